From an optimization exercise on the open Yosys and OpenROAD flow, aimed at small area and a short achievable clock period; shortcuts taken in it are not production practice.
At most, simulation tests tie the RTL to the original design; equivalence was not proved.
Order is by start time. A run may have started before the one above it ended, and the first run may already hold edits.
The series may have gaps, and a smaller design here may also do less where the tests do not look.
Only the layout flow was run in runs 3, 4, 7 and 8; the RTL was not checked for function there.

$ cat flow/design.v
module ROM_12x16_z0
(
    input   wire            [3:0]   address ,
    input   wire                    clock   ,
    output  reg     signed  [11:0]  q
);
always@(posedge clock)
    case(address)
        4'd0  :   q<=12'sd0;
        4'd1  :   q<=12'sd362;
        4'd2  :   q<=12'sd362;
        4'd3  :   q<=12'sd724;
        4'd4  :   q<=12'sd362;
        4'd5  :   q<=12'sd724;
        4'd6  :   q<=12'sd724;
        4'd7  :   q<=12'sd1086;
        4'd8  :   q<=12'sd362;
        4'd9  :   q<=12'sd724;
        4'd10 :   q<=12'sd724;
        4'd11 :   q<=12'sd1086;
        4'd12 :   q<=12'sd724;
        4'd13 :   q<=12'sd1086;
        4'd14 :   q<=12'sd1086;
        4'd15 :   q<=12'sd1448;
        default:   q<=12'sd0;
    endcase
endmodule
module ROM_12x16_z1
(
    input   wire            [3:0]   address ,
    input   wire                    clock   ,
    output  reg     signed  [11:0]  q
);
always@(posedge clock)
    case(address)
        4'd0  :   q<=12'sd0;
        4'd1  :   q<=12'sd100;
        4'd2  :   q<=12'sd284;
        4'd3  :   q<=12'sd384;
        4'd4  :   q<=12'sd426;
        4'd5  :   q<=12'sd526;
        4'd6  :   q<=12'sd710;
        4'd7  :   q<=12'sd810;
        4'd8  :   q<=12'sd502;
        4'd9  :   q<=12'sd602;
        4'd10 :   q<=12'sd786;
        4'd11 :   q<=12'sd886;
        4'd12 :   q<=12'sd928;
        4'd13 :   q<=12'sd1028;
        4'd14 :   q<=12'sd1212;
        4'd15 :   q<=12'sd1312;
        default:   q<=12'sd0;
    endcase
endmodule
module ROM_12x16_z2
(
    input   wire            [3:0]   address ,
    input   wire                    clock   ,
    output  reg     signed  [11:0]  q
);
always@(posedge clock)
    case(address)
        4'd0  :   q<=12'sd0;
        4'd1  :   q<=-12'sd473;
        4'd2  :   q<=-12'sd196;
        4'd3  :   q<=-12'sd669;
        4'd4  :   q<=12'sd196;
        4'd5  :   q<=-12'sd277;
        4'd6  :   q<=12'sd0;
        4'd7  :   q<=-12'sd473;
        4'd8  :   q<=12'sd473;
        4'd9  :   q<=12'sd0;
        4'd10 :   q<=12'sd277;
        4'd11 :   q<=-12'sd196;
        4'd12 :   q<=12'sd669;
        4'd13 :   q<=12'sd196;
        4'd14 :   q<=12'sd473;
        4'd15 :   q<=12'sd0;
        default:   q<=12'sd0;
    endcase
endmodule
module ROM_12x16_z3
(
    input   wire            [3:0]   address ,
    input   wire                    clock   ,
    output  reg     signed  [11:0]  q
);
always@(posedge clock)
    case(address)
        4'd0  :   q<=12'sd0;
        4'd1  :   q<=-12'sd284;
        4'd2  :   q<=-12'sd502;
        4'd3  :   q<=-12'sd786;
        4'd4  :   q<=-12'sd100;
        4'd5  :   q<=-12'sd384;
        4'd6  :   q<=-12'sd602;
        4'd7  :   q<=-12'sd886;
        4'd8  :   q<=12'sd426;
        4'd9  :   q<=12'sd142;
        4'd10 :   q<=-12'sd76;
        4'd11 :   q<=-12'sd360;
        4'd12 :   q<=12'sd326;
        4'd13 :   q<=12'sd42;
        4'd14 :   q<=-12'sd176;
        4'd15 :   q<=-12'sd460;
        default:   q<=12'sd0;
    endcase
endmodule
module ROM_12x16_z4
(
    input   wire            [3:0]   address ,
    input   wire                    clock   ,
    output  reg     signed  [11:0]  q
);
always@(posedge clock)
    case(address)
        4'd0  :   q<=12'sd0;
        4'd1  :   q<=12'sd362;
        4'd2  :   q<=-12'sd362;
        4'd3  :   q<=12'sd0;
        4'd4  :   q<=-12'sd362;
        4'd5  :   q<=12'sd0;
        4'd6  :   q<=-12'sd724;
        4'd7  :   q<=-12'sd362;
        4'd8  :   q<=12'sd362;
        4'd9  :   q<=12'sd724;
        4'd10 :   q<=12'sd0;
        4'd11 :   q<=12'sd362;
        4'd12 :   q<=12'sd0;
        4'd13 :   q<=12'sd362;
        4'd14 :   q<=-12'sd362;
        4'd15 :   q<=12'sd0;
        default:   q<=12'sd0;
    endcase
endmodule
module ROM_12x16_z5
(
    input   wire            [3:0]   address ,
    input   wire                    clock   ,
    output  reg     signed  [11:0]  q
);
always@(posedge clock)
    case(address)
        4'd0  :   q<=12'sd0;
        4'd1  :   q<=12'sd426;
        4'd2  :   q<=12'sd100;
        4'd3  :   q<=12'sd526;
        4'd4  :   q<=-12'sd502;
        4'd5  :   q<=-12'sd76;
        4'd6  :   q<=-12'sd402;
        4'd7  :   q<=12'sd24;
        4'd8  :   q<=12'sd284;
        4'd9  :   q<=12'sd710;
        4'd10 :   q<=12'sd384;
        4'd11 :   q<=12'sd810;
        4'd12 :   q<=-12'sd218;
        4'd13 :   q<=12'sd208;
        4'd14 :   q<=-12'sd118;
        4'd15 :   q<=12'sd308;
        default:   q<=12'sd0;
    endcase
endmodule
module ROM_12x16_z6
(
    input   wire            [3:0]   address ,
    input   wire                    clock   ,
    output  reg     signed  [11:0]  q
);
always@(posedge clock)
    case(address)
        4'd0  :   q<=12'sd0;
        4'd1  :   q<=-12'sd196;
        4'd2  :   q<=12'sd473;
        4'd3  :   q<=12'sd277;
        4'd4  :   q<=-12'sd473;
        4'd5  :   q<=-12'sd669;
        4'd6  :   q<=12'sd0;
        4'd7  :   q<=-12'sd196;
        4'd8  :   q<=12'sd196;
        4'd9  :   q<=12'sd0;
        4'd10 :   q<=12'sd669;
        4'd11 :   q<=12'sd473;
        4'd12 :   q<=-12'sd277;
        4'd13 :   q<=-12'sd473;
        4'd14 :   q<=12'sd196;
        4'd15 :   q<=12'sd0;
        default:   q<=12'sd0;
    endcase
endmodule
module ROM_12x16_z7
(
    input   wire            [3:0]   address ,
    input   wire                    clock   ,
    output  reg     signed  [11:0]  q
);
always@(posedge clock)
    case(address)
        4'd0  :   q<=12'sd0;
        4'd1  :   q<=-12'sd502;
        4'd2  :   q<=12'sd426;
        4'd3  :   q<=-12'sd76;
        4'd4  :   q<=-12'sd284;
        4'd5  :   q<=-12'sd786;
        4'd6  :   q<=12'sd142;
        4'd7  :   q<=-12'sd360;
        4'd8  :   q<=12'sd100;
        4'd9  :   q<=-12'sd402;
        4'd10 :   q<=12'sd526;
        4'd11 :   q<=12'sd24;
        4'd12 :   q<=-12'sd184;
        4'd13 :   q<=-12'sd686;
        4'd14 :   q<=12'sd242;
        4'd15 :   q<=-12'sd260;
        default:   q<=12'sd0;
    endcase
endmodule
module DA_z0
(
    input   wire                    sys_clk         ,
    input   wire                    sys_rst_n       ,
    input   wire    signed  [11:0]  X0              ,
    input   wire    signed  [11:0]  X1              ,
    input   wire    signed  [11:0]  X2              ,
    input   wire    signed  [11:0]  X3              ,
    input   wire                    DA_start        ,
    output  reg     signed  [11:0]  DCT_data_o      
);
reg     [2:0]   cnt_addr        ;
wire    [3:0]   addr_1          ;
wire    [3:0]   addr_2          ;
wire    [3:0]   addr_3          ;
wire    [3:0]   addr_4          ;
reg             DA_out          ;
reg             DA_out_1        ;
wire    signed  [11:0]  Rom_dat_1       ;
wire    signed  [11:0]  Rom_dat_2       ;
wire    signed  [11:0]  Rom_dat_3       ;
wire    signed  [11:0]  Rom_dat_4       ;
reg     signed  [21:0]  Rom_dat_4_temp  ;
reg     signed  [21:0]  DCT_dat_1       ;
reg     signed  [21:0]  DCT_dat_2       ;
reg     signed  [21:0]  DCT_dat_3       ;
reg     signed  [21:0]  DCT_dat_4       ;
reg                     flag            ;
reg                     max_flag        ;
reg                     busy            ;
always@(posedge sys_clk or negedge sys_rst_n)
    if(sys_rst_n==1'b0)
        max_flag<=1'b0;
    else if(cnt_addr==3'd1)
        max_flag<=1'b1;
    else
        max_flag<=1'b0;
always@(posedge sys_clk or negedge sys_rst_n)
    if(sys_rst_n==1'b0)
        flag<=1'b0;
    else if(cnt_addr==3'd3 || DA_start==1'b1 || DA_out==1'b1)
        flag<=1'b1;
    else
        flag<=1'b0;
always@(posedge sys_clk or negedge sys_rst_n)
    if(sys_rst_n==1'b0)
        cnt_addr<=3'd0;
    else if(DA_start==1'b1 || cnt_addr==3'd3 || DA_out==1'b1)
        cnt_addr<=3'd0;
    else if(flag==1'b1)
        cnt_addr<=3'd0;
    else if(busy==1'b1)
        cnt_addr<=cnt_addr+1'b1;
    else
        cnt_addr<=cnt_addr;
always@(posedge sys_clk or negedge sys_rst_n)
    if(sys_rst_n==1'b0)
        busy<=1'b0;
    else if(DA_start==1'b1)
        busy<=1'b1;
    else if(cnt_addr==3'd3)
        busy<=1'b0;
    else
        busy<=busy;
always@(posedge sys_clk or negedge sys_rst_n)
    if(sys_rst_n==1'b0)
        DA_out<=1'b0;
    else if(cnt_addr==3'd3)
        DA_out<=1'b1;
    else
        DA_out<=1'b0;
always@(posedge sys_clk or negedge sys_rst_n)
    if(sys_rst_n==1'b0)
        DA_out_1<=1'b0;
    else
        DA_out_1<=DA_out;
assign  addr_1=(cnt_addr==3'd0)? 4'd0 : {X0[4'd3-cnt_addr],X1[4'd3-cnt_addr],X2[4'd3-cnt_addr],X3[4'd3-cnt_addr]};
assign  addr_2=(cnt_addr==3'd0)? 4'd0 : {X0[4'd6-cnt_addr],X1[4'd6-cnt_addr],X2[4'd6-cnt_addr],X3[4'd6-cnt_addr]};
assign  addr_3=(cnt_addr==3'd0)? 4'd0 : {X0[4'd9-cnt_addr],X1[4'd9-cnt_addr],X2[4'd9-cnt_addr],X3[4'd9-cnt_addr]};
assign  addr_4=(cnt_addr==3'd0)? 4'd0 : {X0[4'd12-cnt_addr],X1[4'd12-cnt_addr],X2[4'd12-cnt_addr],X3[4'd12-cnt_addr]};
ROM_12x16_z0	ROM_12x16_z0_inst_1
(
    .address(addr_1) ,
    .clock  ( sys_clk )   ,
    .q      ( Rom_dat_1)
);
ROM_12x16_z0	ROM_12x16_z0_inst_2
(
    .address(addr_2) ,
    .clock  ( sys_clk )   ,
    .q      ( Rom_dat_2)
);
ROM_12x16_z0	ROM_12x16_z0_inst_3
(
    .address(addr_3) ,
    .clock  ( sys_clk )   ,
    .q      ( Rom_dat_3)
);
ROM_12x16_z0	ROM_12x16_z0_inst_4
(
    .address(addr_4) ,
    .clock  ( sys_clk )   ,
    .q      ( Rom_dat_4)
);
always@(posedge sys_clk or negedge sys_rst_n)
    if(sys_rst_n==1'b0)
        Rom_dat_4_temp<=22'd0;
    else if(max_flag==1'b1)
        Rom_dat_4_temp<={{10{Rom_dat_4[11]}},Rom_dat_4};
    else
        Rom_dat_4_temp<=Rom_dat_4_temp;
always@(posedge sys_clk or negedge sys_rst_n)
    if(sys_rst_n==1'b0)
        begin
            DCT_dat_1<=22'd0;
            DCT_dat_2<=22'd0;
            DCT_dat_3<=22'd0;
            DCT_dat_4<=22'd0;
        end
    else if(DA_out_1==1'b1 || (cnt_addr==4'd0&&DA_out==1'b0))
        begin
            DCT_dat_1<=22'd0;
            DCT_dat_2<=22'd0;
            DCT_dat_3<=22'd0;
            DCT_dat_4<=22'd0;
        end
    else
        begin
            DCT_dat_1<=(DCT_dat_1<<1)+{{10{Rom_dat_1[11]}},Rom_dat_1};
            DCT_dat_2<=(DCT_dat_2<<1)+{{10{Rom_dat_2[11]}},Rom_dat_2};
            DCT_dat_3<=(DCT_dat_3<<1)+{{10{Rom_dat_3[11]}},Rom_dat_3};
            DCT_dat_4<=(DCT_dat_4<<1)+{{10{Rom_dat_4[11]}},Rom_dat_4};
        end
always@(posedge sys_clk or negedge sys_rst_n)
    if(sys_rst_n==1'b0)
        DCT_data_o<=12'd0;
    else if(DA_out_1==1'b1)
        DCT_data_o<=((DCT_dat_4<<9)+(DCT_dat_3<<6)+(DCT_dat_2<<3)+DCT_dat_1-(Rom_dat_4_temp<<12))>>>10;
    else
        DCT_data_o<=12'd0;
endmodule
module DA_z1
(
    input   wire                    sys_clk         ,
    input   wire                    sys_rst_n       ,
    input   wire    signed  [11:0]  X0              ,
    input   wire    signed  [11:0]  X1              ,
    input   wire    signed  [11:0]  X2              ,
    input   wire    signed  [11:0]  X3              ,
    input   wire                    DA_start        ,
    output  reg     signed  [11:0]  DCT_data_o      
);
reg     [2:0]   cnt_addr        ;
wire    [3:0]   addr_1          ;
wire    [3:0]   addr_2          ;
wire    [3:0]   addr_3          ;
wire    [3:0]   addr_4          ;
reg             DA_out          ;
reg             DA_out_1        ;
wire    signed  [11:0]  Rom_dat_1       ;
wire    signed  [11:0]  Rom_dat_2       ;
wire    signed  [11:0]  Rom_dat_3       ;
wire    signed  [11:0]  Rom_dat_4       ;
reg     signed  [21:0]  Rom_dat_4_temp  ;
reg     signed  [21:0]  DCT_dat_1       ;
reg     signed  [21:0]  DCT_dat_2       ;
reg     signed  [21:0]  DCT_dat_3       ;
reg     signed  [21:0]  DCT_dat_4       ;
reg                     flag            ;
reg                     max_flag        ;
reg                     busy            ;
always@(posedge sys_clk or negedge sys_rst_n)
    if(sys_rst_n==1'b0)
        max_flag<=1'b0;
    else if(cnt_addr==3'd1)
        max_flag<=1'b1;
    else
        max_flag<=1'b0;
always@(posedge sys_clk or negedge sys_rst_n)
    if(sys_rst_n==1'b0)
        flag<=1'b0;
    else if(cnt_addr==3'd3 || DA_start==1'b1 || DA_out==1'b1)
        flag<=1'b1;
    else
        flag<=1'b0;
always@(posedge sys_clk or negedge sys_rst_n)
    if(sys_rst_n==1'b0)
        cnt_addr<=3'd0;
    else if(DA_start==1'b1 || cnt_addr==3'd3 || DA_out==1'b1)
        cnt_addr<=3'd0;
    else if(flag==1'b1)
        cnt_addr<=3'd0;
    else if(busy==1'b1)
        cnt_addr<=cnt_addr+1'b1;
    else
        cnt_addr<=cnt_addr;
always@(posedge sys_clk or negedge sys_rst_n)
    if(sys_rst_n==1'b0)
        busy<=1'b0;
    else if(DA_start==1'b1)
        busy<=1'b1;
    else if(cnt_addr==3'd3)
        busy<=1'b0;
    else
        busy<=busy;
always@(posedge sys_clk or negedge sys_rst_n)
    if(sys_rst_n==1'b0)
        DA_out<=1'b0;
    else if(cnt_addr==3'd3)
        DA_out<=1'b1;
    else
        DA_out<=1'b0;
always@(posedge sys_clk or negedge sys_rst_n)
    if(sys_rst_n==1'b0)
        DA_out_1<=1'b0;
    else
        DA_out_1<=DA_out;
assign  addr_1=(cnt_addr==3'd0)? 4'd0 : {X0[4'd3-cnt_addr],X1[4'd3-cnt_addr],X2[4'd3-cnt_addr],X3[4'd3-cnt_addr]};
assign  addr_2=(cnt_addr==3'd0)? 4'd0 : {X0[4'd6-cnt_addr],X1[4'd6-cnt_addr],X2[4'd6-cnt_addr],X3[4'd6-cnt_addr]};
assign  addr_3=(cnt_addr==3'd0)? 4'd0 : {X0[4'd9-cnt_addr],X1[4'd9-cnt_addr],X2[4'd9-cnt_addr],X3[4'd9-cnt_addr]};
assign  addr_4=(cnt_addr==3'd0)? 4'd0 : {X0[4'd12-cnt_addr],X1[4'd12-cnt_addr],X2[4'd12-cnt_addr],X3[4'd12-cnt_addr]};
ROM_12x16_z1	ROM_12x16_z1_inst_1
(
    .address(addr_1) ,
    .clock  ( sys_clk )   ,
    .q      ( Rom_dat_1)
);
ROM_12x16_z1	ROM_12x16_z1_inst_2
(
    .address(addr_2) ,
    .clock  ( sys_clk )   ,
    .q      ( Rom_dat_2)
);
ROM_12x16_z1	ROM_12x16_z1_inst_3
(
    .address(addr_3) ,
    .clock  ( sys_clk )   ,
    .q      ( Rom_dat_3)
);
ROM_12x16_z1	ROM_12x16_z1_inst_4
(
    .address(addr_4) ,
    .clock  ( sys_clk )   ,
    .q      ( Rom_dat_4)
);
always@(posedge sys_clk or negedge sys_rst_n)
    if(sys_rst_n==1'b0)
        Rom_dat_4_temp<=22'd0;
    else if(max_flag==1'b1)
        Rom_dat_4_temp<={{10{Rom_dat_4[11]}},Rom_dat_4};
    else
        Rom_dat_4_temp<=Rom_dat_4_temp;
always@(posedge sys_clk or negedge sys_rst_n)
    if(sys_rst_n==1'b0)
        begin
            DCT_dat_1<=22'd0;
            DCT_dat_2<=22'd0;
            DCT_dat_3<=22'd0;
            DCT_dat_4<=22'd0;
        end
    else if(DA_out_1==1'b1 || (cnt_addr==4'd0&&DA_out==1'b0))
        begin
            DCT_dat_1<=22'd0;
            DCT_dat_2<=22'd0;
            DCT_dat_3<=22'd0;
            DCT_dat_4<=22'd0;
        end
    else
        begin
            DCT_dat_1<=(DCT_dat_1<<1)+{{10{Rom_dat_1[11]}},Rom_dat_1};
            DCT_dat_2<=(DCT_dat_2<<1)+{{10{Rom_dat_2[11]}},Rom_dat_2};
            DCT_dat_3<=(DCT_dat_3<<1)+{{10{Rom_dat_3[11]}},Rom_dat_3};
            DCT_dat_4<=(DCT_dat_4<<1)+{{10{Rom_dat_4[11]}},Rom_dat_4};
        end
always@(posedge sys_clk or negedge sys_rst_n)
    if(sys_rst_n==1'b0)
        DCT_data_o<=12'd0;
    else if(DA_out_1==1'b1)
        DCT_data_o<=((DCT_dat_4<<9)+(DCT_dat_3<<6)+(DCT_dat_2<<3)+DCT_dat_1-(Rom_dat_4_temp<<12))>>>10;
    else
        DCT_data_o<=12'd0;
endmodule
module DA_z2
(
    input   wire                    sys_clk         ,
    input   wire                    sys_rst_n       ,
    input   wire    signed  [11:0]  X0              ,
    input   wire    signed  [11:0]  X1              ,
    input   wire    signed  [11:0]  X2              ,
    input   wire    signed  [11:0]  X3              ,
    input   wire                    DA_start        ,
    output  reg     signed  [11:0]  DCT_data_o      
);
reg     [2:0]   cnt_addr        ;
wire    [3:0]   addr_1          ;
wire    [3:0]   addr_2          ;
wire    [3:0]   addr_3          ;
wire    [3:0]   addr_4          ;
reg             DA_out          ;
reg             DA_out_1        ;
wire    signed  [11:0]  Rom_dat_1       ;
wire    signed  [11:0]  Rom_dat_2       ;
wire    signed  [11:0]  Rom_dat_3       ;
wire    signed  [11:0]  Rom_dat_4       ;
reg     signed  [21:0]  Rom_dat_4_temp  ;
reg     signed  [21:0]  DCT_dat_1       ;
reg     signed  [21:0]  DCT_dat_2       ;
reg     signed  [21:0]  DCT_dat_3       ;
reg     signed  [21:0]  DCT_dat_4       ;
reg                     flag            ;
reg                     max_flag        ;
reg                     busy            ;
always@(posedge sys_clk or negedge sys_rst_n)
    if(sys_rst_n==1'b0)
        max_flag<=1'b0;
    else if(cnt_addr==3'd1)
        max_flag<=1'b1;
    else
        max_flag<=1'b0;
always@(posedge sys_clk or negedge sys_rst_n)
    if(sys_rst_n==1'b0)
        flag<=1'b0;
    else if(cnt_addr==3'd3 || DA_start==1'b1 || DA_out==1'b1)
        flag<=1'b1;
    else
        flag<=1'b0;
always@(posedge sys_clk or negedge sys_rst_n)
    if(sys_rst_n==1'b0)
        cnt_addr<=3'd0;
    else if(DA_start==1'b1 || cnt_addr==3'd3 || DA_out==1'b1)
        cnt_addr<=3'd0;
    else if(flag==1'b1)
        cnt_addr<=3'd0;
    else if(busy==1'b1)
        cnt_addr<=cnt_addr+1'b1;
    else
        cnt_addr<=cnt_addr;
always@(posedge sys_clk or negedge sys_rst_n)
    if(sys_rst_n==1'b0)
        busy<=1'b0;
    else if(DA_start==1'b1)
        busy<=1'b1;
    else if(cnt_addr==3'd3)
        busy<=1'b0;
    else
        busy<=busy;
always@(posedge sys_clk or negedge sys_rst_n)
    if(sys_rst_n==1'b0)
        DA_out<=1'b0;
    else if(cnt_addr==3'd3)
        DA_out<=1'b1;
    else
        DA_out<=1'b0;
always@(posedge sys_clk or negedge sys_rst_n)
    if(sys_rst_n==1'b0)
        DA_out_1<=1'b0;
    else
        DA_out_1<=DA_out;
assign  addr_1=(cnt_addr==3'd0)? 4'd0 : {X0[4'd3-cnt_addr],X1[4'd3-cnt_addr],X2[4'd3-cnt_addr],X3[4'd3-cnt_addr]};
assign  addr_2=(cnt_addr==3'd0)? 4'd0 : {X0[4'd6-cnt_addr],X1[4'd6-cnt_addr],X2[4'd6-cnt_addr],X3[4'd6-cnt_addr]};
assign  addr_3=(cnt_addr==3'd0)? 4'd0 : {X0[4'd9-cnt_addr],X1[4'd9-cnt_addr],X2[4'd9-cnt_addr],X3[4'd9-cnt_addr]};
assign  addr_4=(cnt_addr==3'd0)? 4'd0 : {X0[4'd12-cnt_addr],X1[4'd12-cnt_addr],X2[4'd12-cnt_addr],X3[4'd12-cnt_addr]};
ROM_12x16_z2	ROM_12x16_z2_inst_1
(
    .address(addr_1) ,
    .clock  ( sys_clk )   ,
    .q      ( Rom_dat_1)
);
ROM_12x16_z2	ROM_12x16_z2_inst_2
(
    .address(addr_2) ,
    .clock  ( sys_clk )   ,
    .q      ( Rom_dat_2)
);
ROM_12x16_z2	ROM_12x16_z2_inst_3
(
    .address(addr_3) ,
    .clock  ( sys_clk )   ,
    .q      ( Rom_dat_3)
);
ROM_12x16_z2	ROM_12x16_z2_inst_4
(
    .address(addr_4) ,
    .clock  ( sys_clk )   ,
    .q      ( Rom_dat_4)
);
always@(posedge sys_clk or negedge sys_rst_n)
    if(sys_rst_n==1'b0)
        Rom_dat_4_temp<=22'd0;
    else if(max_flag==1'b1)
        Rom_dat_4_temp<={{10{Rom_dat_4[11]}},Rom_dat_4};
    else
        Rom_dat_4_temp<=Rom_dat_4_temp;
always@(posedge sys_clk or negedge sys_rst_n)
    if(sys_rst_n==1'b0)
        begin
            DCT_dat_1<=22'd0;
            DCT_dat_2<=22'd0;
            DCT_dat_3<=22'd0;
            DCT_dat_4<=22'd0;
        end
    else if(DA_out_1==1'b1 || (cnt_addr==4'd0&&DA_out==1'b0))
        begin
            DCT_dat_1<=22'd0;
            DCT_dat_2<=22'd0;
            DCT_dat_3<=22'd0;
            DCT_dat_4<=22'd0;
        end
    else
        begin
            DCT_dat_1<=(DCT_dat_1<<1)+{{10{Rom_dat_1[11]}},Rom_dat_1};
            DCT_dat_2<=(DCT_dat_2<<1)+{{10{Rom_dat_2[11]}},Rom_dat_2};
            DCT_dat_3<=(DCT_dat_3<<1)+{{10{Rom_dat_3[11]}},Rom_dat_3};
            DCT_dat_4<=(DCT_dat_4<<1)+{{10{Rom_dat_4[11]}},Rom_dat_4};
        end
always@(posedge sys_clk or negedge sys_rst_n)
    if(sys_rst_n==1'b0)
        DCT_data_o<=12'd0;
    else if(DA_out_1==1'b1)
        DCT_data_o<=((DCT_dat_4<<9)+(DCT_dat_3<<6)+(DCT_dat_2<<3)+DCT_dat_1-(Rom_dat_4_temp<<12))>>>10;
    else
        DCT_data_o<=12'd0;
endmodule
module DA_z3
(
    input   wire                    sys_clk         ,
    input   wire                    sys_rst_n       ,
    input   wire    signed  [11:0]  X0              ,
    input   wire    signed  [11:0]  X1              ,
    input   wire    signed  [11:0]  X2              ,
    input   wire    signed  [11:0]  X3              ,
    input   wire                    DA_start        ,
    output  reg     signed  [11:0]  DCT_data_o      
);
reg     [2:0]   cnt_addr        ;
wire    [3:0]   addr_1          ;
wire    [3:0]   addr_2          ;
wire    [3:0]   addr_3          ;
wire    [3:0]   addr_4          ;
reg             DA_out          ;
reg             DA_out_1        ;
wire    signed  [11:0]  Rom_dat_1       ;
wire    signed  [11:0]  Rom_dat_2       ;
wire    signed  [11:0]  Rom_dat_3       ;
wire    signed  [11:0]  Rom_dat_4       ;
reg     signed  [21:0]  Rom_dat_4_temp  ;
reg     signed  [21:0]  DCT_dat_1       ;
reg     signed  [21:0]  DCT_dat_2       ;
reg     signed  [21:0]  DCT_dat_3       ;
reg     signed  [21:0]  DCT_dat_4       ;
reg                     flag            ;
reg                     max_flag        ;
reg                     busy            ;
always@(posedge sys_clk or negedge sys_rst_n)
    if(sys_rst_n==1'b0)
        max_flag<=1'b0;
    else if(cnt_addr==3'd1)
        max_flag<=1'b1;
    else
        max_flag<=1'b0;
always@(posedge sys_clk or negedge sys_rst_n)
    if(sys_rst_n==1'b0)
        flag<=1'b0;
    else if(cnt_addr==3'd3 || DA_start==1'b1 || DA_out==1'b1)
        flag<=1'b1;
    else
        flag<=1'b0;
always@(posedge sys_clk or negedge sys_rst_n)
    if(sys_rst_n==1'b0)
        cnt_addr<=3'd0;
    else if(DA_start==1'b1 || cnt_addr==3'd3 || DA_out==1'b1)
        cnt_addr<=3'd0;
    else if(flag==1'b1)
        cnt_addr<=3'd0;
    else if(busy==1'b1)
        cnt_addr<=cnt_addr+1'b1;
    else
        cnt_addr<=cnt_addr;
always@(posedge sys_clk or negedge sys_rst_n)
    if(sys_rst_n==1'b0)
        busy<=1'b0;
    else if(DA_start==1'b1)
        busy<=1'b1;
    else if(cnt_addr==3'd3)
        busy<=1'b0;
    else
        busy<=busy;
always@(posedge sys_clk or negedge sys_rst_n)
    if(sys_rst_n==1'b0)
        DA_out<=1'b0;
    else if(cnt_addr==3'd3)
        DA_out<=1'b1;
    else
        DA_out<=1'b0;
always@(posedge sys_clk or negedge sys_rst_n)
    if(sys_rst_n==1'b0)
        DA_out_1<=1'b0;
    else
        DA_out_1<=DA_out;
assign  addr_1=(cnt_addr==3'd0)? 4'd0 : {X0[4'd3-cnt_addr],X1[4'd3-cnt_addr],X2[4'd3-cnt_addr],X3[4'd3-cnt_addr]};
assign  addr_2=(cnt_addr==3'd0)? 4'd0 : {X0[4'd6-cnt_addr],X1[4'd6-cnt_addr],X2[4'd6-cnt_addr],X3[4'd6-cnt_addr]};
assign  addr_3=(cnt_addr==3'd0)? 4'd0 : {X0[4'd9-cnt_addr],X1[4'd9-cnt_addr],X2[4'd9-cnt_addr],X3[4'd9-cnt_addr]};
assign  addr_4=(cnt_addr==3'd0)? 4'd0 : {X0[4'd12-cnt_addr],X1[4'd12-cnt_addr],X2[4'd12-cnt_addr],X3[4'd12-cnt_addr]};
ROM_12x16_z3	ROM_12x16_z3_inst_1
(
    .address(addr_1) ,
    .clock  ( sys_clk )   ,
    .q      ( Rom_dat_1)
);
ROM_12x16_z3	ROM_12x16_z3_inst_2
(
    .address(addr_2) ,
    .clock  ( sys_clk )   ,
    .q      ( Rom_dat_2)
);
ROM_12x16_z3	ROM_12x16_z3_inst_3
(
    .address(addr_3) ,
    .clock  ( sys_clk )   ,
    .q      ( Rom_dat_3)
);
ROM_12x16_z3	ROM_12x16_z3_inst_4
(
    .address(addr_4) ,
    .clock  ( sys_clk )   ,
    .q      ( Rom_dat_4)
);
always@(posedge sys_clk or negedge sys_rst_n)
    if(sys_rst_n==1'b0)
        Rom_dat_4_temp<=22'd0;
    else if(max_flag==1'b1)
        Rom_dat_4_temp<={{10{Rom_dat_4[11]}},Rom_dat_4};
    else
        Rom_dat_4_temp<=Rom_dat_4_temp;
always@(posedge sys_clk or negedge sys_rst_n)
    if(sys_rst_n==1'b0)
        begin
            DCT_dat_1<=22'd0;
            DCT_dat_2<=22'd0;
            DCT_dat_3<=22'd0;
            DCT_dat_4<=22'd0;
        end
    else if(DA_out_1==1'b1 || (cnt_addr==4'd0&&DA_out==1'b0))
        begin
            DCT_dat_1<=22'd0;
            DCT_dat_2<=22'd0;
            DCT_dat_3<=22'd0;
            DCT_dat_4<=22'd0;
        end
    else
        begin
            DCT_dat_1<=(DCT_dat_1<<1)+{{10{Rom_dat_1[11]}},Rom_dat_1};
            DCT_dat_2<=(DCT_dat_2<<1)+{{10{Rom_dat_2[11]}},Rom_dat_2};
            DCT_dat_3<=(DCT_dat_3<<1)+{{10{Rom_dat_3[11]}},Rom_dat_3};
            DCT_dat_4<=(DCT_dat_4<<1)+{{10{Rom_dat_4[11]}},Rom_dat_4};
        end
always@(posedge sys_clk or negedge sys_rst_n)
    if(sys_rst_n==1'b0)
        DCT_data_o<=12'd0;
    else if(DA_out_1==1'b1)
        DCT_data_o<=((DCT_dat_4<<9)+(DCT_dat_3<<6)+(DCT_dat_2<<3)+DCT_dat_1-(Rom_dat_4_temp<<12))>>>10;
    else
        DCT_data_o<=12'd0;
endmodule
module DA_z4
(
    input   wire                    sys_clk         ,
    input   wire                    sys_rst_n       ,
    input   wire    signed  [11:0]  X0              ,
    input   wire    signed  [11:0]  X1              ,
    input   wire    signed  [11:0]  X2              ,
    input   wire    signed  [11:0]  X3              ,
    input   wire                    DA_start        ,
    output  reg     signed  [11:0]  DCT_data_o      
);
reg     [2:0]   cnt_addr        ;
wire    [3:0]   addr_1          ;
wire    [3:0]   addr_2          ;
wire    [3:0]   addr_3          ;
wire    [3:0]   addr_4          ;
reg             DA_out          ;
reg             DA_out_1        ;
wire    signed  [11:0]  Rom_dat_1       ;
wire    signed  [11:0]  Rom_dat_2       ;
wire    signed  [11:0]  Rom_dat_3       ;
wire    signed  [11:0]  Rom_dat_4       ;
reg     signed  [21:0]  Rom_dat_4_temp  ;
reg     signed  [21:0]  DCT_dat_1       ;
reg     signed  [21:0]  DCT_dat_2       ;
reg     signed  [21:0]  DCT_dat_3       ;
reg     signed  [21:0]  DCT_dat_4       ;
reg                     flag            ;
reg                     max_flag        ;
reg                     busy            ;
always@(posedge sys_clk or negedge sys_rst_n)
    if(sys_rst_n==1'b0)
        max_flag<=1'b0;
    else if(cnt_addr==3'd1)
        max_flag<=1'b1;
    else
        max_flag<=1'b0;
always@(posedge sys_clk or negedge sys_rst_n)
    if(sys_rst_n==1'b0)
        flag<=1'b0;
    else if(cnt_addr==3'd3 || DA_start==1'b1 || DA_out==1'b1)
        flag<=1'b1;
    else
        flag<=1'b0;
always@(posedge sys_clk or negedge sys_rst_n)
    if(sys_rst_n==1'b0)
        cnt_addr<=3'd0;
    else if(DA_start==1'b1 || cnt_addr==3'd3 || DA_out==1'b1)
        cnt_addr<=3'd0;
    else if(flag==1'b1)
        cnt_addr<=3'd0;
    else if(busy==1'b1)
        cnt_addr<=cnt_addr+1'b1;
    else
        cnt_addr<=cnt_addr;
always@(posedge sys_clk or negedge sys_rst_n)
    if(sys_rst_n==1'b0)
        busy<=1'b0;
    else if(DA_start==1'b1)
        busy<=1'b1;
    else if(cnt_addr==3'd3)
        busy<=1'b0;
    else
        busy<=busy;
always@(posedge sys_clk or negedge sys_rst_n)
    if(sys_rst_n==1'b0)
        DA_out<=1'b0;
    else if(cnt_addr==3'd3)
        DA_out<=1'b1;
    else
        DA_out<=1'b0;
always@(posedge sys_clk or negedge sys_rst_n)
    if(sys_rst_n==1'b0)
        DA_out_1<=1'b0;
    else
        DA_out_1<=DA_out;
assign  addr_1=(cnt_addr==3'd0)? 4'd0 : {X0[4'd3-cnt_addr],X1[4'd3-cnt_addr],X2[4'd3-cnt_addr],X3[4'd3-cnt_addr]};
assign  addr_2=(cnt_addr==3'd0)? 4'd0 : {X0[4'd6-cnt_addr],X1[4'd6-cnt_addr],X2[4'd6-cnt_addr],X3[4'd6-cnt_addr]};
assign  addr_3=(cnt_addr==3'd0)? 4'd0 : {X0[4'd9-cnt_addr],X1[4'd9-cnt_addr],X2[4'd9-cnt_addr],X3[4'd9-cnt_addr]};
assign  addr_4=(cnt_addr==3'd0)? 4'd0 : {X0[4'd12-cnt_addr],X1[4'd12-cnt_addr],X2[4'd12-cnt_addr],X3[4'd12-cnt_addr]};
ROM_12x16_z4	ROM_12x16_z4_inst_1
(
    .address(addr_1) ,
    .clock  ( sys_clk )   ,
    .q      ( Rom_dat_1)
);
ROM_12x16_z4	ROM_12x16_z4_inst_2
(
    .address(addr_2) ,
    .clock  ( sys_clk )   ,
    .q      ( Rom_dat_2)
);
ROM_12x16_z4	ROM_12x16_z4_inst_3
(
    .address(addr_3) ,
    .clock  ( sys_clk )   ,
    .q      ( Rom_dat_3)
);
ROM_12x16_z4	ROM_12x16_z4_inst_4
(
    .address(addr_4) ,
    .clock  ( sys_clk )   ,
    .q      ( Rom_dat_4)
);
always@(posedge sys_clk or negedge sys_rst_n)
    if(sys_rst_n==1'b0)
        Rom_dat_4_temp<=22'd0;
    else if(max_flag==1'b1)
        Rom_dat_4_temp<={{10{Rom_dat_4[11]}},Rom_dat_4};
    else
        Rom_dat_4_temp<=Rom_dat_4_temp;
always@(posedge sys_clk or negedge sys_rst_n)
    if(sys_rst_n==1'b0)
        begin
            DCT_dat_1<=22'd0;
            DCT_dat_2<=22'd0;
            DCT_dat_3<=22'd0;
            DCT_dat_4<=22'd0;
        end
    else if(DA_out_1==1'b1 || (cnt_addr==4'd0&&DA_out==1'b0))
        begin
            DCT_dat_1<=22'd0;
            DCT_dat_2<=22'd0;
            DCT_dat_3<=22'd0;
            DCT_dat_4<=22'd0;
        end
    else
        begin
            DCT_dat_1<=(DCT_dat_1<<1)+{{10{Rom_dat_1[11]}},Rom_dat_1};
            DCT_dat_2<=(DCT_dat_2<<1)+{{10{Rom_dat_2[11]}},Rom_dat_2};
            DCT_dat_3<=(DCT_dat_3<<1)+{{10{Rom_dat_3[11]}},Rom_dat_3};
            DCT_dat_4<=(DCT_dat_4<<1)+{{10{Rom_dat_4[11]}},Rom_dat_4};
        end
always@(posedge sys_clk or negedge sys_rst_n)
    if(sys_rst_n==1'b0)
        DCT_data_o<=12'd0;
    else if(DA_out_1==1'b1)
        DCT_data_o<=((DCT_dat_4<<9)+(DCT_dat_3<<6)+(DCT_dat_2<<3)+DCT_dat_1-(Rom_dat_4_temp<<12))>>>10;
    else
        DCT_data_o<=12'd0;
endmodule
module DA_z5
(
    input   wire                    sys_clk         ,
    input   wire                    sys_rst_n       ,
    input   wire    signed  [11:0]  X0              ,
    input   wire    signed  [11:0]  X1              ,
    input   wire    signed  [11:0]  X2              ,
    input   wire    signed  [11:0]  X3              ,
    input   wire                    DA_start        ,
    output  reg     signed  [11:0]  DCT_data_o      
);
reg     [2:0]   cnt_addr        ;
wire    [3:0]   addr_1          ;
wire    [3:0]   addr_2          ;
wire    [3:0]   addr_3          ;
wire    [3:0]   addr_4          ;
reg             DA_out          ;
reg             DA_out_1        ;
wire    signed  [11:0]  Rom_dat_1       ;
wire    signed  [11:0]  Rom_dat_2       ;
wire    signed  [11:0]  Rom_dat_3       ;
wire    signed  [11:0]  Rom_dat_4       ;
reg     signed  [21:0]  Rom_dat_4_temp  ;
reg     signed  [21:0]  DCT_dat_1       ;
reg     signed  [21:0]  DCT_dat_2       ;
reg     signed  [21:0]  DCT_dat_3       ;
reg     signed  [21:0]  DCT_dat_4       ;
reg                     flag            ;
reg                     max_flag        ;
reg                     busy            ;
always@(posedge sys_clk or negedge sys_rst_n)
    if(sys_rst_n==1'b0)
        max_flag<=1'b0;
    else if(cnt_addr==3'd1)
        max_flag<=1'b1;
    else
        max_flag<=1'b0;
always@(posedge sys_clk or negedge sys_rst_n)
    if(sys_rst_n==1'b0)
        flag<=1'b0;
    else if(cnt_addr==3'd3 || DA_start==1'b1 || DA_out==1'b1)
        flag<=1'b1;
    else
        flag<=1'b0;
always@(posedge sys_clk or negedge sys_rst_n)
    if(sys_rst_n==1'b0)
        cnt_addr<=3'd0;
    else if(DA_start==1'b1 || cnt_addr==3'd3 || DA_out==1'b1)
        cnt_addr<=3'd0;
    else if(flag==1'b1)
        cnt_addr<=3'd0;
    else if(busy==1'b1)
        cnt_addr<=cnt_addr+1'b1;
    else
        cnt_addr<=cnt_addr;
always@(posedge sys_clk or negedge sys_rst_n)
    if(sys_rst_n==1'b0)
        busy<=1'b0;
    else if(DA_start==1'b1)
        busy<=1'b1;
    else if(cnt_addr==3'd3)
        busy<=1'b0;
    else
        busy<=busy;
always@(posedge sys_clk or negedge sys_rst_n)
    if(sys_rst_n==1'b0)
        DA_out<=1'b0;
    else if(cnt_addr==3'd3)
        DA_out<=1'b1;
    else
        DA_out<=1'b0;
always@(posedge sys_clk or negedge sys_rst_n)
    if(sys_rst_n==1'b0)
        DA_out_1<=1'b0;
    else
        DA_out_1<=DA_out;
assign  addr_1=(cnt_addr==3'd0)? 4'd0 : {X0[4'd3-cnt_addr],X1[4'd3-cnt_addr],X2[4'd3-cnt_addr],X3[4'd3-cnt_addr]};
assign  addr_2=(cnt_addr==3'd0)? 4'd0 : {X0[4'd6-cnt_addr],X1[4'd6-cnt_addr],X2[4'd6-cnt_addr],X3[4'd6-cnt_addr]};
assign  addr_3=(cnt_addr==3'd0)? 4'd0 : {X0[4'd9-cnt_addr],X1[4'd9-cnt_addr],X2[4'd9-cnt_addr],X3[4'd9-cnt_addr]};
assign  addr_4=(cnt_addr==3'd0)? 4'd0 : {X0[4'd12-cnt_addr],X1[4'd12-cnt_addr],X2[4'd12-cnt_addr],X3[4'd12-cnt_addr]};
ROM_12x16_z5	ROM_12x16_z5_inst_1
(
    .address(addr_1) ,
    .clock  ( sys_clk )   ,
    .q      ( Rom_dat_1)
);
ROM_12x16_z5	ROM_12x16_z5_inst_2
(
    .address(addr_2) ,
    .clock  ( sys_clk )   ,
    .q      ( Rom_dat_2)
);
ROM_12x16_z5	ROM_12x16_z5_inst_3
(
    .address(addr_3) ,
    .clock  ( sys_clk )   ,
    .q      ( Rom_dat_3)
);
ROM_12x16_z5	ROM_12x16_z5_inst_4
(
    .address(addr_4) ,
    .clock  ( sys_clk )   ,
    .q      ( Rom_dat_4)
);
always@(posedge sys_clk or negedge sys_rst_n)
    if(sys_rst_n==1'b0)
        Rom_dat_4_temp<=22'd0;
    else if(max_flag==1'b1)
        Rom_dat_4_temp<={{10{Rom_dat_4[11]}},Rom_dat_4};
    else
        Rom_dat_4_temp<=Rom_dat_4_temp;
always@(posedge sys_clk or negedge sys_rst_n)
    if(sys_rst_n==1'b0)
        begin
            DCT_dat_1<=22'd0;
            DCT_dat_2<=22'd0;
            DCT_dat_3<=22'd0;
            DCT_dat_4<=22'd0;
        end
    else if(DA_out_1==1'b1 || (cnt_addr==4'd0&&DA_out==1'b0))
        begin
            DCT_dat_1<=22'd0;
            DCT_dat_2<=22'd0;
            DCT_dat_3<=22'd0;
            DCT_dat_4<=22'd0;
        end
    else
        begin
            DCT_dat_1<=(DCT_dat_1<<1)+{{10{Rom_dat_1[11]}},Rom_dat_1};
            DCT_dat_2<=(DCT_dat_2<<1)+{{10{Rom_dat_2[11]}},Rom_dat_2};
            DCT_dat_3<=(DCT_dat_3<<1)+{{10{Rom_dat_3[11]}},Rom_dat_3};
            DCT_dat_4<=(DCT_dat_4<<1)+{{10{Rom_dat_4[11]}},Rom_dat_4};
        end
always@(posedge sys_clk or negedge sys_rst_n)
    if(sys_rst_n==1'b0)
        DCT_data_o<=12'd0;
    else if(DA_out_1==1'b1)
        DCT_data_o<=((DCT_dat_4<<9)+(DCT_dat_3<<6)+(DCT_dat_2<<3)+DCT_dat_1-(Rom_dat_4_temp<<12))>>>10;
    else
        DCT_data_o<=12'd0;
endmodule
module DA_z6
(
    input   wire                    sys_clk         ,
    input   wire                    sys_rst_n       ,
    input   wire    signed  [11:0]  X0              ,
    input   wire    signed  [11:0]  X1              ,
    input   wire    signed  [11:0]  X2              ,
    input   wire    signed  [11:0]  X3              ,
    input   wire                    DA_start        ,
    output  reg     signed  [11:0]  DCT_data_o      
);
reg     [2:0]   cnt_addr        ;
wire    [3:0]   addr_1          ;
wire    [3:0]   addr_2          ;
wire    [3:0]   addr_3          ;
wire    [3:0]   addr_4          ;
reg             DA_out          ;
reg             DA_out_1        ;
wire    signed  [11:0]  Rom_dat_1       ;
wire    signed  [11:0]  Rom_dat_2       ;
wire    signed  [11:0]  Rom_dat_3       ;
wire    signed  [11:0]  Rom_dat_4       ;
reg     signed  [21:0]  Rom_dat_4_temp  ;
reg     signed  [21:0]  DCT_dat_1       ;
reg     signed  [21:0]  DCT_dat_2       ;
reg     signed  [21:0]  DCT_dat_3       ;
reg     signed  [21:0]  DCT_dat_4       ;
reg                     flag            ;
reg                     max_flag        ;
reg                     busy            ;
always@(posedge sys_clk or negedge sys_rst_n)
    if(sys_rst_n==1'b0)
        max_flag<=1'b0;
    else if(cnt_addr==3'd1)
        max_flag<=1'b1;
    else
        max_flag<=1'b0;
always@(posedge sys_clk or negedge sys_rst_n)
    if(sys_rst_n==1'b0)
        flag<=1'b0;
    else if(cnt_addr==3'd3 || DA_start==1'b1 || DA_out==1'b1)
        flag<=1'b1;
    else
        flag<=1'b0;
always@(posedge sys_clk or negedge sys_rst_n)
    if(sys_rst_n==1'b0)
        cnt_addr<=3'd0;
    else if(DA_start==1'b1 || cnt_addr==3'd3 || DA_out==1'b1)
        cnt_addr<=3'd0;
    else if(flag==1'b1)
        cnt_addr<=3'd0;
    else if(busy==1'b1)
        cnt_addr<=cnt_addr+1'b1;
    else
        cnt_addr<=cnt_addr;
always@(posedge sys_clk or negedge sys_rst_n)
    if(sys_rst_n==1'b0)
        busy<=1'b0;
    else if(DA_start==1'b1)
        busy<=1'b1;
    else if(cnt_addr==3'd3)
        busy<=1'b0;
    else
        busy<=busy;
always@(posedge sys_clk or negedge sys_rst_n)
    if(sys_rst_n==1'b0)
        DA_out<=1'b0;
    else if(cnt_addr==3'd3)
        DA_out<=1'b1;
    else
        DA_out<=1'b0;
always@(posedge sys_clk or negedge sys_rst_n)
    if(sys_rst_n==1'b0)
        DA_out_1<=1'b0;
    else
        DA_out_1<=DA_out;
assign  addr_1=(cnt_addr==3'd0)? 4'd0 : {X0[4'd3-cnt_addr],X1[4'd3-cnt_addr],X2[4'd3-cnt_addr],X3[4'd3-cnt_addr]};
assign  addr_2=(cnt_addr==3'd0)? 4'd0 : {X0[4'd6-cnt_addr],X1[4'd6-cnt_addr],X2[4'd6-cnt_addr],X3[4'd6-cnt_addr]};
assign  addr_3=(cnt_addr==3'd0)? 4'd0 : {X0[4'd9-cnt_addr],X1[4'd9-cnt_addr],X2[4'd9-cnt_addr],X3[4'd9-cnt_addr]};
assign  addr_4=(cnt_addr==3'd0)? 4'd0 : {X0[4'd12-cnt_addr],X1[4'd12-cnt_addr],X2[4'd12-cnt_addr],X3[4'd12-cnt_addr]};
ROM_12x16_z6	ROM_12x16_z6_inst_1
(
    .address(addr_1) ,
    .clock  ( sys_clk )   ,
    .q      ( Rom_dat_1)
);
ROM_12x16_z6	ROM_12x16_z6_inst_2
(
    .address(addr_2) ,
    .clock  ( sys_clk )   ,
    .q      ( Rom_dat_2)
);
ROM_12x16_z6	ROM_12x16_z6_inst_3
(
    .address(addr_3) ,
    .clock  ( sys_clk )   ,
    .q      ( Rom_dat_3)
);
ROM_12x16_z6	ROM_12x16_z6_inst_4
(
    .address(addr_4) ,
    .clock  ( sys_clk )   ,
    .q      ( Rom_dat_4)
);
always@(posedge sys_clk or negedge sys_rst_n)
    if(sys_rst_n==1'b0)
        Rom_dat_4_temp<=22'd0;
    else if(max_flag==1'b1)
        Rom_dat_4_temp<={{10{Rom_dat_4[11]}},Rom_dat_4};
    else
        Rom_dat_4_temp<=Rom_dat_4_temp;
always@(posedge sys_clk or negedge sys_rst_n)
    if(sys_rst_n==1'b0)
        begin
            DCT_dat_1<=22'd0;
            DCT_dat_2<=22'd0;
            DCT_dat_3<=22'd0;
            DCT_dat_4<=22'd0;
        end
    else if(DA_out_1==1'b1 || (cnt_addr==4'd0&&DA_out==1'b0))
        begin
            DCT_dat_1<=22'd0;
            DCT_dat_2<=22'd0;
            DCT_dat_3<=22'd0;
            DCT_dat_4<=22'd0;
        end
    else
        begin
            DCT_dat_1<=(DCT_dat_1<<1)+{{10{Rom_dat_1[11]}},Rom_dat_1};
            DCT_dat_2<=(DCT_dat_2<<1)+{{10{Rom_dat_2[11]}},Rom_dat_2};
            DCT_dat_3<=(DCT_dat_3<<1)+{{10{Rom_dat_3[11]}},Rom_dat_3};
            DCT_dat_4<=(DCT_dat_4<<1)+{{10{Rom_dat_4[11]}},Rom_dat_4};
        end
always@(posedge sys_clk or negedge sys_rst_n)
    if(sys_rst_n==1'b0)
        DCT_data_o<=12'd0;
    else if(DA_out_1==1'b1)
        DCT_data_o<=((DCT_dat_4<<9)+(DCT_dat_3<<6)+(DCT_dat_2<<3)+DCT_dat_1-(Rom_dat_4_temp<<12))>>>10;
    else
        DCT_data_o<=12'd0;
endmodule
module DA_z7
(
    input   wire                    sys_clk         ,
    input   wire                    sys_rst_n       ,
    input   wire    signed  [11:0]  X0              ,
    input   wire    signed  [11:0]  X1              ,
    input   wire    signed  [11:0]  X2              ,
    input   wire    signed  [11:0]  X3              ,
    input   wire                    DA_start        ,
    output  reg     signed  [11:0]  DCT_data_o      
);
reg     [2:0]   cnt_addr        ;
wire    [3:0]   addr_1          ;
wire    [3:0]   addr_2          ;
wire    [3:0]   addr_3          ;
wire    [3:0]   addr_4          ;
reg             DA_out          ;
reg             DA_out_1        ;
wire    signed  [11:0]  Rom_dat_1       ;
wire    signed  [11:0]  Rom_dat_2       ;
wire    signed  [11:0]  Rom_dat_3       ;
wire    signed  [11:0]  Rom_dat_4       ;
reg     signed  [21:0]  Rom_dat_4_temp  ;
reg     signed  [21:0]  DCT_dat_1       ;
reg     signed  [21:0]  DCT_dat_2       ;
reg     signed  [21:0]  DCT_dat_3       ;
reg     signed  [21:0]  DCT_dat_4       ;
reg                     flag            ;
reg                     max_flag        ;
reg                     busy            ;
always@(posedge sys_clk or negedge sys_rst_n)
    if(sys_rst_n==1'b0)
        max_flag<=1'b0;
    else if(cnt_addr==3'd1)
        max_flag<=1'b1;
    else
        max_flag<=1'b0;
always@(posedge sys_clk or negedge sys_rst_n)
    if(sys_rst_n==1'b0)
        flag<=1'b0;
    else if(cnt_addr==3'd3 || DA_start==1'b1 || DA_out==1'b1)
        flag<=1'b1;
    else
        flag<=1'b0;
always@(posedge sys_clk or negedge sys_rst_n)
    if(sys_rst_n==1'b0)
        cnt_addr<=3'd0;
    else if(DA_start==1'b1 || cnt_addr==3'd3 || DA_out==1'b1)
        cnt_addr<=3'd0;
    else if(flag==1'b1)
        cnt_addr<=3'd0;
    else if(busy==1'b1)
        cnt_addr<=cnt_addr+1'b1;
    else
        cnt_addr<=cnt_addr;
always@(posedge sys_clk or negedge sys_rst_n)
    if(sys_rst_n==1'b0)
        busy<=1'b0;
    else if(DA_start==1'b1)
        busy<=1'b1;
    else if(cnt_addr==3'd3)
        busy<=1'b0;
    else
        busy<=busy;
always@(posedge sys_clk or negedge sys_rst_n)
    if(sys_rst_n==1'b0)
        DA_out<=1'b0;
    else if(cnt_addr==3'd3)
        DA_out<=1'b1;
    else
        DA_out<=1'b0;
always@(posedge sys_clk or negedge sys_rst_n)
    if(sys_rst_n==1'b0)
        DA_out_1<=1'b0;
    else
        DA_out_1<=DA_out;
assign  addr_1=(cnt_addr==3'd0)? 4'd0 : {X0[4'd3-cnt_addr],X1[4'd3-cnt_addr],X2[4'd3-cnt_addr],X3[4'd3-cnt_addr]};
assign  addr_2=(cnt_addr==3'd0)? 4'd0 : {X0[4'd6-cnt_addr],X1[4'd6-cnt_addr],X2[4'd6-cnt_addr],X3[4'd6-cnt_addr]};
assign  addr_3=(cnt_addr==3'd0)? 4'd0 : {X0[4'd9-cnt_addr],X1[4'd9-cnt_addr],X2[4'd9-cnt_addr],X3[4'd9-cnt_addr]};
assign  addr_4=(cnt_addr==3'd0)? 4'd0 : {X0[4'd12-cnt_addr],X1[4'd12-cnt_addr],X2[4'd12-cnt_addr],X3[4'd12-cnt_addr]};
ROM_12x16_z7	ROM_12x16_z7_inst_1
(
    .address(addr_1) ,
    .clock  ( sys_clk )   ,
    .q      ( Rom_dat_1)
);
ROM_12x16_z7	ROM_12x16_z7_inst_2
(
    .address(addr_2) ,
    .clock  ( sys_clk )   ,
    .q      ( Rom_dat_2)
);
ROM_12x16_z7	ROM_12x16_z7_inst_3
(
    .address(addr_3) ,
    .clock  ( sys_clk )   ,
    .q      ( Rom_dat_3)
);
ROM_12x16_z7	ROM_12x16_z7_inst_4
(
    .address(addr_4) ,
    .clock  ( sys_clk )   ,
    .q      ( Rom_dat_4)
);
always@(posedge sys_clk or negedge sys_rst_n)
    if(sys_rst_n==1'b0)
        Rom_dat_4_temp<=22'd0;
    else if(max_flag==1'b1)
        Rom_dat_4_temp<={{10{Rom_dat_4[11]}},Rom_dat_4};
    else
        Rom_dat_4_temp<=Rom_dat_4_temp;
always@(posedge sys_clk or negedge sys_rst_n)
    if(sys_rst_n==1'b0)
        begin
            DCT_dat_1<=22'd0;
            DCT_dat_2<=22'd0;
            DCT_dat_3<=22'd0;
            DCT_dat_4<=22'd0;
        end
    else if(DA_out_1==1'b1 || (cnt_addr==4'd0&&DA_out==1'b0))
        begin
            DCT_dat_1<=22'd0;
            DCT_dat_2<=22'd0;
            DCT_dat_3<=22'd0;
            DCT_dat_4<=22'd0;
        end
    else
        begin
            DCT_dat_1<=(DCT_dat_1<<1)+{{10{Rom_dat_1[11]}},Rom_dat_1};
            DCT_dat_2<=(DCT_dat_2<<1)+{{10{Rom_dat_2[11]}},Rom_dat_2};
            DCT_dat_3<=(DCT_dat_3<<1)+{{10{Rom_dat_3[11]}},Rom_dat_3};
            DCT_dat_4<=(DCT_dat_4<<1)+{{10{Rom_dat_4[11]}},Rom_dat_4};
        end
always@(posedge sys_clk or negedge sys_rst_n)
    if(sys_rst_n==1'b0)
        DCT_data_o<=12'd0;
    else if(DA_out_1==1'b1)
        DCT_data_o<=((DCT_dat_4<<9)+(DCT_dat_3<<6)+(DCT_dat_2<<3)+DCT_dat_1-(Rom_dat_4_temp<<12))>>>10;
    else
        DCT_data_o<=12'd0;
endmodule
module DCT_one_dimensional
(
    input   wire                    sys_clk         ,
    input   wire                    sys_rst_n       ,
    input   wire                    start           ,
    input   wire            [95:0]  DCT_data_in     ,
    output  wire    signed  [11:0]  DCT_data_o_z0   ,
    output  wire    signed  [11:0]  DCT_data_o_z1   ,
    output  wire    signed  [11:0]  DCT_data_o_z2   ,
    output  wire    signed  [11:0]  DCT_data_o_z3   ,
    output  wire    signed  [11:0]  DCT_data_o_z4   ,
    output  wire    signed  [11:0]  DCT_data_o_z5   ,
    output  wire    signed  [11:0]  DCT_data_o_z6   ,
    output  wire    signed  [11:0]  DCT_data_o_z7   ,
    output  wire                    data_en         
);
reg             [95:0]  DCT_data            ;
reg     signed  [11:0]  X0                  ;
reg     signed  [11:0]  X1                  ;
reg     signed  [11:0]  X2                  ;
reg     signed  [11:0]  X3                  ;
reg     signed  [11:0]  X4                  ;
reg     signed  [11:0]  X5                  ;
reg     signed  [11:0]  X6                  ;
reg     signed  [11:0]  X7                  ;
reg                     DA_start            ;
reg             [2:0]   start_cnt           ;
reg                     DCT_start           ;
always@(posedge sys_clk or negedge sys_rst_n)
    if(sys_rst_n==1'b0)
        DCT_start<=1'b0;
    else if(start==1'b1)
        DCT_start<=1'b1;
    else
        DCT_start<=DCT_start;                        
always@(posedge sys_clk or negedge sys_rst_n)
    if(sys_rst_n==1'b0)
        start_cnt<=3'd0;
    else if(start_cnt==3'd7)
        start_cnt<=3'd0;
    else if(DA_start==1'b1)
        start_cnt<=3'd0;
    else if(DCT_start==1'b1)
        start_cnt<=start_cnt+1'b1;
    else
        start_cnt<=start_cnt;        
reg             [8:0]   en_sr               ;
always@(posedge sys_clk or negedge sys_rst_n)
    if(sys_rst_n==1'b0)
        en_sr<=9'd0;
    else
        en_sr<={en_sr[7:0],start};
assign data_en=en_sr[8];
always@(posedge sys_clk or negedge sys_rst_n)
    if(sys_rst_n==1'b0)
        DCT_data<=96'd0;
    else if(start==1'b1)
        DCT_data<=DCT_data_in;
    else
        DCT_data<=DCT_data;
always@(posedge sys_clk or negedge sys_rst_n)
    if(sys_rst_n==1'b0)
        begin
            X0<=12'd0;
            X1<=12'd0;
            X2<=12'd0;
            X3<=12'd0;
            X4<=12'd0;
            X5<=12'd0;
            X6<=12'd0;
            X7<=12'd0;
        end
    else
        begin
            X0<=DCT_data[11: 0]+DCT_data[95:84];
            X2<=DCT_data[23:12]+DCT_data[83:72];
            X4<=DCT_data[35:24]+DCT_data[71:60];
            X6<=DCT_data[47:36]+DCT_data[59:48];
            X1<=DCT_data[11: 0]-DCT_data[95:84];
            X3<=DCT_data[23:12]-DCT_data[83:72];
            X5<=DCT_data[35:24]-DCT_data[71:60];
            X7<=DCT_data[47:36]-DCT_data[59:48];
        end
always@(posedge sys_clk or negedge sys_rst_n)
    if(sys_rst_n==1'b0)
        DA_start<=1'b0;
    else
        DA_start<=start;
DA_z0   DA_z0_inst
(
    .sys_clk         (sys_clk   ),
    .sys_rst_n       (sys_rst_n ),
    .X0              (X0        ),
    .X1              (X2        ),
    .X2              (X4        ),
    .X3              (X6        ),
    .DA_start        (DA_start  ),
    .DCT_data_o      (DCT_data_o_z0)
);
DA_z1   DA_z1_inst
(
    .sys_clk         (sys_clk   ),
    .sys_rst_n       (sys_rst_n ),
    .X0              (X1        ),
    .X1              (X3        ),
    .X2              (X5        ),
    .X3              (X7        ),
    .DA_start        (DA_start  ),
    .DCT_data_o      (DCT_data_o_z1)
);
DA_z2   DA_z2_inst
(
    .sys_clk         (sys_clk   ),
    .sys_rst_n       (sys_rst_n ),
    .X0              (X0        ),
    .X1              (X2        ),
    .X2              (X4        ),
    .X3              (X6        ),
    .DA_start        (DA_start  ),
    .DCT_data_o      (DCT_data_o_z2)
);
DA_z3   DA_z3_inst
(
    .sys_clk         (sys_clk   ),
    .sys_rst_n       (sys_rst_n ),
    .X0              (X1        ),
    .X1              (X3        ),
    .X2              (X5        ),
    .X3              (X7        ),
    .DA_start        (DA_start  ),
    .DCT_data_o      (DCT_data_o_z3)
);
DA_z4   DA_z4_inst
(
    .sys_clk         (sys_clk   ),
    .sys_rst_n       (sys_rst_n ),
    .X0              (X0        ),
    .X1              (X2        ),
    .X2              (X4        ),
    .X3              (X6        ),
    .DA_start        (DA_start  ),
    .DCT_data_o      (DCT_data_o_z4)
);
DA_z5   DA_z5_inst
(
    .sys_clk         (sys_clk   ),
    .sys_rst_n       (sys_rst_n ),
    .X0              (X1        ),
    .X1              (X3        ),
    .X2              (X5        ),
    .X3              (X7        ),
    .DA_start        (DA_start  ),
    .DCT_data_o      (DCT_data_o_z5)
);
DA_z6   DA_z6_inst
(
    .sys_clk         (sys_clk   ),
    .sys_rst_n       (sys_rst_n ),
    .X0              (X0        ),
    .X1              (X2        ),
    .X2              (X4        ),
    .X3              (X6        ),
    .DA_start        (DA_start  ),
    .DCT_data_o      (DCT_data_o_z6)
);
DA_z7   DA_z7_inst
(
    .sys_clk         (sys_clk   ),
    .sys_rst_n       (sys_rst_n ),
    .X0              (X1        ),
    .X1              (X3        ),
    .X2              (X5        ),
    .X3              (X7        ),
    .DA_start        (DA_start  ),
    .DCT_data_o      (DCT_data_o_z7)
);
endmodule
$ cat flow/run.sh
#!/bin/bash
# synth_recipe.tcl (not shown) runs the flow's synth.tcl, then flattens the netlist and writes it again
# the make line also repeats each setting of config.mk as NAME=value (left out here)
make -C /OpenROAD-flow-scripts/flow DESIGN_CONFIG=/design/flow/config.mk WORK_HOME=/design/flow/orfs CLKGATE_MAP_FILE= SYNTH_SCRIPT=/design/flow/synth_recipe.tcl finish
$ cat flow/config.mk
export PLATFORM = sky130hd
export DESIGN_NAME = DCT_one_dimensional
export DESIGN_NICKNAME = DCT_one_dimensional
export VERILOG_FILES = /design/flow/design.v
export SDC_FILE = /design/flow/constraint.sdc
export NUM_CORES = 4
export LEC_CHECK = 0
export CAP_MARGIN = 20
export CORE_MARGIN = 2
export CORE_UTILIZATION = 40
export SLEW_MARGIN = 20
$ cat flow/constraint.sdc
create_clock -name core_clock -period 5.0 [get_ports {sys_clk}]
set_input_delay 1.0000 -clock core_clock [delete_from_list [all_inputs] [get_ports {sys_clk}]]
set_output_delay 1.0000 -clock core_clock [all_outputs]
set_load 0.01 [all_outputs]
==> results.yml, run 1 <==
clock_tree:
  cts_buffers: 152
  cts.path.max_buffers: 3
  clk_pin_slew_ns: 0.06
  cts_tree: "done"
  cts_resized: 0
  clock-sinks: 1257
  post-cts-setup-buffers: 0
  worstSkewPairLatency_ns: 0.82
  ctsHoldBuffers: 0
  cts-root-buf: "clkbuf_16"
  h-tree-depth: 4
synthesis:
  synth-edff-count: 0
  synthFlopType: "dfrtp_1"
  synth_top_area_share_pct: 25.7
  syn_inst: 9439
  ys_types: 120
  yosys_warnings: 17
  ys_ff_latch: 1257
  ys_top_cells_by_area: "dfrtp_1 26%, ha_1 15%, fa_1 6.6%"
  async_reset_ff_share_pct: 76.5
  avgSynthCellArea_um2: 9.90
  synth_seq_area_share_pct: 32.1
  synth_fp_nets: 10900
  synthesis.area_um2: 93500
  synth_area_leader_cell: "dfrtp_1"
sta:
  fmax_ghz: 0.243
  hold_viol: 0
  rsz0062_at_grt: "no"
  slew_viol_final: 0
  tns_ns: 0
  max_slew.worst_pin.slew_ns: 1.10
  fin_worst_skew_ns: 0.0374
  slew_headroom_pct: 26.9
  fin_crit_sh_pct: 82.4
  finalCriticalPeriod_ns: 4.12
  setup_viol: 0
  fin_hold_ws_ns: 0.245
critical_path:
  cp-end-kind: "register"
  crit-reg2reg-capture: "DA_z6_inst.ROM_12x16_z6_inst_4.q[2]"
  reg2reg_slack_ns: 0.88
  reg2reg_depth: 12
  startpoint_type: "register"
  worstReg2RegStart: "DA_z6_inst.cnt_addr[1]"
  critPathRequiredTime_ns: 5.70
  critPathKind: "reg -> reg"
  worst_ep_arrival_time_ns: 4.82
  cp_max_fo: 22
drt:
  wl_per_cell_um: 18.8
  drtIter0Drc: 4933
  ant_nets: 0
  vias: 67800
  first_pass_iters: 8
  remaining_drc_errors: 0
  wirelength_um: 238000
  routed_via_density: 5.34
power_and_ir_drop:
  power_density_nw_per_um2: 471
  leakage_uw: 0.0488
  totalPowerFinal_uw: 48600
  peakVddDrop_v: 0.000434
placement:
  hpwl_um: 178000
  portBuffers: 195
  dpl-instance-area_um2: 98200
  dpl.cell_count: 12400
  finalWeightedCongestion: 0.885
global_routing:
  gr-usage-all-layers_pct: 20.0
  grt_pass1_wl_um: 381000
  grt_pass1_vias: 69200
  grt_max_degree: 125
  grt-ovfl-total: 0
  antenna_found_initial: 9
die:
  floorplan.rows: 177
  die_area_um2: 238000
  fp.dieH_um: 487
  ioPinCount: 196
  start_util_pct: 40.2
  die_w_um: 487
  core-area_um2: 233000
cells_and_area:
  drive_above_1_share_pct: 8.85
  nets: 11000
  area_growth_syn_to_layout_pct: 10.6
  final_cells: 12700
  final_common_cell: "inv_1"
  layout_common_cells: "1150 x inv_1, 1096 x ha_1, 953 x dfrtp_1, 828 x nor2_1, 533 x a21oi_1"
  stdcell_area_um2: 103000
worst_hold_path:
  hold_path_class: "in -> async"
run:
  max_cap_violations: 0
outcome:
  status: "finished clean"
## worst max path at each step
stage	startpoint	to	depth (start not counted)
after floorplan	DA_z6_inst.DCT_dat_4[7]	DA_z6_inst.DCT_data_o[11]	14
after global placement	DA_z6_inst.cnt_addr[1]	DA_z6_inst.ROM_12x16_z6_inst_4.q[2]	12
after detailed placement	DA_z6_inst.cnt_addr[1]	DA_z6_inst.ROM_12x16_z6_inst_4.q[2]	12
after CTS	DA_z6_inst.cnt_addr[1]	DA_z6_inst.ROM_12x16_z6_inst_4.q[2]	12
after global routing	DA_z6_inst.cnt_addr[1]	DA_z6_inst.ROM_12x16_z6_inst_4.q[2]	12
final	DA_z6_inst.cnt_addr[1]	DA_z6_inst.ROM_12x16_z6_inst_4.q[2]	12
## synth_stat cells (243+ instances only)
cell type	count
nand2_1	487
fa_1	310
ha_1	1096
clkbuf_1	243
xnor2_1	410
nor2_1	828
dfrtp_1	961
mux4_2	267
inv_1	1150
a21oi_1	535
dfxtp_1	296
o21ai_0	437
## critical path, cell delays in order (launching register included)
cell	delay [ns]
dfrtp_1	0.89
inv_1	0.25
ha_1	0.26
ha_1	0.58
mux4_2	0.38
mux2i_1	0.14
nor2_1	0.05
a31oi_1	0.23
nor2_1	0.16
inv_1	0.24
ha_1	0.32
xor2_1	0.18
a211oi_1	0.32
## sequential cells by signal, summed over array words and instances (netlist names), 19 cells and up
name,count
DA_z7_inst.DCT_dat_1,21
DA_z3_inst.DCT_dat_1,21
DA_z6_inst.DCT_dat_2,19
DA_z4_inst.DCT_dat_1,21
DA_z6_inst.DCT_dat_1,22
DA_z2_inst.DCT_dat_2,19
DA_z2_inst.DCT_dat_1,22
DA_z5_inst.DCT_dat_1,21
DA_z0_inst.DCT_dat_1,21
DCT_data,96
DA_z1_inst.DCT_dat_1,21
## layout make-up
| class | instances | area (um^2) |
|---|---|---|
| fillers | 21800 | 129000 |
| multi-input cells | 6664 | 57400 |
| flip-flops and latches | 1257 | 30000 |
| clock buffers | 221 | 4490 |
| inverters | 1156 | 4340 |
| well taps | 3043 | 3810 |
| repair buffers | 271 | 2670 |
| clock inverters | 63 | 681 |
| diodes | 2 | 5.00 |
## layer usage
layer  GRT usage [%]  vias up  part of all wire (%)
li1                -    32400                     -
met1            26.1    33000                    43
met2            32.3     1894                    46
met3            3.84      447                   6.3
met4            8.43        2                   4.4
met5               0        -                0.0029
## cells by family (layout without fill, tap and decap cells)
family                   Yosys count  after routing  share of synthesized area (%)
AO/OA/AOI/OAI                   1848           1848                           12.6
XOR/XNOR                         630            630                           5.93
adder cells (fa/ha/maj)         1412           1412                           21.4
buffers and inverters           1518           1711                           6.53
flip-flops                      1257           1257                           32.1
multiplexers                     557            557                           10.3
other                              0              2                              0
AND/OR/NAND/NOR                 2217           2217                           11.2
## metrics by stage
step / utilization (%) / setup WS [ns]
final: 44.5 / 0.880
after global routing: 44.5 / 0.580
after CTS: 44.5 / 0.848
after detailed placement: 42.2 / 0.863
after global placement: 42.2 / 0.967
after floorplan: - / 1.22
## report_power, final
group / switching [uW] / internal [uW] / total (uW)
clock: 4700 / 6710 / 11400
sequential: 2760 / 11700 / 14500
combinational: 12300 / 10400 / 22700
total: 19800 / 28800 / 48600
==> inputs of run 2 (changes only) <==
==> flow/design.v (replaced) <==
module DA_z0
(
    input   wire            sys_clk ,
    input   wire    [3:0]   b_lo    ,
    input   wire    [3:0]   b_hi    ,
    input   wire            first   ,
    input   wire            last    ,
    output  wire    [11:0]  z
);
function [11:0] rom_lo(input [3:0] a);
    reg [11:0] r;
    begin
        case (a)
        4'd0: r = 12'h000;
        4'd1: r = 12'h16a;
        4'd2: r = 12'h16a;
        4'd3: r = 12'h2d4;
        4'd4: r = 12'h16a;
        4'd5: r = 12'h2d4;
        4'd6: r = 12'h2d4;
        4'd7: r = 12'h43e;
        4'd8: r = 12'h16a;
        4'd9: r = 12'h2d4;
        4'd10: r = 12'h2d4;
        4'd11: r = 12'h43e;
        4'd12: r = 12'h2d4;
        4'd13: r = 12'h43e;
        4'd14: r = 12'h43e;
        4'd15: r = 12'h5a8;
        endcase
        rom_lo = r;
    end
endfunction
function [11:0] rom_hi(input [4:0] a);
    reg [11:0] r;
    begin
        case (a)
        5'd0: r = 12'h000;
        5'd1: r = 12'h16a;
        5'd2: r = 12'h16a;
        5'd3: r = 12'h2d4;
        5'd4: r = 12'h16a;
        5'd5: r = 12'h2d4;
        5'd6: r = 12'h2d4;
        5'd7: r = 12'h43e;
        5'd8: r = 12'h16a;
        5'd9: r = 12'h2d4;
        5'd10: r = 12'h2d4;
        5'd11: r = 12'h43e;
        5'd12: r = 12'h2d4;
        5'd13: r = 12'h43e;
        5'd14: r = 12'h43e;
        5'd15: r = 12'h5a8;
        5'd16: r = 12'ha58;
        5'd17: r = 12'hbc2;
        5'd18: r = 12'hbc2;
        5'd19: r = 12'hd2c;
        5'd20: r = 12'hbc2;
        5'd21: r = 12'hd2c;
        5'd22: r = 12'hd2c;
        5'd23: r = 12'he96;
        5'd24: r = 12'hbc2;
        5'd25: r = 12'hd2c;
        5'd26: r = 12'hd2c;
        5'd27: r = 12'he96;
        5'd28: r = 12'hd2c;
        5'd29: r = 12'he96;
        5'd30: r = 12'he96;
        5'd31: r = 12'h000;
        endcase
        rom_hi = r;
    end
endfunction
reg     [11:0]  acc ;
reg     [1:0]   low ;
wire    [11:0]  ra  = rom_lo(b_lo);
wire    [11:0]  rb  = rom_hi({last, b_hi});
wire    [11:0]  ai  = first ? 12'd0 : acc;
wire    [13:0]  sum = {{2{ai[11]}}, ai} + {{2{ra[11]}}, ra} + {rb[11], rb, 1'b0};
always @(posedge sys_clk) begin
    acc <= sum[13:2];
    low <= sum[1:0];
end
assign z = {acc[9:0], low};
endmodule
module DA_z1
(
    input   wire            sys_clk ,
    input   wire    [3:0]   b_lo    ,
    input   wire    [3:0]   b_hi    ,
    input   wire            first   ,
    input   wire            last    ,
    output  wire    [11:0]  z
);
function [11:0] rom_lo(input [3:0] a);
    reg [11:0] r;
    begin
        case (a)
        4'd0: r = 12'h000;
        4'd1: r = 12'h1f6;
        4'd2: r = 12'h1aa;
        4'd3: r = 12'h3a0;
        4'd4: r = 12'h11c;
        4'd5: r = 12'h312;
        4'd6: r = 12'h2c6;
        4'd7: r = 12'h4bc;
        4'd8: r = 12'h064;
        4'd9: r = 12'h25a;
        4'd10: r = 12'h20e;
        4'd11: r = 12'h404;
        4'd12: r = 12'h180;
        4'd13: r = 12'h376;
        4'd14: r = 12'h32a;
        4'd15: r = 12'h520;
        endcase
        rom_lo = r;
    end
endfunction
function [11:0] rom_hi(input [4:0] a);
    reg [11:0] r;
    begin
        case (a)
        5'd0: r = 12'h000;
        5'd1: r = 12'h1f6;
        5'd2: r = 12'h1aa;
        5'd3: r = 12'h3a0;
        5'd4: r = 12'h11c;
        5'd5: r = 12'h312;
        5'd6: r = 12'h2c6;
        5'd7: r = 12'h4bc;
        5'd8: r = 12'h064;
        5'd9: r = 12'h25a;
        5'd10: r = 12'h20e;
        5'd11: r = 12'h404;
        5'd12: r = 12'h180;
        5'd13: r = 12'h376;
        5'd14: r = 12'h32a;
        5'd15: r = 12'h520;
        5'd16: r = 12'hae0;
        5'd17: r = 12'hcd6;
        5'd18: r = 12'hc8a;
        5'd19: r = 12'he80;
        5'd20: r = 12'hbfc;
        5'd21: r = 12'hdf2;
        5'd22: r = 12'hda6;
        5'd23: r = 12'hf9c;
        5'd24: r = 12'hb44;
        5'd25: r = 12'hd3a;
        5'd26: r = 12'hcee;
        5'd27: r = 12'hee4;
        5'd28: r = 12'hc60;
        5'd29: r = 12'he56;
        5'd30: r = 12'he0a;
        5'd31: r = 12'h000;
        endcase
        rom_hi = r;
    end
endfunction
reg     [11:0]  acc ;
reg     [1:0]   low ;
wire    [11:0]  ra  = rom_lo(b_lo);
wire    [11:0]  rb  = rom_hi({last, b_hi});
wire    [11:0]  ai  = first ? 12'd0 : acc;
wire    [13:0]  sum = {{2{ai[11]}}, ai} + {{2{ra[11]}}, ra} + {rb[11], rb, 1'b0};
always @(posedge sys_clk) begin
    acc <= sum[13:2];
    low <= sum[1:0];
end
assign z = {acc[9:0], low};
endmodule
module DA_z2
(
    input   wire            sys_clk ,
    input   wire    [3:0]   b_lo    ,
    input   wire    [3:0]   b_hi    ,
    input   wire            first   ,
    input   wire            last    ,
    output  wire    [11:0]  z
);
function [11:0] rom_lo(input [3:0] a);
    reg [11:0] r;
    begin
        case (a)
        4'd0: r = 12'h000;
        4'd1: r = 12'h1d9;
        4'd2: r = 12'h0c4;
        4'd3: r = 12'h29d;
        4'd4: r = 12'hf3c;
        4'd5: r = 12'h115;
        4'd6: r = 12'h000;
        4'd7: r = 12'h1d9;
        4'd8: r = 12'he27;
        4'd9: r = 12'h000;
        4'd10: r = 12'heeb;
        4'd11: r = 12'h0c4;
        4'd12: r = 12'hd63;
        4'd13: r = 12'hf3c;
        4'd14: r = 12'he27;
        4'd15: r = 12'h000;
        endcase
        rom_lo = r;
    end
endfunction
function [11:0] rom_hi(input [3:0] a);
    reg [11:0] r;
    begin
        case (a)
        4'd0: r = 12'h000;
        4'd1: r = 12'h1d9;
        4'd2: r = 12'h0c4;
        4'd3: r = 12'h29d;
        4'd4: r = 12'hf3c;
        4'd5: r = 12'h115;
        4'd6: r = 12'h000;
        4'd7: r = 12'h1d9;
        4'd8: r = 12'he27;
        4'd9: r = 12'h000;
        4'd10: r = 12'heeb;
        4'd11: r = 12'h0c4;
        4'd12: r = 12'hd63;
        4'd13: r = 12'hf3c;
        4'd14: r = 12'he27;
        4'd15: r = 12'h000;
        endcase
        rom_hi = r;
    end
endfunction
reg     [11:0]  acc ;
reg     [1:0]   low ;
wire    [11:0]  ra  = rom_lo(b_lo);
wire    [11:0]  rb  = rom_hi(b_hi);
wire    [11:0]  ai  = first ? 12'd0 : acc;
wire    [13:0]  sum = {{2{ai[11]}}, ai} + {{2{ra[11]}}, ra} + {rb[11], rb, 1'b0};
always @(posedge sys_clk) begin
    acc <= sum[13:2];
    low <= sum[1:0];
end
assign z = {acc[9:0], low};
endmodule
module DA_z3
(
    input   wire            sys_clk ,
    input   wire    [3:0]   b_lo    ,
    input   wire    [3:0]   b_hi    ,
    input   wire            first   ,
    input   wire            last    ,
    output  wire    [11:0]  z
);
function [11:0] rom_lo(input [3:0] a);
    reg [11:0] r;
    begin
        case (a)
        4'd0: r = 12'h000;
        4'd1: r = 12'h1aa;
        4'd2: r = 12'hf9c;
        4'd3: r = 12'h146;
        4'd4: r = 12'he0a;
        4'd5: r = 12'hfb4;
        4'd6: r = 12'hda6;
        4'd7: r = 12'hf50;
        4'd8: r = 12'hee4;
        4'd9: r = 12'h08e;
        4'd10: r = 12'he80;
        4'd11: r = 12'h02a;
        4'd12: r = 12'hcee;
        4'd13: r = 12'he98;
        4'd14: r = 12'hc8a;
        4'd15: r = 12'he34;
        endcase
        rom_lo = r;
    end
endfunction
function [11:0] rom_hi(input [4:0] a);
    reg [11:0] r;
    begin
        case (a)
        5'd0: r = 12'h000;
        5'd1: r = 12'h1aa;
        5'd2: r = 12'hf9c;
        5'd3: r = 12'h146;
        5'd4: r = 12'he0a;
        5'd5: r = 12'hfb4;
        5'd6: r = 12'hda6;
        5'd7: r = 12'hf50;
        5'd8: r = 12'hee4;
        5'd9: r = 12'h08e;
        5'd10: r = 12'he80;
        5'd11: r = 12'h02a;
        5'd12: r = 12'hcee;
        5'd13: r = 12'he98;
        5'd14: r = 12'hc8a;
        5'd15: r = 12'he34;
        5'd16: r = 12'h1cc;
        5'd17: r = 12'h376;
        5'd18: r = 12'h168;
        5'd19: r = 12'h312;
        5'd20: r = 12'hfd6;
        5'd21: r = 12'h180;
        5'd22: r = 12'hf72;
        5'd23: r = 12'h11c;
        5'd24: r = 12'h0b0;
        5'd25: r = 12'h25a;
        5'd26: r = 12'h04c;
        5'd27: r = 12'h1f6;
        5'd28: r = 12'heba;
        5'd29: r = 12'h064;
        5'd30: r = 12'he56;
        5'd31: r = 12'h000;
        endcase
        rom_hi = r;
    end
endfunction
reg     [11:0]  acc ;
reg     [1:0]   low ;
wire    [11:0]  ra  = rom_lo(b_lo);
wire    [11:0]  rb  = rom_hi({last, b_hi});
wire    [11:0]  ai  = first ? 12'd0 : acc;
wire    [13:0]  sum = {{2{ai[11]}}, ai} + {{2{ra[11]}}, ra} + {rb[11], rb, 1'b0};
always @(posedge sys_clk) begin
    acc <= sum[13:2];
    low <= sum[1:0];
end
assign z = {acc[9:0], low};
endmodule
module DA_z4
(
    input   wire            sys_clk ,
    input   wire    [3:0]   b_lo    ,
    input   wire    [3:0]   b_hi    ,
    input   wire            first   ,
    input   wire            last    ,
    output  wire    [11:0]  z
);
function [11:0] rom_lo(input [3:0] a);
    reg [11:0] r;
    begin
        case (a)
        4'd0: r = 12'h000;
        4'd1: r = 12'h16a;
        4'd2: r = 12'he96;
        4'd3: r = 12'h000;
        4'd4: r = 12'he96;
        4'd5: r = 12'h000;
        4'd6: r = 12'hd2c;
        4'd7: r = 12'he96;
        4'd8: r = 12'h16a;
        4'd9: r = 12'h2d4;
        4'd10: r = 12'h000;
        4'd11: r = 12'h16a;
        4'd12: r = 12'h000;
        4'd13: r = 12'h16a;
        4'd14: r = 12'he96;
        4'd15: r = 12'h000;
        endcase
        rom_lo = r;
    end
endfunction
function [11:0] rom_hi(input [3:0] a);
    reg [11:0] r;
    begin
        case (a)
        4'd0: r = 12'h000;
        4'd1: r = 12'h16a;
        4'd2: r = 12'he96;
        4'd3: r = 12'h000;
        4'd4: r = 12'he96;
        4'd5: r = 12'h000;
        4'd6: r = 12'hd2c;
        4'd7: r = 12'he96;
        4'd8: r = 12'h16a;
        4'd9: r = 12'h2d4;
        4'd10: r = 12'h000;
        4'd11: r = 12'h16a;
        4'd12: r = 12'h000;
        4'd13: r = 12'h16a;
        4'd14: r = 12'he96;
        4'd15: r = 12'h000;
        endcase
        rom_hi = r;
    end
endfunction
reg     [11:0]  acc ;
reg     [1:0]   low ;
wire    [11:0]  ra  = rom_lo(b_lo);
wire    [11:0]  rb  = rom_hi(b_hi);
wire    [11:0]  ai  = first ? 12'd0 : acc;
wire    [13:0]  sum = {{2{ai[11]}}, ai} + {{2{ra[11]}}, ra} + {rb[11], rb, 1'b0};
always @(posedge sys_clk) begin
    acc <= sum[13:2];
    low <= sum[1:0];
end
assign z = {acc[9:0], low};
endmodule
module DA_z5
(
    input   wire            sys_clk ,
    input   wire    [3:0]   b_lo    ,
    input   wire    [3:0]   b_hi    ,
    input   wire            first   ,
    input   wire            last    ,
    output  wire    [11:0]  z
);
function [11:0] rom_lo(input [3:0] a);
    reg [11:0] r;
    begin
        case (a)
        4'd0: r = 12'h000;
        4'd1: r = 12'h11c;
        4'd2: r = 12'he0a;
        4'd3: r = 12'hf26;
        4'd4: r = 12'h064;
        4'd5: r = 12'h180;
        4'd6: r = 12'he6e;
        4'd7: r = 12'hf8a;
        4'd8: r = 12'h1aa;
        4'd9: r = 12'h2c6;
        4'd10: r = 12'hfb4;
        4'd11: r = 12'h0d0;
        4'd12: r = 12'h20e;
        4'd13: r = 12'h32a;
        4'd14: r = 12'h018;
        4'd15: r = 12'h134;
        endcase
        rom_lo = r;
    end
endfunction
function [11:0] rom_hi(input [4:0] a);
    reg [11:0] r;
    begin
        case (a)
        5'd0: r = 12'h000;
        5'd1: r = 12'h11c;
        5'd2: r = 12'he0a;
        5'd3: r = 12'hf26;
        5'd4: r = 12'h064;
        5'd5: r = 12'h180;
        5'd6: r = 12'he6e;
        5'd7: r = 12'hf8a;
        5'd8: r = 12'h1aa;
        5'd9: r = 12'h2c6;
        5'd10: r = 12'hfb4;
        5'd11: r = 12'h0d0;
        5'd12: r = 12'h20e;
        5'd13: r = 12'h32a;
        5'd14: r = 12'h018;
        5'd15: r = 12'h134;
        5'd16: r = 12'hecc;
        5'd17: r = 12'hfe8;
        5'd18: r = 12'hcd6;
        5'd19: r = 12'hdf2;
        5'd20: r = 12'hf30;
        5'd21: r = 12'h04c;
        5'd22: r = 12'hd3a;
        5'd23: r = 12'he56;
        5'd24: r = 12'h076;
        5'd25: r = 12'h192;
        5'd26: r = 12'he80;
        5'd27: r = 12'hf9c;
        5'd28: r = 12'h0da;
        5'd29: r = 12'h1f6;
        5'd30: r = 12'hee4;
        5'd31: r = 12'h000;
        endcase
        rom_hi = r;
    end
endfunction
reg     [11:0]  acc ;
reg     [1:0]   low ;
wire    [11:0]  ra  = rom_lo(b_lo);
wire    [11:0]  rb  = rom_hi({last, b_hi});
wire    [11:0]  ai  = first ? 12'd0 : acc;
wire    [13:0]  sum = {{2{ai[11]}}, ai} + {{2{ra[11]}}, ra} + {rb[11], rb, 1'b0};
always @(posedge sys_clk) begin
    acc <= sum[13:2];
    low <= sum[1:0];
end
assign z = {acc[9:0], low};
endmodule
module DA_z6
(
    input   wire            sys_clk ,
    input   wire    [3:0]   b_lo    ,
    input   wire    [3:0]   b_hi    ,
    input   wire            first   ,
    input   wire            last    ,
    output  wire    [11:0]  z
);
function [11:0] rom_lo(input [3:0] a);
    reg [11:0] r;
    begin
        case (a)
        4'd0: r = 12'h000;
        4'd1: r = 12'h0c4;
        4'd2: r = 12'he27;
        4'd3: r = 12'heeb;
        4'd4: r = 12'h1d9;
        4'd5: r = 12'h29d;
        4'd6: r = 12'h000;
        4'd7: r = 12'h0c4;
        4'd8: r = 12'hf3c;
        4'd9: r = 12'h000;
        4'd10: r = 12'hd63;
        4'd11: r = 12'he27;
        4'd12: r = 12'h115;
        4'd13: r = 12'h1d9;
        4'd14: r = 12'hf3c;
        4'd15: r = 12'h000;
        endcase
        rom_lo = r;
    end
endfunction
function [11:0] rom_hi(input [3:0] a);
    reg [11:0] r;
    begin
        case (a)
        4'd0: r = 12'h000;
        4'd1: r = 12'h0c4;
        4'd2: r = 12'he27;
        4'd3: r = 12'heeb;
        4'd4: r = 12'h1d9;
        4'd5: r = 12'h29d;
        4'd6: r = 12'h000;
        4'd7: r = 12'h0c4;
        4'd8: r = 12'hf3c;
        4'd9: r = 12'h000;
        4'd10: r = 12'hd63;
        4'd11: r = 12'he27;
        4'd12: r = 12'h115;
        4'd13: r = 12'h1d9;
        4'd14: r = 12'hf3c;
        4'd15: r = 12'h000;
        endcase
        rom_hi = r;
    end
endfunction
reg     [11:0]  acc ;
reg     [1:0]   low ;
wire    [11:0]  ra  = rom_lo(b_lo);
wire    [11:0]  rb  = rom_hi(b_hi);
wire    [11:0]  ai  = first ? 12'd0 : acc;
wire    [13:0]  sum = {{2{ai[11]}}, ai} + {{2{ra[11]}}, ra} + {rb[11], rb, 1'b0};
always @(posedge sys_clk) begin
    acc <= sum[13:2];
    low <= sum[1:0];
end
assign z = {acc[9:0], low};
endmodule
module DA_z7
(
    input   wire            sys_clk ,
    input   wire    [3:0]   b_lo    ,
    input   wire    [3:0]   b_hi    ,
    input   wire            first   ,
    input   wire            last    ,
    output  wire    [11:0]  z
);
function [11:0] rom_lo(input [3:0] a);
    reg [11:0] r;
    begin
        case (a)
        4'd0: r = 12'h000;
        4'd1: r = 12'h064;
        4'd2: r = 12'hee4;
        4'd3: r = 12'hf48;
        4'd4: r = 12'h1aa;
        4'd5: r = 12'h20e;
        4'd6: r = 12'h08e;
        4'd7: r = 12'h0f2;
        4'd8: r = 12'he0a;
        4'd9: r = 12'he6e;
        4'd10: r = 12'hcee;
        4'd11: r = 12'hd52;
        4'd12: r = 12'hfb4;
        4'd13: r = 12'h018;
        4'd14: r = 12'he98;
        4'd15: r = 12'hefc;
        endcase
        rom_lo = r;
    end
endfunction
function [11:0] rom_hi(input [4:0] a);
    reg [11:0] r;
    begin
        case (a)
        5'd0: r = 12'h000;
        5'd1: r = 12'h064;
        5'd2: r = 12'hee4;
        5'd3: r = 12'hf48;
        5'd4: r = 12'h1aa;
        5'd5: r = 12'h20e;
        5'd6: r = 12'h08e;
        5'd7: r = 12'h0f2;
        5'd8: r = 12'he0a;
        5'd9: r = 12'he6e;
        5'd10: r = 12'hcee;
        5'd11: r = 12'hd52;
        5'd12: r = 12'hfb4;
        5'd13: r = 12'h018;
        5'd14: r = 12'he98;
        5'd15: r = 12'hefc;
        5'd16: r = 12'h104;
        5'd17: r = 12'h168;
        5'd18: r = 12'hfe8;
        5'd19: r = 12'h04c;
        5'd20: r = 12'h2ae;
        5'd21: r = 12'h312;
        5'd22: r = 12'h192;
        5'd23: r = 12'h1f6;
        5'd24: r = 12'hf0e;
        5'd25: r = 12'hf72;
        5'd26: r = 12'hdf2;
        5'd27: r = 12'he56;
        5'd28: r = 12'h0b8;
        5'd29: r = 12'h11c;
        5'd30: r = 12'hf9c;
        5'd31: r = 12'h000;
        endcase
        rom_hi = r;
    end
endfunction
reg     [11:0]  acc ;
reg     [1:0]   low ;
wire    [11:0]  ra  = rom_lo(b_lo);
wire    [11:0]  rb  = rom_hi({last, b_hi});
wire    [11:0]  ai  = first ? 12'd0 : acc;
wire    [13:0]  sum = {{2{ai[11]}}, ai} + {{2{ra[11]}}, ra} + {rb[11], rb, 1'b0};
always @(posedge sys_clk) begin
    acc <= sum[13:2];
    low <= sum[1:0];
end
assign z = {acc[9:0], low};
endmodule
module DCT_one_dimensional
(
    input   wire                    sys_clk         ,
    input   wire                    sys_rst_n       ,
    input   wire                    start           ,
    input   wire            [95:0]  DCT_data_in     ,
    output  wire    signed  [11:0]  DCT_data_o_z0   ,
    output  wire    signed  [11:0]  DCT_data_o_z1   ,
    output  wire    signed  [11:0]  DCT_data_o_z2   ,
    output  wire    signed  [11:0]  DCT_data_o_z3   ,
    output  wire    signed  [11:0]  DCT_data_o_z4   ,
    output  wire    signed  [11:0]  DCT_data_o_z5   ,
    output  wire    signed  [11:0]  DCT_data_o_z6   ,
    output  wire    signed  [11:0]  DCT_data_o_z7   ,
    output  wire                    data_en
);
reg     [2:0]   cnt     ;
reg             den     ;
always @(posedge sys_clk or negedge sys_rst_n)
    if (sys_rst_n == 1'b0)
        cnt <= 3'd0;
    else if (start == 1'b1)
        cnt <= 3'd1;
    else if (cnt != 3'd0)
        cnt <= cnt + 3'd1;
always @(posedge sys_clk or negedge sys_rst_n)
    if (sys_rst_n == 1'b0)
        den <= 1'b0;
    else
        den <= (cnt == 3'd7);
assign data_en = den;
wire    b_first = (cnt == 3'd1);
wire    b_last  = (cnt == 3'd6);
wire    a_first = (cnt == 3'd2);
wire    a_last  = (cnt == 3'd7);
reg     [95:0]  xs      ;
wire    [95:0]  xs_nxt  ;
genvar          gi, gj;
generate
    for (gi = 0; gi < 8; gi = gi + 1) begin : g_smp
        for (gj = 0; gj < 12; gj = gj + 1) begin : g_bit
            if (gj >= 10) begin : g_top
                assign xs_nxt[12*gi+gj] = DCT_data_in[12*gi+gj];
            end else begin : g_shf
                assign xs_nxt[12*gi+gj] = start ? DCT_data_in[12*gi+gj] : xs[12*gi+gj+2];
            end
        end
    end
endgenerate
always @(posedge sys_clk)
    xs <= xs_nxt;
reg     [3:0]   ce, cd  ;        
reg     [3:0]   e_lo, e_hi, d_lo, d_hi;      
wire    [3:0]   ce_n, cd_n, el_n, eh_n, dl_n, dh_n;
generate
    for (gi = 0; gi < 4; gi = gi + 1) begin : g_bfly
        wire a0 = xs[12*gi];
        wire a1 = xs[12*gi+1];
        wire b0 = xs[12*(7-gi)];
        wire b1 = xs[12*(7-gi)+1];
        wire n0 = ~b0;
        wire n1 = ~b1;
        wire ec0 = b_first ? 1'b0 : ce[gi];
        wire es0 = a0 ^ b0 ^ ec0;
        wire ec1 = (a0 & b0) | (a0 & ec0) | (b0 & ec0);
        wire es1 = a1 ^ b1 ^ ec1;
        wire ec2 = (a1 & b1) | (a1 & ec1) | (b1 & ec1);
        wire dc0 = b_first ? 1'b1 : cd[gi];
        wire ds0 = a0 ^ n0 ^ dc0;
        wire dc1 = (a0 & n0) | (a0 & dc0) | (n0 & dc0);
        wire ds1 = a1 ^ n1 ^ dc1;
        wire dc2 = (a1 & n1) | (a1 & dc1) | (n1 & dc1);
        assign ce_n[gi] = ec2;
        assign cd_n[gi] = dc2;
        assign el_n[gi] = es0;
        assign eh_n[gi] = es1 ^ b_last;
        assign dl_n[gi] = ds0;
        assign dh_n[gi] = ds1 ^ b_last;
    end
endgenerate
always @(posedge sys_clk) begin
    ce   <= ce_n;
    cd   <= cd_n;
    e_lo <= el_n;
    e_hi <= eh_n;
    d_lo <= dl_n;
    d_hi <= dh_n;
end
DA_z0 DA_z0_inst (.sys_clk(sys_clk), .b_lo(e_lo), .b_hi(e_hi), .first(a_first), .last(a_last), .z(DCT_data_o_z0));
DA_z1 DA_z1_inst (.sys_clk(sys_clk), .b_lo(d_lo), .b_hi(d_hi), .first(a_first), .last(a_last), .z(DCT_data_o_z1));
DA_z2 DA_z2_inst (.sys_clk(sys_clk), .b_lo(e_lo), .b_hi(e_hi), .first(a_first), .last(a_last), .z(DCT_data_o_z2));
DA_z3 DA_z3_inst (.sys_clk(sys_clk), .b_lo(d_lo), .b_hi(d_hi), .first(a_first), .last(a_last), .z(DCT_data_o_z3));
DA_z4 DA_z4_inst (.sys_clk(sys_clk), .b_lo(e_lo), .b_hi(e_hi), .first(a_first), .last(a_last), .z(DCT_data_o_z4));
DA_z5 DA_z5_inst (.sys_clk(sys_clk), .b_lo(d_lo), .b_hi(d_hi), .first(a_first), .last(a_last), .z(DCT_data_o_z5));
DA_z6 DA_z6_inst (.sys_clk(sys_clk), .b_lo(e_lo), .b_hi(e_hi), .first(a_first), .last(a_last), .z(DCT_data_o_z6));
DA_z7 DA_z7_inst (.sys_clk(sys_clk), .b_lo(d_lo), .b_hi(d_hi), .first(a_first), .last(a_last), .z(DCT_data_o_z7));
endmodule
==> run 2 against run 1 <==
Core utilization increased by 2.9 points. Global-route usage decreased by 0.86 points. Critical path depth increased by 7. Synthesized cell count decreased by 76%. Still clean on timing, DRC and antenna. Wire length decreased by 79%. Non-clock buffer count decreased by 52. Cell count decreased by 76%. Area after synthesis decreased by 78%. Largest cell class unchanged.
==> results.yml, run 2 <==
clock_tree:
  cts_tree: "done"
  clk_pin_slew_ns: 0.06
  cts_resized: 0
  cts.path.max_buffers: 3
  cts_buffers: 40
  post-cts-setup-buffers: 0
  clock-sinks: 321
  cts-root-buf: "clkbuf_16"
  ctsHoldBuffers: 0
  worstSkewPairLatency_ns: 0.57
  h-tree-depth: 2
placement:
  hpwl_um: 38700
  portBuffers: 195
  finalWeightedCongestion: 0.866
critical_path:
  cp_max_fo: 42
  crit-reg2reg-capture: "DA_z2_inst.acc[10]"
  critPathRequiredTime_ns: 5.45
  reg2reg_slack_ns: 0.59
  crit_end: "DA_z2_inst.acc[10]"
  crit_start: "cnt[0]"
  worstReg2RegStart: "cnt[0]"
  reg2reg_depth: 19
  startpoint_type: "register"
  worst_ep_arrival_time_ns: 4.86
  critPathKind: "reg -> reg"
  cp-end-kind: "register"
synthesis:
  avgSynthCellArea_um2: 8.93
  synth_top_area_share_pct: 31.2
  synthAdderAreaFrac_pct: 17.8
  synth_compound_area_share_pct: 16.6
  synth_top_family_by_area: "adder cells"
  yosys.area_share.simple_pct: 13.7
  ys_types: 75
  ys_top_cells_by_area: "dfxtp_1 31%, ha_1 14%, xnor2_1 5.1%"
  synth_mux_area_share_pct: 6.23
  async_reset_ff_share_pct: 1.25
  synthesis.area_um2: 20400
  synth.most_common_cell: "dfxtp_1"
  synth-edff-count: 0
  synth_common_cells: "317 x dfxtp_1, 236 x ha_1, 177 x a21oi_1"
  synthFlopType: "dfxtp_1"
  syn_inst: 2281
  synth_fp_nets: 2650
  synth_area_leader_cell: "dfxtp_1"
  yosys_warnings: 9
  synth-xor-area-share_pct: 7.17
  ys_ff_latch: 321
  synth_seq_area_share_pct: 31.6
sta:
  setup_viol: 0
  slew_viol_final: 0
  tns_ns: 0
  fmax_ghz: 0.227
  slew_headroom_pct: 27.4
  fin_crit_sh_pct: 88.2
  hold_viol: 0
  rsz0062_at_grt: "no"
  max_slew.worst_pin.slew_ns: 1.09
  fin_worst_skew_ns: 0.0100
  finalCriticalPeriod_ns: 4.41
cells_and_area:
  fillerInstances: 4812
  nets: 2742
  drive_above_1_share_pct: 8.74
  largest_reg_flops: 96
  multi_input_area_um2: 12500
  largest_register: "xs"
  final_common_cell: "dfxtp_1"
  layout_common_cells: "315 x dfxtp_1, 235 x ha_1, 194 x clkdlybuf4s50_1, 177 x a21oi_1, 162 x nand2_1"
  final-seq-area_um2: 6450
  area_growth_syn_to_layout_pct: 16.5
global_routing:
  grt_max_degree: 84
  grt_pass1_wl_um: 81600
  grt_pass1_vias: 15700
  gr-usage-all-layers_pct: 19.1
  grt-ovfl-total: 0
  antenna_found_initial: 1
run:
  max_cap_violations: 0
die:
  start_util_pct: 40.6
  ioPinCount: 196
  die_area_um2: 52800
  floorplan.rows: 82
  core-area_um2: 50200
  fp.dieH_um: 230
  die_w_um: 230
drt:
  wl_per_cell_um: 16.5
  ant_nets: 0
  first_pass_iters: 7
  drtIter0Drc: 794
  routed_via_density: 5.18
  vias: 15900
  remaining_drc_errors: 0
  wirelength_um: 50900
worst_hold_path:
  hold_path_class: "reg -> reg"
  hp-start: "xs[93]"
outcome:
  status: "finished clean"
-- run 2: changes by cell type after synthesis, moves of 276 or more --
cell     previous run  this run
a21oi_1           535       177
fa_1              310        34
nor2_1            828       152
inv_1            1150       114
o21ai_0           437       143
dfrtp_1           961         4
nand2_1           487       162
ha_1             1096       236
xnor2_1           410       118
-- run 2: cells by family (layout without fill, tap and decap cells) --
kind of cell / count (synthesis) / in the layout
compound gates: 546 / 546
buf+inv: 288 / 410
flops: 321 / 321
fa+ha+maj: 270 / 270
simple gates: 578 / 578
mux: 113 / 113
other cells: 0 / 1
xor+xnor: 165 / 165
-- run 2: how the worst min path moves through the flow --
stage / cells past startpoint / to / slack, ns
after floorplan: 1 / DA_z7_inst.low[1] / 0.42
after global placement: 1 / xs[52] / 0.44
after detailed placement: 1 / xs[18] / 0.44
after CTS: 1 / xs[43] / 0.45
after global routing: 1 / xs[6] / 0.46
final: 1 / xs[91] / 0.45
-- run 2: through the flow --
stage               cells  setup WS (ns)  area, um^2  util, %  hold WS (ns)
floorplan            2281           1.04       20400        -         0.420
global placement     3003          0.708       22400     44.7         0.437
detailed placement   3003          0.587       22400     44.7         0.440
CTS                  3075          0.579       23700     47.3         0.452
global route         3075          0.231       23700     47.3         0.461
finish               3076          0.590       23700     47.3         0.450
-- run 2: layer usage --
layer	vias to the layer above	share of wire [%]	GRT usage (%)
met1	7415	45	24.6
met5	-	0.026	0
met2	419	46	31.4
li1	7994	-	-
met4	2	3.0	6.49
met3	104	6.2	4.44
-- run 2: layout make-up --
| type | count | share of cell area, % |
|---|---|---|
| diodes | 1 | 0.0105 |
| clock buffers | 52 | 4.57 |
| clock inverters | 20 | 1.04 |
| inverters | 119 | 1.88 |
| multi-input cells | 1672 | 52.8 |
| flip-flops and latches | 321 | 27.2 |
| well taps | 672 | 3.54 |
| repair buffers | 219 | 8.97 |
-- run 2: worst max-delay path, cell delays in order, from the launching register on --
cell and delay [ns]:
dfrtp_1 0.37, inv_1 0.09, ha_1 0.25, nand2b_4 0.37
and2_1 0.19, ha_1 0.18, inv_1 0.07, fa_1 0.42
nor2b_1 0.11, o21ai_0 0.10, a21oi_1 0.21, o21ai_0 0.24
xnor2_1 0.19, ha_1 0.33, inv_1 0.09, a2111oi_2 0.33
o31ai_1 0.15, a21boi_2 0.19, nor4_1 0.07, a311o_1 0.32
Power of run 2 is not shown: default switching activity piles up to over one toggle a cycle in this logic, so the estimate is an artifact.
==> inputs of run 3 (changes only) <==
==> flow/design.v (replaced) <==
module DA_z0
(
    input   wire            sys_clk ,
    input   wire    [3:0]   b_lo    ,
    input   wire    [3:0]   b_hi    ,
    input   wire            clr     ,
    input   wire            last    ,
    output  wire    [11:0]  z
);
localparam [16*12-1:0] ROM_LO = {12'h5a8, 12'h43e, 12'h43e, 12'h2d4, 12'h43e, 12'h2d4, 12'h2d4, 12'h16a, 12'h43e, 12'h2d4, 12'h2d4, 12'h16a, 12'h2d4, 12'h16a, 12'h16a, 12'h000};
localparam [32*12-1:0] ROM_HI = {12'h000, 12'he96, 12'he96, 12'hd2c, 12'he96, 12'hd2c, 12'hd2c, 12'hbc2, 12'he96, 12'hd2c, 12'hd2c, 12'hbc2, 12'hd2c, 12'hbc2, 12'hbc2, 12'ha58, 12'h5a8, 12'h43e, 12'h43e, 12'h2d4, 12'h43e, 12'h2d4, 12'h2d4, 12'h16a, 12'h43e, 12'h2d4, 12'h2d4, 12'h16a, 12'h2d4, 12'h16a, 12'h16a, 12'h000};
reg     [11:0]  acc ;
reg     [1:0]   low ;
wire    [11:0]  ra  = ROM_LO[12*b_lo +: 12];
wire    [11:0]  rb  = ROM_HI[12*{last, b_hi} +: 12];
wire    [13:0]  sum = {{2{acc[11]}}, acc} + {{2{ra[11]}}, ra} + {rb[11], rb, 1'b0};
always @(posedge sys_clk) begin
    acc <= clr ? 12'd0 : sum[13:2];
    low <= sum[1:0];
end
assign z = {acc[9:0], low};
endmodule
module DA_z1
(
    input   wire            sys_clk ,
    input   wire    [3:0]   b_lo    ,
    input   wire    [3:0]   b_hi    ,
    input   wire            clr     ,
    input   wire            last    ,
    output  wire    [11:0]  z
);
localparam [16*12-1:0] ROM_LO = {12'h520, 12'h32a, 12'h376, 12'h180, 12'h404, 12'h20e, 12'h25a, 12'h064, 12'h4bc, 12'h2c6, 12'h312, 12'h11c, 12'h3a0, 12'h1aa, 12'h1f6, 12'h000};
localparam [32*12-1:0] ROM_HI = {12'h000, 12'he0a, 12'he56, 12'hc60, 12'hee4, 12'hcee, 12'hd3a, 12'hb44, 12'hf9c, 12'hda6, 12'hdf2, 12'hbfc, 12'he80, 12'hc8a, 12'hcd6, 12'hae0, 12'h520, 12'h32a, 12'h376, 12'h180, 12'h404, 12'h20e, 12'h25a, 12'h064, 12'h4bc, 12'h2c6, 12'h312, 12'h11c, 12'h3a0, 12'h1aa, 12'h1f6, 12'h000};
reg     [11:0]  acc ;
reg     [1:0]   low ;
wire    [11:0]  ra  = ROM_LO[12*b_lo +: 12];
wire    [11:0]  rb  = ROM_HI[12*{last, b_hi} +: 12];
wire    [13:0]  sum = {{2{acc[11]}}, acc} + {{2{ra[11]}}, ra} + {rb[11], rb, 1'b0};
always @(posedge sys_clk) begin
    acc <= clr ? 12'd0 : sum[13:2];
    low <= sum[1:0];
end
assign z = {acc[9:0], low};
endmodule
module DA_z2
(
    input   wire            sys_clk ,
    input   wire    [3:0]   b_lo    ,
    input   wire    [3:0]   b_hi    ,
    input   wire            clr     ,
    input   wire            last    ,
    output  wire    [11:0]  z
);
localparam [16*12-1:0] ROM_LO = {12'h000, 12'he27, 12'hf3c, 12'hd63, 12'h0c4, 12'heeb, 12'h000, 12'he27, 12'h1d9, 12'h000, 12'h115, 12'hf3c, 12'h29d, 12'h0c4, 12'h1d9, 12'h000};
localparam [16*12-1:0] ROM_HI = {12'h000, 12'he27, 12'hf3c, 12'hd63, 12'h0c4, 12'heeb, 12'h000, 12'he27, 12'h1d9, 12'h000, 12'h115, 12'hf3c, 12'h29d, 12'h0c4, 12'h1d9, 12'h000};
reg     [11:0]  acc ;
reg     [1:0]   low ;
wire    [11:0]  ra  = ROM_LO[12*b_lo +: 12];
wire    [11:0]  rb  = ROM_HI[12*b_hi +: 12];
wire    [13:0]  sum = {{2{acc[11]}}, acc} + {{2{ra[11]}}, ra} + {rb[11], rb, 1'b0};
always @(posedge sys_clk) begin
    acc <= clr ? 12'd0 : sum[13:2];
    low <= sum[1:0];
end
assign z = {acc[9:0], low};
endmodule
module DA_z3
(
    input   wire            sys_clk ,
    input   wire    [3:0]   b_lo    ,
    input   wire    [3:0]   b_hi    ,
    input   wire            clr     ,
    input   wire            last    ,
    output  wire    [11:0]  z
);
localparam [16*12-1:0] ROM_LO = {12'he34, 12'hc8a, 12'he98, 12'hcee, 12'h02a, 12'he80, 12'h08e, 12'hee4, 12'hf50, 12'hda6, 12'hfb4, 12'he0a, 12'h146, 12'hf9c, 12'h1aa, 12'h000};
localparam [32*12-1:0] ROM_HI = {12'h000, 12'he56, 12'h064, 12'heba, 12'h1f6, 12'h04c, 12'h25a, 12'h0b0, 12'h11c, 12'hf72, 12'h180, 12'hfd6, 12'h312, 12'h168, 12'h376, 12'h1cc, 12'he34, 12'hc8a, 12'he98, 12'hcee, 12'h02a, 12'he80, 12'h08e, 12'hee4, 12'hf50, 12'hda6, 12'hfb4, 12'he0a, 12'h146, 12'hf9c, 12'h1aa, 12'h000};
reg     [11:0]  acc ;
reg     [1:0]   low ;
wire    [11:0]  ra  = ROM_LO[12*b_lo +: 12];
wire    [11:0]  rb  = ROM_HI[12*{last, b_hi} +: 12];
wire    [13:0]  sum = {{2{acc[11]}}, acc} + {{2{ra[11]}}, ra} + {rb[11], rb, 1'b0};
always @(posedge sys_clk) begin
    acc <= clr ? 12'd0 : sum[13:2];
    low <= sum[1:0];
end
assign z = {acc[9:0], low};
endmodule
module DA_z4
(
    input   wire            sys_clk ,
    input   wire    [3:0]   b_lo    ,
    input   wire    [3:0]   b_hi    ,
    input   wire            clr     ,
    input   wire            last    ,
    output  wire    [11:0]  z
);
localparam [16*12-1:0] ROM_LO = {12'h000, 12'he96, 12'h16a, 12'h000, 12'h16a, 12'h000, 12'h2d4, 12'h16a, 12'he96, 12'hd2c, 12'h000, 12'he96, 12'h000, 12'he96, 12'h16a, 12'h000};
localparam [16*12-1:0] ROM_HI = {12'h000, 12'he96, 12'h16a, 12'h000, 12'h16a, 12'h000, 12'h2d4, 12'h16a, 12'he96, 12'hd2c, 12'h000, 12'he96, 12'h000, 12'he96, 12'h16a, 12'h000};
reg     [11:0]  acc ;
reg     [1:0]   low ;
wire    [11:0]  ra  = ROM_LO[12*b_lo +: 12];
wire    [11:0]  rb  = ROM_HI[12*b_hi +: 12];
wire    [13:0]  sum = {{2{acc[11]}}, acc} + {{2{ra[11]}}, ra} + {rb[11], rb, 1'b0};
always @(posedge sys_clk) begin
    acc <= clr ? 12'd0 : sum[13:2];
    low <= sum[1:0];
end
assign z = {acc[9:0], low};
endmodule
module DA_z5
(
    input   wire            sys_clk ,
    input   wire    [3:0]   b_lo    ,
    input   wire    [3:0]   b_hi    ,
    input   wire            clr     ,
    input   wire            last    ,
    output  wire    [11:0]  z
);
localparam [16*12-1:0] ROM_LO = {12'h134, 12'h018, 12'h32a, 12'h20e, 12'h0d0, 12'hfb4, 12'h2c6, 12'h1aa, 12'hf8a, 12'he6e, 12'h180, 12'h064, 12'hf26, 12'he0a, 12'h11c, 12'h000};
localparam [32*12-1:0] ROM_HI = {12'h000, 12'hee4, 12'h1f6, 12'h0da, 12'hf9c, 12'he80, 12'h192, 12'h076, 12'he56, 12'hd3a, 12'h04c, 12'hf30, 12'hdf2, 12'hcd6, 12'hfe8, 12'hecc, 12'h134, 12'h018, 12'h32a, 12'h20e, 12'h0d0, 12'hfb4, 12'h2c6, 12'h1aa, 12'hf8a, 12'he6e, 12'h180, 12'h064, 12'hf26, 12'he0a, 12'h11c, 12'h000};
reg     [11:0]  acc ;
reg     [1:0]   low ;
wire    [11:0]  ra  = ROM_LO[12*b_lo +: 12];
wire    [11:0]  rb  = ROM_HI[12*{last, b_hi} +: 12];
wire    [13:0]  sum = {{2{acc[11]}}, acc} + {{2{ra[11]}}, ra} + {rb[11], rb, 1'b0};
always @(posedge sys_clk) begin
    acc <= clr ? 12'd0 : sum[13:2];
    low <= sum[1:0];
end
assign z = {acc[9:0], low};
endmodule
module DA_z6
(
    input   wire            sys_clk ,
    input   wire    [3:0]   b_lo    ,
    input   wire    [3:0]   b_hi    ,
    input   wire            clr     ,
    input   wire            last    ,
    output  wire    [11:0]  z
);
localparam [16*12-1:0] ROM_LO = {12'h000, 12'hf3c, 12'h1d9, 12'h115, 12'he27, 12'hd63, 12'h000, 12'hf3c, 12'h0c4, 12'h000, 12'h29d, 12'h1d9, 12'heeb, 12'he27, 12'h0c4, 12'h000};
localparam [16*12-1:0] ROM_HI = {12'h000, 12'hf3c, 12'h1d9, 12'h115, 12'he27, 12'hd63, 12'h000, 12'hf3c, 12'h0c4, 12'h000, 12'h29d, 12'h1d9, 12'heeb, 12'he27, 12'h0c4, 12'h000};
reg     [11:0]  acc ;
reg     [1:0]   low ;
wire    [11:0]  ra  = ROM_LO[12*b_lo +: 12];
wire    [11:0]  rb  = ROM_HI[12*b_hi +: 12];
wire    [13:0]  sum = {{2{acc[11]}}, acc} + {{2{ra[11]}}, ra} + {rb[11], rb, 1'b0};
always @(posedge sys_clk) begin
    acc <= clr ? 12'd0 : sum[13:2];
    low <= sum[1:0];
end
assign z = {acc[9:0], low};
endmodule
module DA_z7
(
    input   wire            sys_clk ,
    input   wire    [3:0]   b_lo    ,
    input   wire    [3:0]   b_hi    ,
    input   wire            clr     ,
    input   wire            last    ,
    output  wire    [11:0]  z
);
localparam [16*12-1:0] ROM_LO = {12'hefc, 12'he98, 12'h018, 12'hfb4, 12'hd52, 12'hcee, 12'he6e, 12'he0a, 12'h0f2, 12'h08e, 12'h20e, 12'h1aa, 12'hf48, 12'hee4, 12'h064, 12'h000};
localparam [32*12-1:0] ROM_HI = {12'h000, 12'hf9c, 12'h11c, 12'h0b8, 12'he56, 12'hdf2, 12'hf72, 12'hf0e, 12'h1f6, 12'h192, 12'h312, 12'h2ae, 12'h04c, 12'hfe8, 12'h168, 12'h104, 12'hefc, 12'he98, 12'h018, 12'hfb4, 12'hd52, 12'hcee, 12'he6e, 12'he0a, 12'h0f2, 12'h08e, 12'h20e, 12'h1aa, 12'hf48, 12'hee4, 12'h064, 12'h000};
reg     [11:0]  acc ;
reg     [1:0]   low ;
wire    [11:0]  ra  = ROM_LO[12*b_lo +: 12];
wire    [11:0]  rb  = ROM_HI[12*{last, b_hi} +: 12];
wire    [13:0]  sum = {{2{acc[11]}}, acc} + {{2{ra[11]}}, ra} + {rb[11], rb, 1'b0};
always @(posedge sys_clk) begin
    acc <= clr ? 12'd0 : sum[13:2];
    low <= sum[1:0];
end
assign z = {acc[9:0], low};
endmodule
module DCT_one_dimensional
(
    input   wire                    sys_clk         ,
    input   wire                    sys_rst_n       ,
    input   wire                    start           ,
    input   wire            [95:0]  DCT_data_in     ,
    output  wire    signed  [11:0]  DCT_data_o_z0   ,
    output  wire    signed  [11:0]  DCT_data_o_z1   ,
    output  wire    signed  [11:0]  DCT_data_o_z2   ,
    output  wire    signed  [11:0]  DCT_data_o_z3   ,
    output  wire    signed  [11:0]  DCT_data_o_z4   ,
    output  wire    signed  [11:0]  DCT_data_o_z5   ,
    output  wire    signed  [11:0]  DCT_data_o_z6   ,
    output  wire    signed  [11:0]  DCT_data_o_z7   ,
    output  wire                    data_en
);
reg     [8:1]   st      ;
always @(posedge sys_clk or negedge sys_rst_n)
    if (sys_rst_n == 1'b0)
        st <= 8'd0;
    else
        st <= {st[7:1], start};
assign data_en = st[8];
wire    b_first = st[1];
wire    b_last  = st[6];
wire    a_clr   = st[1];
wire    a_last  = st[7];
reg     [95:0]  xs      ;
wire    [95:0]  xs_nxt  ;
genvar          gi, gj;
generate
    for (gi = 0; gi < 8; gi = gi + 1) begin : g_smp
        for (gj = 0; gj < 12; gj = gj + 1) begin : g_bit
            if (gj >= 10) begin : g_top
                assign xs_nxt[12*gi+gj] = DCT_data_in[12*gi+gj];
            end else begin : g_shf
                assign xs_nxt[12*gi+gj] = start ? DCT_data_in[12*gi+gj] : xs[12*gi+gj+2];
            end
        end
    end
endgenerate
always @(posedge sys_clk)
    xs <= xs_nxt;
reg     [3:0]   ce, cd  ;        
reg     [3:0]   e_lo, e_hi, d_lo, d_hi;      
wire    [3:0]   ce_n, cd_n, el_n, eh_n, dl_n, dh_n;
generate
    for (gi = 0; gi < 4; gi = gi + 1) begin : g_bfly
        wire a0 = xs[12*gi];
        wire a1 = xs[12*gi+1];
        wire b0 = xs[12*(7-gi)];
        wire b1 = xs[12*(7-gi)+1];
        wire n0 = ~b0;
        wire n1 = ~b1;
        wire ec0 = b_first ? 1'b0 : ce[gi];
        wire es0 = a0 ^ b0 ^ ec0;
        wire ec1 = (a0 & b0) | (a0 & ec0) | (b0 & ec0);
        wire es1 = a1 ^ b1 ^ ec1;
        wire ec2 = (a1 & b1) | (a1 & ec1) | (b1 & ec1);
        wire dc0 = b_first ? 1'b1 : cd[gi];
        wire ds0 = a0 ^ n0 ^ dc0;
        wire dc1 = (a0 & n0) | (a0 & dc0) | (n0 & dc0);
        wire ds1 = a1 ^ n1 ^ dc1;
        wire dc2 = (a1 & n1) | (a1 & dc1) | (n1 & dc1);
        assign ce_n[gi] = ec2;
        assign cd_n[gi] = dc2;
        assign el_n[gi] = es0;
        assign eh_n[gi] = es1 ^ b_last;
        assign dl_n[gi] = ds0;
        assign dh_n[gi] = ds1 ^ b_last;
    end
endgenerate
always @(posedge sys_clk) begin
    ce   <= ce_n;
    cd   <= cd_n;
    e_lo <= el_n;
    e_hi <= eh_n;
    d_lo <= dl_n;
    d_hi <= dh_n;
end
DA_z0 DA_z0_inst (.sys_clk(sys_clk), .b_lo(e_lo), .b_hi(e_hi), .clr(a_clr), .last(a_last), .z(DCT_data_o_z0));
DA_z1 DA_z1_inst (.sys_clk(sys_clk), .b_lo(d_lo), .b_hi(d_hi), .clr(a_clr), .last(a_last), .z(DCT_data_o_z1));
DA_z2 DA_z2_inst (.sys_clk(sys_clk), .b_lo(e_lo), .b_hi(e_hi), .clr(a_clr), .last(a_last), .z(DCT_data_o_z2));
DA_z3 DA_z3_inst (.sys_clk(sys_clk), .b_lo(d_lo), .b_hi(d_hi), .clr(a_clr), .last(a_last), .z(DCT_data_o_z3));
DA_z4 DA_z4_inst (.sys_clk(sys_clk), .b_lo(e_lo), .b_hi(e_hi), .clr(a_clr), .last(a_last), .z(DCT_data_o_z4));
DA_z5 DA_z5_inst (.sys_clk(sys_clk), .b_lo(d_lo), .b_hi(d_hi), .clr(a_clr), .last(a_last), .z(DCT_data_o_z5));
DA_z6 DA_z6_inst (.sys_clk(sys_clk), .b_lo(e_lo), .b_hi(e_hi), .clr(a_clr), .last(a_last), .z(DCT_data_o_z6));
DA_z7 DA_z7_inst (.sys_clk(sys_clk), .b_lo(d_lo), .b_hi(d_hi), .clr(a_clr), .last(a_last), .z(DCT_data_o_z7));
endmodule
--- a/flow/config.mk
+++ b/flow/config.mk
@@ -9,3 +9,4 @@
 export CORE_MARGIN = 2
 export CORE_UTILIZATION = 40
+export SETUP_SLACK_MARGIN = 2.0
 export SLEW_MARGIN = 20
==> run 3 against run 2 <==
Still clean. Wire length is 11% higher. Area after synthesis fell by 8.5%. Sequential share of layout area decreased by 8.2 points. Final area rose by 8.4%. Register-to-register slack better by 0.51 ns. First-iteration DRC count grew 35%. Critical path type unchanged. Critical endpoint is now DA_z0_inst.acc[10]. Largest cell class unchanged.
==> results.yml, run 3 <==
die:
  die_w_um: 220
  start_util_pct: 40.3
  floorplan.rows: 79
  fp.dieH_um: 220
  core-area_um2: 46300
  ioPinCount: 196
  die_area_um2: 48400
synthesis:
  syn_inst: 2194
  yosys_warnings: 9
  synth_common_cells: "232 x dfxtp_1, 223 x ha_1, 205 x nor2_1"
  synth_fp_nets: 2548
  synthFlopType: "dfxtp_1"
  synth_seq_area_share_pct: 26.0
  async_reset_ff_share_pct: 3.33
  ys_types: 76
  synth.most_common_cell: "dfxtp_1"
  avgSynthCellArea_um2: 8.50
  synth-edff-count: 0
  ys_top_cells_by_area: "dfxtp_1 25%, ha_1 15%, mux2_2 6.0%"
  synth_top_area_share_pct: 24.9
  synth_area_leader_cell: "dfxtp_1"
  ys_ff_latch: 240
  synthesis.area_um2: 18600
worst_hold_path:
  hp-start: "st[5]"
  worst_hold_path.endpoint: "st[6]"
  hold_path_class: "reg -> reg"
  worstHoldPathCells: 0
critical_path:
  cp_max_fo: 4
  crit_family: "adder cells"
  crit-reg2reg-capture: "DA_z0_inst.acc[10]"
  critPathKind: "reg -> reg"
  critPathMostFrequentCell: "ha_4"
  cp_cell_sequence: "inv_6, ha_4, nand2b_4, and2_4, xnor2_4, ha_4, inv_2, fa_2, inv_2, ha_4, fa_2, a211oi_2, nor2_2, o31a_1, o32ai_2, mux2_4"
  reg2reg_slack_ns: 1.10
  crit_path_top_delay_cell: "fa_2"
  cpPeakStageDelay_ns: 0.56
  path_depth: 16
  worstReg2RegStart: "e_lo[0]"
  critPathRequiredTime_ns: 5.48
  startpoint_type: "register"
  worst-path-buf-inv: 3
  cp-end-kind: "register"
  worst_ep_arrival_time_ns: 4.38
  reg2reg_depth: 16
run:
  max_cap_violations: 0
global_routing:
  grt_pass1_wl_um: 87300
  grt_pass1_vias: 16700
  grt_max_degree: 82
  gr-usage-all-layers_pct: 22.3
  antenna_found_initial: 1
  grt-ovfl-total: 0
cells_and_area:
  nets: 2789
  largest_reg_flops: 96
  layout_common_cells: "222 x dfxtp_1, 194 x clkdlybuf4s50_1, 182 x nor2_1, 153 x ha_1, 139 x buf_4"
  area_growth_syn_to_layout_pct: 38.0
  largest_register: "xs"
  drive_above_1_share_pct: 29.9
  final_common_cell: "dfxtp_1"
  diodes: 0
placement:
  portBuffers: 195
  hpwl_um: 39200
  finalWeightedCongestion: 0.922
sta:
  hold_viol: 0
  tns_ns: 0
  setup_viol: 0
  fmax_ghz: 0.257
  fin_worst_skew_ns: 0.0213
  slew_headroom_pct: 35.1
  slew_viol_final: 0
  finalCriticalPeriod_ns: 3.90
  max_slew.worst_pin.slew_ns: 0.973
  fin_crit_sh_pct: 78.0
  rsz0062_at_grt: "yes"
drt:
  wl_met2_um: 26500
  routed_via_density: 5.57
  highest_layer: "met5"
  drtIter0Drc: 1068
  ant_nets: 0
  vias: 17100
  wirelength_um: 56400
  met3WireLength_um: 3760
  first_pass_iters: 5
  wl_per_cell_um: 18.4
  wl_met1_um: 24800
  remaining_drc_errors: 0
clock_tree:
  cts_tree: "done"
  clock-sinks: 240
  cts_buffers: 29
  ctsHoldBuffers: 0
  cts-root-buf: "clkbuf_16"
  h-tree-depth: 1
  clk_pin_slew_ns: 0.06
  worstSkewPairLatency_ns: 0.60
  cts.path.max_buffers: 3
outcome:
  status: "finished clean"
run 3: cell types whose count changed in the layout (fill, tap and decap cells not counted), moves of 28 or more:
cell	previous run	this run
a21oi_1	177	88
xnor2_1	118	61
buf_4	25	139
nand2_1	162	120
nor2_1	152	182
buf_6	0	36
ha_1	235	153
o21ai_0	143	76
and2_1	100	2
ha_4	0	49
dfxtp_1	315	222
o21ai_2	0	34
o21a_1	12	40
run 3: final cells by class:
class	instances	area [um^2]
Fill cell	3981	20500
Multi-Input combinational cell	1675	15000
Sequential cell	240	4880
Timing Repair Buffer	382	3660
Clock buffer	40	848
Tap cell	607	759
Inverter	107	438
Clock inverter	14	174
run 3: per-stage QoR:
step | instance area (um^2) | instances | worst slack [ns] | hold slack, ns | util [%]
global placement | 21000 | 2837 | 0.905 | 0.333 | 45.3
global route | 25700 | 3065 | 0.954 | 0.358 | 55.6
floorplan | 19200 | 2194 | 1.25 | 0.331 | -
finish | 25700 | 3065 | 1.10 | 0.350 | 55.6
CTS | 24600 | 3023 | 1.20 | 0.353 | 53.1
detailed placement | 21000 | 2837 | 0.809 | 0.339 | 45.3
run 3: per-layer routing:
layer  up-vias  global-route usage, %
li1       8269                      -
met1      8180                   29.6
met2       534                   37.3
met3        89                   4.27
met4         2                   5.32
met5         -                      0
run 3: worst reg2reg max path: stages, from the launching register on:
cell	delay (ns)
dfxtp_4	0.40
inv_6	0.05
ha_4	0.25
nand2b_4	0.14
and2_4	0.16
xnor2_4	0.19
ha_4	0.17
inv_2	0.04
fa_2	0.56
inv_2	0.05
ha_4	0.16
fa_2	0.38
a211oi_2	0.26
nor2_2	0.06
o31a_1	0.36
o32ai_2	0.25
mux2_4	0.32
run 3: what timing repair did:
item                                    4_1_cts  5_1_grt
endpoints found under the setup margin       82       75
gates resized for setup                     337      148
pin swaps                                   222      140
buffers inserted                            131       41
cloned                                        1        1
run 3: worst max-delay path by stage:
stage               startpoint                  to
floorplan              e_lo[1]  DA_z0_inst.acc[10]
global placement       e_lo[0]  DA_z4_inst.acc[10]
detailed placement     e_lo[0]  DA_z0_inst.acc[10]
CTS                    e_lo[0]  DA_z4_inst.acc[10]
global route           e_lo[0]   DA_z4_inst.acc[8]
finish                 e_lo[0]  DA_z0_inst.acc[10]
run 3: cells by family (layout without fill, tap and decap cells):
family / count (synthesis) / after routing / share of synthesized area [%]
buffers and inverters: 279 / 543 / 7.24
XOR/XNOR: 121 / 121 / 5.68
multiplexers: 117 / 117 / 7.02
AO/OA/AOI/OAI: 582 / 582 / 20.5
AND/OR/NAND/NOR: 599 / 599 / 15.1
adder cells (fa/ha/maj): 256 / 256 / 18.5
flip-flops: 240 / 240 / 26.0
Power of run 3 is left out for the same reason.
==> inputs of run 4 (changes only) <==
--- a/flow/config.mk
+++ b/flow/config.mk
@@ -9,4 +9,4 @@
 export CORE_MARGIN = 2
 export CORE_UTILIZATION = 40
-export SETUP_SLACK_MARGIN = 2.0
+export SETUP_SLACK_MARGIN = 3.0
 export SLEW_MARGIN = 20
==> run 4 against run 3 <==
Still clean on timing, DRC and antenna. Wire length rose by 4.6%. Synthesized cell count did not move. Die area stayed put. Area after synthesis is the same. Largest cell class unchanged. Highest routed layer is now met4.
==> results.yml, run 4 <==
outcome:
  status: "finished clean"
critical_path:
  crit_start: "d_lo[0]"
  critPathKind: "reg -> reg"
  worst_ep_arrival_time_ns: 4.36
  startpoint_type: "register"
  cp-end-kind: "register"
  worstReg2RegStart: "d_lo[0]"
  cp_max_fo: 6
  critPathRequiredTime_ns: 5.49
worst_hold_path:
  hp-start: "st[3]"
  hold_path_class: "reg -> reg"
synthesis:
  ys_top_cells_by_area: "dfxtp_1 25%, ha_1 15%, mux2_2 6.0%"
  synth.most_common_cell: "dfxtp_1"
  async_reset_ff_share_pct: 3.33
  synth_area_leader_cell: "dfxtp_1"
  synthFlopType: "dfxtp_1"
  synthesis.area_um2: 18600
  synth_seq_area_share_pct: 26.0
  synth-edff-count: 0
  ys_ff_latch: 240
  yosys_warnings: 9
  synth_top_area_share_pct: 24.9
  synth_common_cells: "232 x dfxtp_1, 223 x ha_1, 205 x nor2_1"
  ys_types: 76
  synth_fp_nets: 2548
  syn_inst: 2194
  avgSynthCellArea_um2: 8.50
drt:
  wirelength_um: 59000
  ant_nets: 0
  routed_via_density: 5.56
  first_pass_iters: 5
  wl_per_cell_um: 18.8
  drtIter0Drc: 1061
  vias: 17500
  remaining_drc_errors: 0
clock_tree:
  clock-sinks: 240
  cts_buffers: 30
  ctsHoldBuffers: 0
  clk_pin_slew_ns: 0.06
  cts.path.max_buffers: 3
  h-tree-depth: 1
  cts-root-buf: "clkbuf_16"
  cts_tree: "done"
  worstSkewPairLatency_ns: 0.61
cells_and_area:
  largest_reg_flops: 96
  final_common_cell: "buf_4"
  layout_common_cells: "182 x buf_4, 175 x nor2_1, 156 x buf_6, 141 x ha_1, 137 x dfxtp_1"
  nets: 2869
  drive_above_1_share_pct: 41.2
  area_growth_syn_to_layout_pct: 44.7
  largest_register: "xs"
placement:
  portBuffers: 195
  finalWeightedCongestion: 0.888
  hpwl_um: 38900
sta:
  fin_crit_sh_pct: 77.4
  slew_headroom_pct: 34.3
  fmax_ghz: 0.258
  hold_viol: 0
  max_slew.worst_pin.slew_ns: 0.980
  tns_ns: 0
  finalCriticalPeriod_ns: 3.87
  slew_viol_final: 0
  fin_worst_skew_ns: 0.0296
  setup_viol: 0
  rsz0062_at_grt: "yes"
global_routing:
  use_met2_pct: 38.4
  grt_max_degree: 82
  met3_usage_pct: 4.11
  antenna_found_initial: 3
  top_usage_layer: "met2"
  gr-usage-all-layers_pct: 22.7
  grt-ovfl-total: 0
  grt_pass1_wl_um: 88800
  gr-usage-met1_pct: 29.5
  grt_pass1_vias: 16800
die:
  ioPinCount: 196
  die_area_um2: 48400
  core-area_um2: 46300
  fp.dieH_um: 220
  die_w_um: 220
  start_util_pct: 40.3
  floorplan.rows: 79
run:
  max_cap_violations: 0
## run 4: cells by family (layout without fill, tap and decap cells)
family / Yosys count / in the layout / synth area share, %
DFF: 240 / 240 / 26.0
and+or+nand+nor: 599 / 599 / 15.1
AOI/OAI and AO/OA: 582 / 582 / 20.5
buffers and inverters: 279 / 622 / 7.24
adders and majority gates: 256 / 256 / 18.5
muxes: 117 / 117 / 7.02
other: 0 / 1 / 0
xor gates and xnor gates: 121 / 121 / 5.68
## run 4: worst max-delay path: stages (launching register included)
cell and delay [ns]:
dfxtp_4 0.41, inv_8 0.05, ha_4 0.27, buf_6 0.13
buf_12 0.12, xnor2_4 0.18, ha_4 0.24, a21oi_4 0.19
o21ai_4 0.10, nor4_4 0.26, nor2b_1 0.09, xor2_1 0.15
ha_1 0.32, a211o_1 0.32, or2_4 0.23, o22a_1 0.18
a31oi_1 0.17, mux2_2 0.36
## run 4: path summary, 6_finish.rpt
path	slack, ns	to	cells after the start
worst max-delay path	1.13	DA_z7_inst.acc[10]	17
worst min-delay path	0.35	st[4]	0
min in group asynchronous	0.69	st[2]	1
worst max register to register	1.13	DA_z7_inst.acc[10]	17
worst min register to register	0.35	st[4]	0
max in group asynchronous	4.00	st[1]	1
## run 4: metal layers
layer	part of all wire (%)	routed length, um
met5	0	0
met4	3.0	1750
met3	6.3	3730
met2	47	28000
met1	43	25500
## run 4: layout make-up
class                      count  area [um^2]
clock buffer                  45          877
antenna                        1         2.50
timing repair buffer         461         4410
tap                          607          759
clock inverter                 9          128
sequential                   240         5070
fill                        3913        19300
multi-input combinational   1675        15300
inverter                     107          433
## run 4: through the flow
| stage | worst slack [ns] | instances | hold slack, ns | util (%) | area [um^2] |
|---|---|---|---|---|---|
| 2_1_floorplan | 1.25 | 2194 | 0.331 | - | 19300 |
| 3_3_place_gp | 0.828 | 2837 | 0.332 | 45.6 | 21100 |
| 3_5_place_dp | 0.742 | 2837 | 0.337 | 45.6 | 21100 |
| 4_1_cts | 1.14 | 3067 | 0.351 | 55.0 | 25500 |
| 5_1_grt | 1.03 | 3144 | 0.353 | 58.3 | 27000 |
| 6_report | 1.13 | 3145 | 0.352 | 58.3 | 27000 |
## run 4: repair_timing
action                     CTS  global route
hold endpoints to repair     0             0
pin swaps                  220           144
setup buffers              176            75
gates cloned                 0             2
resized for setup          973           182
setup endpoints to repair  211           195
Power of run 4 is left out for the same reason.
==> inputs of run 5 (changes only) <==
==> flow/design.v (replaced) <==
module DA_z0
(
    input   wire            sys_clk ,
    input   wire    [15:0]  h_lo    ,    
    input   wire    [15:0]  h_hi    ,    
    input   wire    [15:0]  h_p     ,    
    input   wire    [15:0]  h_n     ,    
    input   wire            clr     ,
    output  wire    [11:0]  z
);
wire    [11:0]  ra  ;
wire    [11:0]  rb  ;
assign  ra[ 0] = 1'b0;
assign  ra[ 1] = h_lo[1] | h_lo[2] | h_lo[4] | h_lo[7] | h_lo[8] | h_lo[11] | h_lo[13] | h_lo[14];
assign  ra[ 2] = h_lo[3] | h_lo[5] | h_lo[6] | h_lo[7] | h_lo[9] | h_lo[10] | h_lo[11] | h_lo[12] | h_lo[13] | h_lo[14];
assign  ra[ 3] = h_lo[1] | h_lo[2] | h_lo[4] | h_lo[7] | h_lo[8] | h_lo[11] | h_lo[13] | h_lo[14] | h_lo[15];
assign  ra[ 4] = h_lo[3] | h_lo[5] | h_lo[6] | h_lo[7] | h_lo[9] | h_lo[10] | h_lo[11] | h_lo[12] | h_lo[13] | h_lo[14];
assign  ra[ 5] = h_lo[1] | h_lo[2] | h_lo[4] | h_lo[7] | h_lo[8] | h_lo[11] | h_lo[13] | h_lo[14] | h_lo[15];
assign  ra[ 6] = h_lo[1] | h_lo[2] | h_lo[3] | h_lo[4] | h_lo[5] | h_lo[6] | h_lo[8] | h_lo[9] | h_lo[10] | h_lo[12];
assign  ra[ 7] = h_lo[3] | h_lo[5] | h_lo[6] | h_lo[9] | h_lo[10] | h_lo[12] | h_lo[15];
assign  ra[ 8] = h_lo[1] | h_lo[2] | h_lo[4] | h_lo[8] | h_lo[15];
assign  ra[ 9] = h_lo[3] | h_lo[5] | h_lo[6] | h_lo[9] | h_lo[10] | h_lo[12];
assign  ra[10] = h_lo[7] | h_lo[11] | h_lo[13] | h_lo[14] | h_lo[15];
assign  ra[11] = 1'b0;
assign  rb[ 0] = 1'b0;
assign  rb[ 1] = h_hi[1] | h_hi[2] | h_hi[4] | h_hi[7] | h_hi[8] | h_hi[11] | h_hi[13] | h_hi[14];
assign  rb[ 2] = h_hi[3] | h_hi[5] | h_hi[6] | h_hi[7] | h_hi[9] | h_hi[10] | h_hi[11] | h_hi[12] | h_hi[13] | h_hi[14];
assign  rb[ 3] = h_p[1] | h_p[2] | h_p[4] | h_p[7] | h_p[8] | h_p[11] | h_p[13] | h_p[14] | h_p[15] | h_n[0] | h_n[3] | h_n[5] | h_n[6] | h_n[9] | h_n[10] | h_n[12];
assign  rb[ 4] = h_hi[7] | h_hi[11] | h_hi[13] | h_hi[14] | h_p[3] | h_p[5] | h_p[6] | h_p[9] | h_p[10] | h_p[12] | h_n[0];
assign  rb[ 5] = h_p[1] | h_p[2] | h_p[4] | h_p[7] | h_p[8] | h_p[11] | h_p[13] | h_p[14] | h_p[15] | h_n[3] | h_n[5] | h_n[6] | h_n[9] | h_n[10] | h_n[12];
assign  rb[ 6] = h_hi[1] | h_hi[2] | h_hi[4] | h_hi[8] | h_p[3] | h_p[5] | h_p[6] | h_p[9] | h_p[10] | h_p[12] | h_n[0];
assign  rb[ 7] = h_p[3] | h_p[5] | h_p[6] | h_p[9] | h_p[10] | h_p[12] | h_p[15] | h_n[1] | h_n[2] | h_n[4] | h_n[7] | h_n[8] | h_n[11] | h_n[13] | h_n[14];
assign  rb[ 8] = h_hi[1] | h_hi[2] | h_hi[4] | h_hi[8] | h_p[15] | h_n[3] | h_n[5] | h_n[6] | h_n[9] | h_n[10] | h_n[12];
assign  rb[ 9] = h_p[3] | h_p[5] | h_p[6] | h_p[9] | h_p[10] | h_p[12] | h_n[0] | h_n[1] | h_n[2] | h_n[4] | h_n[7] | h_n[8] | h_n[11] | h_n[13] | h_n[14];
assign  rb[10] = h_hi[7] | h_hi[11] | h_hi[13] | h_hi[14] | h_p[15] | h_n[3] | h_n[5] | h_n[6] | h_n[9] | h_n[10] | h_n[12];
assign  rb[11] = h_n[0] | h_n[1] | h_n[2] | h_n[3] | h_n[4] | h_n[5] | h_n[6] | h_n[7] | h_n[8] | h_n[9] | h_n[10] | h_n[11] | h_n[12] | h_n[13] | h_n[14];
reg     [13:0]  v   ;
reg     [11:0]  acc ;
reg     [1:0]   low ;
wire    [13:0]  sum = {{2{acc[11]}}, acc} + v;
always @(posedge sys_clk) begin
    v   <= {{2{ra[11]}}, ra} + {rb[11], rb, 1'b0};
    acc <= sum[13:2] & {12{~clr}};
    low <= sum[1:0];
end
assign z = {acc[9:0], low};
endmodule
module DA_z1
(
    input   wire            sys_clk ,
    input   wire    [15:0]  h_lo    ,    
    input   wire    [15:0]  h_hi    ,    
    input   wire    [15:0]  h_p     ,    
    input   wire    [15:0]  h_n     ,    
    input   wire            clr     ,
    output  wire    [11:0]  z
);
wire    [11:0]  ra  ;
wire    [11:0]  rb  ;
assign  ra[ 0] = 1'b0;
assign  ra[ 1] = h_lo[1] | h_lo[2] | h_lo[5] | h_lo[6] | h_lo[9] | h_lo[10] | h_lo[13] | h_lo[14];
assign  ra[ 2] = h_lo[1] | h_lo[4] | h_lo[6] | h_lo[7] | h_lo[8] | h_lo[10] | h_lo[11] | h_lo[13];
assign  ra[ 3] = h_lo[2] | h_lo[4] | h_lo[7] | h_lo[9] | h_lo[10] | h_lo[14];
assign  ra[ 4] = h_lo[1] | h_lo[4] | h_lo[5] | h_lo[7] | h_lo[9] | h_lo[13];
assign  ra[ 5] = h_lo[1] | h_lo[2] | h_lo[3] | h_lo[7] | h_lo[8] | h_lo[13] | h_lo[14] | h_lo[15];
assign  ra[ 6] = h_lo[1] | h_lo[6] | h_lo[8] | h_lo[9] | h_lo[13];
assign  ra[ 7] = h_lo[1] | h_lo[2] | h_lo[3] | h_lo[6] | h_lo[7] | h_lo[12];
assign  ra[ 8] = h_lo[1] | h_lo[2] | h_lo[3] | h_lo[4] | h_lo[5] | h_lo[12] | h_lo[13] | h_lo[14] | h_lo[15];
assign  ra[ 9] = h_lo[3] | h_lo[5] | h_lo[6] | h_lo[9] | h_lo[10] | h_lo[13] | h_lo[14];
assign  ra[10] = h_lo[7] | h_lo[11] | h_lo[15];
assign  ra[11] = 1'b0;
assign  rb[ 0] = 1'b0;
assign  rb[ 1] = h_hi[1] | h_hi[2] | h_hi[5] | h_hi[6] | h_hi[9] | h_hi[10] | h_hi[13] | h_hi[14];
assign  rb[ 2] = h_hi[1] | h_hi[4] | h_hi[6] | h_hi[7] | h_hi[8] | h_hi[10] | h_hi[11] | h_hi[13];
assign  rb[ 3] = h_hi[2] | h_hi[4] | h_hi[7] | h_hi[9] | h_hi[10] | h_hi[14];
assign  rb[ 4] = h_hi[1] | h_hi[4] | h_hi[5] | h_hi[7] | h_hi[9] | h_hi[13];
assign  rb[ 5] = h_p[1] | h_p[2] | h_p[3] | h_p[7] | h_p[8] | h_p[13] | h_p[14] | h_p[15] | h_n[0] | h_n[4] | h_n[5] | h_n[6] | h_n[9] | h_n[10] | h_n[11] | h_n[12];
assign  rb[ 6] = h_hi[1] | h_hi[8] | h_hi[13] | h_p[6] | h_p[9] | h_n[0] | h_n[4] | h_n[5] | h_n[10] | h_n[11] | h_n[12];
assign  rb[ 7] = h_hi[1] | h_hi[2] | h_hi[3] | h_hi[6] | h_hi[7] | h_p[12] | h_n[0] | h_n[4] | h_n[5] | h_n[10] | h_n[11];
assign  rb[ 8] = h_hi[4] | h_hi[5] | h_p[1] | h_p[2] | h_p[3] | h_p[12] | h_p[13] | h_p[14] | h_p[15] | h_n[6] | h_n[7] | h_n[8] | h_n[9];
assign  rb[ 9] = h_hi[3] | h_hi[13] | h_hi[14] | h_p[5] | h_p[6] | h_p[9] | h_p[10] | h_n[0] | h_n[4] | h_n[7] | h_n[8] | h_n[11];
assign  rb[10] = h_hi[7] | h_hi[11] | h_p[15] | h_n[1] | h_n[2] | h_n[3] | h_n[5] | h_n[6] | h_n[9] | h_n[10] | h_n[12] | h_n[13] | h_n[14];
assign  rb[11] = h_n[0] | h_n[1] | h_n[2] | h_n[3] | h_n[4] | h_n[5] | h_n[6] | h_n[7] | h_n[8] | h_n[9] | h_n[10] | h_n[11] | h_n[12] | h_n[13] | h_n[14];
reg     [13:0]  v   ;
reg     [11:0]  acc ;
reg     [1:0]   low ;
wire    [13:0]  sum = {{2{acc[11]}}, acc} + v;
always @(posedge sys_clk) begin
    v   <= {{2{ra[11]}}, ra} + {rb[11], rb, 1'b0};
    acc <= sum[13:2] & {12{~clr}};
    low <= sum[1:0];
end
assign z = {acc[9:0], low};
endmodule
module DA_z2
(
    input   wire            sys_clk ,
    input   wire    [15:0]  h_lo    ,    
    input   wire    [15:0]  h_hi    ,    
    input   wire            clr     ,
    output  wire    [11:0]  z
);
wire    [11:0]  ra  ;
wire    [11:0]  rb  ;
assign  ra[ 0] = h_lo[1] | h_lo[3] | h_lo[5] | h_lo[7] | h_lo[8] | h_lo[10] | h_lo[12] | h_lo[14];
assign  ra[ 1] = h_lo[8] | h_lo[10] | h_lo[12] | h_lo[14];
assign  ra[ 2] = h_lo[2] | h_lo[3] | h_lo[4] | h_lo[5] | h_lo[8] | h_lo[11] | h_lo[13] | h_lo[14];
assign  ra[ 3] = h_lo[1] | h_lo[3] | h_lo[4] | h_lo[7] | h_lo[10] | h_lo[13];
assign  ra[ 4] = h_lo[1] | h_lo[3] | h_lo[4] | h_lo[5] | h_lo[7] | h_lo[13];
assign  ra[ 5] = h_lo[4] | h_lo[8] | h_lo[10] | h_lo[12] | h_lo[13] | h_lo[14];
assign  ra[ 6] = h_lo[1] | h_lo[2] | h_lo[7] | h_lo[10] | h_lo[11] | h_lo[12];
assign  ra[ 7] = h_lo[1] | h_lo[2] | h_lo[3] | h_lo[7] | h_lo[10] | h_lo[11];
assign  ra[ 8] = h_lo[1] | h_lo[4] | h_lo[5] | h_lo[7] | h_lo[12] | h_lo[13];
assign  ra[ 9] = h_lo[3] | h_lo[4] | h_lo[8] | h_lo[10] | h_lo[13] | h_lo[14];
assign  ra[10] = h_lo[4] | h_lo[8] | h_lo[10] | h_lo[12] | h_lo[13] | h_lo[14];
assign  ra[11] = h_lo[4] | h_lo[8] | h_lo[10] | h_lo[12] | h_lo[13] | h_lo[14];
assign  rb[ 0] = h_hi[1] | h_hi[3] | h_hi[5] | h_hi[7] | h_hi[8] | h_hi[10] | h_hi[12] | h_hi[14];
assign  rb[ 1] = h_hi[8] | h_hi[10] | h_hi[12] | h_hi[14];
assign  rb[ 2] = h_hi[2] | h_hi[3] | h_hi[4] | h_hi[5] | h_hi[8] | h_hi[11] | h_hi[13] | h_hi[14];
assign  rb[ 3] = h_hi[1] | h_hi[3] | h_hi[4] | h_hi[7] | h_hi[10] | h_hi[13];
assign  rb[ 4] = h_hi[1] | h_hi[3] | h_hi[4] | h_hi[5] | h_hi[7] | h_hi[13];
assign  rb[ 5] = h_hi[4] | h_hi[8] | h_hi[10] | h_hi[12] | h_hi[13] | h_hi[14];
assign  rb[ 6] = h_hi[1] | h_hi[2] | h_hi[7] | h_hi[10] | h_hi[11] | h_hi[12];
assign  rb[ 7] = h_hi[1] | h_hi[2] | h_hi[3] | h_hi[7] | h_hi[10] | h_hi[11];
assign  rb[ 8] = h_hi[1] | h_hi[4] | h_hi[5] | h_hi[7] | h_hi[12] | h_hi[13];
assign  rb[ 9] = h_hi[3] | h_hi[4] | h_hi[8] | h_hi[10] | h_hi[13] | h_hi[14];
assign  rb[10] = h_hi[4] | h_hi[8] | h_hi[10] | h_hi[12] | h_hi[13] | h_hi[14];
assign  rb[11] = h_hi[4] | h_hi[8] | h_hi[10] | h_hi[12] | h_hi[13] | h_hi[14];
reg     [13:0]  v   ;
reg     [11:0]  acc ;
reg     [1:0]   low ;
wire    [13:0]  sum = {{2{acc[11]}}, acc} + v;
always @(posedge sys_clk) begin
    v   <= {{2{ra[11]}}, ra} + {rb[11], rb, 1'b0};
    acc <= sum[13:2] & {12{~clr}};
    low <= sum[1:0];
end
assign z = {acc[9:0], low};
endmodule
module DA_z3
(
    input   wire            sys_clk ,
    input   wire    [15:0]  h_lo    ,    
    input   wire    [15:0]  h_hi    ,    
    input   wire    [15:0]  h_p     ,    
    input   wire    [15:0]  h_n     ,    
    input   wire            clr     ,
    output  wire    [11:0]  z
);
wire    [11:0]  ra  ;
wire    [11:0]  rb  ;
assign  ra[ 0] = 1'b0;
assign  ra[ 1] = h_lo[1] | h_lo[3] | h_lo[4] | h_lo[6] | h_lo[9] | h_lo[11] | h_lo[12] | h_lo[14];
assign  ra[ 2] = h_lo[2] | h_lo[3] | h_lo[5] | h_lo[6] | h_lo[8] | h_lo[9] | h_lo[12] | h_lo[15];
assign  ra[ 3] = h_lo[1] | h_lo[2] | h_lo[4] | h_lo[9] | h_lo[11] | h_lo[12] | h_lo[13] | h_lo[14];
assign  ra[ 4] = h_lo[2] | h_lo[5] | h_lo[7] | h_lo[13] | h_lo[15];
assign  ra[ 5] = h_lo[1] | h_lo[5] | h_lo[6] | h_lo[8] | h_lo[11] | h_lo[12] | h_lo[15];
assign  ra[ 6] = h_lo[3] | h_lo[7] | h_lo[8] | h_lo[12];
assign  ra[ 7] = h_lo[1] | h_lo[2] | h_lo[5] | h_lo[6] | h_lo[8] | h_lo[9] | h_lo[10] | h_lo[12] | h_lo[13] | h_lo[14];
assign  ra[ 8] = h_lo[1] | h_lo[2] | h_lo[3] | h_lo[5] | h_lo[6] | h_lo[7];
assign  ra[ 9] = h_lo[2] | h_lo[4] | h_lo[5] | h_lo[7] | h_lo[8] | h_lo[10] | h_lo[13] | h_lo[15];
assign  ra[10] = h_lo[2] | h_lo[4] | h_lo[5] | h_lo[6] | h_lo[7] | h_lo[8] | h_lo[10] | h_lo[12] | h_lo[13] | h_lo[14] | h_lo[15];
assign  ra[11] = h_lo[2] | h_lo[4] | h_lo[5] | h_lo[6] | h_lo[7] | h_lo[8] | h_lo[10] | h_lo[12] | h_lo[13] | h_lo[14] | h_lo[15];
assign  rb[ 0] = 1'b0;
assign  rb[ 1] = h_hi[1] | h_hi[3] | h_hi[4] | h_hi[6] | h_hi[9] | h_hi[11] | h_hi[12] | h_hi[14];
assign  rb[ 2] = h_p[2] | h_p[3] | h_p[5] | h_p[6] | h_p[8] | h_p[9] | h_p[12] | h_p[15] | h_n[0] | h_n[1] | h_n[4] | h_n[7] | h_n[10] | h_n[11] | h_n[13] | h_n[14];
assign  rb[ 3] = h_hi[2] | h_hi[9] | h_hi[12] | h_p[1] | h_p[4] | h_p[11] | h_p[13] | h_p[14] | h_n[0] | h_n[7] | h_n[10];
assign  rb[ 4] = h_hi[7] | h_p[2] | h_p[5] | h_p[13] | h_p[15] | h_n[1] | h_n[3] | h_n[4] | h_n[6] | h_n[8] | h_n[9] | h_n[11] | h_n[12] | h_n[14];
assign  rb[ 5] = h_hi[1] | h_hi[6] | h_hi[8] | h_hi[11] | h_hi[12] | h_p[5] | h_p[15] | h_n[2] | h_n[13];
assign  rb[ 6] = h_p[3] | h_p[7] | h_p[8] | h_p[12] | h_n[0] | h_n[1] | h_n[2] | h_n[4] | h_n[6] | h_n[9] | h_n[10] | h_n[11] | h_n[13] | h_n[14];
assign  rb[ 7] = h_hi[5] | h_hi[8] | h_hi[12] | h_p[1] | h_p[2] | h_p[6] | h_p[9] | h_p[10] | h_p[13] | h_p[14] | h_n[0] | h_n[4] | h_n[11];
assign  rb[ 8] = h_hi[1] | h_hi[2] | h_hi[3] | h_hi[5] | h_hi[6] | h_hi[7] | h_n[0] | h_n[4] | h_n[11];
assign  rb[ 9] = h_hi[4] | h_p[2] | h_p[5] | h_p[7] | h_p[8] | h_p[10] | h_p[13] | h_p[15] | h_n[1] | h_n[3] | h_n[6] | h_n[9] | h_n[12] | h_n[14];
assign  rb[10] = h_hi[4] | h_hi[6] | h_hi[12] | h_hi[14] | h_p[2] | h_p[5] | h_p[7] | h_p[8] | h_p[10] | h_p[13] | h_p[15];
assign  rb[11] = h_hi[4] | h_hi[6] | h_hi[12] | h_hi[14] | h_p[2] | h_p[5] | h_p[7] | h_p[8] | h_p[10] | h_p[13] | h_p[15];
reg     [13:0]  v   ;
reg     [11:0]  acc ;
reg     [1:0]   low ;
wire    [13:0]  sum = {{2{acc[11]}}, acc} + v;
always @(posedge sys_clk) begin
    v   <= {{2{ra[11]}}, ra} + {rb[11], rb, 1'b0};
    acc <= sum[13:2] & {12{~clr}};
    low <= sum[1:0];
end
assign z = {acc[9:0], low};
endmodule
module DA_z4
(
    input   wire            sys_clk ,
    input   wire    [15:0]  h_lo    ,    
    input   wire    [15:0]  h_hi    ,    
    input   wire            clr     ,
    output  wire    [11:0]  z
);
wire    [11:0]  ra  ;
wire    [11:0]  rb  ;
assign  ra[ 0] = 1'b0;
assign  ra[ 1] = h_lo[1] | h_lo[2] | h_lo[4] | h_lo[7] | h_lo[8] | h_lo[11] | h_lo[13] | h_lo[14];
assign  ra[ 2] = h_lo[2] | h_lo[4] | h_lo[6] | h_lo[7] | h_lo[9] | h_lo[14];
assign  ra[ 3] = h_lo[1] | h_lo[6] | h_lo[8] | h_lo[11] | h_lo[13];
assign  ra[ 4] = h_lo[2] | h_lo[4] | h_lo[7] | h_lo[9] | h_lo[14];
assign  ra[ 5] = h_lo[1] | h_lo[6] | h_lo[8] | h_lo[11] | h_lo[13];
assign  ra[ 6] = h_lo[1] | h_lo[8] | h_lo[9] | h_lo[11] | h_lo[13];
assign  ra[ 7] = h_lo[2] | h_lo[4] | h_lo[7] | h_lo[9] | h_lo[14];
assign  ra[ 8] = h_lo[1] | h_lo[6] | h_lo[8] | h_lo[11] | h_lo[13];
assign  ra[ 9] = h_lo[2] | h_lo[4] | h_lo[7] | h_lo[9] | h_lo[14];
assign  ra[10] = h_lo[2] | h_lo[4] | h_lo[6] | h_lo[7] | h_lo[14];
assign  ra[11] = h_lo[2] | h_lo[4] | h_lo[6] | h_lo[7] | h_lo[14];
assign  rb[ 0] = 1'b0;
assign  rb[ 1] = h_hi[1] | h_hi[2] | h_hi[4] | h_hi[7] | h_hi[8] | h_hi[11] | h_hi[13] | h_hi[14];
assign  rb[ 2] = h_hi[2] | h_hi[4] | h_hi[6] | h_hi[7] | h_hi[9] | h_hi[14];
assign  rb[ 3] = h_hi[1] | h_hi[6] | h_hi[8] | h_hi[11] | h_hi[13];
assign  rb[ 4] = h_hi[2] | h_hi[4] | h_hi[7] | h_hi[9] | h_hi[14];
assign  rb[ 5] = h_hi[1] | h_hi[6] | h_hi[8] | h_hi[11] | h_hi[13];
assign  rb[ 6] = h_hi[1] | h_hi[8] | h_hi[9] | h_hi[11] | h_hi[13];
assign  rb[ 7] = h_hi[2] | h_hi[4] | h_hi[7] | h_hi[9] | h_hi[14];
assign  rb[ 8] = h_hi[1] | h_hi[6] | h_hi[8] | h_hi[11] | h_hi[13];
assign  rb[ 9] = h_hi[2] | h_hi[4] | h_hi[7] | h_hi[9] | h_hi[14];
assign  rb[10] = h_hi[2] | h_hi[4] | h_hi[6] | h_hi[7] | h_hi[14];
assign  rb[11] = h_hi[2] | h_hi[4] | h_hi[6] | h_hi[7] | h_hi[14];
reg     [13:0]  v   ;
reg     [11:0]  acc ;
reg     [1:0]   low ;
wire    [13:0]  sum = {{2{acc[11]}}, acc} + v;
always @(posedge sys_clk) begin
    v   <= {{2{ra[11]}}, ra} + {rb[11], rb, 1'b0};
    acc <= sum[13:2] & {12{~clr}};
    low <= sum[1:0];
end
assign z = {acc[9:0], low};
endmodule
module DA_z5
(
    input   wire            sys_clk ,
    input   wire    [15:0]  h_lo    ,    
    input   wire    [15:0]  h_hi    ,    
    input   wire    [15:0]  h_p     ,    
    input   wire    [15:0]  h_n     ,    
    input   wire            clr     ,
    output  wire    [11:0]  z
);
wire    [11:0]  ra  ;
wire    [11:0]  rb  ;
assign  ra[ 0] = 1'b0;
assign  ra[ 1] = h_lo[2] | h_lo[3] | h_lo[6] | h_lo[7] | h_lo[8] | h_lo[9] | h_lo[12] | h_lo[13];
assign  ra[ 2] = h_lo[1] | h_lo[3] | h_lo[4] | h_lo[6] | h_lo[9] | h_lo[10] | h_lo[12] | h_lo[15];
assign  ra[ 3] = h_lo[1] | h_lo[2] | h_lo[6] | h_lo[7] | h_lo[8] | h_lo[12] | h_lo[13] | h_lo[14];
assign  ra[ 4] = h_lo[1] | h_lo[10] | h_lo[11] | h_lo[14] | h_lo[15];
assign  ra[ 5] = h_lo[3] | h_lo[4] | h_lo[6] | h_lo[8] | h_lo[10] | h_lo[13] | h_lo[15];
assign  ra[ 6] = h_lo[4] | h_lo[6] | h_lo[9] | h_lo[11];
assign  ra[ 7] = h_lo[5] | h_lo[7] | h_lo[8] | h_lo[9] | h_lo[10] | h_lo[11];
assign  ra[ 8] = h_lo[1] | h_lo[3] | h_lo[5] | h_lo[7] | h_lo[8] | h_lo[10] | h_lo[13] | h_lo[15];
assign  ra[ 9] = h_lo[2] | h_lo[3] | h_lo[6] | h_lo[7] | h_lo[9] | h_lo[10] | h_lo[12] | h_lo[13];
assign  ra[10] = h_lo[2] | h_lo[3] | h_lo[6] | h_lo[7] | h_lo[10];
assign  ra[11] = h_lo[2] | h_lo[3] | h_lo[6] | h_lo[7] | h_lo[10];
assign  rb[ 0] = 1'b0;
assign  rb[ 1] = h_hi[2] | h_hi[3] | h_hi[6] | h_hi[7] | h_hi[8] | h_hi[9] | h_hi[12] | h_hi[13];
assign  rb[ 2] = h_p[1] | h_p[3] | h_p[4] | h_p[6] | h_p[9] | h_p[10] | h_p[12] | h_p[15] | h_n[0] | h_n[2] | h_n[5] | h_n[7] | h_n[8] | h_n[11] | h_n[13] | h_n[14];
assign  rb[ 3] = h_hi[1] | h_hi[6] | h_hi[12] | h_p[2] | h_p[7] | h_p[8] | h_p[13] | h_p[14] | h_n[0] | h_n[5] | h_n[11];
assign  rb[ 4] = h_hi[11] | h_p[1] | h_p[10] | h_p[14] | h_p[15] | h_n[2] | h_n[3] | h_n[4] | h_n[6] | h_n[7] | h_n[8] | h_n[9] | h_n[12] | h_n[13];
assign  rb[ 5] = h_hi[3] | h_hi[4] | h_hi[6] | h_hi[8] | h_hi[13] | h_p[10] | h_p[15] | h_n[1] | h_n[14];
assign  rb[ 6] = h_p[4] | h_p[6] | h_p[9] | h_p[11] | h_n[0] | h_n[1] | h_n[2] | h_n[3] | h_n[5] | h_n[7] | h_n[8] | h_n[12] | h_n[13] | h_n[14];
assign  rb[ 7] = h_hi[9] | h_hi[10] | h_hi[11] | h_p[5] | h_p[7] | h_p[8] | h_n[0] | h_n[1] | h_n[2] | h_n[3] | h_n[12] | h_n[13] | h_n[14];
assign  rb[ 8] = h_hi[1] | h_hi[3] | h_hi[13] | h_p[5] | h_p[7] | h_p[8] | h_p[10] | h_p[15] | h_n[4] | h_n[6] | h_n[9] | h_n[11];
assign  rb[ 9] = h_hi[7] | h_hi[10] | h_p[2] | h_p[3] | h_p[6] | h_p[9] | h_p[12] | h_p[13] | h_n[0] | h_n[1] | h_n[4] | h_n[11] | h_n[14];
assign  rb[10] = h_hi[2] | h_hi[3] | h_hi[6] | h_hi[7] | h_hi[10] | h_n[0] | h_n[1] | h_n[4] | h_n[11] | h_n[14];
assign  rb[11] = h_hi[2] | h_hi[3] | h_hi[6] | h_hi[7] | h_hi[10] | h_n[0] | h_n[1] | h_n[4] | h_n[11] | h_n[14];
reg     [13:0]  v   ;
reg     [11:0]  acc ;
reg     [1:0]   low ;
wire    [13:0]  sum = {{2{acc[11]}}, acc} + v;
always @(posedge sys_clk) begin
    v   <= {{2{ra[11]}}, ra} + {rb[11], rb, 1'b0};
    acc <= sum[13:2] & {12{~clr}};
    low <= sum[1:0];
end
assign z = {acc[9:0], low};
endmodule
module DA_z6
(
    input   wire            sys_clk ,
    input   wire    [15:0]  h_lo    ,    
    input   wire    [15:0]  h_hi    ,    
    input   wire            clr     ,
    output  wire    [11:0]  z
);
wire    [11:0]  ra  ;
wire    [11:0]  rb  ;
assign  ra[ 0] = h_lo[2] | h_lo[3] | h_lo[4] | h_lo[5] | h_lo[10] | h_lo[11] | h_lo[12] | h_lo[13];
assign  ra[ 1] = h_lo[2] | h_lo[3] | h_lo[10] | h_lo[11];
assign  ra[ 2] = h_lo[1] | h_lo[2] | h_lo[5] | h_lo[7] | h_lo[8] | h_lo[11] | h_lo[12] | h_lo[14];
assign  ra[ 3] = h_lo[3] | h_lo[4] | h_lo[5] | h_lo[8] | h_lo[13] | h_lo[14];
assign  ra[ 4] = h_lo[4] | h_lo[5] | h_lo[8] | h_lo[12] | h_lo[13] | h_lo[14];
assign  ra[ 5] = h_lo[2] | h_lo[3] | h_lo[8] | h_lo[10] | h_lo[11] | h_lo[14];
assign  ra[ 6] = h_lo[1] | h_lo[3] | h_lo[4] | h_lo[7] | h_lo[10] | h_lo[13];
assign  ra[ 7] = h_lo[1] | h_lo[3] | h_lo[4] | h_lo[5] | h_lo[7] | h_lo[13];
assign  ra[ 8] = h_lo[4] | h_lo[8] | h_lo[10] | h_lo[12] | h_lo[13] | h_lo[14];
assign  ra[ 9] = h_lo[2] | h_lo[3] | h_lo[5] | h_lo[8] | h_lo[11] | h_lo[14];
assign  ra[10] = h_lo[2] | h_lo[3] | h_lo[8] | h_lo[10] | h_lo[11] | h_lo[14];
assign  ra[11] = h_lo[2] | h_lo[3] | h_lo[8] | h_lo[10] | h_lo[11] | h_lo[14];
assign  rb[ 0] = h_hi[2] | h_hi[3] | h_hi[4] | h_hi[5] | h_hi[10] | h_hi[11] | h_hi[12] | h_hi[13];
assign  rb[ 1] = h_hi[2] | h_hi[3] | h_hi[10] | h_hi[11];
assign  rb[ 2] = h_hi[1] | h_hi[2] | h_hi[5] | h_hi[7] | h_hi[8] | h_hi[11] | h_hi[12] | h_hi[14];
assign  rb[ 3] = h_hi[3] | h_hi[4] | h_hi[5] | h_hi[8] | h_hi[13] | h_hi[14];
assign  rb[ 4] = h_hi[4] | h_hi[5] | h_hi[8] | h_hi[12] | h_hi[13] | h_hi[14];
assign  rb[ 5] = h_hi[2] | h_hi[3] | h_hi[8] | h_hi[10] | h_hi[11] | h_hi[14];
assign  rb[ 6] = h_hi[1] | h_hi[3] | h_hi[4] | h_hi[7] | h_hi[10] | h_hi[13];
assign  rb[ 7] = h_hi[1] | h_hi[3] | h_hi[4] | h_hi[5] | h_hi[7] | h_hi[13];
assign  rb[ 8] = h_hi[4] | h_hi[8] | h_hi[10] | h_hi[12] | h_hi[13] | h_hi[14];
assign  rb[ 9] = h_hi[2] | h_hi[3] | h_hi[5] | h_hi[8] | h_hi[11] | h_hi[14];
assign  rb[10] = h_hi[2] | h_hi[3] | h_hi[8] | h_hi[10] | h_hi[11] | h_hi[14];
assign  rb[11] = h_hi[2] | h_hi[3] | h_hi[8] | h_hi[10] | h_hi[11] | h_hi[14];
reg     [13:0]  v   ;
reg     [11:0]  acc ;
reg     [1:0]   low ;
wire    [13:0]  sum = {{2{acc[11]}}, acc} + v;
always @(posedge sys_clk) begin
    v   <= {{2{ra[11]}}, ra} + {rb[11], rb, 1'b0};
    acc <= sum[13:2] & {12{~clr}};
    low <= sum[1:0];
end
assign z = {acc[9:0], low};
endmodule
module DA_z7
(
    input   wire            sys_clk ,
    input   wire    [15:0]  h_lo    ,    
    input   wire    [15:0]  h_hi    ,    
    input   wire    [15:0]  h_p     ,    
    input   wire    [15:0]  h_n     ,    
    input   wire            clr     ,
    output  wire    [11:0]  z
);
wire    [11:0]  ra  ;
wire    [11:0]  rb  ;
assign  ra[ 0] = 1'b0;
assign  ra[ 1] = h_lo[4] | h_lo[5] | h_lo[6] | h_lo[7] | h_lo[8] | h_lo[9] | h_lo[10] | h_lo[11];
assign  ra[ 2] = h_lo[1] | h_lo[2] | h_lo[5] | h_lo[6] | h_lo[9] | h_lo[10] | h_lo[12] | h_lo[15];
assign  ra[ 3] = h_lo[3] | h_lo[4] | h_lo[5] | h_lo[6] | h_lo[8] | h_lo[9] | h_lo[10] | h_lo[13] | h_lo[14] | h_lo[15];
assign  ra[ 4] = h_lo[7] | h_lo[11] | h_lo[12] | h_lo[13] | h_lo[14] | h_lo[15];
assign  ra[ 5] = h_lo[1] | h_lo[2] | h_lo[4] | h_lo[7] | h_lo[9] | h_lo[10] | h_lo[12] | h_lo[15];
assign  ra[ 6] = h_lo[1] | h_lo[2] | h_lo[3] | h_lo[7] | h_lo[9] | h_lo[10] | h_lo[11] | h_lo[15];
assign  ra[ 7] = h_lo[2] | h_lo[4] | h_lo[6] | h_lo[7] | h_lo[10] | h_lo[12] | h_lo[14] | h_lo[15];
assign  ra[ 8] = h_lo[3] | h_lo[4] | h_lo[11] | h_lo[12];
assign  ra[ 9] = h_lo[2] | h_lo[3] | h_lo[5] | h_lo[8] | h_lo[9] | h_lo[12] | h_lo[14] | h_lo[15];
assign  ra[10] = h_lo[2] | h_lo[3] | h_lo[8] | h_lo[9] | h_lo[10] | h_lo[11] | h_lo[12] | h_lo[14] | h_lo[15];
assign  ra[11] = h_lo[2] | h_lo[3] | h_lo[8] | h_lo[9] | h_lo[10] | h_lo[11] | h_lo[12] | h_lo[14] | h_lo[15];
assign  rb[ 0] = 1'b0;
assign  rb[ 1] = h_hi[4] | h_hi[5] | h_hi[6] | h_hi[7] | h_hi[8] | h_hi[9] | h_hi[10] | h_hi[11];
assign  rb[ 2] = h_p[1] | h_p[2] | h_p[5] | h_p[6] | h_p[9] | h_p[10] | h_p[12] | h_p[15] | h_n[0] | h_n[3] | h_n[4] | h_n[7] | h_n[8] | h_n[11] | h_n[13] | h_n[14];
assign  rb[ 3] = h_hi[3] | h_hi[4] | h_hi[8] | h_hi[13] | h_hi[14] | h_p[5] | h_p[6] | h_p[9] | h_p[10] | h_p[15] | h_n[1] | h_n[2] | h_n[12];
assign  rb[ 4] = h_hi[7] | h_hi[11] | h_hi[12] | h_hi[13] | h_hi[14] | h_p[15] | h_n[5] | h_n[6] | h_n[9] | h_n[10];
assign  rb[ 5] = h_hi[1] | h_hi[2] | h_hi[4] | h_hi[7] | h_hi[9] | h_hi[10] | h_hi[12] | h_p[15];
assign  rb[ 6] = h_hi[1] | h_hi[2] | h_hi[3] | h_hi[7] | h_hi[9] | h_hi[10] | h_hi[11] | h_p[15];
assign  rb[ 7] = h_hi[2] | h_hi[4] | h_hi[6] | h_hi[7] | h_hi[10] | h_hi[12] | h_hi[14] | h_p[15];
assign  rb[ 8] = h_p[3] | h_p[4] | h_p[11] | h_p[12] | h_n[0] | h_n[1] | h_n[2] | h_n[5] | h_n[6] | h_n[7] | h_n[8] | h_n[9] | h_n[10] | h_n[13] | h_n[14];
assign  rb[ 9] = h_hi[2] | h_hi[5] | h_hi[8] | h_hi[9] | h_hi[14] | h_p[3] | h_p[12] | h_p[15] | h_n[4] | h_n[11];
assign  rb[10] = h_hi[2] | h_hi[8] | h_hi[9] | h_hi[10] | h_hi[11] | h_hi[14] | h_p[3] | h_p[12] | h_p[15];
assign  rb[11] = h_hi[2] | h_hi[8] | h_hi[9] | h_hi[10] | h_hi[11] | h_hi[14] | h_p[3] | h_p[12] | h_p[15];
reg     [13:0]  v   ;
reg     [11:0]  acc ;
reg     [1:0]   low ;
wire    [13:0]  sum = {{2{acc[11]}}, acc} + v;
always @(posedge sys_clk) begin
    v   <= {{2{ra[11]}}, ra} + {rb[11], rb, 1'b0};
    acc <= sum[13:2] & {12{~clr}};
    low <= sum[1:0];
end
assign z = {acc[9:0], low};
endmodule
module DCT_one_dimensional
(
    input   wire                    sys_clk         ,
    input   wire                    sys_rst_n       ,
    input   wire                    start           ,
    input   wire            [95:0]  DCT_data_in     ,
    output  wire    signed  [11:0]  DCT_data_o_z0   ,
    output  wire    signed  [11:0]  DCT_data_o_z1   ,
    output  wire    signed  [11:0]  DCT_data_o_z2   ,
    output  wire    signed  [11:0]  DCT_data_o_z3   ,
    output  wire    signed  [11:0]  DCT_data_o_z4   ,
    output  wire    signed  [11:0]  DCT_data_o_z5   ,
    output  wire    signed  [11:0]  DCT_data_o_z6   ,
    output  wire    signed  [11:0]  DCT_data_o_z7   ,
    output  wire                    data_en
);
reg     [9:1]   st      ;
always @(posedge sys_clk or negedge sys_rst_n)
    if (sys_rst_n == 1'b0)
        st <= 9'd0;
    else
        st <= {st[8:1], start};
assign data_en = st[9];
reg             busy    ;
always @(posedge sys_clk or negedge sys_rst_n)
    if (sys_rst_n == 1'b0)
        busy <= 1'b0;
    else if (start == 1'b1)
        busy <= 1'b1;
    else if (st[5] == 1'b1)
        busy <= 1'b0;
wire    b_first = st[1];
wire    b_last  = st[6];
wire    r_last  = st[7];
wire    a_clr   = st[2];
reg     [95:0]  xs      ;
wire    [95:0]  xs_nxt  ;
genvar          gi, gj;
generate
    for (gi = 0; gi < 8; gi = gi + 1) begin : g_smp
        for (gj = 0; gj < 12; gj = gj + 1) begin : g_bit
            if (gj >= 10) begin : g_top
                assign xs_nxt[12*gi+gj] = DCT_data_in[12*gi+gj];
            end else begin : g_shf
                assign xs_nxt[12*gi+gj] = busy ? xs[12*gi+gj+2] : DCT_data_in[12*gi+gj];
            end
        end
    end
endgenerate
always @(posedge sys_clk)
    xs <= xs_nxt;
reg     [3:0]   ce, cd  ;        
wire    [3:0]   ce_n, cd_n, el_n, eh_n, dl_n, dh_n;
generate
    for (gi = 0; gi < 4; gi = gi + 1) begin : g_bfly
        wire a0 = xs[12*gi];
        wire a1 = xs[12*gi+1];
        wire b0 = xs[12*(7-gi)];
        wire b1 = xs[12*(7-gi)+1];
        wire n0 = ~b0;
        wire n1 = ~b1;
        wire ec0 = b_first ? 1'b0 : ce[gi];
        wire es0 = a0 ^ b0 ^ ec0;
        wire ec1 = (a0 & b0) | (a0 & ec0) | (b0 & ec0);
        wire es1 = a1 ^ b1 ^ ec1;
        wire ec2 = (a1 & b1) | (a1 & ec1) | (b1 & ec1);
        wire dc0 = b_first ? 1'b1 : cd[gi];
        wire ds0 = a0 ^ n0 ^ dc0;
        wire dc1 = (a0 & n0) | (a0 & dc0) | (n0 & dc0);
        wire ds1 = a1 ^ n1 ^ dc1;
        wire dc2 = (a1 & n1) | (a1 & dc1) | (n1 & dc1);
        assign ce_n[gi] = ec2;
        assign cd_n[gi] = dc2;
        assign el_n[gi] = es0;
        assign eh_n[gi] = es1 ^ b_last;
        assign dl_n[gi] = ds0;
        assign dh_n[gi] = ds1 ^ b_last;
    end
endgenerate
reg     [15:0]  oel, oeh, odl, odh;
always @(posedge sys_clk) begin
    ce  <= ce_n;
    cd  <= cd_n;
    oel <= 16'd1 << el_n;
    oeh <= 16'd1 << eh_n;
    odl <= 16'd1 << dl_n;
    odh <= 16'd1 << dh_n;
end
wire    [15:0]  oeh_p = oeh & {16{~r_last}};
wire    [15:0]  oeh_n = oeh & {16{r_last}};
wire    [15:0]  odh_p = odh & {16{~r_last}};
wire    [15:0]  odh_n = odh & {16{r_last}};
DA_z0 DA_z0_inst (.sys_clk(sys_clk), .h_lo(oel), .h_hi(oeh), .h_p(oeh_p), .h_n(oeh_n), .clr(a_clr), .z(DCT_data_o_z0));
DA_z1 DA_z1_inst (.sys_clk(sys_clk), .h_lo(odl), .h_hi(odh), .h_p(odh_p), .h_n(odh_n), .clr(a_clr), .z(DCT_data_o_z1));
DA_z2 DA_z2_inst (.sys_clk(sys_clk), .h_lo(oel), .h_hi(oeh),                            .clr(a_clr), .z(DCT_data_o_z2));
DA_z3 DA_z3_inst (.sys_clk(sys_clk), .h_lo(odl), .h_hi(odh), .h_p(odh_p), .h_n(odh_n), .clr(a_clr), .z(DCT_data_o_z3));
DA_z4 DA_z4_inst (.sys_clk(sys_clk), .h_lo(oel), .h_hi(oeh),                            .clr(a_clr), .z(DCT_data_o_z4));
DA_z5 DA_z5_inst (.sys_clk(sys_clk), .h_lo(odl), .h_hi(odh), .h_p(odh_p), .h_n(odh_n), .clr(a_clr), .z(DCT_data_o_z5));
DA_z6 DA_z6_inst (.sys_clk(sys_clk), .h_lo(oel), .h_hi(oeh),                            .clr(a_clr), .z(DCT_data_o_z6));
DA_z7 DA_z7_inst (.sys_clk(sys_clk), .h_lo(odl), .h_hi(odh), .h_p(odh_p), .h_n(odh_n), .clr(a_clr), .z(DCT_data_o_z7));
endmodule
--- a/flow/config.mk
+++ b/flow/config.mk
@@ -9,4 +9,4 @@
 export CORE_MARGIN = 2
 export CORE_UTILIZATION = 40
-export SETUP_SLACK_MARGIN = 3.0
+export SETUP_SLACK_MARGIN = 2.0
 export SLEW_MARGIN = 20
==> run 5 against run 4 <==
Worst hold slack worse by 0.0039 ns. Highest routed layer unchanged. Global-route usage shrank 4.1 points. Count of clock-buffer cells in the layout grew 6. Clock skew is 0.012 ns lower. Maximum frequency up 29%. Final area decreased by 10%. Wire length decreased by 17%.
==> results.yml, run 5 <==
outcome:
  status: "finished clean"
synthesis:
  synth.most_common_cell: "dfxtp_1"
  synthFlopType: "dfxtp_1"
  synth-edff-count: 0
  syn_inst: 2141
  avgSynthCellArea_um2: 9.33
  synth_area_leader_cell: "dfxtp_1"
  synth_common_cells: "377 x dfxtp_1, 262 x nor2_1, 174 x ha_1"
  ys_ff_latch: 387
  synth_top_area_share_pct: 37.8
  synthesis.area_um2: 20000
  synth_fp_nets: 2446
  synth_seq_area_share_pct: 39.1
  yosys_warnings: 9
  ys_top_cells_by_area: "dfxtp_1 38%, ha_1 11%, nor2_1 4.9%"
  async_reset_ff_share_pct: 2.58
  ys_types: 76
cells_and_area:
  final_cells: 2975
  area_growth_syn_to_layout_pct: 21.4
  fillerInstances: 4614
  diodes: 0
  stdcell_area_um2: 24200
  largest_register: "xs"
  drive_above_1_share_pct: 13.6
  reg_top3: "xs x96, odh x16, oeh x16"
  layout_common_cells: "364 x dfxtp_1, 253 x nor2_1, 195 x clkdlybuf4s50_1, 168 x ha_1, 103 x nand2_1"
  nets: 2583
  final_common_cell: "dfxtp_1"
  largest_reg_flops: 96
die:
  die_w_um: 227
  die_area_um2: 51700
  floorplan.rows: 81
  start_util_pct: 40.6
  core-area_um2: 49200
  ioPinCount: 196
  fp.dieH_um: 227
sta:
  worst_slack_ns: 1.99
  fin_worst_skew_ns: 0.0173
  rsz0062_at_grt: "yes"
  finalCriticalPeriod_ns: 3.01
  fin_crit_sh_pct: 60.1
  setup_viol: 0
  max_slew.worst_pin.slew_ns: 1.00
  slew_viol_final: 0
  hold_viol: 0
  tns_ns: 0
  slew_headroom_pct: 33.4
  fmax_ghz: 0.333
critical_path:
  crit_path_top_delay_cell: "or4_4"
  path_depth: 11
  cp_max_fo: 6
  worst-path-buf-inv: 1
  cpPeakStageDelay_ns: 0.53
  crit_start: "st[7]"
  reg2reg_slack_ns: 1.99
  startpoint_type: "register"
  critPathKind: "reg -> reg"
  cp_cell_sequence: "buf_6, nor3_4, a21oi_2, or4_4, ha_4, a21oi_4, o211ai_1, a2111oi_4, o21bai_1, a21oi_1, xnor2_1"
  critPathRequiredTime_ns: 5.51
  reg2reg_depth: 11
  crit_family: "compound AO/OA/AOI/OAI gates"
  worst_ep_arrival_time_ns: 3.52
  crit-reg2reg-capture: "DA_z3_inst.v[11]"
  cp-end-kind: "register"
  worstReg2RegStart: "st[7]"
  crit_end: "DA_z3_inst.v[11]"
placement:
  dpl.cell_count: 2864
  finalWeightedCongestion: 0.882
  hpwl_um: 37000
  portBuffers: 195
  dpl-instance-area_um2: 21900
  dp_slack_ns: 1.22
global_routing:
  antenna_found_initial: 0
  grt_pass1_vias: 15100
  gr-usage-all-layers_pct: 18.6
  grt-ovfl-total: 0
  grt_pass1_wl_um: 77200
  grt_max_degree: 82
worst_hold_path:
  hold_path_class: "reg -> reg"
  worstHoldPathCells: 0
drt:
  routed_via_density: 5.22
  ant_nets: 0
  first_pass_iters: 5
  wl_per_cell_um: 16.4
  drtIter0Drc: 1046
  wirelength_um: 48900
  vias: 15500
  remaining_drc_errors: 0
clock_tree:
  clk_pin_slew_ns: 0.06
  ctsHoldBuffers: 0
  worstSkewPairLatency_ns: 0.59
  h-tree-depth: 2
  cts_buffers: 43
  cts-root-buf: "clkbuf_16"
  cts.path.max_buffers: 3
  clock-sinks: 387
  cts_tree: "done"
run:
  max_cap_violations: 0
run 5: cell types whose count changed after synthesis, sizes merged, moves of 21 or more:
cell / change
dfxtp: +145
nor2: +56
o21ai: -30
a21oi: -40
nor4: +22
nor2b: -30
ha: -49
clkbuf: -21
nand2: -24
run 5: worst min path at each step:
| stage | start | end | slack, ns |
|---|---|---|---|
| 2_1_floorplan | st[3] | st[4] | 0.33 |
| 3_3_place_gp | DA_z3_inst.acc[0] | DA_z3_inst.low[0] | 0.33 |
| 3_5_place_dp | st[4] | st[5] | 0.33 |
| 4_1_cts | st[4] | st[5] | 0.35 |
| 5_1_grt | DA_z1_inst.acc[0] | DA_z1_inst.low[0] | 0.35 |
| 6_report | st[4] | st[5] | 0.35 |
run 5: area by class of cell:
type / instances / area [um^2] / area share (%)
clock inverters: 27 / 394 / 1.63
repair buffers: 232 / 2270 / 9.35
flip-flops and latches: 387 / 7820 / 32.3
clock buffers: 51 / 1160 / 4.77
well taps: 664 / 831 / 3.43
inverters: 94 / 357 / 1.47
multi-input cells: 1520 / 11400 / 47.1
run 5: worst register-to-register path, delay by kind of cell (launching register included):
family,cells,cell delay [ns]
DFF,1,0.48
buffers and inverters,1,0.16
adders and majority gates,1,0.27
AOI/OAI and AO/OA,6,1.08
xor gates and xnor gates,1,0.13
and+or+nand+nor,2,0.81
run 5: cells by family after synthesis:
kind of cell	count (synthesis)	share of synthesized area, %
flops	387	39.1
simple gates	658	15.8
fa+ha+maj	206	14.1
compound gates	460	15.5
mux	84	4.71
buf+inv	234	5.95
xor+xnor	112	4.91
run 5: metrics by stage:
stage	utilization (%)	hold slack (ns)
after floorplan	-	0.331
after global placement	44.6	0.332
after detailed placement	44.7	0.335
after CTS	48.2	0.349
after global routing	49.3	0.353
final	49.3	0.348
run 5: metal layers:
metal | vias to the layer above | track usage [%] | share of wire, %
met3 | 97 | 5.70 | 7.8
met4 | 0 | 6.33 | 2.8
li1 | 7777 | - | -
met5 | - | 0 | 0
met2 | 505 | 28.8 | 43
met1 | 7151 | 24.7 | 47
run 5: timing repair:
item	in CTS	in global routing
gates cloned	0	1
endpoints found under the setup margin	30	33
gates resized for setup	25	81
setup buffers	11	21
pin swaps	4	24
Power of run 5 is not shown: the default activity estimate is doubtful for this run.
==> inputs of run 6 (changes only) <==
--- a/flow/config.mk
+++ b/flow/config.mk
@@ -6,7 +6,8 @@
 export NUM_CORES = 4
 export LEC_CHECK = 0
+export ABC_AREA = 1
 export CAP_MARGIN = 20
 export CORE_MARGIN = 2
 export CORE_UTILIZATION = 40
-export SETUP_SLACK_MARGIN = 2.0
+export SETUP_SLACK_MARGIN = 2.2
 export SLEW_MARGIN = 20
==> run 6 against run 5 <==
First-iteration DRC count increased by 19%. Synthesized cell count increased by 51%. Worst hold slack got worse by 0.0026 ns.
==> results.yml, run 6 <==
global_routing:
  grt_pass1_vias: 18500
  grt_pass1_wl_um: 93600
  gr-usage-all-layers_pct: 20.1
  grt_max_degree: 68
  grt-ovfl-total: 0
  antenna_found_initial: 2
drt:
  drtIter0Drc: 1247
  vias: 19900
  first_pass_iters: 5
  wirelength_um: 58300
  wl_per_cell_um: 14.1
  highest_layer: "met5"
  wl_met2_um: 25900
  routed_via_density: 4.81
  met3WireLength_um: 3960
  ant_nets: 0
  wl_met1_um: 26900
  remaining_drc_errors: 0
clock_tree:
  h-tree-depth: 2
  ctsHoldBuffers: 0
  cts_buffers: 45
  cts-root-buf: "clkbuf_16"
  worstSkewPairLatency_ns: 0.59
  clock-sinks: 387
  cts.path.max_buffers: 3
  clk_pin_slew_ns: 0.06
  cts_tree: "done"
placement:
  dpl.cell_count: 4054
  portBuffers: 195
  hpwl_um: 45800
  finalWeightedCongestion: 0.972
  dpl-instance-area_um2: 24500
synthesis:
  syn_inst: 3227
  async_reset_ff_share_pct: 2.58
  synth_top_area_share_pct: 33.7
  synth-edff-count: 0
  yosys_warnings: 9
  synth_fp_nets: 3532
  ys_types: 46
  synthesis.area_um2: 22400
  synth_seq_area_share_pct: 34.9
  ys_top_cells_by_area: "dfxtp_1 34%, nand2_1 16%, ha_1 9.7%"
  synth_common_cells: "967 x nand2_1, 423 x inv_1, 403 x nor2_1"
  synth.most_common_cell: "nand2_1"
  synth_area_leader_cell: "dfxtp_1"
  synthFlopType: "dfxtp_1"
  avgSynthCellArea_um2: 6.93
  ys_ff_latch: 387
sta:
  slew_headroom_pct: 28.0
  setup_viol: 0
  max_slew.worst_pin.slew_ns: 1.08
  fin_crit_sh_pct: 54.0
  fin_worst_skew_ns: 0.0246
  fmax_ghz: 0.370
  rsz0062_at_grt: "yes"
  slew_viol_final: 0
  fin_hold_ws_ns: 0.345
  hold_viol: 0
  finalCriticalPeriod_ns: 2.70
  tns_ns: 0
critical_path:
  cp_cell_sequence: "buf_6, nand2_4, nand2_4, nor4_2, nand4_1, ha_1, nand2_1, inv_1, a21boi_1, nand3_1, nand2_1, nand2_1"
  cp-end-kind: "register"
  startpoint_type: "register"
  cpPeakStageDelay_ns: 0.56
  cp_max_fo: 10
  critPathMostFrequentCell: "nand2_1"
  worst_ep_arrival_time_ns: 3.17
  critPathKind: "reg -> reg"
  critPathRequiredTime_ns: 5.47
  crit_path_top_delay_cell: "dfrtp_4"
cells_and_area:
  stdcell_area_um2: 26200
  area_growth_syn_to_layout_pct: 17.2
  diodes: 0
  final_cells: 4140
  largest_reg_flops: 96
  layout_common_cells: "966 x nand2_1, 423 x inv_1, 401 x nor2_1, 376 x dfxtp_1, 226 x nand3_1"
  fillerInstances: 5628
  drive_above_1_share_pct: 4.22
  largest_register: "xs"
  nets: 3662
  final_common_cell: "nand2_1"
  reg_top3: "xs x96, odh x16, oeh x16"
outcome:
  status: "finished clean"
die:
  core-area_um2: 55200
  die_area_um2: 57800
  die_w_um: 240
  floorplan.rows: 86
  start_util_pct: 40.5
  ioPinCount: 196
  fp.dieH_um: 240
run:
  max_cap_violations: 0
worst_hold_path:
  hold_path_class: "reg -> reg"
## run 6: cell types whose count changed in the layout (fill, tap and decap cells not counted), moves of 41 or more
cell,delta
nand2_1,+863
inv_1,+330
nand3_1,+187
nor2_1,+148
mux2_2,-80
nand4_1,+62
xnor2_1,-57
a21oi_1,+51
a211oi_1,-41
## run 6: what timing repair did
| action | CTS | global route |
|---|---|---|
| pin swaps | 0 | 3 |
| resized for setup | 5 | 24 |
| setup endpoints to repair | 37 | 28 |
| buffers inserted | 2 | 2 |
## run 6: critical path, delay by kind of cell, from the launching register on
family,cells,cell delay [ns]
simple gates,8,1.14
flops,1,0.56
compound gates,1,0.20
buf+inv,2,0.24
fa+ha+maj,1,0.42
## run 6: path summary, 6_finish.rpt
path | slack (ns) | start | depth (start not counted) | to
setup / recovery | 2.30 | st[7] | 12 | DA_z7_inst.v[11]
hold / removal | 0.35 | DA_z0_inst.acc[0] | 0 | DA_z0_inst.low[0]
setup reg to reg | 2.30 | st[7] | 12 | DA_z7_inst.v[11]
hold reg to reg | 0.35 | DA_z0_inst.acc[0] | 0 | DA_z0_inst.low[0]
max in group asynchronous | 3.87 | sys_rst_n | 1 | st[7]
min in group asynchronous | 0.75 | sys_rst_n | 1 | st[5]
## run 6: cells by family (layout without fill, tap and decap cells)
family	count (synthesis)	in the layout	share of synthesized area, %
simple gates	1788	1788	33.5
buf+inv	548	713	10.8
flops	387	387	34.9
compound gates	232	232	5.58
fa+ha+maj	206	206	12.6
xor+xnor	66	66	2.65
## run 6: cell type report
type | count | area, um^2 | area share [%]
inverters | 428 | 1610 | 6.14
clock buffers | 55 | 1230 | 4.71
flip-flops and latches | 387 | 7800 | 29.8
well taps | 748 | 936 | 3.57
multi-input cells | 2292 | 12300 | 46.7
clock inverters | 27 | 363 | 1.38
repair buffers | 203 | 2020 | 7.70
## run 6: metal layers
layer	GRT usage (%)	vias to the layer above
met3	4.58	115
met1	26.7	8837
met5	0	-
li1	-	10400
met2	32.6	555
met4	5.89	2
## run 6: stage by stage
stage,setup WS [ns],utilization (%)
after floorplan,2.64,-
after global placement,1.57,44.3
after detailed placement,1.63,44.3
after CTS,2.14,47.3
after global routing,2.13,47.5
final,2.30,47.5
Power of run 6 is not shown: the default activity estimate is doubtful for this run.
==> inputs of run 7 (changes only) <==
--- a/flow/design.v
+++ b/flow/design.v
@@ -400,7 +400,5 @@
     else if (st[5] == 1'b1)
         busy <= 1'b0;
-wire    b_first = st[1];
 wire    b_last  = st[6];
-wire    r_last  = st[7];
 wire    a_clr   = st[2];
 reg     [95:0]  xs      ;
@@ -427,38 +425,40 @@
         wire a1 = xs[12*gi+1];
         wire b0 = xs[12*(7-gi)];
-        wire b1 = xs[12*(7-gi)+1];
-        wire n0 = ~b0;
-        wire n1 = ~b1;
-        wire ec0 = b_first ? 1'b0 : ce[gi];
+        wire b1 = xs[12*(7-gi)+1] ^ b_last;
+        wire n0 = ~xs[12*(7-gi)];
+        wire n1 = ~xs[12*(7-gi)+1] ^ b_last;
+        wire ec0 = ce[gi];
         wire es0 = a0 ^ b0 ^ ec0;
         wire ec1 = (a0 & b0) | (a0 & ec0) | (b0 & ec0);
         wire es1 = a1 ^ b1 ^ ec1;
         wire ec2 = (a1 & b1) | (a1 & ec1) | (b1 & ec1);
-        wire dc0 = b_first ? 1'b1 : cd[gi];
+        wire dc0 = cd[gi];
         wire ds0 = a0 ^ n0 ^ dc0;
         wire dc1 = (a0 & n0) | (a0 & dc0) | (n0 & dc0);
         wire ds1 = a1 ^ n1 ^ dc1;
         wire dc2 = (a1 & n1) | (a1 & dc1) | (n1 & dc1);
-        assign ce_n[gi] = ec2;
-        assign cd_n[gi] = dc2;
+        assign ce_n[gi] = busy & ec2;
+        assign cd_n[gi] = ~busy | dc2;
         assign el_n[gi] = es0;
-        assign eh_n[gi] = es1 ^ b_last;
+        assign eh_n[gi] = es1;
         assign dl_n[gi] = ds0;
-        assign dh_n[gi] = ds1 ^ b_last;
+        assign dh_n[gi] = ds1;
     end
 endgenerate
-reg     [15:0]  oel, oeh, odl, odh;
+wire    [15:0]  eh1 = 16'd1 << eh_n;
+wire    [15:0]  dh1 = 16'd1 << dh_n;
+reg     [15:0]  oel, oeh, odl, odh, oeh_p, oeh_n, odh_p, odh_n;
 always @(posedge sys_clk) begin
-    ce  <= ce_n;
-    cd  <= cd_n;
-    oel <= 16'd1 << el_n;
-    oeh <= 16'd1 << eh_n;
-    odl <= 16'd1 << dl_n;
-    odh <= 16'd1 << dh_n;
+    ce    <= ce_n;
+    cd    <= cd_n;
+    oel   <= 16'd1 << el_n;
+    odl   <= 16'd1 << dl_n;
+    oeh   <= eh1;
+    odh   <= dh1;
+    oeh_p <= eh1 & {16{~b_last}};
+    oeh_n <= eh1 & {16{b_last}};
+    odh_p <= dh1 & {16{~b_last}};
+    odh_n <= dh1 & {16{b_last}};
 end
-wire    [15:0]  oeh_p = oeh & {16{~r_last}};
-wire    [15:0]  oeh_n = oeh & {16{r_last}};
-wire    [15:0]  odh_p = odh & {16{~r_last}};
-wire    [15:0]  odh_n = odh & {16{r_last}};
 DA_z0 DA_z0_inst (.sys_clk(sys_clk), .h_lo(oel), .h_hi(oeh), .h_p(oeh_p), .h_n(oeh_n), .clr(a_clr), .z(DCT_data_o_z0));
 DA_z1 DA_z1_inst (.sys_clk(sys_clk), .h_lo(odl), .h_hi(odh), .h_p(odh_p), .h_n(odh_n), .clr(a_clr), .z(DCT_data_o_z1));
--- a/flow/config.mk
+++ b/flow/config.mk
@@ -10,4 +10,4 @@
 export CORE_MARGIN = 2
 export CORE_UTILIZATION = 40
-export SETUP_SLACK_MARGIN = 2.2
+export SETUP_SLACK_MARGIN = 2.5
 export SLEW_MARGIN = 20
==> run 7 against run 6 <==
First-iteration DRC count increased by 8.7%. Worst hold slack gained 0.0030 ns. Via count rose by 1.4%. Clock skew grew 0.011 ns. Wire length increased by 0.63%.
==> results.yml, run 7 <==
sta:
  fin_crit_sh_pct: 49.0
  setup_viol: 0
  max_slew.worst_pin.slew_ns: 1.11
  slew_headroom_pct: 25.7
  hold_viol: 0
  rsz0062_at_grt: "yes"
  finalCriticalPeriod_ns: 2.45
  tns_ns: 0
  fin_worst_skew_ns: 0.0351
  fin_hold_ws_ns: 0.348
  slew_viol_final: 0
  fmax_ghz: 0.408
clock_tree:
  cts.path.max_buffers: 3
  cts_buffers: 49
  clock-sinks: 443
  h-tree-depth: 2
  worstSkewPairLatency_ns: 0.62
  cts_tree: "done"
  clk_pin_slew_ns: 0.06
  cts-root-buf: "clkbuf_16"
cells_and_area:
  largest_register: "xs"
  layout_common_cells: "930 x nand2_1, 424 x nor2_1, 419 x dfxtp_1, 408 x inv_1, 217 x nand3_1"
  largest_reg_flops: 96
  fillerInstances: 5900
  area_growth_syn_to_layout_pct: 16.8
  nets: 3732
  diodes: 0
  drive_above_1_share_pct: 5.51
  final_common_cell: "nand2_1"
synthesis:
  synthFlopType: "dfxtp_1"
  synth_top_area_share_pct: 36.7
  yosys_warnings: 9
  synth_area_leader_cell: "dfxtp_1"
  ys_ff_latch: 443
  synth-edff-count: 0
  ys_types: 41
  async_reset_ff_share_pct: 2.26
  avgSynthCellArea_um2: 7.16
  ys_top_cells_by_area: "dfxtp_1 37%, nand2_1 15%, ha_1 9.2%"
  synthesis.area_um2: 23600
  synth_fp_nets: 3602
  synth_seq_area_share_pct: 37.8
  synth.most_common_cell: "nand2_1"
  syn_inst: 3297
  synth_common_cells: "931 x nand2_1, 433 x dfxtp_1, 428 x nor2_1"
critical_path:
  crit_path_top_delay_cell: "clkdlybuf4s50_1"
  crit-reg2reg-capture: "DA_z7_inst.v[12]"
  crit_start: "DA_z5_inst.acc[1]"
  cp-end-kind: "primary output"
  cpPeakStageDelay_ns: 0.54
  worst-path-buf-inv: 1
  critPathKind: "reg -> out"
  reg2reg_slack_ns: 2.65
  reg2reg_depth: 12
  worst_ep_arrival_time_ns: 1.45
  worstReg2RegStart: "odh_p[15]"
  cp_max_fo: 2
  critPathRequiredTime_ns: 4.00
  cp_cell_sequence: "clkdlybuf4s50_1"
  crit_family: "buffers and inverters"
  startpoint_type: "register"
drt:
  first_pass_iters: 6
  wirelength_um: 58700
  wl_per_cell_um: 13.9
  drtIter0Drc: 1355
  remaining_drc_errors: 0
  routed_via_density: 4.77
  vias: 20200
  ant_nets: 0
die:
  die_w_um: 247
  ioPinCount: 196
  core-area_um2: 58700
  start_util_pct: 40.3
  floorplan.rows: 89
  die_area_um2: 61000
  fp.dieH_um: 247
worst_hold_path:
  hp-start: "DA_z4_inst.acc[0]"
  worstHoldPathCells: 0
  hold_path_class: "reg -> reg"
  worst_hold_path.endpoint: "DA_z4_inst.low[0]"
global_routing:
  antenna_found_initial: 1
  grt_max_degree: 90
  gr-usage-all-layers_pct: 19.1
  grt-ovfl-total: 0
  grt_pass1_wl_um: 94500
  grt_pass1_vias: 18700
placement:
  hpwl_um: 45600
  portBuffers: 195
  finalWeightedCongestion: 0.950
run:
  max_cap_violations: 0
outcome:
  status: "finished clean"
-- run 7: cell types whose count changed after synthesis, sizes merged, moves of 8 or more --
cell    previous run  this run
a21oi            128       120
buf               91       108
clkbuf            29        21
dfxtp            377       433
inv              427       416
nand2            978       936
nand3            228       220
nand4             68        80
nor2             411       441
nor3              64        96
o21ai             69        53
xor2              44        52
-- run 7: final cells by class --
cell class                 instances  area, um^2  share of cell area [%]
tap                              773         967                    3.51
clock buffer                      56        1280                    4.65
timing repair buffer             208        1970                    7.13
inverter                         416        1570                    5.69
clock inverter                    33         438                    1.59
multi-input combinational       2309       12400                    45.0
sequential                       443        8940                    32.4
-- run 7: through the flow --
stage	area (um^2)	worst slack (ns)	utilization [%]	instances
after floorplan	23600	2.70	-	3297
after global placement	25700	2.44	43.9	4140
after detailed placement	25700	2.39	43.9	4140
after CTS	27400	2.50	46.7	4230
after global routing	27600	2.45	47.0	4238
final	27600	2.55	47.0	4238
-- run 7: logic make-up after synthesis --
logic type	synth area share [%]
simple gates	32.9
buf+inv	10.1
flops	37.8
compound gates	4.83
fa+ha+maj	11.9
xor+xnor	2.52
-- run 7: timing repair --
item / 4_1_cts / 5_1_grt
gates resized for setup: 82 / 44
buffers inserted: 1 / 8
pin swaps: 1 / 7
endpoints found under the setup margin: 131 / 46
hold buffers: 0 / 0
-- run 7: worst max-delay path by stage --
stage | endpoint | slack, ns | cells past startpoint
floorplan | DA_z0_inst.v[12] | 2.70 | 16
global placement | DA_z7_inst.acc[1] | 2.44 | 4
detailed placement | DA_z7_inst.acc[1] | 2.39 | 4
CTS | DCT_data_o_z0[1] | 2.50 | 1
global route | DA_z0_inst.v[12] | 2.45 | 16
finish | DCT_data_o_z5[3] | 2.55 | 1
-- run 7: routing by layer --
metal  vias to the layer above  track usage, %  wire [um]
met5                         -               0          0
met4                         0            5.88       1600
met3                        99            5.21       4420
met2                       594            28.9      24400
met1                      8825            26.4      28300
li1                      10700               -          -
Power of run 7 is not shown: default switching activity piles up to over one toggle a cycle in this logic, so the estimate is an artifact.
==> inputs of run 8 (changes only) <==
--- a/flow/config.mk
+++ b/flow/config.mk
@@ -10,4 +10,5 @@
 export CORE_MARGIN = 2
 export CORE_UTILIZATION = 40
+export CTS_BUF_LIST = sky130_fd_sc_hd__clkbuf_4 sky130_fd_sc_hd__clkbuf_8
 export SETUP_SLACK_MARGIN = 2.5
 export SLEW_MARGIN = 20
==> run 8 against run 7 <==
Area after synthesis unchanged. Global-route usage up 0.19 points. Die area unchanged. Register-to-register slack better by 0.02 ns. Sequential share of layout area about the same. Maximum frequency up 4.6%. Count of clock-buffer cells in the layout up 71. Sequential cell count unchanged. Largest cell class unchanged. Non-clock buffer count unchanged. First-iteration DRC count up 5.0%. Setup slack better by 0.11 ns.
==> results.yml, run 8 <==
outcome:
  status: "finished clean"
cells_and_area:
  largest_reg_flops: 96
  final_common_cell: "nand2_1"
  drive_above_1_share_pct: 6.99
  postLayoutCoreUtil_pct: 47.1
  layout_common_cells: "931 x nand2_1, 424 x nor2_1, 419 x dfxtp_1, 409 x inv_1, 217 x nand3_1"
  nets: 3761
  largest_register: "xs"
  fillerInstances: 5920
  area_growth_syn_to_layout_pct: 16.9
synthesis:
  synth_area_leader_cell: "dfxtp_1"
  synth_seq_area_share_pct: 37.8
  synthesis.area_um2: 23600
  synth_top_area_share_pct: 36.7
  synthFlopType: "dfxtp_1"
  avgSynthCellArea_um2: 7.16
  synth.most_common_cell: "nand2_1"
  ys_types: 41
  ys_top_cells_by_area: "dfxtp_1 37%, nand2_1 15%, ha_1 9.2%"
  syn_inst: 3297
  synth_common_cells: "931 x nand2_1, 433 x dfxtp_1, 428 x nor2_1"
  yosys_warnings: 9
  async_reset_ff_share_pct: 2.26
  synth-edff-count: 0
  synth_fp_nets: 3602
  ys_ff_latch: 443
critical_path:
  cpPeakStageDelay_ns: 0.37
  crit_family: "buffers and inverters"
  crit_start: "DA_z1_inst.acc[5]"
  critPathKind: "reg -> out"
  cp_max_fo: 2
  critPathRequiredTime_ns: 4.00
  worst_ep_arrival_time_ns: 1.34
  worstReg2RegStart: "oeh[1]"
  startpoint_type: "register"
  cp-end-kind: "primary output"
  worst-path-buf-inv: 1
  cp_cell_sequence: "dlygate4sd2_1"
  crit_path_top_delay_cell: "dlygate4sd2_1"
run:
  max_cap_violations: 0
sta:
  fmax_ghz: 0.427
  fin_crit_sh_pct: 46.8
  max_slew.worst_pin.slew_ns: 1.11
  worst_slack_ns: 2.66
  setup_viol: 0
  tns_ns: 0
  fin_worst_skew_ns: 0.0372
  hold_viol: 0
  slew_headroom_pct: 25.9
  finalCriticalPeriod_ns: 2.34
  slew_viol_final: 0
  rsz0062_at_grt: "yes"
placement:
  portBuffers: 195
  hpwl_um: 45600
  finalWeightedCongestion: 0.950
  dp_slack_ns: 2.39
global_routing:
  antenna_found_initial: 2
  grt_pass1_vias: 19000
  gr-usage-all-layers_pct: 19.3
  grt_pass1_wl_um: 95000
  grt_max_degree: 90
  grt-ovfl-total: 0
clock_tree:
  h-tree-depth: 3
  ctsHoldBuffers: 0
  cts_tree: "done"
  cts-root-buf: "clkbuf_8"
  cts.path.max_buffers: 3
  cts_buffers: 78
  clock-sinks: 443
  worstSkewPairLatency_ns: 0.66
  clk_pin_slew_ns: 0.06
die:
  fp.dieH_um: 247
  floorplan.rows: 89
  start_util_pct: 40.3
  die_w_um: 247
  die_area_um2: 61000
  core-area_um2: 58700
  ioPinCount: 196
drt:
  wirelength_um: 58900
  ant_nets: 0
  vias: 20400
  drtIter0Drc: 1423
  wl_per_cell_um: 13.7
  routed_via_density: 4.76
  first_pass_iters: 7
  remaining_drc_errors: 0
worst_hold_path:
  hold_path_class: "reg -> reg"
  hp-start: "DA_z7_inst.acc[0]"
[run 8: cell types whose count changed in the layout (fill, tap and decap cells not counted), sizes merged, moves of 4 or more]
cell           change
bufinv             -7
clkbuf            +71
clkdlybuf4s50     -17
clkinv             -7
dlygate4sd2       +21
dlymetal6s2s       -4
[run 8: worst register-to-register path, cell delays in order (launching register included)]
cell and delay [ns]:
dfxtp_1 0.33, nor2_2 0.19, inv_1 0.08, nor3_1 0.34
nand2_1 0.11, ha_1 0.44, nand2_1 0.11, nand2_1 0.10
inv_1 0.12, o21ai_1 0.07, nand2_1 0.08, nand3_1 0.09
nand2_1 0.07, nand2_1 0.07
[run 8: through the flow]
step                      area, um^2  hold WS (ns)  cells
final                          27600         0.345   4293
after global placement         25700         0.335   4140
after CTS                      27400         0.350   4283
after detailed placement       25700         0.339   4140
after global routing           27600         0.361   4293
after floorplan                23600         0.331   3297
[run 8: metal layers]
metal	vias up	track usage [%]	routed length, um
met1	8882	26.4	28100
met2	653	28.6	24200
li1	10800	-	-
met4	0	7.87	1930
met3	129	5.34	4650
met5	-	0	0
[run 8: cell families after synthesis]
family | count (synthesis) | synth area share (%)
simple gates | 1828 | 32.9
buf+inv | 545 | 10.1
flops | 443 | 37.8
compound gates | 207 | 4.83
fa+ha+maj | 206 | 11.9
xor+xnor | 68 | 2.52
[run 8: timing repair]
action / CTS / global route
setup buffers: 0 / 9
gates resized for setup: 102 / 39
pin swaps: 0 / 4
cloned: 0 / 0
setup endpoints to repair: 156 / 53
[run 8: final cells by class]
cell class	instances	area, um^2	share of cell area [%]
multi-input combinational	2309	12400	45.0
tap	773	967	3.50
clock buffer	127	1640	5.95
sequential	443	8940	32.4
timing repair buffer	208	1930	7.00
inverter	416	1570	5.69
antenna	1	2.50	0.00906
clock inverter	16	131	0.476
[run 8: worst paths after layout]
check,cells after the start,to,slack [ns]
min,0,DA_z7_inst.low[0],0.35
min reg2reg,0,DA_z7_inst.low[0],0.35
max,1,DCT_data_o_z1[7],2.66
max in group asynchronous,1,busy,3.96
max reg2reg,13,DA_z2_inst.v[10],2.67
min in group asynchronous,1,st[9],0.67
Power of run 8 is left out for the same reason.
==> inputs of run 9 (changes only) <==
--- a/flow/design.v
+++ b/flow/design.v
@@ -4,6 +4,5 @@
     input   wire    [15:0]  h_lo    ,    
     input   wire    [15:0]  h_hi    ,    
-    input   wire    [15:0]  h_p     ,    
-    input   wire    [15:0]  h_n     ,    
+    input   wire            last    ,    
     input   wire            clr     ,
     output  wire    [11:0]  z
@@ -23,16 +22,24 @@
 assign  ra[10] = h_lo[7] | h_lo[11] | h_lo[13] | h_lo[14] | h_lo[15];
 assign  ra[11] = 1'b0;
+wire    [4:0]   pc  ;    
+assign  pc[0] = h_hi[0];
+assign  pc[1] = h_hi[1] | h_hi[2] | h_hi[4] | h_hi[8];
+assign  pc[2] = h_hi[3] | h_hi[5] | h_hi[6] | h_hi[9] | h_hi[10] | h_hi[12];
+assign  pc[3] = h_hi[7] | h_hi[11] | h_hi[13] | h_hi[14];
+assign  pc[4] = h_hi[15];
+wire    [4:0]   pc_p = pc & {5{~last}};
+wire    [4:0]   pc_n = pc & {5{last}};
 assign  rb[ 0] = 1'b0;
-assign  rb[ 1] = h_hi[1] | h_hi[2] | h_hi[4] | h_hi[7] | h_hi[8] | h_hi[11] | h_hi[13] | h_hi[14];
-assign  rb[ 2] = h_hi[3] | h_hi[5] | h_hi[6] | h_hi[7] | h_hi[9] | h_hi[10] | h_hi[11] | h_hi[12] | h_hi[13] | h_hi[14];
-assign  rb[ 3] = h_p[1] | h_p[2] | h_p[4] | h_p[7] | h_p[8] | h_p[11] | h_p[13] | h_p[14] | h_p[15] | h_n[0] | h_n[3] | h_n[5] | h_n[6] | h_n[9] | h_n[10] | h_n[12];
-assign  rb[ 4] = h_hi[7] | h_hi[11] | h_hi[13] | h_hi[14] | h_p[3] | h_p[5] | h_p[6] | h_p[9] | h_p[10] | h_p[12] | h_n[0];
-assign  rb[ 5] = h_p[1] | h_p[2] | h_p[4] | h_p[7] | h_p[8] | h_p[11] | h_p[13] | h_p[14] | h_p[15] | h_n[3] | h_n[5] | h_n[6] | h_n[9] | h_n[10] | h_n[12];
-assign  rb[ 6] = h_hi[1] | h_hi[2] | h_hi[4] | h_hi[8] | h_p[3] | h_p[5] | h_p[6] | h_p[9] | h_p[10] | h_p[12] | h_n[0];
-assign  rb[ 7] = h_p[3] | h_p[5] | h_p[6] | h_p[9] | h_p[10] | h_p[12] | h_p[15] | h_n[1] | h_n[2] | h_n[4] | h_n[7] | h_n[8] | h_n[11] | h_n[13] | h_n[14];
-assign  rb[ 8] = h_hi[1] | h_hi[2] | h_hi[4] | h_hi[8] | h_p[15] | h_n[3] | h_n[5] | h_n[6] | h_n[9] | h_n[10] | h_n[12];
-assign  rb[ 9] = h_p[3] | h_p[5] | h_p[6] | h_p[9] | h_p[10] | h_p[12] | h_n[0] | h_n[1] | h_n[2] | h_n[4] | h_n[7] | h_n[8] | h_n[11] | h_n[13] | h_n[14];
-assign  rb[10] = h_hi[7] | h_hi[11] | h_hi[13] | h_hi[14] | h_p[15] | h_n[3] | h_n[5] | h_n[6] | h_n[9] | h_n[10] | h_n[12];
-assign  rb[11] = h_n[0] | h_n[1] | h_n[2] | h_n[3] | h_n[4] | h_n[5] | h_n[6] | h_n[7] | h_n[8] | h_n[9] | h_n[10] | h_n[11] | h_n[12] | h_n[13] | h_n[14];
+assign  rb[ 1] = pc[1] | pc[3];
+assign  rb[ 2] = pc[2] | pc[3];
+assign  rb[ 3] = pc_p[1] | pc_p[3] | pc_p[4] | pc_n[0] | pc_n[2];
+assign  rb[ 4] = pc[3] | pc_p[2] | pc_n[0];
+assign  rb[ 5] = pc_p[1] | pc_p[3] | pc_p[4] | pc_n[2];
+assign  rb[ 6] = pc[1] | pc_p[2] | pc_n[0];
+assign  rb[ 7] = pc_p[2] | pc_p[4] | pc_n[1] | pc_n[3];
+assign  rb[ 8] = pc[1] | pc_p[4] | pc_n[2];
+assign  rb[ 9] = pc_p[2] | pc_n[0] | pc_n[1] | pc_n[3];
+assign  rb[10] = pc[3] | pc_p[4] | pc_n[2];
+assign  rb[11] = pc_n[0] | pc_n[1] | pc_n[2] | pc_n[3];
 reg     [13:0]  v   ;
 reg     [11:0]  acc ;
@@ -50,5 +57,4 @@
     input   wire            sys_clk ,
     input   wire    [15:0]  h_lo    ,    
-    input   wire    [15:0]  h_hi    ,    
     input   wire    [15:0]  h_p     ,    
     input   wire    [15:0]  h_n     ,    
@@ -71,14 +77,14 @@
 assign  ra[11] = 1'b0;
 assign  rb[ 0] = 1'b0;
-assign  rb[ 1] = h_hi[1] | h_hi[2] | h_hi[5] | h_hi[6] | h_hi[9] | h_hi[10] | h_hi[13] | h_hi[14];
-assign  rb[ 2] = h_hi[1] | h_hi[4] | h_hi[6] | h_hi[7] | h_hi[8] | h_hi[10] | h_hi[11] | h_hi[13];
-assign  rb[ 3] = h_hi[2] | h_hi[4] | h_hi[7] | h_hi[9] | h_hi[10] | h_hi[14];
-assign  rb[ 4] = h_hi[1] | h_hi[4] | h_hi[5] | h_hi[7] | h_hi[9] | h_hi[13];
+assign  rb[ 1] = h_p[1] | h_p[2] | h_p[5] | h_p[6] | h_p[9] | h_p[10] | h_p[13] | h_p[14] | h_n[1] | h_n[2] | h_n[5] | h_n[6] | h_n[9] | h_n[10] | h_n[13] | h_n[14];
+assign  rb[ 2] = h_p[1] | h_p[4] | h_p[6] | h_p[7] | h_p[8] | h_p[10] | h_p[11] | h_p[13] | h_n[1] | h_n[4] | h_n[6] | h_n[7] | h_n[8] | h_n[10] | h_n[11] | h_n[13];
+assign  rb[ 3] = h_p[2] | h_p[4] | h_p[7] | h_p[9] | h_p[10] | h_p[14] | h_n[2] | h_n[4] | h_n[7] | h_n[9] | h_n[10] | h_n[14];
+assign  rb[ 4] = h_p[1] | h_p[4] | h_p[5] | h_p[7] | h_p[9] | h_p[13] | h_n[1] | h_n[4] | h_n[5] | h_n[7] | h_n[9] | h_n[13];
 assign  rb[ 5] = h_p[1] | h_p[2] | h_p[3] | h_p[7] | h_p[8] | h_p[13] | h_p[14] | h_p[15] | h_n[0] | h_n[4] | h_n[5] | h_n[6] | h_n[9] | h_n[10] | h_n[11] | h_n[12];
-assign  rb[ 6] = h_hi[1] | h_hi[8] | h_hi[13] | h_p[6] | h_p[9] | h_n[0] | h_n[4] | h_n[5] | h_n[10] | h_n[11] | h_n[12];
-assign  rb[ 7] = h_hi[1] | h_hi[2] | h_hi[3] | h_hi[6] | h_hi[7] | h_p[12] | h_n[0] | h_n[4] | h_n[5] | h_n[10] | h_n[11];
-assign  rb[ 8] = h_hi[4] | h_hi[5] | h_p[1] | h_p[2] | h_p[3] | h_p[12] | h_p[13] | h_p[14] | h_p[15] | h_n[6] | h_n[7] | h_n[8] | h_n[9];
-assign  rb[ 9] = h_hi[3] | h_hi[13] | h_hi[14] | h_p[5] | h_p[6] | h_p[9] | h_p[10] | h_n[0] | h_n[4] | h_n[7] | h_n[8] | h_n[11];
-assign  rb[10] = h_hi[7] | h_hi[11] | h_p[15] | h_n[1] | h_n[2] | h_n[3] | h_n[5] | h_n[6] | h_n[9] | h_n[10] | h_n[12] | h_n[13] | h_n[14];
+assign  rb[ 6] = h_p[1] | h_p[8] | h_p[13] | h_n[1] | h_n[8] | h_n[13] | h_p[6] | h_p[9] | h_n[0] | h_n[4] | h_n[5] | h_n[10] | h_n[11] | h_n[12];
+assign  rb[ 7] = h_p[1] | h_p[2] | h_p[3] | h_p[6] | h_p[7] | h_n[1] | h_n[2] | h_n[3] | h_n[6] | h_n[7] | h_p[12] | h_n[0] | h_n[4] | h_n[5] | h_n[10] | h_n[11];
+assign  rb[ 8] = h_p[4] | h_p[5] | h_n[4] | h_n[5] | h_p[1] | h_p[2] | h_p[3] | h_p[12] | h_p[13] | h_p[14] | h_p[15] | h_n[6] | h_n[7] | h_n[8] | h_n[9];
+assign  rb[ 9] = h_p[3] | h_p[13] | h_p[14] | h_n[3] | h_n[13] | h_n[14] | h_p[5] | h_p[6] | h_p[9] | h_p[10] | h_n[0] | h_n[4] | h_n[7] | h_n[8] | h_n[11];
+assign  rb[10] = h_p[7] | h_p[11] | h_n[7] | h_n[11] | h_p[15] | h_n[1] | h_n[2] | h_n[3] | h_n[5] | h_n[6] | h_n[9] | h_n[10] | h_n[12] | h_n[13] | h_n[14];
 assign  rb[11] = h_n[0] | h_n[1] | h_n[2] | h_n[3] | h_n[4] | h_n[5] | h_n[6] | h_n[7] | h_n[8] | h_n[9] | h_n[10] | h_n[11] | h_n[12] | h_n[13] | h_n[14];
 reg     [13:0]  v   ;
@@ -142,5 +148,4 @@
     input   wire            sys_clk ,
     input   wire    [15:0]  h_lo    ,    
-    input   wire    [15:0]  h_hi    ,    
     input   wire    [15:0]  h_p     ,    
     input   wire    [15:0]  h_n     ,    
@@ -163,15 +168,15 @@
 assign  ra[11] = h_lo[2] | h_lo[4] | h_lo[5] | h_lo[6] | h_lo[7] | h_lo[8] | h_lo[10] | h_lo[12] | h_lo[13] | h_lo[14] | h_lo[15];
 assign  rb[ 0] = 1'b0;
-assign  rb[ 1] = h_hi[1] | h_hi[3] | h_hi[4] | h_hi[6] | h_hi[9] | h_hi[11] | h_hi[12] | h_hi[14];
+assign  rb[ 1] = h_p[1] | h_p[3] | h_p[4] | h_p[6] | h_p[9] | h_p[11] | h_p[12] | h_p[14] | h_n[1] | h_n[3] | h_n[4] | h_n[6] | h_n[9] | h_n[11] | h_n[12] | h_n[14];
 assign  rb[ 2] = h_p[2] | h_p[3] | h_p[5] | h_p[6] | h_p[8] | h_p[9] | h_p[12] | h_p[15] | h_n[0] | h_n[1] | h_n[4] | h_n[7] | h_n[10] | h_n[11] | h_n[13] | h_n[14];
-assign  rb[ 3] = h_hi[2] | h_hi[9] | h_hi[12] | h_p[1] | h_p[4] | h_p[11] | h_p[13] | h_p[14] | h_n[0] | h_n[7] | h_n[10];
-assign  rb[ 4] = h_hi[7] | h_p[2] | h_p[5] | h_p[13] | h_p[15] | h_n[1] | h_n[3] | h_n[4] | h_n[6] | h_n[8] | h_n[9] | h_n[11] | h_n[12] | h_n[14];
-assign  rb[ 5] = h_hi[1] | h_hi[6] | h_hi[8] | h_hi[11] | h_hi[12] | h_p[5] | h_p[15] | h_n[2] | h_n[13];
+assign  rb[ 3] = h_p[2] | h_p[9] | h_p[12] | h_n[2] | h_n[9] | h_n[12] | h_p[1] | h_p[4] | h_p[11] | h_p[13] | h_p[14] | h_n[0] | h_n[7] | h_n[10];
+assign  rb[ 4] = h_p[7] | h_n[7] | h_p[2] | h_p[5] | h_p[13] | h_p[15] | h_n[1] | h_n[3] | h_n[4] | h_n[6] | h_n[8] | h_n[9] | h_n[11] | h_n[12] | h_n[14];
+assign  rb[ 5] = h_p[1] | h_p[6] | h_p[8] | h_p[11] | h_p[12] | h_n[1] | h_n[6] | h_n[8] | h_n[11] | h_n[12] | h_p[5] | h_p[15] | h_n[2] | h_n[13];
 assign  rb[ 6] = h_p[3] | h_p[7] | h_p[8] | h_p[12] | h_n[0] | h_n[1] | h_n[2] | h_n[4] | h_n[6] | h_n[9] | h_n[10] | h_n[11] | h_n[13] | h_n[14];
-assign  rb[ 7] = h_hi[5] | h_hi[8] | h_hi[12] | h_p[1] | h_p[2] | h_p[6] | h_p[9] | h_p[10] | h_p[13] | h_p[14] | h_n[0] | h_n[4] | h_n[11];
-assign  rb[ 8] = h_hi[1] | h_hi[2] | h_hi[3] | h_hi[5] | h_hi[6] | h_hi[7] | h_n[0] | h_n[4] | h_n[11];
-assign  rb[ 9] = h_hi[4] | h_p[2] | h_p[5] | h_p[7] | h_p[8] | h_p[10] | h_p[13] | h_p[15] | h_n[1] | h_n[3] | h_n[6] | h_n[9] | h_n[12] | h_n[14];
-assign  rb[10] = h_hi[4] | h_hi[6] | h_hi[12] | h_hi[14] | h_p[2] | h_p[5] | h_p[7] | h_p[8] | h_p[10] | h_p[13] | h_p[15];
-assign  rb[11] = h_hi[4] | h_hi[6] | h_hi[12] | h_hi[14] | h_p[2] | h_p[5] | h_p[7] | h_p[8] | h_p[10] | h_p[13] | h_p[15];
+assign  rb[ 7] = h_p[5] | h_p[8] | h_p[12] | h_n[5] | h_n[8] | h_n[12] | h_p[1] | h_p[2] | h_p[6] | h_p[9] | h_p[10] | h_p[13] | h_p[14] | h_n[0] | h_n[4] | h_n[11];
+assign  rb[ 8] = h_p[1] | h_p[2] | h_p[3] | h_p[5] | h_p[6] | h_p[7] | h_n[1] | h_n[2] | h_n[3] | h_n[5] | h_n[6] | h_n[7] | h_n[0] | h_n[4] | h_n[11];
+assign  rb[ 9] = h_p[4] | h_n[4] | h_p[2] | h_p[5] | h_p[7] | h_p[8] | h_p[10] | h_p[13] | h_p[15] | h_n[1] | h_n[3] | h_n[6] | h_n[9] | h_n[12] | h_n[14];
+assign  rb[10] = h_p[4] | h_p[6] | h_p[12] | h_p[14] | h_n[4] | h_n[6] | h_n[12] | h_n[14] | h_p[2] | h_p[5] | h_p[7] | h_p[8] | h_p[10] | h_p[13] | h_p[15];
+assign  rb[11] = h_p[4] | h_p[6] | h_p[12] | h_p[14] | h_n[4] | h_n[6] | h_n[12] | h_n[14] | h_p[2] | h_p[5] | h_p[7] | h_p[8] | h_p[10] | h_p[13] | h_p[15];
 reg     [13:0]  v   ;
 reg     [11:0]  acc ;
@@ -234,5 +239,4 @@
     input   wire            sys_clk ,
     input   wire    [15:0]  h_lo    ,    
-    input   wire    [15:0]  h_hi    ,    
     input   wire    [15:0]  h_p     ,    
     input   wire    [15:0]  h_n     ,    
@@ -255,15 +259,15 @@
 assign  ra[11] = h_lo[2] | h_lo[3] | h_lo[6] | h_lo[7] | h_lo[10];
 assign  rb[ 0] = 1'b0;
-assign  rb[ 1] = h_hi[2] | h_hi[3] | h_hi[6] | h_hi[7] | h_hi[8] | h_hi[9] | h_hi[12] | h_hi[13];
+assign  rb[ 1] = h_p[2] | h_p[3] | h_p[6] | h_p[7] | h_p[8] | h_p[9] | h_p[12] | h_p[13] | h_n[2] | h_n[3] | h_n[6] | h_n[7] | h_n[8] | h_n[9] | h_n[12] | h_n[13];
 assign  rb[ 2] = h_p[1] | h_p[3] | h_p[4] | h_p[6] | h_p[9] | h_p[10] | h_p[12] | h_p[15] | h_n[0] | h_n[2] | h_n[5] | h_n[7] | h_n[8] | h_n[11] | h_n[13] | h_n[14];
-assign  rb[ 3] = h_hi[1] | h_hi[6] | h_hi[12] | h_p[2] | h_p[7] | h_p[8] | h_p[13] | h_p[14] | h_n[0] | h_n[5] | h_n[11];
-assign  rb[ 4] = h_hi[11] | h_p[1] | h_p[10] | h_p[14] | h_p[15] | h_n[2] | h_n[3] | h_n[4] | h_n[6] | h_n[7] | h_n[8] | h_n[9] | h_n[12] | h_n[13];
-assign  rb[ 5] = h_hi[3] | h_hi[4] | h_hi[6] | h_hi[8] | h_hi[13] | h_p[10] | h_p[15] | h_n[1] | h_n[14];
+assign  rb[ 3] = h_p[1] | h_p[6] | h_p[12] | h_n[1] | h_n[6] | h_n[12] | h_p[2] | h_p[7] | h_p[8] | h_p[13] | h_p[14] | h_n[0] | h_n[5] | h_n[11];
+assign  rb[ 4] = h_p[11] | h_n[11] | h_p[1] | h_p[10] | h_p[14] | h_p[15] | h_n[2] | h_n[3] | h_n[4] | h_n[6] | h_n[7] | h_n[8] | h_n[9] | h_n[12] | h_n[13];
+assign  rb[ 5] = h_p[3] | h_p[4] | h_p[6] | h_p[8] | h_p[13] | h_n[3] | h_n[4] | h_n[6] | h_n[8] | h_n[13] | h_p[10] | h_p[15] | h_n[1] | h_n[14];
 assign  rb[ 6] = h_p[4] | h_p[6] | h_p[9] | h_p[11] | h_n[0] | h_n[1] | h_n[2] | h_n[3] | h_n[5] | h_n[7] | h_n[8] | h_n[12] | h_n[13] | h_n[14];
-assign  rb[ 7] = h_hi[9] | h_hi[10] | h_hi[11] | h_p[5] | h_p[7] | h_p[8] | h_n[0] | h_n[1] | h_n[2] | h_n[3] | h_n[12] | h_n[13] | h_n[14];
-assign  rb[ 8] = h_hi[1] | h_hi[3] | h_hi[13] | h_p[5] | h_p[7] | h_p[8] | h_p[10] | h_p[15] | h_n[4] | h_n[6] | h_n[9] | h_n[11];
-assign  rb[ 9] = h_hi[7] | h_hi[10] | h_p[2] | h_p[3] | h_p[6] | h_p[9] | h_p[12] | h_p[13] | h_n[0] | h_n[1] | h_n[4] | h_n[11] | h_n[14];
-assign  rb[10] = h_hi[2] | h_hi[3] | h_hi[6] | h_hi[7] | h_hi[10] | h_n[0] | h_n[1] | h_n[4] | h_n[11] | h_n[14];
-assign  rb[11] = h_hi[2] | h_hi[3] | h_hi[6] | h_hi[7] | h_hi[10] | h_n[0] | h_n[1] | h_n[4] | h_n[11] | h_n[14];
+assign  rb[ 7] = h_p[9] | h_p[10] | h_p[11] | h_n[9] | h_n[10] | h_n[11] | h_p[5] | h_p[7] | h_p[8] | h_n[0] | h_n[1] | h_n[2] | h_n[3] | h_n[12] | h_n[13] | h_n[14];
+assign  rb[ 8] = h_p[1] | h_p[3] | h_p[13] | h_n[1] | h_n[3] | h_n[13] | h_p[5] | h_p[7] | h_p[8] | h_p[10] | h_p[15] | h_n[4] | h_n[6] | h_n[9] | h_n[11];
+assign  rb[ 9] = h_p[7] | h_p[10] | h_n[7] | h_n[10] | h_p[2] | h_p[3] | h_p[6] | h_p[9] | h_p[12] | h_p[13] | h_n[0] | h_n[1] | h_n[4] | h_n[11] | h_n[14];
+assign  rb[10] = h_p[2] | h_p[3] | h_p[6] | h_p[7] | h_p[10] | h_n[2] | h_n[3] | h_n[6] | h_n[7] | h_n[10] | h_n[0] | h_n[1] | h_n[4] | h_n[11] | h_n[14];
+assign  rb[11] = h_p[2] | h_p[3] | h_p[6] | h_p[7] | h_p[10] | h_n[2] | h_n[3] | h_n[6] | h_n[7] | h_n[10] | h_n[0] | h_n[1] | h_n[4] | h_n[11] | h_n[14];
 reg     [13:0]  v   ;
 reg     [11:0]  acc ;
@@ -326,5 +330,4 @@
     input   wire            sys_clk ,
     input   wire    [15:0]  h_lo    ,    
-    input   wire    [15:0]  h_hi    ,    
     input   wire    [15:0]  h_p     ,    
     input   wire    [15:0]  h_n     ,    
@@ -347,15 +350,15 @@
 assign  ra[11] = h_lo[2] | h_lo[3] | h_lo[8] | h_lo[9] | h_lo[10] | h_lo[11] | h_lo[12] | h_lo[14] | h_lo[15];
 assign  rb[ 0] = 1'b0;
-assign  rb[ 1] = h_hi[4] | h_hi[5] | h_hi[6] | h_hi[7] | h_hi[8] | h_hi[9] | h_hi[10] | h_hi[11];
+assign  rb[ 1] = h_p[4] | h_p[5] | h_p[6] | h_p[7] | h_p[8] | h_p[9] | h_p[10] | h_p[11] | h_n[4] | h_n[5] | h_n[6] | h_n[7] | h_n[8] | h_n[9] | h_n[10] | h_n[11];
 assign  rb[ 2] = h_p[1] | h_p[2] | h_p[5] | h_p[6] | h_p[9] | h_p[10] | h_p[12] | h_p[15] | h_n[0] | h_n[3] | h_n[4] | h_n[7] | h_n[8] | h_n[11] | h_n[13] | h_n[14];
-assign  rb[ 3] = h_hi[3] | h_hi[4] | h_hi[8] | h_hi[13] | h_hi[14] | h_p[5] | h_p[6] | h_p[9] | h_p[10] | h_p[15] | h_n[1] | h_n[2] | h_n[12];
-assign  rb[ 4] = h_hi[7] | h_hi[11] | h_hi[12] | h_hi[13] | h_hi[14] | h_p[15] | h_n[5] | h_n[6] | h_n[9] | h_n[10];
-assign  rb[ 5] = h_hi[1] | h_hi[2] | h_hi[4] | h_hi[7] | h_hi[9] | h_hi[10] | h_hi[12] | h_p[15];
-assign  rb[ 6] = h_hi[1] | h_hi[2] | h_hi[3] | h_hi[7] | h_hi[9] | h_hi[10] | h_hi[11] | h_p[15];
-assign  rb[ 7] = h_hi[2] | h_hi[4] | h_hi[6] | h_hi[7] | h_hi[10] | h_hi[12] | h_hi[14] | h_p[15];
+assign  rb[ 3] = h_p[3] | h_p[4] | h_p[8] | h_p[13] | h_p[14] | h_n[3] | h_n[4] | h_n[8] | h_n[13] | h_n[14] | h_p[5] | h_p[6] | h_p[9] | h_p[10] | h_p[15] | h_n[1] | h_n[2] | h_n[12];
+assign  rb[ 4] = h_p[7] | h_p[11] | h_p[12] | h_p[13] | h_p[14] | h_n[7] | h_n[11] | h_n[12] | h_n[13] | h_n[14] | h_p[15] | h_n[5] | h_n[6] | h_n[9] | h_n[10];
+assign  rb[ 5] = h_p[1] | h_p[2] | h_p[4] | h_p[7] | h_p[9] | h_p[10] | h_p[12] | h_n[1] | h_n[2] | h_n[4] | h_n[7] | h_n[9] | h_n[10] | h_n[12] | h_p[15];
+assign  rb[ 6] = h_p[1] | h_p[2] | h_p[3] | h_p[7] | h_p[9] | h_p[10] | h_p[11] | h_n[1] | h_n[2] | h_n[3] | h_n[7] | h_n[9] | h_n[10] | h_n[11] | h_p[15];
+assign  rb[ 7] = h_p[2] | h_p[4] | h_p[6] | h_p[7] | h_p[10] | h_p[12] | h_p[14] | h_n[2] | h_n[4] | h_n[6] | h_n[7] | h_n[10] | h_n[12] | h_n[14] | h_p[15];
 assign  rb[ 8] = h_p[3] | h_p[4] | h_p[11] | h_p[12] | h_n[0] | h_n[1] | h_n[2] | h_n[5] | h_n[6] | h_n[7] | h_n[8] | h_n[9] | h_n[10] | h_n[13] | h_n[14];
-assign  rb[ 9] = h_hi[2] | h_hi[5] | h_hi[8] | h_hi[9] | h_hi[14] | h_p[3] | h_p[12] | h_p[15] | h_n[4] | h_n[11];
-assign  rb[10] = h_hi[2] | h_hi[8] | h_hi[9] | h_hi[10] | h_hi[11] | h_hi[14] | h_p[3] | h_p[12] | h_p[15];
-assign  rb[11] = h_hi[2] | h_hi[8] | h_hi[9] | h_hi[10] | h_hi[11] | h_hi[14] | h_p[3] | h_p[12] | h_p[15];
+assign  rb[ 9] = h_p[2] | h_p[5] | h_p[8] | h_p[9] | h_p[14] | h_n[2] | h_n[5] | h_n[8] | h_n[9] | h_n[14] | h_p[3] | h_p[12] | h_p[15] | h_n[4] | h_n[11];
+assign  rb[10] = h_p[2] | h_p[8] | h_p[9] | h_p[10] | h_p[11] | h_p[14] | h_n[2] | h_n[8] | h_n[9] | h_n[10] | h_n[11] | h_n[14] | h_p[3] | h_p[12] | h_p[15];
+assign  rb[11] = h_p[2] | h_p[8] | h_p[9] | h_p[10] | h_p[11] | h_p[14] | h_n[2] | h_n[8] | h_n[9] | h_n[10] | h_n[11] | h_n[14] | h_p[3] | h_p[12] | h_p[15];
 reg     [13:0]  v   ;
 reg     [11:0]  acc ;
@@ -401,4 +404,5 @@
         busy <= 1'b0;
 wire    b_last  = st[6];
+wire    r_last  = st[7];
 wire    a_clr   = st[2];
 reg     [95:0]  xs      ;
@@ -448,5 +452,5 @@
 wire    [15:0]  eh1 = 16'd1 << eh_n;
 wire    [15:0]  dh1 = 16'd1 << dh_n;
-reg     [15:0]  oel, oeh, odl, odh, oeh_p, oeh_n, odh_p, odh_n;
+reg     [15:0]  oel, oeh, odl, odh_p, odh_n;
 always @(posedge sys_clk) begin
     ce    <= ce_n;
@@ -455,17 +459,14 @@
     odl   <= 16'd1 << dl_n;
     oeh   <= eh1;
-    odh   <= dh1;
-    oeh_p <= eh1 & {16{~b_last}};
-    oeh_n <= eh1 & {16{b_last}};
     odh_p <= dh1 & {16{~b_last}};
     odh_n <= dh1 & {16{b_last}};
 end
-DA_z0 DA_z0_inst (.sys_clk(sys_clk), .h_lo(oel), .h_hi(oeh), .h_p(oeh_p), .h_n(oeh_n), .clr(a_clr), .z(DCT_data_o_z0));
-DA_z1 DA_z1_inst (.sys_clk(sys_clk), .h_lo(odl), .h_hi(odh), .h_p(odh_p), .h_n(odh_n), .clr(a_clr), .z(DCT_data_o_z1));
+DA_z0 DA_z0_inst (.sys_clk(sys_clk), .h_lo(oel), .h_hi(oeh), .last(r_last),            .clr(a_clr), .z(DCT_data_o_z0));
+DA_z1 DA_z1_inst (.sys_clk(sys_clk), .h_lo(odl), .h_p(odh_p), .h_n(odh_n),             .clr(a_clr), .z(DCT_data_o_z1));
 DA_z2 DA_z2_inst (.sys_clk(sys_clk), .h_lo(oel), .h_hi(oeh),                            .clr(a_clr), .z(DCT_data_o_z2));
-DA_z3 DA_z3_inst (.sys_clk(sys_clk), .h_lo(odl), .h_hi(odh), .h_p(odh_p), .h_n(odh_n), .clr(a_clr), .z(DCT_data_o_z3));
+DA_z3 DA_z3_inst (.sys_clk(sys_clk), .h_lo(odl), .h_p(odh_p), .h_n(odh_n),             .clr(a_clr), .z(DCT_data_o_z3));
 DA_z4 DA_z4_inst (.sys_clk(sys_clk), .h_lo(oel), .h_hi(oeh),                            .clr(a_clr), .z(DCT_data_o_z4));
-DA_z5 DA_z5_inst (.sys_clk(sys_clk), .h_lo(odl), .h_hi(odh), .h_p(odh_p), .h_n(odh_n), .clr(a_clr), .z(DCT_data_o_z5));
+DA_z5 DA_z5_inst (.sys_clk(sys_clk), .h_lo(odl), .h_p(odh_p), .h_n(odh_n),             .clr(a_clr), .z(DCT_data_o_z5));
 DA_z6 DA_z6_inst (.sys_clk(sys_clk), .h_lo(oel), .h_hi(oeh),                            .clr(a_clr), .z(DCT_data_o_z6));
-DA_z7 DA_z7_inst (.sys_clk(sys_clk), .h_lo(odl), .h_hi(odh), .h_p(odh_p), .h_n(odh_n), .clr(a_clr), .z(DCT_data_o_z7));
+DA_z7 DA_z7_inst (.sys_clk(sys_clk), .h_lo(odl), .h_p(odh_p), .h_n(odh_n),             .clr(a_clr), .z(DCT_data_o_z7));
 endmodule
==> flow/flow/run.sh (new file) <==
#!/bin/bash
# The standard layout, with the I/O port buffers made from plain buffers
# (sky130_fd_sc_hd__buf_2) instead of the delay-cell buffers buffer_ports
# picks by default. Every port still gets its buffer.
set -euo pipefail
export BUFFER_PORTS_ARGS="-buffer_cell sky130_fd_sc_hd__buf_2"
bash standard.sh > standard.log 2>&1
==> flow/standard.sh (new file) <==
#!/bin/bash
# synth_recipe.tcl (not shown) runs the flow's synth.tcl, then flattens the netlist and writes it again
# the make line also repeats each setting of config.mk as NAME=value (left out here)
make -C /OpenROAD-flow-scripts/flow DESIGN_CONFIG=/design/flow/config.mk WORK_HOME=/design/flow/orfs CLKGATE_MAP_FILE= SYNTH_SCRIPT=/design/flow/synth_recipe.tcl "${@:-finish}"
--- a/flow/config.mk
+++ b/flow/config.mk
@@ -10,5 +10,4 @@
 export CORE_MARGIN = 2
 export CORE_UTILIZATION = 40
-export CTS_BUF_LIST = sky130_fd_sc_hd__clkbuf_4 sky130_fd_sc_hd__clkbuf_8
-export SETUP_SLACK_MARGIN = 2.5
+export SETUP_SLACK_MARGIN = 2.6
 export SLEW_MARGIN = 20
removed: flow/run.sh
==> run 9 against run 8 <==
Synthesized cell count down 2.0%. Via count shrank 1.1%. Count of clock-buffer cells in the layout is 67 lower. Final area fell by 3.5%. Global-route usage grew 1.2 points. Cell count fell by 2.7%. Critical endpoint is now DA_z7_inst.v[10].
==> results.yml, run 9 <==
cells_and_area:
  largest_register: "xs"
  layout_common_cells: "941 x nand2_1, 386 x inv_1, 379 x nor2_1, 354 x dfxtp_1, 225 x nand3_1"
  nets: 3690
  drive_above_1_share_pct: 15.8
  largest_reg_flops: 96
  fillerInstances: 5703
  final_common_cell: "nand2_1"
  area_growth_syn_to_layout_pct: 17.7
  reg_top3: "xs x96, oeh x16"
  diodes: 0
sta:
  fin_worst_skew_ns: 0.0307
  finalCriticalPeriod_ns: 2.41
  hold_viol: 0
  max_slew.worst_pin.slew_ns: 0.938
  worst_slack_ns: 2.59
  fin_crit_sh_pct: 48.3
  setup_viol: 0
  slew_headroom_pct: 37.5
  tns_ns: 0
  slew_viol_final: 0
  fmax_ghz: 0.414
  rsz0062_at_grt: "yes"
global_routing:
  grt_pass1_wl_um: 97900
  grt_pass1_vias: 18800
  grt-ovfl-total: 0
  gr-usage-all-layers_pct: 20.5
  grt_max_degree: 88
  antenna_found_initial: 1
synthesis:
  synth_fp_nets: 3536
  ys_ff_latch: 401
  synth_seq_area_share_pct: 35.7
  synth_top_area_share_pct: 34.6
  synth.most_common_cell: "nand2_1"
  synthesis.area_um2: 22600
  synthFlopType: "dfxtp_1"
  yosys_warnings: 9
  ys_types: 39
  avgSynthCellArea_um2: 7.01
  synth_common_cells: "960 x nand2_1, 404 x nor2_1, 402 x inv_1"
  ys_top_cells_by_area: "dfxtp_1 35%, nand2_1 16%, ha_1 9.6%"
  synth-edff-count: 0
  async_reset_ff_share_pct: 2.49
  syn_inst: 3231
  synth_area_leader_cell: "dfxtp_1"
placement:
  portBuffers: 195
  dp_slack_ns: 2.06
  hpwl_um: 48100
  finalWeightedCongestion: 1.04
clock_tree:
  cts_tree: "done"
  clock-sinks: 401
  cts_buffers: 47
  clk_pin_slew_ns: 0.06
  cts.path.max_buffers: 3
  ctsHoldBuffers: 0
  worstSkewPairLatency_ns: 0.60
  h-tree-depth: 2
  cts-root-buf: "clkbuf_16"
drt:
  first_pass_iters: 10
  vias: 20200
  routed_via_density: 4.84
  drtIter0Drc: 1469
  wl_per_cell_um: 14.8
  wirelength_um: 61900
  remaining_drc_errors: 0
  ant_nets: 0
critical_path:
  worst_ep_arrival_time_ns: 2.88
  cp-end-kind: "register"
  cp_max_fo: 5
  critPathKind: "reg -> reg"
  startpoint_type: "register"
  critPathRequiredTime_ns: 5.47
die:
  die_area_um2: 58500
  die_w_um: 242
  core-area_um2: 56200
  ioPinCount: 196
  fp.dieH_um: 242
  start_util_pct: 40.3
  floorplan.rows: 87
outcome:
  status: "finished clean"
run:
  max_cap_violations: 0
worst_hold_path:
  hold_path_class: "in -> async"
==> run 9: layout make-up <==
class                           count  area, um^2  area share (%)
Sequential cell                   401        8160            30.6
Timing Repair Buffer              231        1260            4.72
Clock buffer                       60        1350            5.05
Multi-Input combinational cell   2294       13000            48.8
Clock inverter                     26         374            1.40
Inverter                          410        1560            5.84
Tap cell                          756         946            3.55
==> run 9: worst paths after layout <==
check / startpoint / to / slack [ns] / cells after the start
max in group asynchronous: sys_rst_n / busy / 4.55 / 1
worst max register to register: odh_n[8] / DA_z7_inst.v[10] / 2.59 / 11
worst min-delay path: sys_rst_n / st[9] / 0.24 / 1
worst min register to register: DA_z7_inst.acc[0] / DA_z7_inst.low[0] / 0.33 / 0
worst max-delay path: odh_n[8] / DA_z7_inst.v[10] / 2.59 / 11
min in group core_clock: DA_z7_inst.acc[0] / DA_z7_inst.low[0] / 0.33 / 0
==> run 9: routing by layer <==
layer  global-route usage [%]  vias to the layer above  wire length [um]
li1                         -                    10500                 -
met3                     4.36                      173              3700
met5                        0                        -                16
met2                     31.9                      573             26600
met4                     7.15                        2              2240
met1                     28.1                     8942             29300
==> run 9: logic make-up after synthesis <==
family	synth area share (%)
and+or+nand+nor	33.8
buffers and inverters	10.5
DFF	35.7
AOI/OAI and AO/OA	5.10
adders and majority gates	12.4
xor gates and xnor gates	2.48
==> run 9: stage by stage <==
stage / cell area [um^2] / instances / hold WS [ns] / utilization, %
2_1_floorplan: 22600 / 3231 / 0.331 / -
3_3_place_gp: 23800 / 4059 / 0.330 / 42.3
3_5_place_dp: 23800 / 4059 / 0.331 / 42.3
4_1_cts: 25800 / 4155 / 0.220 / 45.9
5_1_grt: 26600 / 4178 / 0.237 / 47.4
6_report: 26600 / 4178 / 0.244 / 47.4
==> run 9: what timing repair did <==
action	4_1_cts	5_1_grt
endpoints found under the setup margin	65	46
resized for setup	72	164
buffers inserted	10	23
pin swaps	15	41
==> run 9: worst max-delay path: stages, from the launching register on <==
cell,delay [ns]
dfxtp_4,0.37
nor2_4,0.14
inv_4,0.07
nor4_4,0.34
nand4_1,0.25
ha_2,0.28
fa_2,0.38
nand3_2,0.09
nand2_4,0.07
nand3_2,0.08
nand3_2,0.07
xor2_1,0.14
Power of run 9 is left out for the same reason.
==> inputs of run 10 (changes only) <==
==> flow/flow/run.sh (replaced) <==
#!/bin/bash
# The standard layout, with the I/O port buffers made from plain buffers
# (sky130_fd_sc_hd__buf_1) instead of the delay-cell buffers buffer_ports
# picks by default. Every port still gets its buffer.
set -euo pipefail
export BUFFER_PORTS_ARGS="-buffer_cell sky130_fd_sc_hd__buf_1"
bash standard.sh > standard.log 2>&1
==> run 10 against run 9 <==
First-iteration DRC count is 6.0% higher. Core utilization is 0.73 points lower. Critical path depth is 4 higher. Cell count is 0.29% higher. Maximum frequency is 2.1% higher. Register-to-register slack better by 0.05 ns. Die area stayed put. Clock skew is 0.013 ns higher.
==> results.yml, run 10 <==
clock_tree:
  h-tree-depth: 2
  cts-root-buf: "clkbuf_16"
  clock-sinks: 401
  clk_pin_slew_ns: 0.06
  worstSkewPairLatency_ns: 0.61
  cts.path.max_buffers: 3
  cts_buffers: 48
  cts_tree: "done"
drt:
  wl_per_cell_um: 14.9
  drtIter0Drc: 1557
  first_pass_iters: 9
  routed_via_density: 4.84
  wirelength_um: 62300
  remaining_drc_errors: 0
  ant_nets: 0
  vias: 20300
placement:
  dpl-instance-area_um2: 23500
  hpwl_um: 48100
  finalWeightedCongestion: 0.996
  portBuffers: 195
synthesis:
  synthesis.area_um2: 22600
  synth_fp_nets: 3536
  synth_mux_area_share_pct: 0
  synth-xor-area-share_pct: 2.48
  synth.most_common_cell: "nand2_1"
  async_reset_ff_share_pct: 2.49
  synth_compound_area_share_pct: 5.10
  synth-edff-count: 0
  synth_common_cells: "960 x nand2_1, 404 x nor2_1, 402 x inv_1"
  ys_top_cells_by_area: "dfxtp_1 35%, nand2_1 16%, ha_1 9.6%"
  synth_top_family_by_area: "simple AND/OR/NAND/NOR gates"
  avgSynthCellArea_um2: 7.01
  synth_area_leader_cell: "dfxtp_1"
  yosys.area_share.simple_pct: 33.8
  synthAdderAreaFrac_pct: 12.4
  syn_inst: 3231
  synthFlopType: "dfxtp_1"
  synth_top_area_share_pct: 34.6
  yosys_warnings: 9
  ys_types: 39
  synth_seq_area_share_pct: 35.7
  ys_ff_latch: 401
die:
  ioPinCount: 196
  floorplan.rows: 87
  fp.dieH_um: 242
  start_util_pct: 40.3
  die_w_um: 242
  die_area_um2: 58500
  core-area_um2: 56200
global_routing:
  grt_max_degree: 88
  met3_usage_pct: 4.36
  antenna_found_initial: 2
  grt_pass1_vias: 18800
  gr-usage-all-layers_pct: 20.6
  top_usage_layer: "met2"
  grt-ovfl-total: 0
  use_met2_pct: 32.4
  grt_pass1_wl_um: 97900
  gr-usage-met1_pct: 28.0
critical_path:
  critPathKind: "reg -> reg"
  critPathRequiredTime_ns: 5.50
  startpoint_type: "register"
  cp-end-kind: "register"
  worst_ep_arrival_time_ns: 2.86
  cp_max_fo: 6
  reg2reg_slack_ns: 2.64
sta:
  slew_viol_final: 0
  fin_crit_sh_pct: 47.3
  rsz0062_at_grt: "yes"
  slew_headroom_pct: 40.2
  tns_ns: 0
  max_slew.worst_pin.slew_ns: 0.897
  fmax_ghz: 0.423
  fin_worst_skew_ns: 0.0437
  finalCriticalPeriod_ns: 2.36
  hold_viol: 0
  setup_viol: 0
cells_and_area:
  layout_common_cells: "938 x nand2_1, 386 x inv_1, 377 x nor2_1, 359 x dfxtp_1, 229 x nand3_1"
  diodes: 0
  reg_top3: "xs x96, oeh x16"
  area_growth_syn_to_layout_pct: 15.9
  stdcell_area_um2: 26200
  drive_above_1_share_pct: 9.64
  multi_input_area_um2: 12800
  largest_register: "xs"
  final_common_cell: "nand2_1"
  largest_reg_flops: 96
  fillerInstances: 5787
  final-seq-area_um2: 8150
  nets: 3701
run:
  max_cap_violations: 0
worst_hold_path:
  hold_path_class: "reg -> reg"
outcome:
  status: "finished clean"
## run 10: cells by family (layout without fill, tap and decap cells)
kind of cell,count (synthesis),in the layout
fa+ha+maj,206,206
buf+inv,536,739
compound gates,212,212
xor+xnor,64,64
flops,401,401
simple gates,1812,1812
## run 10: cell type report
type | count | area share (%)
clock buffers | 66 | 5.26
clock inverters | 22 | 0.954
inverters | 410 | 5.91
multi-input cells | 2294 | 49.0
flip-flops and latches | 401 | 31.1
well taps | 756 | 3.61
repair buffers | 241 | 4.21
## run 10: final timing paths
| check | start | depth (start not counted) | end |
|---|---|---|---|
| setup reg to reg | odh_p[7] | 15 | DA_z1_inst.v[12] |
| min in group asynchronous | sys_rst_n | 1 | st[9] |
| hold reg to reg | DA_z7_inst.acc[0] | 0 | DA_z7_inst.low[0] |
| setup / recovery | odh_p[7] | 15 | DA_z1_inst.v[12] |
| max in group asynchronous | sys_rst_n | 1 | busy |
| hold / removal | DA_z7_inst.acc[0] | 0 | DA_z7_inst.low[0] |
## run 10: repair_timing
| item | in CTS | in global routing |
|---|---|---|
| hold buffers | 0 | 0 |
| setup buffers | 16 | 26 |
| gates resized for setup | 77 | 140 |
| cloned | 0 | 0 |
| pin swaps | 20 | 44 |
| setup endpoints to repair | 35 | 51 |
## run 10: per-stage QoR
step | setup WS, ns | hold WS (ns) | cells | util (%)
floorplan | 2.73 | 0.331 | 3231 | -
global placement | 2.02 | 0.332 | 4060 | 41.9
detailed placement | 2.07 | 0.336 | 4060 | 41.9
CTS | 2.58 | 0.311 | 4164 | 45.4
global route | 2.54 | 0.326 | 4190 | 46.7
finish | 2.64 | 0.318 | 4190 | 46.7
## run 10: worst max-delay path, cell delays in order (launching register included)
cell     delay [ns]
dfxtp_2        0.36
inv_2          0.08
buf_4          0.16
nand2_1        0.11
nor4_1         0.25
nand3_1        0.27
ha_4           0.38
nand3_1        0.10
nand2_2        0.12
nand2_1        0.06
nand2_1        0.09
nand2_1        0.06
nand2_1        0.07
nand2_1        0.05
nand2_1        0.05
nand2_1        0.04
## run 10: layer usage
| layer | vias to the layer above | routed length, um |
|---|---|---|
| li1 | 10600 | - |
| met1 | 8993 | 29500 |
| met2 | 566 | 27000 |
| met3 | 148 | 3910 |
| met4 | 2 | 1970 |
| met5 | - | 13 |
Power of run 10 is left out for the same reason.
==> inputs of run 11 (changes only) <==
--- a/flow/config.mk
+++ b/flow/config.mk
@@ -6,8 +6,7 @@
 export NUM_CORES = 4
 export LEC_CHECK = 0
-export ABC_AREA = 1
 export CAP_MARGIN = 20
 export CORE_MARGIN = 2
-export CORE_UTILIZATION = 40
+export CORE_UTILIZATION = 55
 export SETUP_SLACK_MARGIN = 2.6
 export SLEW_MARGIN = 20
==> run 11 against run 10 <==
Still clean on timing, DRC and antenna. Worst hold slack improved by 0.034 ns. Sequential share of layout area increased by 1.6 points. Synthesized cell count decreased by 33%. Core utilization increased by 22 points. First-iteration DRC count is 38% lower. Final area down 4.3%. Die area decreased by 34%. Wire length is 15% lower. Critical endpoint unchanged. Largest cell class unchanged.
==> results.yml, run 11 <==
die:
  fp.dieH_um: 196
  ioPinCount: 196
  die_area_um2: 38300
  die_w_um: 196
  floorplan.rows: 70
  core-area_um2: 36400
  start_util_pct: 55.5
clock_tree:
  cts_tree: "done"
  worstSkewPairLatency_ns: 0.57
  ctsHoldBuffers: 0
  cts.path.max_buffers: 3
  h-tree-depth: 2
  clk_pin_slew_ns: 0.06
  clock-sinks: 401
  cts-root-buf: "clkbuf_16"
  cts_buffers: 43
drt:
  routed_via_density: 5.72
  wirelength_um: 53000
  remaining_drc_errors: 0
  drtIter0Drc: 960
  vias: 16500
  wl_per_cell_um: 18.4
  first_pass_iters: 5
  ant_nets: 0
critical_path:
  critPathKind: "reg -> reg"
  cp_max_fo: 4
  startpoint_type: "register"
  critPathRequiredTime_ns: 5.41
  worst_ep_arrival_time_ns: 3.13
  cp-end-kind: "register"
synthesis:
  synth_top_area_share_pct: 38.7
  synth_area_leader_cell: "dfxtp_1"
  synth-xor-area-share_pct: 5.71
  yosys_warnings: 9
  async_reset_ff_share_pct: 2.49
  synth_seq_area_share_pct: 39.9
  ys_ff_latch: 401
  yosys.area_share.simple_pct: 17.8
  synth_mux_area_share_pct: 4.50
  synthFlopType: "dfxtp_1"
  synthAdderAreaFrac_pct: 13.9
  synth_common_cells: "391 x dfxtp_1, 274 x nor2_1, 174 x ha_1"
  synth_fp_nets: 2455
  synth.most_common_cell: "dfxtp_1"
  avgSynthCellArea_um2: 9.41
  syn_inst: 2150
  synth-edff-count: 0
  synthesis.area_um2: 20200
  ys_top_cells_by_area: "dfxtp_1 39%, ha_1 11%, nor2_1 5.1%"
  ys_types: 71
  synth_compound_area_share_pct: 12.5
  synth_top_family_by_area: "simple AND/OR/NAND/NOR gates"
global_routing:
  grt_pass1_wl_um: 81500
  grt_pass1_vias: 16000
  grt-ovfl-total: 0
  gr-usage-all-layers_pct: 26.4
  grt_max_degree: 90
  antenna_found_initial: 2
sta:
  slew_headroom_pct: 29.3
  rsz0062_at_grt: "yes"
  fin_worst_skew_ns: 0.0238
  hold_viol: 0
  setup_viol: 0
  tns_ns: 0
  fin_crit_sh_pct: 54.4
  max_slew.worst_pin.slew_ns: 1.06
  fmax_ghz: 0.367
  finalCriticalPeriod_ns: 2.72
  slew_viol_final: 0
worst_hold_path:
  hold_path_class: "reg -> reg"
cells_and_area:
  largest_register: "xs"
  stdcell_area_um2: 25100
  diodes: 0
  drive_above_1_share_pct: 25.2
  layout_common_cells: "343 x dfxtp_1, 255 x nor2_1, 195 x buf_1, 145 x ha_1, 109 x buf_4"
  nets: 2685
  area_growth_syn_to_layout_pct: 24.1
  reg_top3: "xs x96, oeh x16"
  fillerInstances: 2747
  largest_reg_flops: 96
  final_common_cell: "dfxtp_1"
placement:
  hpwl_um: 37300
  finalWeightedCongestion: 0.963
  portBuffers: 195
  dpl-instance-area_um2: 21000
outcome:
  status: "finished clean"
run:
  max_cap_violations: 0
run 11: cell types whose count changed in the layout (fill, tap and decap cells not counted), moves of 65 or more:
cell / previous run / this run
nand2_1: 938 / 95
inv_1: 386 / 67
nand3_1: 229 / 35
nor2_1: 377 / 255
mux2_2: 0 / 80
a21oi_1: 123 / 44
buf_4: 44 / 109
run 11: cell families after synthesis:
| kind of cell | Yosys count |
|---|---|
| AND/OR/NAND/NOR | 741 |
| flip-flops | 401 |
| AO/OA/AOI/OAI | 371 |
| buffers and inverters | 218 |
| adder cells (fa/ha/maj) | 206 |
| XOR/XNOR | 132 |
| multiplexers | 81 |
run 11: critical path, stage by stage, from the launching register on:
cell	delay, ns
dfxtp_4	0.37
or4_4	0.56
nor3_4	0.21
nand4_1	0.33
ha_4	0.41
o21ai_2	0.06
nand2b_1	0.14
nand3_2	0.14
a21oi_2	0.14
o21ai_2	0.06
xor2_1	0.14
run 11: worst paths after layout:
| path | from | to | slack [ns] | cells after the start |
|---|---|---|---|---|
| setup / recovery | odh_n[1] | DA_z1_inst.v[12] | 2.28 | 10 |
| hold / removal | st[1] | st[2] | 0.35 | 0 |
| setup reg to reg | odh_n[1] | DA_z1_inst.v[12] | 2.28 | 10 |
| hold reg to reg | st[1] | st[2] | 0.35 | 0 |
| max in group asynchronous | sys_rst_n | st[2] | 4.19 | 1 |
| min in group asynchronous | sys_rst_n | st[3] | 0.40 | 1 |
run 11: layout make-up:
| class | instances | area (um^2) | area share [%] |
|---|---|---|---|
| clock buffers | 57 | 1190 | 4.73 |
| clock inverters | 20 | 213 | 0.847 |
| inverters | 75 | 284 | 1.13 |
| multi-input cells | 1531 | 12800 | 50.8 |
| flip-flops and latches | 401 | 8210 | 32.7 |
| well taps | 468 | 586 | 2.33 |
| repair buffers | 328 | 1860 | 7.42 |
run 11: layer usage:
metal  vias up  track usage [%]  routed length (um)
met1      7802             34.1               23200
met4         0             9.76                1830
li1       7972                -                   -
met5         -                0                   0
met2       559             43.1               24300
met3       135             6.31                3680
run 11: through the flow:
| step | worst slack (ns) | utilization [%] | hold slack [ns] | cells |
|---|---|---|---|---|
| after CTS | 2.25 | 64.9 | 0.353 | 2812 |
| final | 2.28 | 68.9 | 0.352 | 2880 |
| after global placement | 1.87 | 57.7 | 0.330 | 2671 |
| after detailed placement | 1.86 | 57.7 | 0.337 | 2671 |
| after floorplan | 2.33 | - | 0.331 | 2150 |
| after global routing | 2.20 | 68.9 | 0.355 | 2880 |
run 11: repair_timing:
action                     4_1_cts  5_1_grt
pin swaps                       78      117
gates resized for setup        177      191
setup endpoints to repair       57       65
setup buffers                   64       68
Power of run 11 is left out for the same reason.
==> inputs of run 12 (changes only) <==
--- a/flow/config.mk
+++ b/flow/config.mk
@@ -6,7 +6,8 @@
 export NUM_CORES = 4
 export LEC_CHECK = 0
+export ABC_AREA = 1
 export CAP_MARGIN = 20
 export CORE_MARGIN = 2
 export CORE_UTILIZATION = 55
-export SETUP_SLACK_MARGIN = 2.6
+export SETUP_SLACK_MARGIN = 2.7
 export SLEW_MARGIN = 20
==> run 12 against run 11 <==
Via count increased by 28%. Worst hold slack worse by 0.0070 ns. First-iteration DRC count grew 65%. Critical endpoint is now DA_z5_inst.v[11]. Highest routed layer is now met5. Largest cell class unchanged. Critical path type unchanged.
==> results.yml, run 12 <==
clock_tree:
  clock-sinks: 401
  clk_pin_slew_ns: 0.07
  cts.path.max_buffers: 3
  cts_tree: "done"
  h-tree-depth: 2
  worstSkewPairLatency_ns: 0.59
  cts_buffers: 44
  cts-root-buf: "clkbuf_16"
  ctsHoldBuffers: 0
drt:
  met3WireLength_um: 4070
  wl_met2_um: 29100
  highest_layer: "met5"
  remaining_drc_errors: 0
  wl_met1_um: 27900
  wl_per_cell_um: 15.9
  drtIter0Drc: 1582
  vias: 21100
  first_pass_iters: 8
  ant_nets: 0
  wirelength_um: 63400
  routed_via_density: 5.30
synthesis:
  synth-edff-count: 0
  synth_area_leader_cell: "dfxtp_1"
  yosys_warnings: 9
  synth_seq_area_share_pct: 35.7
  synth_common_cells: "960 x nand2_1, 404 x nor2_1, 402 x inv_1"
  synth_fp_nets: 3536
  synthesis.area_um2: 22600
  avgSynthCellArea_um2: 7.01
  ys_types: 39
  synthFlopType: "dfxtp_1"
  async_reset_ff_share_pct: 2.49
  ys_top_cells_by_area: "dfxtp_1 35%, nand2_1 16%, ha_1 9.6%"
  synth_top_area_share_pct: 34.6
  ys_ff_latch: 401
  syn_inst: 3231
  synth.most_common_cell: "nand2_1"
critical_path:
  worst_ep_arrival_time_ns: 2.83
  startpoint_type: "register"
  critPathRequiredTime_ns: 5.47
  cp-end-kind: "register"
  critPathKind: "reg -> reg"
  cp_max_fo: 9
cells_and_area:
  drive_above_1_share_pct: 13.3
  largest_reg_flops: 96
  largest_register: "xs"
  final-seq-area_um2: 8190
  final_common_cell: "nand2_1"
  area_growth_syn_to_layout_pct: 17.7
  final_cells: 3989
  multi_input_area_um2: 13400
  fillerInstances: 3575
  diodes: 0
  reg_top3: "xs x96, oeh x16"
  layout_common_cells: "925 x nand2_1, 377 x inv_1, 370 x nor2_1, 343 x dfxtp_1, 216 x nand3_1"
  nets: 3727
placement:
  finalWeightedCongestion: 0.972
  hpwl_um: 48400
  dpl.cell_count: 3836
  portBuffers: 195
sta:
  slew_headroom_pct: 45.4
  fmax_ghz: 0.423
  slew_viol_final: 0
  tns_ns: 0
  setup_viol: 0
  fin_worst_skew_ns: 0.0349
  max_slew.worst_pin.slew_ns: 0.820
  hold_viol: 0
  rsz0062_at_grt: "yes"
  fin_crit_sh_pct: 47.3
  fin_hold_ws_ns: 0.345
  finalCriticalPeriod_ns: 2.36
global_routing:
  antenna_found_initial: 1
  grt_pass1_wl_um: 98400
  grt_pass1_vias: 19800
  grt_max_degree: 89
  gr-usage-all-layers_pct: 28.9
  grt-ovfl-total: 0
die:
  fp.dieH_um: 207
  die_w_um: 207
  core-area_um2: 40700
  floorplan.rows: 74
  die_area_um2: 42800
  start_util_pct: 55.6
  ioPinCount: 196
outcome:
  status: "finished clean"
run:
  max_cap_violations: 0
worst_hold_path:
  hold_path_class: "reg -> reg"
==> run 12: changes by cell type after synthesis, moves of 33 or more <==
cell      previous run  this run
nor2_1             274       404
a21oi_1             70       126
nor3_1              92        59
xnor2_1             80        16
mux2_2              80         0
a211oi_1            34         0
o21ai_0             91        43
nand2b_1            49         0
inv_1               75       402
nand3_1             42       234
nand4_1             24        81
nand2_1            102       960
==> run 12: logic make-up (layout without fill, tap and decap cells) <==
| logic type | Yosys count | after routing | synth area share, % |
|---|---|---|---|
| AO/OA/AOI/OAI | 212 | 212 | 5.10 |
| XOR/XNOR | 64 | 64 | 2.48 |
| adder cells (fa/ha/maj) | 206 | 206 | 12.4 |
| buffers and inverters | 536 | 762 | 10.5 |
| flip-flops | 401 | 401 | 35.7 |
| AND/OR/NAND/NOR | 1812 | 1812 | 33.8 |
==> run 12: layout make-up <==
class / instances / area share (%)
multi-input cells: 2294 / 50.1
inverters: 410 / 5.87
flip-flops and latches: 401 / 30.7
clock inverters: 21 / 0.967
clock buffers: 60 / 4.85
repair buffers: 271 / 4.97
well taps: 532 / 2.50
==> run 12: layer usage <==
layer	up-vias	track usage, %
met1	9612	37.6
met4	2	10.5
met5	-	0
met2	753	48.5
li1	10600	-
met3	169	4.47
==> run 12: worst paths after layout <==
kind	from	to	slack, ns	cells after the start
worst min-delay path	st[8]	st[9]	0.34	0
worst min register to register	st[8]	st[9]	0.34	0
worst max-delay path	odh_n[4]	DA_z5_inst.v[11]	2.64	10
worst max register to register	odh_n[4]	DA_z5_inst.v[11]	2.64	10
min in group asynchronous	sys_rst_n	st[9]	0.37	1
max in group asynchronous	sys_rst_n	busy	4.24	1
==> run 12: repair_timing <==
action                     CTS  global route
setup endpoints to repair   47            67
pin swaps                   38            74
buffers inserted            26            46
gates resized for setup    146           205
==> run 12: critical path, stage by stage, from the launching register on <==
cell and delay, ns:
dfxtp_2 0.41, nor2_4 0.18, nand3_2 0.12, nor2_2 0.20
nand4_1 0.36, ha_4 0.39, a21oi_1 0.14, a21boi_2 0.22
nand3_1 0.11, nand2_1 0.07, nand2_1 0.04
==> run 12: metrics by stage <==
step | area (um^2) | setup WS [ns] | utilization [%]
2_1_floorplan | 22600 | 2.73 | -
3_3_place_gp | 23200 | 2.21 | 57.0
3_5_place_dp | 23200 | 2.19 | 57.0
4_1_cts | 25500 | 2.68 | 62.5
5_1_grt | 26700 | 2.60 | 65.4
6_report | 26700 | 2.64 | 65.4
Power of run 12 is left out for the same reason.
==> inputs of run 13 (changes only) <==
--- a/flow/config.mk
+++ b/flow/config.mk
@@ -9,5 +9,8 @@
 export CAP_MARGIN = 20
 export CORE_MARGIN = 2
-export CORE_UTILIZATION = 55
-export SETUP_SLACK_MARGIN = 2.7
+export CORE_UTILIZATION = 40
+export CTS_BUF_LIST = sky130_fd_sc_hd__clkbuf_16
+export CTS_CLUSTER_DIAMETER = 80
+export CTS_CLUSTER_SIZE = 30
+export SETUP_SLACK_MARGIN = 2.6
 export SLEW_MARGIN = 20
==> run 13 against run 12 <==
Final area decreased by 4.1%. Wire length decreased by 3.3%. Setup slack got worse by 0.046 ns. Sequential share of layout area increased by 1.2 points. Register-to-register slack got worse by 0.05 ns. Highest routed layer is now met4. Core utilization decreased by 20 points. Worst hold slack got worse by 0.0027 ns. Still clean on timing, DRC and antenna. Die area increased by 37%. Count of clock-buffer cells in the layout decreased by 33. Clock skew decreased by 0.011 ns.
==> results.yml, run 13 <==
critical_path:
  cp-end-kind: "register"
  worst_ep_arrival_time_ns: 2.91
  critPathRequiredTime_ns: 5.50
  critPathMostFrequentCell: "nand2_1"
  critPathKind: "reg -> reg"
  startpoint_type: "register"
  crit_path_top_delay_cell: "dfxtp_1"
  cp_max_fo: 7
  cpPeakStageDelay_ns: 0.42
  cp_cell_sequence: "nor3_1, nand4_1, ha_4, fa_2, nand3_1, nand2_1, nand2_1, nand2_1, nand2_1, nand2_1, nand3_1, nand2_1"
drt:
  met3WireLength_um: 3480
  drtIter0Drc: 1551
  first_pass_iters: 9
  ant_nets: 0
  wl_met1_um: 29300
  vias: 20100
  wl_met2_um: 26400
  remaining_drc_errors: 0
  wl_per_cell_um: 14.8
  highest_layer: "met4"
  routed_via_density: 4.84
  wirelength_um: 61300
clock_tree:
  ctsHoldBuffers: 0
  cts-root-buf: "clkbuf_16"
  cts_tree: "done"
  cts.path.max_buffers: 3
  cts_buffers: 27
  worstSkewPairLatency_ns: 0.60
  clock-sinks: 401
  h-tree-depth: 1
  clk_pin_slew_ns: 0.09
synthesis:
  synth_top_area_share_pct: 34.6
  syn_inst: 3231
  avgSynthCellArea_um2: 7.01
  synth.most_common_cell: "nand2_1"
  synth-edff-count: 0
  synth_area_leader_cell: "dfxtp_1"
  synth_common_cells: "960 x nand2_1, 404 x nor2_1, 402 x inv_1"
  ys_top_cells_by_area: "dfxtp_1 35%, nand2_1 16%, ha_1 9.6%"
  async_reset_ff_share_pct: 2.49
  synth_seq_area_share_pct: 35.7
  ys_ff_latch: 401
  synthFlopType: "dfxtp_1"
  synthesis.area_um2: 22600
  ys_types: 39
  synth_fp_nets: 3536
  yosys_warnings: 9
global_routing:
  grt-ovfl-total: 0
  grt_max_degree: 88
  antenna_found_initial: 0
  grt_pass1_vias: 18500
  gr-usage-all-layers_pct: 20.2
  grt_pass1_wl_um: 96700
cells_and_area:
  final_common_cell: "nand2_1"
  layout_common_cells: "944 x nand2_1, 388 x inv_1, 383 x nor2_1, 356 x dfxtp_1, 229 x nand3_1"
  largest_reg_flops: 96
  nets: 3675
  final_cells: 4147
  area_growth_syn_to_layout_pct: 12.9
  reg_top3: "xs x96, oeh x16"
  largest_register: "xs"
  drive_above_1_share_pct: 8.44
die:
  fp.dieH_um: 242
  die_area_um2: 58500
  floorplan.rows: 87
  start_util_pct: 40.3
  ioPinCount: 196
  die_w_um: 242
  core-area_um2: 56200
sta:
  fmax_ghz: 0.415
  hold_viol: 0
  setup_viol: 0
  fin_worst_skew_ns: 0.0234
  slew_viol_final: 0
  finalCriticalPeriod_ns: 2.41
  tns_ns: 0
  worst_slack_ns: 2.59
  fin_crit_sh_pct: 48.2
  fin_hold_ws_ns: 0.342
  slew_headroom_pct: 42.1
  rsz0062_at_grt: "yes"
  max_slew.worst_pin.slew_ns: 0.869
worst_hold_path:
  hold_path_class: "reg -> reg"
placement:
  hpwl_um: 48100
  portBuffers: 195
  dpl.cell_count: 4060
  finalWeightedCongestion: 0.996
  dp_slack_ns: 2.07
run:
  max_cap_violations: 0
outcome:
  status: "finished clean"
-- run 13: path summary, 6_finish.rpt --
kind | depth (start not counted) | slack (ns) | from | to
worst min-delay path | 0 | 0.34 | DA_z7_inst.acc[0] | DA_z7_inst.low[0]
worst max-delay path | 12 | 2.59 | odl[10] | DA_z1_inst.v[12]
worst min register to register | 0 | 0.34 | DA_z7_inst.acc[0] | DA_z7_inst.low[0]
min in group asynchronous | 1 | 0.35 | sys_rst_n | st[8]
worst max register to register | 12 | 2.59 | odl[10] | DA_z1_inst.v[12]
max in group asynchronous | 1 | 4.27 | sys_rst_n | busy
-- run 13: area by class of cell --
| cell class | count | area (um^2) |
|---|---|---|
| Clock inverter | 22 | 325 |
| Timing Repair Buffer | 236 | 1090 |
| Fill cell | 5827 | 30600 |
| Clock buffer | 27 | 676 |
| Inverter | 410 | 1550 |
| Tap cell | 756 | 946 |
| Multi-Input combinational cell | 2294 | 12800 |
| Antenna cell | 1 | 2.50 |
| Sequential cell | 401 | 8160 |
-- run 13: critical path, delay by kind of cell (launching register included) --
kind / cells / cell delay [ns]
adders and majority gates: 2 / 0.64
DFF: 1 / 0.42
and+or+nand+nor: 10 / 1.26
-- run 13: through the flow --
stage | util (%) | cell area (um^2)
3_3_place_gp | 41.9 | 23500
2_1_floorplan | - | 22600
3_5_place_dp | 41.9 | 23500
4_1_cts | 44.3 | 24900
5_1_grt | 45.5 | 25600
6_report | 45.5 | 25600
-- run 13: cells by family (layout without fill, tap and decap cells) --
group,Yosys count,in the layout,synth area share (%)
xor gates and xnor gates,64,64,2.48
DFF,401,401,35.7
adders and majority gates,206,206,12.4
AOI/OAI and AO/OA,212,212,5.10
other,0,1,0
and+or+nand+nor,1812,1812,33.8
buffers and inverters,536,695,10.5
-- run 13: timing repair --
action | in CTS | in global routing
endpoints found under the setup margin | 35 | 51
gates resized for setup | 75 | 131
pin swaps | 18 | 38
buffers inserted | 18 | 19
cloned | 0 | 0
-- run 13: layer usage --
layer  track usage [%]  up-vias
met5                 0        -
met4              6.30        0
met3              3.25      127
met2              32.0      565
met1              28.2     8888
li1                  -    10500
Power of run 13 is left out for the same reason.
==> inputs of run 14 (changes only) <==
--- a/flow/config.mk
+++ b/flow/config.mk
@@ -10,7 +10,7 @@
 export CORE_MARGIN = 2
 export CORE_UTILIZATION = 40
-export CTS_BUF_LIST = sky130_fd_sc_hd__clkbuf_16
-export CTS_CLUSTER_DIAMETER = 80
-export CTS_CLUSTER_SIZE = 30
+export CTS_BUF_LIST = sky130_fd_sc_hd__clkbuf_8 sky130_fd_sc_hd__clkbuf_16
+export CTS_CLUSTER_DIAMETER = 100
+export CTS_CLUSTER_SIZE = 25
 export SETUP_SLACK_MARGIN = 2.6
 export SLEW_MARGIN = 20
==> run 14 against run 13 <==
Largest cell class unchanged. Wire length decreased by 0.12%. Critical path depth decreased by 1. Final area decreased by 1.2%. Sequential share of layout area increased by 0.38 points. Critical endpoint is now DA_z7_inst.v[11]. First-iteration DRC count decreased by 3.7%. Die area unchanged. Via count decreased by 0.29%. Count of clock-buffer cells in the layout decreased by 3. Register-to-register slack improved by 0.06 ns.
==> results.yml, run 14 <==
outcome:
  status: "finished clean"
synthesis:
  synth_area_leader_cell: "dfxtp_1"
  ys_types: 39
  synth_common_cells: "960 x nand2_1, 404 x nor2_1, 402 x inv_1"
  synthFlopType: "dfxtp_1"
  async_reset_ff_share_pct: 2.49
  synth-edff-count: 0
  yosys_warnings: 9
  synth_top_area_share_pct: 34.6
  synthesis.area_um2: 22600
  avgSynthCellArea_um2: 7.01
  syn_inst: 3231
  synth.most_common_cell: "nand2_1"
  ys_top_cells_by_area: "dfxtp_1 35%, nand2_1 16%, ha_1 9.6%"
  ys_ff_latch: 401
  synth_fp_nets: 3536
  synth_seq_area_share_pct: 35.7
die:
  die_w_um: 242
  core-area_um2: 56200
  fp.dieH_um: 242
  start_util_pct: 40.3
  floorplan.rows: 87
  ioPinCount: 196
  die_area_um2: 58500
worst_hold_path:
  worstHoldPathCells: 0
  hp-start: "DA_z7_inst.acc[0]"
  worst_hold_path.endpoint: "DA_z7_inst.low[0]"
  hold_path_class: "reg -> reg"
clock_tree:
  clock-sinks: 401
  h-tree-depth: 1
  cts_buffers: 23
  clk_pin_slew_ns: 0.09
  worstSkewPairLatency_ns: 0.58
  cts_tree: "done"
  cts.path.max_buffers: 3
  cts-root-buf: "clkbuf_16"
  ctsHoldBuffers: 0
drt:
  drtIter0Drc: 1494
  ant_nets: 0
  wirelength_um: 61200
  vias: 20000
  remaining_drc_errors: 0
  wl_per_cell_um: 14.8
  routed_via_density: 4.84
  first_pass_iters: 7
sta:
  fin_hold_ws_ns: 0.351
  slew_viol_final: 0
  fmax_ghz: 0.426
  finalCriticalPeriod_ns: 2.35
  rsz0062_at_grt: "yes"
  hold_viol: 0
  setup_viol: 0
  slew_headroom_pct: 41.4
  max_slew.worst_pin.slew_ns: 0.879
  fin_worst_skew_ns: 0.0219
  fin_crit_sh_pct: 47.0
  tns_ns: 0
critical_path:
  crit-reg2reg-capture: "DA_z7_inst.v[11]"
  critPathKind: "reg -> reg"
  critPathMostFrequentCell: "nand2_1"
  startpoint_type: "register"
  reg2reg_depth: 11
  reg2reg_slack_ns: 2.65
  cp-end-kind: "register"
  worst_ep_arrival_time_ns: 2.81
  cp_cell_sequence: "inv_2, nand2_4, nor3_1, nand4_1, ha_1, inv_1, o21bai_1, a21boi_1, nand3_1, nand2_1, nand2_1"
  critPathRequiredTime_ns: 5.46
  worstReg2RegStart: "odh_p[15]"
  cpPeakStageDelay_ns: 0.43
  cp_max_fo: 6
  crit_path_top_delay_cell: "dfxtp_1"
cells_and_area:
  area_growth_syn_to_layout_pct: 11.5
  nets: 3673
  multi_input_area_um2: 12800
  layout_common_cells: "941 x nand2_1, 388 x inv_1, 381 x nor2_1, 357 x dfxtp_1, 228 x nand3_1"
  largest_reg_flops: 96
  largest_register: "xs"
  reg_top3: "xs x96, oeh x16"
  final_common_cell: "nand2_1"
  diodes: 0
  final-seq-area_um2: 8160
  fillerInstances: 5863
  drive_above_1_share_pct: 8.11
placement:
  finalWeightedCongestion: 0.996
  hpwl_um: 48100
  portBuffers: 195
run:
  max_cap_violations: 0
global_routing:
  grt_pass1_wl_um: 96500
  grt_max_degree: 88
  grt-ovfl-total: 0
  grt_pass1_vias: 18400
  gr-usage-all-layers_pct: 20.2
  antenna_found_initial: 0
==> run 14: cell counts after synthesis <==
Identical to the previous run, type by type.
==> run 14: through the flow <==
step | setup slack, ns | std cells | area, um^2 | util (%)
finish | 2.65 | 4135 | 25200 | 44.9
global route | 2.52 | 4135 | 25200 | 44.9
CTS | 2.55 | 4115 | 24600 | 43.7
detailed placement | 2.07 | 4060 | 23500 | 41.9
global placement | 2.02 | 4060 | 23500 | 41.9
floorplan | 2.73 | 3231 | 22600 | -
==> run 14: cell type report <==
class	instances	area share (%)
Multi-Input combinational cell	2294	50.7
Sequential cell	401	32.3
Inverter	410	6.18
Timing Repair Buffer	238	4.23
Tap cell	756	3.75
Clock buffer	24	2.33
Clock inverter	12	0.505
==> run 14: worst max-delay path by stage <==
stage                          from                to  slack [ns]  cells past startpoint
after floorplan            odh_p[8]  DA_z5_inst.v[10]        2.73                     12
after global placement    odh_n[11]  DA_z3_inst.v[10]        2.02                     11
after detailed placement  odh_n[11]  DA_z3_inst.v[10]        2.07                     11
after CTS                  odh_p[6]  DA_z5_inst.v[10]        2.55                     11
after global routing         oel[5]  DA_z0_inst.v[12]        2.52                     17
final                     odh_p[15]  DA_z7_inst.v[11]        2.65                     11
==> run 14: timing repair <==
action	4_1_cts	5_1_grt
resized for setup	63	147
setup buffers	19	20
endpoints found under the setup margin	35	51
pin swaps	16	36
==> run 14: cells by family (layout without fill, tap and decap cells) <==
logic type,count (synthesis),after routing,synth area share (%)
xor+xnor,64,64,2.48
simple gates,1812,1812,33.8
buf+inv,536,684,10.5
flops,401,401,35.7
fa+ha+maj,206,206,12.4
compound gates,212,212,5.10
==> run 14: worst max-delay path: cells and delay by family, from the launching register on <==
kind                       cells  cell delay [ns]
and+or+nand+nor                6             0.85
DFF                            1             0.43
adders and majority gates      1             0.36
AOI/OAI and AO/OA              2             0.32
buffers and inverters          2             0.28
==> run 14: routing by layer <==
metal | track usage [%] | vias up | share of wire [%]
met1 | 28.0 | 8899 | 47
met3 | 3.68 | 109 | 6.3
met5 | 0 | - | 0
met2 | 32.0 | 547 | 43
li1 | - | 10500 | -
met4 | 5.99 | 0 | 2.8
Power of run 14 is left out for the same reason.
==> inputs of run 15 (changes only) <==
--- a/flow/config.mk
+++ b/flow/config.mk
@@ -11,6 +11,6 @@
 export CORE_UTILIZATION = 40
 export CTS_BUF_LIST = sky130_fd_sc_hd__clkbuf_8 sky130_fd_sc_hd__clkbuf_16
-export CTS_CLUSTER_DIAMETER = 100
-export CTS_CLUSTER_SIZE = 25
+export CTS_CLUSTER_DIAMETER = 120
+export CTS_CLUSTER_SIZE = 32
 export SETUP_SLACK_MARGIN = 2.6
 export SLEW_MARGIN = 20
==> run 15 against run 14 <==
Register-to-register slack barely moved. Synthesized cell count is the same. Sequential share of layout area up 0.18 points. Highest routed layer is now met5. Via count barely moved. Worst hold slack got worse by 0.011 ns. Cell count fell by 0.24%. Sequential cell count is the same. Non-clock buffer count stayed put. Maximum frequency rose by 0.40%. Global-route usage is 0.054 points lower. Setup slack better by 0.0094 ns.
==> results.yml, run 15 <==
drt:
  routed_via_density: 4.86
  drtIter0Drc: 1340
  first_pass_iters: 6
  remaining_drc_errors: 0
  wl_per_cell_um: 14.8
  wirelength_um: 61000
  ant_nets: 0
  vias: 20000
critical_path:
  cp-end-kind: "register"
  critPathKind: "reg -> reg"
  crit-reg2reg-capture: "DA_z1_inst.v[11]"
  reg2reg_depth: 13
  startpoint_type: "register"
  cp_max_fo: 5
  worst_ep_arrival_time_ns: 2.80
  worstReg2RegStart: "odh_p[3]"
  reg2reg_slack_ns: 2.66
  critPathRequiredTime_ns: 5.46
sta:
  fmax_ghz: 0.427
  tns_ns: 0
  slew_viol_final: 0
  setup_viol: 0
  rsz0062_at_grt: "yes"
  fin_worst_skew_ns: 0.0239
  slew_headroom_pct: 41.0
  fin_crit_sh_pct: 46.8
  max_slew.worst_pin.slew_ns: 0.884
  finalCriticalPeriod_ns: 2.34
  hold_viol: 0
clock_tree:
  worstSkewPairLatency_ns: 0.55
  cts_buffers: 17
  cts.path.max_buffers: 3
  cts_tree: "done"
  cts-root-buf: "clkbuf_16"
  h-tree-depth: 1
  clk_pin_slew_ns: 0.12
  clock-sinks: 401
die:
  ioPinCount: 196
  fp.dieH_um: 242
  start_util_pct: 40.3
  core-area_um2: 56200
  die_area_um2: 58500
  floorplan.rows: 87
  die_w_um: 242
global_routing:
  grt_max_degree: 88
  antenna_found_initial: 1
  grt-ovfl-total: 0
  grt_pass1_wl_um: 96500
  grt_pass1_vias: 18400
  gr-usage-all-layers_pct: 20.2
outcome:
  status: "finished clean"
worst_hold_path:
  hp-start: "DA_z7_inst.acc[0]"
  hold_path_class: "reg -> reg"
  worst_hold_path.endpoint: "DA_z7_inst.low[0]"
  worstHoldPathCells: 0
placement:
  finalWeightedCongestion: 0.996
  portBuffers: 195
  hpwl_um: 48100
synthesis:
  synth_area_leader_cell: "dfxtp_1"
  async_reset_ff_share_pct: 2.49
  synth_fp_nets: 3536
  ys_types: 39
  synth-edff-count: 0
  synthFlopType: "dfxtp_1"
  synth_top_area_share_pct: 34.6
  ys_ff_latch: 401
  yosys_warnings: 9
  ys_top_cells_by_area: "dfxtp_1 35%, nand2_1 16%, ha_1 9.6%"
  syn_inst: 3231
  synthesis.area_um2: 22600
  synth_seq_area_share_pct: 35.7
  avgSynthCellArea_um2: 7.01
  synth.most_common_cell: "nand2_1"
  synth_common_cells: "960 x nand2_1, 404 x nor2_1, 402 x inv_1"
cells_and_area:
  final_common_cell: "nand2_1"
  largest_reg_flops: 96
  layout_common_cells: "939 x nand2_1, 389 x inv_1, 378 x nor2_1, 353 x dfxtp_1, 231 x nand3_1"
  area_growth_syn_to_layout_pct: 11.1
  drive_above_1_share_pct: 8.01
  largest_register: "xs"
  nets: 3667
  fillerInstances: 5873
  reg_top3: "xs x96, oeh x16"
  diodes: 0
run:
  max_cap_violations: 0
run 15: cell counts after synthesis:
Identical to the previous run, type by type.
run 15: per-layer routing:
metal	part of all wire [%]	GRT usage, %	vias to the layer above
met5	0.021	0	-
met4	2.9	5.83	2
met3	5.6	3.36	119
met2	44	32.2	515
met1	48	28.0	8923
li1	-	-	10500
run 15: through the flow:
stage | instances | hold slack, ns | setup WS [ns] | utilization [%] | area (um^2)
floorplan | 3231 | 0.331 | 2.73 | - | 22600
global placement | 4060 | 0.332 | 2.02 | 41.9 | 23500
detailed placement | 4060 | 0.336 | 2.07 | 41.9 | 23500
CTS | 4106 | 0.345 | 2.56 | 43.5 | 24400
global route | 4125 | 0.358 | 2.52 | 44.8 | 25100
finish | 4125 | 0.340 | 2.66 | 44.8 | 25100
run 15: final cells by class:
class	count	area, um^2	share of cell area [%]
tap	756	946	3.76
sequential	401	8170	32.5
multi-input combinational	2294	12800	51.1
clock buffer	18	439	1.75
timing repair buffer	238	1080	4.30
clock inverter	8	111	0.443
inverter	410	1550	6.17
run 15: repair_timing:
action                     in CTS  in global routing
setup endpoints to repair      34                 51
gates cloned                    0                  0
gates resized for setup        69                155
setup buffers                  20                 19
hold buffers                    0                  0
pin swaps                      15                 36
run 15: worst max-delay path by stage:
stage              start          endpoint  slack (ns)  depth (start not counted)
2_1_floorplan   odh_p[8]  DA_z5_inst.v[10]        2.73                         12
3_3_place_gp   odh_n[11]  DA_z3_inst.v[10]        2.02                         11
3_5_place_dp   odh_n[11]  DA_z3_inst.v[10]        2.07                         11
4_1_cts        odh_n[12]  DA_z3_inst.v[10]        2.56                         11
5_1_grt         odh_p[2]  DA_z5_inst.v[11]        2.52                         12
6_report        odh_p[3]  DA_z1_inst.v[11]        2.66                         13
run 15: cell families (layout without fill, tap and decap cells):
logic type               after synthesis  in the layout  share of synthesized area (%)
AND/OR/NAND/NOR                     1812           1812                           33.8
buffers and inverters                536            674                           10.5
flip-flops                           401            401                           35.7
AO/OA/AOI/OAI                        212            212                           5.10
adder cells (fa/ha/maj)              206            206                           12.4
XOR/XNOR                              64             64                           2.48
run 15: critical path, stage by stage (launching register included):
cell and delay, ns:
dfxtp_2 0.37, inv_2 0.10, nand2_2 0.11, nor2_4 0.15
nand2_2 0.10, nor4_4 0.24, nand4_1 0.21, ha_4 0.29
a21oi_1 0.24, o21ai_2 0.11, nand2_1 0.07, nand3_1 0.09
nor2_1 0.13, nor2_2 0.05
Power of run 15 is left out for the same reason.
==> inputs of run 16 (changes only) <==
--- a/flow/config.mk
+++ b/flow/config.mk
@@ -11,6 +11,6 @@
 export CORE_UTILIZATION = 40
 export CTS_BUF_LIST = sky130_fd_sc_hd__clkbuf_8 sky130_fd_sc_hd__clkbuf_16
-export CTS_CLUSTER_DIAMETER = 120
-export CTS_CLUSTER_SIZE = 32
-export SETUP_SLACK_MARGIN = 2.6
+export CTS_CLUSTER_DIAMETER = 100
+export CTS_CLUSTER_SIZE = 25
+export SETUP_SLACK_MARGIN = 2.75
 export SLEW_MARGIN = 20
==> run 16 against run 15 <==
First-iteration DRC count is 13% higher. Area after synthesis stayed put. Largest cell class unchanged. Register-to-register slack better by 0.06 ns. Clock skew is 0.012 ns higher. Critical endpoint is now DA_z5_inst.v[10]. Via count is 1.6% higher. Critical path type unchanged. Still clean. Final area is 4.7% higher.
==> results.yml, run 16 <==
synthesis:
  yosys.area_share.simple_pct: 33.8
  yosys_warnings: 9
  synth_top_area_share_pct: 34.6
  synth-xor-area-share_pct: 2.48
  synthesis.area_um2: 22600
  synthAdderAreaFrac_pct: 12.4
  synth_compound_area_share_pct: 5.10
  synth_common_cells: "960 x nand2_1, 404 x nor2_1, 402 x inv_1"
  synth.most_common_cell: "nand2_1"
  avgSynthCellArea_um2: 7.01
  synth_top_family_by_area: "simple AND/OR/NAND/NOR gates"
  synth_mux_area_share_pct: 0
  synth_fp_nets: 3536
  async_reset_ff_share_pct: 2.49
  synthFlopType: "dfxtp_1"
  syn_inst: 3231
  ys_top_cells_by_area: "dfxtp_1 35%, nand2_1 16%, ha_1 9.6%"
  synth_area_leader_cell: "dfxtp_1"
  synth_seq_area_share_pct: 35.7
  ys_ff_latch: 401
  ys_types: 39
  synth-edff-count: 0
placement:
  dp_slack_ns: 2.32
  finalWeightedCongestion: 1.06
  portBuffers: 195
  hpwl_um: 47200
drt:
  vias: 20400
  drtIter0Drc: 1514
  routed_via_density: 4.88
  ant_nets: 0
  first_pass_iters: 9
  wirelength_um: 62100
  remaining_drc_errors: 0
  wl_per_cell_um: 14.9
sta:
  worst_slack_ns: 2.72
  slew_viol_final: 0
  max_slew.worst_pin.slew_ns: 0.924
  setup_viol: 0
  tns_ns: 0
  fmax_ghz: 0.438
  slew_headroom_pct: 38.4
  rsz0062_at_grt: "yes"
  finalCriticalPeriod_ns: 2.28
  fin_worst_skew_ns: 0.0364
  fin_crit_sh_pct: 45.6
  hold_viol: 0
critical_path:
  reg2reg_depth: 12
  crit_path_top_delay_cell: "dfxtp_4"
  cp_max_fo: 4
  path_depth: 12
  cp_cell_sequence: "inv_4, nand4_1, buf_4, nor4_4, nand3_2, ha_4, fa_2, nand3_2, nand2_2, nand3_2, nand3_2, xor2_1"
  critPathKind: "reg -> reg"
  cpPeakStageDelay_ns: 0.38
  critPathRequiredTime_ns: 5.48
  critPathMostFrequentCell: "nand3_2"
  worst_ep_arrival_time_ns: 2.76
  cp-end-kind: "register"
  worst-path-buf-inv: 2
  crit_family: "simple AND/OR/NAND/NOR gates"
  startpoint_type: "register"
die:
  start_util_pct: 40.3
  fp.dieH_um: 242
  die_w_um: 242
  floorplan.rows: 87
  ioPinCount: 196
  core-area_um2: 56200
  die_area_um2: 58500
clock_tree:
  cts_tree: "done"
  worstSkewPairLatency_ns: 0.59
  cts-root-buf: "clkbuf_16"
  clock-sinks: 401
  cts.path.max_buffers: 3
  h-tree-depth: 1
  clk_pin_slew_ns: 0.10
  ctsHoldBuffers: 0
  cts_buffers: 22
cells_and_area:
  multi_input_area_um2: 13500
  largest_reg_flops: 96
  largest_register: "xs"
  area_growth_syn_to_layout_pct: 16.3
  nets: 3710
  final-seq-area_um2: 8210
  drive_above_1_share_pct: 13.0
  final_common_cell: "nand2_1"
  layout_common_cells: "926 x nand2_1, 377 x inv_1, 364 x nor2_1, 337 x dfxtp_1, 215 x nand3_1"
  reg_top3: "xs x96, oeh x16"
  fillerInstances: 5753
global_routing:
  grt-ovfl-total: 0
  antenna_found_initial: 1
  grt_pass1_wl_um: 96700
  grt_pass1_vias: 18600
  gr-usage-all-layers_pct: 20.1
  grt_max_degree: 83
worst_hold_path:
  worstHoldPathCells: 0
  hold_path_class: "reg -> reg"
outcome:
  status: "finished clean"
run:
  max_cap_violations: 0
run 16: cell counts after synthesis:
Identical to the previous run, type by type.
run 16: area by class of cell:
class,count,area share (%)
multi-input combinational,2294,51.2
sequential,401,31.2
inverter,410,5.95
timing repair buffer,276,5.40
tap,756,3.59
clock buffer,24,2.24
clock inverter,8,0.361
antenna,1,0.00951
run 16: per-layer routing:
| metal | track usage, % | routed length (um) | vias up |
|---|---|---|---|
| met5 | 0 | 0 | - |
| met4 | 5.97 | 2210 | 0 |
| met3 | 3.83 | 4030 | 177 |
| met2 | 32.4 | 27400 | 639 |
| met1 | 27.3 | 28500 | 8996 |
| li1 | - | - | 10500 |
run 16: timing repair:
action / CTS / global route
gates resized for setup: 155 / 248
setup buffers: 31 / 46
endpoints found under the hold margin: 0 / 0
pin swaps: 34 / 80
setup endpoints to repair: 54 / 60
run 16: path summary, 6_finish.rpt:
path | startpoint | end | slack (ns)
min in group asynchronous | sys_rst_n | st[9] | 0.37
worst max-delay path | odh_p[6] | DA_z5_inst.v[10] | 2.72
worst min register to register | DA_z7_inst.acc[0] | DA_z7_inst.low[0] | 0.35
max in group asynchronous | sys_rst_n | st[6] | 4.23
worst max register to register | odh_p[6] | DA_z5_inst.v[10] | 2.72
worst min-delay path | DA_z7_inst.acc[0] | DA_z7_inst.low[0] | 0.35
run 16: cells by family after synthesis:
family | after synthesis
adders and majority gates | 206
buffers and inverters | 536
DFF | 401
xor gates and xnor gates | 64
and+or+nand+nor | 1812
AOI/OAI and AO/OA | 212
run 16: worst register-to-register path, stage by stage (launching register included):
cell     delay, ns
dfxtp_4       0.38
inv_4         0.08
nand4_1       0.15
buf_4         0.18
nor4_4        0.19
nand3_2       0.17
ha_4          0.21
fa_2          0.38
nand3_2       0.08
nand2_2       0.08
nand3_2       0.08
nand3_2       0.07
xor2_1        0.14
run 16: through the flow:
step / area [um^2] / hold WS (ns) / util [%] / instances
6_report: 26300 / 0.354 / 46.9 / 4170
5_1_grt: 26300 / 0.362 / 46.9 / 4169
4_1_cts: 25000 / 0.357 / 44.5 / 4123
3_5_place_dp: 23500 / 0.337 / 41.9 / 4060
3_3_place_gp: 23500 / 0.333 / 41.9 / 4060
2_1_floorplan: 22600 / 0.331 / - / 3231
Power of run 16 is left out for the same reason.
==> inputs of run 17 (changes only) <==
--- a/flow/config.mk
+++ b/flow/config.mk
@@ -13,4 +13,4 @@
 export CTS_CLUSTER_DIAMETER = 100
 export CTS_CLUSTER_SIZE = 25
-export SETUP_SLACK_MARGIN = 2.75
+export SETUP_SLACK_MARGIN = 2.45
 export SLEW_MARGIN = 20
==> run 17 against run 16 <==
Setup slack worse by 0.22 ns. Via count decreased by 2.1%. First-iteration DRC count is 6.3% lower. Die area stayed put. Clock skew shrank 0.017 ns. Maximum frequency fell by 8.7%. Area after synthesis did not move. Core utilization shrank 2.7 points. Count of clock-buffer cells in the layout unchanged. Critical endpoint is now DA_z5_inst.v[11]. Global-route usage about the same. Highest routed layer unchanged.
==> results.yml, run 17 <==
synthesis:
  ys_ff_latch: 401
  synth-edff-count: 0
  synth_area_leader_cell: "dfxtp_1"
  synth_seq_area_share_pct: 35.7
  synthFlopType: "dfxtp_1"
  synth_top_area_share_pct: 34.6
  avgSynthCellArea_um2: 7.01
  synth_fp_nets: 3536
  yosys_warnings: 9
  synth.most_common_cell: "nand2_1"
  synth_common_cells: "960 x nand2_1, 404 x nor2_1, 402 x inv_1"
  async_reset_ff_share_pct: 2.49
  ys_types: 39
  synthesis.area_um2: 22600
  ys_top_cells_by_area: "dfxtp_1 35%, nand2_1 16%, ha_1 9.6%"
  syn_inst: 3231
cells_and_area:
  area_growth_syn_to_layout_pct: 9.52
  stdcell_area_um2: 24800
  drive_above_1_share_pct: 5.74
  nets: 3657
  layout_common_cells: "952 x nand2_1, 391 x inv_1, 390 x nor2_1, 370 x dfxtp_1, 233 x nand3_1"
  largest_register: "xs"
  fillerInstances: 5901
  final_cells: 4119
  reg_top3: "xs x96, oeh x16"
  diodes: 0
  largest_reg_flops: 96
  final_common_cell: "nand2_1"
die:
  die_area_um2: 58500
  ioPinCount: 196
  fp.dieH_um: 242
  core-area_um2: 56200
  start_util_pct: 40.3
  floorplan.rows: 87
  die_w_um: 242
placement:
  finalWeightedCongestion: 0.996
  hpwl_um: 48100
  dpl-instance-area_um2: 23500
  dpl.cell_count: 4060
  portBuffers: 195
worst_hold_path:
  hold_path_class: "reg -> reg"
  worst_hold_path.endpoint: "DA_z7_inst.low[0]"
  worstHoldPathCells: 0
  hp-start: "DA_z7_inst.acc[0]"
critical_path:
  crit-reg2reg-capture: "DA_z5_inst.v[11]"
  worstReg2RegStart: "odh_p[7]"
  startpoint_type: "register"
  cp-end-kind: "register"
  worst_ep_arrival_time_ns: 2.98
  critPathRequiredTime_ns: 5.48
  reg2reg_slack_ns: 2.50
  reg2reg_depth: 12
  cp_cell_sequence: "inv_2, buf_4, nand2_1, nor3_1, nand4_1, ha_1, inv_1, o21bai_1, a21boi_0, nand3_1, nand2_1, nand2_1"
  cp_max_fo: 4
  crit_path_top_delay_cell: "ha_1"
  cpPeakStageDelay_ns: 0.40
  critPathMostFrequentCell: "nand2_1"
  critPathKind: "reg -> reg"
sta:
  slew_viol_final: 0
  fin_worst_skew_ns: 0.0190
  finalCriticalPeriod_ns: 2.50
  slew_headroom_pct: 41.7
  setup_viol: 0
  max_slew.worst_pin.slew_ns: 0.875
  rsz0062_at_grt: "yes"
  tns_ns: 0
  hold_viol: 0
  fmax_ghz: 0.400
  fin_crit_sh_pct: 50.0
drt:
  remaining_drc_errors: 0
  ant_nets: 0
  drtIter0Drc: 1419
  vias: 19900
  first_pass_iters: 8
  routed_via_density: 4.84
  wl_per_cell_um: 14.8
  wirelength_um: 60800
global_routing:
  grt_max_degree: 88
  grt_pass1_vias: 18300
  gr-usage-all-layers_pct: 20.1
  antenna_found_initial: 0
  grt_pass1_wl_um: 95900
  grt-ovfl-total: 0
clock_tree:
  worstSkewPairLatency_ns: 0.58
  clock-sinks: 401
  h-tree-depth: 1
  cts_tree: "done"
  clk_pin_slew_ns: 0.10
  cts_buffers: 23
  cts.path.max_buffers: 3
  cts-root-buf: "clkbuf_16"
run:
  max_cap_violations: 0
outcome:
  status: "finished clean"
run 17: critical path, delay by kind of cell (launching register included):
family	cells	cell delay, ns
and+or+nand+nor	6	0.94
buffers and inverters	3	0.33
adders and majority gates	1	0.40
AOI/OAI and AO/OA	2	0.34
DFF	1	0.39
run 17: cells by family (layout without fill, tap and decap cells):
kind of cell	Yosys count	after routing	share of synthesized area, %
and+or+nand+nor	1812	1812	33.8
buffers and inverters	536	668	10.5
DFF	401	401	35.7
AOI/OAI and AO/OA	212	212	5.10
adders and majority gates	206	206	12.4
xor gates and xnor gates	64	64	2.48
run 17: what timing repair did:
item                                    CTS  global route
hold buffers                              0             0
endpoints found under the setup margin   20            30
endpoints found under the hold margin     0             0
gates resized for setup                  31            80
pin swaps                                 7            21
buffers inserted                          3            20
run 17: through the flow:
step           util (%)  hold WS, ns  setup slack, ns
2_1_floorplan         -        0.331             2.73
3_3_place_gp       41.9        0.332             2.02
3_5_place_dp       41.9        0.336             2.07
4_1_cts            43.4        0.349             2.44
5_1_grt            44.1        0.359             2.40
6_report           44.1        0.351             2.50
run 17: cell type report:
class	instances	area (um^2)	share of cell area, %
clock buffers	24	589	2.38
clock inverters	12	128	0.515
inverters	410	1550	6.24
multi-input cells	2294	12500	50.4
flip-flops and latches	401	8120	32.8
well taps	756	946	3.82
repair buffers	222	960	3.87
run 17: how the worst max path moves through the flow:
| stage | endpoint | depth (start not counted) | slack [ns] | startpoint |
|---|---|---|---|---|
| after CTS | DA_z3_inst.v[10] | 11 | 2.44 | odh_p[11] |
| after floorplan | DA_z5_inst.v[10] | 12 | 2.73 | odh_p[8] |
| after global placement | DA_z3_inst.v[10] | 11 | 2.02 | odh_n[11] |
| after global routing | DA_z5_inst.v[11] | 11 | 2.40 | odh_p[13] |
| final | DA_z5_inst.v[11] | 12 | 2.50 | odh_p[7] |
| after detailed placement | DA_z3_inst.v[10] | 11 | 2.07 | odh_n[11] |
run 17: per-layer routing:
metal	part of all wire [%]	global-route usage, %
met1	47	27.9
met4	3.1	6.43
met2	43	31.7
met5	0	0
met3	6.5	3.63
Power of run 17 is left out for the same reason.
==> inputs of run 18 (changes only) <==
--- a/flow/design.v
+++ b/flow/design.v
@@ -57,6 +57,6 @@
     input   wire            sys_clk ,
     input   wire    [15:0]  h_lo    ,    
-    input   wire    [15:0]  h_p     ,    
-    input   wire    [15:0]  h_n     ,    
+    input   wire    [15:0]  h_hi    ,    
+    input   wire            last    ,    
     input   wire            clr     ,
     output  wire    [11:0]  z
@@ -77,15 +77,15 @@
 assign  ra[11] = 1'b0;
 assign  rb[ 0] = 1'b0;
-assign  rb[ 1] = h_p[1] | h_p[2] | h_p[5] | h_p[6] | h_p[9] | h_p[10] | h_p[13] | h_p[14] | h_n[1] | h_n[2] | h_n[5] | h_n[6] | h_n[9] | h_n[10] | h_n[13] | h_n[14];
-assign  rb[ 2] = h_p[1] | h_p[4] | h_p[6] | h_p[7] | h_p[8] | h_p[10] | h_p[11] | h_p[13] | h_n[1] | h_n[4] | h_n[6] | h_n[7] | h_n[8] | h_n[10] | h_n[11] | h_n[13];
-assign  rb[ 3] = h_p[2] | h_p[4] | h_p[7] | h_p[9] | h_p[10] | h_p[14] | h_n[2] | h_n[4] | h_n[7] | h_n[9] | h_n[10] | h_n[14];
-assign  rb[ 4] = h_p[1] | h_p[4] | h_p[5] | h_p[7] | h_p[9] | h_p[13] | h_n[1] | h_n[4] | h_n[5] | h_n[7] | h_n[9] | h_n[13];
-assign  rb[ 5] = h_p[1] | h_p[2] | h_p[3] | h_p[7] | h_p[8] | h_p[13] | h_p[14] | h_p[15] | h_n[0] | h_n[4] | h_n[5] | h_n[6] | h_n[9] | h_n[10] | h_n[11] | h_n[12];
-assign  rb[ 6] = h_p[1] | h_p[8] | h_p[13] | h_n[1] | h_n[8] | h_n[13] | h_p[6] | h_p[9] | h_n[0] | h_n[4] | h_n[5] | h_n[10] | h_n[11] | h_n[12];
-assign  rb[ 7] = h_p[1] | h_p[2] | h_p[3] | h_p[6] | h_p[7] | h_n[1] | h_n[2] | h_n[3] | h_n[6] | h_n[7] | h_p[12] | h_n[0] | h_n[4] | h_n[5] | h_n[10] | h_n[11];
-assign  rb[ 8] = h_p[4] | h_p[5] | h_n[4] | h_n[5] | h_p[1] | h_p[2] | h_p[3] | h_p[12] | h_p[13] | h_p[14] | h_p[15] | h_n[6] | h_n[7] | h_n[8] | h_n[9];
-assign  rb[ 9] = h_p[3] | h_p[13] | h_p[14] | h_n[3] | h_n[13] | h_n[14] | h_p[5] | h_p[6] | h_p[9] | h_p[10] | h_n[0] | h_n[4] | h_n[7] | h_n[8] | h_n[11];
-assign  rb[10] = h_p[7] | h_p[11] | h_n[7] | h_n[11] | h_p[15] | h_n[1] | h_n[2] | h_n[3] | h_n[5] | h_n[6] | h_n[9] | h_n[10] | h_n[12] | h_n[13] | h_n[14];
-assign  rb[11] = h_n[0] | h_n[1] | h_n[2] | h_n[3] | h_n[4] | h_n[5] | h_n[6] | h_n[7] | h_n[8] | h_n[9] | h_n[10] | h_n[11] | h_n[12] | h_n[13] | h_n[14];
+assign  rb[ 1] = h_hi[1] | h_hi[2] | h_hi[5] | h_hi[6] | h_hi[9] | h_hi[10] | h_hi[13] | h_hi[14];
+assign  rb[ 2] = h_hi[1] | h_hi[4] | h_hi[6] | h_hi[7] | h_hi[8] | h_hi[10] | h_hi[11] | h_hi[13];
+assign  rb[ 3] = h_hi[2] | h_hi[4] | h_hi[7] | h_hi[9] | h_hi[10] | h_hi[14];
+assign  rb[ 4] = h_hi[1] | h_hi[4] | h_hi[5] | h_hi[7] | h_hi[9] | h_hi[13];
+assign  rb[ 5] = last ? (h_hi[0] | h_hi[4] | h_hi[5] | h_hi[6] | h_hi[9] | h_hi[10] | h_hi[11] | h_hi[12]) : (h_hi[1] | h_hi[2] | h_hi[3] | h_hi[7] | h_hi[8] | h_hi[13] | h_hi[14] | h_hi[15]);
+assign  rb[ 6] = last ? (h_hi[0] | h_hi[1] | h_hi[4] | h_hi[5] | h_hi[8] | h_hi[10] | h_hi[11] | h_hi[12] | h_hi[13]) : (h_hi[1] | h_hi[6] | h_hi[8] | h_hi[9] | h_hi[13]);
+assign  rb[ 7] = last ? (h_hi[0] | h_hi[1] | h_hi[2] | h_hi[3] | h_hi[4] | h_hi[5] | h_hi[6] | h_hi[7] | h_hi[10] | h_hi[11]) : (h_hi[1] | h_hi[2] | h_hi[3] | h_hi[6] | h_hi[7] | h_hi[12]);
+assign  rb[ 8] = last ? (h_hi[4] | h_hi[5] | h_hi[6] | h_hi[7] | h_hi[8] | h_hi[9]) : (h_hi[1] | h_hi[2] | h_hi[3] | h_hi[4] | h_hi[5] | h_hi[12] | h_hi[13] | h_hi[14] | h_hi[15]);
+assign  rb[ 9] = last ? (h_hi[0] | h_hi[3] | h_hi[4] | h_hi[7] | h_hi[8] | h_hi[11] | h_hi[13] | h_hi[14]) : (h_hi[3] | h_hi[5] | h_hi[6] | h_hi[9] | h_hi[10] | h_hi[13] | h_hi[14]);
+assign  rb[10] = last ? (h_hi[1] | h_hi[2] | h_hi[3] | h_hi[5] | h_hi[6] | h_hi[7] | h_hi[9] | h_hi[10] | h_hi[11] | h_hi[12] | h_hi[13] | h_hi[14]) : (h_hi[7] | h_hi[11] | h_hi[15]);
+assign  rb[11] = last ? (h_hi[0] | h_hi[1] | h_hi[2] | h_hi[3] | h_hi[4] | h_hi[5] | h_hi[6] | h_hi[7] | h_hi[8] | h_hi[9] | h_hi[10] | h_hi[11] | h_hi[12] | h_hi[13] | h_hi[14]) : (1'b0);
 reg     [13:0]  v   ;
 reg     [11:0]  acc ;
@@ -148,6 +148,6 @@
     input   wire            sys_clk ,
     input   wire    [15:0]  h_lo    ,    
-    input   wire    [15:0]  h_p     ,    
-    input   wire    [15:0]  h_n     ,    
+    input   wire    [15:0]  h_hi    ,    
+    input   wire            last    ,    
     input   wire            clr     ,
     output  wire    [11:0]  z
@@ -168,15 +168,15 @@
 assign  ra[11] = h_lo[2] | h_lo[4] | h_lo[5] | h_lo[6] | h_lo[7] | h_lo[8] | h_lo[10] | h_lo[12] | h_lo[13] | h_lo[14] | h_lo[15];
 assign  rb[ 0] = 1'b0;
-assign  rb[ 1] = h_p[1] | h_p[3] | h_p[4] | h_p[6] | h_p[9] | h_p[11] | h_p[12] | h_p[14] | h_n[1] | h_n[3] | h_n[4] | h_n[6] | h_n[9] | h_n[11] | h_n[12] | h_n[14];
-assign  rb[ 2] = h_p[2] | h_p[3] | h_p[5] | h_p[6] | h_p[8] | h_p[9] | h_p[12] | h_p[15] | h_n[0] | h_n[1] | h_n[4] | h_n[7] | h_n[10] | h_n[11] | h_n[13] | h_n[14];
-assign  rb[ 3] = h_p[2] | h_p[9] | h_p[12] | h_n[2] | h_n[9] | h_n[12] | h_p[1] | h_p[4] | h_p[11] | h_p[13] | h_p[14] | h_n[0] | h_n[7] | h_n[10];
-assign  rb[ 4] = h_p[7] | h_n[7] | h_p[2] | h_p[5] | h_p[13] | h_p[15] | h_n[1] | h_n[3] | h_n[4] | h_n[6] | h_n[8] | h_n[9] | h_n[11] | h_n[12] | h_n[14];
-assign  rb[ 5] = h_p[1] | h_p[6] | h_p[8] | h_p[11] | h_p[12] | h_n[1] | h_n[6] | h_n[8] | h_n[11] | h_n[12] | h_p[5] | h_p[15] | h_n[2] | h_n[13];
-assign  rb[ 6] = h_p[3] | h_p[7] | h_p[8] | h_p[12] | h_n[0] | h_n[1] | h_n[2] | h_n[4] | h_n[6] | h_n[9] | h_n[10] | h_n[11] | h_n[13] | h_n[14];
-assign  rb[ 7] = h_p[5] | h_p[8] | h_p[12] | h_n[5] | h_n[8] | h_n[12] | h_p[1] | h_p[2] | h_p[6] | h_p[9] | h_p[10] | h_p[13] | h_p[14] | h_n[0] | h_n[4] | h_n[11];
-assign  rb[ 8] = h_p[1] | h_p[2] | h_p[3] | h_p[5] | h_p[6] | h_p[7] | h_n[1] | h_n[2] | h_n[3] | h_n[5] | h_n[6] | h_n[7] | h_n[0] | h_n[4] | h_n[11];
-assign  rb[ 9] = h_p[4] | h_n[4] | h_p[2] | h_p[5] | h_p[7] | h_p[8] | h_p[10] | h_p[13] | h_p[15] | h_n[1] | h_n[3] | h_n[6] | h_n[9] | h_n[12] | h_n[14];
-assign  rb[10] = h_p[4] | h_p[6] | h_p[12] | h_p[14] | h_n[4] | h_n[6] | h_n[12] | h_n[14] | h_p[2] | h_p[5] | h_p[7] | h_p[8] | h_p[10] | h_p[13] | h_p[15];
-assign  rb[11] = h_p[4] | h_p[6] | h_p[12] | h_p[14] | h_n[4] | h_n[6] | h_n[12] | h_n[14] | h_p[2] | h_p[5] | h_p[7] | h_p[8] | h_p[10] | h_p[13] | h_p[15];
+assign  rb[ 1] = h_hi[1] | h_hi[3] | h_hi[4] | h_hi[6] | h_hi[9] | h_hi[11] | h_hi[12] | h_hi[14];
+assign  rb[ 2] = last ? (h_hi[0] | h_hi[1] | h_hi[4] | h_hi[7] | h_hi[10] | h_hi[11] | h_hi[13] | h_hi[14]) : (h_hi[2] | h_hi[3] | h_hi[5] | h_hi[6] | h_hi[8] | h_hi[9] | h_hi[12] | h_hi[15]);
+assign  rb[ 3] = last ? (h_hi[0] | h_hi[2] | h_hi[7] | h_hi[9] | h_hi[10] | h_hi[12]) : (h_hi[1] | h_hi[2] | h_hi[4] | h_hi[9] | h_hi[11] | h_hi[12] | h_hi[13] | h_hi[14]);
+assign  rb[ 4] = last ? (h_hi[1] | h_hi[3] | h_hi[4] | h_hi[6] | h_hi[7] | h_hi[8] | h_hi[9] | h_hi[11] | h_hi[12] | h_hi[14]) : (h_hi[2] | h_hi[5] | h_hi[7] | h_hi[13] | h_hi[15]);
+assign  rb[ 5] = last ? (h_hi[1] | h_hi[2] | h_hi[6] | h_hi[8] | h_hi[11] | h_hi[12] | h_hi[13]) : (h_hi[1] | h_hi[5] | h_hi[6] | h_hi[8] | h_hi[11] | h_hi[12] | h_hi[15]);
+assign  rb[ 6] = last ? (h_hi[0] | h_hi[1] | h_hi[2] | h_hi[4] | h_hi[6] | h_hi[9] | h_hi[10] | h_hi[11] | h_hi[13] | h_hi[14]) : (h_hi[3] | h_hi[7] | h_hi[8] | h_hi[12]);
+assign  rb[ 7] = last ? (h_hi[0] | h_hi[4] | h_hi[5] | h_hi[8] | h_hi[11] | h_hi[12]) : (h_hi[1] | h_hi[2] | h_hi[5] | h_hi[6] | h_hi[8] | h_hi[9] | h_hi[10] | h_hi[12] | h_hi[13] | h_hi[14]);
+assign  rb[ 8] = last ? (h_hi[0] | h_hi[1] | h_hi[2] | h_hi[3] | h_hi[4] | h_hi[5] | h_hi[6] | h_hi[7] | h_hi[11]) : (h_hi[1] | h_hi[2] | h_hi[3] | h_hi[5] | h_hi[6] | h_hi[7]);
+assign  rb[ 9] = last ? (h_hi[1] | h_hi[3] | h_hi[4] | h_hi[6] | h_hi[9] | h_hi[12] | h_hi[14]) : (h_hi[2] | h_hi[4] | h_hi[5] | h_hi[7] | h_hi[8] | h_hi[10] | h_hi[13] | h_hi[15]);
+assign  rb[10] = last ? (h_hi[4] | h_hi[6] | h_hi[12] | h_hi[14]) : (h_hi[2] | h_hi[4] | h_hi[5] | h_hi[6] | h_hi[7] | h_hi[8] | h_hi[10] | h_hi[12] | h_hi[13] | h_hi[14] | h_hi[15]);
+assign  rb[11] = last ? (h_hi[4] | h_hi[6] | h_hi[12] | h_hi[14]) : (h_hi[2] | h_hi[4] | h_hi[5] | h_hi[6] | h_hi[7] | h_hi[8] | h_hi[10] | h_hi[12] | h_hi[13] | h_hi[14] | h_hi[15]);
 reg     [13:0]  v   ;
 reg     [11:0]  acc ;
@@ -239,6 +239,6 @@
     input   wire            sys_clk ,
     input   wire    [15:0]  h_lo    ,    
-    input   wire    [15:0]  h_p     ,    
-    input   wire    [15:0]  h_n     ,    
+    input   wire    [15:0]  h_hi    ,    
+    input   wire            last    ,    
     input   wire            clr     ,
     output  wire    [11:0]  z
@@ -259,15 +259,15 @@
 assign  ra[11] = h_lo[2] | h_lo[3] | h_lo[6] | h_lo[7] | h_lo[10];
 assign  rb[ 0] = 1'b0;
-assign  rb[ 1] = h_p[2] | h_p[3] | h_p[6] | h_p[7] | h_p[8] | h_p[9] | h_p[12] | h_p[13] | h_n[2] | h_n[3] | h_n[6] | h_n[7] | h_n[8] | h_n[9] | h_n[12] | h_n[13];
-assign  rb[ 2] = h_p[1] | h_p[3] | h_p[4] | h_p[6] | h_p[9] | h_p[10] | h_p[12] | h_p[15] | h_n[0] | h_n[2] | h_n[5] | h_n[7] | h_n[8] | h_n[11] | h_n[13] | h_n[14];
-assign  rb[ 3] = h_p[1] | h_p[6] | h_p[12] | h_n[1] | h_n[6] | h_n[12] | h_p[2] | h_p[7] | h_p[8] | h_p[13] | h_p[14] | h_n[0] | h_n[5] | h_n[11];
-assign  rb[ 4] = h_p[11] | h_n[11] | h_p[1] | h_p[10] | h_p[14] | h_p[15] | h_n[2] | h_n[3] | h_n[4] | h_n[6] | h_n[7] | h_n[8] | h_n[9] | h_n[12] | h_n[13];
-assign  rb[ 5] = h_p[3] | h_p[4] | h_p[6] | h_p[8] | h_p[13] | h_n[3] | h_n[4] | h_n[6] | h_n[8] | h_n[13] | h_p[10] | h_p[15] | h_n[1] | h_n[14];
-assign  rb[ 6] = h_p[4] | h_p[6] | h_p[9] | h_p[11] | h_n[0] | h_n[1] | h_n[2] | h_n[3] | h_n[5] | h_n[7] | h_n[8] | h_n[12] | h_n[13] | h_n[14];
-assign  rb[ 7] = h_p[9] | h_p[10] | h_p[11] | h_n[9] | h_n[10] | h_n[11] | h_p[5] | h_p[7] | h_p[8] | h_n[0] | h_n[1] | h_n[2] | h_n[3] | h_n[12] | h_n[13] | h_n[14];
-assign  rb[ 8] = h_p[1] | h_p[3] | h_p[13] | h_n[1] | h_n[3] | h_n[13] | h_p[5] | h_p[7] | h_p[8] | h_p[10] | h_p[15] | h_n[4] | h_n[6] | h_n[9] | h_n[11];
-assign  rb[ 9] = h_p[7] | h_p[10] | h_n[7] | h_n[10] | h_p[2] | h_p[3] | h_p[6] | h_p[9] | h_p[12] | h_p[13] | h_n[0] | h_n[1] | h_n[4] | h_n[11] | h_n[14];
-assign  rb[10] = h_p[2] | h_p[3] | h_p[6] | h_p[7] | h_p[10] | h_n[2] | h_n[3] | h_n[6] | h_n[7] | h_n[10] | h_n[0] | h_n[1] | h_n[4] | h_n[11] | h_n[14];
-assign  rb[11] = h_p[2] | h_p[3] | h_p[6] | h_p[7] | h_p[10] | h_n[2] | h_n[3] | h_n[6] | h_n[7] | h_n[10] | h_n[0] | h_n[1] | h_n[4] | h_n[11] | h_n[14];
+assign  rb[ 1] = h_hi[2] | h_hi[3] | h_hi[6] | h_hi[7] | h_hi[8] | h_hi[9] | h_hi[12] | h_hi[13];
+assign  rb[ 2] = last ? (h_hi[0] | h_hi[2] | h_hi[5] | h_hi[7] | h_hi[8] | h_hi[11] | h_hi[13] | h_hi[14]) : (h_hi[1] | h_hi[3] | h_hi[4] | h_hi[6] | h_hi[9] | h_hi[10] | h_hi[12] | h_hi[15]);
+assign  rb[ 3] = last ? (h_hi[0] | h_hi[1] | h_hi[5] | h_hi[6] | h_hi[11] | h_hi[12]) : (h_hi[1] | h_hi[2] | h_hi[6] | h_hi[7] | h_hi[8] | h_hi[12] | h_hi[13] | h_hi[14]);
+assign  rb[ 4] = last ? (h_hi[2] | h_hi[3] | h_hi[4] | h_hi[6] | h_hi[7] | h_hi[8] | h_hi[9] | h_hi[11] | h_hi[12] | h_hi[13]) : (h_hi[1] | h_hi[10] | h_hi[11] | h_hi[14] | h_hi[15]);
+assign  rb[ 5] = last ? (h_hi[1] | h_hi[3] | h_hi[4] | h_hi[6] | h_hi[8] | h_hi[13] | h_hi[14]) : (h_hi[3] | h_hi[4] | h_hi[6] | h_hi[8] | h_hi[10] | h_hi[13] | h_hi[15]);
+assign  rb[ 6] = last ? (h_hi[0] | h_hi[1] | h_hi[2] | h_hi[3] | h_hi[5] | h_hi[7] | h_hi[8] | h_hi[12] | h_hi[13] | h_hi[14]) : (h_hi[4] | h_hi[6] | h_hi[9] | h_hi[11]);
+assign  rb[ 7] = last ? (h_hi[0] | h_hi[1] | h_hi[2] | h_hi[3] | h_hi[9] | h_hi[10] | h_hi[11] | h_hi[12] | h_hi[13] | h_hi[14]) : (h_hi[5] | h_hi[7] | h_hi[8] | h_hi[9] | h_hi[10] | h_hi[11]);
+assign  rb[ 8] = last ? (h_hi[1] | h_hi[3] | h_hi[4] | h_hi[6] | h_hi[9] | h_hi[11] | h_hi[13]) : (h_hi[1] | h_hi[3] | h_hi[5] | h_hi[7] | h_hi[8] | h_hi[10] | h_hi[13] | h_hi[15]);
+assign  rb[ 9] = last ? (h_hi[0] | h_hi[1] | h_hi[4] | h_hi[7] | h_hi[10] | h_hi[11] | h_hi[14]) : (h_hi[2] | h_hi[3] | h_hi[6] | h_hi[7] | h_hi[9] | h_hi[10] | h_hi[12] | h_hi[13]);
+assign  rb[10] = last ? (h_hi[0] | h_hi[1] | h_hi[2] | h_hi[3] | h_hi[4] | h_hi[6] | h_hi[7] | h_hi[10] | h_hi[11] | h_hi[14]) : (h_hi[2] | h_hi[3] | h_hi[6] | h_hi[7] | h_hi[10]);
+assign  rb[11] = last ? (h_hi[0] | h_hi[1] | h_hi[2] | h_hi[3] | h_hi[4] | h_hi[6] | h_hi[7] | h_hi[10] | h_hi[11] | h_hi[14]) : (h_hi[2] | h_hi[3] | h_hi[6] | h_hi[7] | h_hi[10]);
 reg     [13:0]  v   ;
 reg     [11:0]  acc ;
@@ -330,6 +330,6 @@
     input   wire            sys_clk ,
     input   wire    [15:0]  h_lo    ,    
-    input   wire    [15:0]  h_p     ,    
-    input   wire    [15:0]  h_n     ,    
+    input   wire    [15:0]  h_hi    ,    
+    input   wire            last    ,    
     input   wire            clr     ,
     output  wire    [11:0]  z
@@ -350,15 +350,15 @@
 assign  ra[11] = h_lo[2] | h_lo[3] | h_lo[8] | h_lo[9] | h_lo[10] | h_lo[11] | h_lo[12] | h_lo[14] | h_lo[15];
 assign  rb[ 0] = 1'b0;
-assign  rb[ 1] = h_p[4] | h_p[5] | h_p[6] | h_p[7] | h_p[8] | h_p[9] | h_p[10] | h_p[11] | h_n[4] | h_n[5] | h_n[6] | h_n[7] | h_n[8] | h_n[9] | h_n[10] | h_n[11];
-assign  rb[ 2] = h_p[1] | h_p[2] | h_p[5] | h_p[6] | h_p[9] | h_p[10] | h_p[12] | h_p[15] | h_n[0] | h_n[3] | h_n[4] | h_n[7] | h_n[8] | h_n[11] | h_n[13] | h_n[14];
-assign  rb[ 3] = h_p[3] | h_p[4] | h_p[8] | h_p[13] | h_p[14] | h_n[3] | h_n[4] | h_n[8] | h_n[13] | h_n[14] | h_p[5] | h_p[6] | h_p[9] | h_p[10] | h_p[15] | h_n[1] | h_n[2] | h_n[12];
-assign  rb[ 4] = h_p[7] | h_p[11] | h_p[12] | h_p[13] | h_p[14] | h_n[7] | h_n[11] | h_n[12] | h_n[13] | h_n[14] | h_p[15] | h_n[5] | h_n[6] | h_n[9] | h_n[10];
-assign  rb[ 5] = h_p[1] | h_p[2] | h_p[4] | h_p[7] | h_p[9] | h_p[10] | h_p[12] | h_n[1] | h_n[2] | h_n[4] | h_n[7] | h_n[9] | h_n[10] | h_n[12] | h_p[15];
-assign  rb[ 6] = h_p[1] | h_p[2] | h_p[3] | h_p[7] | h_p[9] | h_p[10] | h_p[11] | h_n[1] | h_n[2] | h_n[3] | h_n[7] | h_n[9] | h_n[10] | h_n[11] | h_p[15];
-assign  rb[ 7] = h_p[2] | h_p[4] | h_p[6] | h_p[7] | h_p[10] | h_p[12] | h_p[14] | h_n[2] | h_n[4] | h_n[6] | h_n[7] | h_n[10] | h_n[12] | h_n[14] | h_p[15];
-assign  rb[ 8] = h_p[3] | h_p[4] | h_p[11] | h_p[12] | h_n[0] | h_n[1] | h_n[2] | h_n[5] | h_n[6] | h_n[7] | h_n[8] | h_n[9] | h_n[10] | h_n[13] | h_n[14];
-assign  rb[ 9] = h_p[2] | h_p[5] | h_p[8] | h_p[9] | h_p[14] | h_n[2] | h_n[5] | h_n[8] | h_n[9] | h_n[14] | h_p[3] | h_p[12] | h_p[15] | h_n[4] | h_n[11];
-assign  rb[10] = h_p[2] | h_p[8] | h_p[9] | h_p[10] | h_p[11] | h_p[14] | h_n[2] | h_n[8] | h_n[9] | h_n[10] | h_n[11] | h_n[14] | h_p[3] | h_p[12] | h_p[15];
-assign  rb[11] = h_p[2] | h_p[8] | h_p[9] | h_p[10] | h_p[11] | h_p[14] | h_n[2] | h_n[8] | h_n[9] | h_n[10] | h_n[11] | h_n[14] | h_p[3] | h_p[12] | h_p[15];
+assign  rb[ 1] = h_hi[4] | h_hi[5] | h_hi[6] | h_hi[7] | h_hi[8] | h_hi[9] | h_hi[10] | h_hi[11];
+assign  rb[ 2] = last ? (h_hi[0] | h_hi[3] | h_hi[4] | h_hi[7] | h_hi[8] | h_hi[11] | h_hi[13] | h_hi[14]) : (h_hi[1] | h_hi[2] | h_hi[5] | h_hi[6] | h_hi[9] | h_hi[10] | h_hi[12] | h_hi[15]);
+assign  rb[ 3] = last ? (h_hi[1] | h_hi[2] | h_hi[3] | h_hi[4] | h_hi[8] | h_hi[12] | h_hi[13] | h_hi[14]) : (h_hi[3] | h_hi[4] | h_hi[5] | h_hi[6] | h_hi[8] | h_hi[9] | h_hi[10] | h_hi[13] | h_hi[14] | h_hi[15]);
+assign  rb[ 4] = last ? (h_hi[5] | h_hi[6] | h_hi[7] | h_hi[9] | h_hi[10] | h_hi[11] | h_hi[12] | h_hi[13] | h_hi[14]) : (h_hi[7] | h_hi[11] | h_hi[12] | h_hi[13] | h_hi[14] | h_hi[15]);
+assign  rb[ 5] = last ? (h_hi[1] | h_hi[2] | h_hi[4] | h_hi[7] | h_hi[9] | h_hi[10] | h_hi[12]) : (h_hi[1] | h_hi[2] | h_hi[4] | h_hi[7] | h_hi[9] | h_hi[10] | h_hi[12] | h_hi[15]);
+assign  rb[ 6] = last ? (h_hi[1] | h_hi[2] | h_hi[3] | h_hi[7] | h_hi[9] | h_hi[10] | h_hi[11]) : (h_hi[1] | h_hi[2] | h_hi[3] | h_hi[7] | h_hi[9] | h_hi[10] | h_hi[11] | h_hi[15]);
+assign  rb[ 7] = last ? (h_hi[2] | h_hi[4] | h_hi[6] | h_hi[7] | h_hi[10] | h_hi[12] | h_hi[14]) : (h_hi[2] | h_hi[4] | h_hi[6] | h_hi[7] | h_hi[10] | h_hi[12] | h_hi[14] | h_hi[15]);
+assign  rb[ 8] = last ? (h_hi[0] | h_hi[1] | h_hi[2] | h_hi[5] | h_hi[6] | h_hi[7] | h_hi[8] | h_hi[9] | h_hi[10] | h_hi[13] | h_hi[14]) : (h_hi[3] | h_hi[4] | h_hi[11] | h_hi[12]);
+assign  rb[ 9] = last ? (h_hi[2] | h_hi[4] | h_hi[5] | h_hi[8] | h_hi[9] | h_hi[11] | h_hi[14]) : (h_hi[2] | h_hi[3] | h_hi[5] | h_hi[8] | h_hi[9] | h_hi[12] | h_hi[14] | h_hi[15]);
+assign  rb[10] = last ? (h_hi[2] | h_hi[8] | h_hi[9] | h_hi[10] | h_hi[11] | h_hi[14]) : (h_hi[2] | h_hi[3] | h_hi[8] | h_hi[9] | h_hi[10] | h_hi[11] | h_hi[12] | h_hi[14] | h_hi[15]);
+assign  rb[11] = last ? (h_hi[2] | h_hi[8] | h_hi[9] | h_hi[10] | h_hi[11] | h_hi[14]) : (h_hi[2] | h_hi[3] | h_hi[8] | h_hi[9] | h_hi[10] | h_hi[11] | h_hi[12] | h_hi[14] | h_hi[15]);
 reg     [13:0]  v   ;
 reg     [11:0]  acc ;
@@ -450,7 +450,5 @@
     end
 endgenerate
-wire    [15:0]  eh1 = 16'd1 << eh_n;
-wire    [15:0]  dh1 = 16'd1 << dh_n;
-reg     [15:0]  oel, oeh, odl, odh_p, odh_n;
+reg     [15:0]  oel, oeh, odl, odh;
 always @(posedge sys_clk) begin
     ce    <= ce_n;
@@ -458,15 +456,14 @@
     oel   <= 16'd1 << el_n;
     odl   <= 16'd1 << dl_n;
-    oeh   <= eh1;
-    odh_p <= dh1 & {16{~b_last}};
-    odh_n <= dh1 & {16{b_last}};
+    oeh   <= 16'd1 << eh_n;
+    odh   <= 16'd1 << dh_n;
 end
 DA_z0 DA_z0_inst (.sys_clk(sys_clk), .h_lo(oel), .h_hi(oeh), .last(r_last),            .clr(a_clr), .z(DCT_data_o_z0));
-DA_z1 DA_z1_inst (.sys_clk(sys_clk), .h_lo(odl), .h_p(odh_p), .h_n(odh_n),             .clr(a_clr), .z(DCT_data_o_z1));
+DA_z1 DA_z1_inst (.sys_clk(sys_clk), .h_lo(odl), .h_hi(odh), .last(r_last),            .clr(a_clr), .z(DCT_data_o_z1));
 DA_z2 DA_z2_inst (.sys_clk(sys_clk), .h_lo(oel), .h_hi(oeh),                            .clr(a_clr), .z(DCT_data_o_z2));
-DA_z3 DA_z3_inst (.sys_clk(sys_clk), .h_lo(odl), .h_p(odh_p), .h_n(odh_n),             .clr(a_clr), .z(DCT_data_o_z3));
+DA_z3 DA_z3_inst (.sys_clk(sys_clk), .h_lo(odl), .h_hi(odh), .last(r_last),            .clr(a_clr), .z(DCT_data_o_z3));
 DA_z4 DA_z4_inst (.sys_clk(sys_clk), .h_lo(oel), .h_hi(oeh),                            .clr(a_clr), .z(DCT_data_o_z4));
-DA_z5 DA_z5_inst (.sys_clk(sys_clk), .h_lo(odl), .h_p(odh_p), .h_n(odh_n),             .clr(a_clr), .z(DCT_data_o_z5));
+DA_z5 DA_z5_inst (.sys_clk(sys_clk), .h_lo(odl), .h_hi(odh), .last(r_last),            .clr(a_clr), .z(DCT_data_o_z5));
 DA_z6 DA_z6_inst (.sys_clk(sys_clk), .h_lo(oel), .h_hi(oeh),                            .clr(a_clr), .z(DCT_data_o_z6));
-DA_z7 DA_z7_inst (.sys_clk(sys_clk), .h_lo(odl), .h_p(odh_p), .h_n(odh_n),             .clr(a_clr), .z(DCT_data_o_z7));
+DA_z7 DA_z7_inst (.sys_clk(sys_clk), .h_lo(odl), .h_hi(odh), .last(r_last),            .clr(a_clr), .z(DCT_data_o_z7));
 endmodule
--- a/flow/config.mk
+++ b/flow/config.mk
@@ -13,4 +13,4 @@
 export CTS_CLUSTER_DIAMETER = 100
 export CTS_CLUSTER_SIZE = 25
-export SETUP_SLACK_MARGIN = 2.45
+export SETUP_SLACK_MARGIN = 2.6
 export SLEW_MARGIN = 20
==> run 18 against run 17 <==
Sequential cell count fell by 14. First-iteration DRC count fell by 20%. Area after synthesis decreased by 2.4%. Synthesized cell count down 2.4%. Die area is 2.4% lower. Count of clock-buffer cells in the layout shrank 1. Global-route usage fell by 0.57 points. Non-clock buffer count grew 10. Worst hold slack improved by 0.00099 ns. Register-to-register slack improved by 0.14 ns. Core utilization increased by 0.62 points. Critical path type unchanged.
==> results.yml, run 18 <==
die:
  start_util_pct: 40.3
  core-area_um2: 54900
  ioPinCount: 196
  die_w_um: 239
  die_area_um2: 57100
  fp.dieH_um: 239
  floorplan.rows: 86
clock_tree:
  worstSkewPairLatency_ns: 0.56
  h-tree-depth: 1
  cts-root-buf: "clkbuf_16"
  clock-sinks: 387
  ctsHoldBuffers: 0
  clk_pin_slew_ns: 0.09
  cts_buffers: 23
  cts.path.max_buffers: 3
  cts_tree: "done"
drt:
  ant_nets: 0
  wl_per_cell_um: 14.3
  vias: 19300
  first_pass_iters: 5
  routed_via_density: 4.82
  wirelength_um: 57100
  drtIter0Drc: 1135
  remaining_drc_errors: 0
sta:
  finalCriticalPeriod_ns: 2.36
  slew_headroom_pct: 52.3
  hold_viol: 0
  setup_viol: 0
  fmax_ghz: 0.424
  tns_ns: 0
  fin_worst_skew_ns: 0.0193
  rsz0062_at_grt: "yes"
  fin_crit_sh_pct: 47.2
  max_slew.worst_pin.slew_ns: 0.716
  slew_viol_final: 0
synthesis:
  ys_top_cells_by_area: "dfxtp_1 34%, nand2_1 16%, ha_1 9.9%"
  ys_types: 49
  async_reset_ff_share_pct: 2.58
  synth_top_area_share_pct: 34.2
  synth_seq_area_share_pct: 35.3
  synth_fp_nets: 3458
  avgSynthCellArea_um2: 7.01
  synthesis.area_um2: 22100
  syn_inst: 3153
  synth.most_common_cell: "nand2_1"
  synth-edff-count: 0
  synth_area_leader_cell: "dfxtp_1"
  synth_common_cells: "951 x nand2_1, 398 x inv_1, 377 x dfxtp_1"
  ys_ff_latch: 387
  synthFlopType: "dfxtp_1"
  yosys_warnings: 9
outcome:
  status: "finished clean"
cells_and_area:
  largest_reg_flops: 96
  reg_top3: "xs x96, odh x16, oeh x16"
  diodes: 0
  area_growth_syn_to_layout_pct: 11.2
  final_common_cell: "nand2_1"
  largest_register: "xs"
  drive_above_1_share_pct: 7.62
  nets: 3590
  layout_common_cells: "937 x nand2_1, 393 x inv_1, 353 x dfxtp_1, 345 x nor2_1, 215 x nand3_1"
critical_path:
  worst_ep_arrival_time_ns: 2.82
  critPathMostFrequentCell: "nand2_1"
  crit_path_top_delay_cell: "dfxtp_4"
  startpoint_type: "register"
  cpPeakStageDelay_ns: 0.41
  cp_cell_sequence: "nor2_2, nand2_1, inv_1, nand3_1, nor3_2, a22oi_1, ha_1, a21oi_1, a21boi_1, nand3_1, nand2_1, nand2_1"
  critPathKind: "reg -> reg"
  cp-end-kind: "register"
  critPathRequiredTime_ns: 5.46
  cp_max_fo: 7
global_routing:
  grt-ovfl-total: 0
  gr-usage-all-layers_pct: 19.6
  antenna_found_initial: 2
  grt_pass1_vias: 17700
  grt_max_degree: 88
  grt_pass1_wl_um: 90900
placement:
  portBuffers: 195
  finalWeightedCongestion: 0.981
  hpwl_um: 44600
run:
  max_cap_violations: 0
worst_hold_path:
  hold_path_class: "reg -> reg"
run 18: cell types whose count changed after synthesis, moves of 8 or more:
cell      change
nand4_1      -34
dfxtp_1      -14
o21ai_0      +10
nand3_1      -14
a31oi_1       +9
nand2_1       -9
nand3b_1      +8
nor2_1       -36
nor4_1       -12
run 18: cell type report:
class / instances / area (um^2)
clock buffers: 23 / 576
repair inverters: 1 / 8.76
clock inverters: 13 / 145
repair buffers: 232 / 1020
flip-flops and latches: 387 / 7850
fillers: 5782 / 30300
well taps: 704 / 881
multi-input cells: 2233 / 12500
inverters: 407 / 1550
run 18: final timing paths:
path | from | end | slack, ns | cells past startpoint
max | odh[5] | DA_z3_inst.v[11] | 2.64 | 12
min | DA_z0_inst.acc[0] | DA_z0_inst.low[0] | 0.35 | 0
min reg2reg | DA_z0_inst.acc[0] | DA_z0_inst.low[0] | 0.35 | 0
max in group asynchronous | sys_rst_n | busy | 4.16 | 1
min in group asynchronous | sys_rst_n | st[7] | 0.42 | 1
max reg2reg | odh[5] | DA_z3_inst.v[11] | 2.64 | 12
run 18: cells by family (layout without fill, tap and decap cells):
family                   count (synthesis)  count (layout)  share of synthesized area [%]
AND/OR/NAND/NOR                       1711            1711                           32.3
AO/OA/AOI/OAI                          249             249                           6.25
buffers and inverters                  533             676                           10.7
flip-flops                             387             387                           35.3
adder cells (fa/ha/maj)                206             206                           12.8
XOR/XNOR                                67              67                           2.66
run 18: routing by layer:
metal | up-vias | wire [um] | global-route usage, % | part of all wire [%]
li1 | 10200 | - | - | -
met1 | 8509 | 27600 | 27.7 | 48
met4 | 0 | 1530 | 4.92 | 2.7
met2 | 509 | 24600 | 30.9 | 43
met5 | - | 0 | 0 | 0
met3 | 89 | 3340 | 3.24 | 5.8
run 18: critical path, delay by kind of cell, from the launching register on:
| family | cells | cell delay (ns) |
|---|---|---|
| fa+ha+maj | 1 | 0.38 |
| flops | 1 | 0.41 |
| buf+inv | 1 | 0.14 |
| compound gates | 3 | 0.49 |
| simple gates | 7 | 0.85 |
run 18: timing repair:
item,4_1_cts,5_1_grt
setup buffers,7,26
pin swaps,0,36
gates cloned,0,1
endpoints found under the setup margin,45,52
resized for setup,38,150
run 18: per-stage QoR:
step	area (um^2)	hold slack (ns)	instances	worst slack, ns	util (%)
after floorplan	22100	0.331	3153	2.84	-
after global placement	22900	0.332	3930	2.11	41.7
after detailed placement	22900	0.335	3930	2.12	41.7
after CTS	23800	0.354	3973	2.60	43.3
after global routing	24600	0.364	4000	2.48	44.8
final	24600	0.352	4000	2.64	44.8
Power of run 18 is left out for the same reason.
==> inputs of run 19 (changes only) <==
--- a/flow/config.mk
+++ b/flow/config.mk
@@ -9,5 +9,5 @@
 export CAP_MARGIN = 20
 export CORE_MARGIN = 2
-export CORE_UTILIZATION = 40
+export CORE_UTILIZATION = 70
 export CTS_BUF_LIST = sky130_fd_sc_hd__clkbuf_8 sky130_fd_sc_hd__clkbuf_16
 export CTS_CLUSTER_DIAMETER = 100
==> run 19 against run 18 <==
Critical path depth decreased by 3. Sequential cell count did not move. Core utilization up 32 points. Highest routed layer unchanged. Global-route usage is 16 points higher. Largest cell class unchanged.
==> results.yml, run 19 <==
sta:
  hold_viol: 0
  fin_crit_sh_pct: 49.0
  finalCriticalPeriod_ns: 2.45
  fmax_ghz: 0.408
  tns_ns: 0
  setup_viol: 0
  slew_headroom_pct: 43.5
  rsz0062_at_grt: "yes"
  fin_worst_skew_ns: 0.0142
  slew_viol_final: 0
  max_slew.worst_pin.slew_ns: 0.848
critical_path:
  cp-end-kind: "register"
  cp_max_fo: 5
  critPathKind: "reg -> reg"
  reg2reg_depth: 9
  critPathRequiredTime_ns: 5.45
  startpoint_type: "register"
  worst_ep_arrival_time_ns: 2.90
synthesis:
  yosys_warnings: 9
  synth.most_common_cell: "nand2_1"
  synth_seq_area_share_pct: 35.3
  synth_common_cells: "951 x nand2_1, 398 x inv_1, 377 x dfxtp_1"
  synth-edff-count: 0
  async_reset_ff_share_pct: 2.58
  synthesis.area_um2: 22100
  syn_inst: 3153
  ys_top_cells_by_area: "dfxtp_1 34%, nand2_1 16%, ha_1 9.9%"
  ys_ff_latch: 387
  synth_area_leader_cell: "dfxtp_1"
  avgSynthCellArea_um2: 7.01
  synth_fp_nets: 3458
  ys_types: 49
  synthFlopType: "dfxtp_1"
  synth_top_area_share_pct: 34.2
placement:
  portBuffers: 195
  hpwl_um: 46400
  finalWeightedCongestion: 1.03
clock_tree:
  cts.path.max_buffers: 3
  cts_buffers: 19
  cts_tree: "done"
  cts-root-buf: "clkbuf_16"
  h-tree-depth: 1
  ctsHoldBuffers: 0
  worstSkewPairLatency_ns: 0.55
  clk_pin_slew_ns: 0.10
  clock-sinks: 387
cells_and_area:
  drive_above_1_share_pct: 7.16
  nets: 3583
  diodes: 0
  layout_common_cells: "944 x nand2_1, 391 x inv_1, 352 x dfxtp_1, 347 x nor2_1, 208 x nand3_1"
  largest_register: "xs"
  area_growth_syn_to_layout_pct: 8.39
  final_common_cell: "nand2_1"
  reg_top3: "xs x96, odh x16, oeh x16"
  largest_reg_flops: 96
worst_hold_path:
  worstHoldPathCells: 0
  hold_path_class: "reg -> reg"
die:
  die_w_um: 182
  floorplan.rows: 65
  ioPinCount: 196
  die_area_um2: 33000
  fp.dieH_um: 182
  core-area_um2: 31300
  start_util_pct: 70.5
global_routing:
  grt_pass1_vias: 19700
  grt_pass1_wl_um: 95200
  gr-usage-all-layers_pct: 35.2
  grt_max_degree: 88
  grt-ovfl-total: 0
  antenna_found_initial: 2
drt:
  routed_via_density: 5.68
  remaining_drc_errors: 0
  first_pass_iters: 6
  wirelength_um: 60600
  drtIter0Drc: 1887
  vias: 20900
  ant_nets: 0
  wl_per_cell_um: 16.4
outcome:
  status: "finished clean"
run:
  max_cap_violations: 0
## run 19: logic make-up after synthesis
group,count (synthesis),share of synthesized area (%)
flip-flops,387,35.3
adder cells (fa/ha/maj),206,12.8
XOR/XNOR,67,2.66
AND/OR/NAND/NOR,1711,32.3
buffers and inverters,533,10.7
AO/OA/AOI/OAI,249,6.25
## run 19: per-stage QoR
step	cells	util [%]	hold slack, ns	cell area (um^2)	worst slack [ns]
2_1_floorplan	3153	-	0.331	22100	2.84
3_3_place_gp	3628	71.9	0.332	22500	2.23
3_5_place_dp	3628	71.9	0.335	22500	2.20
4_1_cts	3656	74.0	0.357	23200	2.57
5_1_grt	3683	76.5	0.364	23900	2.49
6_report	3683	76.5	0.356	23900	2.55
## run 19: layout make-up
type	instances	area, um^2
multi-input combinational	2233	12500
timing repair buffer	228	996
clock inverter	4	26.3
fill	2253	7370
timing repair inverter	2	17.5
inverter	407	1550
tap	402	503
clock buffer	20	489
sequential	387	7860
## run 19: what timing repair did
action                     4_1_cts  5_1_grt
setup endpoints to repair       46       54
hold endpoints to repair         0        0
cloned                           0        2
buffers inserted                 4       25
pin swaps                        0       30
resized for setup               36      146
## run 19: routing by layer
metal | GRT usage [%] | vias to the layer above | wire length (um)
li1 | - | 10100 | -
met1 | 45.8 | 9606 | 25000
met2 | 60.6 | 992 | 28200
met3 | 4.93 | 189 | 5080
met4 | 11.6 | 0 | 2340
met5 | 0 | - | 0
## run 19: final timing paths
check                                  start                 to  slack [ns]
max                                   odh[1]    DA_z7_inst.v[8]        2.55
min                        DA_z3_inst.acc[0]  DA_z3_inst.low[0]        0.36
max reg2reg                           odh[1]    DA_z7_inst.v[8]        2.55
min reg2reg                DA_z3_inst.acc[0]  DA_z3_inst.low[0]        0.36
max in group asynchronous          sys_rst_n              st[7]        4.18
min in group asynchronous          sys_rst_n              st[8]        0.41
## run 19: critical path, stage by stage, from the launching register on
cell	delay, ns
dfxtp_4	0.38
inv_2	0.13
nand2_4	0.09
nor3_1	0.41
nand3b_1	0.25
ha_1	0.45
nand2_1	0.12
nor3_1	0.21
nor3_1	0.08
xnor2_1	0.23
Power of run 19 is left out for the same reason.
==> inputs of run 20 (changes only) <==
--- a/flow/config.mk
+++ b/flow/config.mk
@@ -9,5 +9,5 @@
 export CAP_MARGIN = 20
 export CORE_MARGIN = 2
-export CORE_UTILIZATION = 70
+export CORE_UTILIZATION = 60
 export CTS_BUF_LIST = sky130_fd_sc_hd__clkbuf_8 sky130_fd_sc_hd__clkbuf_16
 export CTS_CLUSTER_DIAMETER = 100
==> run 20 against run 19 <==
Still clean on timing, DRC and antenna. Maximum frequency grew 3.6%. Global-route usage shrank 6.1 points. Sequential cell count is the same. Final area grew 1.3%. Setup slack gained 0.084 ns. Critical path depth grew 2. Cell count grew 2.0%. Die area grew 16%. Area after synthesis is the same. Synthesized cell count is the same. Critical endpoint is now DA_z5_inst.v[11]. Largest cell class unchanged.
==> results.yml, run 20 <==
synthesis:
  synthFlopType: "dfxtp_1"
  yosys_warnings: 9
  synth.most_common_cell: "nand2_1"
  ys_top_cells_by_area: "dfxtp_1 34%, nand2_1 16%, ha_1 9.9%"
  synth_area_leader_cell: "dfxtp_1"
  synth_top_area_share_pct: 34.2
  synth_seq_area_share_pct: 35.3
  ys_ff_latch: 387
  synth_fp_nets: 3458
  synth_common_cells: "951 x nand2_1, 398 x inv_1, 377 x dfxtp_1"
  synthesis.area_um2: 22100
  synth-edff-count: 0
  syn_inst: 3153
  ys_types: 49
  async_reset_ff_share_pct: 2.58
  avgSynthCellArea_um2: 7.01
worst_hold_path:
  hold_path_class: "reg -> reg"
  worstHoldPathCells: 0
cells_and_area:
  final_cells: 3757
  reg_top3: "xs x96, odh x16, oeh x16"
  largest_register: "xs"
  area_growth_syn_to_layout_pct: 9.84
  diodes: 0
  nets: 3587
  largest_reg_flops: 96
  drive_above_1_share_pct: 7.78
  final_common_cell: "nand2_1"
  layout_common_cells: "939 x nand2_1, 394 x inv_1, 348 x nor2_1, 345 x dfxtp_1, 215 x nand3_1"
global_routing:
  grt_max_degree: 87
  grt-ovfl-total: 0
  antenna_found_initial: 1
  grt_pass1_vias: 18800
  grt_pass1_wl_um: 91400
  gr-usage-all-layers_pct: 29.1
placement:
  dp_slack_ns: 2.22
  hpwl_um: 44700
  finalWeightedCongestion: 1.03
  portBuffers: 195
  dpl.cell_count: 3694
critical_path:
  crit_path_top_delay_cell: "dfrtp_2"
  critPathRequiredTime_ns: 5.44
  worst_ep_arrival_time_ns: 2.80
  reg2reg_slack_ns: 2.63
  cp_max_fo: 6
  startpoint_type: "register"
  cp-end-kind: "register"
  worst-path-buf-inv: 2
  crit_family: "simple AND/OR/NAND/NOR gates"
  reg2reg_depth: 11
  path_depth: 11
  cp_cell_sequence: "clkinv_8, clkbuf_2, nor2_1, a32oi_1, ha_1, a21oi_1, nor2_1, o21ai_1, nand3_1, nand2_1, nand2_1"
  cpPeakStageDelay_ns: 0.51
  critPathKind: "reg -> reg"
die:
  floorplan.rows: 70
  die_w_um: 196
  ioPinCount: 196
  start_util_pct: 60.6
  core-area_um2: 36400
  fp.dieH_um: 196
  die_area_um2: 38400
clock_tree:
  cts_buffers: 20
  clk_pin_slew_ns: 0.09
  ctsHoldBuffers: 0
  h-tree-depth: 1
  cts-root-buf: "clkbuf_16"
  clock-sinks: 387
  cts.path.max_buffers: 3
  worstSkewPairLatency_ns: 0.56
  cts_tree: "done"
drt:
  met3WireLength_um: 3980
  vias: 20100
  remaining_drc_errors: 0
  routed_via_density: 5.34
  wl_per_cell_um: 15.2
  wirelength_um: 57200
  first_pass_iters: 6
  drtIter0Drc: 1566
  highest_layer: "met4"
  wl_met2_um: 25800
  ant_nets: 0
  wl_met1_um: 25700
sta:
  slew_viol_final: 0
  slew_headroom_pct: 45.0
  max_slew.worst_pin.slew_ns: 0.826
  tns_ns: 0
  hold_viol: 0
  finalCriticalPeriod_ns: 2.37
  fin_crit_sh_pct: 47.3
  rsz0062_at_grt: "yes"
  fmax_ghz: 0.423
  fin_hold_ws_ns: 0.357
  worst_slack_ns: 2.63
  fin_worst_skew_ns: 0.0279
  setup_viol: 0
run:
  max_cap_violations: 0
outcome:
  status: "finished clean"
==> run 20: cell counts after synthesis <==
Identical to the previous run, type by type.
==> run 20: worst paths after layout <==
kind | startpoint | end
setup / recovery | st[7] | DA_z5_inst.v[11]
hold / removal | DA_z4_inst.acc[0] | DA_z4_inst.low[0]
setup reg to reg | st[7] | DA_z5_inst.v[11]
hold reg to reg | DA_z4_inst.acc[0] | DA_z4_inst.low[0]
max in group asynchronous | sys_rst_n | busy
min in group asynchronous | sys_rst_n | st[8]
==> run 20: metal layers <==
layer,track usage (%),vias to the layer above
li1,-,10200
met1,39.5,9063
met2,48.6,705
met3,4.40,130
met4,7.74,0
met5,0,-
==> run 20: cell families (layout without fill, tap and decap cells) <==
kind of cell / count (synthesis) / count (layout) / synth area share, %
buf+inv: 533 / 669 / 10.7
fa+ha+maj: 206 / 206 / 12.8
xor+xnor: 67 / 67 / 2.66
simple gates: 1711 / 1711 / 32.3
compound gates: 249 / 249 / 6.25
flops: 387 / 387 / 35.3
==> run 20: repair_timing <==
action                                  4_1_cts  5_1_grt
endpoints found under the setup margin       52       54
pin swaps                                     0       35
setup buffers                                 4       29
resized for setup                            47      165
gates cloned                                  0        1
==> run 20: layout make-up <==
cell class | instances | area, um^2
clock buffers | 20 | 500
fillers | 3180 | 12200
clock inverters | 9 | 82.6
repair inverters | 1 | 8.76
well taps | 468 | 586
inverters | 407 | 1550
multi-input cells | 2233 | 12600
repair buffers | 232 | 1020
flip-flops and latches | 387 | 7870
==> run 20: through the flow <==
step	util [%]	instance area, um^2
after global placement	62.0	22600
after CTS	64.1	23400
after detailed placement	62.0	22600
after global routing	66.6	24300
final	66.6	24300
after floorplan	-	22100
Power of run 20 is left out for the same reason.
==> inputs of run 21 (changes only) <==
--- a/flow/config.mk
+++ b/flow/config.mk
@@ -9,5 +9,5 @@
 export CAP_MARGIN = 20
 export CORE_MARGIN = 2
-export CORE_UTILIZATION = 60
+export CORE_UTILIZATION = 50
 export CTS_BUF_LIST = sky130_fd_sc_hd__clkbuf_8 sky130_fd_sc_hd__clkbuf_16
 export CTS_CLUSTER_DIAMETER = 100
==> run 21 against run 20 <==
First-iteration DRC count down 13%. Still clean on timing, DRC and antenna. Final area is 0.48% lower. Area after synthesis did not move. Critical path depth shrank 2. Sequential cell count is the same. Sequential share of layout area is 0.15 points higher. Core utilization down 12 points. Count of clock-buffer cells in the layout shrank 1. Setup slack improved by 0.024 ns. Synthesized cell count unchanged.
==> results.yml, run 21 <==
synthesis:
  synth_top_area_share_pct: 34.2
  synthFlopType: "dfxtp_1"
  synth_seq_area_share_pct: 35.3
  synthesis.area_um2: 22100
  synth.most_common_cell: "nand2_1"
  yosys_warnings: 9
  ys_top_cells_by_area: "dfxtp_1 34%, nand2_1 16%, ha_1 9.9%"
  synth-edff-count: 0
  synth_fp_nets: 3458
  synth_area_leader_cell: "dfxtp_1"
  ys_types: 49
  synth_common_cells: "951 x nand2_1, 398 x inv_1, 377 x dfxtp_1"
  ys_ff_latch: 387
  async_reset_ff_share_pct: 2.58
  syn_inst: 3153
  avgSynthCellArea_um2: 7.01
clock_tree:
  worstSkewPairLatency_ns: 0.55
  cts.path.max_buffers: 3
  clk_pin_slew_ns: 0.09
  cts-root-buf: "clkbuf_16"
  ctsHoldBuffers: 0
  cts_tree: "done"
  clock-sinks: 387
  cts_buffers: 19
  h-tree-depth: 1
die:
  floorplan.rows: 77
  ioPinCount: 196
  start_util_pct: 50.3
  fp.dieH_um: 214
  core-area_um2: 43900
  die_area_um2: 45900
  die_w_um: 214
critical_path:
  cp_max_fo: 8
  cp-end-kind: "register"
  critPathRequiredTime_ns: 5.43
  critPathKind: "reg -> reg"
  worst_ep_arrival_time_ns: 2.77
  startpoint_type: "register"
global_routing:
  gr-usage-met1_pct: 34.1
  grt_pass1_wl_um: 91600
  top_usage_layer: "met2"
  grt-ovfl-total: 0
  gr-usage-all-layers_pct: 24.3
  use_met2_pct: 39.1
  antenna_found_initial: 2
  met3_usage_pct: 2.96
  grt_pass1_vias: 18000
  grt_max_degree: 87
sta:
  slew_viol_final: 0
  tns_ns: 0
  max_slew.worst_pin.slew_ns: 0.831
  fmax_ghz: 0.427
  setup_viol: 0
  slew_headroom_pct: 44.6
  fin_worst_skew_ns: 0.0238
  rsz0062_at_grt: "yes"
  hold_viol: 0
  finalCriticalPeriod_ns: 2.34
  fin_crit_sh_pct: 46.8
cells_and_area:
  drive_above_1_share_pct: 6.86
  nets: 3582
  reg_top3: "xs x96, odh x16, oeh x16"
  largest_register: "xs"
  largest_reg_flops: 96
  final_common_cell: "nand2_1"
  layout_common_cells: "942 x nand2_1, 394 x inv_1, 351 x dfxtp_1, 347 x nor2_1, 214 x nand3_1"
  area_growth_syn_to_layout_pct: 9.31
drt:
  wl_per_cell_um: 15.0
  ant_nets: 0
  wirelength_um: 58000
  drtIter0Drc: 1357
  remaining_drc_errors: 0
  first_pass_iters: 5
  vias: 19600
  routed_via_density: 5.05
placement:
  finalWeightedCongestion: 0.978
  portBuffers: 195
  hpwl_um: 45700
run:
  max_cap_violations: 0
worst_hold_path:
  hold_path_class: "reg -> reg"
outcome:
  status: "finished clean"
[run 21: final cells by class]
type / instances / area (um^2)
Antenna cell: 1 / 2.50
Clock buffer: 19 / 475
Clock inverter: 6 / 36.3
Fill cell: 4408 / 19800
Inverter: 407 / 1550
Multi-Input combinational cell: 2233 / 12500
Sequential cell: 387 / 7870
Tap cell: 592 / 741
Timing Repair Buffer: 228 / 980
Timing Repair inverter: 1 / 8.76
[run 21: per-stage QoR]
| step | cell area (um^2) | cells | hold WS (ns) | setup slack, ns | utilization (%) |
|---|---|---|---|---|---|
| after floorplan | 22100 | 3153 | 0.331 | 2.84 | - |
| after global placement | 22800 | 3818 | 0.334 | 2.18 | 51.8 |
| after detailed placement | 22800 | 3818 | 0.335 | 2.09 | 51.8 |
| after CTS | 23400 | 3849 | 0.360 | 2.58 | 53.3 |
| after global routing | 24100 | 3873 | 0.363 | 2.52 | 55.0 |
| final | 24100 | 3874 | 0.354 | 2.66 | 55.0 |
[run 21: critical path, stage by stage, from the launching register on]
cell and delay (ns):
dfrtp_4 0.58, buf_4 0.20, nor4_4 0.33, a32oi_1 0.12, ha_1 0.38, nand2_1 0.08, o21ai_2 0.19, buf_4 0.15
a21oi_1 0.06, xor2_1 0.14
[run 21: worst paths after layout]
check	startpoint	end	slack (ns)	cells past startpoint
min	st[1]	st[2]	0.35	0
min reg2reg	st[1]	st[2]	0.35	0
min in group asynchronous	sys_rst_n	st[3]	0.41	1
max reg2reg	st[7]	DA_z3_inst.v[8]	2.66	9
max in group asynchronous	sys_rst_n	st[7]	4.18	1
max	st[7]	DA_z3_inst.v[8]	2.66	9
[run 21: logic make-up (layout without fill, tap and decap cells)]
kind of cell | after synthesis | in the layout | share of synthesized area, %
AOI/OAI and AO/OA | 249 | 249 | 6.25
xor gates and xnor gates | 67 | 67 | 2.66
adders and majority gates | 206 | 206 | 12.8
buffers and inverters | 533 | 661 | 10.7
DFF | 387 | 387 | 35.3
other | 0 | 1 | 0
and+or+nand+nor | 1711 | 1711 | 32.3
[run 21: routing by layer]
| layer | part of all wire [%] | up-vias |
|---|---|---|
| met5 | 0 | - |
| met4 | 2.8 | 0 |
| met3 | 5.0 | 103 |
| met2 | 44 | 522 |
| met1 | 48 | 8818 |
| li1 | - | 10100 |
[run 21: repair_timing]
action                     in CTS  in global routing
setup endpoints to repair      44                 56
setup buffers                   6                 23
resized for setup              45                138
pin swaps                       0                 35
gates cloned                    0                  1
hold endpoints to repair        0                  0
Power of run 21 is left out for the same reason.
==> inputs of run 22 (changes only) <==
--- a/flow/design.v
+++ b/flow/design.v
@@ -42,4 +42,5 @@
 assign  rb[10] = pc[3] | pc_p[4] | pc_n[2];
 assign  rb[11] = pc_n[0] | pc_n[1] | pc_n[2] | pc_n[3];
+wire    [13:0]  vn  = {{2{ra[11]}}, ra} + {rb[11], rb, 1'b0};
 reg     [13:0]  v   ;
 reg     [11:0]  acc ;
@@ -47,5 +48,5 @@
 wire    [13:0]  sum = {{2{acc[11]}}, acc} + v;
 always @(posedge sys_clk) begin
-    v   <= {{2{ra[11]}}, ra} + {rb[11], rb, 1'b0};
+    v   <= vn[13:0];
     acc <= sum[13:2] & {12{~clr}};
     low <= sum[1:0];
@@ -88,10 +89,11 @@
 assign  rb[10] = last ? (h_hi[1] | h_hi[2] | h_hi[3] | h_hi[5] | h_hi[6] | h_hi[7] | h_hi[9] | h_hi[10] | h_hi[11] | h_hi[12] | h_hi[13] | h_hi[14]) : (h_hi[7] | h_hi[11] | h_hi[15]);
 assign  rb[11] = last ? (h_hi[0] | h_hi[1] | h_hi[2] | h_hi[3] | h_hi[4] | h_hi[5] | h_hi[6] | h_hi[7] | h_hi[8] | h_hi[9] | h_hi[10] | h_hi[11] | h_hi[12] | h_hi[13] | h_hi[14]) : (1'b0);
-reg     [13:0]  v   ;
+wire    [13:0]  vn  = {{2{ra[11]}}, ra} + {rb[11], rb, 1'b0};
+reg     [12:0]  v   ;
 reg     [11:0]  acc ;
 reg     [1:0]   low ;
-wire    [13:0]  sum = {{2{acc[11]}}, acc} + v;
+wire    [13:0]  sum = {{2{acc[11]}}, acc} + {{1{v[12]}}, v};
 always @(posedge sys_clk) begin
-    v   <= {{2{ra[11]}}, ra} + {rb[11], rb, 1'b0};
+    v   <= vn[12:0];
     acc <= sum[13:2] & {12{~clr}};
     low <= sum[1:0];
@@ -133,11 +135,12 @@
 assign  rb[10] = h_hi[4] | h_hi[8] | h_hi[10] | h_hi[12] | h_hi[13] | h_hi[14];
 assign  rb[11] = h_hi[4] | h_hi[8] | h_hi[10] | h_hi[12] | h_hi[13] | h_hi[14];
-reg     [13:0]  v   ;
-reg     [11:0]  acc ;
+wire    [13:0]  vn  = {{2{ra[11]}}, ra} + {rb[11], rb, 1'b0};
+reg     [11:0]  v   ;
+reg     [10:0]  acc ;
 reg     [1:0]   low ;
-wire    [13:0]  sum = {{2{acc[11]}}, acc} + v;
+wire    [12:0]  sum = {{2{acc[10]}}, acc} + {{1{v[11]}}, v};
 always @(posedge sys_clk) begin
-    v   <= {{2{ra[11]}}, ra} + {rb[11], rb, 1'b0};
-    acc <= sum[13:2] & {12{~clr}};
+    v   <= vn[11:0];
+    acc <= sum[12:2] & {11{~clr}};
     low <= sum[1:0];
 end
@@ -179,11 +182,12 @@
 assign  rb[10] = last ? (h_hi[4] | h_hi[6] | h_hi[12] | h_hi[14]) : (h_hi[2] | h_hi[4] | h_hi[5] | h_hi[6] | h_hi[7] | h_hi[8] | h_hi[10] | h_hi[12] | h_hi[13] | h_hi[14] | h_hi[15]);
 assign  rb[11] = last ? (h_hi[4] | h_hi[6] | h_hi[12] | h_hi[14]) : (h_hi[2] | h_hi[4] | h_hi[5] | h_hi[6] | h_hi[7] | h_hi[8] | h_hi[10] | h_hi[12] | h_hi[13] | h_hi[14] | h_hi[15]);
-reg     [13:0]  v   ;
-reg     [11:0]  acc ;
+wire    [13:0]  vn  = {{2{ra[11]}}, ra} + {rb[11], rb, 1'b0};
+reg     [12:0]  v   ;
+reg     [10:0]  acc ;
 reg     [1:0]   low ;
-wire    [13:0]  sum = {{2{acc[11]}}, acc} + v;
+wire    [12:0]  sum = {{2{acc[10]}}, acc} + v;
 always @(posedge sys_clk) begin
-    v   <= {{2{ra[11]}}, ra} + {rb[11], rb, 1'b0};
-    acc <= sum[13:2] & {12{~clr}};
+    v   <= vn[12:0];
+    acc <= sum[12:2] & {11{~clr}};
     low <= sum[1:0];
 end
@@ -224,11 +228,12 @@
 assign  rb[10] = h_hi[2] | h_hi[4] | h_hi[6] | h_hi[7] | h_hi[14];
 assign  rb[11] = h_hi[2] | h_hi[4] | h_hi[6] | h_hi[7] | h_hi[14];
-reg     [13:0]  v   ;
-reg     [11:0]  acc ;
+wire    [13:0]  vn  = {{2{ra[11]}}, ra} + {rb[11], rb, 1'b0};
+reg     [12:0]  v   ;
+reg     [10:0]  acc ;
 reg     [1:0]   low ;
-wire    [13:0]  sum = {{2{acc[11]}}, acc} + v;
+wire    [12:0]  sum = {{2{acc[10]}}, acc} + v;
 always @(posedge sys_clk) begin
-    v   <= {{2{ra[11]}}, ra} + {rb[11], rb, 1'b0};
-    acc <= sum[13:2] & {12{~clr}};
+    v   <= vn[12:0];
+    acc <= sum[12:2] & {11{~clr}};
     low <= sum[1:0];
 end
@@ -270,11 +275,12 @@
 assign  rb[10] = last ? (h_hi[0] | h_hi[1] | h_hi[2] | h_hi[3] | h_hi[4] | h_hi[6] | h_hi[7] | h_hi[10] | h_hi[11] | h_hi[14]) : (h_hi[2] | h_hi[3] | h_hi[6] | h_hi[7] | h_hi[10]);
 assign  rb[11] = last ? (h_hi[0] | h_hi[1] | h_hi[2] | h_hi[3] | h_hi[4] | h_hi[6] | h_hi[7] | h_hi[10] | h_hi[11] | h_hi[14]) : (h_hi[2] | h_hi[3] | h_hi[6] | h_hi[7] | h_hi[10]);
-reg     [13:0]  v   ;
-reg     [11:0]  acc ;
+wire    [13:0]  vn  = {{2{ra[11]}}, ra} + {rb[11], rb, 1'b0};
+reg     [12:0]  v   ;
+reg     [10:0]  acc ;
 reg     [1:0]   low ;
-wire    [13:0]  sum = {{2{acc[11]}}, acc} + v;
+wire    [12:0]  sum = {{2{acc[10]}}, acc} + v;
 always @(posedge sys_clk) begin
-    v   <= {{2{ra[11]}}, ra} + {rb[11], rb, 1'b0};
-    acc <= sum[13:2] & {12{~clr}};
+    v   <= vn[12:0];
+    acc <= sum[12:2] & {11{~clr}};
     low <= sum[1:0];
 end
@@ -315,11 +321,12 @@
 assign  rb[10] = h_hi[2] | h_hi[3] | h_hi[8] | h_hi[10] | h_hi[11] | h_hi[14];
 assign  rb[11] = h_hi[2] | h_hi[3] | h_hi[8] | h_hi[10] | h_hi[11] | h_hi[14];
-reg     [13:0]  v   ;
-reg     [11:0]  acc ;
+wire    [13:0]  vn  = {{2{ra[11]}}, ra} + {rb[11], rb, 1'b0};
+reg     [11:0]  v   ;
+reg     [10:0]  acc ;
 reg     [1:0]   low ;
-wire    [13:0]  sum = {{2{acc[11]}}, acc} + v;
+wire    [12:0]  sum = {{2{acc[10]}}, acc} + {{1{v[11]}}, v};
 always @(posedge sys_clk) begin
-    v   <= {{2{ra[11]}}, ra} + {rb[11], rb, 1'b0};
-    acc <= sum[13:2] & {12{~clr}};
+    v   <= vn[11:0];
+    acc <= sum[12:2] & {11{~clr}};
     low <= sum[1:0];
 end
@@ -361,11 +368,12 @@
 assign  rb[10] = last ? (h_hi[2] | h_hi[8] | h_hi[9] | h_hi[10] | h_hi[11] | h_hi[14]) : (h_hi[2] | h_hi[3] | h_hi[8] | h_hi[9] | h_hi[10] | h_hi[11] | h_hi[12] | h_hi[14] | h_hi[15]);
 assign  rb[11] = last ? (h_hi[2] | h_hi[8] | h_hi[9] | h_hi[10] | h_hi[11] | h_hi[14]) : (h_hi[2] | h_hi[3] | h_hi[8] | h_hi[9] | h_hi[10] | h_hi[11] | h_hi[12] | h_hi[14] | h_hi[15]);
-reg     [13:0]  v   ;
-reg     [11:0]  acc ;
+wire    [13:0]  vn  = {{2{ra[11]}}, ra} + {rb[11], rb, 1'b0};
+reg     [12:0]  v   ;
+reg     [10:0]  acc ;
 reg     [1:0]   low ;
-wire    [13:0]  sum = {{2{acc[11]}}, acc} + v;
+wire    [12:0]  sum = {{2{acc[10]}}, acc} + v;
 always @(posedge sys_clk) begin
-    v   <= {{2{ra[11]}}, ra} + {rb[11], rb, 1'b0};
-    acc <= sum[13:2] & {12{~clr}};
+    v   <= vn[12:0];
+    acc <= sum[12:2] & {11{~clr}};
     low <= sum[1:0];
 end
==> run 22 against run 21 <==
Sequential cell count is 9 lower. Non-clock buffer count is 3 higher. Die area is 3.3% lower. Global-route usage is 0.73 points higher. Register-to-register slack worse by 0.09 ns. Wire length is 2.7% lower. Core utilization is 1.3 points higher. Setup slack worse by 0.092 ns. Count of clock-buffer cells in the layout is 3 higher. Maximum frequency is 3.8% lower. Critical path type unchanged. Critical endpoint is now DA_z7_inst.v[11].
==> results.yml, run 22 <==
die:
  die_w_um: 211
  core-area_um2: 42000
  fp.dieH_um: 211
  start_util_pct: 50.8
  ioPinCount: 196
  floorplan.rows: 75
  die_area_um2: 44400
drt:
  routed_via_density: 5.16
  drtIter0Drc: 975
  first_pass_iters: 7
  remaining_drc_errors: 0
  wl_per_cell_um: 15.5
  vias: 18800
  wirelength_um: 56400
  ant_nets: 0
critical_path:
  startpoint_type: "register"
  worst_ep_arrival_time_ns: 2.90
  critPathKind: "reg -> reg"
  cp_max_fo: 21
  critPathRequiredTime_ns: 5.47
  cp-end-kind: "register"
sta:
  finalCriticalPeriod_ns: 2.43
  fmax_ghz: 0.411
  max_slew.worst_pin.slew_ns: 0.639
  hold_viol: 0
  rsz0062_at_grt: "yes"
  fin_crit_sh_pct: 48.7
  slew_viol_final: 0
  slew_headroom_pct: 57.4
  fin_worst_skew_ns: 0.0292
  tns_ns: 0
  setup_viol: 0
placement:
  finalWeightedCongestion: 1.01
  hpwl_um: 44800
  dpl-instance-area_um2: 22000
  dpl.cell_count: 3589
  portBuffers: 195
cells_and_area:
  area_growth_syn_to_layout_pct: 10.7
  layout_common_cells: "853 x nand2_1, 347 x dfxtp_1, 328 x inv_1, 320 x nor2_1, 219 x nand3_1"
  final_cells: 3651
  drive_above_1_share_pct: 8.58
  multi_input_area_um2: 12300
  final_common_cell: "nand2_1"
  diodes: 0
  final-seq-area_um2: 7670
  fillerInstances: 4101
  largest_reg_flops: 96
  reg_top3: "xs x96, odh x16, oeh x16"
  stdcell_area_um2: 23600
  largest_register: "xs"
  nets: 3400
synthesis:
  synthFlopType: "dfxtp_1"
  synthesis.area_um2: 21400
  ys_top_cells_by_area: "dfxtp_1 34%, nand2_1 15%, ha_1 9.7%"
  yosys_warnings: 9
  syn_inst: 2974
  synth_fp_nets: 3271
  avgSynthCellArea_um2: 7.18
  synth_top_area_share_pct: 34.5
  async_reset_ff_share_pct: 2.65
  synth-edff-count: 0
  synth.most_common_cell: "nand2_1"
  ys_ff_latch: 378
  synth_common_cells: "864 x nand2_1, 368 x dfxtp_1, 340 x nor2_1"
  ys_types: 51
  synth_seq_area_share_pct: 35.7
  synth_area_leader_cell: "dfxtp_1"
worst_hold_path:
  hold_path_class: "reg -> reg"
clock_tree:
  clock-sinks: 378
  cts_buffers: 20
  cts_tree: "done"
  h-tree-depth: 1
  worstSkewPairLatency_ns: 0.56
  cts-root-buf: "clkbuf_16"
  clk_pin_slew_ns: 0.10
  ctsHoldBuffers: 0
  cts.path.max_buffers: 3
global_routing:
  gr-usage-all-layers_pct: 25.0
  grt_pass1_vias: 17900
  grt_pass1_wl_um: 90000
  grt_max_degree: 88
  antenna_found_initial: 0
  grt-ovfl-total: 0
run:
  max_cap_violations: 0
outcome:
  status: "finished clean"
-- run 22: what timing repair did --
item / 4_1_cts / 5_1_grt
resized for setup: 40 / 146
endpoints found under the setup margin: 27 / 79
pin swaps: 4 / 26
setup buffers: 7 / 24
-- run 22: cell families (layout without fill, tap and decap cells) --
group / count (synthesis) / in the layout / share of synthesized area [%]
AOI/OAI and AO/OA: 221 / 221 / 5.86
buffers and inverters: 482 / 620 / 10.1
DFF: 378 / 378 / 35.7
xor gates and xnor gates: 92 / 92 / 3.77
adders and majority gates: 198 / 198 / 12.7
and+or+nand+nor: 1603 / 1603 / 31.8
-- run 22: area by class of cell --
cell class                 count  share of cell area, %
timing repair buffer         231                   4.43
multi-input combinational   2114                   51.9
clock buffer                  22                   2.23
sequential                   378                   32.4
clock inverter                 9                  0.424
inverter                     358                   5.75
tap                          539                   2.85
-- run 22: worst max-delay path: stages (launching register included) --
cell,delay [ns]
dfrtp_1,0.44
buf_12,0.19
nor2_4,0.21
nand2_1,0.16
nor2_4,0.17
o2111ai_1,0.22
ha_1,0.37
inv_1,0.05
nor3_1,0.23
nand3_1,0.14
nand4_1,0.11
nand2_1,0.05
-- run 22: routing by layer --
metal | up-vias | routed length [um] | track usage [%]
met5 | - | 0 | 0
met2 | 509 | 25600 | 41.6
met1 | 8571 | 26300 | 33.7
met3 | 97 | 3010 | 3.98
met4 | 0 | 1590 | 6.73
li1 | 9655 | - | -
-- run 22: final timing paths --
kind,from,to,slack [ns],cells after the start
hold / removal,DA_z5_inst.acc[0],DA_z5_inst.low[0],0.36,0
hold reg to reg,DA_z5_inst.acc[0],DA_z5_inst.low[0],0.36,0
max in group asynchronous,sys_rst_n,busy,4.19,1
setup / recovery,st[7],DA_z7_inst.v[11],2.57,11
min in group asynchronous,sys_rst_n,st[6],0.39,1
setup reg to reg,st[7],DA_z7_inst.v[11],2.57,11
-- run 22: through the flow --
step,utilization [%],hold WS (ns),setup slack [ns]
after floorplan,-,0.331,2.76
after global placement,52.3,0.333,2.36
after detailed placement,52.3,0.336,2.37
after CTS,54.3,0.357,2.59
after global routing,56.2,0.368,2.49
final,56.2,0.356,2.57
Power of run 22 is left out for the same reason.
==> inputs of run 23 (changes only) <==
--- a/flow/config.mk
+++ b/flow/config.mk
@@ -13,4 +13,4 @@
 export CTS_CLUSTER_DIAMETER = 100
 export CTS_CLUSTER_SIZE = 25
-export SETUP_SLACK_MARGIN = 2.6
+export SETUP_SLACK_MARGIN = 2.7
 export SLEW_MARGIN = 20
==> run 23 against run 22 <==
Cell count up 0.30%. Critical endpoint is now DA_z3_inst.v[10]. Maximum frequency up 1.1%. Clock skew up 0.0011 ns. Largest cell class unchanged. Die area unchanged. Highest routed layer unchanged. Still clean.
==> results.yml, run 23 <==
outcome:
  status: "finished clean"
cells_and_area:
  nets: 3411
  drive_above_1_share_pct: 10.8
  multi_input_area_um2: 12500
  largest_register: "xs"
  diodes: 0
  final_common_cell: "nand2_1"
  final-seq-area_um2: 7680
  area_growth_syn_to_layout_pct: 12.2
  largest_reg_flops: 96
  reg_top3: "xs x96, odh x16, oeh x16"
  fillerInstances: 4055
  layout_common_cells: "843 x nand2_1, 342 x dfxtp_1, 327 x inv_1, 316 x nor2_1, 213 x nand3_1"
synthesis:
  yosys_warnings: 9
  synthAdderAreaFrac_pct: 12.7
  synth_top_family_by_area: "simple AND/OR/NAND/NOR gates"
  synth-xor-area-share_pct: 3.77
  avgSynthCellArea_um2: 7.18
  ys_top_cells_by_area: "dfxtp_1 34%, nand2_1 15%, ha_1 9.7%"
  synth-edff-count: 0
  synth_compound_area_share_pct: 5.86
  synth_area_leader_cell: "dfxtp_1"
  async_reset_ff_share_pct: 2.65
  synthFlopType: "dfxtp_1"
  synth_mux_area_share_pct: 0
  synth.most_common_cell: "nand2_1"
  synth_common_cells: "864 x nand2_1, 368 x dfxtp_1, 340 x nor2_1"
  syn_inst: 2974
  ys_ff_latch: 378
  synthesis.area_um2: 21400
  ys_types: 51
  synth_fp_nets: 3271
  yosys.area_share.simple_pct: 31.8
  synth_top_area_share_pct: 34.5
  synth_seq_area_share_pct: 35.7
run:
  max_cap_violations: 0
die:
  core-area_um2: 42000
  die_w_um: 211
  start_util_pct: 50.8
  die_area_um2: 44400
  ioPinCount: 196
  fp.dieH_um: 211
  floorplan.rows: 75
worst_hold_path:
  hold_path_class: "reg -> reg"
  hp-start: "DA_z5_inst.acc[0]"
clock_tree:
  cts.path.max_buffers: 3
  clk_pin_slew_ns: 0.10
  clock-sinks: 378
  cts_buffers: 20
  worstSkewPairLatency_ns: 0.57
  cts_tree: "done"
  cts-root-buf: "clkbuf_16"
  h-tree-depth: 1
  ctsHoldBuffers: 0
placement:
  portBuffers: 195
  hpwl_um: 44800
  finalWeightedCongestion: 1.01
sta:
  fin_crit_sh_pct: 48.2
  slew_headroom_pct: 57.1
  hold_viol: 0
  setup_viol: 0
  fmax_ghz: 0.415
  max_slew.worst_pin.slew_ns: 0.643
  rsz0062_at_grt: "yes"
  finalCriticalPeriod_ns: 2.41
  tns_ns: 0
  fin_worst_skew_ns: 0.0304
  slew_viol_final: 0
global_routing:
  grt_pass1_wl_um: 90500
  antenna_found_initial: 0
  grt-ovfl-total: 0
  gr-usage-all-layers_pct: 25.1
  grt_pass1_vias: 18000
  grt_max_degree: 88
critical_path:
  crit_start: "st[7]"
  worst-path-buf-inv: 1
  crit_family: "simple AND/OR/NAND/NOR gates"
  cp_max_fo: 11
  critPathKind: "reg -> reg"
  worstReg2RegStart: "st[7]"
  cp_cell_sequence: "buf_12, nor2_4, nand2_4, nor4_4, a41oi_2, ha_1, a21oi_2, nand2_2, nand3_2, nand3_2, xor2_1"
  worst_ep_arrival_time_ns: 2.86
  critPathRequiredTime_ns: 5.45
  startpoint_type: "register"
  cpPeakStageDelay_ns: 0.45
  crit_path_top_delay_cell: "dfrtp_2"
  critPathMostFrequentCell: "nand3_2"
  cp-end-kind: "register"
drt:
  wl_per_cell_um: 15.5
  remaining_drc_errors: 0
  wirelength_um: 56800
  drtIter0Drc: 1042
  first_pass_iters: 7
  ant_nets: 0
  vias: 18900
  routed_via_density: 5.16
## run 23: routing by layer
layer,global-route usage [%],vias up,share of wire [%]
met5,0,-,0
met4,6.61,0,2.8
met3,4.10,104,5.3
met2,42.0,494,45
met1,33.8,8611,46
li1,-,9674,-
## run 23: per-stage QoR
step	instance area (um^2)	util, %	worst slack, ns	hold WS [ns]	std cells
after floorplan	21400	-	2.76	0.331	2974
after global routing	24000	57.0	2.55	0.368	3662
final	24000	57.0	2.59	0.356	3662
after global placement	22000	52.3	2.36	0.333	3589
after CTS	23100	54.9	2.65	0.357	3631
after detailed placement	22000	52.3	2.37	0.336	3589
## run 23: worst reg2reg max path, cell delays in order, from the launching register on
cell	delay (ns)
dfrtp_2	0.45
buf_12	0.16
nor2_4	0.26
nand2_4	0.12
nor4_4	0.23
a41oi_2	0.09
ha_1	0.42
a21oi_2	0.18
nand2_2	0.10
nand3_2	0.08
nand3_2	0.07
xor2_1	0.15
## run 23: timing repair
action                     4_1_cts  5_1_grt
gates cloned                     1        0
pin swaps                       12       35
setup buffers                   10       31
gates resized for setup         94      155
setup endpoints to repair       45       57
## run 23: layout make-up
type / count / share of cell area, %
Clock buffer: 22 / 2.20
Clock inverter: 9 / 0.418
Inverter: 358 / 5.68
Multi-Input combinational cell: 2114 / 52.1
Sequential cell: 378 / 32.0
Tap cell: 539 / 2.81
Timing Repair Buffer: 242 / 4.71
## run 23: logic make-up after synthesis
family | Yosys count
fa+ha+maj | 198
compound gates | 221
flops | 378
buf+inv | 482
xor+xnor | 92
simple gates | 1603
## run 23: path summary, 6_finish.rpt
kind                       depth (start not counted)  slack [ns]           endpoint
min                                                0        0.36  DA_z5_inst.low[0]
max in group asynchronous                          1        4.19              st[7]
min in group asynchronous                          1        0.39              st[6]
max                                               11        2.59   DA_z3_inst.v[10]
min reg2reg                                        0        0.36  DA_z5_inst.low[0]
max reg2reg                                       11        2.59   DA_z3_inst.v[10]
Power of run 23 is left out for the same reason.
==> inputs of run 24 (changes only) <==
--- a/flow/config.mk
+++ b/flow/config.mk
@@ -9,8 +9,8 @@
 export CAP_MARGIN = 20
 export CORE_MARGIN = 2
-export CORE_UTILIZATION = 50
+export CORE_UTILIZATION = 40
 export CTS_BUF_LIST = sky130_fd_sc_hd__clkbuf_8 sky130_fd_sc_hd__clkbuf_16
 export CTS_CLUSTER_DIAMETER = 100
 export CTS_CLUSTER_SIZE = 25
-export SETUP_SLACK_MARGIN = 2.7
+export SETUP_SLACK_MARGIN = 2.6
 export SLEW_MARGIN = 20
==> run 24 against run 23 <==
Wire length down 3.8%. Clock skew down 0.011 ns. Die area up 25%. Global-route usage down 6.1 points. Critical path depth up 2. Non-clock buffer count down 13. Core utilization down 12 points. First-iteration DRC count up 6.9%. Cell count up 3.9%. Largest cell class unchanged. Highest routed layer unchanged.
==> results.yml, run 24 <==
outcome:
  status: "finished clean"
cells_and_area:
  fillerInstances: 5395
  drive_above_1_share_pct: 8.51
  largest_reg_flops: 96
  largest_register: "xs"
  reg_top3: "xs x96, odh x16, oeh x16"
  nets: 3400
  final_common_cell: "nand2_1"
  postLayoutCoreUtil_pct: 45.2
  diodes: 0
  area_growth_syn_to_layout_pct: 11.6
  layout_common_cells: "853 x nand2_1, 349 x dfxtp_1, 329 x inv_1, 325 x nor2_1, 224 x nand3_1"
synthesis:
  synth_common_cells: "864 x nand2_1, 368 x dfxtp_1, 340 x nor2_1"
  async_reset_ff_share_pct: 2.65
  synth_seq_area_share_pct: 35.7
  ys_ff_latch: 378
  synth-edff-count: 0
  avgSynthCellArea_um2: 7.18
  ys_types: 51
  synthesis.area_um2: 21400
  synth_top_area_share_pct: 34.5
  synth_area_leader_cell: "dfxtp_1"
  yosys_warnings: 9
  synth_fp_nets: 3271
  synthFlopType: "dfxtp_1"
  synth.most_common_cell: "nand2_1"
  ys_top_cells_by_area: "dfxtp_1 34%, nand2_1 15%, ha_1 9.7%"
  syn_inst: 2974
global_routing:
  grt_max_degree: 87
  grt_pass1_wl_um: 87600
  antenna_found_initial: 0
  gr-usage-all-layers_pct: 19.1
  grt_pass1_vias: 17200
  grt-ovfl-total: 0
sta:
  fin_crit_sh_pct: 46.5
  slew_viol_final: 0
  slew_headroom_pct: 44.4
  rsz0062_at_grt: "yes"
  fin_hold_ws_ns: 0.353
  hold_viol: 0
  tns_ns: 0
  setup_viol: 0
  finalCriticalPeriod_ns: 2.32
  fin_worst_skew_ns: 0.0189
  max_slew.worst_pin.slew_ns: 0.834
  fmax_ghz: 0.430
die:
  die_area_um2: 55300
  ioPinCount: 196
  fp.dieH_um: 235
  die_w_um: 235
  floorplan.rows: 84
  core-area_um2: 52700
  start_util_pct: 40.6
worst_hold_path:
  hold_path_class: "reg -> reg"
  worstHoldPathCells: 0
clock_tree:
  worstSkewPairLatency_ns: 0.56
  clock-sinks: 378
  cts_buffers: 22
  cts_tree: "done"
  clk_pin_slew_ns: 0.10
  cts-root-buf: "clkbuf_16"
  cts.path.max_buffers: 3
  h-tree-depth: 1
critical_path:
  cp-end-kind: "register"
  reg2reg_depth: 13
  critPathKind: "reg -> reg"
  startpoint_type: "register"
  worst_ep_arrival_time_ns: 2.80
  cp_max_fo: 6
  critPathRequiredTime_ns: 5.48
run:
  max_cap_violations: 0
drt:
  remaining_drc_errors: 0
  wl_per_cell_um: 14.4
  vias: 18400
  drtIter0Drc: 1114
  routed_via_density: 4.85
  wirelength_um: 54600
  first_pass_iters: 8
  ant_nets: 0
placement:
  hpwl_um: 42600
  finalWeightedCongestion: 1.01
  portBuffers: 195
run 24: cell counts after synthesis:
No cell type changed its count.
run 24: critical path, stage by stage, from the launching register on:
cell and delay, ns:
dfrtp_4 0.51, buf_4 0.17, buf_4 0.12, nand3_2 0.11
inv_1 0.12, a41oi_2 0.16, ha_1 0.37, inv_1 0.08
o21ai_1 0.24, nand2_1 0.08, nand3_1 0.12, nand2_1 0.06
nand2_1 0.05, nand2_1 0.04
run 24: metal layers:
| layer | up-vias | share of wire (%) | track usage [%] |
|---|---|---|---|
| met2 | 547 | 43 | 30.0 |
| met3 | 127 | 6.2 | 3.56 |
| met1 | 8098 | 48 | 26.5 |
| li1 | 9660 | - | - |
| met4 | 0 | 3.2 | 5.64 |
| met5 | - | 0 | 0 |
run 24: timing repair:
item                                    4_1_cts  5_1_grt
gates resized for setup                      44      123
endpoints found under the setup margin       47       51
setup buffers                                14       16
hold buffers                                  0        0
pin swaps                                     3       30
run 24: through the flow:
step           instances  setup slack (ns)  cell area, um^2
4_1_cts             3787              2.59            23200
3_5_place_dp        3737              1.78            22200
6_report            3803              2.68            23800
5_1_grt             3803              2.50            23800
3_3_place_gp        3737              1.81            22200
2_1_floorplan       2974              2.76            21400
run 24: area by class of cell:
type | count | area, um^2 | share of cell area (%)
Timing Repair Buffer | 229 | 1020 | 4.29
Inverter | 358 | 1360 | 5.70
Tap cell | 688 | 861 | 3.61
Clock inverter | 13 | 175 | 0.735
Multi-Input combinational cell | 2114 | 12200 | 51.1
Clock buffer | 23 | 576 | 2.42
Sequential cell | 378 | 7660 | 32.2
run 24: final timing paths:
kind                       slack [ns]                 to         startpoint
hold / removal                   0.35  DA_z4_inst.low[0]  DA_z4_inst.acc[0]
setup / recovery                 2.68   DA_z3_inst.v[12]              st[7]
setup reg to reg                 2.68   DA_z3_inst.v[12]              st[7]
min in group asynchronous        0.39              st[6]          sys_rst_n
max in group asynchronous        4.17              st[7]          sys_rst_n
hold reg to reg                  0.35  DA_z4_inst.low[0]  DA_z4_inst.acc[0]
run 24: cells by family after synthesis:
kind of cell             synth area share (%)
adder cells (fa/ha/maj)                  12.7
AND/OR/NAND/NOR                          31.8
AO/OA/AOI/OAI                            5.86
flip-flops                               35.7
buffers and inverters                    10.1
XOR/XNOR                                 3.77
Power of run 24 is left out for the same reason.
==> inputs of run 25 (changes only) <==
--- a/flow/config.mk
+++ b/flow/config.mk
@@ -9,5 +9,5 @@
 export CAP_MARGIN = 20
 export CORE_MARGIN = 2
-export CORE_UTILIZATION = 40
+export CORE_UTILIZATION = 45
 export CTS_BUF_LIST = sky130_fd_sc_hd__clkbuf_8 sky130_fd_sc_hd__clkbuf_16
 export CTS_CLUSTER_DIAMETER = 100
==> run 25 against run 24 <==
Non-clock buffer count is 9 higher. Core utilization is 5.6 points higher. Setup slack worse by 0.076 ns. First-iteration DRC count is 38% higher. Via count is 2.2% higher. Sequential share of layout area is 0.13 points higher. Final area is 0.43% lower. Wire length is 4.9% higher. Die area is 11% lower. Largest cell class unchanged.
==> results.yml, run 25 <==
outcome:
  status: "finished clean"
global_routing:
  antenna_found_initial: 0
  grt_pass1_wl_um: 91800
  grt_pass1_vias: 17800
  grt_max_degree: 88
  gr-usage-all-layers_pct: 22.7
  grt-ovfl-total: 0
cells_and_area:
  largest_register: "xs"
  reg_top3: "xs x96, odh x16, oeh x16"
  layout_common_cells: "848 x nand2_1, 350 x dfxtp_1, 330 x inv_1, 322 x nor2_1, 224 x nand3_1"
  area_growth_syn_to_layout_pct: 11.1
  largest_reg_flops: 96
  diodes: 0
  final_common_cell: "nand2_1"
  nets: 3407
  drive_above_1_share_pct: 8.88
run:
  max_cap_violations: 0
die:
  core-area_um2: 46700
  die_w_um: 222
  fp.dieH_um: 222
  start_util_pct: 45.8
  ioPinCount: 196
  die_area_um2: 49200
  floorplan.rows: 79
synthesis:
  synth_fp_nets: 3271
  synthFlopType: "dfxtp_1"
  synth_seq_area_share_pct: 35.7
  syn_inst: 2974
  async_reset_ff_share_pct: 2.65
  synth.most_common_cell: "nand2_1"
  synth_top_area_share_pct: 34.5
  ys_ff_latch: 378
  synthesis.area_um2: 21400
  synth_common_cells: "864 x nand2_1, 368 x dfxtp_1, 340 x nor2_1"
  ys_top_cells_by_area: "dfxtp_1 34%, nand2_1 15%, ha_1 9.7%"
  synth_area_leader_cell: "dfxtp_1"
  avgSynthCellArea_um2: 7.18
  synth-edff-count: 0
  ys_types: 51
  yosys_warnings: 9
worst_hold_path:
  hold_path_class: "reg -> reg"
  worstHoldPathCells: 0
  worst_hold_path.endpoint: "st[2]"
  hp-start: "st[1]"
placement:
  finalWeightedCongestion: 1.01
  hpwl_um: 45000
  portBuffers: 195
clock_tree:
  cts_buffers: 20
  worstSkewPairLatency_ns: 0.57
  clk_pin_slew_ns: 0.10
  cts.path.max_buffers: 3
  clock-sinks: 378
  ctsHoldBuffers: 0
  h-tree-depth: 1
  cts_tree: "done"
  cts-root-buf: "clkbuf_16"
drt:
  vias: 18800
  wl_met1_um: 27400
  wl_met2_um: 25500
  routed_via_density: 5.05
  wl_per_cell_um: 15.4
  drtIter0Drc: 1532
  first_pass_iters: 6
  remaining_drc_errors: 0
  highest_layer: "met4"
  ant_nets: 0
  wirelength_um: 57300
  met3WireLength_um: 2990
critical_path:
  worstReg2RegStart: "odh[4]"
  cp_max_fo: 6
  startpoint_type: "register"
  reg2reg_depth: 13
  critPathKind: "reg -> reg"
  cp-end-kind: "register"
  critPathRequiredTime_ns: 5.47
  reg2reg_slack_ns: 2.60
  crit-reg2reg-capture: "DA_z3_inst.v[10]"
  worst_ep_arrival_time_ns: 2.86
sta:
  fin_hold_ws_ns: 0.357
  rsz0062_at_grt: "yes"
  fin_crit_sh_pct: 48.0
  finalCriticalPeriod_ns: 2.40
  setup_viol: 0
  max_slew.worst_pin.slew_ns: 1.07
  hold_viol: 0
  slew_headroom_pct: 28.4
  slew_viol_final: 0
  fin_worst_skew_ns: 0.0319
  tns_ns: 0
  fmax_ghz: 0.417
## run 25: how the worst max path moves through the flow
| stage | start | to | cells past startpoint |
|---|---|---|---|
| 4_1_cts | st[7] | DA_z7_inst.v[11] | 11 |
| 2_1_floorplan | oel[14] | DA_z0_inst.v[12] | 12 |
| 5_1_grt | st[7] | DA_z5_inst.v[11] | 13 |
| 3_5_place_dp | st[7] | DA_z7_inst.v[11] | 13 |
| 3_3_place_gp | st[7] | DA_z3_inst.v[10] | 12 |
| 6_report | odh[4] | DA_z3_inst.v[10] | 13 |
## run 25: per-stage QoR
stage	utilization [%]	setup WS, ns	cell area [um^2]	cells
after detailed placement	47.3	2.08	22100	3657
after floorplan	-	2.76	21400	2974
after CTS	49.4	2.60	23100	3700
after global placement	47.3	2.14	22100	3657
final	50.8	2.60	23700	3726
after global routing	50.8	2.46	23700	3726
## run 25: timing repair
item                                    4_1_cts  5_1_grt
gates resized for setup                      76      105
buffers inserted                             12       26
endpoints found under the setup margin       44       72
gates cloned                                  0        0
pin swaps                                     8       27
## run 25: cells by family (layout without fill, tap and decap cells)
| group | count (synthesis) | in the layout | synth area share (%) |
|---|---|---|---|
| and+or+nand+nor | 1603 | 1603 | 31.8 |
| xor gates and xnor gates | 92 | 92 | 3.77 |
| buffers and inverters | 482 | 627 | 10.1 |
| DFF | 378 | 378 | 35.7 |
| adders and majority gates | 198 | 198 | 12.7 |
| AOI/OAI and AO/OA | 221 | 221 | 5.86 |
## run 25: worst max-delay path, stage by stage (launching register included)
cell,delay [ns]
dfxtp_4,0.40
inv_2,0.10
nand2_2,0.12
nor2_4,0.13
inv_2,0.07
nor3_4,0.19
nand3_1,0.12
ha_2,0.22
fa_2,0.41
nand3_1,0.10
nand2_1,0.11
nand3_1,0.09
nand3_1,0.10
xor2_1,0.15
## run 25: area by class of cell
| class | instances | area (um^2) |
|---|---|---|
| fillers | 4702 | 22900 |
| multi-input cells | 2114 | 12300 |
| flip-flops and latches | 378 | 7660 |
| inverters | 358 | 1360 |
| repair buffers | 238 | 1090 |
| well taps | 607 | 759 |
| clock buffers | 20 | 500 |
| clock inverters | 11 | 96.3 |
## run 25: metal layers
layer	global-route usage, %	vias to the layer above
li1	-	9664
met1	31.9	8554
met2	37.0	524
met3	2.94	88
met4	5.84	0
met5	0	-
Power of run 25 is left out for the same reason.
==> inputs of run 26 (changes only) <==
--- a/flow/config.mk
+++ b/flow/config.mk
@@ -9,8 +9,8 @@
 export CAP_MARGIN = 20
 export CORE_MARGIN = 2
-export CORE_UTILIZATION = 45
+export CORE_UTILIZATION = 40
 export CTS_BUF_LIST = sky130_fd_sc_hd__clkbuf_8 sky130_fd_sc_hd__clkbuf_16
 export CTS_CLUSTER_DIAMETER = 100
 export CTS_CLUSTER_SIZE = 25
-export SETUP_SLACK_MARGIN = 2.6
+export SETUP_SLACK_MARGIN = 2.7
 export SLEW_MARGIN = 20
==> run 26 against run 25 <==
Wire length fell by 3.8%. Count of clock-buffer cells in the layout rose by 3. Sequential cell count did not move. Area after synthesis did not move. Critical path type unchanged.
==> results.yml, run 26 <==
critical_path:
  cp_cell_sequence: "clkinvlp_4, buf_6, nand2_2, a21boi_4, nand2_1, ha_4, nand2_1, nor2_1, nand2_2, nand2_2, nand2_1, nand2_1, nand2_1, nand2_1, nand2_1"
  worst_ep_arrival_time_ns: 2.82
  crit_path_top_delay_cell: "dfrtp_4"
  startpoint_type: "register"
  cp-end-kind: "register"
  critPathKind: "reg -> reg"
  cpPeakStageDelay_ns: 0.55
  critPathMostFrequentCell: "nand2_1"
  worstReg2RegStart: "st[7]"
  crit_start: "st[7]"
  crit_family: "simple AND/OR/NAND/NOR gates"
  critPathRequiredTime_ns: 5.46
  worst-path-buf-inv: 2
  cp_max_fo: 8
clock_tree:
  cts.path.max_buffers: 3
  cts_buffers: 22
  clock-sinks: 378
  clk_pin_slew_ns: 0.10
  h-tree-depth: 1
  cts-root-buf: "clkbuf_16"
  worstSkewPairLatency_ns: 0.56
  cts_tree: "done"
global_routing:
  antenna_found_initial: 0
  grt_max_degree: 87
  grt_pass1_wl_um: 88100
  gr-usage-all-layers_pct: 19.2
  grt_pass1_vias: 17300
  grt-ovfl-total: 0
placement:
  dpl.cell_count: 3737
  portBuffers: 195
  hpwl_um: 42600
  finalWeightedCongestion: 1.01
synthesis:
  ys_top_cells_by_area: "dfxtp_1 34%, nand2_1 15%, ha_1 9.7%"
  synth_seq_area_share_pct: 35.7
  yosys_warnings: 9
  synth_top_area_share_pct: 34.5
  synthFlopType: "dfxtp_1"
  synth_area_leader_cell: "dfxtp_1"
  synth_common_cells: "864 x nand2_1, 368 x dfxtp_1, 340 x nor2_1"
  async_reset_ff_share_pct: 2.65
  avgSynthCellArea_um2: 7.18
  ys_ff_latch: 378
  ys_types: 51
  synth_fp_nets: 3271
  synthesis.area_um2: 21400
  syn_inst: 2974
  synth-edff-count: 0
  synth.most_common_cell: "nand2_1"
cells_and_area:
  reg_top3: "xs x96, odh x16, oeh x16"
  largest_reg_flops: 96
  final_common_cell: "nand2_1"
  layout_common_cells: "840 x nand2_1, 347 x dfxtp_1, 326 x inv_1, 319 x nor2_1, 220 x nand3_1"
  nets: 3423
  fillerInstances: 5364
  area_growth_syn_to_layout_pct: 13.7
  multi_input_area_um2: 12400
  postLayoutCoreUtil_pct: 46.1
  diodes: 0
  final_cells: 3826
  largest_register: "xs"
  drive_above_1_share_pct: 10.9
  final-seq-area_um2: 7670
outcome:
  status: "finished clean"
sta:
  fin_worst_skew_ns: 0.0198
  slew_viol_final: 0
  max_slew.worst_pin.slew_ns: 0.830
  slew_headroom_pct: 44.7
  rsz0062_at_grt: "yes"
  tns_ns: 0
  setup_viol: 0
  fmax_ghz: 0.424
  fin_crit_sh_pct: 47.1
  finalCriticalPeriod_ns: 2.36
  hold_viol: 0
die:
  die_area_um2: 55300
  ioPinCount: 196
  floorplan.rows: 84
  die_w_um: 235
  start_util_pct: 40.6
  core-area_um2: 52700
  fp.dieH_um: 235
run:
  max_cap_violations: 0
worst_hold_path:
  hold_path_class: "reg -> reg"
  hp-start: "DA_z4_inst.acc[0]"
drt:
  ant_nets: 0
  remaining_drc_errors: 0
  first_pass_iters: 5
  wirelength_um: 55100
  wl_per_cell_um: 14.4
  vias: 18600
  drtIter0Drc: 1114
  routed_via_density: 4.86
==> run 26: layout make-up <==
type                    count  share of cell area [%]
multi-input cells        2114                    51.2
well taps                 688                    3.55
clock inverters            13                   0.721
flip-flops and latches    378                    31.6
inverters                 358                    5.61
repair buffers            252                    4.94
clock buffers              23                    2.37
==> run 26: worst paths after layout <==
| kind | end | slack, ns | cells after the start |
|---|---|---|---|
| setup reg to reg | DA_z0_inst.v[12] | 2.64 | 15 |
| max in group asynchronous | st[7] | 4.16 | 1 |
| hold / removal | DA_z4_inst.low[0] | 0.35 | 0 |
| hold reg to reg | DA_z4_inst.low[0] | 0.35 | 0 |
| setup / recovery | DA_z0_inst.v[12] | 2.64 | 15 |
| min in group asynchronous | busy | 0.40 | 1 |
==> run 26: through the flow <==
step / setup slack, ns / cell area, um^2 / hold WS [ns]
2_1_floorplan: 2.76 / 21400 / 0.331
3_3_place_gp: 1.81 / 22200 / 0.331
3_5_place_dp: 1.78 / 22200 / 0.333
4_1_cts: 2.67 / 23500 / 0.354
5_1_grt: 2.53 / 24300 / 0.363
6_report: 2.64 / 24300 / 0.353
==> run 26: kinds of logic (layout without fill, tap and decap cells) <==
kind of cell,after synthesis,after routing,synth area share [%]
AO/OA/AOI/OAI,221,221,5.86
XOR/XNOR,92,92,3.77
AND/OR/NAND/NOR,1603,1603,31.8
flip-flops,378,378,35.7
buffers and inverters,482,646,10.1
adder cells (fa/ha/maj),198,198,12.7
==> run 26: timing repair <==
item | 4_1_cts | 5_1_grt
cloned | 0 | 0
buffers inserted | 26 | 27
endpoints found under the setup margin | 54 | 57
hold buffers | 0 | 0
resized for setup | 93 | 145
pin swaps | 15 | 49
==> run 26: per-layer routing <==
layer | GRT usage [%] | up-vias | part of all wire, %
met5 | 0 | - | 0
met4 | 5.70 | 0 | 3.1
met3 | 3.67 | 122 | 6.4
met2 | 30.2 | 553 | 43
met1 | 26.6 | 8229 | 48
li1 | - | 9703 | -
==> run 26: worst reg2reg max path: cells and delay by family, from the launching register on <==
kind / cells / cell delay, ns
simple gates: 11 / 0.79
buf+inv: 2 / 0.37
fa+ha+maj: 1 / 0.32
flops: 1 / 0.55
compound gates: 1 / 0.23
Power of run 26 is left out for the same reason.
==> inputs of run 27 (changes only) <==
--- a/flow/config.mk
+++ b/flow/config.mk
@@ -7,5 +7,5 @@
 export LEC_CHECK = 0
 export ABC_AREA = 1
-export CAP_MARGIN = 20
+export CAP_MARGIN = 5
 export CORE_MARGIN = 2
 export CORE_UTILIZATION = 40
@@ -13,4 +13,4 @@
 export CTS_CLUSTER_DIAMETER = 100
 export CTS_CLUSTER_SIZE = 25
-export SETUP_SLACK_MARGIN = 2.7
-export SLEW_MARGIN = 20
+export SETUP_SLACK_MARGIN = 2.6
+export SLEW_MARGIN = 5
==> run 27 against run 26 <==
Register-to-register slack improved by 0.03 ns. Cell count is 0.60% lower. Final area is 1.9% lower. Worst hold slack hardly changed. Count of clock-buffer cells in the layout is the same. Sequential cell count is the same. Die area stayed put. Critical path depth fell by 2. Synthesized cell count unchanged. Area after synthesis is the same. Sequential share of layout area grew 0.57 points. Largest cell class unchanged.
==> results.yml, run 27 <==
outcome:
  status: "finished clean"
cells_and_area:
  layout_common_cells: "853 x nand2_1, 349 x dfxtp_1, 329 x inv_1, 325 x nor2_1, 224 x nand3_1"
  diodes: 0
  drive_above_1_share_pct: 8.51
  largest_reg_flops: 96
  final_common_cell: "nand2_1"
  area_growth_syn_to_layout_pct: 11.6
  largest_register: "xs"
  reg_top3: "xs x96, odh x16, oeh x16"
  nets: 3400
  postLayoutCoreUtil_pct: 45.2
clock_tree:
  clk_pin_slew_ns: 0.10
  h-tree-depth: 1
  ctsHoldBuffers: 0
  cts_tree: "done"
  cts_buffers: 22
  cts.path.max_buffers: 3
  cts-root-buf: "clkbuf_16"
  worstSkewPairLatency_ns: 0.56
  clock-sinks: 378
placement:
  hpwl_um: 42600
  finalWeightedCongestion: 1.01
  portBuffers: 195
synthesis:
  synth_area_leader_cell: "dfxtp_1"
  synth_fp_nets: 3271
  synth.most_common_cell: "nand2_1"
  ys_top_cells_by_area: "dfxtp_1 34%, nand2_1 15%, ha_1 9.7%"
  synth_seq_area_share_pct: 35.7
  avgSynthCellArea_um2: 7.18
  synth-edff-count: 0
  ys_ff_latch: 378
  synth_top_area_share_pct: 34.5
  async_reset_ff_share_pct: 2.65
  syn_inst: 2974
  synthFlopType: "dfxtp_1"
  yosys_warnings: 9
  synthesis.area_um2: 21400
  synth_common_cells: "864 x nand2_1, 368 x dfxtp_1, 340 x nor2_1"
  ys_types: 51
worst_hold_path:
  worstHoldPathCells: 0
  hp-start: "DA_z4_inst.acc[0]"
  hold_path_class: "reg -> reg"
  worst_hold_path.endpoint: "DA_z4_inst.low[0]"
die:
  start_util_pct: 40.6
  core-area_um2: 52700
  ioPinCount: 196
  fp.dieH_um: 235
  die_w_um: 235
  die_area_um2: 55300
  floorplan.rows: 84
global_routing:
  antenna_found_initial: 0
  grt_pass1_vias: 17200
  grt_pass1_wl_um: 87600
  grt_max_degree: 87
  gr-usage-all-layers_pct: 19.1
  grt-ovfl-total: 0
critical_path:
  startpoint_type: "register"
  reg2reg_depth: 13
  cp_cell_sequence: "buf_4, buf_4, nand3_2, inv_1, a41oi_2, ha_1, inv_1, o21ai_1, nand2_1, nand3_1, nand2_1, nand2_1, nand2_1"
  critPathMostFrequentCell: "nand2_1"
  worst-path-buf-inv: 4
  worst_ep_arrival_time_ns: 2.80
  crit_start: "st[7]"
  crit-reg2reg-capture: "DA_z3_inst.v[12]"
  cp-end-kind: "register"
  crit_family: "flip-flops"
  critPathRequiredTime_ns: 5.48
  cp_max_fo: 6
  reg2reg_slack_ns: 2.68
  cpPeakStageDelay_ns: 0.51
  critPathKind: "reg -> reg"
  crit_path_top_delay_cell: "dfrtp_4"
  worstReg2RegStart: "st[7]"
sta:
  finalCriticalPeriod_ns: 2.32
  rsz0062_at_grt: "yes"
  fin_worst_skew_ns: 0.0189
  tns_ns: 0
  fmax_ghz: 0.430
  hold_viol: 0
  setup_viol: 0
  slew_headroom_pct: 44.4
  fin_crit_sh_pct: 46.5
  max_slew.worst_pin.slew_ns: 0.834
  slew_viol_final: 0
drt:
  routed_via_density: 4.85
  ant_nets: 0
  wl_per_cell_um: 14.4
  remaining_drc_errors: 0
  wirelength_um: 54600
  vias: 18400
  first_pass_iters: 8
  drtIter0Drc: 1114
run:
  max_cap_violations: 0
==> run 27: cell families (layout without fill, tap and decap cells) <==
logic type,Yosys count,in the layout,share of synthesized area (%)
compound gates,221,221,5.86
flops,378,378,35.7
xor+xnor,92,92,3.77
buf+inv,482,623,10.1
fa+ha+maj,198,198,12.7
simple gates,1603,1603,31.8
==> run 27: area by class of cell <==
cell class,count,area (um^2)
tap,688,861
inverter,358,1360
clock inverter,13,175
clock buffer,23,576
timing repair buffer,229,1020
multi-input combinational,2114,12200
fill,5395,28800
sequential,378,7660
==> run 27: stage by stage <==
step	hold slack [ns]	instances	area, um^2	worst slack [ns]
4_1_cts	0.354	3787	23200	2.59
2_1_floorplan	0.331	2974	21400	2.76
5_1_grt	0.363	3803	23800	2.50
3_3_place_gp	0.331	3737	22200	1.81
6_report	0.353	3803	23800	2.68
3_5_place_dp	0.333	3737	22200	1.78
==> run 27: repair_timing <==
item / 4_1_cts / 5_1_grt
setup endpoints to repair: 47 / 51
pin swaps: 3 / 30
resized for setup: 44 / 123
buffers inserted: 14 / 16
hold endpoints to repair: 0 / 0
==> run 27: worst max path at each step <==
| stage | end | slack [ns] | cells past startpoint |
|---|---|---|---|
| 3_5_place_dp | DA_z7_inst.v[11] | 1.78 | 12 |
| 4_1_cts | DA_z1_inst.v[11] | 2.59 | 11 |
| 5_1_grt | DA_z1_inst.v[12] | 2.50 | 15 |
| 6_report | DA_z3_inst.v[12] | 2.68 | 13 |
| 2_1_floorplan | DA_z0_inst.v[12] | 2.76 | 12 |
| 3_3_place_gp | DA_z3_inst.v[10] | 1.81 | 11 |
==> run 27: layer usage <==
metal / up-vias / part of all wire (%) / GRT usage [%]
met2: 547 / 43 / 30.0
met3: 127 / 6.2 / 3.56
met4: 0 / 3.2 / 5.64
met5: - / 0 / 0
met1: 8098 / 48 / 26.5
li1: 9660 / - / -
==> run 27: worst reg2reg max path, stage by stage, from the launching register on <==
cell	delay, ns
dfrtp_4	0.51
buf_4	0.17
buf_4	0.12
nand3_2	0.11
inv_1	0.12
a41oi_2	0.16
ha_1	0.37
inv_1	0.08
o21ai_1	0.24
nand2_1	0.08
nand3_1	0.12
nand2_1	0.06
nand2_1	0.05
nand2_1	0.04
Power of run 27 is left out for the same reason.
==> inputs of run 28 (changes only) <==
--- a/flow/config.mk
+++ b/flow/config.mk
@@ -7,10 +7,10 @@
 export LEC_CHECK = 0
 export ABC_AREA = 1
-export CAP_MARGIN = 5
+export CAP_MARGIN = 20
 export CORE_MARGIN = 2
 export CORE_UTILIZATION = 40
 export CTS_BUF_LIST = sky130_fd_sc_hd__clkbuf_8 sky130_fd_sc_hd__clkbuf_16
 export CTS_CLUSTER_DIAMETER = 100
-export CTS_CLUSTER_SIZE = 25
+export CTS_CLUSTER_SIZE = 28
 export SETUP_SLACK_MARGIN = 2.6
-export SLEW_MARGIN = 5
+export SLEW_MARGIN = 20
==> run 28 against run 27 <==
Critical path type unchanged. Register-to-register slack hardly changed. Area after synthesis is the same. Worst hold slack is essentially flat. Maximum frequency barely moved. Clock skew grew 0.011 ns.
==> results.yml, run 28 <==
cells_and_area:
  area_growth_syn_to_layout_pct: 10.9
  fillerInstances: 5406
  layout_common_cells: "856 x nand2_1, 348 x dfxtp_1, 329 x inv_1, 324 x nor2_1, 225 x nand3_1"
  largest_register: "xs"
  postLayoutCoreUtil_pct: 45.0
  diodes: 0
  largest_reg_flops: 96
  stdcell_area_um2: 23700
  nets: 3398
  final_common_cell: "nand2_1"
  reg_top3: "xs x96, odh x16, oeh x16"
  drive_above_1_share_pct: 8.32
sta:
  fin_worst_skew_ns: 0.0302
  worst_slack_ns: 2.68
  slew_headroom_pct: 44.9
  tns_ns: 0
  max_slew.worst_pin.slew_ns: 0.827
  setup_viol: 0
  hold_viol: 0
  rsz0062_at_grt: "yes"
  finalCriticalPeriod_ns: 2.32
  slew_viol_final: 0
  fmax_ghz: 0.431
  fin_crit_sh_pct: 46.5
clock_tree:
  clock-sinks: 378
  cts_buffers: 20
  cts_tree: "done"
  h-tree-depth: 1
  ctsHoldBuffers: 0
  cts-root-buf: "clkbuf_16"
  cts.path.max_buffers: 3
  clk_pin_slew_ns: 0.11
  worstSkewPairLatency_ns: 0.56
critical_path:
  worst_ep_arrival_time_ns: 2.77
  cp-end-kind: "register"
  critPathKind: "reg -> reg"
  cp_max_fo: 5
  reg2reg_slack_ns: 2.68
  crit-reg2reg-capture: "DA_z3_inst.v[10]"
  reg2reg_depth: 13
  startpoint_type: "register"
  worstReg2RegStart: "odh[6]"
  critPathRequiredTime_ns: 5.45
drt:
  vias: 18400
  ant_nets: 0
  routed_via_density: 4.85
  drtIter0Drc: 1114
  first_pass_iters: 8
  wirelength_um: 54500
  remaining_drc_errors: 0
  wl_per_cell_um: 14.3
global_routing:
  grt_pass1_vias: 17200
  grt-ovfl-total: 0
  grt_pass1_wl_um: 87400
  grt_max_degree: 87
  antenna_found_initial: 0
  gr-usage-all-layers_pct: 19.0
synthesis:
  synthesis.area_um2: 21400
  synth_fp_nets: 3271
  async_reset_ff_share_pct: 2.65
  synth_top_area_share_pct: 34.5
  ys_types: 51
  syn_inst: 2974
  synthFlopType: "dfxtp_1"
  synth-edff-count: 0
  yosys_warnings: 9
  ys_ff_latch: 378
  avgSynthCellArea_um2: 7.18
  ys_top_cells_by_area: "dfxtp_1 34%, nand2_1 15%, ha_1 9.7%"
  synth.most_common_cell: "nand2_1"
  synth_seq_area_share_pct: 35.7
  synth_area_leader_cell: "dfxtp_1"
  synth_common_cells: "864 x nand2_1, 368 x dfxtp_1, 340 x nor2_1"
outcome:
  status: "finished clean"
die:
  floorplan.rows: 84
  die_w_um: 235
  start_util_pct: 40.6
  fp.dieH_um: 235
  core-area_um2: 52700
  ioPinCount: 196
  die_area_um2: 55300
worst_hold_path:
  hp-start: "DA_z4_inst.acc[0]"
  worstHoldPathCells: 0
  worst_hold_path.endpoint: "DA_z4_inst.low[0]"
  hold_path_class: "reg -> reg"
placement:
  hpwl_um: 42600
  portBuffers: 195
  finalWeightedCongestion: 1.01
  dpl-instance-area_um2: 22200
  dp_slack_ns: 1.78
run:
  max_cap_violations: 0
-- run 28: cell counts after synthesis --
No cell type changed its count.
-- run 28: per-layer routing --
metal | track usage [%] | wire length, um | vias to the layer above
li1 | - | - | 9662
met1 | 26.4 | 26100 | 8087
met2 | 30.0 | 23200 | 565
met3 | 3.57 | 3460 | 123
met4 | 5.72 | 1680 | 0
met5 | 0 | 0 | -
-- run 28: repair_timing --
item | CTS | global route
setup endpoints to repair | 49 | 52
buffers inserted | 14 | 16
gates cloned | 0 | 0
resized for setup | 42 | 113
pin swaps | 5 | 27
-- run 28: stage by stage --
stage	std cells	hold WS, ns
detailed placement	3737	0.333
CTS	3785	0.354
finish	3801	0.353
floorplan	2974	0.331
global route	3801	0.364
global placement	3737	0.331
-- run 28: worst max-delay path, stage by stage (launching register included) --
cell and delay [ns]:
dfxtp_4 0.38, inv_4 0.09, nand2_4 0.08, nor2_4 0.12, inv_2 0.06, nor3_4 0.29
nand3_2 0.11, ha_2 0.21, fa_2 0.40, nand3_1 0.09, nand2_2 0.08, nand3_1 0.07
nand3_1 0.10, xor2_1 0.16
-- run 28: cell families (layout without fill, tap and decap cells) --
logic type	Yosys count	count (layout)	share of synthesized area, %
buffers and inverters	482	621	10.1
DFF	378	378	35.7
xor gates and xnor gates	92	92	3.77
and+or+nand+nor	1603	1603	31.8
AOI/OAI and AO/OA	221	221	5.86
adders and majority gates	198	198	12.7
-- run 28: worst max-delay path by stage --
stage | startpoint | end | slack, ns | cells after the start
after floorplan | oel[14] | DA_z0_inst.v[12] | 2.76 | 12
after global placement | st[7] | DA_z3_inst.v[10] | 1.81 | 11
after detailed placement | st[7] | DA_z7_inst.v[11] | 1.78 | 12
after CTS | st[7] | DA_z7_inst.v[11] | 2.56 | 12
after global routing | odh[3] | DA_z1_inst.v[12] | 2.51 | 14
final | odh[6] | DA_z3_inst.v[10] | 2.68 | 13
-- run 28: final cells by class --
class,instances,area [um^2],share of cell area [%]
well taps,688,861,3.64
flip-flops and latches,378,7660,32.4
clock buffers,23,553,2.34
inverters,358,1350,5.72
repair buffers,229,1010,4.26
clock inverters,11,126,0.534
multi-input cells,2114,12100,51.2
Power of run 28 is left out for the same reason.

==> separate check: timing with driven ports <==
The results above use ideal ports. As a check the final layouts listed here were re-extracted and re-timed, cells and wires unchanged.
Step 1 assumes that a clkbuf_16 drives the clock port and a buf_2 every other input.
Step 2 also shifts input and output timing later by t, the mid clock arrival at the registers, as if the neighbouring blocks saw the same clock.
Slacks: ideal / step 1 / step 2; pairs: ideal / step 1.
run | t, ns | setup WS [ns] | worst setup path at the end
run 1 | 0.896 | 0.880 / 0.880 / 0.880 | register to register
run 2 | 0.617 | 0.590 / 0.590 / 0.590 | register to register
run 3 | 0.651 | 1.102 / 1.102 / 1.102 | register to register
run 4 | 0.653 | 1.131 / 1.131 / 1.131 | register to register
run 5 | 0.637 | 1.994 / 1.994 / 1.994 | register to register
run 6 | 0.639 | 2.301 / 2.301 / 2.301 | register to register
run 7 | 0.659 | 2.550 / 2.492 / 2.653 | register to register
run 8 | 0.699 | 2.658 / 2.601 / 2.667 | register to register
run 9 | 0.653 | 2.587 / 2.587 / 2.587 | register to register
run 10 | 0.653 | 2.637 / 2.637 / 2.637 | register to register
run 11 | 0.615 | 2.278 / 2.278 / 2.278 | register to register
run 12 | 0.632 | 2.635 / 2.635 / 2.635 | register to register
run 13 | 0.655 | 2.589 / 2.589 / 2.589 | register to register
run 14 | 0.625 | 2.651 / 2.651 / 2.651 | register to register
run 15 | 0.600 | 2.660 / 2.660 / 2.660 | register to register
run 16 | 0.627 | 2.718 / 2.718 / 2.718 | register to register
run 17 | 0.623 | 2.501 / 2.501 / 2.501 | register to register
run 18 | 0.613 | 2.642 / 2.642 / 2.642 | register to register
run 19 | 0.594 | 2.551 / 2.551 / 2.551 | register to register
run 20 | 0.600 | 2.635 / 2.635 / 2.635 | register to register
run 21 | 0.603 | 2.659 / 2.659 / 2.659 | register to register
run 22 | 0.609 | 2.567 / 2.567 / 2.567 | register to register
run 23 | 0.609 | 2.592 / 2.592 / 2.592 | register to register
run 24 | 0.613 | 2.677 / 2.677 / 2.677 | register to register
run 25 | 0.613 | 2.601 / 2.601 / 2.601 | register to register
run 26 | 0.611 | 2.644 / 2.644 / 2.644 | register to register
run 27 | 0.613 | 2.677 / 2.677 / 2.677 | register to register
run 28 | 0.609 | 2.677 / 2.677 / 2.677 | register to register
After both steps setup and hold are still met in every run listed.
